Source: an optimization exercise on an open RTL-to-GDS flow (aim: small area and a short achievable clock period). Production flows keep margins and buffers that such runs may drop.
At most, simulation tests tie the RTL to the original design; equivalence was not proved.
Runs are listed by start time; runs that overlapped did not see each other's results, and the first one shown may already differ from the original design.
Some runs may be left out. An edit can pass the tests and still lose a function that they never use.
Only the layout flow was run in runs 3 to 15, 26, 27, 33, 34, 36 to 39, 42 to 44, 47 to 49, 51 and 52; the RTL was not checked for function there.
Power figures rest on the tool's default switching activity, not on a simulated workload.

==> flow/design.v <==
module SimpleRam(
   input wire reset_i,
   input wire clk_i,
   input wire wr_i,
   input wire rd_i,
   input wire [LOG2_SIZE - 1: 0] addr_i,
   input wire [DATA_WIDTH - 1:0] data_i,
   output wire [DATA_WIDTH - 1:0] data_o
);
   parameter LOG2_SIZE = 5;
   parameter SIZE = 2**LOG2_SIZE;
   parameter DATA_WIDTH = 16;
   reg [DATA_WIDTH - 1:0] storage[SIZE-1:0];
   reg [DATA_WIDTH - 1:0] out;
   assign data_o = out;
   always @ (posedge clk_i)
   begin
      if (reset_i)
      begin
         out <= 16'h0;
      end
      else
      begin
         if (wr_i)
         begin
            storage[addr_i] <= data_i;
         end
         if (rd_i)
         begin
            out <= storage[addr_i];
         end
      end
   end
endmodule
`timescale 1ns / 1ps
module simple_debug(
   input wire [15:0] data_i,               
   output wire [15:0] data_o,              
   input wire [24:0] addr_i,               
   input wire read_i,                      
   input wire write_i,                     
   input wire [1:0] cs_i,                  
   input wire clk_i,                       
   input wire reset_i,                     
   input wire irq_i,                       
   output wire irq_o,                      
   output wire [4:0] leds_o                
);
   localparam DATA_WIDTH = 16;
   localparam COUNTER_WIDTH = 16;
   reg stage_1;
   reg stage_2;
   reg stage_3;
   wire chip_select = cs_i[0] && cs_i[1];
   wire [DATA_WIDTH - 1:0] data_to_iface = data_i;
   reg [DATA_WIDTH - 1:0] data_from_iface;
   assign data_o = data_from_iface;
   reg [15:0] stored_data;
   reg	[COUNTER_WIDTH - 1:0] counter;  
   assign leds_o[0] = 1;
   assign leds_o[1] = counter[0];
   assign leds_o[2] = counter[COUNTER_WIDTH - 1];
   assign leds_o[3] = irq_i;
   assign leds_o[4] = stored_data[0];
   reg irq;
   assign irq_o = irq;
   parameter RAM_ADDRESS_START = 25'h2000;
   parameter RAM_SIZE = 32;
   parameter RAM_SIZE_LOG2 = 5;
   wire ram_accessed = (({cs_i[0], addr_i} >= RAM_ADDRESS_START) && ({cs_i[0], addr_i} < (RAM_ADDRESS_START + RAM_SIZE*2))) ? 1 : 0;
	wire clear_irq = ({cs_i[0], addr_i} == 25'h0);
   wire [DATA_WIDTH - 1:0] ram_d;
   SimpleRam #(.DATA_WIDTH(DATA_WIDTH),
               .SIZE(RAM_SIZE),
               .LOG2_SIZE(RAM_SIZE_LOG2))
             RAM0(.reset_i(!reset_i),
                  .clk_i(clk_i),
                  .rd_i(!read_i && ram_accessed),
                  .wr_i(!write_i && ram_accessed),
                  .addr_i(addr_i[RAM_SIZE_LOG2:1]),  
                  .data_i(data_to_iface),
                  .data_o(ram_d));
   wire iface_accessed = {stage_2, stage_3} == 2'b01;
   always @ (posedge clk_i) 
   begin
      if (!reset_i)
      begin
         counter <= 0;
         stage_3 <= 0;
         stage_2 <= 0;
         stage_1 <= 0;
         data_from_iface <= 0;
         irq <= 0;
      end
      else
      begin
			if (counter == {COUNTER_WIDTH{1'b1}})
			begin
				irq <= 1;
			end
         counter <= counter + 1;
         stage_3 <= stage_2;
         stage_2 <= stage_1;
         stage_1 <= chip_select;
         if (iface_accessed)
         begin
            if (!read_i)
            begin
               if (ram_accessed)
               begin
                  data_from_iface <= ram_d;
               end
               else
               begin
                  data_from_iface <= (addr_i[DATA_WIDTH - 1:0] | cs_i[0]);
               end
            end
            if (!write_i)
            begin
               if (!ram_accessed)
               begin
						if (clear_irq)
						begin
							irq <= data_to_iface[0];
						end
						else
						begin
	                  stored_data <= data_to_iface;
						end
               end
            end
         end
      end
   end
endmodule
==> flow/run.sh <==
#!/bin/bash
# synth_recipe.tcl (not shown) runs the flow's synth.tcl, then flattens the netlist and writes it again
# the make line also repeats each setting of config.mk as NAME=value (left out here)
make -C /OpenROAD-flow-scripts/flow DESIGN_CONFIG=/design/flow/config.mk WORK_HOME=/design/flow/orfs CLKGATE_MAP_FILE= SYNTH_SCRIPT=/design/flow/synth_recipe.tcl finish
==> flow/config.mk <==
export PLATFORM = sky130hd
export DESIGN_NAME = simple_debug
export DESIGN_NICKNAME = simple_debug
export VERILOG_FILES = /design/flow/design.v
export SDC_FILE = /design/flow/constraint.sdc
export NUM_CORES = 4
export LEC_CHECK = 0
export CAP_MARGIN = 20
export CORE_MARGIN = 2
export CORE_UTILIZATION = 40
export SLEW_MARGIN = 20
==> flow/constraint.sdc <==
create_clock -name core_clock -period 3.0 [get_ports {clk_i}]
set_input_delay 0.6000 -clock core_clock [delete_from_list [all_inputs] [get_ports {clk_i}]]
set_output_delay 0.6000 -clock core_clock [all_outputs]
set_load 0.01 [all_outputs]
==> results of run 1 <==
[state kept, by name (all words and copies together) (netlist names)]
signal / count
stage_2: 1
stored_data: 1
RAM0.storage: 512
stage_3: 1
irq: 1
counter: 16
data_from_iface: 16
stage_1: 1
RAM0.out: 16
[power groups by stage]
stage,Sequential (W),Clock [W],Combinational [W]
floorplan,0.00875,0,0.000399
global placement,0.00875,0,0.000824
detailed placement,0.00875,0,0.000828
CTS,0.00858,0.00693,0.000831
global route,0.00858,0.00723,0.000873
finish,0.00858,0.00681,0.000829
[through the flow]
stage	instances	setup slack, ns	util	power, W
2_1_floorplan	1247	0.1169	-	0.009153
3_3_place_gp	2079	-0.2227	0.4502	0.009575
3_5_place_dp	2079	-0.2074	0.4502	0.009580
4_1_cts	2185	0.4307	0.4827	0.01635
5_1_grt	2185	0.1635	0.4827	0.01668
6_report	2186	0.2645	0.4828	0.01623
[layout by cell type (no fill, tap or decap), types with 7 or more instances in the layout]
cell type,count
edfxtp_1,513
mux2i_1,163
buf_4,104
clkdlybuf4s50_1,63
clkbuf_16,57
o22ai_1,54
dfxtp_1,52
mux4_2,51
a21oi_1,46
nor2_1,42
o21ai_0,36
buf_12,35
nand2_1,23
clkinv_1,21
a22oi_1,17
nand3_1,16
and2_1,15
nor2b_1,10
or4_1,10
clkinv_2,10
nor4_1,9
and3_1,7
[logic make-up after synthesis]
logic type,Yosys count
muxes,218
AOI/OAI and AO/OA,189
other,1
buffers and inverters,78
adders and majority gates,1
and+or+nand+nor,184
DFF,565
xor gates and xnor gates,11
[critical path, stage by stage]
cell	delay, ns
clkdlybuf4s50_1	0.47
buf_4	0.20
or4bb_1	0.35
buf_4	0.19
o22ai_1	0.06
nor4_1	0.88
and3_1	0.37
a21oi_1	0.09
[final timing paths]
path                             from     endpoint  cells after the start
setup / recovery            addr_i[3]  RAM0.out[9]                      8
hold / removal             counter[0]   counter[0]                      1
setup reg to reg  RAM0.storage[10][0]  RAM0.out[0]                      5
hold reg to reg            counter[0]   counter[0]                      1
[layer usage]
metal / track usage / share of wire / wire length, um / up-vias
met4: 0.06534 / 0.028 / 1612 / 0
met2: 0.3110 / 0.46 / 26200 / 493
met3: 0.03838 / 0.072 / 4109 / 103
met5: 0 / 0 / 0 / -
li1: - / - / - / 5404
met1: 0.2852 / 0.44 / 25210 / 6284
[final cells by class]
type | instances | area, um^2 | area share
multi-input combinational | 604 | 5239 | 0.1977
inverter | 2 | 7.507 | 0.0002834
tap | 704 | 880.8 | 0.03325
clock buffer | 63 | 1449 | 0.05469
clock inverter | 43 | 336.6 | 0.01270
antenna | 1 | 2.502 | 0.00009446
timing repair buffer | 204 | 2132 | 0.08048
sequential | 565 | 16450 | 0.6208
==> notes.md, run 1 <==
- RSZ-0062 raised after global routing: no
- R2R setup slack: ~0.83 ns
- GRT overflow: 0
- Crit-path max FO: 12
- Crit. End Element: flip-flop
- First-pass GRT wire length: 82570 um
- Leakage: 8.961 nW
- Net Switching: 0.003427 W
- Dpl cell area: 24700 um^2
- Routed via count: 12280
- Fill count: 4631
- Setup Crit Path Kind: in2reg
- Clock Tree Root: clkbuf_16
- Crit start category: primary input
- Num ports: 70
- Post-Synthesis Cells: between 1000 and 1500
- Area grow syn2layout: 19.61%
- Cell taking the most area after synthesis: edfxtp_1
- Compound-Gate Fraction of Synth Area: 0.05332
- Post-cts resize count: 0
- Reg clk slew, reported paths: roughly 0.060 ns
- Clk latency of the worst-skew pair: 0.61 ns
- Full die area: ~57000 um^2
- Starting Density: 0.4036
- Post-synthesis mux area share: 0.1275
- Max-Cap Viols: 0
- Max Buffers Root-to-Sink: 3
- Final WL: 57130 um
- Post-synthesis net count: 1296
- Max-slew violation count: 0
- Core ar.: 54880 um^2
- H-tree Lvls: 2
- Synth Register Bits: 565
- Final nets: 1482
- Drc violations: 0
- Pre-antenna DRT Iters: 5
- Fmax: 365.6 MHz
- Mapped Area: 22150 um^2
- Cell Rows: 86
- Design Area, Final: 26490 um^2
- Outcome: timing/DRC/antenna clean
- Seq/Total Area, Yosys: 0.7425
- Period utilization: 0.9118
- Number of enable flip-flop cells after synthesis: 513
- Gpl congestion: 0.9164
- Final Setup Violations: 0
- P per Cell Area: just over 600 nW/um^2
- Die H: 239.3 um
- Hold Slack: 0.4694 ns
- XOR/XNOR share of the synthesized area: 0.004350
- Num Clock Sinks: 565
- Largest family of logic cells by synthesized area: multiplexers
- CTS tree: yes
- Post-synth top area share: 0.6955
- Clock Skew: 0.02140 ns
- Pin count of the biggest net entering global routing: 54
- Wire per inst: roughly 26 um
- IO buf count: 66
- Post-DP HPWL: ~37000 um
- Number of global-route vias before repair: 11980
- Share of layout cells above drive strength 1: 0.1951
- Most area-consuming cells after synthesis: edfxtp_1 (70%), mux2i_1 (7.4%), mux4_2 (5.2%)
- Fin Setup TNS: 0 ns
- Die Wd: 239.3 um
- Initial antenna violation count: 0
- Crit path time final: 2.735 ns
- Worst min path class: reg2reg
- Relative slew slack: 0.3150
- Yosys warnings: 2
- Net Sw Frac: 0.2112
- Clock power share: 0.420
- Total track usage: 0.2004
- Syn_area_per_cell: 17.76 um^2
- Num CTS Buffers: 56
- Synth async-reset ratio: 0
- Hold buffers post-CTS: 0
- Library cells used by synthesis: 65
- Comb pwr share: 0.051
- Detail Route Antenna Nets: 0
- Worst EP required: 3.48 ns
- Main synth FF type: edfxtp_1
- Synth Area in Adders: 0.0005649
- Hold Fails Final Rpt: 0
- Synth top cells by count: edfxtp_1 (513), mux2i_1 (163), o22ai_1 (54)
- Worst EP arrival: 3.22 ns
- Simple-Gate Fraction of Synth Area: 0.04892
- Reg power frac: 0.529
- Pint: around 0.013 W
- Postcts setup bufs: 0
- First DRT Iteration DRCs: 1251
- Worst VDD drop: 0.6124 mV
- Most numerous cell in the Yosys netlist: edfxtp_1
- Vias/cell: about 5.6
- Worst slew pin tran: 1.018 ns
==> inputs of run 2 (changes only) <==
--- a/flow/config.mk
+++ b/flow/config.mk
@@ -10,2 +10,3 @@
 export CORE_UTILIZATION = 40
+export SETUP_SLACK_MARGIN = 1.5
 export SLEW_MARGIN = 20
==> notes.md, run 2 <==
- Worst slew pin tran: 0.5972 ns (was 1.018 ns)
- Largest reg by FF count: RAM0.storage (unchanged)
- Hold Startpoint: addr_i[11] (was counter[0])
- Pin count of the biggest net entering global routing: 54 (unchanged)
- Relative slew slack: 0.5988 (was 0.3150)
- Yosys warnings: 2 (unchanged)
- Mapped Area: 22150 um^2 (unchanged)
- Register-to-Register Path Depth: 5 (unchanged)
- First-pass GRT wire length: 92360 um (was 82570 um)
- Clock Tree Root: clkbuf_16 (unchanged)
- Total track usage: 0.2261 (was 0.2004)
- Setup Crit Path Kind: in2reg (unchanged)
- Slowest CP cell: nor4_4 (was nor4_1)
- Reg2reg end: RAM0.out[7] (was RAM0.out[0])
- Drc violations: 0 (unchanged)
- Clock Skew: 0.01443 ns (was 0.02140 ns)
- Period utilization: 0.7119 (was 0.9118)
- Fmax: 468.3 MHz (was 365.6 MHz)
- Die H: 239.3 um (unchanged)
- Starting Density: 0.4036 (unchanged)
- Leakage: 10.20 nW (was 8.961 nW)
- Crit. End Element: flip-flop (unchanged)
- Area grow syn2layout: 34.62% (was 19.61%)
- Library cells used by synthesis: 65 (unchanged)
- Most area-consuming cells after synthesis: edfxtp_1 (70%), mux2i_1 (7.4%), mux4_2 (5.2%) (unchanged)
- Final WL: 64910 um (was 57130 um)
- Most common cell after layout, fill and taps aside: edfxtp_1 (unchanged)
- RSZ-0062 raised after global routing: yes (was no)
- Worst VDD drop: 0.3686 mV (was 0.6124 mV)
- Cell taking the most area after synthesis: edfxtp_1 (unchanged)
- CTS tree: yes (unchanged)
- Post-synth top area share: 0.6955 (unchanged)
- Main synth FF type: edfxtp_1 (unchanged)
- Initial antenna violation count: 3 (was 0)
- Seq/Total Area, Yosys: 0.7425 (unchanged)
- Tot Pwr: 0.01670 W (was 0.01623 W)
- H-tree Lvls: 2 (unchanged)
- Pre-antenna DRT Iters: 5 (unchanged)
- Die Wd: 239.3 um (unchanged)
- Most used cell along the critical path: buf_6 (was buf_4)
- Number of global-route vias before repair: 13030 (was 11980)
- R2R Path Start: RAM0.storage[2][7] (was RAM0.storage[10][0])
- R2R setup slack: 1.13 ns (was 0.83 ns)
- First DRT Iteration DRCs: 1381 (was 1251)
- Max Buffers Root-to-Sink: 3 (unchanged)
- Full die area: 57270 um^2 (unchanged)
- Final nets: 1601 (was 1482)
- Worst EP arrival: 2.45 ns (was 3.22 ns)
- Wire length on met1: 27160 um (was 25210 um)
- Routed via count: 13390 (was 12280)
- Synth top cells by count: edfxtp_1 (513), mux2i_1 (163), o22ai_1 (54) (unchanged)
- Max-slew violation count: 0 (unchanged)
- Reg clk slew, reported paths: 0.06 ns (about the same)
- Share of layout cells above drive strength 1: 0.3851 (was 0.1951)
- Vias/cell: 5.803 (was 5.619)
- Clk latency of the worst-skew pair: 0.60 ns (was 0.61 ns)
- Gpl congestion: 0.9064 (was 0.9164)
- Max-Cap Viols: 0 (unchanged)
- Synth Register Bits: 565 (unchanged)
- Final Setup Violations: 0 (unchanged)
- Detail Route Antenna Nets: 0 (unchanged)
- Hold Path Cell Cnt: 3 (was 1)
- Syn_area_per_cell: 17.76 um^2 (unchanged)
- Hold Fails Final Rpt: 0 (unchanged)
- Worst EP required: 3.32 ns (was 3.48 ns)
- Max FFs per register: 512 (unchanged)
- Hold buffers post-CTS: 0 (unchanged)
- Core ar.: 54880 um^2 (unchanged)
- Post-DP HPWL: 37190 um (was 37410 um)
- Post-Synthesis Cells: 1247 (unchanged)
- Cell Rows: 86 (unchanged)
- Synth async-reset ratio: 0 (unchanged)
- IO buf count: 66 (unchanged)
- Number of enable flip-flop cells after synthesis: 513 (unchanged)
- Num ports: 70 (unchanged)
- Num Clock Sinks: 565 (unchanged)
- Crit-path max cell delay: 0.34 ns (was 0.88 ns)
- Hold Slack: 0.2564 ns (was 0.4694 ns)
- Most frequent cells in the layout: edfxtp_1 (513), mux2i_1 (126), buf_4 (114) (was edfxtp_1 (513), mux2i_1 (163), buf_4 (104))
- Max layer used: met4 (unchanged)
- Crit start category: primary input (unchanged)
- Routed wl met2: 30800 um (was 26200 um)
- Post-synthesis net count: 1296 (unchanged)
- Setup WS post-layout: 0.8644 ns (was 0.2645 ns)
- Worst min path class: in2reg (was reg2reg)
- Wire per inst: 28.12 um (was 26.13 um)
- Most numerous cell in the Yosys netlist: edfxtp_1 (unchanged)
- Cell Chain, Critical Path: buf_6 > nor4_4 > nand4b_1 > nor2_4 > buf_6 > buf_6 > nand4_1 > buf_4 > nor2_4 > clkbuf_16 (was clkdlybuf4s50_1 > buf_4 > or4bb_1 > buf_4 > o22ai_1 > nor4_1 > and3_1 > a21oi_1)
- P per Cell Area: 560.2 nW/um^2 (was 612.5 nW/um^2)
- Crit path time final: 2.136 ns (was 2.735 ns)
- Post-place setup slack: -0.2648 ns (was -0.2074 ns)
- Crit-path max FO: 8 (was 12)
- GRT overflow: 0 (unchanged)
- Outcome: timing/DRC/antenna clean (unchanged)
- Routed wl met3: 4703 um (was 4109 um)
- Hold Crit Endpoint: data_from_iface[11] (was counter[0])
- Num CTS Buffers: 58 (was 56)
## run 2: cell type report
class / instances / area [um^2]
repair buffers: 321 / 4220
flip-flops and latches: 565 / 16470
clock buffers: 85 / 1657
fillers: 4228 / 25060
clock inverters: 25 / 191.4
diodes: 2 / 5.005
inverters: 2 / 7.507
well taps: 704 / 880.8
multi-input cells: 604 / 6382
## run 2: worst max-delay path: cells and delay by family
kind	cells	cell delay, ns
AND/OR/NAND/NOR	5	1.10
buffers and inverters	5	0.75
## run 2: report_power, final
part / internal (W) / switching [W] / total [W]
sequential: 0.00858 / 0.00000639 / 0.00859
clock: 0.00407 / 0.00291 / 0.00698
combinational: 0.000519 / 0.000618 / 0.00114
total: 0.0132 / 0.00354 / 0.0167
## run 2: worst max path at each step
stage / startpoint / endpoint
floorplan: addr_i[2] / RAM0.storage[9][0]
global placement: addr_i[4] / RAM0.out[12]
detailed placement: addr_i[4] / RAM0.out[12]
CTS: addr_i[11] / RAM0.storage[10][9]
global route: addr_i[11] / RAM0.storage[10][0]
finish: addr_i[11] / RAM0.storage[15][9]
## run 2: cells by family after synthesis
group           after synthesis  synth area share
buf+inv                      78           0.02265
fa+ha+maj                     1         0.0005648
flops                       565            0.7425
xor+xnor                     11          0.004349
simple gates                184           0.04892
compound gates              189           0.05332
mux                         218            0.1275
other cells                   1         0.0001693
## run 2: per-stage QoR
stage          instance area [um^2]  setup TNS (ns)    util  instances
3_5_place_dp                  24940          -3.604  0.4545       2070
4_1_cts                       29380               0  0.5353       2287
6_report                      29820               0  0.5433       2308
3_3_place_gp                  24940         -0.9324  0.4545       2070
5_1_grt                       29810               0  0.5433       2307
2_1_floorplan                 22410               0       -       1247
## run 2: timing repair
action,CTS,global route
cloned,28,6
pin swaps,73,35
resized for setup,447,47
buffers inserted,79,13
endpoints found under the setup margin,574,572
## run 2: routing by layer
metal | vias up | track usage
met5 | - | 0
li1 | 5690 | -
met4 | 0 | 0.08087
met1 | 7000 | 0.3163
met2 | 577 | 0.3600
met3 | 127 | 0.03561
==> inputs of run 3 (changes only) <==
==> flow/design.v (replaced) <==
module SimpleRam(
   input wire clk_i,
   input wire wr_i,
   input wire [4:0] waddr_i,
   input wire [15:0] wdata_i,
   input wire [4:0] raddr_i,
   output wire [15:0] rdata_o
);
   reg [15:0] storage[31:0];
   always @ (posedge clk_i)
   begin
      if (wr_i)
         storage[waddr_i] <= wdata_i;
   end
   assign rdata_o = storage[raddr_i];
endmodule
`timescale 1ns / 1ps
module simple_debug(
   input wire [15:0] data_i,
   output wire [15:0] data_o,
   input wire [24:0] addr_i,
   input wire read_i,
   input wire write_i,
   input wire [1:0] cs_i,
   input wire clk_i,
   input wire reset_i,
   input wire irq_i,
   output wire irq_o,
   output wire [4:0] leds_o
);
   reg stage_1, stage_2, stage_3;
   reg [15:0] counter;
   reg [15:0] data_q;
   reg irq;
   reg led;
   wire chip_select = cs_i[0] & cs_i[1];
   wire [25:0] a = {cs_i[0], addr_i};
   wire ram_accessed = (a[25:6] == 20'h80);
   wire clear_irq = (a == 26'h0);
   wire access = ~stage_2 & stage_3;
   reg p_wr, p_rd, p_rst;
   reg [4:0] p_addr;
   reg [15:0] p_data;
   reg [15:0] rd_q;         
   wire [15:0] ram_word;
   SimpleRam RAM0(.clk_i(clk_i), .wr_i(p_wr), .waddr_i(p_addr), .wdata_i(p_data),
                  .raddr_i(p_addr), .rdata_o(ram_word));
   wire [15:0] rd_now = p_rst ? 16'h0 : (p_rd ? ram_word : rd_q);
   assign data_o = data_q;
   assign irq_o = irq;
   assign leds_o = {led, irq_i, counter[15], counter[0], 1'b1};
   always @ (posedge clk_i)
   begin
      p_wr <= reset_i & ~write_i & ram_accessed;
      p_rd <= ~read_i & ram_accessed;
      p_rst <= ~reset_i;
      p_addr <= addr_i[5:1];
      p_data <= data_i;
      rd_q <= rd_now;
      if (!reset_i)
      begin
         counter <= 0;
         stage_3 <= 0;
         stage_2 <= 0;
         stage_1 <= 0;
         data_q <= 0;
         irq <= 0;
      end
      else
      begin
         if (&counter)
            irq <= 1;
         counter <= counter + 1;
         stage_3 <= stage_2;
         stage_2 <= stage_1;
         stage_1 <= chip_select;
         if (access)
         begin
            if (!read_i)
               data_q <= ram_accessed ? rd_now : (addr_i[15:0] | {15'b0, cs_i[0]});
            if (!write_i && !ram_accessed)
            begin
               if (clear_irq)
                  irq <= data_i[0];
               else
                  led <= data_i[0];
            end
         end
      end
   end
endmodule
==> notes.md, run 3 <==
- Outcome: timing/DRC/antenna clean (unchanged)
- Full die area: 59080 um^2 (was 57270 um^2)
- Post-place setup slack: 0.2911 ns (was -0.2648 ns)
- CTS tree: yes (unchanged)
- Register area: 16970 um^2 (was 16470 um^2)
- Routed via count: 13730 (was 13390)
- IO buf count: 66 (unchanged)
- Max-Cap Viols: 0 (unchanged)
- Crit path time final: 2.348 ns (was 2.136 ns)
- Fmax: 425.8 MHz (was 468.3 MHz)
- Largest reg by FF count: RAM0.storage (unchanged)
- Hold Fails Final Rpt: 0 (unchanged)
- Main synth FF type: edfxtp_1 (unchanged)
- Fin Setup TNS: 0 ns (unchanged)
- Max-slew violation count: 0 (unchanged)
- Area grow syn2layout: 32.82% (was 34.62%)
- Multi-input logic area: 6270 um^2 (was 6382 um^2)
- Yosys warnings: 2 (unchanged)
- Num CTS Buffers: 61 (was 58)
- Post-DP HPWL: 37720 um (was 37190 um)
- GRT overflow: 0 (unchanged)
- Vias/cell: 5.677 (was 5.803)
- Reg clk slew, reported paths: 0.06 ns (about the same)
- Period utilization: 0.7828 (was 0.7119)
- Worst min path class: in2reg (unchanged)
- Final nets: 1660 (was 1601)
- Most area-consuming cells after synthesis: edfxtp_1 (67%), dfxtp_1 (6.7%), mux2i_1 (5.5%) (was edfxtp_1 (70%), mux2i_1 (7.4%), mux4_2 (5.2%))
- Gpl congestion: 0.8640 (was 0.9064)
- Seq/Total Area, Yosys: 0.7404 (was 0.7425)
- Core ar.: 56500 um^2 (was 54880 um^2)
- Post-Synthesis Cells: 1272 (was 1247)
- Synth async-reset ratio: 0 (unchanged)
- Register-to-Register Path Depth: 9 (was 5)
- Worst slew pin tran: 0.7912 ns (was 0.5972 ns)
- Final Setup Violations: 0 (unchanged)
- Pin count of the biggest net entering global routing: 41 (was 54)
- Crit start category: flip-flop (was primary input)
- Hold Path Cell Cnt: 1 (was 3)
- First DRT Iteration DRCs: 1586 (was 1381)
- Worst EP arrival: 2.87 ns (was 2.45 ns)
- Most frequent cells in the layout: edfxtp_1 (513), buf_4 (129), mux2i_1 (120) (was edfxtp_1 (513), mux2i_1 (126), buf_4 (114))
- Placed cells: 2135 (was 2070)
- Post-synth top area share: 0.6739 (was 0.6955)
- Syn_area_per_cell: 17.97 um^2 (was 17.76 um^2)
- Share of layout cells above drive strength 1: 0.3881 (was 0.3851)
- Dpl cell area: 25050 um^2 (was 24940 um^2)
- H-tree Lvls: 2 (unchanged)
- Cell taking the most area after synthesis: edfxtp_1 (unchanged)
- Crit-path max FO: 7 (was 8)
- Crit. End Element: flip-flop (unchanged)
- Clock Tree Root: clkbuf_16 (unchanged)
- Cell Rows: 87 (was 86)
- Num Clock Sinks: 589 (was 565)
- Relative slew slack: 0.4725 (was 0.5988)
- Setup Crit Path Kind: reg2reg (was in2reg)
- Detail Route Antenna Nets: 0 (unchanged)
- Mapped Area: 22860 um^2 (was 22150 um^2)
- Total track usage: 0.2155 (was 0.2261)
- P per Cell Area: 574.8 nW/um^2 (was 560.2 nW/um^2)
- Post-synthesis net count: 1321 (was 1296)
- Hold Slack: 0.1600 ns (was 0.2564 ns)
- Die H: 243.1 um (was 239.3 um)
- Num ports: 70 (unchanged)
- Clk latency of the worst-skew pair: 0.63 ns (was 0.60 ns)
- Die Wd: 243.1 um (was 239.3 um)
- Library cells used by synthesis: 68 (was 65)
- Leakage: 10.37 nW (was 10.20 nW)
- Drc violations: 0 (unchanged)
- Max Buffers Root-to-Sink: 3 (unchanged)
- Worst EP required: 3.52 ns (was 3.32 ns)
- Most common cell after layout, fill and taps aside: edfxtp_1 (unchanged)
- Number of diodes: 0 (was 2)
- Design Area, Final: 30360 um^2 (was 29820 um^2)
- Synth top cells by count: edfxtp_1 (513), mux2i_1 (126), nor2_1 (82) (was edfxtp_1 (513), mux2i_1 (163), o22ai_1 (54))
- Initial antenna violation count: 0 (was 3)
- Setup WS post-layout: 0.6516 ns (was 0.8644 ns)
- Most numerous cell in the Yosys netlist: edfxtp_1 (unchanged)
- Synth Register Bits: 589 (was 565)
- Fill count: 4357 (was 4228)
- Wire per inst: 27.81 um (was 28.12 um)
- Final WL: 67230 um (was 64910 um)
- Number of enable flip-flop cells after synthesis: 513 (unchanged)
- Worst VDD drop: 0.4785 mV (was 0.3686 mV)
- Max FFs per register: 512 (unchanged)
- Clock Skew: 0.02240 ns (was 0.01443 ns)
- Starting Density: 0.4046 (was 0.4036)
- Tot Pwr: 0.01745 W (was 0.01670 W)
- Pre-antenna DRT Iters: 5 (unchanged)
- Number of global-route vias before repair: 13300 (was 13030)
- RSZ-0062 raised after global routing: yes (unchanged)
- Finished Layout Cells: 2418 (was 2308)
- First-pass GRT wire length: 92720 um (was 92360 um)
- Final Core Density: 0.5374 (was 0.5433)
## run 3: cell count changes in the layout (fill, tap and decap cells not counted), sizes merged, moves of 12 or more
cell,change
a21oi,-14
a22o,+12
a22oi,+17
clkbuf,+19
dfxtp,+24
mux2i,-37
nand2,+15
nor2,+40
o22ai,-35
## run 3: repair_timing
| action | in CTS | in global routing |
|---|---|---|
| pin swaps | 32 | 65 |
| hold buffers | 0 | 0 |
| gates cloned | 18 | 14 |
| setup endpoints to repair | 573 | 573 |
| setup buffers | 71 | 66 |
| resized for setup | 351 | 140 |
## run 3: logic make-up after synthesis
kind of cell | after synthesis | share of synthesized area
mux | 196 | 0.1209
buf+inv | 73 | 0.02649
other cells | 1 | 0.0001640
fa+ha+maj | 1 | 0.0005473
flops | 589 | 0.7404
compound gates | 185 | 0.06032
xor+xnor | 12 | 0.004598
simple gates | 215 | 0.04658
## run 3: routing by layer
| metal | GRT usage | up-vias | share of wire |
|---|---|---|---|
| met1 | 0.3007 | 7090 | 0.41 |
| met3 | 0.04036 | 157 | 0.091 |
| li1 | - | 5797 | - |
| met5 | 0 | - | 0 |
| met4 | 0.05846 | 0 | 0.038 |
| met2 | 0.3473 | 682 | 0.46 |
## run 3: critical path, stage by stage (launching register included)
cell and delay, ns:
dfxtp_4 0.35, buf_12 0.14, buf_12 0.13, buf_16 0.14
mux4_2 0.55, a22o_1 0.27, a211oi_2 0.23, a311oi_4 0.18
a21oi_1 0.17, a21oi_1 0.07
## run 3: final timing paths
| kind | endpoint | slack, ns | start |
|---|---|---|---|
| max | data_q[7] | 0.65 | p_addr[0] |
| min reg2reg | stage_3 | 0.46 | stage_2 |
| max reg2reg | data_q[7] | 0.65 | p_addr[0] |
| min | p_addr[0] | 0.16 | addr_i[1] |
## run 3: report_power, final
part	internal, W	switching (W)
clock	0.00433	0.00313
combinational	0.000464	0.000588
sequential	0.00891	0.0000301
## run 3: area by class of cell
type / count / share of cell area
clock inverter: 31 / 0.009149
tap: 756 / 0.03115
sequential: 589 / 0.5590
clock buffer: 83 / 0.05539
inverter: 4 / 0.0005357
multi-input combinational: 610 / 0.2065
timing repair buffer: 345 / 0.1383
==> inputs of run 4 (changes only) <==
--- a/flow/design.v
+++ b/flow/design.v
@@ -1 +1,13 @@
+module SimpleRamAoi3(
+   input wire a1, a2, b1, b2, c1, c2,
+   output wire y
+);
+   assign y = ~((a1 & a2) | (b1 & b2) | (c1 & c2));
+endmodule
+module SimpleRamNand11(
+   input wire [10:0] n,
+   output wire y
+);
+   assign y = ~&n;
+endmodule
 module SimpleRam(
@@ -5,3 +17,4 @@
    input wire [15:0] wdata_i,
-   input wire [4:0] raddr_i,
+   input wire [32:0] rsel_i,       
+   input wire [15:0] hold_i,
    output wire [15:0] rdata_o
@@ -14,3 +27,20 @@
    end
-   assign rdata_o = storage[raddr_i];
+   genvar b, g;
+   generate
+      for (b = 0; b < 16; b = b + 1) begin : bits
+         wire [32:0] col;
+         wire [10:0] n;
+         for (g = 0; g < 32; g = g + 1) begin : words
+            assign col[g] = storage[g][b];
+         end
+         assign col[32] = hold_i[b];
+         for (g = 0; g < 11; g = g + 1) begin : groups
+            SimpleRamAoi3 aoi(.a1(col[3*g]), .a2(rsel_i[3*g]),
+                              .b1(col[3*g+1]), .b2(rsel_i[3*g+1]),
+                              .c1(col[3*g+2]), .c2(rsel_i[3*g+2]),
+                              .y(n[g]));
+         end
+         SimpleRamNand11 comb(.n(n), .y(rdata_o[b]));
+      end
+   endgenerate
 endmodule
@@ -44,6 +74,7 @@
    reg [15:0] rd_q;         
-   wire [15:0] ram_word;
+   wire p_read = p_rd & ~p_rst;
+   wire [32:0] rsel = {~p_rd & ~p_rst, {32{p_read}} & (32'b1 << p_addr)};
+   wire [15:0] rd_now;
    SimpleRam RAM0(.clk_i(clk_i), .wr_i(p_wr), .waddr_i(p_addr), .wdata_i(p_data),
-                  .raddr_i(p_addr), .rdata_o(ram_word));
-   wire [15:0] rd_now = p_rst ? 16'h0 : (p_rd ? ram_word : rd_q);
+                  .rsel_i(rsel), .hold_i(rd_q), .rdata_o(rd_now));
    assign data_o = data_q;
--- a/flow/config.mk
+++ b/flow/config.mk
@@ -10,3 +10,3 @@
 export CORE_UTILIZATION = 40
-export SETUP_SLACK_MARGIN = 1.5
 export SLEW_MARGIN = 20
+export SYNTH_HIERARCHICAL = 1
==> notes.md, run 4 <==
- Initial antenna violation count: 4 (was 0)
- Worst EP required: 3.50 ns (was 3.52 ns)
- Starting Density: 0.4034 (was 0.4046)
- P per Cell Area: 672.6 nW/um^2 (was 574.8 nW/um^2)
- CTS tree: yes (unchanged)
- Die H: 231.0 um (was 243.1 um)
- Num Clock Sinks: 589 (unchanged)
- GR peak layer: met2 (unchanged)
- Most area-consuming cells after synthesis: edfxtp_1 (75%), a222oi_1 (8.5%), dfxtp_1 (7.4%) (was edfxtp_1 (67%), dfxtp_1 (6.7%), mux2i_1 (5.5%))
- Net Sw Frac: 0.1977 (was 0.2146)
- Drc violations: 0 (unchanged)
- H-tree Lvls: 2 (unchanged)
- Register-to-Register Path Depth: 10 (was 9)
- Clock Tree Root: clkbuf_16 (unchanged)
- Detail Route Antenna Nets: 0 (unchanged)
- Num CTS Buffers: 60 (was 61)
- Library cells used by synthesis: 50 (was 68)
- Leakage: 8.161 nW (was 10.37 nW)
- Max-slew violation count: 0 (unchanged)
- Pre-antenna DRT Iters: 10 (was 5)
- GRT overflow: 0 (unchanged)
- Share of layout cells above drive strength 1: 0.1811 (was 0.3881)
- Core ar.: 51090 um^2 (was 56500 um^2)
- Crit start category: flip-flop (unchanged)
- Crit-path max FO: 16 (was 7)
- Clk latency of the worst-skew pair: 0.62 ns (was 0.63 ns)
- Post-Synthesis Cells: 1100 (was 1272)
- Main synth FF type: edfxtp_1 (unchanged)
- Final nets: 1384 (was 1660)
- Final Setup Violations: 0 (unchanged)
- Fin Setup TNS: 0 ns (unchanged)
- Hold Fails Final Rpt: 0 (unchanged)
- Die Wd: 231.0 um (was 243.1 um)
- Hold Startpoint: data_i[4] (was addr_i[1])
- Full die area: 53370 um^2 (was 59080 um^2)
- Worst EP arrival: 3.41 ns (was 2.87 ns)
- Mapped Area: 20610 um^2 (was 22860 um^2)
- Worst slew pin tran: 0.9085 ns (was 0.7912 ns)
- Reg power frac: 0.530 (was 0.512)
- Syn_area_per_cell: 18.74 um^2 (was 17.97 um^2)
- Clock power share: 0.453 (was 0.427)
- Most numerous cell in the Yosys netlist: edfxtp_1 (unchanged)
- Pin count of the biggest net entering global routing: 33 (was 41)
- Synth top cells by count: edfxtp_1 (513), a222oi_1 (176), nor2_1 (85) (was edfxtp_1 (513), mux2i_1 (126), nor2_1 (82))
- Vias/cell: 5.991 (was 5.677)
- Postcts setup bufs: 0 (was 71)
- Net Switching: 0.003342 W (was 0.003745 W)
- Tot Pwr: 0.01690 W (was 0.01745 W)
- Post-synthesis net count: 1149 (was 1321)
- Max-Cap Viols: 0 (unchanged)
- Worst VDD drop: 0.4558 mV (was 0.4785 mV)
- Gpl congestion: 0.8509 (was 0.8640)
- Total track usage: 0.2087 (was 0.2155)
- Synth async-reset ratio: 0 (unchanged)
- Reg clk slew, reported paths: 0.06 ns (about the same)
- Number of enable flip-flop cells after synthesis: 513 (unchanged)
- Max FFs per register: 512 (unchanged)
- Worst min path class: in2reg (unchanged)
- Cell Rows: 83 (was 87)
- Clock Skew: 0.02236 ns (was 0.02240 ns)
- Fill count: 4238 (was 4357)
- Routed via count: 12380 (was 13730)
- Number of diodes: 0 (unchanged)
- Hold Path Cell Cnt: 1 (unchanged)
- Most common cell after layout, fill and taps aside: edfxtp_1 (unchanged)
- Comb pwr share: 0.017 (was 0.060)
- Most frequent cells in the layout: edfxtp_1 (513), a222oi_1 (176), buf_4 (123) (was edfxtp_1 (513), buf_4 (129), mux2i_1 (120))
- Yosys warnings: 8 (was 2)
- Seq/Total Area, Yosys: 0.8211 (was 0.7404)
- Outcome: timing/DRC/antenna clean (unchanged)
- Met2 Use GR: 0.3357 (was 0.3473)
## run 4: worst max-delay path: stages (launching register included)
cell and delay (ns):
dfxtp_1 0.34, buf_4 0.11, and3b_1 0.22, nand2_1 0.14
nor2_1 0.10, buf_12 0.16, a222oi_1 0.54, nand4_1 0.36
or3_1 0.49, a41oi_1 0.22, a21oi_1 0.09
## run 4: final cells by class
cell class                 count  area [um^2]  share of cell area
clock inverter                40        434.2             0.01728
multi-input combinational    481         3553              0.1414
inverter                       6        22.52           0.0008963
clock buffer                  73         1592             0.06334
timing repair buffer         197         1744             0.06942
sequential                   589        16930              0.6738
tap                          680        850.8             0.03386
## run 4: logic make-up after synthesis
| group | after synthesis | synth area share |
|---|---|---|
| buf+inv | 30 | 0.008558 |
| xor+xnor | 12 | 0.005099 |
| compound gates | 231 | 0.1022 |
| fa+ha+maj | 1 | 0.0006069 |
| other cells | 1 | 0.0001819 |
| flops | 589 | 0.8211 |
| simple gates | 236 | 0.06228 |
## run 4: through the flow
| step | utilization | instances | setup WS (ns) | cell area [um^2] | hold slack (ns) |
|---|---|---|---|---|---|
| 2_1_floorplan | - | 1100 | 0.7072 | 20610 | 0.4119 |
| 3_3_place_gp | 0.4515 | 1953 | 0.01023 | 23070 | 0.4293 |
| 3_5_place_dp | 0.4515 | 1953 | 0.08370 | 23070 | 0.4308 |
| 4_1_cts | 0.4912 | 2066 | 0.03628 | 25100 | 0.3917 |
| 5_1_grt | 0.4918 | 2066 | -0.0004408 | 25130 | 0.4193 |
| 6_report | 0.4918 | 2066 | 0.08748 | 25130 | 0.4275 |
## run 4: Yosys stat by module, one instance, submodules excluded
module	flops+latches	cells inside	cell area, um^2	copies in the design
simple_debug	77	301	2863	1
SimpleRamNand11	0	4	23.77	16
SimpleRam	512	559	15610	1
SimpleRamAoi3	0	1	10.01	176
## run 4: power groups by stage
| stage | registers, W | logic, W | clock network (W) |
|---|---|---|---|
| 3_3_place_gp | 0.00913 | 0.000284 | 0 |
| 6_report | 0.00896 | 0.000295 | 0.00765 |
| 3_5_place_dp | 0.00913 | 0.000290 | 0 |
| 5_1_grt | 0.00895 | 0.000313 | 0.00809 |
| 2_1_floorplan | 0.00915 | 0.0000558 | 0 |
| 4_1_cts | 0.00895 | 0.000293 | 0.00777 |
## run 4: per-layer routing
layer	part of all wire	wire length, um
met5	0	0
met4	0.024	1347
met3	0.092	5149
met2	0.47	26510
met1	0.41	22910
## run 4: timing repair
action | in CTS | in global routing
setup endpoints to repair | 0 | 12
resized for setup | 0 | 8
hold buffers | 0 | 0
==> inputs of run 5 (changes only) <==
--- a/flow/config.mk
+++ b/flow/config.mk
@@ -10,2 +10,3 @@
 export CORE_UTILIZATION = 40
+export CTS_BUF_LIST = sky130_fd_sc_hd__clkbuf_4 sky130_fd_sc_hd__clkbuf_8
 export SLEW_MARGIN = 20
==> notes.md, run 5 <==
- Outcome: timing/DRC/antenna clean (unchanged)
- Syn_area_per_cell: 18.74 um^2 (unchanged)
- Starting Density: 0.4034 (unchanged)
- Worst slew pin tran: 0.9093 ns (was 0.9085 ns)
- Crit start category: flip-flop (unchanged)
- Worst VDD drop: 0.3381 mV (was 0.4558 mV)
- Most area-consuming cells after synthesis: edfxtp_1 (75%), a222oi_1 (8.5%), dfxtp_1 (7.4%) (unchanged)
- CP startpoint: p_rst (unchanged)
- Cell Rows: 83 (unchanged)
- Final nets: 1420 (was 1384)
- Max Buffers Root-to-Sink: 3 (unchanged)
- Post-synthesis mux area share: 0 (unchanged)
- Core ar.: 51090 um^2 (unchanged)
- Initial antenna violation count: 6 (was 4)
- Synth top cells by count: edfxtp_1 (513), a222oi_1 (176), nor2_1 (85) (unchanged)
- Synth Area in Adders: 0.0006070 (unchanged)
- Wire per inst: 26.24 um (was 27.06 um)
- Compound-Gate Fraction of Synth Area: 0.1022 (unchanged)
- Largest family of logic cells by synthesized area: compound AO/OA/AOI/OAI gates (unchanged)
- Worst EP required: 3.54 ns (was 3.50 ns)
- Leakage: 8.210 nW (was 8.161 nW)
- IO buf count: 66 (unchanged)
- Die Wd: 231.0 um (unchanged)
- Num ports: 70 (unchanged)
- Seq/Total Area, Yosys: 0.8211 (unchanged)
- Fin Setup TNS: 0 ns (unchanged)
- Max FFs per register: 512 (unchanged)
- Most numerous cell in the Yosys netlist: edfxtp_1 (unchanged)
- Design Area, Final: 25060 um^2 (was 25130 um^2)
- Reg clk slew, reported paths: 0.06 ns (about the same)
- Cell taking the most area after synthesis: edfxtp_1 (unchanged)
- Simple-Gate Fraction of Synth Area: 0.06228 (unchanged)
- Comb pwr share: 0.018 (was 0.017)
- Total track usage: 0.2093 (was 0.2087)
- Mapped Area: 20610 um^2 (unchanged)
- R2R Path Start: p_rst (unchanged)
- Register-to-Register Path Depth: 10 (unchanged)
- Largest reg by FF count: RAM0.storage (unchanged)
- Routed via count: 12470 (was 12380)
- Post-DP HPWL: 33780 um (unchanged)
- Hold Startpoint: data_i[4] (unchanged)
- Vias/cell: 5.852 (was 5.991)
- CTS tree: yes (unchanged)
- Most frequent cells in the layout: edfxtp_1 (513), a222oi_1 (176), buf_4 (123) (unchanged)
- First DRT Iteration DRCs: 1790 (was 1932)
- Gpl congestion: 0.8509 (unchanged)
- Reg power frac: 0.551 (was 0.530)
- Post-Synthesis Cells: 1100 (unchanged)
- Crit-path max FO: 16 (unchanged)
- Clock Tree Root: clkbuf_8 (was clkbuf_16)
- Setup Crit Path Kind: reg2reg (unchanged)
- Fmax: 339.8 MHz (was 343.3 MHz)
- Max-slew violation count: 0 (unchanged)
- Post-synth top area share: 0.7473 (unchanged)
- Net Switching: 0.003332 W (was 0.003342 W)
- Hold Path Cell Cnt: 1 (unchanged)
- Worst EP arrival: 3.48 ns (was 3.41 ns)
- Synth Register Bits: 589 (unchanged)
- P per Cell Area: 649.3 nW/um^2 (was 672.6 nW/um^2)
- Pint: 0.01294 W (was 0.01356 W)
- Pin count of the biggest net entering global routing: 33 (unchanged)
- Yosys warnings: 8 (unchanged)
- GRT overflow: 0 (unchanged)
- XOR/XNOR share of the synthesized area: 0.005099 (unchanged)
- Net Sw Frac: 0.2048 (was 0.1977)
- Number of enable flip-flop cells after synthesis: 513 (unchanged)
- Worst min path class: in2reg (unchanged)
- Share of layout cells above drive strength 1: 0.2243 (was 0.1811)
- H-tree Lvls: 3 (was 2)
- Post-synthesis net count: 1149 (unchanged)
- Clock Skew: 0.04012 ns (was 0.02236 ns)
- Period utilization: 0.9810 (was 0.9708)
- Final WL: 55900 um (was 55910 um)
- RSZ-0062 raised after global routing: no (was yes)
- Dpl cell area: 23070 um^2 (unchanged)
- Hold Fails Final Rpt: 0 (unchanged)
- Full die area: 53370 um^2 (unchanged)
- Clk latency of the worst-skew pair: 0.68 ns (was 0.62 ns)
- First-pass GRT wire length: 81480 um (was 81410 um)
- Area grow syn2layout: 21.58% (was 21.89%)
- Synth async-reset ratio: 0 (unchanged)
- Crit path time final: 2.943 ns (was 2.913 ns)
- Relative slew slack: 0.3938 (was 0.3943)
- Max-Cap Viols: 0 (unchanged)
- Clock power share: 0.431 (was 0.453)
- Drc violations: 0 (unchanged)
- Main synth FF type: edfxtp_1 (unchanged)
- Number of global-route vias before repair: 12400 (was 12080)
- Num CTS Buffers: 96 (was 60)
- Num Clock Sinks: 589 (unchanged)
- Hold buffers post-CTS: 0 (unchanged)
- Final Setup Violations: 0 (unchanged)
- Crit. End Element: flip-flop (unchanged)
- Detail Route Antenna Nets: 0 (unchanged)
- Pre-antenna DRT Iters: 10 (unchanged)
- Die H: 231.0 um (unchanged)
- Most common cell after layout, fill and taps aside: edfxtp_1 (unchanged)
- Library cells used by synthesis: 50 (unchanged)
run 5: logic make-up (layout without fill, tap and decap cells):
group / Yosys count / in the layout
AOI/OAI and AO/OA: 231 / 231
buffers and inverters: 30 / 379
xor gates and xnor gates: 12 / 12
adders and majority gates: 1 / 1
and+or+nand+nor: 236 / 236
DFF: 589 / 589
other: 1 / 2
run 5: metrics by stage:
stage                     cells    util  power, W  hold WS, ns  setup WS (ns)
after floorplan            1100       -  0.009211       0.4119         0.7072
after global placement     1953  0.4515  0.009411       0.4293        0.01023
after detailed placement   1953  0.4515  0.009419       0.4308        0.08370
after CTS                  2129  0.4899   0.01642       0.3103        0.04415
after global routing       2129  0.4905   0.01678       0.3279       0.003072
final                      2130  0.4905   0.01627       0.3775        0.05714
run 5: repair_timing:
action | 4_1_cts | 5_1_grt
hold endpoints to repair | 0 | 0
setup buffers | 0 | 0
endpoints found under the setup margin | 0 | 14
gates resized for setup | 0 | 9
run 5: final timing paths:
path / end / slack [ns]
max: data_q[6] / 0.06
min: p_data[4] / 0.38
max reg2reg: data_q[6] / 0.06
min reg2reg: stage_2 / 0.44
run 5: layer usage:
metal	track usage	wire length, um	vias up	part of all wire
li1	-	-	5410	-
met1	0.2885	22960	6364	0.41
met2	0.3355	26540	611	0.47
met3	0.04700	5158	80	0.092
met4	0.05806	1232	0	0.022
met5	0	0	-	0
run 5: cell type report:
type	instances	area [um^2]
diodes	1	2.502
clock inverters	33	247.7
inverters	6	22.52
repair buffers	197	1744
well taps	680	850.8
fillers	4253	26030
clock buffers	143	1712
multi-input cells	481	3551
flip-flops and latches	589	16930
run 5: per-module statistics from Yosys, one instance, submodules excluded:
module / flip-flops and latches / times used
SimpleRam: 512 / 1
SimpleRamAoi3: 0 / 176
SimpleRamNand11: 0 / 16
simple_debug: 77 / 1
run 5: power groups by stage:
stage	Clock, W	Sequential [W]	Combinational (W)
6_report	0.00702	0.00896	0.000295
5_1_grt	0.00751	0.00896	0.000312
4_1_cts	0.00717	0.00896	0.000292
3_5_place_dp	0	0.00913	0.000290
3_3_place_gp	0	0.00913	0.000284
2_1_floorplan	0	0.00915	0.0000558
run 5: worst max-delay path, stage by stage, from the launching register on:
cell and delay [ns]:
dfxtp_1 0.33, buf_4 0.11, and3b_1 0.22, nand3_2 0.15, nor2_1 0.10, buf_12 0.17, a222oi_1 0.54, nand4_1 0.40
or3_4 0.46, a41oi_1 0.21, a21oi_1 0.10
==> inputs of run 6 (changes only) <==
--- a/flow/config.mk
+++ b/flow/config.mk
@@ -10,3 +10,3 @@
 export CORE_UTILIZATION = 40
-export CTS_BUF_LIST = sky130_fd_sc_hd__clkbuf_4 sky130_fd_sc_hd__clkbuf_8
+export SETUP_SLACK_MARGIN = 1.2
 export SLEW_MARGIN = 20
==> notes.md, run 6 <==
- Routed via count: 12550 (was 12470)
- Hold Crit Endpoint: p_addr[2] (was p_data[4])
- Crit start category: flip-flop (unchanged)
- Num ports: 70 (unchanged)
- Pre-antenna DRT Iters: 9 (was 10)
- Initial antenna violation count: 0 (was 6)
- Share of layout cells above drive strength 1: 0.2772 (was 0.2243)
- R2R Path Start: p_addr[2] (was p_rst)
- Hold Startpoint: addr_i[3] (was data_i[4])
- RSZ-0062 raised after global routing: yes (was no)
- Met2 Use GR: 0.3109 (was 0.3355)
- Synth async-reset ratio: 0 (unchanged)
- Relative slew slack: 0.3037 (was 0.3938)
- Met1 usage: 0.3084 (was 0.2885)
- Tot Pwr: 0.01683 W (was 0.01627 W)
- Num CTS Buffers: 58 (was 96)
- Setup Crit Path Kind: reg2reg (unchanged)
- Fin Setup TNS: 0 ns (unchanged)
- Yosys warnings: 8 (unchanged)
- Combinational Power: 0.000367 W (was 0.000295 W)
- Hold Path Cell Cnt: 1 (unchanged)
- Area grow syn2layout: 26.51% (was 21.58%)
- Buf/Inv on CP: 0 (was 2)
- Clock Skew: 0.02300 ns (was 0.04012 ns)
- Crit-path max FO: 7 (was 16)
- Detail Route Antenna Nets: 0 (unchanged)
- Register area: 16970 um^2 (was 16930 um^2)
- Max-Cap Viols: 0 (unchanged)
- Pint: 0.01350 W (was 0.01294 W)
- Fill count: 4125 (was 4253)
- Most area-consuming cells after synthesis: edfxtp_1 (75%), a222oi_1 (8.5%), dfxtp_1 (7.4%) (unchanged)
- Most numerous cell in the Yosys netlist: edfxtp_1 (unchanged)
- Cell taking the most area after synthesis: edfxtp_1 (unchanged)
- H-tree Lvls: 2 (was 3)
- Reg power frac: 0.531 (was 0.551)
- Net Sw Frac: 0.1976 (was 0.2048)
- Pin count of the biggest net entering global routing: 33 (unchanged)
- Worst VDD drop: 0.4369 mV (was 0.3381 mV)
- Syn_area_per_cell: 18.74 um^2 (unchanged)
- Worst min path class: in2reg (unchanged)
- Worst slew pin tran: 1.043 ns (was 0.9093 ns)
- Most frequent cells in the layout: edfxtp_1 (513), a222oi_1 (176), buf_4 (112) (was edfxtp_1 (513), a222oi_1 (176), buf_4 (123))
- Worst EP arrival: 3.21 ns (was 3.48 ns)
- Num Clock Sinks: 589 (unchanged)
- Clock Tree Root: clkbuf_16 (was clkbuf_8)
- Full die area: 53370 um^2 (unchanged)
- Main synth FF type: edfxtp_1 (unchanged)
- First DRT Iteration DRCs: 2194 (was 1790)
- GR peak layer: met2 (unchanged)
- Seq/Total Area, Yosys: 0.8211 (unchanged)
- Outcome: timing/DRC/antenna clean (unchanged)
- Final nets: 1419 (was 1420)
- Post-DP HPWL: 33000 um (was 33780 um)
- Leakage: 8.517 nW (was 8.210 nW)
- IO buf count: 66 (unchanged)
- Post-synth top area share: 0.7473 (unchanged)
- Fmax: 369.8 MHz (was 339.8 MHz)
- Cell Chain, Critical Path: nor2_1 > nand2_4 > nor2_4 > a222oi_1 > nand4_1 > or3_4 > a41oi_2 > a21oi_1 (was buf_4 > and3b_1 > nand3_2 > nor2_1 > buf_12 > a222oi_1 > nand4_1 > or3_4 > a41oi_1 > a21oi_1)
- Post-synthesis net count: 1149 (unchanged)
- Slowest CP cell: a222oi_1 (unchanged)
- Cell Rows: 83 (unchanged)
- Core ar.: 51090 um^2 (unchanged)
- CP delay by family, top: simple AND/OR/NAND/NOR gates (unchanged)
- Crit. End Element: flip-flop (unchanged)
- Register-to-Register Path Depth: 8 (was 10)
- Clock power share: 0.447 (was 0.431)
- Number of diodes: 0 (was 1)
- Reg2reg end: data_q[8] (was data_q[6])
- Final WL: 57270 um (was 55900 um)
- Mapped Area: 20610 um^2 (unchanged)
- GR Layer Usage met3: 0.04208 (was 0.04700)
run 6: cell counts after synthesis:
Identical to the previous run, type by type.
run 6: metal layers:
layer  wire [um]  vias to the layer above
met5           0                        -
met4        1576                        0
met3        5563                       80
met2       26000                      683
met1       24140                     6387
li1            -                     5398
run 6: timing repair:
item,4_1_cts,5_1_grt
buffers inserted,41,37
pin swaps,82,67
setup endpoints to repair,117,55
gates resized for setup,180,40
hold endpoints to repair,0,0
gates cloned,8,7
run 6: worst reg2reg max path, delay by kind of cell (launching register included):
kind | cells | cell delay, ns
flip-flops | 1 | 0.41
AND/OR/NAND/NOR | 5 | 1.26
AO/OA/AOI/OAI | 3 | 0.91
run 6: how the worst max path moves through the flow:
| stage | from | end | slack (ns) | cells past startpoint |
|---|---|---|---|---|
| floorplan | p_rst | data_q[13] | 0.96 | 7 |
| finish | p_addr[2] | data_q[8] | 0.30 | 8 |
| global placement | p_addr[4] | data_q[0] | 0.23 | 8 |
| detailed placement | p_addr[4] | data_q[0] | 0.22 | 8 |
| CTS | p_addr[4] | data_q[14] | 0.39 | 9 |
| global route | p_addr[4] | data_q[14] | 0.30 | 9 |
run 6: layout make-up:
| type | count | area share |
|---|---|---|
| inverter | 6 | 0.0008636 |
| multi-input combinational | 488 | 0.1575 |
| sequential | 589 | 0.6508 |
| clock buffer | 76 | 0.06016 |
| tap | 680 | 0.03262 |
| clock inverter | 32 | 0.01607 |
| timing repair buffer | 227 | 0.08204 |
run 6: cell families after synthesis:
| logic type | after synthesis | synth area share |
|---|---|---|
| compound gates | 231 | 0.1022 |
| xor+xnor | 12 | 0.005099 |
| fa+ha+maj | 1 | 0.0006069 |
| buf+inv | 30 | 0.008558 |
| flops | 589 | 0.8211 |
| other cells | 1 | 0.0001819 |
| simple gates | 236 | 0.06228 |
run 6: per-module statistics from Yosys, one instance, submodules excluded:
module	cell area (um^2)	flip-flops and latches	times used
SimpleRamNand11	23.77	0	16
SimpleRam	15610	512	1
simple_debug	2863	77	1
SimpleRamAoi3	10.01	0	176
run 6: per-stage QoR:
step / area, um^2 / utilization / setup WS [ns] / hold WS (ns)
final: 26080 / 0.5104 / 0.2958 / 0.2939
after global routing: 26080 / 0.5104 / 0.2979 / 0.2700
after CTS: 25450 / 0.4981 / 0.3915 / 0.3920
after detailed placement: 22730 / 0.4448 / 0.2230 / 0.4319
after global placement: 22730 / 0.4448 / 0.2333 / 0.4285
after floorplan: 20830 / - / 0.9639 / 0.4119
==> inputs of run 7 (changes only) <==
--- a/flow/design.v
+++ b/flow/design.v
@@ -65,2 +65,3 @@
    reg led;
+   reg [15:0] rd_q;         
    wire chip_select = cs_i[0] & cs_i[1];
@@ -70,10 +71,7 @@
    wire access = ~stage_2 & stage_3;
-   reg p_wr, p_rd, p_rst;
-   reg [4:0] p_addr;
-   reg [15:0] p_data;
-   reg [15:0] rd_q;         
-   wire p_read = p_rd & ~p_rst;
-   wire [32:0] rsel = {~p_rd & ~p_rst, {32{p_read}} & (32'b1 << p_addr)};
+   wire ram_rd = reset_i & ~read_i & ram_accessed;
+   wire ram_wr = reset_i & ~write_i & ram_accessed;
+   wire [32:0] rsel = {reset_i & ~ram_rd, {32{ram_rd}} & (32'b1 << addr_i[5:1])};
    wire [15:0] rd_now;
-   SimpleRam RAM0(.clk_i(clk_i), .wr_i(p_wr), .waddr_i(p_addr), .wdata_i(p_data),
+   SimpleRam RAM0(.clk_i(clk_i), .wr_i(ram_wr), .waddr_i(addr_i[5:1]), .wdata_i(data_i),
                   .rsel_i(rsel), .hold_i(rd_q), .rdata_o(rd_now));
@@ -84,7 +82,2 @@
    begin
-      p_wr <= reset_i & ~write_i & ram_accessed;
-      p_rd <= ~read_i & ram_accessed;
-      p_rst <= ~reset_i;
-      p_addr <= addr_i[5:1];
-      p_data <= data_i;
       rd_q <= rd_now;
@@ -110,3 +103,3 @@
             if (!read_i)
-               data_q <= ram_accessed ? rd_now : (addr_i[15:0] | {15'b0, cs_i[0]});
+               data_q <= ram_accessed ? rd_q : (addr_i[15:0] | {15'b0, cs_i[0]});
             if (!write_i && !ram_accessed)
==> notes.md, run 7 <==
- Yosys warnings: 8 (unchanged)
- Post-Synthesis Cells: 1091 (was 1100)
- Share of layout cells above drive strength 1: 0.2991 (was 0.2772)
- Clk latency of the worst-skew pair: 0.64 ns (was 0.62 ns)
- Crit path time final: 2.489 ns (was 2.704 ns)
- Largest reg by FF count: RAM0.storage (unchanged)
- Worst EP arrival: 3.00 ns (was 3.21 ns)
- Post-synth top area share: 0.7641 (was 0.7473)
- Mapped Area: 20160 um^2 (was 20610 um^2)
- Pint: 0.01275 W (was 0.01350 W)
- RSZ-0062 raised after global routing: yes (unchanged)
- Finished Layout Cells: 2180 (was 2098)
- Full die area: 52210 um^2 (was 53370 um^2)
- Cell Chain, Critical Path: buf_8 > nor4_4 > buf_4 > and3_4 > nand2_8 > buf_8 > buf_6 > nor3_4 > buf_12 > buf_4 > a222oi_1 > nand4_1 > or3_1 (was nor2_1 > nand2_4 > nor2_4 > a222oi_1 > nand4_1 > or3_4 > a41oi_2 > a21oi_1)
- Die H: 228.5 um (was 231.0 um)
- Buf/Inv on CP: 6 (was 0)
- Clock Skew: 0.05486 ns (was 0.02300 ns)
- Max Buffers Root-to-Sink: 3 (unchanged)
- Area grow syn2layout: 35.40% (was 26.51%)
- First-pass GRT wire length: 85800 um (was 81160 um)
- Clock power share: 0.438 (was 0.447)
- Total track usage: 0.2246 (was 0.2076)
- Leakage: 9.339 nW (was 8.517 nW)
- Final WL: 60170 um (was 57270 um)
- Hold Slack: 0.3345 ns (was 0.2939 ns)
- IO buf count: 66 (unchanged)
- Max-Cap Viols: 0 (unchanged)
- Setup Crit Path Kind: in2reg (was reg2reg)
- Core ar.: 49970 um^2 (was 51090 um^2)
- Most frequent cells in the layout: edfxtp_1 (513), a222oi_1 (176), buf_4 (140) (was edfxtp_1 (513), a222oi_1 (176), buf_4 (112))
- Final nets: 1510 (was 1419)
- Period utilization: 0.8296 (was 0.9014)
- Number of diodes: 0 (unchanged)
- Worst EP required: 3.51 ns (was 3.50 ns)
- Most area-consuming cells after synthesis: edfxtp_1 (76%), a222oi_1 (8.7%), dfxtp_1 (5.2%) (was edfxtp_1 (75%), a222oi_1 (8.5%), dfxtp_1 (7.4%))
- Library cells used by synthesis: 45 (was 50)
- P per Cell Area: 583.8 nW/um^2 (was 645.3 nW/um^2)
- First DRT Iteration DRCs: 2070 (was 2194)
- Post-synthesis net count: 1140 (was 1149)
- Wire per inst: 27.60 um (was 27.30 um)
- Clock Tree Root: clkbuf_16 (unchanged)
- Pin count of the biggest net entering global routing: 33 (unchanged)
- Synth top cells by count: edfxtp_1 (513), a222oi_1 (176), nor2_1 (74) (was edfxtp_1 (513), a222oi_1 (176), nor2_1 (85))
- Crit start category: primary input (was flip-flop)
- Crit-path max cell delay: 0.45 ns (was 0.63 ns)
- Num Clock Sinks: 565 (was 589)
- Reg power frac: 0.539 (was 0.531)
- Drc violations: 0 (unchanged)
- Main synth FF type: edfxtp_1 (unchanged)
- Seq/Total Area, Yosys: 0.8157 (was 0.8211)
- Max-slew violation count: 0 (unchanged)
- Crit. End Element: flip-flop (unchanged)
- Number of enable flip-flop cells after synthesis: 513 (unchanged)
- Synth Register Bits: 565 (was 589)
- Slowest CP cell: a222oi_1 (unchanged)
- Worst VDD drop: 0.4773 mV (was 0.4369 mV)
- Gpl congestion: 0.8482 (was 0.8656)
- Placed cells: 1983 (was 1897)
- Hold buffers post-CTS: 0 (unchanged)
- Synth async-reset ratio: 0 (unchanged)
- Starting Density: 0.4035 (was 0.4034)
- CP delay by family, top: simple AND/OR/NAND/NOR gates (unchanged)
- Fmax: 401.8 MHz (was 369.8 MHz)
- GRT overflow: 0 (unchanged)
- Max FFs per register: 512 (unchanged)
- Most numerous cell in the Yosys netlist: edfxtp_1 (unchanged)
- Net Sw Frac: 0.2001 (was 0.1976)
- Num ports: 70 (unchanged)
- Cell taking the most area after synthesis: edfxtp_1 (unchanged)
- Worst slew pin tran: 0.8869 ns (was 1.043 ns)
- Worst min path class: in2reg (unchanged)
- Initial antenna violation count: 0 (unchanged)
- Most common cell after layout, fill and taps aside: edfxtp_1 (unchanged)
- Reg clk slew, reported paths: 0.06 ns (about the same)
- Detail Route Antenna Nets: 0 (unchanged)
- Cell Rows: 82 (was 83)
- Comb pwr share: 0.023 (was 0.022)
- Final Setup Violations: 0 (unchanged)
- Die Wd: 228.5 um (was 231.0 um)
- Post-DP HPWL: 34770 um (was 33000 um)
- Num CTS Buffers: 56 (was 58)
- CTS tree: yes (unchanged)
- Hold Fails Final Rpt: 0 (unchanged)
- Vias/cell: 6.002 (was 5.981)
- Outcome: timing/DRC/antenna clean (unchanged)
- Pre-antenna DRT Iters: 9 (unchanged)
- Syn_area_per_cell: 18.48 um^2 (was 18.74 um^2)
- Net Switching: 0.003190 W (was 0.003326 W)
- Crit-path max FO: 7 (unchanged)
- H-tree Lvls: 2 (unchanged)
- Number of global-route vias before repair: 12720 (was 11970)
- Routed via count: 13080 (was 12550)
- Relative slew slack: 0.4087 (was 0.3037)
[run 7: Yosys stat by module, one instance, submodules excluded]
module	times used	cells inside	area [um^2]
SimpleRam	1	559	15610
SimpleRamNand11	16	4	23.77
SimpleRamAoi3	176	1	10.01
simple_debug	1	292	2410
[run 7: cells by family after synthesis]
family                     count (synthesis)  share of synthesized area
AOI/OAI and AO/OA                        224                     0.1017
xor gates and xnor gates                  10                   0.004345
adders and majority gates                  1                  0.0006205
buffers and inverters                     33                   0.007199
DFF                                      565                     0.8157
other                                      1                  0.0001860
and+or+nand+nor                          257                    0.07019
[run 7: metal layers]
layer	vias up	part of all wire	wire length, um	track usage
li1	5618	-	-	-
met1	6583	0.40	24310	0.3128
met2	803	0.45	27320	0.3419
met3	80	0.11	6561	0.05464
met4	0	0.033	1971	0.08578
met5	-	0	0	0
[run 7: stage by stage]
stage	power (W)	TNS, ns	setup WS, ns	instance area [um^2]	utilization
final	0.01594	0	0.5111	27300	0.5463
after global routing	0.01636	0	0.4345	27300	0.5463
after CTS	0.01601	0	0.5929	26800	0.5364
after detailed placement	0.009116	-93.07	-0.6477	23790	0.4762
after global placement	0.009106	-97.05	-0.6337	23790	0.4762
after floorplan	0.008826	0	0.1562	20440	-
[run 7: worst paths after layout]
path                       startpoint          to  slack (ns)  cells after the start
setup / recovery           addr_i[24]     rd_q[7]        0.51                     13
hold / removal              addr_i[9]   data_q[9]        0.33                      4
setup reg to reg  RAM0.storage[12][6]     rd_q[6]        1.10                      3
hold reg to reg            counter[0]  counter[0]        0.45                      1
[run 7: final cells by class]
type,count,area [um^2]
Fill cell,3889,22670
Sequential cell,565,16450
Multi-Input combinational cell,493,4103
Timing Repair Buffer,340,4023
Clock buffer,80,1593
Tap cell,672,840.8
Clock inverter,25,272.8
Inverter,5,18.77
[run 7: power by group through the flow]
| stage | Combinational [W] | Clock [W] | Sequential (W) |
|---|---|---|---|
| after floorplan | 0.0000706 | 0 | 0.00876 |
| after global placement | 0.000354 | 0 | 0.00875 |
| final | 0.000373 | 0.00698 | 0.00859 |
| after CTS | 0.000368 | 0.00706 | 0.00859 |
| after detailed placement | 0.000364 | 0 | 0.00875 |
| after global routing | 0.000397 | 0.00738 | 0.00858 |
[run 7: repair_timing]
| action | 4_1_cts | 5_1_grt |
|---|---|---|
| pin swaps | 48 | 42 |
| cloned | 21 | 7 |
| endpoints found under the setup margin | 557 | 548 |
| buffers inserted | 43 | 21 |
| resized for setup | 171 | 74 |
==> inputs of run 8 (changes only) <==
--- a/flow/design.v
+++ b/flow/design.v
@@ -6,7 +6,25 @@
 endmodule
-module SimpleRamNand11(
-   input wire [10:0] n,
+module SimpleRamAoi2(
+   input wire a1, a2, b1, b2,
    output wire y
 );
-   assign y = ~&n;
+   assign y = ~((a1 & a2) | (b1 & b2));
+endmodule
+module SimpleRamAnd4(
+   input wire a, b, c, d,
+   output wire y
+);
+   assign y = a & b & c & d;
+endmodule
+module SimpleRamAnd3(
+   input wire a, b, c,
+   output wire y
+);
+   assign y = a & b & c;
+endmodule
+module SimpleRamNand3(
+   input wire a, b, c,
+   output wire y
+);
+   assign y = ~(a & b & c);
 endmodule
@@ -14,8 +32,8 @@
    input wire clk_i,
-   input wire wr_i,
-   input wire [4:0] waddr_i,
-   input wire [15:0] wdata_i,
-   input wire [32:0] rsel_i,       
-   input wire [15:0] hold_i,
-   output wire [15:0] rdata_o
+   input wire wr_i,                
+   input wire rd_i,                
+   input wire clr_i,               
+   input wire [4:0] addr_i,
+   input wire [15:0] data_i,
+   output reg [15:0] data_o
 );
@@ -25,4 +43,6 @@
       if (wr_i)
-         storage[waddr_i] <= wdata_i;
+         storage[addr_i] <= data_i;
    end
+   wire [31:0] rsel = {32{~clr_i}} & (32'b1 << addr_i);
+   wire [15:0] word;
    genvar b, g;
@@ -30,4 +50,5 @@
       for (b = 0; b < 16; b = b + 1) begin : bits
-         wire [32:0] col;
+         wire [31:0] col;
          wire [10:0] n;
+         wire [2:0] m;
          for (g = 0; g < 32; g = g + 1) begin : words
@@ -35,12 +56,20 @@
          end
-         assign col[32] = hold_i[b];
-         for (g = 0; g < 11; g = g + 1) begin : groups
-            SimpleRamAoi3 aoi(.a1(col[3*g]), .a2(rsel_i[3*g]),
-                              .b1(col[3*g+1]), .b2(rsel_i[3*g+1]),
-                              .c1(col[3*g+2]), .c2(rsel_i[3*g+2]),
+         for (g = 0; g < 10; g = g + 1) begin : groups
+            SimpleRamAoi3 aoi(.a1(col[3*g]), .a2(rsel[3*g]),
+                              .b1(col[3*g+1]), .b2(rsel[3*g+1]),
+                              .c1(col[3*g+2]), .c2(rsel[3*g+2]),
                               .y(n[g]));
          end
-         SimpleRamNand11 comb(.n(n), .y(rdata_o[b]));
+         SimpleRamAoi2 aoi2(.a1(col[30]), .a2(rsel[30]), .b1(col[31]), .b2(rsel[31]), .y(n[10]));
+         SimpleRamAnd4 and_0(.a(n[0]), .b(n[1]), .c(n[2]), .d(n[3]), .y(m[0]));
+         SimpleRamAnd4 and_1(.a(n[4]), .b(n[5]), .c(n[6]), .d(n[7]), .y(m[1]));
+         SimpleRamAnd3 and_2(.a(n[8]), .b(n[9]), .c(n[10]), .y(m[2]));
+         SimpleRamNand3 out(.a(m[0]), .b(m[1]), .c(m[2]), .y(word[b]));
       end
    endgenerate
+   always @ (posedge clk_i)
+   begin
+      if (rd_i)
+         data_o <= word;
+   end
 endmodule
@@ -65,3 +94,2 @@
    reg led;
-   reg [15:0] rd_q;         
    wire chip_select = cs_i[0] & cs_i[1];
@@ -71,8 +99,10 @@
    wire access = ~stage_2 & stage_3;
-   wire ram_rd = reset_i & ~read_i & ram_accessed;
-   wire ram_wr = reset_i & ~write_i & ram_accessed;
-   wire [32:0] rsel = {reset_i & ~ram_rd, {32{ram_rd}} & (32'b1 << addr_i[5:1])};
-   wire [15:0] rd_now;
-   SimpleRam RAM0(.clk_i(clk_i), .wr_i(ram_wr), .waddr_i(addr_i[5:1]), .wdata_i(data_i),
-                  .rsel_i(rsel), .hold_i(rd_q), .rdata_o(rd_now));
+   wire [15:0] ram_d;
+   SimpleRam RAM0(.clk_i(clk_i),
+                  .wr_i(reset_i & ~write_i & ram_accessed),
+                  .rd_i(~reset_i | (~read_i & ram_accessed)),
+                  .clr_i(~reset_i),
+                  .addr_i(addr_i[5:1]),
+                  .data_i(data_i),
+                  .data_o(ram_d));
    assign data_o = data_q;
@@ -82,3 +112,2 @@
    begin
-      rd_q <= rd_now;
       if (!reset_i)
@@ -103,3 +132,3 @@
             if (!read_i)
-               data_q <= ram_accessed ? rd_q : (addr_i[15:0] | {15'b0, cs_i[0]});
+               data_q <= ram_accessed ? ram_d : (addr_i[15:0] | {15'b0, cs_i[0]});
             if (!write_i && !ram_accessed)
==> notes.md, run 8 <==
- Clock Skew: 0.02970 ns (was 0.05486 ns)
- Initial antenna violation count: 2 (was 0)
- Core ar.: 50170 um^2 (was 49970 um^2)
- Num Clock Sinks: 565 (unchanged)
- Post-synth top area share: 0.7805 (was 0.7641)
- Area grow syn2layout: 38.18% (was 35.40%)
- Post-synthesis net count: 1117 (was 1140)
- Clock power share: 0.426 (was 0.438)
- Leakage: 9.283 nW (was 9.339 nW)
- Setup Crit Path Kind: in2reg (unchanged)
- Slowest CP cell: nor4_4 (was a222oi_1)
- Num ports: 70 (unchanged)
- Library cells used by synthesis: 48 (was 45)
- Pint: 0.01300 W (was 0.01275 W)
- Number of diodes: 0 (unchanged)
- Most area-consuming cells after synthesis: edfxtp_1 (78%), a222oi_1 (7.9%), dfxtp_1 (3.5%) (was edfxtp_1 (76%), a222oi_1 (8.7%), dfxtp_1 (5.2%))
- Largest reg by FF count: RAM0.storage (unchanged)
- Hold Path Cell Cnt: 3 (was 4)
- Met1 usage: 0.2980 (was 0.3128)
- Number of global-route vias before repair: 12850 (was 12720)
- Period utilization: 0.8058 (was 0.8296)
- Total track usage: 0.2210 (was 0.2246)
- Seq/Total Area, Yosys: 0.8159 (was 0.8157)
- H-tree Lvls: 2 (unchanged)
- Synth Register Bits: 565 (unchanged)
- Outcome: timing/DRC/antenna clean (unchanged)
- Synth async-reset ratio: 0 (unchanged)
- Max-Cap Viols: 0 (unchanged)
- Routed via count: 13080 (about the same)
- Full die area: 52700 um^2 (was 52210 um^2)
- Worst min path class: in2reg (unchanged)
- Max Buffers Root-to-Sink: 3 (unchanged)
- Main synth FF type: edfxtp_1 (unchanged)
- Die Wd: 229.6 um (was 228.5 um)
- Pin count of the biggest net entering global routing: 33 (unchanged)
- Reg power frac: 0.531 (was 0.539)
- P per Cell Area: 580.6 nW/um^2 (was 583.8 nW/um^2)
- Number of enable flip-flop cells after synthesis: 529 (was 513)
- Worst slew pin tran: 0.6912 ns (was 0.8869 ns)
- Most frequent cells in the layout: edfxtp_1 (529), buf_4 (170), a222oi_1 (160) (was edfxtp_1 (513), a222oi_1 (176), buf_4 (140))
- Detail Route Antenna Nets: 0 (unchanged)
- First DRT Iteration DRCs: 1817 (was 2070)
- Worst EP required: 3.33 ns (was 3.51 ns)
- Yosys warnings: 8 (unchanged)
- Placed cells: 1985 (was 1983)
- Relative slew slack: 0.5392 (was 0.4087)
- Final Core Density: 0.5605 (was 0.5463)
- Crit-path max FO: 8 (was 7)
- Crit-path max cell delay: 0.33 ns (was 0.45 ns)
- Cell taking the most area after synthesis: edfxtp_1 (unchanged)
- Hold Fails Final Rpt: 0 (unchanged)
- Postcts setup bufs: 87 (was 43)
- Max FFs per register: 512 (unchanged)
- CTS tree: yes (unchanged)
- Final Setup Violations: 0 (unchanged)
- Met2 Use GR: 0.3458 (was 0.3419)
- IO buf count: 66 (unchanged)
- Fill count: 3766 (was 3889)
- Fmax: 413.7 MHz (was 401.8 MHz)
- Share of layout cells above drive strength 1: 0.3961 (was 0.2991)
- Crit. End Element: flip-flop (unchanged)
- GR Layer Usage met3: 0.06511 (was 0.05464)
- First-pass GRT wire length: 85250 um (was 85800 um)
- Post-DP HPWL: 33570 um (was 34770 um)
- Final WL: 59780 um (was 60170 um)
- Fin Setup TNS: 0 ns (unchanged)
- Max layer used: met5 (was met4)
- RSZ-0062 raised after global routing: yes (unchanged)
- Routed wl met3: 5852 um (was 6561 um)
- Hold Startpoint: addr_i[3] (was addr_i[9])
- Reg2reg end: RAM0.data_o[4] (was rd_q[6])
- Worst VDD drop: 0.4898 mV (was 0.4773 mV)
- Num CTS Buffers: 57 (was 56)
- Synth top cells by count: edfxtp_1 (529), a222oi_1 (160), nor2_1 (83) (was edfxtp_1 (513), a222oi_1 (176), nor2_1 (74))
- Crit start category: primary input (unchanged)
- Register-to-Register Path Depth: 3 (unchanged)
- Cell Rows: 82 (unchanged)
- Finished Layout Cells: 2212 (was 2180)
- Most common cell after layout, fill and taps aside: edfxtp_1 (unchanged)
- Max-slew violation count: 0 (unchanged)
- GRT overflow: 0 (unchanged)
- Starting Density: 0.4057 (was 0.4035)
- Wire length on met1: 23950 um (was 24310 um)
- Syn_area_per_cell: 19.06 um^2 (was 18.48 um^2)
- Most numerous cell in the Yosys netlist: edfxtp_1 (unchanged)
- Clock Tree Root: clkbuf_16 (unchanged)
- Vias/cell: 5.915 (was 6.002)
- Pre-antenna DRT Iters: 10 (was 9)
- Hold buffers post-CTS: 0 (unchanged)
- Final nets: 1548 (was 1510)
- Reg clk slew, reported paths: 0.06 ns (about the same)
- Worst EP arrival: 2.75 ns (was 3.00 ns)
- Net Switching: 0.003328 W (was 0.003190 W)
- Die H: 229.6 um (was 228.5 um)
- Net Sw Frac: 0.2038 (was 0.2001)
- Hold Crit Endpoint: data_q[3] (was data_q[9])
- Routed wl met2: 28420 um (was 27320 um)
- Mapped Area: 20350 um^2 (was 20160 um^2)
- R2R setup slack: 1.29 ns (was 1.10 ns)
- Drc violations: 0 (unchanged)
- Crit path time final: 2.417 ns (was 2.489 ns)
- GR peak layer: met2 (unchanged)
## run 8: cell count changes after synthesis, sizes merged, moves of 12 or more
cell / delta
a22oi: +16
edfxtp: +16
nand4: -33
dfxtp: -16
a222oi: -16
nor4: -15
and3: +12
and4: +31
or3: -20
## run 8: cell type report
class                      instances  area, um^2  area share
sequential                       565       16610      0.5906
timing repair buffer             398        4481      0.1593
multi-input combinational        472        4352      0.1547
clock buffer                      64        1453     0.05165
tap                              672       840.8     0.02990
clock inverter                    36       360.3     0.01281
inverter                           5       26.28   0.0009343
## run 8: power by group through the flow
stage	clock, W	sequential, W	combinational [W]
after floorplan	0	0.00882	0.000143
after global placement	0	0.00883	0.000536
after detailed placement	0	0.00883	0.000547
after CTS	0.00705	0.00866	0.000656
after global routing	0.00735	0.00866	0.000741
final	0.00695	0.00866	0.000710
## run 8: how the worst max path moves through the flow
stage                                       to  slack (ns)  depth (start not counted)
after floorplan            RAM0.storage[12][0]        0.11                          8
after global placement         RAM0.data_o[12]       -0.33                         10
after detailed placement       RAM0.data_o[12]       -0.33                         10
after CTS                   RAM0.storage[0][4]        0.72                          9
after global routing      RAM0.storage[21][13]        0.55                         13
final                     RAM0.storage[21][10]        0.58                         13
## run 8: stage by stage
step | hold WS, ns | worst slack (ns) | power [W] | instance area (um^2)
3_5_place_dp | 0.4169 | -0.3286 | 0.009375 | 24110
6_report | 0.3295 | 0.5825 | 0.01633 | 28120
4_1_cts | 0.2970 | 0.7167 | 0.01637 | 27640
5_1_grt | 0.3144 | 0.5520 | 0.01675 | 28120
3_3_place_gp | 0.4241 | -0.3344 | 0.009365 | 24110
2_1_floorplan | 0.4119 | 0.1133 | 0.008962 | 20580
## run 8: modules after synthesis, one instance, submodules excluded
module	flip-flops and latches	cell area (um^2)	copies in the design	cells inside
SimpleRamAoi3	0	10.01	160	1
SimpleRamNand3	0	5.005	16	1
SimpleRamAnd4	0	8.758	32	1
simple_debug	37	1770	1	206
SimpleRamAnd3	0	6.256	16	1
SimpleRamAoi2	0	12.51	16	1
SimpleRam	528	16320	1	622
## run 8: kinds of logic after synthesis
kind of cell    after synthesis  synth area share
xor+xnor                     11          0.004734
compound gates              232            0.1058
mux                           1         0.0004918
flops                       565            0.8159
fa+ha+maj                     1         0.0006147
other cells                   1         0.0001843
simple gates                225           0.06363
buf+inv                      32          0.008607
## run 8: critical path: cells and delay by family
kind	cells	cell delay, ns
buffers and inverters	7	0.97
AND/OR/NAND/NOR	6	1.17
==> inputs of run 9 (changes only) <==
--- a/flow/config.mk
+++ b/flow/config.mk
@@ -7,2 +7,3 @@
 export LEC_CHECK = 0
+export ABC_CLOCK_PERIOD_IN_PS = 800
 export CAP_MARGIN = 20
==> notes.md, run 9 <==
- Clock power share: 0.426 (about the same)
- Most common cell after layout, fill and taps aside: edfxtp_1 (unchanged)
- Largest reg by FF count: RAM0.storage (unchanged)
- Net Sw Frac: 0.2038 (unchanged)
- Crit start category: primary input (unchanged)
- Hold Path Cell Cnt: 3 (unchanged)
- Total track usage: 0.2210 (unchanged)
- Post-place setup slack: -0.3286 ns (unchanged)
- Hold Fails Final Rpt: 0 (unchanged)
- Fmax: 413.7 MHz (unchanged)
- Net Switching: 0.003328 W (unchanged)
- Cell Rows: 82 (unchanged)
- Finished Layout Cells: 2212 (unchanged)
- Most numerous cell in the Yosys netlist: edfxtp_1 (unchanged)
- Setup WS post-layout: 0.5825 ns (unchanged)
- Most frequent cells in the layout: edfxtp_1 (529), buf_4 (170), a222oi_1 (160) (unchanged)
- Reg power frac: 0.531 (about the same)
- Comb pwr share: 0.043 (about the same)
- Worst min path class: in2reg (unchanged)
- Routed via count: 13080 (unchanged)
- Relative slew slack: 0.5392 (unchanged)
- Outcome: timing/DRC/antenna clean (unchanged)
- Reg clk slew, reported paths: 0.06 ns (about the same)
- Detail Route Antenna Nets: 0 (unchanged)
- Worst slew pin tran: 0.6912 ns (unchanged)
- Most area-consuming cells after synthesis: edfxtp_1 (78%), a222oi_1 (7.9%), dfxtp_1 (3.5%) (unchanged)
- Num ports: 70 (unchanged)
- Register area: 16610 um^2 (unchanged)
- Starting Density: 0.4057 (unchanged)
- Clk latency of the worst-skew pair: 0.61 ns (about the same)
- Max Buffers Root-to-Sink: 3 (unchanged)
- Final Setup Violations: 0 (unchanged)
- Max-slew violation count: 0 (unchanged)
- Multi-input logic area: 4352 um^2 (unchanged)
- Seq/Total Area, Yosys: 0.8159 (unchanged)
- P per Cell Area: 580.6 nW/um^2 (unchanged)
- Max-Cap Viols: 0 (unchanged)
- IO buf count: 66 (unchanged)
- Die H: 229.6 um (unchanged)
- Pint: 0.01300 W (unchanged)
- GRT overflow: 0 (unchanged)
- Clock Tree Root: clkbuf_16 (unchanged)
- CTS tree: yes (unchanged)
- Worst EP arrival: 2.75 ns (about the same)
- Post-DP HPWL: 33570 um (unchanged)
- Hold Slack: 0.3295 ns (unchanged)
- Number of global-route vias before repair: 12850 (unchanged)
- Crit path time final: 2.417 ns (unchanged)
- Final WL: 59780 um (unchanged)
- Num Clock Sinks: 565 (unchanged)
- First-pass GRT wire length: 85250 um (unchanged)
- Wire per inst: 27.02 um (unchanged)
- First DRT Iteration DRCs: 1817 (unchanged)
- Post-synthesis net count: 1117 (unchanged)
- Library cells used by synthesis: 48 (unchanged)
- Die Wd: 229.6 um (unchanged)
- Full die area: 52700 um^2 (unchanged)
- Synth top cells by count: edfxtp_1 (529), a222oi_1 (160), nor2_1 (83) (unchanged)
- Cell taking the most area after synthesis: edfxtp_1 (unchanged)
- Area grow syn2layout: 38.18% (unchanged)
- Number of diodes: 0 (unchanged)
- Worst VDD drop: 0.4898 mV (unchanged)
- Final Core Density: 0.5605 (unchanged)
- Synth async-reset ratio: 0 (unchanged)
- Fill count: 3766 (unchanged)
- Max FFs per register: 512 (unchanged)
- Placed cells: 1985 (unchanged)
- Main synth FF type: edfxtp_1 (unchanged)
- Initial antenna violation count: 2 (unchanged)
- Register-to-Register Path Depth: 3 (unchanged)
- Period utilization: 0.8058 (unchanged)
- Post-synth top area share: 0.7805 (unchanged)
- Crit-path max FO: 8 (unchanged)
- Pin count of the biggest net entering global routing: 33 (unchanged)
- H-tree Lvls: 2 (unchanged)
- Mapped Area: 20350 um^2 (unchanged)
- Core ar.: 50170 um^2 (unchanged)
- Leakage: 9.283 nW (unchanged)
- Share of layout cells above drive strength 1: 0.3961 (unchanged)
- Drc violations: 0 (unchanged)
- Pre-antenna DRT Iters: 10 (unchanged)
- Synth Register Bits: 565 (unchanged)
- Clock Skew: 0.02970 ns (unchanged)
- Final nets: 1548 (unchanged)
- Post-Synthesis Cells: 1068 (unchanged)
- Worst EP required: 3.33 ns (about the same)
- Hold buffers post-CTS: 0 (unchanged)
- Num CTS Buffers: 57 (unchanged)
- Number of enable flip-flop cells after synthesis: 529 (unchanged)
- RSZ-0062 raised after global routing: yes (unchanged)
- Vias/cell: 5.915 (unchanged)
- Gpl congestion: 0.8471 (unchanged)
- Crit. End Element: flip-flop (unchanged)
- Yosys warnings: 8 (unchanged)
- Setup Crit Path Kind: in2reg (unchanged)
- Syn_area_per_cell: 19.06 um^2 (unchanged)
## run 9: final timing paths
| check | startpoint | endpoint | slack [ns] |
|---|---|---|---|
| max | addr_i[24] | RAM0.storage[21][10] | 0.58 |
| min | addr_i[3] | data_q[3] | 0.33 |
| max reg2reg | RAM0.storage[18][4] | RAM0.data_o[4] | 1.29 |
| min reg2reg | stage_1 | stage_2 | 0.46 |
## run 9: stage by stage
stage               instance area [um^2]  total power [W]  TNS, ns
finish                             28120          0.01633        0
global route                       28120          0.01675        0
CTS                                27640          0.01637        0
detailed placement                 24110         0.009375   -84.31
global placement                   24110         0.009365   -79.91
floorplan                          20580         0.008962        0
## run 9: final cells by class
cell class	count	area share
Clock buffer	64	0.05165
Clock inverter	36	0.01281
Inverter	5	0.0009343
Multi-Input combinational cell	472	0.1547
Sequential cell	565	0.5906
Tap cell	672	0.02990
Timing Repair Buffer	398	0.1593
## run 9: power groups by stage
stage	Clock, W	Sequential, W	Combinational [W]
6_report	0.00695	0.00866	0.000710
5_1_grt	0.00735	0.00866	0.000741
4_1_cts	0.00705	0.00866	0.000656
3_5_place_dp	0	0.00883	0.000547
3_3_place_gp	0	0.00883	0.000536
2_1_floorplan	0	0.00882	0.000143
## run 9: logic make-up after synthesis
kind of cell,count (synthesis),synth area share
buf+inv,32,0.008607
mux,1,0.0004918
flops,565,0.8159
other cells,1,0.0001843
simple gates,225,0.06363
xor+xnor,11,0.004734
fa+ha+maj,1,0.0006147
compound gates,232,0.1058
## run 9: timing repair
item	4_1_cts	5_1_grt
resized for setup	363	114
buffers inserted	87	13
setup endpoints to repair	567	545
gates cloned	23	4
pin swaps	79	57
## run 9: metal layers
| metal | global-route usage | vias up | part of all wire |
|---|---|---|---|
| li1 | - | 5617 | - |
| met1 | 0.2980 | 6686 | 0.40 |
| met2 | 0.3458 | 693 | 0.48 |
| met3 | 0.06511 | 85 | 0.098 |
| met4 | 0.06960 | 2 | 0.026 |
| met5 | 0 | - | 0.00022 |
## run 9: critical path, stage by stage
cell and delay [ns]:
buf_2 0.12, nor4_4 0.33, and2_4 0.21, nand3_4 0.09, nor3_4 0.25, buf_4 0.17, buf_6 0.10, buf_6 0.10
nand4b_1 0.12, buf_4 0.16, buf_6 0.12, nor2_4 0.17, clkbuf_16 0.20
==> inputs of run 10 (changes only) <==
--- a/flow/config.mk
+++ b/flow/config.mk
@@ -11,2 +11,4 @@
 export CORE_UTILIZATION = 40
+export CTS_CLUSTER_DIAMETER = 100
+export CTS_CLUSTER_SIZE = 24
 export SETUP_SLACK_MARGIN = 1.2
==> notes.md, run 10 <==
- Outcome: timing/DRC/antenna clean (unchanged)
- R2R setup slack: 1.32 ns (was 1.29 ns)
- CP startpoint: addr_i[9] (was addr_i[24])
- Synth Register Bits: 565 (unchanged)
- Most numerous cell in the Yosys netlist: edfxtp_1 (unchanged)
- XOR/XNOR share of the synthesized area: 0.004734 (unchanged)
- Seq. pwr: 0.00865 W (was 0.00866 W)
- First DRT Iteration DRCs: 1878 (was 1817)
- Total track usage: 0.2122 (was 0.2210)
- Most common cell after layout, fill and taps aside: edfxtp_1 (unchanged)
- Final Core Density: 0.5467 (was 0.5605)
- Worst EP required: 3.30 ns (was 3.33 ns)
- Crit-path max FO: 8 (unchanged)
- Reg2reg end: RAM0.data_o[0] (was RAM0.data_o[4])
- Share of layout cells above drive strength 1: 0.3863 (was 0.3961)
- Max Buffers Root-to-Sink: 3 (unchanged)
- Largest reg by FF count: RAM0.storage (unchanged)
- Hold Path Cell Cnt: 3 (unchanged)
- Synth Area in Adders: 0.0006148 (unchanged)
- Cell Rows: 82 (unchanged)
- Max FFs per register: 512 (unchanged)
- Wire per inst: 27.33 um (was 27.02 um)
- Final Setup Violations: 0 (unchanged)
- Comb pwr share: 0.054 (was 0.043)
- Reg clk slew, reported paths: 0.10 ns (was 0.06 ns)
- Die H: 229.6 um (unchanged)
- Net Switching: 0.002743 W (was 0.003328 W)
- Num CTS Buffers: 27 (was 57)
- Max-Cap Viols: 0 (unchanged)
- Starting Density: 0.4057 (unchanged)
- Full die area: 52700 um^2 (unchanged)
- Pre-antenna DRT Iters: 9 (was 10)
- Simple-Gate Fraction of Synth Area: 0.06363 (unchanged)
- Pint: 0.01060 W (was 0.01300 W)
- Synth async-reset ratio: 0 (unchanged)
- Most frequent cells in the layout: edfxtp_1 (529), buf_4 (171), a222oi_1 (160) (was edfxtp_1 (529), buf_4 (170), a222oi_1 (160))
- Yosys warnings: 8 (unchanged)
- Mapped Area: 20350 um^2 (unchanged)
- Fmax: 406.2 MHz (was 413.7 MHz)
- Period utilization: 0.8205 (was 0.8058)
- Seq/Total Area, Yosys: 0.8159 (unchanged)
- Routed via count: 12870 (was 13080)
- Post-DP HPWL: 33570 um (unchanged)
- Combinational Power: 0.000714 W (was 0.000710 W)
- Compound-Gate Fraction of Synth Area: 0.1058 (unchanged)
- Relative slew slack: 0.5986 (was 0.5392)
- Most area-consuming cells after synthesis: edfxtp_1 (78%), a222oi_1 (7.9%), dfxtp_1 (3.5%) (unchanged)
- Pin count of the biggest net entering global routing: 33 (unchanged)
- Initial antenna violation count: 1 (was 2)
- Clock power share: 0.299 (was 0.426)
- H-tree Lvls: 1 (was 2)
- Register-to-Register Path Depth: 3 (unchanged)
- Library cells used by synthesis: 48 (unchanged)
- Worst slew pin tran: 0.6021 ns (was 0.6912 ns)
- Post-synthesis mux area share: 0.0004918 (unchanged)
- Vias/cell: 5.929 (was 5.915)
- First-pass GRT wire length: 82830 um (was 85250 um)
- Crit path to: RAM0.storage[12][15] (was RAM0.storage[21][10])
- Synth top cells by count: edfxtp_1 (529), a222oi_1 (160), nor2_1 (83) (unchanged)
- Hold Slack: 0.2820 ns (was 0.3295 ns)
- Slowest CP cell: or4b_4 (was nor4_4)
- Number of global-route vias before repair: 12320 (was 12850)
- IO buf count: 66 (unchanged)
- GRT overflow: 0 (unchanged)
- Worst VDD drop: 0.3554 mV (was 0.4898 mV)
- Top power group: registers (unchanged)
- Final WL: 59340 um (was 59780 um)
- Fill count: 3806 (was 3766)
- Num Clock Sinks: 565 (unchanged)
- Worst EP arrival: 2.76 ns (was 2.75 ns)
- Crit start category: primary input (unchanged)
-- run 10: cell count changes in the layout (fill, tap and decap cells not counted), moves of 4 or more --
| cell | previous run | this run |
|---|---|---|
| bufinv_16 | 7 | 0 |
| clkbuf_16 | 68 | 40 |
| clkdlybuf4s15_2 | 4 | 10 |
| nor2_4 | 38 | 43 |
| clkinv_2 | 11 | 0 |
| dfxtp_1 | 33 | 27 |
| clkinv_1 | 12 | 0 |
| clkbuf_1 | 7 | 11 |
| nor2_2 | 15 | 10 |
| dfxtp_2 | 3 | 9 |
| buf_12 | 55 | 59 |
| buf_2 | 23 | 12 |
| buf_6 | 89 | 103 |
-- run 10: area by class of cell --
type	count	area (um^2)	share of cell area
flip-flops and latches	565	16620	0.6058
repair buffers	419	4856	0.1770
multi-input cells	471	4357	0.1588
well taps	672	840.8	0.03065
clock buffers	38	716.9	0.02614
inverters	5	26.28	0.0009579
clock inverters	1	16.27	0.0005930
-- run 10: worst max-delay path: cells and delay by family --
family                 cells  cell delay [ns]
buffers and inverters      5             0.59
AND/OR/NAND/NOR            6             1.55
-- run 10: kinds of logic after synthesis --
kind of cell | after synthesis
flops | 565
simple gates | 225
fa+ha+maj | 1
compound gates | 232
xor+xnor | 11
mux | 1
buf+inv | 32
other cells | 1
-- run 10: per-stage QoR --
step | power [W] | instances
floorplan | 0.008962 | 1068
global placement | 0.009365 | 1985
detailed placement | 0.009375 | 1985
CTS | 0.01329 | 2125
global route | 0.01366 | 2171
finish | 0.01335 | 2171
-- run 10: Yosys stat by module, one instance, submodules excluded --
| module | cells | copies in the design | flip-flops and latches | area (um^2) |
|---|---|---|---|---|
| SimpleRam | 622 | 1 | 528 | 16320 |
| SimpleRamAnd3 | 1 | 16 | 0 | 6.256 |
| SimpleRamAnd4 | 1 | 32 | 0 | 8.758 |
| SimpleRamAoi2 | 1 | 16 | 0 | 12.51 |
| SimpleRamAoi3 | 1 | 160 | 0 | 10.01 |
| SimpleRamNand3 | 1 | 16 | 0 | 5.005 |
| simple_debug | 206 | 1 | 37 | 1770 |
-- run 10: timing repair --
action                     CTS  global route
buffers inserted            76            40
gates cloned                25             6
setup endpoints to repair  567           550
pin swaps                   36            78
gates resized for setup    299           195
-- run 10: per-layer routing --
metal | global-route usage | part of all wire | vias up
met2 | 0.3526 | 0.48 | 610
met5 | 0 | 0 | -
met3 | 0.02851 | 0.080 | 70
li1 | - | - | 5560
met4 | 0.03247 | 0.021 | 0
met1 | 0.3047 | 0.41 | 6631
==> inputs of run 11 (changes only) <==
--- a/flow/design.v
+++ b/flow/design.v
@@ -30,8 +30,78 @@
 endmodule
+module SdNor4(input wire a, b, c, d, output wire y);
+   assign y = ~(a | b | c | d);
+endmodule
+module SdNor3(input wire a, b, c, output wire y);
+   assign y = ~(a | b | c);
+endmodule
+module SdNor2(input wire a, b, output wire y);
+   assign y = ~(a | b);
+endmodule
+module SdNand3(input wire a, b, c, output wire y);
+   assign y = ~(a & b & c);
+endmodule
+module SdAnd2(input wire a, b, output wire y);
+   assign y = a & b;
+endmodule
+module SdInv(input wire a, output wire y);
+   assign y = ~a;
+endmodule
+module SimpleRamDecode(
+   input wire cs0_i,
+   input wire [24:0] addr_i,
+   input wire write_i,             
+   input wire reset_i,             
+   output wire inwin_o,
+   output wire [31:0] wsel_o,
+   output wire [31:0] rsel_o
+);
+   wire [4:0] g;
+   SdNor4 g0(.a(cs0_i), .b(addr_i[24]), .c(addr_i[23]), .d(addr_i[22]), .y(g[0]));
+   SdNor4 g1(.a(addr_i[21]), .b(addr_i[20]), .c(addr_i[19]), .d(addr_i[18]), .y(g[1]));
+   SdNor4 g2(.a(addr_i[17]), .b(addr_i[16]), .c(addr_i[15]), .d(addr_i[14]), .y(g[2]));
+   SdNor4 g3(.a(addr_i[12]), .b(addr_i[11]), .c(addr_i[10]), .d(addr_i[9]), .y(g[3]));
+   SdNor3 g4(.a(addr_i[8]), .b(addr_i[7]), .c(addr_i[6]), .y(g[4]));
+   wire h1, h2;
+   SdNand3 h1g(.a(g[0]), .b(g[1]), .c(g[2]), .y(h1));
+   SdNand3 h2g(.a(g[3]), .b(g[4]), .c(addr_i[13]), .y(h2));
+   SdNor2 inw(.a(h1), .b(h2), .y(inwin_o));
+   wire reset_n, wr, wr_n;         
+   SdInv rinv(.a(reset_i), .y(reset_n));
+   SdNor2 wrg(.a(reset_n), .b(write_i), .y(wr));
+   SdInv wrinv(.a(wr), .y(wr_n));
+   wire [5:1] an;
+   genvar i;
+   generate
+      for (i = 1; i <= 5; i = i + 1) begin : ainv
+         SdInv inv(.a(addr_i[i]), .y(an[i]));
+      end
+   endgenerate
+   wire [7:0] d3n, pb, rb;
+   generate
+      for (i = 0; i < 8; i = i + 1) begin : pre3
+         SdNand3 n(.a(i & 4 ? addr_i[5] : an[5]), .b(i & 2 ? addr_i[4] : an[4]),
+                   .c(i & 1 ? addr_i[3] : an[3]), .y(d3n[i]));
+         SdNor4 w(.a(h1), .b(h2), .c(wr_n), .d(d3n[i]), .y(pb[i]));
+         SdInv r(.a(d3n[i]), .y(rb[i]));
+      end
+   endgenerate
+   wire [3:0] pa, ra;
+   generate
+      for (i = 0; i < 4; i = i + 1) begin : pre2
+         SdNor2 w(.a(i & 2 ? an[2] : addr_i[2]), .b(i & 1 ? an[1] : addr_i[1]), .y(pa[i]));
+         SdNor3 r(.a(reset_n), .b(i & 2 ? an[2] : addr_i[2]), .c(i & 1 ? an[1] : addr_i[1]), .y(ra[i]));
+      end
+   endgenerate
+   generate
+      for (i = 0; i < 32; i = i + 1) begin : sel
+         SdAnd2 w(.a(pa[i & 3]), .b(pb[i >> 2]), .y(wsel_o[i]));
+         SdAnd2 r(.a(ra[i & 3]), .b(rb[i >> 2]), .y(rsel_o[i]));
+      end
+   endgenerate
+endmodule
 module SimpleRam(
    input wire clk_i,
-   input wire wr_i,                
+   input wire [31:0] wsel_i,       
    input wire rd_i,                
-   input wire clr_i,               
-   input wire [4:0] addr_i,
+   input wire [31:0] rsel_i,       
    input wire [15:0] data_i,
@@ -40,8 +110,11 @@
    reg [15:0] storage[31:0];
-   always @ (posedge clk_i)
-   begin
-      if (wr_i)
-         storage[addr_i] <= data_i;
-   end
-   wire [31:0] rsel = {32{~clr_i}} & (32'b1 << addr_i);
+   genvar w;
+   generate
+      for (w = 0; w < 32; w = w + 1) begin : wr
+         always @ (posedge clk_i)
+            if (wsel_i[w])
+               storage[w] <= data_i;
+      end
+   endgenerate
+   wire [31:0] rsel = rsel_i;
    wire [15:0] word;
@@ -96,3 +169,6 @@
    wire [25:0] a = {cs_i[0], addr_i};
-   wire ram_accessed = (a[25:6] == 20'h80);
+   wire ram_accessed;
+   wire [31:0] wsel, rsel;
+   SimpleRamDecode DEC(.cs0_i(cs_i[0]), .addr_i(addr_i), .write_i(write_i), .reset_i(reset_i),
+                       .inwin_o(ram_accessed), .wsel_o(wsel), .rsel_o(rsel));
    wire clear_irq = (a == 26'h0);
@@ -101,6 +177,5 @@
    SimpleRam RAM0(.clk_i(clk_i),
-                  .wr_i(reset_i & ~write_i & ram_accessed),
+                  .wsel_i(wsel),
                   .rd_i(~reset_i | (~read_i & ram_accessed)),
-                  .clr_i(~reset_i),
-                  .addr_i(addr_i[5:1]),
+                  .rsel_i(rsel),
                   .data_i(data_i),
--- a/flow/config.mk
+++ b/flow/config.mk
@@ -7,8 +7,8 @@
 export LEC_CHECK = 0
-export ABC_CLOCK_PERIOD_IN_PS = 800
 export CAP_MARGIN = 20
 export CORE_MARGIN = 2
-export CORE_UTILIZATION = 40
+export CORE_UTILIZATION = 60
 export CTS_CLUSTER_DIAMETER = 100
 export CTS_CLUSTER_SIZE = 24
+export PLACE_DENSITY = 0.72
 export SETUP_SLACK_MARGIN = 1.2
==> notes.md, run 11 <==
- Compound-Gate Fraction of Synth Area: 0.09639 (was 0.1058)
- P per Cell Area: 518.4 nW/um^2 (was 486.6 nW/um^2)
- Pre-antenna DRT Iters: 15 (was 9)
- Starting Density: 0.6101 (was 0.4057)
- Total track usage: 0.3246 (was 0.2122)
- Core ar.: 33620 um^2 (was 50170 um^2)
- Die H: 188.9 um (was 229.6 um)
- Routed via count: 13190 (was 12870)
- Initial antenna violation count: 3 (was 1)
- Final Core Density: 0.7673 (was 0.5467)
- Seq/Total Area, Yosys: 0.8097 (was 0.8159)
- Post-synthesis net count: 1111 (was 1117)
- Number of global-route vias before repair: 12400 (was 12320)
- Design Area, Final: 25790 um^2 (was 27430 um^2)
- Hold buffers post-CTS: 0 (unchanged)
- Crit-path max FO: 6 (was 8)
- Multi-input logic area: 4638 um^2 (was 4357 um^2)
- Simple-Gate Fraction of Synth Area: 0.07352 (was 0.06363)
- Worst EP required: 3.42 ns (was 3.30 ns)
- GR peak layer: met1 (was met2)
- Relative slew slack: 0.4604 (was 0.5986)
- RSZ-0062 raised after global routing: yes (unchanged)
- Setup Crit Path Kind: in2reg (unchanged)
- Max FFs per register: 512 (unchanged)
- Final Setup Violations: 0 (unchanged)
- Max layer used: met5 (was met4)
- Number of enable flip-flop cells after synthesis: 529 (unchanged)
- Synth top cells by count: edfxtp_1 (529), a222oi_1 (160), and2_1 (67) (was edfxtp_1 (529), a222oi_1 (160), nor2_1 (83))
- H-tree Lvls: 1 (unchanged)
- Cell taking the most area after synthesis: edfxtp_1 (unchanged)
- GR Layer Usage met3: 0.06376 (was 0.02851)
- Crit. End Element: flip-flop (unchanged)
- Library cells used by synthesis: 36 (was 48)
- Met1 usage: 0.4963 (was 0.3047)
- Num Clock Sinks: 565 (unchanged)
- Max-Cap Viols: 0 (unchanged)
- Post-synthesis mux area share: 0.007809 (was 0.0004918)
- Most frequent cells in the layout: edfxtp_1 (529), a222oi_1 (160), buf_4 (112) (was edfxtp_1 (529), buf_4 (171), a222oi_1 (160))
- Reg clk slew, reported paths: 0.10 ns (about the same)
- Worst slew pin tran: 0.8094 ns (was 0.6021 ns)
- Yosys warnings: 9 (was 8)
- Area grow syn2layout: 25.76% (was 34.78%)
- Most common cell after layout, fill and taps aside: edfxtp_1 (unchanged)
- Clk latency of the worst-skew pair: 0.60 ns (was 0.59 ns)
- Num ports: 70 (unchanged)
- First DRT Iteration DRCs: 2681 (was 1878)
- Post-DP HPWL: 32910 um (was 33570 um)
- Mapped Area: 20510 um^2 (was 20350 um^2)
- Clock Tree Root: clkbuf_16 (unchanged)
- Post-synth top area share: 0.7746 (was 0.7805)
- Syn_area_per_cell: 19.31 um^2 (was 19.06 um^2)
- Post-Synthesis Cells: 1062 (was 1068)
- Synth Area in Adders: 0.0006101 (was 0.0006148)
- Fmax: 457.2 MHz (was 406.2 MHz)
- Vias/cell: 7.110 (was 5.929)
- Most area-consuming cells after synthesis: edfxtp_1 (77%), a222oi_1 (7.8%), dfxtp_1 (3.5%) (was edfxtp_1 (78%), a222oi_1 (7.9%), dfxtp_1 (3.5%))
- Outcome: timing/DRC/antenna clean (unchanged)
- Detail Route Antenna Nets: 0 (unchanged)
- Max-slew violation count: 0 (unchanged)
- First-pass GRT wire length: 83630 um (was 82830 um)
- Fin Setup TNS: 0 ns (unchanged)
- Tot Pwr: 0.01337 W (was 0.01335 W)
- XOR/XNOR share of the synthesized area: 0.004698 (was 0.004734)
- Cell Rows: 67 (was 82)
- Wire per inst: 32.74 um (was 27.33 um)
- Num CTS Buffers: 27 (unchanged)
- Wire length on met1: 21920 um (was 24600 um)
- Met2 Use GR: 0.4874 (was 0.3526)
- Register area: 16610 um^2 (was 16620 um^2)
- Routed wl met3: 9300 um (was 4741 um)
- Share of layout cells above drive strength 1: 0.3364 (was 0.3863)
run 11: cell types whose count changed after synthesis, sizes merged, moves of 9 or more:
cell,change
a211oi,+15
and2,+63
inv,+16
nor4,+12
a21oi,-9
mux2i,+15
nor2,-47
o21ai,-14
run 11: through the flow:
step | setup WS, ns | instances
after global placement | -0.2435 | 1688
after CTS | 0.9550 | 1831
after detailed placement | -0.2942 | 1688
after floorplan | 0.7408 | 1062
final | 0.8127 | 1855
after global routing | 0.7478 | 1854
run 11: power breakdown:
group          internal [W]  switching (W)  leakage [nW]
Sequential          0.00863      0.0000288          5.07
Combinational      0.000252       0.000403          2.98
Clock               0.00173        0.00233         0.369
run 11: path summary, 6_finish.rpt:
check | cells after the start | start | slack (ns) | endpoint
min | 2 | cs_i[0] | 0.37 | stage_1
min reg2reg | 1 | stage_1 | 0.47 | stage_2
max | 11 | addr_i[9] | 0.81 | data_q[2]
max reg2reg | 3 | RAM0.storage[18][5] | 1.14 | RAM0.data_o[5]
run 11: kinds of logic after synthesis:
group,after synthesis
AOI/OAI and AO/OA,202
buffers and inverters,33
xor gates and xnor gates,11
adders and majority gates,1
DFF,565
other,1
muxes,16
and+or+nand+nor,233
run 11: final cells by class:
class / count / area share
diodes: 1 / 0.00009702
multi-input cells: 496 / 0.1798
well taps: 448 / 0.02173
repair buffers: 275 / 0.1194
inverters: 20 / 0.004900
clock buffers: 47 / 0.02911
clock inverters: 3 / 0.0009217
flip-flops and latches: 565 / 0.6440
run 11: critical path, stage by stage:
cell and delay, ns:
buf_2 0.15, nor4_4 0.21, buf_4 0.18, buf_12 0.10, nand3_4 0.12, buf_6 0.17
nor2_4 0.19, buf_6 0.15, buf_8 0.13, mux2i_1 0.10, a211oi_1 0.49
run 11: what timing repair did:
item / in CTS / in global routing
pin swaps: 73 / 57
setup buffers: 53 / 21
gates resized for setup: 310 / 105
cloned: 40 / 2
endpoints found under the setup margin: 582 / 581
run 11: Yosys stat by module, one instance, submodules excluded, a selection:
| module | flops+latches | cell area, um^2 | cells inside |
|---|---|---|---|
| SimpleRamAoi3 | 0 | 10.01 | 1 |
| SdNor3 | 0 | 10.01 | 1 |
| SdNor2 | 0 | 3.754 | 1 |
| SdAnd2 | 0 | 6.256 | 1 |
| SimpleRamAnd4 | 0 | 8.758 | 1 |
| SdNor4 | 0 | 12.51 | 1 |
| SdNand3 | 0 | 5.005 | 1 |
| SimpleRamAoi2 | 0 | 12.51 | 1 |
==> inputs of run 12 (changes only) <==
--- a/flow/config.mk
+++ b/flow/config.mk
@@ -9,6 +9,5 @@
 export CORE_MARGIN = 2
-export CORE_UTILIZATION = 60
+export CORE_UTILIZATION = 40
 export CTS_CLUSTER_DIAMETER = 100
 export CTS_CLUSTER_SIZE = 24
-export PLACE_DENSITY = 0.72
 export SETUP_SLACK_MARGIN = 1.2
==> notes.md, run 12 <==
- Post-Synthesis Cells: 1062 (unchanged)
- Crit start category: primary input (unchanged)
- Outcome: timing/DRC/antenna clean (unchanged)
- Initial antenna violation count: 0 (was 3)
- Fmax: 502.8 MHz (was 457.2 MHz)
- Most area-consuming cells after synthesis: edfxtp_1 (77%), a222oi_1 (7.8%), dfxtp_1 (3.5%) (unchanged)
- Post-DP HPWL: 31550 um (was 32910 um)
- Design Area, Final: 26320 um^2 (was 25790 um^2)
- Tot Pwr: 0.01330 W (was 0.01337 W)
- Pre-antenna DRT Iters: 14 (was 15)
- Max Buffers Root-to-Sink: 3 (unchanged)
- Clock Skew: 0.03119 ns (was 0.03267 ns)
- Num Clock Sinks: 565 (unchanged)
- Buf/Inv on CP: 8 (was 6)
- Reg clk slew, reported paths: 0.10 ns (about the same)
- H-tree Lvls: 1 (unchanged)
- Most common cell after layout, fill and taps aside: edfxtp_1 (unchanged)
- Max-Cap Viols: 0 (unchanged)
- Leakage: 8.401 nW (was 8.411 nW)
- Cell taking the most area after synthesis: edfxtp_1 (unchanged)
- Share of layout cells above drive strength 1: 0.3307 (was 0.3364)
- Dpl cell area: 23050 um^2 (was 23150 um^2)
- GRT overflow: 0 (unchanged)
- Crit-path max cell delay: 0.28 ns (was 0.49 ns)
- Worst VDD drop: 0.4415 mV (was 0.5156 mV)
- R2R Path Start: counter[1] (was RAM0.storage[18][5])
- Period utilization: 0.6630 (was 0.7291)
- First DRT Iteration DRCs: 2134 (was 2681)
- Number of enable flip-flop cells after synthesis: 529 (unchanged)
- Setup WS post-layout: 1.011 ns (was 0.8127 ns)
- Setup Crit Path Kind: in2reg (unchanged)
- Gpl congestion: 0.7910 (was 0.8792)
- Area grow syn2layout: 28.36% (was 25.76%)
- Number of diodes: 0 (was 1)
- CP startpoint: addr_i[24] (was addr_i[9])
- Crit. End Element: flip-flop (unchanged)
- Wire per inst: 28.33 um (was 32.74 um)
- Post-synthesis net count: 1111 (unchanged)
- Vias/cell: 6.035 (was 7.110)
- Most used cell along the critical path: buf_12 (was buf_6)
- RSZ-0062 raised after global routing: yes (unchanged)
- Clk latency of the worst-skew pair: 0.61 ns (was 0.60 ns)
- Max-slew violation count: 0 (unchanged)
- Final WL: 58360 um (was 60740 um)
- Cell Chain, Critical Path: buf_6 > nor4_4 > buf_4 > nand3_4 > buf_6 > buf_12 > buf_8 > nor4_4 > buf_4 > and2_4 > buf_12 > buf_12 (was buf_2 > nor4_4 > buf_4 > buf_12 > nand3_4 > buf_6 > nor2_4 > buf_6 > buf_8 > mux2i_1 > a211oi_1)
- CP delay by family, top: buffers and inverters (unchanged)
- Worst min path class: in2reg (unchanged)
- Relative slew slack: 0.6399 (was 0.4604)
- Fin Setup TNS: 0 ns (unchanged)
- Worst EP required: 3.31 ns (was 3.42 ns)
- Slowest CP cell: nor4_4 (was a211oi_1)
- Most numerous cell in the Yosys netlist: edfxtp_1 (unchanged)
- Mapped Area: 20510 um^2 (unchanged)
- Starting Density: 0.4071 (was 0.6101)
- Detail Route Antenna Nets: 0 (unchanged)
- Die H: 230.4 um (was 188.9 um)
- Clock Tree Root: clkbuf_16 (unchanged)
- Final Core Density: 0.5226 (was 0.7673)
- Post-place setup slack: -0.1187 ns (was -0.2942 ns)
- Drc violations: 0 (unchanged)
- Post-synth top area share: 0.7746 (unchanged)
- CTS tree: yes (unchanged)
- P per Cell Area: 505.1 nW/um^2 (was 518.4 nW/um^2)
- Routed via count: 12430 (was 13190)
- Seq/Total Area, Yosys: 0.8097 (unchanged)
- Library cells used by synthesis: 36 (unchanged)
- Hold Startpoint: cs_i[0] (unchanged)
- Crit path time final: 1.989 ns (was 2.187 ns)
- Die Wd: 230.4 um (was 188.9 um)
- Cell Rows: 82 (was 67)
- Synth top cells by count: edfxtp_1 (529), a222oi_1 (160), and2_1 (67) (unchanged)
- Crit-path max FO: 7 (was 6)
- Largest reg by FF count: RAM0.storage (unchanged)
- Worst EP arrival: 2.30 ns (was 2.61 ns)
- Worst slew pin tran: 0.5352 ns (was 0.8094 ns)
- IO buf count: 66 (unchanged)
- Synth async-reset ratio: 0 (unchanged)
- Hold Fails Final Rpt: 0 (unchanged)
- Main synth FF type: edfxtp_1 (unchanged)
- First-pass GRT wire length: 83920 um (was 83630 um)
- Synth Register Bits: 565 (unchanged)
- Final nets: 1416 (was 1434)
- Num CTS Buffers: 27 (unchanged)
- Max FFs per register: 512 (unchanged)
- Most frequent cells in the layout: edfxtp_1 (529), a222oi_1 (160), buf_4 (72) (was edfxtp_1 (529), a222oi_1 (160), buf_4 (112))
- Syn_area_per_cell: 19.31 um^2 (unchanged)
- Num ports: 70 (unchanged)
- Core ar.: 50380 um^2 (was 33620 um^2)
- Yosys warnings: 9 (unchanged)
- Total track usage: 0.2160 (was 0.3246)
- Pin count of the biggest net entering global routing: 35 (unchanged)
- Hold buffers post-CTS: 0 (unchanged)
- Number of global-route vias before repair: 12070 (was 12400)
- Final Setup Violations: 0 (unchanged)
- Full die area: 53100 um^2 (was 35680 um^2)
==> run 12: cell counts after synthesis <==
No cell type changed its count.
==> run 12: power breakdown <==
group | internal, W | switching [W] | leakage, nW
combinational | 0.000219 | 0.000337 | 2.96
clock | 0.00172 | 0.00235 | 0.369
sequential | 0.00863 | 0.0000362 | 5.07
total | 0.0106 | 0.00273 | 8.40
==> run 12: cell families after synthesis <==
group,synth area share
xor+xnor,0.004698
flops,0.8097
simple gates,0.07352
buf+inv,0.007077
compound gates,0.09639
fa+ha+maj,0.0006100
other cells,0.0001829
mux,0.007809
==> run 12: repair_timing <==
item	in CTS	in global routing
gates resized for setup	329	97
buffers inserted	89	25
pin swaps	46	59
cloned	32	1
endpoints found under the setup margin	582	574
==> run 12: per-stage QoR <==
step | cells | hold WS, ns
after detailed placement | 1863 | 0.4265
final | 2060 | 0.3042
after global placement | 1863 | 0.4204
after floorplan | 1062 | 0.4118
after CTS | 2034 | 0.3135
after global routing | 2060 | 0.3108
==> run 12: path summary, 6_finish.rpt <==
check	to	slack, ns	depth (start not counted)
max reg2reg	irq	1.36	5
min	stage_1	0.30	2
min reg2reg	counter[0]	0.45	1
max	RAM0.storage[7][3]	1.01	12
==> run 12: area by class of cell <==
cell class	instances	area, um^2
Sequential cell	565	16620
Fill cell	3948	24050
Timing Repair Buffer	272	3517
Multi-Input combinational cell	481	4461
Clock inverter	3	22.52
Tap cell	672	840.8
Inverter	20	111.4
Clock buffer	47	750.7
==> run 12: worst register-to-register path, delay by kind of cell (launching register included) <==
kind,cells,cell delay [ns]
adders and majority gates,1,0.22
AOI/OAI and AO/OA,2,0.23
DFF,1,0.37
and+or+nand+nor,2,0.77
==> run 12: per-layer routing <==
metal,track usage,part of all wire,wire [um],vias up
li1,-,-,-,5298
met1,0.3218,0.41,23850,6379
met2,0.3369,0.46,27020,685
met3,0.02656,0.10,6015,70
met4,0.05786,0.025,1469,0
met5,0,0,0,-
==> run 12: per-module statistics from Yosys, one instance, submodules excluded, excerpt <==
module,copies in the design,cells inside,flip-flops and latches
simple_debug,1,182,37
SimpleRamAoi2,16,1,0
SdNor4,12,1,0
SimpleRamAnd4,32,1,0
SdNor2,6,1,0
SimpleRamNand3,16,1,0
SimpleRamAoi3,160,1,0
SdNor3,5,1,0
SdInv,15,1,0
SdAnd2,64,1,0
SdNand3,10,1,0
SimpleRamAnd3,16,1,0
==> inputs of run 13 (changes only) <==
--- a/flow/config.mk
+++ b/flow/config.mk
@@ -12,3 +12,3 @@
 export CTS_CLUSTER_SIZE = 24
-export SETUP_SLACK_MARGIN = 1.2
+export SETUP_SLACK_MARGIN = 0.9
 export SLEW_MARGIN = 20
==> notes.md, run 13 <==
- Hold Fails Final Rpt: 0 (unchanged)
- Pre-antenna DRT Iters: 10 (was 14)
- H-tree Lvls: 1 (unchanged)
- Drc violations: 0 (unchanged)
- Comb pwr share: 0.041 (was 0.042)
- Post-place setup slack: -0.2085 ns (was -0.1187 ns)
- Synth Register Bits: 565 (unchanged)
- Number of global-route vias before repair: 11760 (was 12070)
- Library cells used by synthesis: 36 (unchanged)
- GRT overflow: 0 (unchanged)
- Tot Pwr: 0.01322 W (was 0.01330 W)
- First DRT Iteration DRCs: 1771 (was 2134)
- Max Buffers Root-to-Sink: 3 (unchanged)
- Pint: 0.01053 W (was 0.01057 W)
- Multi-input logic area: 4359 um^2 (was 4461 um^2)
- Setup Crit Path Kind: in2reg (unchanged)
- Relative slew slack: 0.4948 (was 0.6399)
- Net Sw Frac: 0.2030 (was 0.2050)
- Final Setup Violations: 0 (unchanged)
- Main synth FF type: edfxtp_1 (unchanged)
- Detail Route Antenna Nets: 0 (unchanged)
- Final WL: 56180 um (was 58360 um)
- Area grow syn2layout: 22.47% (was 28.36%)
- CTS tree: yes (unchanged)
- Synth async-reset ratio: 0 (unchanged)
- Num ports: 70 (unchanged)
- Die H: 230.4 um (unchanged)
- Clock power share: 0.304 (was 0.307)
- Largest reg by FF count: RAM0.storage (unchanged)
- Share of layout cells above drive strength 1: 0.2494 (was 0.3307)
- Wire per inst: 27.87 um (was 28.33 um)
- Fin Setup TNS: 0 ns (unchanged)
- Net Switching: 0.002682 W (was 0.002726 W)
- Post-Synthesis Cells: 1062 (unchanged)
- Seq/Total Area, Yosys: 0.8097 (unchanged)
- Max-Cap Viols: 0 (unchanged)
- Number of enable flip-flop cells after synthesis: 529 (unchanged)
- Initial antenna violation count: 2 (was 0)
- Clock Skew: 0.02870 ns (was 0.03119 ns)
- Leakage: 8.078 nW (was 8.401 nW)
- Most area-consuming cells after synthesis: edfxtp_1 (77%), a222oi_1 (7.8%), dfxtp_1 (3.5%) (unchanged)
- Finished Layout Cells: 2016 (was 2060)
- First-pass GRT wire length: 80490 um (was 83920 um)
- Crit-path max FO: 15 (was 7)
- Die Wd: 230.4 um (unchanged)
- Core ar.: 50380 um^2 (unchanged)
- Clk latency of the worst-skew pair: 0.60 ns (was 0.61 ns)
- Mapped Area: 20510 um^2 (unchanged)
- P per Cell Area: 526.2 nW/um^2 (was 505.1 nW/um^2)
- Total track usage: 0.2075 (was 0.2160)
- Most numerous cell in the Yosys netlist: edfxtp_1 (unchanged)
- Post-synth top area share: 0.7746 (unchanged)
- Post-synthesis net count: 1111 (unchanged)
- Syn_area_per_cell: 19.31 um^2 (unchanged)
- Clock Tree Root: clkbuf_16 (unchanged)
- Reg power frac: 0.655 (was 0.652)
- IO buf count: 66 (unchanged)
- Worst VDD drop: 0.4012 mV (was 0.4415 mV)
- Most frequent cells in the layout: edfxtp_1 (529), a222oi_1 (160), buf_4 (103) (was edfxtp_1 (529), a222oi_1 (160), buf_4 (72))
- Full die area: 53100 um^2 (unchanged)
- Setup WS post-layout: 0.8942 ns (was 1.011 ns)
- Hold Slack: 0.3300 ns (was 0.3042 ns)
- Fmax: 474.9 MHz (was 502.8 MHz)
- Starting Density: 0.4071 (unchanged)
- Cell Rows: 82 (unchanged)
- Yosys warnings: 9 (unchanged)
- Reg clk slew, reported paths: 0.09 ns (was 0.10 ns)
- Outcome: timing/DRC/antenna clean (unchanged)
- Fill count: 4100 (was 3948)
- RSZ-0062 raised after global routing: no (was yes)
- Post-DP HPWL: 32400 um (was 31550 um)
- Crit path time final: 2.106 ns (was 1.989 ns)
- Num CTS Buffers: 27 (unchanged)
- Gpl congestion: 0.8480 (was 0.7910)
- Worst EP required: 3.34 ns (was 3.31 ns)
- Period utilization: 0.7019 (was 0.6630)
- Dpl cell area: 23460 um^2 (was 23050 um^2)
- Worst slew pin tran: 0.7578 ns (was 0.5352 ns)
- Cell taking the most area after synthesis: edfxtp_1 (unchanged)
- Worst EP arrival: 2.44 ns (was 2.30 ns)
- Crit. End Element: flip-flop (unchanged)
- Max-slew violation count: 0 (unchanged)
- Worst min path class: in2reg (unchanged)
- Vias/cell: 5.952 (was 6.035)
- Final Core Density: 0.4986 (was 0.5226)
- Max FFs per register: 512 (unchanged)
- Register area: 16610 um^2 (was 16620 um^2)
- Crit start category: primary input (unchanged)
- Routed via count: 12000 (was 12430)
- Num Clock Sinks: 565 (unchanged)
- Most common cell after layout, fill and taps aside: edfxtp_1 (unchanged)
- Design Area, Final: 25120 um^2 (was 26320 um^2)
- Pin count of the biggest net entering global routing: 35 (unchanged)
- Synth top cells by count: edfxtp_1 (529), a222oi_1 (160), and2_1 (67) (unchanged)
- Placed cells: 1915 (was 1863)
- Final nets: 1381 (was 1416)
run 13: path summary, 6_finish.rpt:
| check | from | cells past startpoint | slack, ns | end |
|---|---|---|---|---|
| max | addr_i[3] | 9 | 0.89 | RAM0.data_o[2] |
| min | cs_i[0] | 2 | 0.33 | stage_1 |
| max reg2reg | RAM0.storage[9][2] | 3 | 1.22 | RAM0.data_o[2] |
| min reg2reg | stage_1 | 1 | 0.44 | stage_2 |
run 13: cell families (layout without fill, tap and decap cells):
| logic type | after synthesis | after routing | synth area share |
|---|---|---|---|
| adder cells (fa/ha/maj) | 1 | 1 | 0.0006100 |
| flip-flops | 565 | 565 | 0.8097 |
| AND/OR/NAND/NOR | 233 | 261 | 0.07352 |
| multiplexers | 16 | 16 | 0.007809 |
| buffers and inverters | 33 | 286 | 0.007077 |
| AO/OA/AOI/OAI | 202 | 202 | 0.09639 |
| other | 1 | 2 | 0.0001829 |
| XOR/XNOR | 11 | 11 | 0.004698 |
run 13: routing by layer:
metal,up-vias,wire length (um),global-route usage
met5,-,0,0
met3,73,5291,0.04125
met1,6146,23390,0.2971
li1,5219,-,-
met2,561,26070,0.3272
met4,0,1423,0.05161
run 13: what timing repair did:
item / 4_1_cts / 5_1_grt
endpoints found under the setup margin: 544 / 543
resized for setup: 110 / 48
pin swaps: 43 / 17
gates cloned: 28 / 2
endpoints found under the hold margin: 0 / 0
buffers inserted: 18 / 12
hold buffers: 0 / 0
run 13: worst max-delay path, cell delays in order:
cell      delay (ns)
buf_2           0.14
buf_4           0.16
nand3_2         0.09
inv_1           0.07
and2_4          0.15
buf_12          0.15
a222oi_1        0.63
and4_2          0.38
nand3_2         0.07
run 13: cell type report:
type	count	share of cell area
sequential	565	0.6612
multi-input combinational	492	0.1736
timing repair buffer	226	0.09849
tap	672	0.03348
clock buffer	38	0.02939
inverter	20	0.003387
clock inverter	2	0.0004483
antenna	1	0.00009963
run 13: power by group through the flow:
stage / sequential (W) / combinational, W / clock (W)
2_1_floorplan: 0.00882 / 0.000131 / 0
3_3_place_gp: 0.00883 / 0.000497 / 0
3_5_place_dp: 0.00883 / 0.000506 / 0
4_1_cts: 0.00865 / 0.000533 / 0.00410
5_1_grt: 0.00865 / 0.000579 / 0.00435
6_report: 0.00865 / 0.000545 / 0.00402
==> inputs of run 14 (changes only) <==
--- a/flow/design.v
+++ b/flow/design.v
@@ -51,6 +51,4 @@
    input wire [24:0] addr_i,
-   input wire write_i,             
    input wire reset_i,             
    output wire inwin_o,
-   output wire [31:0] wsel_o,
    output wire [31:0] rsel_o
@@ -67,6 +65,4 @@
    SdNor2 inw(.a(h1), .b(h2), .y(inwin_o));
-   wire reset_n, wr, wr_n;         
+   wire reset_n;
    SdInv rinv(.a(reset_i), .y(reset_n));
-   SdNor2 wrg(.a(reset_n), .b(write_i), .y(wr));
-   SdInv wrinv(.a(wr), .y(wr_n));
    wire [5:1] an;
@@ -78,3 +74,3 @@
    endgenerate
-   wire [7:0] d3n, pb, rb;
+   wire [7:0] d3n, rb;
    generate
@@ -83,3 +79,2 @@
                    .c(i & 1 ? addr_i[3] : an[3]), .y(d3n[i]));
-         SdNor4 w(.a(h1), .b(h2), .c(wr_n), .d(d3n[i]), .y(pb[i]));
          SdInv r(.a(d3n[i]), .y(rb[i]));
@@ -87,6 +82,5 @@
    endgenerate
-   wire [3:0] pa, ra;
+   wire [3:0] ra;
    generate
       for (i = 0; i < 4; i = i + 1) begin : pre2
-         SdNor2 w(.a(i & 2 ? an[2] : addr_i[2]), .b(i & 1 ? an[1] : addr_i[1]), .y(pa[i]));
          SdNor3 r(.a(reset_n), .b(i & 2 ? an[2] : addr_i[2]), .c(i & 1 ? an[1] : addr_i[1]), .y(ra[i]));
@@ -95,5 +89,34 @@
    generate
+      for (i = 0; i < 32; i = i + 1) begin : sel
+         SdAnd2 r(.a(ra[i & 3]), .b(rb[i >> 2]), .y(rsel_o[i]));
+      end
+   endgenerate
+endmodule
+module SimpleRamWDecode(
+   input wire we_i,
+   input wire [4:0] addr_i,
+   output wire [31:0] wsel_o
+);
+   wire [4:0] an;
+   genvar i;
+   generate
+      for (i = 0; i < 5; i = i + 1) begin : ainv
+         SdInv inv(.a(addr_i[i]), .y(an[i]));
+      end
+   endgenerate
+   wire [7:0] d3n, pb;
+   wire [3:0] pa;
+   wire we_n;
+   SdInv weinv(.a(we_i), .y(we_n));
+   generate
+      for (i = 0; i < 8; i = i + 1) begin : pre3
+         SdNand3 n(.a(i & 4 ? addr_i[4] : an[4]), .b(i & 2 ? addr_i[3] : an[3]),
+                   .c(i & 1 ? addr_i[2] : an[2]), .y(d3n[i]));
+         SdNor2 w(.a(we_n), .b(d3n[i]), .y(pb[i]));
+      end
+      for (i = 0; i < 4; i = i + 1) begin : pre2
+         SdNor2 w(.a(i & 2 ? an[1] : addr_i[1]), .b(i & 1 ? an[0] : addr_i[0]), .y(pa[i]));
+      end
       for (i = 0; i < 32; i = i + 1) begin : sel
          SdAnd2 w(.a(pa[i & 3]), .b(pb[i >> 2]), .y(wsel_o[i]));
-         SdAnd2 r(.a(ra[i & 3]), .b(rb[i >> 2]), .y(rsel_o[i]));
       end
@@ -106,2 +129,4 @@
    input wire [31:0] rsel_i,       
+   input wire byp_i,               
+   input wire [15:0] bdata_i,
    input wire [15:0] data_i,
@@ -145,3 +170,3 @@
       if (rd_i)
-         data_o <= word;
+         data_o <= byp_i ? bdata_i : word;
    end
@@ -171,4 +196,15 @@
    wire [31:0] wsel, rsel;
-   SimpleRamDecode DEC(.cs0_i(cs_i[0]), .addr_i(addr_i), .write_i(write_i), .reset_i(reset_i),
-                       .inwin_o(ram_accessed), .wsel_o(wsel), .rsel_o(rsel));
+   SimpleRamDecode DEC(.cs0_i(cs_i[0]), .addr_i(addr_i), .reset_i(reset_i),
+                       .inwin_o(ram_accessed), .rsel_o(rsel));
+   reg pw;
+   reg [4:0] pw_addr;
+   reg [15:0] pw_data;
+   always @ (posedge clk_i)
+   begin
+      pw <= reset_i & ~write_i & ram_accessed;
+      pw_addr <= addr_i[5:1];
+      pw_data <= data_i;
+   end
+   SimpleRamWDecode WDEC(.we_i(pw), .addr_i(pw_addr), .wsel_o(wsel));
+   wire byp = pw & reset_i & (pw_addr == addr_i[5:1]);
    wire clear_irq = (a == 26'h0);
@@ -180,3 +216,5 @@
                   .rsel_i(rsel),
-                  .data_i(data_i),
+                  .byp_i(byp),
+                  .bdata_i(pw_data),
+                  .data_i(pw_data),
                   .data_o(ram_d));
--- a/flow/config.mk
+++ b/flow/config.mk
@@ -12,3 +12,3 @@
 export CTS_CLUSTER_SIZE = 24
-export SETUP_SLACK_MARGIN = 0.9
+export SETUP_SLACK_MARGIN = 1.2
 export SLEW_MARGIN = 20
==> notes.md, run 14 <==
- Comb pwr share: 0.039 (was 0.041)
- Hold Slack: 0.2876 ns (was 0.3300 ns)
- Worst VDD drop: 0.4131 mV (was 0.4012 mV)
- Setup WS post-layout: 0.6536 ns (was 0.8942 ns)
- Net Switching: 0.002859 W (was 0.002682 W)
- Max Buffers Root-to-Sink: 3 (unchanged)
- RSZ-0062 raised after global routing: yes (was no)
- Final Setup Violations: 0 (unchanged)
- Number of diodes: 0 (was 1)
- H-tree Lvls: 1 (unchanged)
- Crit start category: primary input (unchanged)
- Critical path depth: 11 (was 9)
- Outcome: timing/DRC/antenna clean (unchanged)
- GRT overflow: 0 (unchanged)
- IO buf count: 66 (unchanged)
- First-pass GRT wire length: 79800 um (was 80490 um)
- Leakage: 8.378 nW (was 8.078 nW)
- CTS tree: yes (unchanged)
- Starting Density: 0.4047 (was 0.4071)
- R2R Path Start: RAM0.storage[6][12] (was RAM0.storage[9][2])
- Worst min path class: in2reg (unchanged)
- Pin count of the biggest net entering global routing: 34 (was 35)
- Most numerous cell in the Yosys netlist: edfxtp_1 (unchanged)
- Detail Route Antenna Nets: 0 (unchanged)
- Cell taking the most area after synthesis: edfxtp_1 (unchanged)
- Cell Chain, Critical Path: buf_4 > inv_4 > nand3_2 > inv_2 > and2_4 > buf_4 > buf_4 > a222oi_1 > and4_1 > nand3_1 > mux2_4 (was buf_2 > buf_4 > nand3_2 > inv_1 > and2_4 > buf_12 > a222oi_1 > and4_2 > nand3_2)
- Tot Pwr: 0.01388 W (was 0.01322 W)
- Max-slew violation count: 0 (unchanged)
- Library cells used by synthesis: 46 (was 36)
- Most frequent cells in the layout: edfxtp_1 (529), buf_4 (183), a222oi_1 (160) (was edfxtp_1 (529), a222oi_1 (160), buf_4 (103))
- Main synth FF type: edfxtp_1 (unchanged)
- Crit path time final: 2.346 ns (was 2.106 ns)
- Wire per inst: 26.29 um (was 27.87 um)
- Fmax: 426.2 MHz (was 474.9 MHz)
- Cell Rows: 84 (was 82)
- Vias/cell: 5.791 (was 5.952)
- Crit-path max cell delay: 0.60 ns (was 0.63 ns)
- Num CTS Buffers: 28 (was 27)
- Area grow syn2layout: 20.72% (was 22.47%)
- Max-Cap Viols: 0 (unchanged)
- Crit-path max FO: 5 (was 15)
- Number of enable flip-flop cells after synthesis: 529 (unchanged)
- Initial antenna violation count: 1 (was 2)
- Buf/Inv on CP: 5 (was 4)
- Most area-consuming cells after synthesis: edfxtp_1 (75%), a222oi_1 (7.5%), dfxtp_1 (5.5%) (was edfxtp_1 (77%), a222oi_1 (7.8%), dfxtp_1 (3.5%))
- Full die area: 55030 um^2 (was 53100 um^2)
- Drc violations: 0 (unchanged)
- Die Wd: 234.6 um (was 230.4 um)
- Num Clock Sinks: 587 (was 565)
- Post-Synthesis Cells: 1119 (was 1062)
- Hold buffers post-CTS: 0 (unchanged)
- Post-place setup slack: -0.5586 ns (was -0.2085 ns)
- Worst EP arrival: 2.71 ns (was 2.44 ns)
- Clock power share: 0.309 (was 0.304)
- Num ports: 70 (unchanged)
- Yosys warnings: 9 (unchanged)
- Mapped Area: 21270 um^2 (was 20510 um^2)
- Post-synthesis net count: 1168 (was 1111)
- Post-DP HPWL: 36510 um (was 32400 um)
- Final WL: 55910 um (was 56180 um)
- Gpl congestion: 0.8402 (was 0.8480)
- Reg clk slew, reported paths: 0.10 ns (was 0.09 ns)
- Worst slew pin tran: 1.079 ns (was 0.7578 ns)
- Final nets: 1466 (was 1381)
- Net Sw Frac: 0.2060 (was 0.2030)
- Register-to-Register Path Depth: 5 (was 3)
- Synth top cells by count: edfxtp_1 (529), a222oi_1 (160), and2_1 (67) (unchanged)
- Period utilization: 0.7821 (was 0.7019)
- Max FFs per register: 512 (unchanged)
- Finished Layout Cells: 2127 (was 2016)
- Pint: 0.01102 W (was 0.01053 W)
## run 14: changes by cell type after synthesis, sizes merged, moves of 4 or more
cell	previous run	this run
buf	7	11
dfxtp	36	58
inv	20	25
mux2	0	16
nand3	33	41
nor2	36	41
nor4	22	9
xor2	3	8
## run 14: power groups by stage
stage	Sequential [W]	Combinational, W	Clock [W]
2_1_floorplan	0.00919	0.000172	0
3_3_place_gp	0.00924	0.000476	0
3_5_place_dp	0.00924	0.000485	0
4_1_cts	0.00905	0.000516	0.00438
5_1_grt	0.00906	0.000571	0.00467
6_report	0.00905	0.000539	0.00429
## run 14: worst min-delay path by stage
stage	from	to	slack (ns)	depth (start not counted)
final	addr_i[4]	pw_addr[3]	0.29	2
after floorplan	stage_1	stage_2	0.41	1
after detailed placement	stage_1	stage_2	0.43	1
after global placement	stage_1	stage_2	0.42	1
after global routing	addr_i[4]	pw_addr[3]	0.28	2
after CTS	addr_i[4]	pw_addr[3]	0.26	2
## run 14: through the flow
step | area (um^2) | utilization
floorplan | 21400 | -
global placement | 24280 | 0.4620
detailed placement | 24280 | 0.4620
CTS | 25480 | 0.4848
global route | 25680 | 0.4886
finish | 25680 | 0.4886
## run 14: layout make-up
cell class	instances	area, um^2
clock buffers	50	804.5
multi-input cells	494	4345
well taps	688	860.8
inverters	25	110.1
repair buffers	281	2467
clock inverters	2	20.02
fillers	4348	26870
flip-flops and latches	587	17070
## run 14: cell families (layout without fill, tap and decap cells)
group	count (synthesis)	after routing	synth area share
AOI/OAI and AO/OA	205	205	0.09395
xor gates and xnor gates	14	14	0.005765
adders and majority gates	1	1	0.0005882
buffers and inverters	40	358	0.009177
DFF	587	587	0.8015
muxes	32	32	0.01777
other	1	1	0.0001763
and+or+nand+nor	239	241	0.07112
## run 14: worst register-to-register path: cells and delay by family, from the launching register on
family | cells | cell delay (ns)
compound gates | 1 | 0.67
buf+inv | 1 | 0.12
simple gates | 2 | 0.36
mux | 1 | 0.28
flops | 1 | 0.37
## run 14: repair_timing
| item | in CTS | in global routing |
|---|---|---|
| cloned | 1 | 2 |
| setup endpoints to repair | 121 | 208 |
| buffers inserted | 22 | 17 |
| resized for setup | 188 | 55 |
| pin swaps | 33 | 38 |
## run 14: routing by layer
| layer | vias up | track usage | wire length (um) |
|---|---|---|---|
| li1 | 5429 | - | - |
| met2 | 535 | 0.3071 | 25530 |
| met3 | 58 | 0.03779 | 4882 |
| met1 | 6294 | 0.2930 | 24280 |
| met5 | - | 0 | 10 |
| met4 | 2 | 0.04992 | 1207 |
==> inputs of run 15 (changes only) <==
--- a/flow/design.v
+++ b/flow/design.v
@@ -1,30 +1,9 @@
-module SimpleRamAoi3(
-   input wire a1, a2, b1, b2, c1, c2,
-   output wire y
-);
-   assign y = ~((a1 & a2) | (b1 & b2) | (c1 & c2));
-endmodule
-module SimpleRamAoi2(
-   input wire a1, a2, b1, b2,
-   output wire y
-);
-   assign y = ~((a1 & a2) | (b1 & b2));
-endmodule
-module SimpleRamAnd4(
-   input wire a, b, c, d,
-   output wire y
-);
-   assign y = a & b & c & d;
-endmodule
-module SimpleRamAnd3(
-   input wire a, b, c,
-   output wire y
-);
-   assign y = a & b & c;
-endmodule
-module SimpleRamNand3(
-   input wire a, b, c,
-   output wire y
-);
-   assign y = ~(a & b & c);
+module SdOai22(input wire a1, a2, b1, b2, output wire y);
+   assign y = ~((a1 | a2) & (b1 | b2));
+endmodule
+module SdNand4(input wire a, b, c, d, output wire y);
+   assign y = ~(a & b & c & d);
+endmodule
+module SdNand2(input wire a, b, output wire y);
+   assign y = ~(a & b);
 endmodule
@@ -53,3 +32,3 @@
    output wire inwin_o,
-   output wire [31:0] rsel_o
+   output wire [31:0] rsel_n_o
 );
@@ -90,3 +69,3 @@
       for (i = 0; i < 32; i = i + 1) begin : sel
-         SdAnd2 r(.a(ra[i & 3]), .b(rb[i >> 2]), .y(rsel_o[i]));
+         SdNand2 r(.a(ra[i & 3]), .b(rb[i >> 2]), .y(rsel_n_o[i]));
       end
@@ -128,3 +107,4 @@
    input wire rd_i,                
-   input wire [31:0] rsel_i,       
+   input wire clr_i,               
+   input wire [31:0] rsel_n_i,     
    input wire byp_i,               
@@ -143,3 +123,2 @@
    endgenerate
-   wire [31:0] rsel = rsel_i;
    wire [15:0] word;
@@ -149,4 +128,5 @@
          wire [31:0] col;
-         wire [10:0] n;
-         wire [2:0] m;
+         wire [15:0] p;
+         wire [7:0] q;
+         wire [1:0] r;
          for (g = 0; g < 32; g = g + 1) begin : words
@@ -154,13 +134,12 @@
          end
-         for (g = 0; g < 10; g = g + 1) begin : groups
-            SimpleRamAoi3 aoi(.a1(col[3*g]), .a2(rsel[3*g]),
-                              .b1(col[3*g+1]), .b2(rsel[3*g+1]),
-                              .c1(col[3*g+2]), .c2(rsel[3*g+2]),
-                              .y(n[g]));
-         end
-         SimpleRamAoi2 aoi2(.a1(col[30]), .a2(rsel[30]), .b1(col[31]), .b2(rsel[31]), .y(n[10]));
-         SimpleRamAnd4 and_0(.a(n[0]), .b(n[1]), .c(n[2]), .d(n[3]), .y(m[0]));
-         SimpleRamAnd4 and_1(.a(n[4]), .b(n[5]), .c(n[6]), .d(n[7]), .y(m[1]));
-         SimpleRamAnd3 and_2(.a(n[8]), .b(n[9]), .c(n[10]), .y(m[2]));
-         SimpleRamNand3 out(.a(m[0]), .b(m[1]), .c(m[2]), .y(word[b]));
+         for (g = 0; g < 16; g = g + 1) begin : pairs
+            SdOai22 oai(.a1(col[2*g]), .a2(rsel_n_i[2*g]), .b1(col[2*g+1]), .b2(rsel_n_i[2*g+1]),
+                        .y(p[g]));
+         end
+         for (g = 0; g < 8; g = g + 1) begin : quads
+            SdNor2 nor2(.a(p[2*g]), .b(p[2*g+1]), .y(q[g]));
+         end
+         SdNand4 n0(.a(q[0]), .b(q[1]), .c(q[2]), .d(q[3]), .y(r[0]));
+         SdNand4 n1(.a(q[4]), .b(q[5]), .c(q[6]), .d(q[7]), .y(r[1]));
+         SdNor3 clr(.a(r[0]), .b(r[1]), .c(clr_i), .y(word[b]));
       end
@@ -195,5 +174,5 @@
    wire ram_accessed;
-   wire [31:0] wsel, rsel;
+   wire [31:0] wsel, rsel_n;
    SimpleRamDecode DEC(.cs0_i(cs_i[0]), .addr_i(addr_i), .reset_i(reset_i),
-                       .inwin_o(ram_accessed), .rsel_o(rsel));
+                       .inwin_o(ram_accessed), .rsel_n_o(rsel_n));
    reg pw;
@@ -215,3 +194,4 @@
                   .rd_i(~reset_i | (~read_i & ram_accessed)),
-                  .rsel_i(rsel),
+                  .clr_i(~reset_i),
+                  .rsel_n_i(rsel_n),
                   .byp_i(byp),
==> notes.md, run 15 <==
- Max-Cap Viols: 0 (unchanged)
- Seq/Total Area, Yosys: 0.7981 (was 0.8015)
- Tot Pwr: 0.01396 W (was 0.01388 W)
- Fmax: 478.7 MHz (was 426.2 MHz)
- Clock-cell share: 0.03038 (was 0.03211)
- Tap cell count: 688 (unchanged)
- Fin Setup TNS: 0 ns (unchanged)
- Synth async-reset ratio: 0 (unchanged)
- Synth top cells by count: edfxtp_1 (529), o22ai_1 (256), nor2_1 (169) (was edfxtp_1 (529), a222oi_1 (160), and2_1 (67))
- Library cells used by synthesis: 44 (was 46)
- Pre-antenna DRT Iters: 5 (was 9)
- Most numerous cell in the Yosys netlist: edfxtp_1 (unchanged)
- Synth Register Bits: 587 (unchanged)
- Max Buffers Root-to-Sink: 3 (unchanged)
- Post-synth top area share: 0.7437 (was 0.7469)
- Worst min path class: in2reg (unchanged)
- Max FFs per register: 512 (unchanged)
- Crit. End Element: flip-flop (unchanged)
- Most used cell along the critical path: buf_12 (was buf_4)
- Mapped Area: 21360 um^2 (was 21270 um^2)
- P per Cell Area: 513.4 nW/um^2 (was 540.6 nW/um^2)
- Final nets: 1672 (was 1466)
- Count of multi-input gates: 691 (was 494)
- Setup Crit Path Kind: in2reg (unchanged)
- Hold Fails Final Rpt: 0 (unchanged)
- Num Clock Sinks: 587 (unchanged)
- Clock Skew: 0.03380 ns (was 0.03027 ns)
- Most frequent cells in the layout: edfxtp_1 (529), o22ai_1 (189), buf_4 (161) (was edfxtp_1 (529), buf_4 (183), a222oi_1 (160))
- Crit path time final: 2.089 ns (was 2.346 ns)
- Cell taking the most area after synthesis: edfxtp_1 (unchanged)
- Number of diodes: 0 (unchanged)
- Detail Route Antenna Nets: 0 (unchanged)
- Crit-path max FO: 7 (was 5)
- Gpl congestion: 0.8709 (was 0.8402)
- Worst EP required: 3.37 ns (was 3.36 ns)
- Outcome: timing/DRC/antenna clean (unchanged)
- Share of layout cells above drive strength 1: 0.3119 (was 0.2960)
- Routed wl met2: 27040 um (was 25530 um)
- Placed cells: 2227 (was 2033)
- Hold Slack: 0.2131 ns (was 0.2876 ns)
- Core ar.: 52660 um^2 (was 52550 um^2)
- Yosys warnings: 9 (unchanged)
- Crit start category: primary input (unchanged)
- Crit-path max cell delay: 0.29 ns (was 0.60 ns)
- Pin count of the biggest net entering global routing: 34 (unchanged)
- Finished Layout Cells: 2333 (was 2127)
- Routed via count: 13130 (was 12320)
- RSZ-0062 raised after global routing: yes (unchanged)
- CTS tree: yes (unchanged)
- Slowest CP cell: mux2_4 (was a222oi_1)
- Hold Path Cell Cnt: 2 (unchanged)
- Largest reg by FF count: RAM0.storage (unchanged)
- Multi-input logic portion of the cell area: 0.1973 (was 0.1692)
- Starting Density: 0.4056 (was 0.4047)
- Post-Synthesis Cells: 1316 (was 1119)
- Reg clk slew, reported paths: 0.10 ns (about the same)
- Multi-input logic area: 5363 um^2 (was 4345 um^2)
- Num ports: 70 (unchanged)
- Clk latency of the worst-skew pair: 0.61 ns (about the same)
- Total track usage: 0.2049 (was 0.1995)
- Number of global-route vias before repair: 12860 (was 11920)
- Worst EP arrival: 2.46 ns (was 2.71 ns)
- Most area-consuming cells after synthesis: edfxtp_1 (74%), o22ai_1 (7.5%), dfxtp_1 (5.4%) (was edfxtp_1 (75%), a222oi_1 (7.5%), dfxtp_1 (5.5%))
- Syn_area_per_cell: 16.23 um^2 (was 19.01 um^2)
- Wire per inst: 25.03 um (was 26.29 um)
- Relative slew slack: 0.3021 (was 0.2794)
- Buffering overhead: 0.1082 (was 0.09609)
- Clock Tree Root: clkbuf_16 (unchanged)
- Sequential share of cell area: 0.6278 (was 0.6648)
- Max layer used: met4 (was met5)
- Register-to-Register Path Depth: 5 (unchanged)
run 15: changes by cell type in the layout (fill, tap and decap cells not counted), moves of 14 or more:
cell	delta
o22ai_1	+189
a222oi_1	-160
nor2_1	+94
o22ai_2	+47
nand4_1	+32
and2_4	-30
nor2_2	+23
buf_4	-22
buf_12	+20
o22ai_4	+20
and4_1	-18
a22oi_2	-16
and3_1	-15
nor3_2	+14
run 15: power breakdown:
group / internal [W] / leakage, nW / total, W / switching, W
clock: 0.00185 / 0.393 / 0.00428 / 0.00243
combinational: 0.000274 / 3.25 / 0.000668 / 0.000393
sequential: 0.00893 / 5.25 / 0.00901 / 0.0000805
total: 0.0111 / 8.90 / 0.0140 / 0.00291
run 15: per-layer routing:
metal,global-route usage,up-vias
met5,0,-
met4,0.04258,0
met3,0.02009,58
met2,0.3262,479
met1,0.3073,6694
li1,-,5894
run 15: per-stage QoR:
| step | cell area [um^2] | util | setup slack [ns] |
|---|---|---|---|
| 6_report | 27180 | 0.5163 | 0.9109 |
| 5_1_grt | 27180 | 0.5163 | 0.8858 |
| 2_1_floorplan | 21530 | - | 0.7299 |
| 3_3_place_gp | 24560 | 0.4664 | -0.2801 |
| 3_5_place_dp | 24560 | 0.4664 | -0.3043 |
| 4_1_cts | 26780 | 0.5086 | 0.9319 |
run 15: timing repair:
| action | in CTS | in global routing |
|---|---|---|
| cloned | 4 | 3 |
| setup endpoints to repair | 243 | 284 |
| buffers inserted | 43 | 4 |
| pin swaps | 75 | 40 |
| endpoints found under the hold margin | 0 | 0 |
| resized for setup | 303 | 89 |
run 15: cells by family (layout without fill, tap and decap cells):
family | count (synthesis) | after routing | share of synthesized area
XOR/XNOR | 14 | 14 | 0.005741
buffers and inverters | 39 | 367 | 0.008904
adder cells (fa/ha/maj) | 1 | 1 | 0.0005857
multiplexers | 32 | 32 | 0.01769
AND/OR/NAND/NOR | 355 | 356 | 0.08424
flip-flops | 587 | 587 | 0.7981
other | 1 | 1 | 0.0001756
AO/OA/AOI/OAI | 287 | 287 | 0.08459
run 15: worst max-delay path: cells and delay by family:
family / cells / cell delay [ns]
buf+inv: 7 / 0.92
simple gates: 5 / 0.47
mux: 1 / 0.29
compound gates: 1 / 0.15
run 15: final timing paths:
kind | start | to | slack, ns
worst min register to register | stage_1 | stage_2 | 0.45
worst max register to register | pw_addr[1] | RAM0.data_o[2] | 1.09
worst max-delay path | addr_i[2] | RAM0.data_o[6] | 0.91
worst min-delay path | addr_i[1] | pw_addr[0] | 0.21
==> inputs of run 16 (changes only) <==
--- a/flow/design.v
+++ b/flow/design.v
@@ -30,4 +30,6 @@
    input wire [24:0] addr_i,
+   input wire write_i,             
    input wire reset_i,             
    output wire inwin_o,
+   output wire [31:0] wsel_o,
    output wire [31:0] rsel_n_o
@@ -44,4 +46,6 @@
    SdNor2 inw(.a(h1), .b(h2), .y(inwin_o));
-   wire reset_n;
+   wire reset_n, wr, wr_n;         
    SdInv rinv(.a(reset_i), .y(reset_n));
+   SdNor2 wrg(.a(reset_n), .b(write_i), .y(wr));
+   SdInv wrinv(.a(wr), .y(wr_n));
    wire [5:1] an;
@@ -53,3 +57,3 @@
    endgenerate
-   wire [7:0] d3n, rb;
+   wire [7:0] d3n, pb, rb;
    generate
@@ -58,2 +62,3 @@
                    .c(i & 1 ? addr_i[3] : an[3]), .y(d3n[i]));
+         SdNor4 w(.a(h1), .b(h2), .c(wr_n), .d(d3n[i]), .y(pb[i]));
          SdInv r(.a(d3n[i]), .y(rb[i]));
@@ -61,5 +66,6 @@
    endgenerate
-   wire [3:0] ra;
+   wire [3:0] pa, ra;
    generate
       for (i = 0; i < 4; i = i + 1) begin : pre2
+         SdNor2 w(.a(i & 2 ? an[2] : addr_i[2]), .b(i & 1 ? an[1] : addr_i[1]), .y(pa[i]));
          SdNor3 r(.a(reset_n), .b(i & 2 ? an[2] : addr_i[2]), .c(i & 1 ? an[1] : addr_i[1]), .y(ra[i]));
@@ -69,33 +75,4 @@
       for (i = 0; i < 32; i = i + 1) begin : sel
+         SdAnd2 w(.a(pa[i & 3]), .b(pb[i >> 2]), .y(wsel_o[i]));
          SdNand2 r(.a(ra[i & 3]), .b(rb[i >> 2]), .y(rsel_n_o[i]));
-      end
-   endgenerate
-endmodule
-module SimpleRamWDecode(
-   input wire we_i,
-   input wire [4:0] addr_i,
-   output wire [31:0] wsel_o
-);
-   wire [4:0] an;
-   genvar i;
-   generate
-      for (i = 0; i < 5; i = i + 1) begin : ainv
-         SdInv inv(.a(addr_i[i]), .y(an[i]));
-      end
-   endgenerate
-   wire [7:0] d3n, pb;
-   wire [3:0] pa;
-   wire we_n;
-   SdInv weinv(.a(we_i), .y(we_n));
-   generate
-      for (i = 0; i < 8; i = i + 1) begin : pre3
-         SdNand3 n(.a(i & 4 ? addr_i[4] : an[4]), .b(i & 2 ? addr_i[3] : an[3]),
-                   .c(i & 1 ? addr_i[2] : an[2]), .y(d3n[i]));
-         SdNor2 w(.a(we_n), .b(d3n[i]), .y(pb[i]));
-      end
-      for (i = 0; i < 4; i = i + 1) begin : pre2
-         SdNor2 w(.a(i & 2 ? an[1] : addr_i[1]), .b(i & 1 ? an[0] : addr_i[0]), .y(pa[i]));
-      end
-      for (i = 0; i < 32; i = i + 1) begin : sel
-         SdAnd2 w(.a(pa[i & 3]), .b(pb[i >> 2]), .y(wsel_o[i]));
       end
@@ -109,4 +86,2 @@
    input wire [31:0] rsel_n_i,     
-   input wire byp_i,               
-   input wire [15:0] bdata_i,
    input wire [15:0] data_i,
@@ -149,3 +124,3 @@
       if (rd_i)
-         data_o <= byp_i ? bdata_i : word;
+         data_o <= word;
    end
@@ -175,15 +150,4 @@
    wire [31:0] wsel, rsel_n;
-   SimpleRamDecode DEC(.cs0_i(cs_i[0]), .addr_i(addr_i), .reset_i(reset_i),
-                       .inwin_o(ram_accessed), .rsel_n_o(rsel_n));
-   reg pw;
-   reg [4:0] pw_addr;
-   reg [15:0] pw_data;
-   always @ (posedge clk_i)
-   begin
-      pw <= reset_i & ~write_i & ram_accessed;
-      pw_addr <= addr_i[5:1];
-      pw_data <= data_i;
-   end
-   SimpleRamWDecode WDEC(.we_i(pw), .addr_i(pw_addr), .wsel_o(wsel));
-   wire byp = pw & reset_i & (pw_addr == addr_i[5:1]);
+   SimpleRamDecode DEC(.cs0_i(cs_i[0]), .addr_i(addr_i), .write_i(write_i), .reset_i(reset_i),
+                       .inwin_o(ram_accessed), .wsel_o(wsel), .rsel_n_o(rsel_n));
    wire clear_irq = (a == 26'h0);
@@ -196,5 +160,3 @@
                   .rsel_n_i(rsel_n),
-                  .byp_i(byp),
-                  .bdata_i(pw_data),
-                  .data_i(pw_data),
+                  .data_i(data_i),
                   .data_o(ram_d));
==> notes.md, run 16 <==
- Outcome: timing/DRC/antenna clean (unchanged)
- Drc violations: 0 (unchanged)
- Syn_area_per_cell: 16.43 um^2 (was 16.23 um^2)
- Synth Area in Adders: 0.0006068 (was 0.0005858)
- Comb pwr share: 0.050 (was 0.048)
- Synth async-reset ratio: 0 (unchanged)
- Compound-Gate Fraction of Synth Area: 0.08774 (was 0.08459)
- Post-synth top area share: 0.7704 (was 0.7437)
- Max Buffers Root-to-Sink: 3 (unchanged)
- Wire per inst: 27.18 um (was 25.03 um)
- Crit. End Element: flip-flop (unchanged)
- Crit-path max cell delay: 0.20 ns (was 0.29 ns)
- Relative slew slack: 0.6402 (was 0.3021)
- Dpl cell area: 23510 um^2 (was 24560 um^2)
- Post-Synthesis Cells: 1255 (was 1316)
- Gpl congestion: 0.8553 (was 0.8709)
- Final nets: 1572 (was 1672)
- Share of layout cells above drive strength 1: 0.3344 (was 0.3119)
- Clk latency of the worst-skew pair: 0.59 ns (was 0.61 ns)
- Fin Setup TNS: 0 ns (unchanged)
- Design Area, Final: 26360 um^2 (was 27180 um^2)
- Reg power frac: 0.645 (was 0.646)
- Cell Rows: 83 (was 84)
- Post-synthesis net count: 1304 (was 1365)
- Cell Chain, Critical Path: buf_8 > buf_6 > nor3_4 > buf_6 > buf_8 > buf_12 > nand2_8 > buf_16 > o22ai_2 > nor2_1 > buf_4 > nand4_1 > nor3_2 (was buf_8 > buf_6 > nor3_4 > buf_12 > buf_12 > nand2_4 > buf_12 > buf_12 > o22ai_2 > nor2_2 > nand4_1 > buf_6 > nor3_2 > mux2_4)
- Initial antenna violation count: 0 (unchanged)
- Crit start category: primary input (unchanged)
- Number of enable flip-flop cells after synthesis: 529 (unchanged)
- Pin count of the biggest net entering global routing: 35 (was 34)
- Worst EP required: 3.34 ns (was 3.37 ns)
- Crit-path max FO: 8 (was 7)
- Worst min path class: in2reg (unchanged)
- CTS tree: yes (unchanged)
- Routed via count: 12980 (was 13130)
- Net Switching: 0.002826 W (was 0.002907 W)
- Most common cell after layout, fill and taps aside: edfxtp_1 (unchanged)
- Clock power share: 0.305 (was 0.307)
- Post-cts resize count: 371 (was 303)
- Yosys warnings: 9 (unchanged)
- Starting Density: 0.4036 (was 0.4056)
- Detail Route Antenna Nets: 0 (unchanged)
- Total track usage: 0.2223 (was 0.2049)
- Die Wd: 231.0 um (was 235.1 um)
- RSZ-0062 raised after global routing: yes (unchanged)
- Pre-antenna DRT Iters: 5 (unchanged)
- Crit path time final: 1.898 ns (was 2.089 ns)
- Core ar.: 51090 um^2 (was 52660 um^2)
- Area grow syn2layout: 27.82% (was 27.27%)
- R2R setup slack: 1.30 ns (was 1.09 ns)
- Worst slew pin tran: 0.5397 ns (was 1.045 ns)
- Full die area: 53380 um^2 (was 55260 um^2)
- Max-slew violation count: 0 (unchanged)
- Setup Crit Path Kind: in2reg (unchanged)
- Period utilization: 0.6327 (was 0.6964)
- Placed cells: 2106 (was 2227)
- Fmax: 526.8 MHz (was 478.7 MHz)
- Hold Fails Final Rpt: 0 (unchanged)
- Net Sw Frac: 0.2108 (was 0.2082)
- P per Cell Area: 508.6 nW/um^2 (was 513.4 nW/um^2)
- Cell taking the most area after synthesis: edfxtp_1 (unchanged)
- Post-synthesis mux area share: 0.007767 (was 0.01769)
- Final Setup Violations: 0 (unchanged)
- Leakage: 8.478 nW (was 8.898 nW)
- GRT overflow: 0 (unchanged)
- Clock Tree Root: clkbuf_16 (unchanged)
- Most numerous cell in the Yosys netlist: edfxtp_1 (unchanged)
- Num CTS Buffers: 27 (was 28)
- XOR/XNOR share of the synthesized area: 0.003823 (was 0.005741)
- Most frequent cells in the layout: edfxtp_1 (529), o22ai_1 (180), nor2_1 (113) (was edfxtp_1 (529), o22ai_1 (189), buf_4 (161))
- Worst VDD drop: 0.4098 mV (was 0.4427 mV)
- Reg clk slew, reported paths: 0.10 ns (about the same)
run 16: cell count changes after synthesis, sizes merged, moves of 2 or more:
cell   delta
nand3     -9
nor4      +8
dfxtp    -22
xnor2     -5
buf       -3
mux2     -16
inv       -3
nor3      -2
nor2      -8
run 16: worst paths after layout:
kind / from / end / cells past startpoint
setup / recovery: addr_i[2] / RAM0.data_o[3] / 13
hold / removal: addr_i[6] / data_q[6] / 3
setup reg to reg: counter[4] / counter[15] / 4
hold reg to reg: stage_1 / stage_2 / 1
run 16: per-module statistics from Yosys (local to each module, per instance), a selection:
| module | copies in the design | cells inside |
|---|---|---|
| SdNor3 | 21 | 1 |
| SdNor4 | 12 | 1 |
| SdNand4 | 32 | 1 |
| SdNor2 | 134 | 1 |
| simple_debug | 1 | 183 |
| SdNand3 | 10 | 1 |
| SdAnd2 | 32 | 1 |
| SdNand2 | 32 | 1 |
| SdOai22 | 256 | 1 |
| SimpleRam | 1 | 528 |
| SdInv | 15 | 1 |
run 16: per-stage QoR:
step / setup WS, ns / hold slack (ns) / total power, W
2_1_floorplan: 0.7408 / 0.4118 / 0.008968
3_3_place_gp: -0.1624 / 0.4279 / 0.009392
3_5_place_dp: -0.1843 / 0.4279 / 0.009402
4_1_cts: 1.078 / 0.3732 / 0.01343
5_1_grt: 1.072 / 0.3821 / 0.01375
6_report: 1.102 / 0.3849 / 0.01340
run 16: per-layer routing:
metal | wire, um | GRT usage | part of all wire | up-vias
met5 | 0 | 0 | 0 | -
met4 | 1655 | 0.06472 | 0.027 | 0
met3 | 5312 | 0.03408 | 0.088 | 79
met2 | 28710 | 0.3579 | 0.48 | 653
met1 | 24750 | 0.3143 | 0.41 | 6599
li1 | - | - | - | 5649
run 16: layout make-up:
type	count	area, um^2
fillers	4150	24740
flip-flops and latches	565	16630
multi-input cells	684	5458
repair buffers	224	2544
well taps	680	850.8
clock buffers	48	754.5
inverters	21	102.6
clock inverters	1	16.27
run 16: power by group through the flow:
stage          Clock (W)  Sequential [W]  Combinational (W)
4_1_cts          0.00415         0.00864           0.000641
2_1_floorplan          0         0.00882           0.000152
3_3_place_gp           0         0.00882           0.000573
5_1_grt          0.00440         0.00864           0.000700
3_5_place_dp           0         0.00882           0.000582
6_report         0.00409         0.00864           0.000675
run 16: critical path: cells and delay by family:
family,cells,cell delay [ns]
buffers and inverters,7,0.94
and+or+nand+nor,5,0.55
AOI/OAI and AO/OA,1,0.13
==> inputs of run 17 (changes only) <==
--- a/flow/config.mk
+++ b/flow/config.mk
@@ -12,2 +12,3 @@
 export CTS_CLUSTER_SIZE = 24
+export PLACE_DENSITY = 0.75
 export SETUP_SLACK_MARGIN = 1.2
==> notes.md, run 17 <==
- Main synth FF type: edfxtp_1 (unchanged)
- Hold Fails Final Rpt: 0 (unchanged)
- Crit. End Element: flip-flop (unchanged)
- Final Core Density: 0.4974 (was 0.5158)
- R2R Path Start: counter[0] (was counter[4])
- Number of global-route vias before repair: 12570 (was 12580)
- Fin Setup TNS: 0 ns (unchanged)
- Period utilization: 0.6247 (was 0.6327)
- Vias/cell: 6.039 (was 5.839)
- CTS tree: yes (unchanged)
- Pin count of the biggest net entering global routing: 35 (unchanged)
- Clk latency of the worst-skew pair: 0.59 ns (about the same)
- Hold Path Cell Cnt: 3 (unchanged)
- Gpl congestion: 0.8899 (was 0.8553)
- First-pass GRT wire length: 82690 um (was 85620 um)
- Post-Synthesis Cells: 1255 (unchanged)
- Setup Crit Path Kind: in2reg (unchanged)
- Synth top cells by count: edfxtp_1 (529), o22ai_1 (256), nor2_1 (161) (unchanged)
- Number of diodes: 0 (unchanged)
- CP startpoint: addr_i[23] (was addr_i[2])
- Initial antenna violation count: 2 (was 0)
- Reg clk slew, reported paths: 0.10 ns (about the same)
- Crit-path max FO: 8 (unchanged)
- Most numerous cell in the Yosys netlist: edfxtp_1 (unchanged)
- Mapped Area: 20620 um^2 (unchanged)
- Worst EP arrival: 2.17 ns (was 2.23 ns)
- Worst slew pin tran: 0.5364 ns (was 0.5397 ns)
- Worst min path class: in2reg (unchanged)
- Die H: 231.0 um (unchanged)
- First DRT Iteration DRCs: 2018 (was 1498)
- Largest reg by FF count: RAM0.storage (unchanged)
- Synth async-reset ratio: 0 (unchanged)
- Num ports: 70 (unchanged)
- Yosys warnings: 9 (unchanged)
- H-tree Lvls: 1 (unchanged)
- Wire per inst: 26.71 um (was 27.18 um)
- Area grow syn2layout: 23.24% (was 27.82%)
- Core ar.: 51090 um^2 (unchanged)
- Hold Startpoint: addr_i[12] (was addr_i[6])
- Cell taking the most area after synthesis: edfxtp_1 (unchanged)
- Worst EP required: 3.29 ns (was 3.34 ns)
- Routed via count: 13170 (was 12980)
- Final WL: 58260 um (was 60430 um)
- Final Setup Violations: 0 (unchanged)
- Max-Cap Viols: 0 (unchanged)
- Total track usage: 0.2114 (was 0.2223)
- Full die area: 53380 um^2 (unchanged)
- Leakage: 8.153 nW (was 8.478 nW)
- GRT overflow: 0 (unchanged)
- Post-synth top area share: 0.7704 (unchanged)
- Hold buffers post-CTS: 0 (unchanged)
- Relative slew slack: 0.6424 (was 0.6402)
- Clock Skew: 0.01749 ns (was 0.01571 ns)
- Final nets: 1530 (was 1572)
- Syn_area_per_cell: 16.43 um^2 (unchanged)
- Synth Register Bits: 565 (unchanged)
- Register-to-Register Path Depth: 5 (was 4)
- Most frequent cells in the layout: edfxtp_1 (529), o22ai_1 (205), nor2_1 (123) (was edfxtp_1 (529), o22ai_1 (180), nor2_1 (113))
- Fmax: 533.6 MHz (was 526.8 MHz)
- Cell Rows: 83 (unchanged)
- Outcome: timing/DRC/antenna clean (unchanged)
- Reg2reg end: irq (was counter[15])
- Seq/Total Area, Yosys: 0.8053 (unchanged)
- Crit path time final: 1.874 ns (was 1.898 ns)
- IO buf count: 66 (unchanged)
- Num CTS Buffers: 27 (unchanged)
- Most common cell after layout, fill and taps aside: edfxtp_1 (unchanged)
- Register area: 16620 um^2 (was 16630 um^2)
- Max Buffers Root-to-Sink: 3 (unchanged)
- Detail Route Antenna Nets: 0 (unchanged)
- Multi-input logic area: 5066 um^2 (was 5458 um^2)
- P per Cell Area: 524.0 nW/um^2 (was 508.6 nW/um^2)
- Crit path to: RAM0.storage[0][13] (was RAM0.data_o[3])
- Clock Tree Root: clkbuf_16 (unchanged)
- Hold Crit Endpoint: data_q[12] (was data_q[6])
- Die Wd: 231.0 um (unchanged)
- Library cells used by synthesis: 40 (unchanged)
- Fill count: 4050 (was 4150)
- Drc violations: 0 (unchanged)
- Number of enable flip-flop cells after synthesis: 529 (unchanged)
- Starting Density: 0.4036 (unchanged)
- Crit start category: primary input (unchanged)
- Share of layout cells above drive strength 1: 0.2825 (was 0.3344)
- RSZ-0062 raised after global routing: yes (unchanged)
- Worst VDD drop: 0.4213 mV (was 0.4098 mV)
- R2R setup slack: 1.29 ns (was 1.30 ns)
- Post-DP HPWL: 34140 um (was 35540 um)
- Most area-consuming cells after synthesis: edfxtp_1 (77%), o22ai_1 (7.8%), dfxtp_1 (3.5%) (unchanged)
- Max-slew violation count: 0 (unchanged)
- Max FFs per register: 512 (unchanged)
- Pre-antenna DRT Iters: 5 (unchanged)
- Post-synthesis net count: 1304 (unchanged)
- Num Clock Sinks: 565 (unchanged)
==> run 17: logic make-up after synthesis <==
logic type,synth area share
buffers and inverters,0.007160
AO/OA/AOI/OAI,0.08774
multiplexers,0.007767
XOR/XNOR,0.003823
other,0.0001819
adder cells (fa/ha/maj),0.0006067
AND/OR/NAND/NOR,0.08738
flip-flops,0.8053
==> run 17: repair_timing <==
action / CTS / global route
gates resized for setup: 325 / 78
endpoints found under the hold margin: 0 / 0
cloned: 34 / 5
pin swaps: 49 / 35
setup buffers: 11 / 7
setup endpoints to repair: 582 / 576
==> run 17: final cells by class <==
type	count	share of cell area
clock buffer	48	0.02969
inverter	21	0.003939
timing repair buffer	178	0.07888
clock inverter	1	0.0006401
multi-input combinational	688	0.1994
sequential	565	0.6540
tap	680	0.03348
==> run 17: through the flow <==
| stage | cell area (um^2) | hold slack, ns | worst slack [ns] | cells | total power (W) |
|---|---|---|---|---|---|
| 5_1_grt | 25410 | 0.3895 | 1.081 | 2181 | 0.01358 |
| 6_report | 25410 | 0.3452 | 1.126 | 2181 | 0.01332 |
| 2_1_floorplan | 20790 | 0.4118 | 0.7408 | 1255 | 0.008968 |
| 3_5_place_dp | 23240 | 0.4481 | 0.01215 | 2075 | 0.009372 |
| 3_3_place_gp | 23240 | 0.4310 | 0.02369 | 2075 | 0.009359 |
| 4_1_cts | 25110 | 0.3638 | 1.136 | 2169 | 0.01329 |
==> run 17: critical path, cell delays in order <==
cell	delay [ns]
buf_2	0.12
nor4_4	0.29
nand3_4	0.16
buf_12	0.19
nor4_4	0.36
buf_6	0.20
and2_4	0.23
==> run 17: layer usage <==
metal / up-vias / GRT usage / part of all wire
met3: 133 / 0.03236 / 0.12
met4: 4 / 0.07036 / 0.037
li1: 5572 / - / -
met2: 890 / 0.3481 / 0.47
met1: 6571 / 0.2888 / 0.37
met5: - / 0 / 0.00046
==> run 17: modules after synthesis, one instance, submodules excluded, a selection <==
module,cell area [um^2],cells,flip-flops and latches,copies in the design
SdNand4,6.256,1,0,32
SdOai22,6.256,1,0,256
SdNor4,12.51,1,0,12
SdNor2,3.754,1,0,134
SdInv,3.754,1,0,15
SdNand3,5.005,1,0,10
SdNor3,10.01,1,0,21
SimpleRam,15860,528,528,1
SdAnd2,6.256,1,0,32
simple_debug,1673,183,37,1
==> run 17: where the power goes <==
part | internal, W | switching, W
Sequential | 0.00862 | 0.0000251
Clock | 0.00173 | 0.00233
Combinational | 0.000192 | 0.000420
==> inputs of run 18 (changes only) <==
--- a/flow/config.mk
+++ b/flow/config.mk
@@ -12,3 +12,3 @@
 export CTS_CLUSTER_SIZE = 24
-export PLACE_DENSITY = 0.75
+export PLACE_DENSITY = 0.88
 export SETUP_SLACK_MARGIN = 1.2
==> notes.md, run 18 <==
- Outcome: timing/DRC/antenna clean (unchanged)
- Placed cells: 2068 (was 2075)
- Wire per inst: 28.33 um (was 26.71 um)
- Library cells used by synthesis: 40 (unchanged)
- RSZ-0062 raised after global routing: yes (unchanged)
- Reg2reg end: counter[11] (was irq)
- Gpl congestion: 0.9772 (was 0.8899)
- Net Sw Frac: 0.2108 (was 0.2084)
- Seq. pwr: 0.00865 W (about the same)
- Total track usage: 0.2140 (was 0.2114)
- Clk latency of the worst-skew pair: 0.59 ns (about the same)
- Routed via count: 13800 (was 13170)
- R2R setup slack: 1.28 ns (was 1.29 ns)
- Final Setup Violations: 0 (unchanged)
- Worst slew pin tran: 0.5844 ns (was 0.5364 ns)
- Post-place setup slack: 0.02011 ns (was 0.01215 ns)
- Pin count of the biggest net entering global routing: 33 (was 35)
- Worst VDD drop: 0.4222 mV (was 0.4213 mV)
- Number of diodes: 0 (unchanged)
- Final nets: 1520 (was 1530)
- Crit-path max FO: 16 (was 8)
- Clock power share: 0.306 (was 0.305)
- Core ar.: 51090 um^2 (unchanged)
- First DRT Iteration DRCs: 2747 (was 2018)
- Num CTS Buffers: 27 (unchanged)
- Synth Register Bits: 565 (unchanged)
- Post-Synthesis Cells: 1255 (unchanged)
- Most frequent cells in the layout: edfxtp_1 (529), o22ai_1 (195), nor2_1 (128) (was edfxtp_1 (529), o22ai_1 (205), nor2_1 (123))
- Max-slew violation count: 0 (unchanged)
- Crit. End Element: flip-flop (unchanged)
- Fmax: 483.0 MHz (was 533.6 MHz)
- H-tree Lvls: 1 (unchanged)
- Post-synth top area share: 0.7704 (unchanged)
- Period utilization: 0.6901 (was 0.6247)
- Finished Layout Cells: 2171 (was 2181)
- Max FFs per register: 512 (unchanged)
- Cell Rows: 83 (unchanged)
- Pre-antenna DRT Iters: 6 (was 5)
- Fill count: 3930 (was 4050)
- Max Buffers Root-to-Sink: 3 (unchanged)
- Combinational Power: 0.000622 W (was 0.000611 W)
- Register-to-Register Path Depth: 4 (was 5)
- Number of enable flip-flop cells after synthesis: 529 (unchanged)
- Setup WS post-layout: 0.9297 ns (was 1.126 ns)
- Clock Tree Root: clkbuf_16 (unchanged)
- Cell taking the most area after synthesis: edfxtp_1 (unchanged)
- Net Switching: 0.002814 W (was 0.002774 W)
- Relative slew slack: 0.6089 (was 0.6424)
- Drc violations: 0 (unchanged)
- Post-synthesis net count: 1304 (unchanged)
- Synth top cells by count: edfxtp_1 (529), o22ai_1 (256), nor2_1 (161) (unchanged)
- Crit start category: primary input (unchanged)
- Seq/Total Area, Yosys: 0.8053 (unchanged)
- Hold Crit Endpoint: data_q[10] (was data_q[12])
- First-pass GRT wire length: 84150 um (was 82690 um)
- Share of layout cells above drive strength 1: 0.2810 (was 0.2825)
- Leakage: 7.986 nW (was 8.153 nW)
- Crit path time final: 2.070 ns (was 1.874 ns)
- Design Area, Final: 25240 um^2 (was 25410 um^2)
- Comb pwr share: 0.047 (was 0.046)
- Die H: 231.0 um (unchanged)
- Setup Crit Path Kind: in2reg (unchanged)
- Full die area: 53380 um^2 (unchanged)
- Worst EP arrival: 2.49 ns (was 2.17 ns)
- Worst min path class: in2reg (unchanged)
- R2R Path Start: counter[7] (was counter[0])
- Clk. pwr: 0.00408 W (was 0.00405 W)
- Syn_area_per_cell: 16.43 um^2 (unchanged)
- Fin Setup TNS: 0 ns (unchanged)
- Hold Path Cell Cnt: 3 (unchanged)
- Largest reg by FF count: RAM0.storage (unchanged)
- Detail Route Antenna Nets: 0 (unchanged)
- Number of global-route vias before repair: 13170 (was 12570)
- Hold Startpoint: addr_i[10] (was addr_i[12])
- Starting Density: 0.4036 (unchanged)
- Top power group: registers (unchanged)
- Final WL: 61510 um (was 58260 um)
- Max-Cap Viols: 0 (unchanged)
- Most common cell after layout, fill and taps aside: edfxtp_1 (unchanged)
- Hold Fails Final Rpt: 0 (unchanged)
- Worst EP required: 3.41 ns (was 3.29 ns)
- Yosys warnings: 9 (unchanged)
- Post-DP HPWL: 34070 um (was 34140 um)
- Dpl cell area: 23150 um^2 (was 23240 um^2)
- Pint: 0.01053 W (was 0.01054 W)
- Initial antenna violation count: 0 (was 2)
- Hold Slack: 0.3849 ns (was 0.3452 ns)
- Reg clk slew, reported paths: 0.10 ns (about the same)
- GRT overflow: 0 (unchanged)
- P per Cell Area: 528.8 nW/um^2 (was 524.0 nW/um^2)
- CTS tree: yes (unchanged)
- Num Clock Sinks: 565 (unchanged)
- Synth async-reset ratio: 0 (unchanged)
- Most numerous cell in the Yosys netlist: edfxtp_1 (unchanged)
- Vias/cell: 6.355 (was 6.039)
- Area grow syn2layout: 22.41% (was 23.24%)
- Num ports: 70 (unchanged)
- Die Wd: 231.0 um (unchanged)
- Clock Skew: 0.01872 ns (was 0.01749 ns)
- Most area-consuming cells after synthesis: edfxtp_1 (77%), o22ai_1 (7.8%), dfxtp_1 (3.5%) (unchanged)
- Mapped Area: 20620 um^2 (unchanged)
- IO buf count: 66 (unchanged)
- Main synth FF type: edfxtp_1 (unchanged)
- Tot Pwr: 0.01335 W (was 0.01332 W)
- Final Core Density: 0.4940 (was 0.4974)
- Reg power frac: 0.648 (was 0.650)
-- run 18: worst max path at each step --
| stage | startpoint | to | cells past startpoint |
|---|---|---|---|
| after floorplan | addr_i[19] | RAM0.data_o[0] | 7 |
| after global placement | addr_i[9] | RAM0.storage[15][8] | 6 |
| after detailed placement | addr_i[11] | RAM0.storage[14][10] | 6 |
| after CTS | addr_i[15] | RAM0.storage[12][3] | 7 |
| after global routing | addr_i[2] | RAM0.data_o[10] | 10 |
| final | addr_i[2] | RAM0.data_o[10] | 10 |
-- run 18: timing repair --
action,in CTS,in global routing
pin swaps,37,43
setup buffers,9,9
hold buffers,0,0
endpoints found under the setup margin,582,571
resized for setup,258,158
gates cloned,30,6
-- run 18: cell type report --
| type | instances | area, um^2 | area share |
|---|---|---|---|
| clock buffer | 48 | 754.5 | 0.02989 |
| clock inverter | 1 | 16.27 | 0.0006444 |
| inverter | 21 | 97.59 | 0.003867 |
| multi-input combinational | 688 | 5059 | 0.2004 |
| sequential | 565 | 16620 | 0.6584 |
| tap | 680 | 850.8 | 0.03371 |
| timing repair buffer | 168 | 1844 | 0.07307 |
-- run 18: per-module statistics from Yosys (local to each module, per instance), a selection --
module	cells inside	cell area, um^2	flip-flops and latches
SdNand3	1	5.005	0
SdInv	1	3.754	0
simple_debug	183	1673	37
SdOai22	1	6.256	0
SdNor3	1	10.01	0
SimpleRam	528	15860	528
SdNand2	1	3.754	0
SdAnd2	1	6.256	0
SdNor4	1	12.51	0
SdNand4	1	6.256	0
SdNor2	1	3.754	0
-- run 18: worst max-delay path, cell delays in order --
cell	delay (ns)
buf_2	0.18
buf_6	0.16
nor3_4	0.05
buf_6	0.15
nand2_1	0.12
buf_12	0.20
o22ai_4	0.11
nor2_2	0.17
nand4_1	0.39
nor3_2	0.35
-- run 18: kinds of logic after synthesis --
group / after synthesis / synth area share
compound gates: 287 / 0.08774
mux: 16 / 0.007767
flops: 565 / 0.8053
xor+xnor: 9 / 0.003823
buf+inv: 34 / 0.007160
fa+ha+maj: 1 / 0.0006067
other cells: 1 / 0.0001819
simple gates: 342 / 0.08738
-- run 18: routing by layer --
metal  vias up  share of wire  GRT usage
li1       5541              -          -
met2      1281           0.47     0.3529
met3       304           0.13    0.03949
met4         0          0.069     0.1238
met5         -              0          0
met1      6671           0.33     0.2657
==> inputs of run 19 (changes only) <==
--- a/flow/config.mk
+++ b/flow/config.mk
@@ -9,6 +9,6 @@
 export CORE_MARGIN = 2
-export CORE_UTILIZATION = 40
+export CORE_UTILIZATION = 55
 export CTS_CLUSTER_DIAMETER = 100
 export CTS_CLUSTER_SIZE = 24
-export PLACE_DENSITY = 0.88
+export PLACE_DENSITY = 0.8
 export SETUP_SLACK_MARGIN = 1.2
==> notes.md, run 19 <==
- Pre-antenna DRT Iters: 6 (unchanged)
- Hold buffers post-CTS: 0 (unchanged)
- Post-Synthesis Cells: 1255 (unchanged)
- Initial antenna violation count: 0 (unchanged)
- Num ports: 70 (unchanged)
- Share of layout cells above drive strength 1: 0.2979 (was 0.2810)
- Crit path time final: 1.956 ns (was 2.070 ns)
- Core ar.: 36790 um^2 (was 51090 um^2)
- Synth top cells by count: edfxtp_1 (529), o22ai_1 (256), nor2_1 (161) (unchanged)
- Number of diodes: 0 (unchanged)
- Hold Startpoint: cs_i[0] (was addr_i[10])
- P per Cell Area: 519.2 nW/um^2 (was 528.8 nW/um^2)
- Max FFs per register: 512 (unchanged)
- Setup WS post-layout: 1.044 ns (was 0.9297 ns)
- Worst min path class: in2reg (unchanged)
- Post-synthesis mux area share: 0.007767 (unchanged)
- Leakage: 8.414 nW (was 7.986 nW)
- H-tree Lvls: 1 (unchanged)
- Post-synthesis net count: 1304 (unchanged)
- Final WL: 61700 um (was 61510 um)
- Synth Register Bits: 565 (unchanged)
- XOR/XNOR share of the synthesized area: 0.003823 (unchanged)
- Crit start category: primary input (unchanged)
- Clock Skew: 0.02792 ns (was 0.01872 ns)
- Total track usage: 0.2981 (was 0.2140)
- Setup Crit Path Kind: in2reg (unchanged)
- Routed via count: 13910 (was 13800)
- Die H: 197.6 um (was 231.0 um)
- Crit. End Element: flip-flop (unchanged)
- Max-Cap Viols: 0 (unchanged)
- CP startpoint: addr_i[2] (unchanged)
- Reg clk slew, reported paths: 0.11 ns (was 0.10 ns)
- Simple-Gate Fraction of Synth Area: 0.08738 (unchanged)
- Outcome: timing/DRC/antenna clean (unchanged)
- Mapped Area: 20620 um^2 (unchanged)
- Period utilization: 0.6521 (was 0.6901)
- Num Clock Sinks: 565 (unchanged)
- Die Wd: 197.6 um (was 231.0 um)
- Wire per inst: 30.97 um (was 28.33 um)
- Number of global-route vias before repair: 12830 (was 13170)
- Yosys warnings: 9 (unchanged)
- Fin Setup TNS: 0 ns (unchanged)
- Worst slew pin tran: 0.5882 ns (was 0.5844 ns)
- Num CTS Buffers: 27 (unchanged)
- Worst EP arrival: 2.31 ns (was 2.49 ns)
- Max-slew violation count: 0 (unchanged)
- Cell Rows: 70 (was 83)
- Worst VDD drop: 0.4017 mV (was 0.4222 mV)
- Pin count of the biggest net entering global routing: 39 (was 33)
- Fmax: 511.2 MHz (was 483.0 MHz)
- Post-DP HPWL: 32990 um (was 34070 um)
- Cell taking the most area after synthesis: edfxtp_1 (unchanged)
- Fill count: 2069 (was 3930)
- Final nets: 1554 (was 1520)
- Gpl congestion: 0.9317 (was 0.9772)
- Worst EP required: 3.35 ns (was 3.41 ns)
- First-pass GRT wire length: 83790 um (was 84150 um)
- Detail Route Antenna Nets: 0 (unchanged)
- Full die area: 39060 um^2 (was 53380 um^2)
- Library cells used by synthesis: 40 (unchanged)
- Synth Area in Adders: 0.0006068 (unchanged)
- RSZ-0062 raised after global routing: yes (unchanged)
- Clock Tree Root: clkbuf_16 (unchanged)
- Post-place setup slack: 0.01410 ns (was 0.02011 ns)
- Largest reg by FF count: RAM0.storage (unchanged)
- Most area-consuming cells after synthesis: edfxtp_1 (77%), o22ai_1 (7.8%), dfxtp_1 (3.5%) (unchanged)
- Area grow syn2layout: 25.13% (was 22.41%)
- Vias/cell: 6.982 (was 6.355)
- First DRT Iteration DRCs: 2595 (was 2747)
- Compound-Gate Fraction of Synth Area: 0.08774 (unchanged)
- Post-synth top area share: 0.7704 (unchanged)
- Most numerous cell in the Yosys netlist: edfxtp_1 (unchanged)
- R2R Path Start: counter[1] (was counter[7])
- Seq/Total Area, Yosys: 0.8053 (unchanged)
- Clk latency of the worst-skew pair: 0.59 ns (about the same)
- Most common cell after layout, fill and taps aside: edfxtp_1 (unchanged)
- Main synth FF type: edfxtp_1 (unchanged)
- Crit-path max FO: 8 (was 16)
- Hold Fails Final Rpt: 0 (unchanged)
- Largest family of logic cells by synthesized area: compound AO/OA/AOI/OAI gates (unchanged)
- GRT overflow: 0 (unchanged)
- Relative slew slack: 0.6067 (was 0.6089)
- Synth async-reset ratio: 0 (unchanged)
- CTS tree: yes (unchanged)
- Syn_area_per_cell: 16.43 um^2 (unchanged)
- Starting Density: 0.5605 (was 0.4036)
- Most frequent cells in the layout: edfxtp_1 (529), o22ai_1 (194), nor2_1 (133) (was edfxtp_1 (529), o22ai_1 (195), nor2_1 (128))
- Hold Slack: 0.2809 ns (was 0.3849 ns)
- Final Setup Violations: 0 (unchanged)
- Max Buffers Root-to-Sink: 3 (unchanged)
- Number of enable flip-flop cells after synthesis: 529 (unchanged)
- Final Core Density: 0.7014 (was 0.4940)
- IO buf count: 66 (unchanged)
- Drc violations: 0 (unchanged)
[run 19: cell counts after synthesis]
No cell type changed its count.
[run 19: worst max-delay path, stage by stage]
cell and delay, ns:
buf_8 0.11, buf_8 0.13, nor3_4 0.23, buf_6 0.16
buf_4 0.11, nand2_4 0.07, clkbuf_16 0.17, o22ai_1 0.25
nor2_1 0.12, nand4_1 0.25, nor3_2 0.09
[run 19: what timing repair did]
item                       4_1_cts  5_1_grt
resized for setup              304      151
gates cloned                    39        7
pin swaps                       43       51
buffers inserted                15       26
setup endpoints to repair      582      545
[run 19: area by class of cell]
class	count	area, um^2	area share
Inverter	21	111.4	0.004316
Clock buffer	47	750.7	0.02910
Clock inverter	1	16.27	0.0006304
Tap cell	468	585.6	0.02269
Timing Repair Buffer	202	2495	0.09669
Sequential cell	565	16620	0.6441
Multi-Input combinational cell	688	5225	0.2025
[run 19: stage by stage]
stage / cell area [um^2] / power, W / cells
6_report: 25800 / 0.01340 / 1992
5_1_grt: 25800 / 0.01360 / 1992
4_1_cts: 24930 / 0.01322 / 1959
3_5_place_dp: 22990 / 0.009361 / 1857
3_3_place_gp: 22990 / 0.009344 / 1857
2_1_floorplan: 20790 / 0.008968 / 1255
[run 19: per-layer routing]
| metal | global-route usage | wire (um) |
|---|---|---|
| met5 | 0 | 0 |
| met4 | 0.09190 | 2596 |
| met3 | 0.06215 | 8911 |
| met2 | 0.4817 | 29370 |
| met1 | 0.4122 | 20820 |
[run 19: power by group]
part	leakage (nW)	switching [W]	total, W	internal [W]
registers	5.06	0.0000199	0.00864	0.00862
clock network	0.363	0.00237	0.00409	0.00172
logic	2.99	0.000451	0.000666	0.000215
total	8.41	0.00284	0.0134	0.0106
[run 19: cells by family (layout without fill, tap and decap cells)]
| family | Yosys count | count (layout) |
|---|---|---|
| compound gates | 287 | 287 |
| mux | 16 | 16 |
| fa+ha+maj | 1 | 1 |
| simple gates | 342 | 374 |
| flops | 565 | 565 |
| buf+inv | 34 | 271 |
| xor+xnor | 9 | 9 |
| other cells | 1 | 1 |
[run 19: path summary, 6_finish.rpt]
kind	endpoint	slack [ns]	cells after the start
worst max-delay path	RAM0.data_o[14]	1.04	11
worst min-delay path	stage_1	0.28	2
worst min register to register	stage_2	0.49	1
worst max register to register	irq	1.20	5
[run 19: per-module statistics from Yosys, one instance, submodules excluded, a selection]
module        cells inside  area (um^2)
SimpleRam              528        15860
SdAnd2                   1        6.256
SdOai22                  1        6.256
SdNand4                  1        6.256
simple_debug           183         1673
SdNor2                   1        3.754
SdInv                    1        3.754
==> inputs of run 20 (changes only) <==
--- a/flow/design.v
+++ b/flow/design.v
@@ -21,4 +21,4 @@
 endmodule
-module SdAnd2(input wire a, b, output wire y);
-   assign y = a & b;
+module SdAnd3(input wire a, b, c, output wire y);
+   assign y = a & b & c;
 endmodule
@@ -62,3 +62,3 @@
                    .c(i & 1 ? addr_i[3] : an[3]), .y(d3n[i]));
-         SdNor4 w(.a(h1), .b(h2), .c(wr_n), .d(d3n[i]), .y(pb[i]));
+         SdNor2 w(.a(wr_n), .b(d3n[i]), .y(pb[i]));
          SdInv r(.a(d3n[i]), .y(rb[i]));
@@ -75,3 +75,3 @@
       for (i = 0; i < 32; i = i + 1) begin : sel
-         SdAnd2 w(.a(pa[i & 3]), .b(pb[i >> 2]), .y(wsel_o[i]));
+         SdAnd3 w(.a(pa[i & 3]), .b(pb[i >> 2]), .c(inwin_o), .y(wsel_o[i]));
          SdNand2 r(.a(ra[i & 3]), .b(rb[i >> 2]), .y(rsel_n_o[i]));
--- a/flow/config.mk
+++ b/flow/config.mk
@@ -9,6 +9,6 @@
 export CORE_MARGIN = 2
-export CORE_UTILIZATION = 55
+export CORE_UTILIZATION = 40
 export CTS_CLUSTER_DIAMETER = 100
 export CTS_CLUSTER_SIZE = 24
-export PLACE_DENSITY = 0.8
+export PLACE_DENSITY = 0.75
 export SETUP_SLACK_MARGIN = 1.2
==> notes.md, run 20 <==
- Cell Rows: 83 (was 70)
- Crit start category: primary input (unchanged)
- Most area-consuming cells after synthesis: edfxtp_1 (77%), o22ai_1 (7.8%), dfxtp_1 (3.5%) (unchanged)
- Tot Pwr: 0.01352 W (was 0.01340 W)
- Crit-path max cell delay: 0.29 ns (was 0.25 ns)
- Starting Density: 0.4022 (was 0.5605)
- Synth top cells by count: edfxtp_1 (529), o22ai_1 (256), nor2_1 (169) (was edfxtp_1 (529), o22ai_1 (256), nor2_1 (161))
- Most frequent cells in the layout: edfxtp_1 (529), o22ai_1 (171), nor2_1 (115) (was edfxtp_1 (529), o22ai_1 (194), nor2_1 (133))
- Reg clk slew, reported paths: 0.09 ns (was 0.11 ns)
- Dpl cell area: 23100 um^2 (was 22990 um^2)
- IO buf count: 66 (unchanged)
- Post-DP HPWL: 33180 um (was 32990 um)
- Mapped Area: 20550 um^2 (was 20620 um^2)
- Number of enable flip-flop cells after synthesis: 529 (unchanged)
- First DRT Iteration DRCs: 2054 (was 2595)
- P per Cell Area: 499.0 nW/um^2 (was 519.2 nW/um^2)
- Simple-Gate Fraction of Synth Area: 0.08427 (was 0.08738)
- Post-synthesis net count: 1304 (unchanged)
- Hold Startpoint: cs_i[0] (unchanged)
- First-pass GRT wire length: 87350 um (was 83790 um)
- Cell taking the most area after synthesis: edfxtp_1 (unchanged)
- Hold Path Cell Cnt: 2 (unchanged)
- Hold Fails Final Rpt: 0 (unchanged)
- Pin count of the biggest net entering global routing: 33 (was 39)
- Crit path to: RAM0.data_o[4] (was RAM0.data_o[14])
- Num ports: 70 (unchanged)
- Largest family of logic cells by synthesized area: compound AO/OA/AOI/OAI gates (unchanged)
- Outcome: timing/DRC/antenna clean (unchanged)
- Slowest CP cell: nand4_1 (was o22ai_1)
- Synth async-reset ratio: 0 (unchanged)
- Main synth FF type: edfxtp_1 (unchanged)
- Synth Area in Adders: 0.0006089 (was 0.0006068)
- Relative slew slack: 0.5925 (was 0.6067)
- Leakage: 8.577 nW (was 8.414 nW)
- Total track usage: 0.2220 (was 0.2981)
- Fmax: 472.8 MHz (was 511.2 MHz)
- Worst slew pin tran: 0.6093 ns (was 0.5882 ns)
- XOR/XNOR share of the synthesized area: 0.003836 (was 0.003823)
- Max-Cap Viols: 0 (unchanged)
- Clock Tree Root: clkbuf_16 (unchanged)
- Crit. End Element: flip-flop (unchanged)
- Full die area: 53200 um^2 (was 39060 um^2)
- Design Area, Final: 27090 um^2 (was 25800 um^2)
- Post-synth top area share: 0.7730 (was 0.7704)
- Share of layout cells above drive strength 1: 0.3617 (was 0.2979)
- Final nets: 1601 (was 1554)
- CTS tree: yes (unchanged)
- Reg2reg end: irq (unchanged)
- Number of global-route vias before repair: 13160 (was 12830)
- Final WL: 64520 um (was 61700 um)
- R2R setup slack: 1.29 ns (was 1.20 ns)
- CP delay by family, top: simple AND/OR/NAND/NOR gates (unchanged)
- RSZ-0062 raised after global routing: yes (unchanged)
- Initial antenna violation count: 3 (was 0)
- Crit path time final: 2.115 ns (was 1.956 ns)
- Post-synthesis mux area share: 0.007793 (was 0.007767)
- Clk latency of the worst-skew pair: 0.62 ns (was 0.59 ns)
- Worst EP arrival: 2.44 ns (was 2.31 ns)
- Worst min path class: in2reg (unchanged)
- Setup Crit Path Kind: in2reg (unchanged)
- Max FFs per register: 512 (unchanged)
- Buf/Inv on CP: 5 (unchanged)
- Pre-antenna DRT Iters: 6 (unchanged)
- Worst EP required: 3.33 ns (was 3.35 ns)
- Seq/Total Area, Yosys: 0.8081 (was 0.8053)
- Period utilization: 0.7051 (was 0.6521)
- Cell Chain, Critical Path: buf_8 > clkinvlp_4 > buf_12 > nor3_4 > buf_12 > buf_4 > nand2_8 > o22ai_1 > nor2_1 > nand4_1 > nor3_4 (was buf_8 > buf_8 > nor3_4 > buf_6 > buf_4 > nand2_4 > clkbuf_16 > o22ai_1 > nor2_1 > nand4_1 > nor3_2)
- Syn_area_per_cell: 16.37 um^2 (was 16.43 um^2)
- Core ar.: 51090 um^2 (was 36790 um^2)
- Crit-path max FO: 16 (was 8)
- Most numerous cell in the Yosys netlist: edfxtp_1 (unchanged)
-- run 20: cell count changes in the layout (fill, tap and decap cells not counted), moves of 18 or more --
cell and change:
and2_4 -64, and3_4 +57, buf_4 +37, nor2_1 -18, o22ai_1 -23, o22ai_2 +19
-- run 20: kinds of logic after synthesis --
family          count (synthesis)
xor+xnor                        9
fa+ha+maj                       1
simple gates                  342
compound gates                287
flops                         565
buf+inv                        34
mux                            16
other cells                     1
-- run 20: worst reg2reg max path, stage by stage, from the launching register on --
cell,delay (ns)
dfxtp_4,0.38
ha_2,0.21
nand2_1,0.13
or3_2,0.54
o32ai_1,0.28
o21a_1,0.13
-- run 20: area by class of cell --
cell class | count | area, um^2 | area share
Antenna cell | 2 | 5.005 | 0.0001847
Clock buffer | 48 | 754.5 | 0.02785
Clock inverter | 2 | 25.02 | 0.0009237
Inverter | 21 | 125.1 | 0.004619
Multi-Input combinational cell | 682 | 5741 | 0.2119
Sequential cell | 565 | 16620 | 0.6137
Tap cell | 680 | 850.8 | 0.03141
Timing Repair Buffer | 255 | 2964 | 0.1094
-- run 20: routing by layer --
| layer | routed length (um) | global-route usage | part of all wire |
|---|---|---|---|
| met4 | 3729 | 0.08810 | 0.058 |
| met1 | 21680 | 0.2824 | 0.34 |
| met3 | 7713 | 0.03533 | 0.12 |
| met5 | 13 | 0 | 0.00020 |
| met2 | 31380 | 0.3813 | 0.49 |
-- run 20: power breakdown --
group / switching (W) / internal, W / leakage (nW) / total, W
logic: 0.000474 / 0.000226 / 3.14 / 0.000700
clock network: 0.00244 / 0.00173 / 0.369 / 0.00417
registers: 0.0000221 / 0.00862 / 5.07 / 0.00865
total: 0.00293 / 0.0106 / 8.58 / 0.0135
-- run 20: worst min path at each step --
stage,endpoint,slack (ns)
2_1_floorplan,stage_2,0.41
3_3_place_gp,stage_2,0.43
3_5_place_dp,stage_2,0.43
4_1_cts,stage_1,0.30
5_1_grt,stage_1,0.31
6_report,stage_1,0.32
-- run 20: what timing repair did --
item / in CTS / in global routing
gates resized for setup: 423 / 170
pin swaps: 112 / 75
setup buffers: 51 / 32
gates cloned: 35 / 6
setup endpoints to repair: 581 / 547
-- run 20: per-stage QoR --
step	TNS, ns	setup WS, ns	hold WS [ns]	instances	utilization
final	0	0.8848	0.3162	2255	0.5302
after global routing	0	0.8203	0.3077	2254	0.5301
after detailed placement	-0.6494	-0.1359	0.4295	2079	0.4522
after global placement	-0.2447	-0.07829	0.4308	2079	0.4522
after CTS	0	1.002	0.3041	2215	0.5118
after floorplan	0	0.6001	0.4118	1255	-
==> inputs of run 21 (changes only) <==
--- a/flow/design.v
+++ b/flow/design.v
@@ -66,3 +66,3 @@
    endgenerate
-   wire [3:0] pa, ra;
+   wire [3:0] pa;
    generate
@@ -70,3 +70,2 @@
          SdNor2 w(.a(i & 2 ? an[2] : addr_i[2]), .b(i & 1 ? an[1] : addr_i[1]), .y(pa[i]));
-         SdNor3 r(.a(reset_n), .b(i & 2 ? an[2] : addr_i[2]), .c(i & 1 ? an[1] : addr_i[1]), .y(ra[i]));
       end
@@ -76,3 +75,3 @@
          SdAnd3 w(.a(pa[i & 3]), .b(pb[i >> 2]), .c(inwin_o), .y(wsel_o[i]));
-         SdNand2 r(.a(ra[i & 3]), .b(rb[i >> 2]), .y(rsel_n_o[i]));
+         SdNand2 r(.a(pa[i & 3]), .b(rb[i >> 2]), .y(rsel_n_o[i]));
       end
==> notes.md, run 21 <==
- IO buf count: 66 (unchanged)
- Most common cell after layout, fill and taps aside: edfxtp_1 (unchanged)
- Detail Route Antenna Nets: 0 (unchanged)
- Die Wd: 230.4 um (was 230.7 um)
- Num CTS Buffers: 27 (unchanged)
- Clock Skew: 0.02315 ns (was 0.04116 ns)
- Main synth FF type: edfxtp_1 (unchanged)
- Routed via count: 13000 (was 14130)
- Number of global-route vias before repair: 12730 (was 13160)
- Worst EP required: 3.35 ns (was 3.33 ns)
- Drc violations: 0 (unchanged)
- Cell Rows: 82 (was 83)
- Cell taking the most area after synthesis: edfxtp_1 (unchanged)
- Share of layout cells above drive strength 1: 0.2697 (was 0.3617)
- Synth Area in Adders: 0.0006101 (was 0.0006089)
- Synth Register Bits: 565 (unchanged)
- Vias/cell: 5.957 (was 6.266)
- Largest reg by FF count: RAM0.storage (unchanged)
- Leakage: 8.144 nW (was 8.577 nW)
- Library cells used by synthesis: 40 (unchanged)
- P per Cell Area: 526.5 nW/um^2 (was 499.0 nW/um^2)
- Number of enable flip-flop cells after synthesis: 529 (unchanged)
- Crit path time final: 1.871 ns (was 2.115 ns)
- Pin count of the biggest net entering global routing: 39 (was 33)
- Final Core Density: 0.5056 (was 0.5302)
- Syn_area_per_cell: 16.39 um^2 (was 16.37 um^2)
- RSZ-0062 raised after global routing: yes (unchanged)
- Total track usage: 0.2061 (was 0.2220)
- Die H: 230.4 um (was 230.7 um)
- Worst min path class: in2reg (unchanged)
- Clk latency of the worst-skew pair: 0.58 ns (was 0.62 ns)
- Crit start category: primary input (unchanged)
- GRT overflow: 0 (unchanged)
- Post-synthesis net count: 1300 (was 1304)
- Hold Fails Final Rpt: 0 (unchanged)
- Hold buffers post-CTS: 0 (unchanged)
- Final Setup Violations: 0 (unchanged)
- Simple-Gate Fraction of Synth Area: 0.08248 (was 0.08427)
- Gpl congestion: 0.9212 (was 0.8733)
- CTS tree: yes (unchanged)
- Fin Setup TNS: 0 ns (unchanged)
- Fmax: 534.6 MHz (was 472.8 MHz)
- Starting Density: 0.4071 (was 0.4022)
- Worst slew pin tran: 0.5033 ns (was 0.6093 ns)
- Pre-antenna DRT Iters: 5 (was 6)
- Most frequent cells in the layout: edfxtp_1 (529), o22ai_1 (240), nor2_1 (125) (was edfxtp_1 (529), o22ai_1 (171), nor2_1 (115))
- Full die area: 53100 um^2 (was 53200 um^2)
- Post-synthesis mux area share: 0.007809 (was 0.007793)
- Max Buffers Root-to-Sink: 3 (unchanged)
- Most area-consuming cells after synthesis: edfxtp_1 (77%), o22ai_1 (7.8%), dfxtp_1 (3.5%) (unchanged)
- Worst EP arrival: 2.22 ns (was 2.44 ns)
- Max-Cap Viols: 0 (unchanged)
- Final nets: 1539 (was 1601)
- Final WL: 56800 um (was 64520 um)
- Max FFs per register: 512 (unchanged)
- Crit. End Element: flip-flop (unchanged)
- Most numerous cell in the Yosys netlist: edfxtp_1 (unchanged)
- Register-to-Register Path Depth: 4 (was 5)
- Area grow syn2layout: 24.19% (was 31.83%)
- Synth async-reset ratio: 0 (unchanged)
- Mapped Area: 20510 um^2 (was 20550 um^2)
- Clock Tree Root: clkbuf_16 (unchanged)
- XOR/XNOR share of the synthesized area: 0.003843 (was 0.003836)
- Outcome: timing/DRC/antenna clean (unchanged)
- First-pass GRT wire length: 81710 um (was 87350 um)
- Yosys warnings: 9 (unchanged)
- Core ar.: 50380 um^2 (was 51090 um^2)
- Post-Synthesis Cells: 1251 (was 1255)
- Synth top cells by count: edfxtp_1 (529), o22ai_1 (256), nor2_1 (169) (unchanged)
- Wire per inst: 26.03 um (was 28.61 um)
- Relative slew slack: 0.6645 (was 0.5925)
- Crit-path max FO: 16 (unchanged)
- First DRT Iteration DRCs: 1896 (was 2054)
- Initial antenna violation count: 1 (was 3)
- H-tree Lvls: 1 (unchanged)
- Period utilization: 0.6235 (was 0.7051)
- Setup Crit Path Kind: in2reg (unchanged)
- Post-synth top area share: 0.7745 (was 0.7730)
- Hold Path Cell Cnt: 2 (unchanged)
- Max-slew violation count: 0 (unchanged)
- Num ports: 70 (unchanged)
- Post-DP HPWL: 32320 um (was 33180 um)
- Reg clk slew, reported paths: 0.10 ns (was 0.09 ns)
- Num Clock Sinks: 565 (unchanged)
- Worst VDD drop: 0.3444 mV (was 0.3253 mV)
- Compound-Gate Fraction of Synth Area: 0.08821 (was 0.08804)
- Largest family of logic cells by synthesized area: compound AO/OA/AOI/OAI gates (unchanged)
- Seq/Total Area, Yosys: 0.8097 (was 0.8081)
[run 21: report_power, final]
group	switching (W)	total [W]	internal [W]
registers	0.0000320	0.00866	0.00863
clock network	0.00232	0.00404	0.00172
logic	0.000470	0.000714	0.000245
[run 21: cell families after synthesis]
| kind of cell | Yosys count |
|---|---|
| compound gates | 287 |
| buf+inv | 34 |
| simple gates | 338 |
| fa+ha+maj | 1 |
| xor+xnor | 9 |
| flops | 565 |
| mux | 16 |
| other cells | 1 |
[run 21: timing repair]
| action | in CTS | in global routing |
|---|---|---|
| gates resized for setup | 294 | 82 |
| setup buffers | 24 | 14 |
| endpoints found under the setup margin | 578 | 387 |
| pin swaps | 56 | 38 |
| gates cloned | 27 | 5 |
[run 21: metal layers]
layer	up-vias	global-route usage	wire (um)
li1	5598	-	-
met1	6404	0.2781	20900
met2	865	0.3368	27260
met3	131	0.02927	6164
met4	0	0.08629	2475
met5	-	0	0
[run 21: final timing paths]
path	start	slack, ns	endpoint
hold reg to reg	stage_1	0.48	stage_2
hold / removal	cs_i[0]	0.35	stage_1
setup / recovery	addr_i[2]	1.13	RAM0.data_o[7]
setup reg to reg	counter[7]	1.31	counter[15]
[run 21: modules after synthesis (local to each module, per instance), excerpt]
module,area (um^2),copies in the design,flip-flops and latches
SdNand4,6.256,32,0
SimpleRam,15860,1,528
SdNor4,12.51,4,0
SdAnd3,6.256,32,0
SdInv,3.754,15,0
SdNor2,3.754,142,0
SdOai22,6.256,256,0
simple_debug,1673,1,37
SdNor3,10.01,17,0
[run 21: final cells by class]
type                    count  area, um^2
clock buffers              47       750.7
multi-input cells         670        4725
inverters                  21       106.4
flip-flops and latches    565       16610
fillers                  3926       24910
diodes                      1       2.502
well taps                 672       840.8
clock inverters             1       16.27
repair buffers            205        2417
[run 21: critical path: stages]
cell and delay, ns:
clkbuf_4 0.15, buf_4 0.15, nor2_4 0.14, buf_6 0.13, buf_16 0.14, buf_4 0.18, nand2_8 0.13, o22ai_2 0.21
nor2_1 0.06, nand4_1 0.25, nor3_2 0.08
[run 21: through the flow]
stage / worst slack, ns / hold WS [ns] / cells / power, W / cell area [um^2]
floorplan: 0.6001 / 0.4118 / 1251 / 0.009017 / 20710
finish: 1.129 / 0.3508 / 2182 / 0.01341 / 25470
detailed placement: 0.05797 / 0.4551 / 2063 / 0.009433 / 23200
CTS: 1.159 / 0.3718 / 2162 / 0.01334 / 25190
global route: 1.138 / 0.3414 / 2181 / 0.01375 / 25470
global placement: 0.1073 / 0.4259 / 2063 / 0.009415 / 23200
==> inputs of run 22 (changes only) <==
--- a/flow/config.mk
+++ b/flow/config.mk
@@ -12,3 +12,3 @@
 export CTS_CLUSTER_SIZE = 24
-export PLACE_DENSITY = 0.75
+export PLACE_DENSITY = 0.68
 export SETUP_SLACK_MARGIN = 1.2
==> notes.md, run 22 <==
- Die H: 230.4 um (unchanged)
- Clk. pwr: 0.00408 W (was 0.00404 W)
- Library cells used by synthesis: 40 (unchanged)
- Fill count: 3939 (was 3926)
- Max FFs per register: 512 (unchanged)
- Worst VDD drop: 0.4481 mV (was 0.3444 mV)
- Seq/Total Area, Yosys: 0.8097 (unchanged)
- Top power group: registers (unchanged)
- Placed cells: 2074 (was 2063)
- Max layer used: met4 (unchanged)
- Setup Crit Path Kind: in2reg (unchanged)
- Pin count of the biggest net entering global routing: 33 (was 39)
- Die Wd: 230.4 um (unchanged)
- Outcome: timing/DRC/antenna clean (unchanged)
- Initial antenna violation count: 1 (unchanged)
- Number of global-route vias before repair: 12810 (was 12730)
- Wire per inst: 26.86 um (was 26.03 um)
- Simple-Gate Fraction of Synth Area: 0.08248 (unchanged)
- First-pass GRT wire length: 84950 um (was 81710 um)
- Fmax: 540.0 MHz (was 534.6 MHz)
- Vias/cell: 5.977 (was 5.957)
- Gpl congestion: 0.8371 (was 0.9212)
- Reg clk slew, reported paths: 0.10 ns (about the same)
- Main synth FF type: edfxtp_1 (unchanged)
- Cell Rows: 82 (unchanged)
- Clock power share: 0.303 (was 0.301)
- Worst EP arrival: 2.29 ns (was 2.22 ns)
- CP startpoint: addr_i[5] (was addr_i[2])
- Synth Area in Adders: 0.0006101 (unchanged)
- First DRT Iteration DRCs: 1803 (was 1896)
- Worst min path class: in2reg (unchanged)
- Routed wl met2: 28380 um (was 27260 um)
- Cell taking the most area after synthesis: edfxtp_1 (unchanged)
- Largest reg by FF count: RAM0.storage (unchanged)
- Full die area: 53100 um^2 (unchanged)
- Routed wl met3: 6878 um (was 6164 um)
- Hold buffers post-CTS: 0 (unchanged)
- Tot Pwr: 0.01349 W (was 0.01341 W)
- Most numerous cell in the Yosys netlist: edfxtp_1 (unchanged)
- Wire length on met1: 22820 um (was 20900 um)
- Period utilization: 0.6172 (was 0.6235)
- IO buf count: 66 (unchanged)
- Final WL: 59620 um (was 56800 um)
- Starting Density: 0.4071 (unchanged)
- Post-DP HPWL: 33420 um (was 32320 um)
- R2R Path Start: counter[1] (was counter[7])
- Register-to-Register Path Depth: 5 (was 4)
- Worst slew pin tran: 0.6031 ns (was 0.5033 ns)
- Post-Synthesis Cells: 1251 (unchanged)
- Mapped Area: 20510 um^2 (unchanged)
- Design Area, Final: 25920 um^2 (was 25470 um^2)
- GRT overflow: 0 (unchanged)
- Combinational Power: 0.000761 W (was 0.000714 W)
- Most common cell after layout, fill and taps aside: edfxtp_1 (unchanged)
- Most area-consuming cells after synthesis: edfxtp_1 (77%), o22ai_1 (7.8%), dfxtp_1 (3.5%) (unchanged)
- Leakage: 8.335 nW (was 8.144 nW)
- CTS tree: yes (unchanged)
- Crit path to: RAM0.data_o[11] (was RAM0.data_o[7])
- Post-synth top area share: 0.7745 (unchanged)
- Max Buffers Root-to-Sink: 3 (unchanged)
- Reg2reg end: irq (was counter[15])
- Crit. End Element: flip-flop (unchanged)
- P per Cell Area: 520.6 nW/um^2 (was 526.5 nW/um^2)
- Setup WS post-layout: 1.148 ns (was 1.129 ns)
- Final Setup Violations: 0 (unchanged)
- H-tree Lvls: 1 (unchanged)
- Max-Cap Viols: 0 (unchanged)
- Worst EP required: 3.44 ns (was 3.35 ns)
- RSZ-0062 raised after global routing: yes (unchanged)
- Area grow syn2layout: 26.37% (was 24.19%)
- Syn_area_per_cell: 16.39 um^2 (unchanged)
- Largest family of logic cells by synthesized area: compound AO/OA/AOI/OAI gates (unchanged)
- Pre-antenna DRT Iters: 6 (was 5)
- Number of diodes: 0 (was 1)
- Dpl cell area: 23240 um^2 (was 23200 um^2)
- Post-synthesis net count: 1300 (unchanged)
- Core ar.: 50380 um^2 (unchanged)
- Total track usage: 0.2158 (was 0.2061)
- Net Sw Frac: 0.2131 (was 0.2101)
- Most frequent cells in the layout: edfxtp_1 (529), o22ai_1 (246), nor2_1 (131) (was edfxtp_1 (529), o22ai_1 (240), nor2_1 (125))
- XOR/XNOR share of the synthesized area: 0.003843 (unchanged)
- Synth Register Bits: 565 (unchanged)
- Num Clock Sinks: 565 (unchanged)
- Detail Route Antenna Nets: 0 (unchanged)
- Comb pwr share: 0.056 (was 0.053)
- Share of layout cells above drive strength 1: 0.2901 (was 0.2697)
- Max-slew violation count: 0 (unchanged)
- Pint: 0.01062 W (was 0.01059 W)
- Final nets: 1577 (was 1539)
- Clk latency of the worst-skew pair: 0.59 ns (was 0.58 ns)
- Synth async-reset ratio: 0 (unchanged)
- Drc violations: 0 (unchanged)
- Compound-Gate Fraction of Synth Area: 0.08821 (unchanged)
- Relative slew slack: 0.5967 (was 0.6645)
- Reg power frac: 0.641 (was 0.646)
- R2R setup slack: 1.26 ns (was 1.31 ns)
- Clock Skew: 0.01356 ns (was 0.02315 ns)
- Num ports: 70 (unchanged)
- Fin Setup TNS: 0 ns (unchanged)
- Clock Tree Root: clkbuf_16 (unchanged)
- Post-place setup slack: -0.1037 ns (was 0.05797 ns)
- Finished Layout Cells: 2220 (was 2182)
==> run 22: cell counts after synthesis <==
Identical to the previous run, type by type.
==> run 22: worst max-delay path: stages <==
cell and delay, ns:
buf_2 0.22, inv_4 0.10, nand3_4 0.14, inv_4 0.09
nand2_4 0.13, buf_12 0.13, o22ai_1 0.10, nor2_1 0.31
nand4_1 0.22, nor3_2 0.22
==> run 22: how the worst min path moves through the flow <==
| stage | slack [ns] | end | cells after the start | start |
|---|---|---|---|---|
| 4_1_cts | 0.31 | stage_1 | 2 | cs_i[0] |
| 2_1_floorplan | 0.41 | stage_2 | 1 | stage_1 |
| 3_3_place_gp | 0.43 | stage_2 | 1 | stage_1 |
| 5_1_grt | 0.28 | stage_1 | 2 | cs_i[0] |
| 6_report | 0.29 | stage_1 | 2 | cs_i[0] |
| 3_5_place_dp | 0.43 | stage_2 | 1 | stage_1 |
==> run 22: final cells by class <==
cell class / instances / area [um^2] / area share
multi-input cells: 672 / 4740 / 0.1829
clock inverters: 1 / 16.27 / 0.0006276
flip-flops and latches: 565 / 16630 / 0.6415
repair buffers: 241 / 2828 / 0.1091
clock buffers: 48 / 754.5 / 0.02911
inverters: 21 / 111.4 / 0.004297
well taps: 672 / 840.8 / 0.03244
==> run 22: kinds of logic after synthesis <==
family	count (synthesis)
multiplexers	16
buffers and inverters	34
other	1
AND/OR/NAND/NOR	338
adder cells (fa/ha/maj)	1
XOR/XNOR	9
flip-flops	565
AO/OA/AOI/OAI	287
==> run 22: modules after synthesis, one instance, submodules excluded, excerpt <==
module / flops+latches / cells inside / cell area, um^2 / copies in the design
SdAnd3: 0 / 1 / 6.256 / 32
SdInv: 0 / 1 / 3.754 / 15
SimpleRam: 528 / 528 / 15860 / 1
SdNand3: 0 / 1 / 5.005 / 10
simple_debug: 37 / 183 / 1673 / 1
SdNand2: 0 / 1 / 3.754 / 32
SdNor3: 0 / 1 / 10.01 / 17
SdNand4: 0 / 1 / 6.256 / 32
SdNor2: 0 / 1 / 3.754 / 142
SdNor4: 0 / 1 / 12.51 / 4
SdOai22: 0 / 1 / 6.256 / 256
==> run 22: layer usage <==
layer,GRT usage,vias to the layer above
met1,0.3027,6634
met2,0.3473,851
met3,0.03755,99
met5,0,-
met4,0.06210,0
li1,-,5686
==> run 22: timing repair <==
| action | CTS | global route |
|---|---|---|
| gates resized for setup | 329 | 79 |
| cloned | 27 | 7 |
| endpoints found under the hold margin | 0 | 0 |
| setup endpoints to repair | 575 | 448 |
| setup buffers | 44 | 19 |
| pin swaps | 54 | 37 |
==> inputs of run 23 (changes only) <==
--- a/flow/config.mk
+++ b/flow/config.mk
@@ -12,4 +12,4 @@
 export CTS_CLUSTER_SIZE = 24
-export PLACE_DENSITY = 0.68
-export SETUP_SLACK_MARGIN = 1.2
+export PLACE_DENSITY = 0.75
+export SETUP_SLACK_MARGIN = 1.4
 export SLEW_MARGIN = 20
==> notes.md, run 23 <==
- Outcome: timing/DRC/antenna clean (unchanged)
- Vias/cell: 6.351 (was 5.977)
- Setup Crit Path Kind: in2reg (unchanged)
- Core ar.: 50380 um^2 (unchanged)
- Crit start category: primary input (unchanged)
- IO buf count: 66 (unchanged)
- Synth top cells by count: edfxtp_1 (529), o22ai_1 (256), nor2_1 (169) (unchanged)
- Syn_area_per_cell: 16.39 um^2 (unchanged)
- Clock Tree Root: clkbuf_16 (unchanged)
- Fin Setup TNS: 0 ns (unchanged)
- Max-slew violation count: 0 (unchanged)
- Fmax: 501.6 MHz (was 540.0 MHz)
- Setup WS post-layout: 1.006 ns (was 1.148 ns)
- Hold buffers post-CTS: 0 (unchanged)
- Max FFs per register: 512 (unchanged)
- Number of global-route vias before repair: 13820 (was 12810)
- Clock Skew: 0.03315 ns (was 0.01356 ns)
- Number of enable flip-flop cells after synthesis: 529 (unchanged)
- Post-synthesis net count: 1300 (unchanged)
- Dpl cell area: 23200 um^2 (was 23240 um^2)
- Post-cts resize count: 602 (was 329)
- Period utilization: 0.6646 (was 0.6172)
- Post-place setup slack: 0.05797 ns (was -0.1037 ns)
- Fill count: 3376 (was 3939)
- Initial antenna violation count: 2 (was 1)
- Largest reg by FF count: RAM0.storage (unchanged)
- Worst EP required: 3.42 ns (was 3.44 ns)
- Wire per inst: 30.73 um (was 26.86 um)
- Yosys warnings: 9 (unchanged)
- Starting Density: 0.4071 (unchanged)
- H-tree Lvls: 1 (unchanged)
- Seq/Total Area, Yosys: 0.8097 (unchanged)
- Wire length on met1: 23180 um (was 22820 um)
- Synth async-reset ratio: 0 (unchanged)
- Postcts setup bufs: 67 (was 44)
- Share of layout cells above drive strength 1: 0.4128 (was 0.2901)
- Gpl congestion: 0.9212 (was 0.8371)
- Clk latency of the worst-skew pair: 0.60 ns (was 0.59 ns)
- Max Buffers Root-to-Sink: 3 (unchanged)
- RSZ-0062 raised after global routing: yes (unchanged)
- Cell Rows: 82 (unchanged)
- Relative slew slack: 0.6164 (was 0.5967)
- Final nets: 1629 (was 1577)
- Worst slew pin tran: 0.5754 ns (was 0.6031 ns)
- Total track usage: 0.2333 (was 0.2158)
- Most frequent cells in the layout: edfxtp_1 (529), o22ai_1 (149), nor2_1 (103) (was edfxtp_1 (529), o22ai_1 (246), nor2_1 (131))
- Number of diodes: 0 (unchanged)
- Worst VDD drop: 0.3392 mV (was 0.4481 mV)
- P per Cell Area: 482.5 nW/um^2 (was 520.6 nW/um^2)
- Tot Pwr: 0.01376 W (was 0.01349 W)
- Worst min path class: in2reg (unchanged)
- First DRT Iteration DRCs: 2208 (was 1803)
- Post-synth top area share: 0.7745 (unchanged)
- Post-DP HPWL: 32320 um (was 33420 um)
- First-pass GRT wire length: 91830 um (was 84950 um)
- Reg clk slew, reported paths: 0.10 ns (about the same)
- Routed wl met2: 34010 um (was 28380 um)
- Most numerous cell in the Yosys netlist: edfxtp_1 (unchanged)
- Final Core Density: 0.5659 (was 0.5145)
- Final Setup Violations: 0 (unchanged)
- Max-Cap Viols: 0 (unchanged)
- Drc violations: 0 (unchanged)
- GRT overflow: 0 (unchanged)
- Library cells used by synthesis: 40 (unchanged)
- Routed wl met3: 7927 um (was 6878 um)
- Cell taking the most area after synthesis: edfxtp_1 (unchanged)
- Leakage: 9.007 nW (was 8.335 nW)
- Post-Synthesis Cells: 1251 (unchanged)
- Detail Route Antenna Nets: 0 (unchanged)
- Pin count of the biggest net entering global routing: 39 (was 33)
- Die H: 230.4 um (unchanged)
- Pre-antenna DRT Iters: 5 (was 6)
- Crit path time final: 1.994 ns (was 1.852 ns)
- Crit-path max FO: 8 (was 7)
- Mapped Area: 20510 um^2 (unchanged)
- Worst EP arrival: 2.41 ns (was 2.29 ns)
- Design Area, Final: 28510 um^2 (was 25920 um^2)
- Full die area: 53100 um^2 (unchanged)
- CTS tree: yes (unchanged)
- Max layer used: met5 (was met4)
- Main synth FF type: edfxtp_1 (unchanged)
- R2R setup slack: 1.32 ns (was 1.26 ns)
- Num Clock Sinks: 565 (unchanged)
- Synth Register Bits: 565 (unchanged)
- Area grow syn2layout: 39.00% (was 26.37%)
- Most area-consuming cells after synthesis: edfxtp_1 (77%), o22ai_1 (7.8%), dfxtp_1 (3.5%) (unchanged)
- Hold Fails Final Rpt: 0 (unchanged)
- Num ports: 70 (unchanged)
- Most common cell after layout, fill and taps aside: edfxtp_1 (unchanged)
- Final WL: 69790 um (was 59620 um)
- Die Wd: 230.4 um (unchanged)
- Routed via count: 14420 (was 13270)
- Num CTS Buffers: 27 (unchanged)
- Crit. End Element: flip-flop (unchanged)
-- run 23: cell counts after synthesis --
Identical to the previous run, type by type.
-- run 23: area by class of cell --
type / count / area (um^2) / area share
Timing Repair Buffer: 290 / 3869 / 0.1357
Tap cell: 672 / 840.8 / 0.02949
Sequential cell: 565 / 16640 / 0.5838
Inverter: 21 / 161.4 / 0.005662
Multi-Input combinational cell: 675 / 6227 / 0.2184
Clock buffer: 47 / 750.7 / 0.02633
Clock inverter: 1 / 16.27 / 0.0005706
-- run 23: routing by layer --
layer | vias up | track usage
li1 | 5784 | -
met1 | 7096 | 0.2909
met2 | 1253 | 0.3927
met3 | 287 | 0.04088
met4 | 2 | 0.1179
met5 | - | 0
-- run 23: path summary, 6_finish.rpt --
| kind | from | endpoint | cells past startpoint |
|---|---|---|---|
| setup / recovery | addr_i[4] | RAM0.data_o[0] | 12 |
| hold / removal | cs_i[0] | stage_1 | 2 |
| setup reg to reg | counter[0] | counter[15] | 5 |
| hold reg to reg | stage_1 | stage_2 | 1 |
-- run 23: report_power, final --
part           total (W)  switching, W  internal (W)
Clock            0.00415       0.00243       0.00172
Combinational   0.000939      0.000592      0.000347
Sequential       0.00867     0.0000396       0.00863
-- run 23: Yosys stat by module (local to each module, per instance), excerpt --
| module | times used | cells inside |
|---|---|---|
| SdNor4 | 4 | 1 |
| SdOai22 | 256 | 1 |
| SdNand3 | 10 | 1 |
| SdNor3 | 17 | 1 |
| SdInv | 15 | 1 |
| SdNand2 | 32 | 1 |
-- run 23: cells by family (layout without fill, tap and decap cells) --
group,Yosys count,count (layout),share of synthesized area
AOI/OAI and AO/OA,287,287,0.08821
muxes,16,16,0.007809
xor gates and xnor gates,9,9,0.003844
other,1,1,0.0001828
DFF,565,565,0.8097
and+or+nand+nor,338,361,0.08248
buffers and inverters,34,359,0.007199
adders and majority gates,1,1,0.0006100
-- run 23: metrics by stage --
stage | instances | hold slack (ns)
after floorplan | 1251 | 0.4118
after global placement | 2063 | 0.4259
after detailed placement | 2063 | 0.4551
after CTS | 2227 | 0.3199
after global routing | 2271 | 0.3532
final | 2271 | 0.3578
-- run 23: worst max-delay path, cell delays in order --
cell      delay (ns)
buf_6           0.10
inv_4           0.05
buf_6           0.12
nand3_4         0.11
clkinv_8        0.10
nand2_8         0.09
buf_8           0.14
buf_6           0.10
o22ai_4         0.07
nor2_4          0.13
nand4_1         0.45
nor3_2          0.34
==> inputs of run 24 (changes only) <==
--- a/flow/config.mk
+++ b/flow/config.mk
@@ -12,4 +12,4 @@
 export CTS_CLUSTER_SIZE = 24
-export PLACE_DENSITY = 0.75
-export SETUP_SLACK_MARGIN = 1.4
+export PLACE_DENSITY = 0.68
+export SETUP_SLACK_MARGIN = 1.3
 export SLEW_MARGIN = 20
==> notes.md, run 24 <==
- Outcome: timing/DRC/antenna clean (unchanged)
- Pre-antenna DRT Iters: 5 (unchanged)
- Hold Fails Final Rpt: 0 (unchanged)
- Period utilization: 0.6053 (was 0.6646)
- Crit. End Element: output pin (was flip-flop)
- Syn_area_per_cell: 16.39 um^2 (unchanged)
- CTS tree: yes (unchanged)
- Final nets: 1614 (was 1629)
- Placed cells: 2074 (was 2063)
- Cell Chain, Critical Path: clkdlybuf4s15_1 (was buf_6 > inv_4 > buf_6 > nand3_4 > clkinv_8 > nand2_8 > buf_8 > buf_6 > o22ai_4 > nor2_4 > nand4_1 > nor3_2)
- Most numerous cell in the Yosys netlist: edfxtp_1 (unchanged)
- Relative slew slack: 0.5972 (was 0.6164)
- P per Cell Area: 503.9 nW/um^2 (was 482.5 nW/um^2)
- Reg clk slew, reported paths: 0.10 ns (about the same)
- First-pass GRT wire length: 85820 um (was 91830 um)
- Leakage: 8.723 nW (was 9.007 nW)
- Slowest CP cell: dfxtp_1 (was nand4_1)
- R2R setup slack: 1.31 ns (was 1.32 ns)
- Worst min path class: in2reg (unchanged)
- Most frequent cells in the layout: edfxtp_1 (529), o22ai_1 (207), buf_4 (129) (was edfxtp_1 (529), o22ai_1 (149), nor2_1 (103))
- Clock Skew: 0.01901 ns (was 0.03315 ns)
- Largest family of logic cells by synthesized area: compound AO/OA/AOI/OAI gates (unchanged)
- Share of layout cells above drive strength 1: 0.3495 (was 0.4128)
- Core ar.: 50380 um^2 (unchanged)
- GRT overflow: 0 (unchanged)
- Number of diodes: 0 (unchanged)
- Main synth FF type: edfxtp_1 (unchanged)
- Mapped Area: 20510 um^2 (unchanged)
- Post-synth top area share: 0.7745 (unchanged)
- Synth top cells by count: edfxtp_1 (529), o22ai_1 (256), nor2_1 (169) (unchanged)
- IO buf count: 66 (unchanged)
- Area grow syn2layout: 31.57% (was 39.00%)
- Final Setup Violations: 0 (unchanged)
- Synth Area in Adders: 0.0006101 (unchanged)
- Pin count of the biggest net entering global routing: 33 (was 39)
- Die Wd: 230.4 um (unchanged)
- Synth Register Bits: 565 (unchanged)
- Crit-path max cell delay: 0.38 ns (was 0.45 ns)
- Cell Rows: 82 (unchanged)
- Reg2reg end: irq (was counter[15])
- Starting Density: 0.4071 (unchanged)
- Dpl cell area: 23240 um^2 (was 23200 um^2)
- Crit-path max FO: 2 (was 8)
- Gpl congestion: 0.8371 (was 0.9212)
- Vias/cell: 6.054 (was 6.351)
- Crit start category: flip-flop (was primary input)
- Synth async-reset ratio: 0 (unchanged)
- Number of global-route vias before repair: 12970 (was 13820)
- H-tree Lvls: 1 (unchanged)
- XOR/XNOR share of the synthesized area: 0.003843 (unchanged)
- Total track usage: 0.2175 (was 0.2333)
- Compound-Gate Fraction of Synth Area: 0.08821 (unchanged)
- Drc violations: 0 (unchanged)
- Detail Route Antenna Nets: 0 (unchanged)
- Initial antenna violation count: 1 (was 2)
- RSZ-0062 raised after global routing: yes (unchanged)
- Cell taking the most area after synthesis: edfxtp_1 (unchanged)
- Crit path to: irq_o (was RAM0.data_o[0])
- Postcts setup bufs: 61 (was 67)
- Max Buffers Root-to-Sink: 3 (unchanged)
- Post-Synthesis Cells: 1251 (unchanged)
- Final WL: 61560 um (was 69790 um)
- Fmax: 550.7 MHz (was 501.6 MHz)
- Critical path depth: 1 (was 12)
- Number of enable flip-flop cells after synthesis: 529 (unchanged)
- Num Clock Sinks: 565 (unchanged)
- Worst VDD drop: 0.4561 mV (was 0.3392 mV)
- Library cells used by synthesis: 40 (unchanged)
- Full die area: 53100 um^2 (unchanged)
- Die H: 230.4 um (unchanged)
- First DRT Iteration DRCs: 1913 (was 2208)
-- run 24: cell types whose count changed in the layout (fill, tap and decap cells not counted), moves of 14 or more --
cell	change
o22ai_2	-28
o22ai_4	-30
o22ai_1	+58
buf_6	-24
nor2_1	+16
buf_4	+34
buf_16	-14
-- run 24: routing by layer --
layer | global-route usage | routed length, um | vias to the layer above
met5 | 0 | 0 | -
met4 | 0.06290 | 2136 | 0
met3 | 0.03545 | 6956 | 127
met2 | 0.3518 | 29000 | 909
met1 | 0.3052 | 23460 | 6857
li1 | - | - | 5770
-- run 24: power by group --
group / leakage, nW / switching [W] / total [W] / internal (W)
combinational: 3.28 / 0.000536 / 0.000852 / 0.000317
sequential: 5.08 / 0.0000226 / 0.00865 / 0.00862
clock: 0.364 / 0.00237 / 0.00410 / 0.00173
total: 8.72 / 0.00293 / 0.0136 / 0.0107
-- run 24: stage by stage --
step           power, W  TNS (ns)  utilization  hold slack [ns]  worst slack (ns)
2_1_floorplan  0.009017         0            -           0.4118            0.6001
6_report        0.01360         0       0.5357           0.2924             1.184
4_1_cts         0.01349         0       0.5108           0.2744             1.140
3_3_place_gp   0.009450  -0.06417       0.4614           0.4270          -0.03630
3_5_place_dp   0.009463   -0.2588       0.4614           0.4317           -0.1037
5_1_grt         0.01388         0       0.5357           0.2748             1.143
-- run 24: modules after synthesis (local to each module, per instance), a selection --
module	copies in the design	flip-flops and latches	area (um^2)
SdNand4	32	0	6.256
SdInv	15	0	3.754
SdNand2	32	0	3.754
simple_debug	1	37	1673
SdNand3	10	0	5.005
SimpleRam	1	528	15860
SdAnd3	32	0	6.256
SdOai22	256	0	6.256
SdNor3	17	0	10.01
SdNor4	4	0	12.51
SdNor2	142	0	3.754
-- run 24: worst min-delay path by stage --
| stage | start | end | slack [ns] | depth (start not counted) |
|---|---|---|---|---|
| floorplan | stage_1 | stage_2 | 0.41 | 1 |
| global placement | stage_1 | stage_2 | 0.43 | 1 |
| detailed placement | stage_1 | stage_2 | 0.43 | 1 |
| CTS | cs_i[0] | stage_1 | 0.27 | 2 |
| global route | cs_i[0] | stage_1 | 0.27 | 2 |
| finish | cs_i[0] | stage_1 | 0.29 | 2 |
-- run 24: layout make-up --
cell class	count	area, um^2	share of cell area
Clock buffer	48	754.5	0.02796
Multi-Input combinational cell	675	5330	0.1975
Tap cell	672	840.8	0.03116
Timing Repair Buffer	275	3258	0.1207
Inverter	21	136.4	0.005054
Clock inverter	1	16.27	0.0006028
Sequential cell	565	16650	0.6170
==> inputs of run 25 (changes only) <==
--- a/flow/design.v
+++ b/flow/design.v
@@ -66,3 +66,3 @@
    endgenerate
-   wire [3:0] pa;
+   wire [3:0] pa, ra;
    generate
@@ -70,2 +70,3 @@
          SdNor2 w(.a(i & 2 ? an[2] : addr_i[2]), .b(i & 1 ? an[1] : addr_i[1]), .y(pa[i]));
+         SdNor3 r(.a(reset_n), .b(i & 2 ? an[2] : addr_i[2]), .c(i & 1 ? an[1] : addr_i[1]), .y(ra[i]));
       end
@@ -75,3 +76,3 @@
          SdAnd3 w(.a(pa[i & 3]), .b(pb[i >> 2]), .c(inwin_o), .y(wsel_o[i]));
-         SdNand2 r(.a(pa[i & 3]), .b(rb[i >> 2]), .y(rsel_n_o[i]));
+         SdNand2 r(.a(ra[i & 3]), .b(rb[i >> 2]), .y(rsel_n_o[i]));
       end
--- a/flow/config.mk
+++ b/flow/config.mk
@@ -13,3 +13,3 @@
 export PLACE_DENSITY = 0.68
-export SETUP_SLACK_MARGIN = 1.3
+export SETUP_SLACK_MARGIN = 1.2
 export SLEW_MARGIN = 20
==> notes.md, run 25 <==
- Outcome: timing/DRC/antenna clean (unchanged)
- Tot Pwr: 0.01333 W (was 0.01360 W)
- Net Sw Frac: 0.2081 (was 0.2157)
- Post-synth top area share: 0.7730 (was 0.7745)
- Initial antenna violation count: 0 (was 1)
- Num ports: 70 (unchanged)
- Most frequent cells in the layout: edfxtp_1 (529), o22ai_1 (218), nor2_1 (133) (was edfxtp_1 (529), o22ai_1 (207), buf_4 (129))
- Setup Crit Path Kind: in2reg (was reg2out)
- Post-synthesis net count: 1304 (was 1300)
- Library cells used by synthesis: 40 (unchanged)
- Final nets: 1556 (was 1614)
- P per Cell Area: 518.6 nW/um^2 (was 503.9 nW/um^2)
- Routed via count: 12880 (was 13660)
- H-tree Lvls: 1 (unchanged)
- GRT overflow: 0 (unchanged)
- Most common cell after layout, fill and taps aside: edfxtp_1 (unchanged)
- Clock Skew: 0.03880 ns (was 0.01901 ns)
- Final WL: 55520 um (was 61560 um)
- Pin count of the biggest net entering global routing: 47 (was 33)
- Clock Tree Root: clkbuf_16 (unchanged)
- Die Wd: 230.7 um (was 230.4 um)
- Pre-antenna DRT Iters: 5 (unchanged)
- Relative slew slack: 0.6552 (was 0.5972)
- Net Switching: 0.002775 W (was 0.002933 W)
- First DRT Iteration DRCs: 1580 (was 1913)
- CP startpoint: reset_i (was irq)
- Cell Chain, Critical Path: buf_2 > inv_4 > nor3_4 > buf_12 > nand2_2 > buf_12 > o22ai_1 > nor2_1 > nand4_1 > nor3_2 (was clkdlybuf4s15_1)
- Reg power frac: 0.648 (was 0.636)
- Total track usage: 0.2046 (was 0.2175)
- Crit path to: RAM0.data_o[7] (was irq_o)
- Vias/cell: 5.832 (was 6.054)
- Period utilization: 0.6007 (was 0.6053)
- Gpl congestion: 0.8642 (was 0.8371)
- First-pass GRT wire length: 81520 um (was 85820 um)
- Full die area: 53200 um^2 (was 53100 um^2)
- Worst slew pin tran: 0.5172 ns (was 0.6024 ns)
- Pint: 0.01056 W (was 0.01067 W)
- Clock power share: 0.304 (was 0.302)
- Clk latency of the worst-skew pair: 0.61 ns (was 0.60 ns)
- Drc violations: 0 (unchanged)
- IO buf count: 66 (unchanged)
- Detail Route Antenna Nets: 0 (unchanged)
- Number of global-route vias before repair: 12590 (was 12970)
- Reg2reg end: counter[11] (was irq)
- Main synth FF type: edfxtp_1 (unchanged)
- Worst EP arrival: 2.27 ns (was 1.22 ns)
- R2R setup slack: 1.28 ns (was 1.31 ns)
- Crit. End Element: flip-flop (was output pin)
- Seq/Total Area, Yosys: 0.8081 (was 0.8097)
- Max-Cap Viols: 0 (unchanged)
- Max-slew violation count: 0 (unchanged)
- Synth top cells by count: edfxtp_1 (529), o22ai_1 (256), nor2_1 (169) (unchanged)
- Share of layout cells above drive strength 1: 0.2984 (was 0.3495)
- RSZ-0062 raised after global routing: yes (unchanged)
- Crit-path max cell delay: 0.30 ns (was 0.38 ns)
- Worst EP required: 3.46 ns (was 2.40 ns)
- Post-Synthesis Cells: 1255 (was 1251)
- Fmax: 554.9 MHz (was 550.7 MHz)
- Most area-consuming cells after synthesis: edfxtp_1 (77%), o22ai_1 (7.8%), dfxtp_1 (3.5%) (unchanged)
- R2R Path Start: counter[2] (was counter[1])
- Register-to-Register Path Depth: 4 (was 5)
- Die H: 230.7 um (was 230.4 um)
- Reg clk slew, reported paths: 0.10 ns (about the same)
- Post-DP HPWL: 33220 um (was 33420 um)
- Cell Rows: 83 (was 82)
- Hold Fails Final Rpt: 0 (unchanged)
- Number of diodes: 0 (unchanged)
- Crit start category: primary input (was flip-flop)
- Largest reg by FF count: RAM0.storage (unchanged)
- Worst VDD drop: 0.5485 mV (was 0.4561 mV)
- Worst min path class: in2reg (unchanged)
- Synth Register Bits: 565 (unchanged)
- Hold buffers post-CTS: 0 (unchanged)
- Crit path time final: 1.802 ns (was 1.816 ns)
- Max FFs per register: 512 (unchanged)
- Slowest CP cell: nand4_1 (was dfxtp_1)
- Hold Path Cell Cnt: 2 (unchanged)
- Num Clock Sinks: 565 (unchanged)
- Mapped Area: 20550 um^2 (was 20510 um^2)
- Synth async-reset ratio: 0 (unchanged)
- Most numerous cell in the Yosys netlist: edfxtp_1 (unchanged)
- Comb pwr share: 0.047 (was 0.063)
- Area grow syn2layout: 25.10% (was 31.57%)
- CTS tree: yes (unchanged)
- Yosys warnings: 9 (unchanged)
- Cell taking the most area after synthesis: edfxtp_1 (unchanged)
- Syn_area_per_cell: 16.37 um^2 (was 16.39 um^2)
- Number of enable flip-flop cells after synthesis: 529 (unchanged)
- Num CTS Buffers: 27 (unchanged)
- Crit-path max FO: 14 (was 2)
- Final Setup Violations: 0 (unchanged)
- Max Buffers Root-to-Sink: 3 (unchanged)
- Starting Density: 0.4022 (was 0.4071)
- Most used cell along the critical path: buf_12
- Core ar.: 51090 um^2 (was 50380 um^2)
- Wire per inst: 25.15 um (was 27.27 um)
- Leakage: 8.184 nW (was 8.723 nW)
- Fin Setup TNS: 0 ns (unchanged)
[run 25: worst min path at each step]
stage	from	endpoint	slack (ns)
2_1_floorplan	stage_1	stage_2	0.41
3_3_place_gp	stage_1	stage_2	0.45
3_5_place_dp	stage_1	stage_2	0.43
4_1_cts	cs_i[0]	stage_1	0.31
5_1_grt	cs_i[0]	stage_1	0.32
6_report	cs_i[0]	stage_1	0.31
[run 25: critical path: cells and delay by family]
family          cells  cell delay, ns
simple gates        5            1.00
buf+inv             4            0.56
compound gates      1            0.08
[run 25: cells by family after synthesis]
family,Yosys count,share of synthesized area
flip-flops,565,0.8081
AND/OR/NAND/NOR,342,0.08427
AO/OA/AOI/OAI,287,0.08804
buffers and inverters,34,0.007185
multiplexers,16,0.007793
XOR/XNOR,9,0.003836
adder cells (fa/ha/maj),1,0.0006088
other,1,0.0001825
[run 25: timing repair]
action | 4_1_cts | 5_1_grt
pin swaps | 70 | 28
buffers inserted | 25 | 14
endpoints found under the setup margin | 572 | 308
resized for setup | 359 | 70
gates cloned | 25 | 4
[run 25: area by class of cell]
cell class | instances | area, um^2
clock buffers | 48 | 754.5
fillers | 4152 | 25390
clock inverters | 2 | 25.02
flip-flops and latches | 565 | 16620
inverters | 21 | 130.1
repair buffers | 216 | 2255
multi-input cells | 676 | 5072
well taps | 680 | 850.8
[run 25: power by group through the flow]
| stage | registers [W] | logic [W] | clock network, W |
|---|---|---|---|
| floorplan | 0.00882 | 0.000158 | 0 |
| global placement | 0.00882 | 0.000514 | 0 |
| detailed placement | 0.00882 | 0.000529 | 0 |
| CTS | 0.00864 | 0.000598 | 0.00410 |
| global route | 0.00865 | 0.000658 | 0.00435 |
| finish | 0.00865 | 0.000631 | 0.00406 |
[run 25: metrics by stage]
step | worst slack [ns] | std cells | utilization | hold slack, ns | cell area (um^2)
2_1_floorplan | 0.6001 | 1255 | - | 0.4118 | 20760
3_3_place_gp | -0.04740 | 2090 | 0.4541 | 0.4474 | 23200
3_5_place_dp | -0.07614 | 2090 | 0.4541 | 0.4253 | 23200
4_1_cts | 1.135 | 2190 | 0.4953 | 0.3056 | 25310
5_1_grt | 1.160 | 2208 | 0.5032 | 0.3209 | 25710
6_report | 1.198 | 2208 | 0.5032 | 0.3074 | 25710
[run 25: metal layers]
layer / wire (um) / up-vias / GRT usage
met3: 5116 / 74 / 0.02582
li1: - / 5642 / -
met2: 26330 / 696 / 0.3319
met5: 0 / - / 0
met1: 22640 / 6464 / 0.2915
met4: 1442 / 0 / 0.05927
==> inputs of run 26 (changes only) <==
--- a/flow/design.v
+++ b/flow/design.v
@@ -60,2 +60,4 @@
       for (i = 0; i < 8; i = i + 1) begin : pre3
+         SdNor3 r(.a(i & 4 ? an[5] : addr_i[5]), .b(i & 2 ? an[4] : addr_i[4]),
+                  .c(i & 1 ? an[3] : addr_i[3]), .y(rb[i]));
          SdNand3 n(.a(i & 4 ? addr_i[5] : an[5]), .b(i & 2 ? addr_i[4] : an[4]),
@@ -63,6 +65,5 @@
          SdNor2 w(.a(wr_n), .b(d3n[i]), .y(pb[i]));
-         SdInv r(.a(d3n[i]), .y(rb[i]));
       end
    endgenerate
-   wire [3:0] pa, ra;
+   wire [3:0] pa;
    generate
@@ -70,3 +71,2 @@
          SdNor2 w(.a(i & 2 ? an[2] : addr_i[2]), .b(i & 1 ? an[1] : addr_i[1]), .y(pa[i]));
-         SdNor3 r(.a(reset_n), .b(i & 2 ? an[2] : addr_i[2]), .c(i & 1 ? an[1] : addr_i[1]), .y(ra[i]));
       end
@@ -76,3 +76,3 @@
          SdAnd3 w(.a(pa[i & 3]), .b(pb[i >> 2]), .c(inwin_o), .y(wsel_o[i]));
-         SdNand2 r(.a(ra[i & 3]), .b(rb[i >> 2]), .y(rsel_n_o[i]));
+         SdNand2 r(.a(pa[i & 3]), .b(rb[i >> 2]), .y(rsel_n_o[i]));
       end
==> notes.md, run 26 <==
- Total track usage: 0.2129 (was 0.2046)
- H-tree Lvls: 1 (unchanged)
- Most frequent cells in the layout: edfxtp_1 (529), o22ai_1 (225), nor2_1 (122) (was edfxtp_1 (529), o22ai_1 (218), nor2_1 (133))
- Gpl congestion: 0.8767 (was 0.8642)
- Clk latency of the worst-skew pair: 0.60 ns (was 0.61 ns)
- Area grow syn2layout: 24.67% (was 25.10%)
- Mapped Area: 20560 um^2 (was 20550 um^2)
- Starting Density: 0.4024 (was 0.4022)
- Num ports: 70 (unchanged)
- Post-synthesis net count: 1300 (was 1304)
- Final nets: 1574 (was 1556)
- Placed cells: 2094 (was 2090)
- Drc violations: 0 (unchanged)
- Reg power frac: 0.643 (was 0.648)
- Setup Crit Path Kind: in2reg (unchanged)
- Most numerous cell in the Yosys netlist: edfxtp_1 (unchanged)
- Max-slew violation count: 0 (unchanged)
- Synth async-reset ratio: 0 (unchanged)
- Syn_area_per_cell: 16.43 um^2 (was 16.37 um^2)
- Seq/Total Area, Yosys: 0.8077 (was 0.8081)
- Max FFs per register: 512 (unchanged)
- Worst VDD drop: 0.4755 mV (was 0.5485 mV)
- Core ar.: 51090 um^2 (unchanged)
- Crit-path max FO: 8 (was 14)
- Number of diodes: 0 (unchanged)
- Die H: 230.7 um (about the same)
- Number of enable flip-flop cells after synthesis: 529 (unchanged)
- Pre-antenna DRT Iters: 5 (unchanged)
- Most area-consuming cells after synthesis: edfxtp_1 (77%), o22ai_1 (7.8%), dfxtp_1 (3.5%) (unchanged)
- Wire per inst: 26.64 um (was 25.15 um)
- Fin Setup TNS: 0 ns (unchanged)
- Hold Path Cell Cnt: 2 (unchanged)
- Clock power share: 0.302 (was 0.304)
- First DRT Iteration DRCs: 1665 (was 1580)
- Final WL: 59290 um (was 55520 um)
- Library cells used by synthesis: 40 (unchanged)
- Period utilization: 0.6163 (was 0.6007)
- Crit-path max cell delay: 0.22 ns (was 0.30 ns)
- GRT overflow: 0 (unchanged)
- Max Buffers Root-to-Sink: 3 (unchanged)
- Max-Cap Viols: 0 (unchanged)
- Detail Route Antenna Nets: 0 (unchanged)
- Outcome: timing/DRC/antenna clean (unchanged)
- Worst EP arrival: 2.20 ns (was 2.27 ns)
- Crit start category: primary input (unchanged)
- Num Clock Sinks: 565 (unchanged)
- Synth Register Bits: 565 (unchanged)
- Share of layout cells above drive strength 1: 0.2984 (about the same)
- Initial antenna violation count: 1 (was 0)
- RSZ-0062 raised after global routing: yes (unchanged)
- Cell taking the most area after synthesis: edfxtp_1 (unchanged)
- Tot Pwr: 0.01346 W (was 0.01333 W)
- Post-synth top area share: 0.7726 (was 0.7730)
- First-pass GRT wire length: 83520 um (was 81520 um)
- CTS tree: yes (unchanged)
- Design Area, Final: 25630 um^2 (was 25710 um^2)
- Comb pwr share: 0.055 (was 0.047)
- Crit path time final: 1.849 ns (was 1.802 ns)
- Leakage: 8.105 nW (was 8.184 nW)
- Dpl cell area: 23100 um^2 (was 23200 um^2)
- Worst slew pin tran: 0.5083 ns (was 0.5172 ns)
- Reg clk slew, reported paths: 0.10 ns (about the same)
- Slowest CP cell: o22ai_2 (was nand4_1)
- Full die area: 53230 um^2 (was 53200 um^2)
- Net Sw Frac: 0.2117 (was 0.2081)
- Routed via count: 13390 (was 12880)
- Register-to-Register Path Depth: 4 (unchanged)
- Pin count of the biggest net entering global routing: 35 (was 47)
- Finished Layout Cells: 2225 (was 2208)
- Hold Fails Final Rpt: 0 (unchanged)
- Main synth FF type: edfxtp_1 (unchanged)
==> run 26: worst max-delay path, delay by kind of cell <==
kind | cells | cell delay, ns
buffers and inverters | 5 | 0.75
and+or+nand+nor | 5 | 0.62
AOI/OAI and AO/OA | 1 | 0.22
==> run 26: final timing paths <==
| kind | end | slack [ns] |
|---|---|---|
| worst max register to register | counter[11] | 1.32 |
| worst min register to register | counter[0] | 0.44 |
| worst min-delay path | stage_1 | 0.25 |
| worst max-delay path | RAM0.data_o[0] | 1.15 |
==> run 26: cells by family after synthesis <==
group / share of synthesized area
AOI/OAI and AO/OA: 0.08800
DFF: 0.8077
xor gates and xnor gates: 0.003834
adders and majority gates: 0.0006085
muxes: 0.007790
buffers and inverters: 0.005720
other: 0.0001824
and+or+nand+nor: 0.08617
==> run 26: final cells by class <==
| class | instances | area (um^2) | area share |
|---|---|---|---|
| well taps | 680 | 850.8 | 0.03320 |
| repair buffers | 230 | 2379 | 0.09280 |
| inverters | 13 | 60.06 | 0.002343 |
| clock buffers | 48 | 754.5 | 0.02944 |
| flip-flops and latches | 565 | 16630 | 0.6488 |
| multi-input cells | 688 | 4942 | 0.1928 |
| clock inverters | 1 | 16.27 | 0.0006346 |
==> run 26: what timing repair did <==
item                                    in CTS  in global routing
endpoints found under the setup margin     597                543
cloned                                      33                  9
endpoints found under the hold margin        0                  0
pin swaps                                   46                 44
hold buffers                                 0                  0
buffers inserted                            33                  7
gates resized for setup                    301                150
==> run 26: per-module statistics from Yosys, one instance, submodules excluded, excerpt <==
module,cells inside,times used
SdInv,1,7
SdAnd3,1,32
simple_debug,183,1
SdNor3,1,25
SimpleRam,528,1
SdNand3,1,10
SdOai22,1,256
SdNand4,1,32
SdNor4,1,4
SdNand2,1,32
SdNor2,1,142
==> run 26: power by group through the flow <==
| stage | logic (W) | clock network [W] | registers [W] |
|---|---|---|---|
| detailed placement | 0.000618 | 0 | 0.00883 |
| global placement | 0.000602 | 0 | 0.00883 |
| finish | 0.000738 | 0.00407 | 0.00865 |
| floorplan | 0.000195 | 0 | 0.00882 |
| CTS | 0.000683 | 0.00409 | 0.00865 |
| global route | 0.000763 | 0.00435 | 0.00865 |
==> run 26: routing by layer <==
layer / vias to the layer above / routed length (um) / track usage / share of wire
met5: - / 0 / 0 / 0
met1: 6696 / 22860 / 0.2964 / 0.39
met3: 134 / 6400 / 0.03471 / 0.11
li1: 5723 / - / - / -
met4: 0 / 2363 / 0.08044 / 0.040
met2: 834 / 27670 / 0.3379 / 0.47
==> inputs of run 27 (changes only) <==
--- a/flow/config.mk
+++ b/flow/config.mk
@@ -7,3 +7,3 @@
 export LEC_CHECK = 0
-export CAP_MARGIN = 20
+export CAP_MARGIN = 0
 export CORE_MARGIN = 2
@@ -14,3 +14,3 @@
 export SETUP_SLACK_MARGIN = 1.2
-export SLEW_MARGIN = 20
+export SLEW_MARGIN = 0
 export SYNTH_HIERARCHICAL = 1
==> notes.md, run 27 <==
- Initial antenna violation count: 1 (unchanged)
- Tot Pwr: 0.01346 W (unchanged)
- GR Layer Usage met3: 0.03471 (unchanged)
- Largest reg by FF count: RAM0.storage (unchanged)
- Synth async-reset ratio: 0 (unchanged)
- Gpl congestion: 0.8767 (unchanged)
- Post-synthesis net count: 1300 (unchanged)
- Library cells used by synthesis: 40 (unchanged)
- R2R setup slack: 1.32 ns (about the same)
- Met1 usage: 0.2964 (unchanged)
- Max-slew violation count: 0 (unchanged)
- Number of diodes: 0 (unchanged)
- Buf/Inv on CP: 5 (unchanged)
- Pre-antenna DRT Iters: 5 (unchanged)
- Share of layout cells above drive strength 1: 0.2984 (unchanged)
- CP delay by family, top: buffers and inverters (unchanged)
- Crit path to: RAM0.data_o[0] (unchanged)
- GR peak layer: met2 (unchanged)
- Clock Skew: 0.01787 ns (unchanged)
- Drc violations: 0 (unchanged)
- Worst min path class: in2reg (unchanged)
- Worst slew pin tran: 0.5083 ns (unchanged)
- H-tree Lvls: 1 (unchanged)
- Final Setup Violations: 0 (unchanged)
- Yosys warnings: 9 (unchanged)
- Cell Rows: 83 (unchanged)
- Max FFs per register: 512 (unchanged)
- Crit path time final: 1.849 ns (unchanged)
- Setup Crit Path Kind: in2reg (unchanged)
- Reg2reg end: counter[11] (unchanged)
- Cell taking the most area after synthesis: edfxtp_1 (unchanged)
- Pint: 0.01061 W (unchanged)
- Seq/Total Area, Yosys: 0.8077 (unchanged)
- Setup WS post-layout: 1.151 ns (unchanged)
- Leakage: 8.105 nW (unchanged)
- Finished Layout Cells: 2225 (unchanged)
- Num CTS Buffers: 27 (unchanged)
- Starting Density: 0.4024 (unchanged)
- Most area-consuming cells after synthesis: edfxtp_1 (77%), o22ai_1 (7.8%), dfxtp_1 (3.5%) (unchanged)
- Crit-path max cell delay: 0.22 ns (about the same)
- Routed via count: 13390 (unchanged)
- Fill count: 4144 (unchanged)
- Register-to-Register Path Depth: 4 (unchanged)
- Crit. End Element: flip-flop (unchanged)
- Die Wd: 230.7 um (unchanged)
- RSZ-0062 raised after global routing: yes (unchanged)
- Die H: 230.7 um (unchanged)
- Vias/cell: 6.017 (unchanged)
- Number of enable flip-flop cells after synthesis: 529 (unchanged)
- Reg clk slew, reported paths: 0.10 ns (about the same)
- Num Clock Sinks: 565 (unchanged)
- Worst VDD drop: 0.4755 mV (unchanged)
- Post-DP HPWL: 33390 um (unchanged)
- Pin count of the biggest net entering global routing: 35 (unchanged)
- Fmax: 540.9 MHz (unchanged)
- Clk latency of the worst-skew pair: 0.60 ns (about the same)
- Wire per inst: 26.64 um (unchanged)
- Area grow syn2layout: 24.67% (unchanged)
- Core ar.: 51090 um^2 (unchanged)
- Hold buffers post-CTS: 0 (unchanged)
- Met2 Use GR: 0.3379 (unchanged)
- Crit-path max FO: 8 (unchanged)
- Detail Route Antenna Nets: 0 (unchanged)
- Syn_area_per_cell: 16.43 um^2 (unchanged)
- First DRT Iteration DRCs: 1665 (unchanged)
- Worst EP arrival: 2.20 ns (about the same)
- Hold Slack: 0.2457 ns (unchanged)
- Max-Cap Viols: 0 (unchanged)
- CTS tree: yes (unchanged)
- Worst EP required: 3.35 ns (about the same)
- Outcome: timing/DRC/antenna clean (unchanged)
- Post-Synthesis Cells: 1251 (unchanged)
- Dpl cell area: 23100 um^2 (unchanged)
- Slowest CP cell: o22ai_2 (unchanged)
- Most frequent cells in the layout: edfxtp_1 (529), o22ai_1 (225), nor2_1 (122) (unchanged)
- Number of global-route vias before repair: 12530 (unchanged)
- Comb pwr share: 0.055 (about the same)
- GRT overflow: 0 (unchanged)
- Post-synth top area share: 0.7726 (unchanged)
- Crit start category: primary input (unchanged)
- Max Buffers Root-to-Sink: 3 (unchanged)
- Final nets: 1574 (unchanged)
- Clock power share: 0.302 (about the same)
- Synth top cells by count: edfxtp_1 (529), o22ai_1 (256), nor2_1 (169) (unchanged)
- Final WL: 59290 um (unchanged)
- IO buf count: 66 (unchanged)
- First-pass GRT wire length: 83520 um (unchanged)
- Total track usage: 0.2129 (unchanged)
- Most numerous cell in the Yosys netlist: edfxtp_1 (unchanged)
- Most common cell after layout, fill and taps aside: edfxtp_1 (unchanged)
- Relative slew slack: 0.6611 (unchanged)
- Post-place setup slack: -0.06269 ns (unchanged)
- Period utilization: 0.6163 (unchanged)
- R2R Path Start: counter[8] (unchanged)
- Main synth FF type: edfxtp_1 (unchanged)
- Reg power frac: 0.643 (about the same)
- Design Area, Final: 25630 um^2 (unchanged)
- Cell Chain, Critical Path: buf_2 > buf_8 > nor3_2 > buf_4 > nand2_1 > buf_6 > buf_6 > o22ai_2 > nor2_4 > nand4_1 > nor3_2 (unchanged)
- Synth Register Bits: 565 (unchanged)
- Full die area: 53230 um^2 (unchanged)
- Fin Setup TNS: 0 ns (unchanged)
- Final Core Density: 0.5016 (unchanged)
==> run 27: cell counts after synthesis <==
No cell type changed its count.
==> run 27: layout make-up <==
class | count | area [um^2] | area share
Inverter | 13 | 60.06 | 0.002343
Multi-Input combinational cell | 688 | 4942 | 0.1928
Clock buffer | 48 | 754.5 | 0.02944
Tap cell | 680 | 850.8 | 0.03320
Sequential cell | 565 | 16630 | 0.6488
Clock inverter | 1 | 16.27 | 0.0006346
Timing Repair Buffer | 230 | 2379 | 0.09280
==> run 27: modules after synthesis, one instance, submodules excluded, a selection <==
module,cells,flops+latches
SdAnd3,1,0
SdInv,1,0
SdNand2,1,0
SdNand3,1,0
SdNand4,1,0
SdNor2,1,0
SdNor3,1,0
SdNor4,1,0
SdOai22,1,0
SimpleRam,528,528
simple_debug,183,37
==> run 27: repair_timing <==
item | in CTS | in global routing
endpoints found under the setup margin | 597 | 543
cloned | 33 | 9
gates resized for setup | 301 | 150
buffers inserted | 33 | 7
pin swaps | 46 | 44
==> run 27: power by group through the flow <==
stage                     Sequential, W  Clock (W)  Combinational, W
after global routing            0.00865    0.00435          0.000763
final                           0.00865    0.00407          0.000738
after global placement          0.00883          0          0.000602
after floorplan                 0.00882          0          0.000195
after CTS                       0.00865    0.00409          0.000683
after detailed placement        0.00883          0          0.000618
==> run 27: worst min path at each step <==
stage / startpoint / to / slack (ns) / cells past startpoint
floorplan: stage_1 / stage_2 / 0.41 / 1
global placement: stage_1 / stage_2 / 0.44 / 1
detailed placement: stage_1 / stage_2 / 0.43 / 1
CTS: addr_i[15] / data_q[15] / 0.37 / 3
global route: cs_i[0] / stage_1 / 0.26 / 2
finish: cs_i[0] / stage_1 / 0.25 / 2
==> run 27: layer usage <==
layer  vias up  wire [um]
met4         0       2363
li1       5723          -
met2       834      27670
met1      6696      22860
met3       134       6400
met5         -          0
==> run 27: kinds of logic after synthesis <==
group / after synthesis / synth area share
other: 1 / 0.0001824
AND/OR/NAND/NOR: 346 / 0.08617
AO/OA/AOI/OAI: 287 / 0.08800
XOR/XNOR: 9 / 0.003834
flip-flops: 565 / 0.8077
multiplexers: 16 / 0.007790
adder cells (fa/ha/maj): 1 / 0.0006085
buffers and inverters: 26 / 0.005720
==> run 27: worst register-to-register path: cells and delay by family, from the launching register on <==
family          cells  cell delay [ns]
compound gates      1             0.15
flops               1             0.38
simple gates        3             1.09
==> inputs of run 28 (changes only) <==
--- a/flow/design.v
+++ b/flow/design.v
@@ -60,4 +60,2 @@
       for (i = 0; i < 8; i = i + 1) begin : pre3
-         SdNor3 r(.a(i & 4 ? an[5] : addr_i[5]), .b(i & 2 ? an[4] : addr_i[4]),
-                  .c(i & 1 ? an[3] : addr_i[3]), .y(rb[i]));
          SdNand3 n(.a(i & 4 ? addr_i[5] : an[5]), .b(i & 2 ? addr_i[4] : an[4]),
@@ -65,2 +63,3 @@
          SdNor2 w(.a(wr_n), .b(d3n[i]), .y(pb[i]));
+         SdInv r(.a(d3n[i]), .y(rb[i]));
       end
==> notes.md, run 28 <==
- Outcome: timing/DRC/antenna clean (unchanged)
- CP startpoint: addr_i[5] (was addr_i[4])
- Num CTS Buffers: 27 (unchanged)
- Most numerous cell in the Yosys netlist: edfxtp_1 (unchanged)
- First DRT Iteration DRCs: 1803 (was 1665)
- Clock Skew: 0.01356 ns (was 0.01787 ns)
- P per Cell Area: 520.6 nW/um^2 (was 525.0 nW/um^2)
- Combinational Power: 0.000761 W (was 0.000738 W)
- Crit-path max FO: 7 (was 8)
- Dpl cell area: 23240 um^2 (was 23100 um^2)
- Clk latency of the worst-skew pair: 0.59 ns (was 0.60 ns)
- Post-synthesis net count: 1300 (unchanged)
- Leakage: 8.335 nW (was 8.105 nW)
- Tot Pwr: 0.01349 W (was 0.01346 W)
- Worst EP required: 3.44 ns (was 3.35 ns)
- Routed wl met2: 28380 um (was 27670 um)
- Hold Slack: 0.2903 ns (was 0.2457 ns)
- Fin Setup TNS: 0 ns (unchanged)
- Cell taking the most area after synthesis: edfxtp_1 (unchanged)
- Synth Register Bits: 565 (unchanged)
- Synth async-reset ratio: 0 (unchanged)
- RSZ-0062 raised after global routing: yes (unchanged)
- Pint: 0.01062 W (was 0.01061 W)
- Most frequent cells in the layout: edfxtp_1 (529), o22ai_1 (246), nor2_1 (131) (was edfxtp_1 (529), o22ai_1 (225), nor2_1 (122))
- Wire per inst: 26.86 um (was 26.64 um)
- Total track usage: 0.2158 (was 0.2129)
- Full die area: 53100 um^2 (was 53230 um^2)
- Max Buffers Root-to-Sink: 3 (unchanged)
- Post-Synthesis Cells: 1251 (unchanged)
- Comb pwr share: 0.056 (was 0.055)
- Worst EP arrival: 2.29 ns (was 2.20 ns)
- CTS tree: yes (unchanged)
- First-pass GRT wire length: 84950 um (was 83520 um)
- Reg power frac: 0.641 (was 0.643)
- IO buf count: 66 (unchanged)
- Net Switching: 0.002875 W (was 0.002848 W)
- Max layer used: met4 (unchanged)
- Post-synth top area share: 0.7745 (was 0.7726)
- Gpl congestion: 0.8371 (was 0.8767)
- Net Sw Frac: 0.2131 (was 0.2117)
- Seq. pwr: 0.00865 W (about the same)
- Seq/Total Area, Yosys: 0.8097 (was 0.8077)
- Relative slew slack: 0.5967 (was 0.6611)
- Mapped Area: 20510 um^2 (was 20560 um^2)
- Cell Rows: 82 (was 83)
- R2R Path Start: counter[1] (was counter[8])
- Finished Layout Cells: 2220 (was 2225)
- Hold Fails Final Rpt: 0 (unchanged)
- Placed cells: 2074 (was 2094)
- Design Area, Final: 25920 um^2 (was 25630 um^2)
- Max-slew violation count: 0 (unchanged)
- Post-place setup slack: -0.1037 ns (was -0.06269 ns)
- Core ar.: 50380 um^2 (was 51090 um^2)
- Hold Startpoint: cs_i[0] (unchanged)
- Most area-consuming cells after synthesis: edfxtp_1 (77%), o22ai_1 (7.8%), dfxtp_1 (3.5%) (unchanged)
- Final Core Density: 0.5145 (was 0.5016)
- Largest reg by FF count: RAM0.storage (unchanged)
- Fill count: 3939 (was 4144)
- Period utilization: 0.6172 (was 0.6163)
- Starting Density: 0.4071 (was 0.4024)
- Routed wl met3: 6878 um (was 6400 um)
- Final nets: 1577 (was 1574)
- Number of diodes: 0 (unchanged)
- Synth top cells by count: edfxtp_1 (529), o22ai_1 (256), nor2_1 (169) (unchanged)
- Max-Cap Viols: 0 (unchanged)
- Routed via count: 13270 (was 13390)
- Die H: 230.4 um (was 230.7 um)
- Post-DP HPWL: 33420 um (was 33390 um)
- Most common cell after layout, fill and taps aside: edfxtp_1 (unchanged)
- Most used cell along the critical path: inv_4
- Slowest CP cell: nor2_1 (was o22ai_2)
[run 28: changes by cell type in the layout (fill, tap and decap cells not counted), sizes merged, moves of 2 or more]
cell	change
buf	+13
and3	-8
nor3	-8
inv	+6
clkdlybuf4s15	-2
clkinvlp	+2
[run 28: routing by layer]
| layer | GRT usage | up-vias |
|---|---|---|
| met5 | 0 | - |
| met4 | 0.06210 | 0 |
| met3 | 0.03755 | 99 |
| met2 | 0.3473 | 851 |
| met1 | 0.3027 | 6634 |
| li1 | - | 5686 |
[run 28: cell type report]
cell class | instances | area [um^2] | share of cell area
flip-flops and latches | 565 | 16630 | 0.6415
multi-input cells | 672 | 4740 | 0.1829
repair buffers | 241 | 2828 | 0.1091
well taps | 672 | 840.8 | 0.03244
clock buffers | 48 | 754.5 | 0.02911
inverters | 21 | 111.4 | 0.004297
clock inverters | 1 | 16.27 | 0.0006276
[run 28: final timing paths]
kind	endpoint	slack, ns	cells after the start
max	RAM0.data_o[11]	1.15	10
max reg2reg	irq	1.26	5
min reg2reg	counter[0]	0.46	1
min	stage_1	0.29	2
[run 28: per-module statistics from Yosys, one instance, submodules excluded, excerpt]
| module | cell area, um^2 | times used | cells inside | flops+latches |
|---|---|---|---|---|
| SdNand3 | 5.005 | 10 | 1 | 0 |
| SdNor2 | 3.754 | 142 | 1 | 0 |
| SdNor3 | 10.01 | 17 | 1 | 0 |
| SdNor4 | 12.51 | 4 | 1 | 0 |
| SdNand2 | 3.754 | 32 | 1 | 0 |
| SdInv | 3.754 | 15 | 1 | 0 |
| SdNand4 | 6.256 | 32 | 1 | 0 |
| SdOai22 | 6.256 | 256 | 1 | 0 |
| SdAnd3 | 6.256 | 32 | 1 | 0 |
[run 28: critical path, delay by kind of cell]
kind	cells	cell delay, ns
AO/OA/AOI/OAI	1	0.10
buffers and inverters	4	0.54
AND/OR/NAND/NOR	5	1.02
[run 28: cells by family (layout without fill, tap and decap cells)]
kind of cell | after synthesis | count (layout) | synth area share
muxes | 16 | 16 | 0.007809
AOI/OAI and AO/OA | 287 | 287 | 0.08821
buffers and inverters | 34 | 311 | 0.007199
DFF | 565 | 565 | 0.8097
xor gates and xnor gates | 9 | 9 | 0.003844
and+or+nand+nor | 338 | 358 | 0.08248
other | 1 | 1 | 0.0001828
adders and majority gates | 1 | 1 | 0.0006100
[run 28: repair_timing]
action                                  in CTS  in global routing
setup buffers                               44                 19
endpoints found under the setup margin     575                448
hold buffers                                 0                  0
resized for setup                          329                 79
pin swaps                                   54                 37
gates cloned                                27                  7
==> inputs of run 29 (changes only) <==
--- a/flow/config.mk
+++ b/flow/config.mk
@@ -7,3 +7,3 @@
 export LEC_CHECK = 0
-export CAP_MARGIN = 0
+export CAP_MARGIN = 20
 export CORE_MARGIN = 2
@@ -12,5 +12,6 @@
 export CTS_CLUSTER_SIZE = 24
+export GPL_TIMING_DRIVEN = 0
 export PLACE_DENSITY = 0.68
 export SETUP_SLACK_MARGIN = 1.2
-export SLEW_MARGIN = 0
+export SLEW_MARGIN = 20
 export SYNTH_HIERARCHICAL = 1
==> notes.md, run 29 <==
- Number of global-route vias before repair: 12870 (was 12810)
- Clk latency of the worst-skew pair: 0.59 ns (about the same)
- Worst EP required: 3.42 ns (was 3.44 ns)
- GRT overflow: 0 (unchanged)
- CTS tree: yes (unchanged)
- Cell Rows: 82 (unchanged)
- P per Cell Area: 531.7 nW/um^2 (was 520.6 nW/um^2)
- Hold Fails Final Rpt: 0 (unchanged)
- Crit start category: primary input (unchanged)
- Pre-antenna DRT Iters: 6 (unchanged)
- Library cells used by synthesis: 40 (unchanged)
- Post-synth top area share: 0.7745 (unchanged)
- Core ar.: 50380 um^2 (unchanged)
- H-tree Lvls: 1 (unchanged)
- Final WL: 58500 um (was 59620 um)
- Setup Crit Path Kind: in2reg (unchanged)
- Relative slew slack: 0.4319 (was 0.5967)
- Number of enable flip-flop cells after synthesis: 529 (unchanged)
- Max Buffers Root-to-Sink: 3 (unchanged)
- Number of diodes: 0 (unchanged)
- Syn_area_per_cell: 16.39 um^2 (unchanged)
- Main synth FF type: edfxtp_1 (unchanged)
- Clock Tree Root: clkbuf_16 (unchanged)
- Max-Cap Viols: 0 (unchanged)
- Total track usage: 0.2157 (was 0.2158)
- IO buf count: 67 (was 66)
- Cell taking the most area after synthesis: edfxtp_1 (unchanged)
- Die Wd: 230.4 um (unchanged)
- Most common cell after layout, fill and taps aside: edfxtp_1 (unchanged)
- Reg clk slew, reported paths: 0.10 ns (about the same)
- Num CTS Buffers: 27 (unchanged)
- Post-DP HPWL: 30520 um (was 33420 um)
- Initial antenna violation count: 1 (unchanged)
- Routed wl met3: 6048 um (was 6878 um)
- Outcome: timing/DRC/antenna clean (unchanged)
- Gpl congestion: 0.8349 (was 0.8371)
- Final nets: 1521 (was 1577)
- Fmax: 542.1 MHz (was 540.0 MHz)
- Period utilization: 0.6149 (was 0.6172)
- Area grow syn2layout: 23.32% (was 26.37%)
- Num ports: 70 (unchanged)
- Hold buffers post-CTS: 0 (unchanged)
- Max FFs per register: 512 (unchanged)
- Share of layout cells above drive strength 1: 0.2721 (was 0.2901)
- Most numerous cell in the Yosys netlist: edfxtp_1 (unchanged)
- Yosys warnings: 9 (unchanged)
- Post-Synthesis Cells: 1251 (unchanged)
- Largest reg by FF count: RAM0.storage (unchanged)
- Crit. End Element: flip-flop (unchanged)
- Mapped Area: 20510 um^2 (unchanged)
- Clock Skew: 0.01449 ns (was 0.01356 ns)
- Max-slew violation count: 0 (unchanged)
- Setup WS post-layout: 1.155 ns (was 1.148 ns)
- Full die area: 53100 um^2 (unchanged)
- Routed via count: 13290 (was 13270)
- Placed cells: 1991 (was 2074)
- Most area-consuming cells after synthesis: edfxtp_1 (77%), o22ai_1 (7.8%), dfxtp_1 (3.5%) (unchanged)
- Met2 Use GR: 0.3525 (was 0.3473)
- GR peak layer: met2 (unchanged)
- Pin count of the biggest net entering global routing: 35 (was 33)
- Fill count: 3953 (was 3939)
- First DRT Iteration DRCs: 1807 (was 1803)
- Starting Density: 0.4071 (unchanged)
- Worst slew pin tran: 0.8521 ns (was 0.6031 ns)
- Synth Register Bits: 565 (unchanged)
- Worst VDD drop: 0.4345 mV (was 0.4481 mV)
- Post-synthesis net count: 1300 (unchanged)
- Crit-path max FO: 7 (unchanged)
- Finished Layout Cells: 2164 (was 2220)
- Final Setup Violations: 0 (unchanged)
- Most frequent cells in the layout: edfxtp_1 (529), o22ai_1 (254), nor2_1 (125) (was edfxtp_1 (529), o22ai_1 (246), nor2_1 (131))
- Drc violations: 0 (unchanged)
- Fin Setup TNS: 0 ns (unchanged)
- Post-place setup slack: -0.5856 ns (was -0.1037 ns)
- Synth async-reset ratio: 0 (unchanged)
- Seq/Total Area, Yosys: 0.8097 (unchanged)
- Num Clock Sinks: 565 (unchanged)
- Crit path time final: 1.845 ns (was 1.852 ns)
- Leakage: 7.923 nW (was 8.335 nW)
- RSZ-0062 raised after global routing: yes (unchanged)
- Vias/cell: 6.140 (was 5.977)
- Die H: 230.4 um (unchanged)
- Tot Pwr: 0.01345 W (was 0.01349 W)
- Routed wl met2: 27530 um (was 28380 um)
- Wire per inst: 27.03 um (was 26.86 um)
- Met1 usage: 0.2923 (was 0.3027)
- Max layer used: met5 (was met4)
- Worst EP arrival: 2.26 ns (was 2.29 ns)
- Worst min path class: in2reg (unchanged)
- Detail Route Antenna Nets: 0 (unchanged)
- First-pass GRT wire length: 84780 um (was 84950 um)
- GR Layer Usage met3: 0.03347 (was 0.03755)
- Wire length on met1: 22410 um (was 22820 um)
- Synth top cells by count: edfxtp_1 (529), o22ai_1 (256), nor2_1 (169) (unchanged)
## run 29: through the flow
step,instance area [um^2],util,hold WS (ns)
floorplan,20710,-,0.4118
global placement,22230,0.4412,0.4403
detailed placement,22180,0.4402,0.4325
CTS,25070,0.4976,0.3666
global route,25290,0.5021,0.3306
finish,25290,0.5021,0.3270
## run 29: cell families (layout without fill, tap and decap cells)
kind of cell | count (synthesis) | in the layout | synth area share
compound gates | 287 | 287 | 0.08821
xor+xnor | 9 | 9 | 0.003844
fa+ha+maj | 1 | 1 | 0.0006100
buf+inv | 34 | 237 | 0.007199
flops | 565 | 565 | 0.8097
mux | 16 | 16 | 0.007809
other cells | 1 | 1 | 0.0001828
simple gates | 338 | 376 | 0.08248
## run 29: path summary, 6_finish.rpt
kind / startpoint / to / slack [ns] / cells after the start
worst min register to register: stage_1 / stage_2 / 0.46 / 1
worst min-delay path: cs_i[0] / stage_1 / 0.33 / 2
worst max register to register: counter[0] / irq / 1.31 / 6
worst max-delay path: addr_i[4] / RAM0.data_o[5] / 1.16 / 11
## run 29: worst max-delay path: stages
cell        delay [ns]
buf_12            0.11
inv_4             0.06
nand3_4           0.09
clkinvlp_4        0.11
buf_6             0.15
nand2_4           0.13
buf_4             0.12
o22ai_1           0.07
nor2_1            0.23
nand4_1           0.31
nor3_4            0.27
## run 29: modules after synthesis (local to each module, per instance), excerpt
module | cells inside | copies in the design | cell area, um^2
simple_debug | 183 | 1 | 1673
SdNand2 | 1 | 32 | 3.754
SdNand3 | 1 | 10 | 5.005
SdNor4 | 1 | 4 | 12.51
SdOai22 | 1 | 256 | 6.256
SdNor3 | 1 | 17 | 10.01
SimpleRam | 528 | 1 | 15860
SdNand4 | 1 | 32 | 6.256
SdInv | 1 | 15 | 3.754
SdAnd3 | 1 | 32 | 6.256
SdNor2 | 1 | 142 | 3.754
## run 29: timing repair
item	CTS	global route
gates resized for setup	374	92
pin swaps	105	38
setup buffers	74	4
setup endpoints to repair	582	422
cloned	44	2
## run 29: cell type report
class                      instances  area (um^2)  area share
inverter                          21        128.9    0.005095
tap                              672        840.8     0.03324
clock buffer                      48        754.5     0.02983
sequential                       565        16630      0.6574
buffer                            13        111.4    0.004403
timing repair buffer             154         1685     0.06664
multi-input combinational        690         5129      0.2028
clock inverter                     1        16.27   0.0006431
## run 29: power breakdown
group / internal, W / total (W) / switching, W
Sequential: 0.00863 / 0.00864 / 0.0000123
Combinational: 0.000217 / 0.000745 / 0.000527
Clock: 0.00172 / 0.00406 / 0.00234
Total: 0.0106 / 0.0134 / 0.00288
==> inputs of run 30 (changes only) <==
==> flow/flow/run.sh (new file) <==
#!/bin/bash
# The standard layout, with the port buffers inserted as buf_2 cells
# instead of the default delay-cell buffers, and timing-driven global
# placement that does not keep its trial buffering. The whole make output
# goes to standard.log; each ORFS step also writes its own log under orfs/logs.
set -euo pipefail
bash standard.sh "BUFFER_PORTS_ARGS=-buffer_cell sky130_fd_sc_hd__buf_2" GPL_KEEP_OVERFLOW=0 finish > standard.log 2>&1
==> flow/standard.sh (new file) <==
#!/bin/bash
# synth_recipe.tcl (not shown) runs the flow's synth.tcl, then flattens the netlist and writes it again
# the make line also repeats each setting of config.mk as NAME=value (left out here)
make -C /OpenROAD-flow-scripts/flow DESIGN_CONFIG=/design/flow/config.mk WORK_HOME=/design/flow/orfs CLKGATE_MAP_FILE= SYNTH_SCRIPT=/design/flow/synth_recipe.tcl "${@:-finish}"
--- a/flow/config.mk
+++ b/flow/config.mk
@@ -12,3 +12,2 @@
 export CTS_CLUSTER_SIZE = 24
-export GPL_TIMING_DRIVEN = 0
 export PLACE_DENSITY = 0.68
removed: flow/run.sh
==> notes.md, run 30 <==
- Syn_area_per_cell: 16.39 um^2 (unchanged)
- Vias/cell: 6.011 (was 6.140)
- Period utilization: 0.6137 (was 0.6149)
- GRT overflow: 0 (unchanged)
- Max-Cap Viols: 0 (unchanged)
- Initial antenna violation count: 0 (was 1)
- Cell Rows: 82 (unchanged)
- Num CTS Buffers: 27 (unchanged)
- Buf/Inv on CP: 4 (was 5)
- Cell Chain, Critical Path: buf_12 > inv_4 > nand3_4 > clkinvlp_4 > nand2_8 > buf_12 > o22ai_1 > nor2_1 > nand4_1 > nor3_2 (was buf_12 > inv_4 > nand3_4 > clkinvlp_4 > buf_6 > nand2_4 > buf_4 > o22ai_1 > nor2_1 > nand4_1 > nor3_4)
- R2R setup slack: 1.27 ns (was 1.31 ns)
- Most used cell along the critical path: buf_12
- CP startpoint: addr_i[5] (was addr_i[4])
- Hold Startpoint: cs_i[1] (was cs_i[0])
- Routed via count: 12840 (was 13290)
- IO buf count: 66 (was 67)
- GR Layer Usage met3: 0.03162 (was 0.03347)
- Final nets: 1493 (was 1521)
- Clk latency of the worst-skew pair: 0.59 ns (about the same)
- Cell taking the most area after synthesis: edfxtp_1 (unchanged)
- Reg2reg end: counter[11] (was irq)
- Outcome: timing/DRC/antenna clean (unchanged)
- Register-to-Register Path Depth: 4 (was 6)
- Synth async-reset ratio: 0 (unchanged)
- CP delay by family, top: simple AND/OR/NAND/NOR gates (unchanged)
- Main synth FF type: edfxtp_1 (unchanged)
- Yosys warnings: 9 (unchanged)
- Num ports: 70 (unchanged)
- Pre-antenna DRT Iters: 5 (was 6)
- Fmax: 543.2 MHz (was 542.1 MHz)
- Share of layout cells above drive strength 1: 0.2514 (was 0.2721)
- Hold Fails Final Rpt: 0 (unchanged)
- Met2 Use GR: 0.3279 (was 0.3525)
- Worst EP required: 3.38 ns (was 3.42 ns)
- CTS tree: yes (unchanged)
- Relative slew slack: 0.4343 (was 0.4319)
- Number of diodes: 0 (unchanged)
- Starting Density: 0.4071 (unchanged)
- Max layer used: met4 (was met5)
- Leakage: 7.772 nW (was 7.923 nW)
- Worst slew pin tran: 0.8486 ns (was 0.8521 ns)
- Final WL: 56050 um (was 58500 um)
- Worst VDD drop: 0.4214 mV (was 0.4345 mV)
- Num Clock Sinks: 565 (unchanged)
- Wire per inst: 26.24 um (was 27.03 um)
- GR peak layer: met2 (unchanged)
- Seq/Total Area, Yosys: 0.8097 (unchanged)
- Synth Register Bits: 565 (unchanged)
- Crit start category: primary input (unchanged)
- Setup Crit Path Kind: in2reg (unchanged)
- Max Buffers Root-to-Sink: 3 (unchanged)
- Routed wl met2: 26600 um (was 27530 um)
- Slowest CP cell: nor3_2 (was nand4_1)
- Die Wd: 230.4 um (unchanged)
- H-tree Lvls: 1 (unchanged)
- Area grow syn2layout: 18.77% (was 23.32%)
- Post-synthesis net count: 1300 (unchanged)
- Post-DP HPWL: 32160 um (was 30520 um)
- Max FFs per register: 512 (unchanged)
- Met1 usage: 0.2792 (was 0.2923)
- Library cells used by synthesis: 40 (unchanged)
- Crit path time final: 1.841 ns (was 1.845 ns)
- Most numerous cell in the Yosys netlist: edfxtp_1 (unchanged)
- Most area-consuming cells after synthesis: edfxtp_1 (77%), o22ai_1 (7.8%), dfxtp_1 (3.5%) (unchanged)
- Die H: 230.4 um (unchanged)
- Hold buffers post-CTS: 0 (unchanged)
- First DRT Iteration DRCs: 1621 (was 1807)
- Worst EP arrival: 2.22 ns (was 2.26 ns)
- Synth top cells by count: edfxtp_1 (529), o22ai_1 (256), nor2_1 (169) (unchanged)
- Hold Path Cell Cnt: 2 (unchanged)
- Wire length on met1: 21930 um (was 22410 um)
## run 30: power by group
group / switching [W] / total, W / internal, W
Combinational: 0.000469 / 0.000652 / 0.000183
Sequential: 0.0000272 / 0.00866 / 0.00863
Clock: 0.00233 / 0.00405 / 0.00172
Total: 0.00283 / 0.0134 / 0.0105
## run 30: cell families after synthesis
| family | Yosys count | share of synthesized area |
|---|---|---|
| AO/OA/AOI/OAI | 287 | 0.08821 |
| adder cells (fa/ha/maj) | 1 | 0.0006100 |
| other | 1 | 0.0001828 |
| multiplexers | 16 | 0.007809 |
| flip-flops | 565 | 0.8097 |
| AND/OR/NAND/NOR | 338 | 0.08248 |
| buffers and inverters | 34 | 0.007199 |
| XOR/XNOR | 9 | 0.003844 |
## run 30: what timing repair did
item,in CTS,in global routing
hold endpoints to repair,0,0
buffers inserted,70,15
pin swaps,41,32
gates cloned,8,13
setup endpoints to repair,435,532
gates resized for setup,117,69
## run 30: per-module statistics from Yosys (local to each module, per instance), a selection
module	area (um^2)	flip-flops and latches
SimpleRam	15860	528
SdNand3	5.005	0
simple_debug	1673	37
SdInv	3.754	0
SdNand2	3.754	0
SdOai22	6.256	0
SdNand4	6.256	0
SdNor2	3.754	0
## run 30: worst register-to-register path, cell delays in order, from the launching register on
cell     delay [ns]
dfxtp_1        0.40
nand4_1        0.19
or4_4          0.56
or3_1          0.34
a21oi_1        0.17
## run 30: final cells by class
type	count	area (um^2)
Timing Repair Buffer	158	1330
Inverter	21	113.9
Fill cell	4079	26020
Multi-Input combinational cell	671	4691
Sequential cell	565	16610
Clock inverter	1	16.27
Clock buffer	48	754.5
Tap cell	672	840.8
## run 30: through the flow
stage                     setup WS [ns]    util  area [um^2]  total power [W]  instances
after global routing              1.057  0.4835        24360          0.01366       2136
after global placement          -0.7114  0.4327        21800         0.009327       1976
after detailed placement        0.05001  0.4346        21890         0.009342       1981
final                             1.159  0.4835        24360          0.01336       2136
after floorplan                  0.6001       -        20710         0.009017       1251
after CTS                         1.159  0.4732        23840          0.01332       2108
## run 30: worst max-delay path by stage
stage                           endpoint  slack [ns]  depth (start not counted)
global route          RAM0.storage[0][6]        1.06                          7
CTS                 RAM0.storage[19][12]        1.16                          7
detailed placement       RAM0.data_o[13]        0.05                          8
floorplan                 RAM0.data_o[0]        0.60                          7
finish                    RAM0.data_o[2]        1.16                         10
global placement               data_q[0]       -0.71                          4
==> inputs of run 31 (changes only) <==
==> flow/flow/run.sh (replaced) <==
#!/bin/bash
# The standard layout, with the port buffers inserted as buf_2 cells
# instead of the default delay-cell buffers. The whole make output goes to
# standard.log; each ORFS step also writes its own log under orfs/logs.
set -euo pipefail
bash standard.sh "BUFFER_PORTS_ARGS=-buffer_cell sky130_fd_sc_hd__buf_2" finish > standard.log 2>&1
==> notes.md, run 31 <==
- Crit. End Element: flip-flop (unchanged)
- Mapped Area: 20510 um^2 (unchanged)
- Most frequent cells in the layout: edfxtp_1 (529), o22ai_1 (252), nor2_1 (123) (was edfxtp_1 (529), o22ai_1 (256), nor2_1 (131))
- Num CTS Buffers: 27 (unchanged)
- Crit-path max FO: 52 (was 8)
- Setup WS post-layout: 1.185 ns (was 1.159 ns)
- Post-Synthesis Cells: 1251 (unchanged)
- First DRT Iteration DRCs: 1344 (was 1621)
- Tot Pwr: 0.01325 W (was 0.01336 W)
- Worst EP arrival: 2.09 ns (was 2.22 ns)
- Crit start category: primary input (unchanged)
- Largest reg by FF count: RAM0.storage (unchanged)
- Full die area: 53100 um^2 (unchanged)
- Most numerous cell in the Yosys netlist: edfxtp_1 (unchanged)
- Core ar.: 50380 um^2 (unchanged)
- Max FFs per register: 512 (unchanged)
- Hold Fails Final Rpt: 0 (unchanged)
- Fin Setup TNS: 0 ns (unchanged)
- Worst min path class: in2reg (unchanged)
- Leakage: 7.491 nW (was 7.772 nW)
- Worst EP required: 3.27 ns (was 3.38 ns)
- Clk latency of the worst-skew pair: 0.59 ns (about the same)
- Post-DP HPWL: 32310 um (was 32160 um)
- Slowest CP cell: and3_4 (was nor3_2)
- Final WL: 54030 um (was 56050 um)
- Cell Rows: 82 (unchanged)
- P per Cell Area: 557.7 nW/um^2 (was 548.6 nW/um^2)
- Most common cell after layout, fill and taps aside: edfxtp_1 (unchanged)
- Register-to-Register Path Depth: 5 (was 4)
- Hold Path Cell Cnt: 2 (unchanged)
- Gpl congestion: 0.8612 (was 0.8700)
- Pre-antenna DRT Iters: 7 (was 5)
- Worst VDD drop: 0.3820 mV (was 0.4214 mV)
- Clock Skew: 0.02216 ns (was 0.01692 ns)
- Worst slew pin tran: 0.8589 ns (was 0.8486 ns)
- Post-synth top area share: 0.7745 (unchanged)
- Final nets: 1441 (was 1493)
- Detail Route Antenna Nets: 0 (unchanged)
- Fmax: 551.0 MHz (was 543.2 MHz)
- Clock Tree Root: clkbuf_16 (unchanged)
- Drc violations: 0 (unchanged)
- Library cells used by synthesis: 40 (unchanged)
- Final Core Density: 0.4714 (was 0.4835)
- Max-Cap Viols: 0 (unchanged)
- CP delay by family, top: simple AND/OR/NAND/NOR gates (unchanged)
- Vias/cell: 5.941 (was 6.011)
- Hold Slack: 0.2724 ns (was 0.2698 ns)
- Relative slew slack: 0.4274 (was 0.4343)
- Wire length on met1: 21620 um (was 21930 um)
- Synth top cells by count: edfxtp_1 (529), o22ai_1 (256), nor2_1 (169) (unchanged)
- Synth async-reset ratio: 0 (unchanged)
- Main synth FF type: edfxtp_1 (unchanged)
- Yosys warnings: 9 (unchanged)
- Routed wl met2: 26200 um (was 26600 um)
- H-tree Lvls: 1 (unchanged)
- Final Setup Violations: 0 (unchanged)
- Dpl cell area: 21970 um^2 (was 21890 um^2)
- Period utilization: 0.6049 (was 0.6137)
- Cell taking the most area after synthesis: edfxtp_1 (unchanged)
- IO buf count: 66 (unchanged)
- Outcome: timing/DRC/antenna clean (unchanged)
- Seq/Total Area, Yosys: 0.8097 (unchanged)
- Pin count of the biggest net entering global routing: 52 (was 35)
- Post-synthesis net count: 1300 (unchanged)
- Synth Register Bits: 565 (unchanged)
- Wire per inst: 26.03 um (was 26.24 um)
- Routed wl met3: 4976 um (was 5906 um)
- Max Buffers Root-to-Sink: 3 (unchanged)
- Hold buffers post-CTS: 0 (unchanged)
- Critical path depth: 6 (was 10)
- Area grow syn2layout: 15.79% (was 18.77%)
- Setup Crit Path Kind: in2reg (unchanged)
- Share of layout cells above drive strength 1: 0.2288 (was 0.2514)
- CTS tree: yes (unchanged)
- Number of global-route vias before repair: 11690 (was 12030)
- RSZ-0062 raised after global routing: yes (unchanged)
- Design Area, Final: 23750 um^2 (was 24360 um^2)
- Buf/Inv on CP: 2 (was 4)
- Die H: 230.4 um (unchanged)
- Max-slew violation count: 0 (unchanged)
- GRT overflow: 0 (unchanged)
- Num ports: 70 (unchanged)
- Num Clock Sinks: 565 (unchanged)
- Post-place setup slack: 0.2563 ns (was 0.05001 ns)
- Starting Density: 0.4071 (unchanged)
- Crit path time final: 1.815 ns (was 1.841 ns)
- Syn_area_per_cell: 16.39 um^2 (unchanged)
- Finished Layout Cells: 2076 (was 2136)
- Placed cells: 1995 (was 1981)
- First-pass GRT wire length: 77520 um (was 78980 um)
- Number of enable flip-flop cells after synthesis: 529 (unchanged)
- Die Wd: 230.4 um (unchanged)
- Most area-consuming cells after synthesis: edfxtp_1 (77%), o22ai_1 (7.8%), dfxtp_1 (3.5%) (unchanged)
- Max layer used: met4 (unchanged)
- Crit-path max cell delay: 0.43 ns (was 0.36 ns)
- Total track usage: 0.1967 (was 0.2004)
- Cell Chain, Critical Path: buf_2 > nor4_2 > nand3_1 > nor2_4 > buf_12 > and3_4 (was buf_12 > inv_4 > nand3_4 > clkinvlp_4 > nand2_8 > buf_12 > o22ai_1 > nor2_1 > nand4_1 > nor3_2)
- Reg clk slew, reported paths: 0.09 ns (was 0.10 ns)
- Initial antenna violation count: 1 (was 0)
- Routed via count: 12330 (was 12840)
## run 31: cell types whose count changed in the layout (fill, tap and decap cells not counted), moves of 6 or more
cell,previous run,this run
buf_4,66,31
nand2_8,13,7
nor2_1,131,123
clkbuf_1,21,11
buf_12,17,10
and3_4,38,32
nor2_2,33,41
## run 31: cells by family (layout without fill, tap and decap cells)
| kind of cell | after synthesis | in the layout | synth area share |
|---|---|---|---|
| flip-flops | 565 | 565 | 0.8097 |
| AND/OR/NAND/NOR | 338 | 343 | 0.08248 |
| AO/OA/AOI/OAI | 287 | 287 | 0.08821 |
| buffers and inverters | 34 | 181 | 0.007199 |
| multiplexers | 16 | 16 | 0.007809 |
| XOR/XNOR | 9 | 9 | 0.003844 |
| adder cells (fa/ha/maj) | 1 | 1 | 0.0006100 |
| other | 1 | 2 | 0.0001828 |
## run 31: final timing paths
kind / startpoint / end / slack [ns]
worst max register to register: counter[0] / irq / 1.31
worst min register to register: counter[0] / counter[0] / 0.46
worst max-delay path: addr_i[11] / RAM0.storage[27][5] / 1.19
worst min-delay path: cs_i[1] / stage_1 / 0.27
## run 31: what timing repair did
item | in CTS | in global routing
setup endpoints to repair | 546 | 531
pin swaps | 28 | 36
buffers inserted | 16 | 16
gates cloned | 3 | 5
resized for setup | 87 | 92
## run 31: routing by layer
layer / global-route usage / up-vias
li1: - / 5350
met3: 0.02927 / 77
met1: 0.2757 / 6267
met2: 0.3217 / 640
met5: 0 / -
met4: 0.05484 / 0
## run 31: layout make-up
type	instances	area [um^2]
inverter	21	105.1
fill	4165	26630
multi-input combinational	657	4496
tap	672	840.8
clock inverter	2	13.76
clock buffer	38	716.9
sequential	565	16610
timing repair buffer	120	964.7
antenna	1	2.502
## run 31: modules after synthesis, one instance, submodules excluded, a selection
module / cell area (um^2) / flip-flops and latches / times used
SdNand2: 3.754 / 0 / 32
SdNor2: 3.754 / 0 / 142
SdInv: 3.754 / 0 / 15
SdNor4: 12.51 / 0 / 4
simple_debug: 1673 / 37 / 1
SimpleRam: 15860 / 528 / 1
SdNand4: 6.256 / 0 / 32
SdAnd3: 6.256 / 0 / 32
SdNand3: 5.005 / 0 / 10
SdNor3: 10.01 / 0 / 17
SdOai22: 6.256 / 0 / 256
## run 31: report_power, final
| part | internal, W | switching (W) | leakage, nW |
|---|---|---|---|
| registers | 0.00863 | 0.0000263 | 5.06 |
| clock network | 0.00167 | 0.00229 | 0.354 |
| logic | 0.000174 | 0.000451 | 2.07 |
==> inputs of run 32 (changes only) <==
==> flow/flow/run.sh (replaced) <==
#!/bin/bash
# The standard layout, with the port buffers inserted as buf_1 cells
# instead of the default delay-cell buffers. The whole make output goes to
# standard.log; each ORFS step also writes its own log under orfs/logs.
set -euo pipefail
bash standard.sh "BUFFER_PORTS_ARGS=-buffer_cell sky130_fd_sc_hd__buf_1" finish > standard.log 2>&1
==> notes.md, run 32 <==
- Outcome: timing/DRC/antenna clean (unchanged)
- Post-synthesis net count: 1300 (unchanged)
- Number of diodes: 0 (was 1)
- Comb pwr share: 0.046 (was 0.047)
- Library cells used by synthesis: 40 (unchanged)
- Slowest CP cell: and3_4 (unchanged)
- Number of global-route vias before repair: 11710 (was 11690)
- Post-cts resize count: 70 (was 87)
- First-pass GRT wire length: 76310 um (was 77520 um)
- Clock power share: 0.304 (was 0.299)
- Final Core Density: 0.4772 (was 0.4714)
- Num CTS Buffers: 27 (unchanged)
- Most area-consuming cells after synthesis: edfxtp_1 (77%), o22ai_1 (7.8%), dfxtp_1 (3.5%) (unchanged)
- Seq/Total Area, Yosys: 0.8097 (unchanged)
- Core ar.: 50380 um^2 (unchanged)
- RSZ-0062 raised after global routing: yes (unchanged)
- Yosys warnings: 9 (unchanged)
- Most used cell along the critical path: nor2_1
- Post-place setup slack: 0.1269 ns (was 0.2563 ns)
- Clock Tree Root: clkbuf_16 (unchanged)
- Fmax: 529.3 MHz (was 551.0 MHz)
- Crit-path max FO: 16 (was 52)
- CP startpoint: write_i (was addr_i[11])
- Vias/cell: 5.960 (was 5.941)
- Cell Chain, Critical Path: buf_1 > nor2_1 > inv_1 > nor2_1 > and3_4 (was buf_2 > nor4_2 > nand3_1 > nor2_4 > buf_12 > and3_4)
- Net Sw Frac: 0.2091 (about the same)
- Most common cell after layout, fill and taps aside: edfxtp_1 (unchanged)
- Max-slew violation count: 0 (unchanged)
- Gpl congestion: 0.8916 (was 0.8612)
- Setup WS post-layout: 1.111 ns (was 1.185 ns)
- First DRT Iteration DRCs: 1663 (was 1344)
- Routed wl met3: 5602 um (was 4976 um)
- Net Switching: 0.002782 W (was 0.002769 W)
- Final nets: 1483 (was 1441)
- Worst slew pin tran: 1.079 ns (was 0.8589 ns)
- Synth top cells by count: edfxtp_1 (529), o22ai_1 (256), nor2_1 (169) (unchanged)
- Critical path depth: 5 (was 6)
- Crit-path max cell delay: 0.46 ns (was 0.43 ns)
- GRT overflow: 0 (unchanged)
- Clock Skew: 0.05291 ns (was 0.02216 ns)
- Routed via count: 12680 (was 12330)
- Crit path time final: 1.889 ns (was 1.815 ns)
- Crit start category: primary input (unchanged)
- Starting Density: 0.4071 (unchanged)
- Mapped Area: 20510 um^2 (unchanged)
- GR Layer Usage met3: 0.02495 (was 0.02927)
- Period utilization: 0.6298 (was 0.6049)
- Reg power frac: 0.650 (was 0.653)
- Initial antenna violation count: 2 (was 1)
- Max Buffers Root-to-Sink: 3 (unchanged)
- Drc violations: 0 (unchanged)
- Cell Rows: 82 (unchanged)
- Die Wd: 230.4 um (unchanged)
- Die H: 230.4 um (unchanged)
- Wire per inst: 25.76 um (was 26.03 um)
- Setup Crit Path Kind: in2reg (unchanged)
- Relative slew slack: 0.2793 (was 0.4274)
- Pin count of the biggest net entering global routing: 52 (unchanged)
- Cell taking the most area after synthesis: edfxtp_1 (unchanged)
- Finished Layout Cells: 2127 (was 2076)
- Postcts setup bufs: 14 (was 16)
- Placed cells: 2030 (was 1995)
- Dpl cell area: 22160 um^2 (was 21970 um^2)
- Post-Synthesis Cells: 1251 (unchanged)
- Met2 Use GR: 0.3218 (was 0.3217)
- Main synth FF type: edfxtp_1 (unchanged)
- Num Clock Sinks: 565 (unchanged)
- Syn_area_per_cell: 16.39 um^2 (unchanged)
- Max FFs per register: 512 (unchanged)
- Worst EP arrival: 2.15 ns (was 2.09 ns)
- Most frequent cells in the layout: edfxtp_1 (529), o22ai_1 (253), nor2_1 (130) (was edfxtp_1 (529), o22ai_1 (252), nor2_1 (123))
- Fin Setup TNS: 0 ns (unchanged)
- Hold Fails Final Rpt: 0 (unchanged)
- Full die area: 53100 um^2 (unchanged)
- Reg2reg end: irq (unchanged)
- P per Cell Area: 553.5 nW/um^2 (was 557.7 nW/um^2)
- GR peak layer: met2 (unchanged)
- CP delay by family, top: simple AND/OR/NAND/NOR gates (unchanged)
- Worst VDD drop: 0.4484 mV (was 0.3820 mV)
- Met1 usage: 0.2694 (was 0.2757)
- Synth async-reset ratio: 0 (unchanged)
- Share of layout cells above drive strength 1: 0.2048 (was 0.2288)
- Hold buffers post-CTS: 0 (unchanged)
- Synth Register Bits: 565 (unchanged)
- Crit. End Element: flip-flop (unchanged)
- Hold Slack: 0.2250 ns (was 0.2724 ns)
- Design Area, Final: 24040 um^2 (was 23750 um^2)
- H-tree Lvls: 1 (unchanged)
- Num ports: 70 (unchanged)
- Post-DP HPWL: 32170 um (was 32310 um)
- Tot Pwr: 0.01331 W (was 0.01325 W)
- Number of enable flip-flop cells after synthesis: 529 (unchanged)
- CTS tree: yes (unchanged)
- Wire length on met1: 21890 um (was 21620 um)
- Max-Cap Viols: 0 (unchanged)
- IO buf count: 66 (unchanged)
- Pre-antenna DRT Iters: 5 (was 7)
- Detail Route Antenna Nets: 0 (unchanged)
- Max layer used: met4 (unchanged)
- R2R Path Start: counter[0] (unchanged)
- Worst EP required: 3.26 ns (was 3.27 ns)
- Routed wl met2: 26340 um (was 26200 um)
[run 32: changes by cell type in the layout (fill, tap and decap cells not counted), moves of 4 or more]
cell	delta
and3_2	+6
nor2_1	+7
buf_4	+26
nor2_2	-7
buf_2	-56
buf_1	+55
clkbuf_2	+4
nand2_4	-10
nand2_2	+4
clkbuf_1	+10
and3_4	+7
buf_8	+4
[run 32: worst reg2reg max path, delay by kind of cell, from the launching register on]
family | cells | cell delay, ns
fa+ha+maj | 1 | 0.22
compound gates | 2 | 0.42
flops | 1 | 0.39
simple gates | 2 | 0.58
[run 32: power groups by stage]
stage / Sequential, W / Clock [W] / Combinational [W]
after floorplan: 0.00882 / 0 / 0.000199
after global placement: 0.00883 / 0 / 0.000519
after detailed placement: 0.00883 / 0 / 0.000533
after CTS: 0.00865 / 0.00408 / 0.000566
after global routing: 0.00865 / 0.00436 / 0.000641
final: 0.00865 / 0.00405 / 0.000610
[run 32: worst min path at each step]
| stage | startpoint | endpoint | slack (ns) | cells past startpoint |
|---|---|---|---|---|
| detailed placement | stage_1 | stage_2 | 0.42 | 1 |
| CTS | cs_i[1] | stage_1 | 0.21 | 2 |
| finish | cs_i[1] | stage_1 | 0.23 | 2 |
| floorplan | stage_1 | stage_2 | 0.41 | 1 |
| global placement | stage_1 | stage_2 | 0.44 | 1 |
| global route | cs_i[1] | stage_1 | 0.26 | 2 |
[run 32: per-module statistics from Yosys (local to each module, per instance), a selection]
| module | area, um^2 | flops+latches | copies in the design |
|---|---|---|---|
| SdOai22 | 6.256 | 0 | 256 |
| simple_debug | 1673 | 37 | 1 |
| SdNor2 | 3.754 | 0 | 142 |
| SdAnd3 | 6.256 | 0 | 32 |
| SdNand3 | 5.005 | 0 | 10 |
| SdNor4 | 12.51 | 0 | 4 |
| SdNand2 | 3.754 | 0 | 32 |
[run 32: cells by family (layout without fill, tap and decap cells)]
kind of cell	after synthesis	count (layout)	synth area share
AOI/OAI and AO/OA	287	287	0.08821
xor gates and xnor gates	9	9	0.003844
adders and majority gates	1	1	0.0006100
buffers and inverters	34	224	0.007199
DFF	565	565	0.8097
muxes	16	16	0.007809
other	1	1	0.0001828
and+or+nand+nor	338	352	0.08248
[run 32: cell type report]
class | count | area, um^2
Timing Repair Buffer | 153 | 1194
Clock buffer | 48 | 754.5
Multi-Input combinational cell | 666 | 4519
Inverter | 21 | 93.84
Tap cell | 672 | 840.8
Fill cell | 4109 | 26340
Sequential cell | 565 | 16610
Clock inverter | 2 | 25.02
==> inputs of run 33 (changes only) <==
--- a/flow/design.v
+++ b/flow/design.v
@@ -66,3 +66,3 @@
    endgenerate
-   wire [3:0] pa;
+   wire [3:0] pa, ra;
    generate
@@ -70,8 +70,12 @@
          SdNor2 w(.a(i & 2 ? an[2] : addr_i[2]), .b(i & 1 ? an[1] : addr_i[1]), .y(pa[i]));
-      end
-   endgenerate
+         SdNor2 r(.a(i & 2 ? an[2] : addr_i[2]), .b(i & 1 ? an[1] : addr_i[1]), .y(ra[i]));
+      end
+   endgenerate
+   wire [1:0] inwh;
+   SdNor2 inw0(.a(h1), .b(h2), .y(inwh[0]));
+   SdNor2 inw1(.a(h1), .b(h2), .y(inwh[1]));
    generate
       for (i = 0; i < 32; i = i + 1) begin : sel
-         SdAnd3 w(.a(pa[i & 3]), .b(pb[i >> 2]), .c(inwin_o), .y(wsel_o[i]));
-         SdNand2 r(.a(pa[i & 3]), .b(rb[i >> 2]), .y(rsel_n_o[i]));
+         SdAnd3 w(.a(pa[i & 3]), .b(pb[i >> 2]), .c(inwh[i >> 4]), .y(wsel_o[i]));
+         SdNand2 r(.a(ra[i & 3]), .b(rb[i >> 2]), .y(rsel_n_o[i]));
       end
==> flow/flow/run.sh (replaced) <==
#!/bin/bash
# The standard layout, with the port buffers inserted as buf_2 cells
# instead of the default delay-cell buffers. The whole make output goes to
# standard.log; each ORFS step also writes its own log under orfs/logs.
set -euo pipefail
bash standard.sh "BUFFER_PORTS_ARGS=-buffer_cell sky130_fd_sc_hd__buf_2" finish > standard.log 2>&1
==> notes.md, run 33 <==
- Main synth FF type: edfxtp_1 (unchanged)
- H-tree Lvls: 1 (unchanged)
- Most numerous cell in the Yosys netlist: edfxtp_1 (unchanged)
- Gpl congestion: 0.9179 (was 0.8916)
- Worst min path class: in2reg (unchanged)
- Final WL: 57410 um (was 54780 um)
- Max-slew violation count: 0 (unchanged)
- Most area-consuming cells after synthesis: edfxtp_1 (77%), o22ai_1 (7.8%), dfxtp_1 (3.5%) (unchanged)
- Num CTS Buffers: 27 (unchanged)
- First-pass GRT wire length: 78640 um (was 76310 um)
- Total track usage: 0.1993 (was 0.1914)
- Number of diodes: 0 (unchanged)
- Routed via count: 12970 (was 12680)
- Share of layout cells above drive strength 1: 0.2362 (was 0.2048)
- Final Core Density: 0.4734 (was 0.4772)
- Num ports: 70 (unchanged)
- Number of global-route vias before repair: 11670 (was 11710)
- Die H: 230.6 um (was 230.4 um)
- P per Cell Area: 552.5 nW/um^2 (was 553.5 nW/um^2)
- First DRT Iteration DRCs: 1796 (was 1663)
- Hold Slack: 0.2517 ns (was 0.2250 ns)
- RSZ-0062 raised after global routing: yes (unchanged)
- Yosys warnings: 9 (unchanged)
- Drc violations: 0 (unchanged)
- CP startpoint: cs_i[0] (was write_i)
- Hold Crit Endpoint: stage_1 (unchanged)
- Clk latency of the worst-skew pair: 0.60 ns (was 0.61 ns)
- Crit path time final: 1.830 ns (was 1.889 ns)
- Num Clock Sinks: 565 (unchanged)
- Leakage: 7.704 nW (was 7.471 nW)
- Relative slew slack: 0.4189 (was 0.2793)
- Area grow syn2layout: 17.57% (was 17.22%)
- Final nets: 1481 (was 1483)
- Outcome: timing/DRC/antenna clean (unchanged)
- Max Buffers Root-to-Sink: 3 (unchanged)
- Dpl cell area: 22050 um^2 (was 22160 um^2)
- Syn_area_per_cell: 16.33 um^2 (was 16.39 um^2)
- Seq/Total Area, Yosys: 0.8088 (was 0.8097)
- Most common cell after layout, fill and taps aside: edfxtp_1 (unchanged)
- Initial antenna violation count: 0 (was 2)
- Worst EP arrival: 2.12 ns (was 2.15 ns)
- Synth top cells by count: edfxtp_1 (529), o22ai_1 (256), nor2_1 (175) (was edfxtp_1 (529), o22ai_1 (256), nor2_1 (169))
- Detail Route Antenna Nets: 0 (unchanged)
- R2R setup slack: 1.30 ns (about the same)
- GRT overflow: 0 (unchanged)
- Hold Startpoint: cs_i[1] (unchanged)
- Pre-antenna DRT Iters: 6 (was 5)
- Register-to-Register Path Depth: 4 (was 5)
- Design Area, Final: 24140 um^2 (was 24040 um^2)
- CTS tree: yes (unchanged)
- Setup WS post-layout: 1.170 ns (was 1.111 ns)
- Reg clk slew, reported paths: 0.09 ns (about the same)
- Tot Pwr: 0.01334 W (was 0.01331 W)
- Clock Skew: 0.02856 ns (was 0.05291 ns)
- Final Setup Violations: 0 (unchanged)
- Max-Cap Viols: 0 (unchanged)
- Cell taking the most area after synthesis: edfxtp_1 (unchanged)
- Fin Setup TNS: 0 ns (unchanged)
- Synth Register Bits: 565 (unchanged)
- Crit-path max FO: 14 (was 16)
- Period utilization: 0.6101 (was 0.6298)
- Core ar.: 50990 um^2 (was 50380 um^2)
- Fill count: 4211 (was 4109)
- Cell Rows: 83 (was 82)
- Pin count of the biggest net entering global routing: 48 (was 52)
- Post-synthesis net count: 1306 (was 1300)
- Synth async-reset ratio: 0 (unchanged)
- Post-place setup slack: 0.2369 ns (was 0.1269 ns)
- Post-Synthesis Cells: 1257 (was 1251)
- Post-synth top area share: 0.7737 (was 0.7745)
- Crit. End Element: flip-flop (unchanged)
- R2R Path Start: counter[2] (was counter[0])
- Crit-path max cell delay: 0.35 ns (was 0.46 ns)
- Finished Layout Cells: 2132 (was 2127)
- Library cells used by synthesis: 40 (unchanged)
- Mapped Area: 20530 um^2 (was 20510 um^2)
- Full die area: 53160 um^2 (was 53100 um^2)
- Reg2reg end: counter[15] (was irq)
- Hold Fails Final Rpt: 0 (unchanged)
- Starting Density: 0.4027 (was 0.4071)
- Most frequent cells in the layout: edfxtp_1 (529), o22ai_1 (248), nor2_1 (141) (was edfxtp_1 (529), o22ai_1 (253), nor2_1 (130))
- IO buf count: 66 (unchanged)
- Largest reg by FF count: RAM0.storage (unchanged)
- Worst slew pin tran: 0.8717 ns (was 1.079 ns)
- Slowest CP cell: and3_4 (unchanged)
- Max FFs per register: 512 (unchanged)
- Post-DP HPWL: 33880 um (was 32170 um)
- Worst VDD drop: 0.4048 mV (was 0.4484 mV)
- Die Wd: 230.6 um (was 230.4 um)
- Clock Tree Root: clkbuf_16 (unchanged)
- Cell Chain, Critical Path: buf_2 > nor4_2 > nand3_2 > nor2_4 > clkbuf_4 > and3_4 (was buf_1 > nor2_1 > inv_1 > nor2_1 > and3_4)
- Fmax: 546.4 MHz (was 529.3 MHz)
- Number of enable flip-flop cells after synthesis: 529 (unchanged)
- Worst EP required: 3.29 ns (was 3.26 ns)
- Hold Path Cell Cnt: 2 (unchanged)
- Setup Crit Path Kind: in2reg (unchanged)
- Wire per inst: 26.93 um (was 25.76 um)
- Placed cells: 2033 (was 2030)
- Crit start category: primary input (unchanged)
- Vias/cell: 6.083 (was 5.960)
-- run 33: cells by family (layout without fill, tap and decap cells) --
| kind of cell | count (synthesis) | in the layout | share of synthesized area |
|---|---|---|---|
| DFF | 565 | 565 | 0.8088 |
| and+or+nand+nor | 344 | 358 | 0.08349 |
| AOI/OAI and AO/OA | 287 | 287 | 0.08812 |
| buffers and inverters | 34 | 215 | 0.007191 |
| muxes | 16 | 16 | 0.007800 |
| xor gates and xnor gates | 9 | 9 | 0.003839 |
| adders and majority gates | 1 | 1 | 0.0006093 |
| other | 1 | 1 | 0.0001826 |
-- run 33: critical path, delay by kind of cell --
kind / cells / cell delay, ns
buffers and inverters: 2 / 0.46
AND/OR/NAND/NOR: 4 / 1.05
-- run 33: what timing repair did --
item	4_1_cts	5_1_grt
buffers inserted	7	16
setup endpoints to repair	335	454
hold buffers	0	0
resized for setup	91	154
gates cloned	8	19
pin swaps	14	38
-- run 33: layout make-up --
| class | count | area [um^2] | share of cell area |
|---|---|---|---|
| clock inverter | 1 | 11.26 | 0.0004665 |
| tap | 680 | 850.8 | 0.03525 |
| multi-input combinational | 672 | 4616 | 0.1912 |
| inverter | 21 | 93.84 | 0.003887 |
| sequential | 565 | 16610 | 0.6880 |
| timing repair buffer | 145 | 1205 | 0.04991 |
| clock buffer | 48 | 754.5 | 0.03125 |
-- run 33: how the worst max path moves through the flow --
| stage | slack (ns) | depth (start not counted) | endpoint |
|---|---|---|---|
| 3_3_place_gp | 0.26 | 10 | RAM0.data_o[14] |
| 5_1_grt | 1.12 | 6 | RAM0.storage[2][8] |
| 6_report | 1.17 | 6 | RAM0.storage[4][0] |
| 2_1_floorplan | 0.85 | 7 | RAM0.data_o[0] |
| 4_1_cts | 1.14 | 10 | RAM0.data_o[9] |
| 3_5_place_dp | 0.24 | 10 | RAM0.data_o[14] |
-- run 33: layer usage --
metal,routed length (um),global-route usage
met1,21430,0.2778
met2,26680,0.3197
met3,6879,0.02866
met4,2423,0.07359
met5,0,0
-- run 33: per-module statistics from Yosys, one instance, submodules excluded, a selection --
module / flops+latches / cells inside
SimpleRam: 528 / 528
SdInv: 0 / 1
SdOai22: 0 / 1
SdAnd3: 0 / 1
simple_debug: 37 / 183
SdNand2: 0 / 1
SdNand4: 0 / 1
SdNor3: 0 / 1
-- run 33: report_power, final --
group,internal (W),switching [W]
logic,0.000172,0.000466
registers,0.00863,0.0000238
clock network,0.00172,0.00232
total,0.0105,0.00281
==> inputs of run 34 (changes only) <==
--- a/flow/design.v
+++ b/flow/design.v
@@ -60,2 +60,4 @@
       for (i = 0; i < 8; i = i + 1) begin : pre3
+         SdNor3 r(.a(i & 4 ? an[5] : addr_i[5]), .b(i & 2 ? an[4] : addr_i[4]),
+                  .c(i & 1 ? an[3] : addr_i[3]), .y(rb[i]));
          SdNand3 n(.a(i & 4 ? addr_i[5] : an[5]), .b(i & 2 ? addr_i[4] : an[4]),
@@ -63,3 +65,2 @@
          SdNor2 w(.a(wr_n), .b(d3n[i]), .y(pb[i]));
-         SdInv r(.a(d3n[i]), .y(rb[i]));
       end
==> notes.md, run 34 <==
- Hold Crit Endpoint: stage_1 (unchanged)
- Total track usage: 0.1971 (was 0.1993)
- Syn_area_per_cell: 16.37 um^2 (was 16.33 um^2)
- Period utilization: 0.6442 (was 0.6101)
- Post-synthesis net count: 1306 (unchanged)
- Area grow syn2layout: 20.70% (was 17.57%)
- Synth Register Bits: 565 (unchanged)
- Hold Fails Final Rpt: 0 (unchanged)
- Library cells used by synthesis: 40 (unchanged)
- Number of enable flip-flop cells after synthesis: 529 (unchanged)
- Post-DP HPWL: 32120 um (was 33880 um)
- Clk latency of the worst-skew pair: 0.59 ns (was 0.60 ns)
- Initial antenna violation count: 0 (unchanged)
- H-tree Lvls: 1 (unchanged)
- Relative slew slack: 0.4436 (was 0.4189)
- Design Area, Final: 24840 um^2 (was 24140 um^2)
- Num CTS Buffers: 27 (unchanged)
- Final nets: 1493 (was 1481)
- Final Setup Violations: 0 (unchanged)
- First-pass GRT wire length: 77770 um (was 78640 um)
- Mapped Area: 20580 um^2 (was 20530 um^2)
- Worst VDD drop: 0.4410 mV (was 0.4048 mV)
- Most frequent cells in the layout: edfxtp_1 (529), o22ai_1 (197), nor2_1 (136) (was edfxtp_1 (529), o22ai_1 (248), nor2_1 (141))
- Gpl congestion: 0.8763 (was 0.9179)
- Dpl cell area: 22130 um^2 (was 22050 um^2)
- Number of global-route vias before repair: 11910 (was 11670)
- Max Buffers Root-to-Sink: 3 (unchanged)
- Outcome: timing/DRC/antenna clean (unchanged)
- CTS tree: yes (unchanged)
- Seq/Total Area, Yosys: 0.8068 (was 0.8088)
- Num Clock Sinks: 565 (unchanged)
- Hold Path Cell Cnt: 2 (unchanged)
- Fill count: 4126 (was 4211)
- Detail Route Antenna Nets: 0 (unchanged)
- GRT overflow: 0 (unchanged)
- Crit-path max FO: 16 (was 14)
- Most numerous cell in the Yosys netlist: edfxtp_1 (unchanged)
- Core ar.: 51090 um^2 (was 50990 um^2)
- R2R Path Start: counter[0] (was counter[2])
- Register-to-Register Path Depth: 5 (was 4)
- Post-synth top area share: 0.7718 (was 0.7737)
- R2R setup slack: 1.30 ns (about the same)
- Worst EP arrival: 2.17 ns (was 2.12 ns)
- Setup WS post-layout: 1.067 ns (was 1.170 ns)
- Crit path time final: 1.933 ns (was 1.830 ns)
- Crit. End Element: flip-flop (unchanged)
- Finished Layout Cells: 2144 (was 2132)
- Tot Pwr: 0.01347 W (was 0.01334 W)
- Final WL: 56530 um (was 57410 um)
- Max-slew violation count: 0 (unchanged)
- Die H: 230.8 um (was 230.6 um)
- First DRT Iteration DRCs: 1576 (was 1796)
- Reg2reg end: irq (was counter[15])
- Placed cells: 2036 (was 2033)
- Clock Tree Root: clkbuf_16 (unchanged)
- Cell Rows: 83 (unchanged)
- Multi-input logic area: 4913 um^2 (was 4616 um^2)
- Routed via count: 12740 (was 12970)
- Leakage: 7.829 nW (was 7.704 nW)
- Main synth FF type: edfxtp_1 (unchanged)
- Synth top cells by count: edfxtp_1 (529), o22ai_1 (256), nor2_1 (175) (unchanged)
- Most area-consuming cells after synthesis: edfxtp_1 (77%), o22ai_1 (7.8%), dfxtp_1 (3.5%) (unchanged)
- Num ports: 70 (unchanged)
- Wire per inst: 26.37 um (was 26.93 um)
- Crit start category: primary input (unchanged)
- Register area: 16610 um^2 (about the same)
- RSZ-0062 raised after global routing: yes (unchanged)
- Worst slew pin tran: 0.8316 ns (was 0.8717 ns)
- Most common cell after layout, fill and taps aside: edfxtp_1 (unchanged)
- Full die area: 53290 um^2 (was 53160 um^2)
- Max FFs per register: 512 (unchanged)
- Synth async-reset ratio: 0 (unchanged)
- Reg clk slew, reported paths: 0.09 ns (about the same)
- Clock Skew: 0.01843 ns (was 0.02856 ns)
- Pin count of the biggest net entering global routing: 40 (was 48)
- Setup Crit Path Kind: in2reg (unchanged)
- Worst EP required: 3.23 ns (was 3.29 ns)
- Worst min path class: in2reg (unchanged)
- Starting Density: 0.4028 (was 0.4027)
- Number of diodes: 0 (unchanged)
- Fmax: 517.4 MHz (was 546.4 MHz)
- Pre-antenna DRT Iters: 7 (was 6)
- Drc violations: 0 (unchanged)
- Post-place setup slack: -0.03117 ns (was 0.2369 ns)
- Max-Cap Viols: 0 (unchanged)
- Post-Synthesis Cells: 1257 (unchanged)
- Cell taking the most area after synthesis: edfxtp_1 (unchanged)
- Largest reg by FF count: RAM0.storage (unchanged)
- IO buf count: 66 (unchanged)
- Hold Startpoint: cs_i[1] (unchanged)
- P per Cell Area: 542.2 nW/um^2 (was 552.5 nW/um^2)
- Die Wd: 230.8 um (was 230.6 um)
- Vias/cell: 5.942 (was 6.083)
- Share of layout cells above drive strength 1: 0.2739 (was 0.2362)
- Yosys warnings: 9 (unchanged)
-- run 34: cell count changes after synthesis, sizes merged --
cell,before,now
inv,21,13
nor3,18,26
-- run 34: final cells by class --
| type | count | area share |
|---|---|---|
| sequential | 565 | 0.6686 |
| clock inverter | 1 | 0.0003526 |
| multi-input combinational | 667 | 0.1978 |
| clock buffer | 48 | 0.03123 |
| timing repair buffer | 170 | 0.06522 |
| tap | 680 | 0.03425 |
| inverter | 13 | 0.002518 |
-- run 34: stage by stage --
step	utilization	setup TNS [ns]	hold slack [ns]
after floorplan	-	0	0.4118
after global routing	0.4862	0	0.2509
final	0.4862	0	0.2553
after global placement	0.4331	0	0.4251
after detailed placement	0.4331	-0.04759	0.4280
after CTS	0.4606	0	0.2485
-- run 34: layer usage --
layer  GRT usage  vias up  share of wire
li1            -     5492              -
met1      0.2849     6347           0.40
met2      0.3041      791           0.45
met3     0.03755      109           0.11
met4     0.05786        0          0.035
met5           0        -              0
-- run 34: repair_timing --
action / in CTS / in global routing
pin swaps: 29 / 77
buffers inserted: 18 / 31
gates resized for setup: 105 / 173
hold buffers: 0 / 0
setup endpoints to repair: 500 / 496
gates cloned: 2 / 8
-- run 34: cells by family (layout without fill, tap and decap cells) --
kind of cell / after synthesis / in the layout / share of synthesized area
adders and majority gates: 1 / 1 / 0.0006078
xor gates and xnor gates: 9 / 9 / 0.003830
DFF: 565 / 565 / 0.8068
buffers and inverters: 26 / 232 / 0.005714
AOI/OAI and AO/OA: 287 / 287 / 0.08790
muxes: 16 / 16 / 0.007781
and+or+nand+nor: 352 / 353 / 0.08717
other: 1 / 1 / 0.0001822
-- run 34: worst max-delay path by stage --
stage / startpoint / slack (ns) / end
final: addr_i[24] / 1.07 / RAM0.storage[3][4]
after CTS: addr_i[24] / 1.11 / RAM0.storage[8][3]
after global placement: addr_i[2] / 0.006 / RAM0.data_o[13]
after floorplan: addr_i[20] / 0.85 / RAM0.data_o[0]
after global routing: addr_i[24] / 1.01 / RAM0.storage[3][4]
after detailed placement: addr_i[1] / -0.03 / RAM0.data_o[6]
-- run 34: critical path, stage by stage --
cell and delay [ns]:
buf_2 0.11, nor4_2 0.27, nand3_1 0.24, nor2_1 0.16
buf_4 0.25, and3_2 0.52
-- run 34: where the power goes --
part | total, W | leakage [nW] | internal, W | switching, W
logic | 0.000684 | 2.39 | 0.000220 | 0.000464
clock network | 0.00413 | 0.373 | 0.00177 | 0.00236
registers | 0.00866 | 5.06 | 0.00863 | 0.0000285
==> inputs of run 35 (changes only) <==
--- a/flow/design.v
+++ b/flow/design.v
@@ -60,4 +60,2 @@
       for (i = 0; i < 8; i = i + 1) begin : pre3
-         SdNor3 r(.a(i & 4 ? an[5] : addr_i[5]), .b(i & 2 ? an[4] : addr_i[4]),
-                  .c(i & 1 ? an[3] : addr_i[3]), .y(rb[i]));
          SdNand3 n(.a(i & 4 ? addr_i[5] : an[5]), .b(i & 2 ? addr_i[4] : an[4]),
@@ -65,5 +63,6 @@
          SdNor2 w(.a(wr_n), .b(d3n[i]), .y(pb[i]));
+         SdInv r(.a(d3n[i]), .y(rb[i]));
       end
    endgenerate
-   wire [3:0] pa, ra;
+   wire [3:0] pa;
    generate
@@ -71,12 +70,8 @@
          SdNor2 w(.a(i & 2 ? an[2] : addr_i[2]), .b(i & 1 ? an[1] : addr_i[1]), .y(pa[i]));
-         SdNor2 r(.a(i & 2 ? an[2] : addr_i[2]), .b(i & 1 ? an[1] : addr_i[1]), .y(ra[i]));
       end
    endgenerate
-   wire [1:0] inwh;
-   SdNor2 inw0(.a(h1), .b(h2), .y(inwh[0]));
-   SdNor2 inw1(.a(h1), .b(h2), .y(inwh[1]));
    generate
       for (i = 0; i < 32; i = i + 1) begin : sel
-         SdAnd3 w(.a(pa[i & 3]), .b(pb[i >> 2]), .c(inwh[i >> 4]), .y(wsel_o[i]));
-         SdNand2 r(.a(ra[i & 3]), .b(rb[i >> 2]), .y(rsel_n_o[i]));
+         SdAnd3 w(.a(pa[i & 3]), .b(pb[i >> 2]), .c(inwin_o), .y(wsel_o[i]));
+         SdNand2 r(.a(pa[i & 3]), .b(rb[i >> 2]), .y(rsel_n_o[i]));
       end
==> flow/flow/run.sh (replaced) <==
#!/bin/bash
# The standard layout, with the port buffers inserted as buf_2 cells
# instead of the default delay-cell buffers, and gate resizing not limited
# to cells of the same footprint. The whole make output goes to
# standard.log; each ORFS step also writes its own log under orfs/logs.
set -euo pipefail
bash standard.sh "BUFFER_PORTS_ARGS=-buffer_cell sky130_fd_sc_hd__buf_2" MATCH_CELL_FOOTPRINT=0 finish > standard.log 2>&1
==> notes.md, run 35 <==
- Detail Route Antenna Nets: 0 (unchanged)
- Max-Cap Viols: 0 (unchanged)
- H-tree Lvls: 1 (unchanged)
- Num ports: 70 (unchanged)
- Vias/cell: 5.935 (was 5.942)
- Crit-path max FO: 6 (was 16)
- Finished Layout Cells: 2129 (was 2144)
- Final WL: 54440 um (was 56530 um)
- Period utilization: 0.6253 (was 0.6442)
- Setup WS post-layout: 1.124 ns (was 1.067 ns)
- Hold Startpoint: cs_i[1] (unchanged)
- Max Buffers Root-to-Sink: 3 (unchanged)
- Setup Crit Path Kind: in2reg (unchanged)
- Slowest CP cell: nand4_1 (was and3_2)
- Met2 Use GR: 0.3213 (was 0.3041)
- Worst min path class: in2reg (unchanged)
- Max FFs per register: 512 (unchanged)
- Clock Tree Root: clkbuf_16 (unchanged)
- GRT overflow: 0 (unchanged)
- R2R Path Start: counter[2] (was counter[0])
- Main synth FF type: edfxtp_1 (unchanged)
- Gpl congestion: 0.8339 (was 0.8763)
- Synth async-reset ratio: 0 (unchanged)
- Placed cells: 2005 (was 2036)
- Number of diodes: 0 (unchanged)
- IO buf count: 66 (unchanged)
- CTS tree: yes (unchanged)
- Tot Pwr: 0.01327 W (was 0.01347 W)
- Die Wd: 230.4 um (was 230.8 um)
- Hold Path Cell Cnt: 2 (unchanged)
- Seq/Total Area, Yosys: 0.8097 (was 0.8068)
- Crit start category: primary input (unchanged)
- Starting Density: 0.4071 (was 0.4028)
- Register-to-Register Path Depth: 4 (was 5)
- Final Core Density: 0.4839 (was 0.4862)
- Reg clk slew, reported paths: 0.10 ns (was 0.09 ns)
- Num CTS Buffers: 27 (unchanged)
- Full die area: 53100 um^2 (was 53290 um^2)
- Final Setup Violations: 0 (unchanged)
- Pin count of the biggest net entering global routing: 52 (was 40)
- Num Clock Sinks: 565 (unchanged)
- Post-synthesis net count: 1300 (was 1306)
- Library cells used by synthesis: 40 (unchanged)
- Wire length on met1: 22050 um (was 22560 um)
- Synth top cells by count: edfxtp_1 (529), o22ai_1 (256), nor2_1 (169) (was edfxtp_1 (529), o22ai_1 (256), nor2_1 (175))
- GR peak layer: met2 (unchanged)
- Initial antenna violation count: 0 (unchanged)
- Clock Skew: 0.02655 ns (was 0.01843 ns)
- R2R setup slack: 1.30 ns (about the same)
- Synth Register Bits: 565 (unchanged)
- Max layer used: met4 (unchanged)
- Post-DP HPWL: 31260 um (was 32120 um)
- Cell Chain, Critical Path: buf_8 > buf_6 > nand3_4 > clkinvlp_4 > nand2_4 > o22ai_2 > nor2_2 > nand4_1 > nor3_2 (was buf_2 > nor4_2 > nand3_1 > nor2_1 > buf_4 > and3_2)
- Worst slew pin tran: 0.8357 ns (was 0.8316 ns)
- Share of layout cells above drive strength 1: 0.2533 (was 0.2739)
- Worst EP required: 3.40 ns (was 3.23 ns)
- Core ar.: 50380 um^2 (was 51090 um^2)
- GR Layer Usage met3: 0.02347 (was 0.03755)
- Outcome: timing/DRC/antenna clean (unchanged)
- Worst VDD drop: 0.3774 mV (was 0.4410 mV)
- First-pass GRT wire length: 76690 um (was 77770 um)
- Max-slew violation count: 0 (unchanged)
- Fill count: 4107 (was 4126)
- First DRT Iteration DRCs: 1581 (was 1576)
- Routed wl met3: 4879 um (was 6425 um)
- Post-place setup slack: 0.2330 ns (was -0.03117 ns)
- RSZ-0062 raised after global routing: yes (unchanged)
- Post-Synthesis Cells: 1251 (was 1257)
- Most frequent cells in the layout: edfxtp_1 (529), o22ai_1 (247), nor2_1 (135) (was edfxtp_1 (529), o22ai_1 (197), nor2_1 (136))
- Number of global-route vias before repair: 11870 (was 11910)
- Yosys warnings: 9 (unchanged)
-- run 35: changes by cell type in the layout (fill, tap and decap cells not counted), sizes merged --
cell	change
nor2	-6
nand2	-1
clkbuf	-14
inv	+8
clkinv	+1
buf	+5
clkinvlp	-1
and3	+9
nor3	-8
-- run 35: stage by stage --
step                instance area [um^2]  hold slack, ns
CTS                                23760          0.2947
detailed placement                 22040          0.4537
global placement                   22040          0.4182
global route                       24370          0.2933
floorplan                          20710          0.4118
finish                             24370          0.2931
-- run 35: cells by family (layout without fill, tap and decap cells) --
family	Yosys count	after routing	synth area share
and+or+nand+nor	338	347	0.08248
adders and majority gates	1	1	0.0006100
other	1	1	0.0001828
xor gates and xnor gates	9	9	0.003844
buffers and inverters	34	231	0.007199
AOI/OAI and AO/OA	287	287	0.08821
muxes	16	16	0.007809
DFF	565	565	0.8097
-- run 35: worst max-delay path: cells and delay by family --
family          cells  cell delay, ns
compound gates      1            0.10
simple gates        5            1.09
buf+inv             3            0.48
-- run 35: modules after synthesis (local to each module, per instance), a selection --
module	flip-flops and latches	cells
SimpleRam	528	528
SdNor3	0	1
SdNand3	0	1
simple_debug	37	183
SdOai22	0	1
SdNor2	0	1
SdNand4	0	1
SdNor4	0	1
SdAnd3	0	1
SdInv	0	1
SdNand2	0	1
-- run 35: what timing repair did --
item,4_1_cts,5_1_grt
gates resized for setup,126,100
endpoints found under the setup margin,529,547
setup buffers,53,18
pin swaps,48,48
hold endpoints to repair,0,0
hold buffers,0,0
gates cloned,3,11
-- run 35: final cells by class --
type / instances / area (um^2) / area share
flip-flops and latches: 565 / 16610 / 0.6815
clock inverters: 1 / 11.26 / 0.0004620
inverters: 21 / 123.9 / 0.005082
multi-input cells: 661 / 4669 / 0.1916
well taps: 672 / 840.8 / 0.03450
clock buffers: 38 / 716.9 / 0.02941
repair buffers: 171 / 1400 / 0.05744
-- run 35: worst max path at each step --
stage	start	endpoint	depth (start not counted)
floorplan	addr_i[20]	RAM0.data_o[0]	7
global placement	addr_i[2]	RAM0.data_o[7]	9
detailed placement	addr_i[2]	RAM0.data_o[9]	8
CTS	addr_i[20]	RAM0.storage[27][14]	6
global route	addr_i[4]	RAM0.data_o[9]	10
finish	addr_i[4]	RAM0.data_o[9]	9
-- run 35: power by group --
part / switching (W) / internal (W) / total (W)
Clock: 0.00229 / 0.00167 / 0.00397
Combinational: 0.000456 / 0.000191 / 0.000647
Sequential: 0.0000265 / 0.00863 / 0.00865
Total: 0.00278 / 0.0105 / 0.0133
==> inputs of run 36 (changes only) <==
--- a/flow/design.v
+++ b/flow/design.v
@@ -21,4 +21,4 @@
 endmodule
-module SdAnd3(input wire a, b, c, output wire y);
-   assign y = a & b & c;
+module SdAnd2(input wire a, b, output wire y);
+   assign y = a & b;
 endmodule
@@ -60,12 +60,14 @@
       for (i = 0; i < 8; i = i + 1) begin : pre3
+         SdNor3 r(.a(i & 4 ? an[5] : addr_i[5]), .b(i & 2 ? an[4] : addr_i[4]),
+                  .c(i & 1 ? an[3] : addr_i[3]), .y(rb[i]));
          SdNand3 n(.a(i & 4 ? addr_i[5] : an[5]), .b(i & 2 ? addr_i[4] : an[4]),
                    .c(i & 1 ? addr_i[3] : an[3]), .y(d3n[i]));
-         SdNor2 w(.a(wr_n), .b(d3n[i]), .y(pb[i]));
-         SdInv r(.a(d3n[i]), .y(rb[i]));
-      end
-   endgenerate
-   wire [3:0] pa;
+         SdNor3 w(.a(wr_n), .b(d3n[i]), .c(h1), .y(pb[i]));
+      end
+   endgenerate
+   wire [3:0] pa, ra;
    generate
       for (i = 0; i < 4; i = i + 1) begin : pre2
-         SdNor2 w(.a(i & 2 ? an[2] : addr_i[2]), .b(i & 1 ? an[1] : addr_i[1]), .y(pa[i]));
+         SdNor3 w(.a(i & 2 ? an[2] : addr_i[2]), .b(i & 1 ? an[1] : addr_i[1]), .c(h2), .y(pa[i]));
+         SdNor2 r(.a(i & 2 ? an[2] : addr_i[2]), .b(i & 1 ? an[1] : addr_i[1]), .y(ra[i]));
       end
@@ -74,4 +76,4 @@
       for (i = 0; i < 32; i = i + 1) begin : sel
-         SdAnd3 w(.a(pa[i & 3]), .b(pb[i >> 2]), .c(inwin_o), .y(wsel_o[i]));
-         SdNand2 r(.a(pa[i & 3]), .b(rb[i >> 2]), .y(rsel_n_o[i]));
+         SdAnd2 w(.a(pa[i & 3]), .b(pb[i >> 2]), .y(wsel_o[i]));
+         SdNand2 r(.a(ra[i & 3]), .b(rb[i >> 2]), .y(rsel_n_o[i]));
       end
==> flow/flow/run.sh (replaced) <==
#!/bin/bash
# The standard layout, with the port buffers inserted as buf_2 cells
# instead of the default delay-cell buffers. The whole make output goes to
# standard.log; each ORFS step also writes its own log under orfs/logs.
set -euo pipefail
bash standard.sh "BUFFER_PORTS_ARGS=-buffer_cell sky130_fd_sc_hd__buf_2" finish > standard.log 2>&1
--- a/flow/config.mk
+++ b/flow/config.mk
@@ -12,3 +12,3 @@
 export CTS_CLUSTER_SIZE = 24
-export PLACE_DENSITY = 0.68
+export PLACE_DENSITY = 0.72
 export SETUP_SLACK_MARGIN = 1.2
==> notes.md, run 36 <==
- Synth async-reset ratio: 0 (unchanged)
- Syn_area_per_cell: 16.45 um^2 (was 16.39 um^2)
- CTS tree: yes (unchanged)
- Max layer used: met4 (unchanged)
- First-pass GRT wire length: 74800 um (was 76690 um)
- Max-slew violation count: 0 (unchanged)
- Final Setup Violations: 0 (unchanged)
- Wire per inst: 25.59 um (was 25.57 um)
- Fmax: 545.0 MHz (was 533.1 MHz)
- Area grow syn2layout: 18.90% (was 18.84%)
- Crit path time final: 1.835 ns (was 1.876 ns)
- Die H: 231.2 um (was 230.4 um)
- Final nets: 1457 (was 1496)
- Post-DP HPWL: 31550 um (was 31260 um)
- Post-Synthesis Cells: 1255 (was 1251)
- Routed via count: 12540 (was 12640)
- Seq/Total Area, Yosys: 0.8042 (was 0.8097)
- Hold buffers post-CTS: 0 (unchanged)
- Fill count: 4121 (was 4107)
- First DRT Iteration DRCs: 1572 (was 1581)
- RSZ-0062 raised after global routing: yes (unchanged)
- Combinational Power: 0.000686 W (was 0.000647 W)
- Hold Fails Final Rpt: 0 (unchanged)
- Core ar.: 51200 um^2 (was 50380 um^2)
- Synth top cells by count: edfxtp_1 (529), o22ai_1 (256), nor2_1 (161) (was edfxtp_1 (529), o22ai_1 (256), nor2_1 (169))
- Reg power frac: 0.644 (was 0.652)
- Max FFs per register: 512 (unchanged)
- Num ports: 70 (unchanged)
- Fin Setup TNS: 0 ns (unchanged)
- Starting Density: 0.4033 (was 0.4071)
- Main synth FF type: edfxtp_1 (unchanged)
- Number of enable flip-flop cells after synthesis: 529 (unchanged)
- Most area-consuming cells after synthesis: edfxtp_1 (77%), o22ai_1 (7.8%), dfxtp_1 (3.5%) (unchanged)
- Die Wd: 231.2 um (was 230.4 um)
- Register area: 16610 um^2 (about the same)
- Leakage: 7.579 nW (was 7.703 nW)
- Most numerous cell in the Yosys netlist: edfxtp_1 (unchanged)
- Period utilization: 0.6116 (was 0.6253)
- Design Area, Final: 24550 um^2 (was 24370 um^2)
- Clk. pwr: 0.00409 W (was 0.00397 W)
- Worst VDD drop: 0.4414 mV (was 0.3774 mV)
- Reg clk slew, reported paths: 0.10 ns (about the same)
- Drc violations: 0 (unchanged)
- Net Sw Frac: 0.2136 (was 0.2092)
- Number of global-route vias before repair: 11850 (was 11870)
- Worst EP arrival: 2.17 ns (was 2.28 ns)
- Seq. pwr: 0.00865 W (about the same)
- Net Switching: 0.002869 W (was 0.002776 W)
- IO buf count: 66 (unchanged)
- Max Buffers Root-to-Sink: 3 (unchanged)
- Setup Crit Path Kind: in2reg (unchanged)
- Pre-antenna DRT Iters: 5 (unchanged)
- H-tree Lvls: 1 (unchanged)
- Pint: 0.01056 W (was 0.01049 W)
- Synth Register Bits: 565 (unchanged)
- Crit. End Element: flip-flop (unchanged)
- Mapped Area: 20650 um^2 (was 20510 um^2)
- Num Clock Sinks: 565 (unchanged)
- Post-synth top area share: 0.7693 (was 0.7745)
- Worst min path class: in2reg (unchanged)
- Cell Rows: 83 (was 82)
- Cell taking the most area after synthesis: edfxtp_1 (unchanged)
- Share of layout cells above drive strength 1: 0.2526 (was 0.2533)
- Routed wl met2: 25520 um (was 26290 um)
- Total track usage: 0.1866 (was 0.1927)
- Hold Slack: 0.2679 ns (was 0.2931 ns)
- Pin count of the biggest net entering global routing: 48 (was 52)
- Comb pwr share: 0.051 (was 0.049)
- Largest reg by FF count: RAM0.storage (unchanged)
- Max-Cap Viols: 0 (unchanged)
- Multi-input logic area: 5125 um^2 (was 4669 um^2)
- P per Cell Area: 547.0 nW/um^2 (was 544.4 nW/um^2)
- Top power group: registers (unchanged)
- Post-synthesis net count: 1304 (was 1300)
- Crit start category: primary input (unchanged)
- Most frequent cells in the layout: edfxtp_1 (529), o22ai_1 (212), nor2_1 (137) (was edfxtp_1 (529), o22ai_1 (247), nor2_1 (135))
- Clock Skew: 0.02928 ns (was 0.02655 ns)
- GRT overflow: 0 (unchanged)
- Final WL: 53960 um (was 54440 um)
- Worst slew pin tran: 0.8211 ns (was 0.8357 ns)
- Routed wl met3: 5744 um (was 4879 um)
- Number of diodes: 0 (unchanged)
- Dpl cell area: 22230 um^2 (was 22040 um^2)
- Library cells used by synthesis: 40 (unchanged)
- Most common cell after layout, fill and taps aside: edfxtp_1 (unchanged)
- Clk latency of the worst-skew pair: 0.61 ns (was 0.59 ns)
- Relative slew slack: 0.4526 (was 0.4429)
- Gpl congestion: 0.9134 (was 0.8339)
- Detail Route Antenna Nets: 0 (unchanged)
- Clock power share: 0.305 (was 0.299)
- Final Core Density: 0.4796 (was 0.4839)
- Outcome: timing/DRC/antenna clean (unchanged)
- Worst EP required: 3.34 ns (was 3.40 ns)
- Initial antenna violation count: 0 (unchanged)
- Full die area: 53460 um^2 (was 53100 um^2)
- Yosys warnings: 9 (unchanged)
- Crit-path max FO: 11 (was 6)
- Clock Tree Root: clkbuf_16 (unchanged)
- Num CTS Buffers: 27 (unchanged)
- Vias/cell: 5.946 (was 5.935)
- Wire length on met1: 21020 um (was 22050 um)
==> run 36: stage by stage <==
stage                     cells  worst slack, ns  total power, W
after floorplan            1255           0.7424        0.009026
after global placement     2010           0.1588        0.009335
after detailed placement   2010           0.1134        0.009357
after CTS                  2086            1.121         0.01333
after global routing       2109            1.118         0.01370
final                      2109            1.165         0.01343
==> run 36: cell families (layout without fill, tap and decap cells) <==
| group | after synthesis | count (layout) | synth area share |
|---|---|---|---|
| buf+inv | 26 | 190 | 0.005695 |
| fa+ha+maj | 1 | 1 | 0.0006058 |
| compound gates | 287 | 287 | 0.08762 |
| flops | 565 | 565 | 0.8042 |
| other cells | 1 | 1 | 0.0001816 |
| simple gates | 350 | 360 | 0.09016 |
| mux | 16 | 16 | 0.007756 |
| xor+xnor | 9 | 9 | 0.003817 |
==> run 36: layer usage <==
metal  GRT usage  vias up
met2      0.2912      724
li1            -     5406
met4     0.06391        0
met3     0.03851       87
met5           0        -
met1      0.2615     6323
==> run 36: Yosys stat by module (local to each module, per instance), a selection <==
module	copies in the design	cell area [um^2]	flip-flops and latches	cells
SdAnd2	32	6.256	0	1
SdInv	7	3.754	0	1
SdNand2	32	3.754	0	1
SdNand3	10	5.005	0	1
SdNand4	32	6.256	0	1
SdNor2	134	3.754	0	1
SdNor3	37	10.01	0	1
SdNor4	4	12.51	0	1
SdOai22	256	6.256	0	1
SimpleRam	1	15860	528	528
simple_debug	1	1673	37	183
==> run 36: path summary, 6_finish.rpt <==
kind / start / to / cells after the start / slack [ns]
worst max-delay path: addr_i[5] / RAM0.data_o[10] / 10 / 1.17
worst min-delay path: cs_i[1] / stage_1 / 2 / 0.27
worst max register to register: counter[4] / counter[11] / 4 / 1.30
worst min register to register: stage_1 / stage_2 / 1 / 0.45
==> run 36: what timing repair did <==
action,CTS,global route
pin swaps,27,41
gates cloned,0,10
gates resized for setup,84,106
setup endpoints to repair,356,169
buffers inserted,26,13
==> run 36: final cells by class <==
| cell class | instances | share of cell area |
|---|---|---|
| clock buffer | 48 | 0.03073 |
| clock inverter | 2 | 0.001019 |
| inverter | 13 | 0.002854 |
| multi-input combinational | 674 | 0.2087 |
| sequential | 565 | 0.6765 |
| tap | 680 | 0.03465 |
| timing repair buffer | 127 | 0.04551 |
==> run 36: worst max-delay path, cell delays in order <==
cell and delay [ns]:
buf_16 0.13, clkinvlp_4 0.14, buf_4 0.16, nor3_4 0.21
buf_12 0.21, nand2_8 0.10, o22ai_1 0.21, nor2_1 0.11
nand4_1 0.20, nor3_2 0.08
==> inputs of run 37 (changes only) <==
--- a/flow/config.mk
+++ b/flow/config.mk
@@ -12,3 +12,3 @@
 export CTS_CLUSTER_SIZE = 24
-export PLACE_DENSITY = 0.72
+export PLACE_DENSITY = 0.68
 export SETUP_SLACK_MARGIN = 1.2
==> notes.md, run 37 <==
- Outcome: timing/DRC/antenna clean (unchanged)
- Worst EP required: 3.40 ns (was 3.34 ns)
- Synth async-reset ratio: 0 (unchanged)
- Starting Density: 0.4033 (unchanged)
- Number of global-route vias before repair: 12030 (was 11850)
- Yosys warnings: 9 (unchanged)
- Crit-path max FO: 6 (was 11)
- Design Area, Final: 24720 um^2 (was 24550 um^2)
- Cell Rows: 83 (unchanged)
- Largest reg by FF count: RAM0.storage (unchanged)
- Fin Setup TNS: 0 ns (unchanged)
- Core ar.: 51200 um^2 (unchanged)
- Post-synthesis net count: 1304 (unchanged)
- Max FFs per register: 512 (unchanged)
- Num ports: 70 (unchanged)
- H-tree Lvls: 1 (unchanged)
- CTS tree: yes (unchanged)
- Clock Skew: 0.02296 ns (was 0.02928 ns)
- Clock power share: 0.302 (was 0.305)
- Worst min path class: in2reg (unchanged)
- Total track usage: 0.1956 (was 0.1866)
- Hold Fails Final Rpt: 0 (unchanged)
- Cell Chain, Critical Path: buf_8 > clkinvlp_4 > buf_6 > nor3_4 > buf_12 > buf_12 > nand2_8 > buf_8 > o22ai_4 > nor2_2 > nand4_1 > nor3_2 (was buf_16 > clkinvlp_4 > buf_4 > nor3_4 > buf_12 > nand2_8 > o22ai_1 > nor2_1 > nand4_1 > nor3_2)
- Max Buffers Root-to-Sink: 3 (unchanged)
- Dpl cell area: 22290 um^2 (was 22230 um^2)
- Clk latency of the worst-skew pair: 0.58 ns (was 0.61 ns)
- Setup Crit Path Kind: in2reg (unchanged)
- Number of diodes: 0 (unchanged)
- Die H: 231.2 um (unchanged)
- Synth top cells by count: edfxtp_1 (529), o22ai_1 (256), nor2_1 (161) (unchanged)
- Final Setup Violations: 0 (unchanged)
- Hold buffers post-CTS: 0 (unchanged)
- Pre-antenna DRT Iters: 5 (unchanged)
- Reg clk slew, reported paths: 0.10 ns (about the same)
- Full die area: 53460 um^2 (unchanged)
- Die Wd: 231.2 um (unchanged)
- Post-place setup slack: 0.1149 ns (was 0.1134 ns)
- Clock Tree Root: clkbuf_16 (unchanged)
- Final Core Density: 0.4829 (was 0.4796)
- Comb pwr share: 0.052 (was 0.051)
- Main synth FF type: edfxtp_1 (unchanged)
- CP delay by family, top: simple AND/OR/NAND/NOR gates (unchanged)
- First-pass GRT wire length: 77960 um (was 74800 um)
- Buf/Inv on CP: 6 (was 4)
- Most common cell after layout, fill and taps aside: edfxtp_1 (unchanged)
- Num Clock Sinks: 565 (unchanged)
- Max-Cap Viols: 0 (unchanged)
- Synth Register Bits: 565 (unchanged)
- Num CTS Buffers: 27 (unchanged)
- Crit. End Element: flip-flop (unchanged)
- Area grow syn2layout: 19.73% (was 18.90%)
- Vias/cell: 5.906 (was 5.946)
- Syn_area_per_cell: 16.45 um^2 (unchanged)
- Max-slew violation count: 0 (unchanged)
- Period utilization: 0.6374 (was 0.6116)
- Initial antenna violation count: 0 (unchanged)
- Library cells used by synthesis: 40 (unchanged)
- Most numerous cell in the Yosys netlist: edfxtp_1 (unchanged)
- Placed cells: 2015 (was 2010)
- Routed via count: 12570 (was 12540)
- Net Sw Frac: 0.2102 (was 0.2136)
- P per Cell Area: 541.2 nW/um^2 (was 547.0 nW/um^2)
- GRT overflow: 0 (unchanged)
- Pint: 0.01057 W (was 0.01056 W)
- Gpl congestion: 0.8517 (was 0.9134)
- Setup WS post-layout: 1.088 ns (was 1.165 ns)
- Leakage: 7.734 nW (was 7.579 nW)
- Final WL: 54850 um (was 53960 um)
- Crit-path max cell delay: 0.34 ns (was 0.21 ns)
- Detail Route Antenna Nets: 0 (unchanged)
- Most frequent cells in the layout: edfxtp_1 (529), o22ai_1 (214), nor2_1 (115) (was edfxtp_1 (529), o22ai_1 (212), nor2_1 (137))
==> run 37: kinds of logic after synthesis <==
| family | synth area share |
|---|---|
| buf+inv | 0.005695 |
| compound gates | 0.08762 |
| xor+xnor | 0.003817 |
| simple gates | 0.09016 |
| fa+ha+maj | 0.0006058 |
| flops | 0.8042 |
| mux | 0.007756 |
| other cells | 0.0001816 |
==> run 37: final timing paths <==
| kind | startpoint | endpoint | slack, ns | depth (start not counted) |
|---|---|---|---|---|
| max reg2reg | counter[6] | counter[11] | 1.32 | 4 |
| min | cs_i[1] | stage_1 | 0.25 | 2 |
| min reg2reg | counter[0] | counter[0] | 0.44 | 1 |
| max | addr_i[4] | RAM0.data_o[6] | 1.09 | 12 |
==> run 37: cell type report <==
| type | instances | area (um^2) |
|---|---|---|
| Tap cell | 680 | 850.8 |
| Sequential cell | 565 | 16610 |
| Multi-Input combinational cell | 670 | 5099 |
| Timing Repair Buffer | 152 | 1324 |
| Clock buffer | 48 | 754.5 |
| Fill cell | 4142 | 26470 |
| Clock inverter | 1 | 16.27 |
| Inverter | 13 | 70.07 |
==> run 37: modules after synthesis (local to each module, per instance), excerpt <==
module        area, um^2  flops+latches  copies in the design  cells inside
SdNand3            5.005              0                    10             1
SdNand4            6.256              0                    32             1
SdNor4             12.51              0                     4             1
SdNor2             3.754              0                   134             1
simple_debug        1673             37                     1           183
SdNand2            3.754              0                    32             1
SdNor3             10.01              0                    37             1
SdOai22            6.256              0                   256             1
SdAnd2             6.256              0                    32             1
==> run 37: timing repair <==
| item | in CTS | in global routing |
|---|---|---|
| pin swaps | 44 | 77 |
| cloned | 1 | 5 |
| buffers inserted | 32 | 27 |
| resized for setup | 112 | 104 |
| endpoints found under the setup margin | 389 | 470 |
==> run 37: metal layers <==
layer / share of wire / vias to the layer above / global-route usage / routed length (um)
met4: 0.029 / 0 / 0.06089 / 1590
met2: 0.48 / 692 / 0.3176 / 26200
met3: 0.10 / 94 / 0.03088 / 5595
met5: 0 / - / 0 / 0
li1: - / 5435 / - / -
met1: 0.39 / 6352 / 0.2719 / 21460
==> run 37: power by group through the flow <==
stage          clock, W  sequential, W  combinational [W]
2_1_floorplan         0        0.00882           0.000209
3_3_place_gp          0        0.00883           0.000523
3_5_place_dp          0        0.00883           0.000539
4_1_cts         0.00406        0.00865           0.000630
5_1_grt         0.00433        0.00865           0.000723
6_report        0.00404        0.00865           0.000690
==> inputs of run 38 (changes only) <==
==> flow/flow/run.sh (replaced) <==
#!/bin/bash
# The standard layout, with the port buffers inserted as buf_2 cells
# instead of the default delay-cell buffers, and gate resizing not limited
# to cells of the same footprint. The whole make output goes to
# standard.log; each ORFS step also writes its own log under orfs/logs.
set -euo pipefail
bash standard.sh "BUFFER_PORTS_ARGS=-buffer_cell sky130_fd_sc_hd__buf_2" MATCH_CELL_FOOTPRINT=0 finish > standard.log 2>&1
--- a/flow/config.mk
+++ b/flow/config.mk
@@ -13,3 +13,3 @@
 export PLACE_DENSITY = 0.68
-export SETUP_SLACK_MARGIN = 1.2
+export SETUP_SLACK_MARGIN = 1.3
 export SLEW_MARGIN = 20
==> notes.md, run 38 <==
- Syn_area_per_cell: 16.45 um^2 (unchanged)
- CTS tree: yes (unchanged)
- Most area-consuming cells after synthesis: edfxtp_1 (77%), o22ai_1 (7.8%), dfxtp_1 (3.5%) (unchanged)
- Largest reg by FF count: RAM0.storage (unchanged)
- Routed wl met2: 29000 um (was 26200 um)
- Wire length on met1: 23070 um (was 21460 um)
- Design Area, Final: 26100 um^2 (was 24720 um^2)
- Num ports: 70 (unchanged)
- Period utilization: 0.6451 (was 0.6374)
- Crit path time final: 1.935 ns (was 1.912 ns)
- IO buf count: 66 (unchanged)
- Max FFs per register: 512 (unchanged)
- Full die area: 53460 um^2 (unchanged)
- Hold Slack: 0.2352 ns (was 0.2465 ns)
- Initial antenna violation count: 0 (unchanged)
- Setup Crit Path Kind: in2reg (unchanged)
- Routed via count: 13330 (was 12570)
- Relative slew slack: 0.4727 (was 0.4607)
- R2R Path Start: counter[2] (was counter[6])
- Most numerous cell in the Yosys netlist: edfxtp_1 (unchanged)
- Clk latency of the worst-skew pair: 0.61 ns (was 0.58 ns)
- Clock Skew: 0.03450 ns (was 0.02296 ns)
- P per Cell Area: 518.9 nW/um^2 (was 541.2 nW/um^2)
- Area grow syn2layout: 26.38% (was 19.73%)
- Cell Rows: 83 (unchanged)
- Leakage: 8.171 nW (was 7.734 nW)
- Vias/cell: 6.102 (was 5.906)
- Post-synth top area share: 0.7693 (unchanged)
- Gpl congestion: 0.8205 (was 0.8517)
- Library cells used by synthesis: 40 (unchanged)
- Main synth FF type: edfxtp_1 (unchanged)
- Max Buffers Root-to-Sink: 3 (unchanged)
- Synth top cells by count: edfxtp_1 (529), o22ai_1 (256), nor2_1 (161) (unchanged)
- CP startpoint: addr_i[3] (was addr_i[4])
- Worst VDD drop: 0.4519 mV (was 0.3862 mV)
- Post-DP HPWL: 32410 um (was 32350 um)
- Num Clock Sinks: 565 (unchanged)
- Pre-antenna DRT Iters: 6 (was 5)
- H-tree Lvls: 1 (unchanged)
- Post-synthesis net count: 1304 (unchanged)
- Number of enable flip-flop cells after synthesis: 529 (unchanged)
- Setup WS post-layout: 1.065 ns (was 1.088 ns)
- First-pass GRT wire length: 85610 um (was 77960 um)
- Share of layout cells above drive strength 1: 0.3387 (was 0.2761)
- Drc violations: 0 (unchanged)
- Final Core Density: 0.5097 (was 0.4829)
- Routed wl met3: 6633 um (was 5595 um)
- Max-Cap Viols: 0 (unchanged)
- Num CTS Buffers: 27 (unchanged)
- Hold Startpoint: cs_i[1] (unchanged)
- Die H: 231.2 um (unchanged)
- Post-Synthesis Cells: 1255 (unchanged)
- Max-slew violation count: 0 (unchanged)
- Crit. End Element: flip-flop (unchanged)
- Wire per inst: 27.86 um (was 25.76 um)
- GRT overflow: 0 (unchanged)
- Most common cell after layout, fill and taps aside: edfxtp_1 (unchanged)
- Seq/Total Area, Yosys: 0.8042 (unchanged)
- Detail Route Antenna Nets: 0 (unchanged)
- Starting Density: 0.4033 (unchanged)
- Mapped Area: 20650 um^2 (unchanged)
- Worst min path class: in2reg (unchanged)
- Dpl cell area: 22220 um^2 (was 22290 um^2)
- Placed cells: 2008 (was 2015)
- Tot Pwr: 0.01354 W (was 0.01338 W)
- Hold buffers post-CTS: 0 (unchanged)
- Finished Layout Cells: 2184 (was 2129)
- Synth Register Bits: 565 (unchanged)
- Cell taking the most area after synthesis: edfxtp_1 (unchanged)
- First DRT Iteration DRCs: 2068 (was 1478)
- Fin Setup TNS: 0 ns (unchanged)
- Final nets: 1531 (was 1478)
- Pin count of the biggest net entering global routing: 39 (was 35)
- Worst EP required: 3.32 ns (was 3.40 ns)
- Final Setup Violations: 0 (unchanged)
- Outcome: timing/DRC/antenna clean (unchanged)
- Worst EP arrival: 2.26 ns (was 2.31 ns)
- Crit-path max FO: 8 (was 6)
- Total track usage: 0.2188 (was 0.1956)
- Post-place setup slack: 0.09809 ns (was 0.1149 ns)
- Die Wd: 231.2 um (unchanged)
- Reg clk slew, reported paths: 0.09 ns (was 0.10 ns)
- Fmax: 516.7 MHz (was 523.0 MHz)
- Most frequent cells in the layout: edfxtp_1 (529), o22ai_1 (173), nor2_1 (122) (was edfxtp_1 (529), o22ai_1 (214), nor2_1 (115))
- Max layer used: met4 (unchanged)
- RSZ-0062 raised after global routing: yes (unchanged)
- Final WL: 60850 um (was 54850 um)
- Core ar.: 51200 um^2 (unchanged)
- Clock Tree Root: clkbuf_16 (unchanged)
- Crit start category: primary input (unchanged)
- Synth async-reset ratio: 0 (unchanged)
- Worst slew pin tran: 0.7910 ns (was 0.8089 ns)
- Yosys warnings: 9 (unchanged)
- Hold Fails Final Rpt: 0 (unchanged)
- Number of global-route vias before repair: 12630 (was 12030)
## run 38: cell counts after synthesis
No cell type changed its count.
## run 38: critical path, stage by stage
cell and delay (ns):
buf_8 0.08, clkinvlp_4 0.18, buf_6 0.19, nor3_4 0.18
buf_12 0.25, nand2_8 0.13, o22ai_2 0.21, nor2_2 0.09
nand4_1 0.26, nor3_2 0.07
## run 38: per-module statistics from Yosys, one instance, submodules excluded, excerpt
module	cells	copies in the design	flip-flops and latches	area [um^2]
SimpleRam	528	1	528	15860
SdOai22	1	256	0	6.256
SdNor4	1	4	0	12.51
simple_debug	183	1	37	1673
SdAnd2	1	32	0	6.256
SdInv	1	7	0	3.754
SdNor2	1	134	0	3.754
SdNand4	1	32	0	6.256
SdNor3	1	37	0	10.01
SdNand3	1	10	0	5.005
SdNand2	1	32	0	3.754
## run 38: power breakdown
| group | internal (W) | leakage, nW | switching (W) |
|---|---|---|---|
| sequential | 0.00863 | 5.07 | 0.0000325 |
| combinational | 0.000235 | 2.72 | 0.000517 |
| clock | 0.00177 | 0.380 | 0.00236 |
| total | 0.0106 | 8.17 | 0.00291 |
## run 38: logic make-up after synthesis
kind of cell / count (synthesis) / share of synthesized area
flops: 565 / 0.8042
fa+ha+maj: 1 / 0.0006058
compound gates: 287 / 0.08762
other cells: 1 / 0.0001816
xor+xnor: 9 / 0.003817
mux: 16 / 0.007756
simple gates: 350 / 0.09016
buf+inv: 26 / 0.005695
## run 38: worst paths after layout
kind | endpoint | slack, ns | cells after the start
setup / recovery | RAM0.data_o[8] | 1.06 | 10
hold / removal | stage_1 | 0.24 | 2
setup reg to reg | counter[11] | 1.37 | 4
hold reg to reg | stage_2 | 0.45 | 1
## run 38: layer usage
layer  global-route usage  vias up
met1               0.3019     6691
met3              0.03383      122
met4              0.07440        0
li1                     -     5585
met2               0.3555      928
met5                    0        -
## run 38: layout make-up
type / count / area [um^2]
Fill cell: 3892 / 25100
Multi-Input combinational cell: 700 / 5867
Sequential cell: 565 / 16630
Timing Repair Buffer: 175 / 1888
Inverter: 13 / 68.82
Clock inverter: 3 / 37.54
Clock buffer: 47 / 750.7
Antenna cell: 1 / 2.502
Tap cell: 680 / 850.8
## run 38: repair_timing
action	4_1_cts	5_1_grt
pin swaps	103	55
endpoints found under the setup margin	570	563
resized for setup	257	102
setup buffers	60	24
gates cloned	35	6
==> inputs of run 39 (changes only) <==
--- a/flow/config.mk
+++ b/flow/config.mk
@@ -13,3 +13,3 @@
 export PLACE_DENSITY = 0.68
-export SETUP_SLACK_MARGIN = 1.3
+export SETUP_SLACK_MARGIN = 1.2
 export SLEW_MARGIN = 20
==> notes.md, run 39 <==
- Worst EP arrival: 2.20 ns (was 2.26 ns)
- Most used cell along the critical path: buf_12
- First-pass GRT wire length: 79410 um (was 85610 um)
- H-tree Lvls: 1 (unchanged)
- Synth async-reset ratio: 0 (unchanged)
- Largest family of logic cells by synthesized area: simple AND/OR/NAND/NOR gates (unchanged)
- Fmax: 532.9 MHz (was 516.7 MHz)
- Mapped Area: 20650 um^2 (unchanged)
- Final WL: 56080 um (was 60850 um)
- Period utilization: 0.6255 (was 0.6451)
- Post-Synthesis Cells: 1255 (unchanged)
- Simple-Gate Fraction of Synth Area: 0.09016 (unchanged)
- Outcome: timing/DRC/antenna clean (unchanged)
- Post-synthesis net count: 1304 (unchanged)
- Met1 usage: 0.2910 (was 0.3019)
- Synth Register Bits: 565 (unchanged)
- First DRT Iteration DRCs: 1860 (was 2068)
- Post-synth top area share: 0.7693 (unchanged)
- Initial antenna violation count: 0 (unchanged)
- Hold buffers post-CTS: 0 (unchanged)
- Die H: 231.2 um (unchanged)
- Cell Chain, Critical Path: buf_8 > clkinvlp_4 > buf_12 > nor3_4 > buf_12 > nand2_8 > o22ai_2 > nor2_2 > nand4_1 > nor3_2 (was buf_8 > clkinvlp_4 > buf_6 > nor3_4 > buf_12 > nand2_8 > o22ai_2 > nor2_2 > nand4_1 > nor3_2)
- Cell Rows: 83 (unchanged)
- Die Wd: 231.2 um (unchanged)
- Full die area: 53460 um^2 (unchanged)
- Final Setup Violations: 0 (unchanged)
- Num CTS Buffers: 27 (unchanged)
- Max FFs per register: 512 (unchanged)
- Num Clock Sinks: 565 (unchanged)
- CTS tree: yes (unchanged)
- Clock Tree Root: clkbuf_16 (unchanged)
- Synth Area in Adders: 0.0006059 (unchanged)
- Tot Pwr: 0.01350 W (was 0.01354 W)
- Main synth FF type: edfxtp_1 (unchanged)
- Crit-path max FO: 8 (unchanged)
- Compound-Gate Fraction of Synth Area: 0.08762 (unchanged)
- IO buf count: 66 (unchanged)
- Most numerous cell in the Yosys netlist: edfxtp_1 (unchanged)
- Number of global-route vias before repair: 11930 (was 12630)
- Max-slew violation count: 0 (unchanged)
- Hold Fails Final Rpt: 0 (unchanged)
- Wire per inst: 26.25 um (was 27.86 um)
- Number of diodes: 0 (was 1)
- Worst min path class: in2reg (unchanged)
- Met2 Use GR: 0.3159 (was 0.3555)
- Max Buffers Root-to-Sink: 3 (unchanged)
- Post-DP HPWL: 32410 um (unchanged)
- Crit-path max cell delay: 0.25 ns (was 0.26 ns)
- Finished Layout Cells: 2136 (was 2184)
- GR Layer Usage met3: 0.03371 (was 0.03383)
- Most area-consuming cells after synthesis: edfxtp_1 (77%), o22ai_1 (7.8%), dfxtp_1 (3.5%) (unchanged)
- Worst slew pin tran: 0.7859 ns (was 0.7910 ns)
- R2R setup slack: 1.29 ns (was 1.37 ns)
- Most frequent cells in the layout: edfxtp_1 (529), o22ai_1 (184), nor2_1 (124) (was edfxtp_1 (529), o22ai_1 (173), nor2_1 (122))
- Gpl congestion: 0.8205 (unchanged)
- Syn_area_per_cell: 16.45 um^2 (unchanged)
- Fin Setup TNS: 0 ns (unchanged)
- Pre-antenna DRT Iters: 6 (unchanged)
- Pin count of the biggest net entering global routing: 39 (unchanged)
- Design Area, Final: 25160 um^2 (was 26100 um^2)
- Seq/Total Area, Yosys: 0.8042 (unchanged)
- Cell taking the most area after synthesis: edfxtp_1 (unchanged)
- Crit. End Element: flip-flop (unchanged)
- Library cells used by synthesis: 40 (unchanged)
- Detail Route Antenna Nets: 0 (unchanged)
- Worst VDD drop: 0.5796 mV (was 0.4519 mV)
- Num ports: 70 (unchanged)
- Area grow syn2layout: 21.82% (was 26.38%)
- Routed via count: 12650 (was 13330)
- Buf/Inv on CP: 4 (unchanged)
- Vias/cell: 5.924 (was 6.102)
==> run 39: cell counts after synthesis <==
Identical to the previous run, type by type.
==> run 39: logic make-up after synthesis <==
kind of cell | count (synthesis)
flip-flops | 565
AO/OA/AOI/OAI | 287
XOR/XNOR | 9
adder cells (fa/ha/maj) | 1
AND/OR/NAND/NOR | 350
other | 1
multiplexers | 16
buffers and inverters | 26
==> run 39: what timing repair did <==
item / CTS / global route
setup endpoints to repair: 292 / 548
gates cloned: 9 / 6
gates resized for setup: 149 / 90
buffers inserted: 36 / 27
pin swaps: 41 / 79
==> run 39: per-stage QoR <==
stage | setup WS (ns) | hold slack [ns]
finish | 1.124 | 0.2457
global route | 1.097 | 0.2386
CTS | 1.134 | 0.2290
detailed placement | 0.09809 | 0.4234
global placement | 0.1551 | 0.4288
floorplan | 0.7424 | 0.4118
==> run 39: layout make-up <==
| type | instances | area [um^2] |
|---|---|---|
| clock inverter | 3 | 37.54 |
| tap | 680 | 850.8 |
| clock buffer | 47 | 750.7 |
| timing repair buffer | 151 | 1333 |
| inverter | 13 | 66.31 |
| sequential | 565 | 16610 |
| multi-input combinational | 677 | 5510 |
| fill | 4038 | 26040 |
==> run 39: routing by layer <==
| layer | share of wire | routed length (um) |
|---|---|---|
| met1 | 0.40 | 22380 |
| met4 | 0.032 | 1778 |
| met5 | 0 | 0 |
| met2 | 0.46 | 26020 |
| met3 | 0.11 | 5898 |
==> run 39: power by group <==
part	switching (W)	leakage (nW)	total [W]	internal, W
clock network	0.00234	0.380	0.00411	0.00177
logic	0.000502	2.29	0.000728	0.000227
registers	0.0000312	5.06	0.00866	0.00863
total	0.00287	7.73	0.0135	0.0106
==> run 39: final timing paths <==
kind         cells after the start        from              end
max                             10   addr_i[5]  RAM0.data_o[10]
min reg2reg                      1     stage_1          stage_2
min                              2     cs_i[1]          stage_1
max reg2reg                      5  counter[0]              irq
==> run 39: modules after synthesis, one instance, submodules excluded, excerpt <==
module / cells / cell area, um^2
SdNor2: 1 / 3.754
SdOai22: 1 / 6.256
SdNor3: 1 / 10.01
SdInv: 1 / 3.754
simple_debug: 183 / 1673
SdNand4: 1 / 6.256
SdAnd2: 1 / 6.256
SimpleRam: 528 / 15860
==> run 39: worst reg2reg max path, delay by kind of cell (launching register included) <==
kind                     cells  cell delay (ns)
adder cells (fa/ha/maj)      1             0.23
flip-flops                   1             0.37
AO/OA/AOI/OAI                2             0.45
AND/OR/NAND/NOR              2             0.61
==> inputs of run 40 (changes only) <==
--- a/flow/design.v
+++ b/flow/design.v
@@ -21,4 +21,4 @@
 endmodule
-module SdAnd2(input wire a, b, output wire y);
-   assign y = a & b;
+module SdAnd3(input wire a, b, c, output wire y);
+   assign y = a & b & c;
 endmodule
@@ -60,14 +60,12 @@
       for (i = 0; i < 8; i = i + 1) begin : pre3
-         SdNor3 r(.a(i & 4 ? an[5] : addr_i[5]), .b(i & 2 ? an[4] : addr_i[4]),
-                  .c(i & 1 ? an[3] : addr_i[3]), .y(rb[i]));
          SdNand3 n(.a(i & 4 ? addr_i[5] : an[5]), .b(i & 2 ? addr_i[4] : an[4]),
                    .c(i & 1 ? addr_i[3] : an[3]), .y(d3n[i]));
-         SdNor3 w(.a(wr_n), .b(d3n[i]), .c(h1), .y(pb[i]));
+         SdNor2 w(.a(wr_n), .b(d3n[i]), .y(pb[i]));
+         SdInv r(.a(d3n[i]), .y(rb[i]));
       end
    endgenerate
-   wire [3:0] pa, ra;
+   wire [3:0] pa;
    generate
       for (i = 0; i < 4; i = i + 1) begin : pre2
-         SdNor3 w(.a(i & 2 ? an[2] : addr_i[2]), .b(i & 1 ? an[1] : addr_i[1]), .c(h2), .y(pa[i]));
-         SdNor2 r(.a(i & 2 ? an[2] : addr_i[2]), .b(i & 1 ? an[1] : addr_i[1]), .y(ra[i]));
+         SdNor2 w(.a(i & 2 ? an[2] : addr_i[2]), .b(i & 1 ? an[1] : addr_i[1]), .y(pa[i]));
       end
@@ -76,4 +74,4 @@
       for (i = 0; i < 32; i = i + 1) begin : sel
-         SdAnd2 w(.a(pa[i & 3]), .b(pb[i >> 2]), .y(wsel_o[i]));
-         SdNand2 r(.a(ra[i & 3]), .b(rb[i >> 2]), .y(rsel_n_o[i]));
+         SdAnd3 w(.a(pa[i & 3]), .b(pb[i >> 2]), .c(inwin_o), .y(wsel_o[i]));
+         SdNand2 r(.a(pa[i & 3]), .b(rb[i >> 2]), .y(rsel_n_o[i]));
       end
==> flow/flow/run.sh (replaced) <==
#!/bin/bash
# The standard layout, with the port buffers inserted as buf_2 cells
# instead of the default delay-cell buffers. The whole make output goes to
# standard.log; each ORFS step also writes its own log under orfs/logs.
set -euo pipefail
bash standard.sh "BUFFER_PORTS_ARGS=-buffer_cell sky130_fd_sc_hd__buf_2" finish > standard.log 2>&1
--- a/flow/config.mk
+++ b/flow/config.mk
@@ -13,3 +13,3 @@
 export PLACE_DENSITY = 0.68
-export SETUP_SLACK_MARGIN = 1.2
+export SETUP_SLACK_MARGIN = 1.1
 export SLEW_MARGIN = 20
==> notes.md, run 40 <==
- Outcome: timing/DRC/antenna clean (unchanged)
- GRT overflow: 0 (unchanged)
- Post-Synthesis Cells: 1251 (was 1255)
- Finished Layout Cells: 2050 (was 2136)
- Crit-path max FO: 51 (was 8)
- Comb pwr share: 0.044 (was 0.054)
- Crit path time final: 1.947 ns (was 1.876 ns)
- Cell taking the most area after synthesis: edfxtp_1 (unchanged)
- Max FFs per register: 512 (unchanged)
- Net Sw Frac: 0.2081 (was 0.2127)
- Slowest CP cell: and3_2 (was nand4_1)
- Placed cells: 1995 (was 2008)
- Period utilization: 0.6491 (was 0.6255)
- Fmax: 513.5 MHz (was 532.9 MHz)
- Crit-path max cell delay: 0.53 ns (was 0.25 ns)
- Crit. End Element: flip-flop (unchanged)
- Number of enable flip-flop cells after synthesis: 529 (unchanged)
- First-pass GRT wire length: 76460 um (was 79410 um)
- Area grow syn2layout: 13.65% (was 21.82%)
- Full die area: 53100 um^2 (was 53460 um^2)
- Pin count of the biggest net entering global routing: 52 (was 39)
- Detail Route Antenna Nets: 0 (unchanged)
- Max-Cap Viols: 0 (unchanged)
- Die H: 230.4 um (was 231.2 um)
- Number of diodes: 0 (unchanged)
- Post-place setup slack: 0.2563 ns (was 0.09809 ns)
- Register area: 16610 um^2 (about the same)
- Library cells used by synthesis: 40 (unchanged)
- Clock Tree Root: clkbuf_16 (unchanged)
- Worst slew pin tran: 0.8637 ns (was 0.7859 ns)
- Setup Crit Path Kind: in2reg (unchanged)
- Worst EP required: 3.23 ns (was 3.32 ns)
- Final Setup Violations: 0 (unchanged)
- Number of global-route vias before repair: 11530 (was 11930)
- Syn_area_per_cell: 16.39 um^2 (was 16.45 um^2)
- Die Wd: 230.4 um (was 231.2 um)
- Num ports: 70 (unchanged)
- Setup WS post-layout: 1.053 ns (was 1.124 ns)
- Initial antenna violation count: 0 (unchanged)
- Share of layout cells above drive strength 1: 0.1952 (was 0.2946)
- Most numerous cell in the Yosys netlist: edfxtp_1 (unchanged)
- Relative slew slack: 0.4242 (was 0.4761)
- Hold Fails Final Rpt: 0 (unchanged)
- Fill count: 4211 (was 4038)
- H-tree Lvls: 1 (unchanged)
- Synth top cells by count: edfxtp_1 (529), o22ai_1 (256), nor2_1 (169) (was edfxtp_1 (529), o22ai_1 (256), nor2_1 (161))
- Pre-antenna DRT Iters: 5 (was 6)
- Leakage: 7.363 nW (was 7.732 nW)
- Total track usage: 0.1936 (was 0.2010)
- Max Buffers Root-to-Sink: 3 (unchanged)
- Max-slew violation count: 0 (unchanged)
- IO buf count: 66 (unchanged)
- Vias/cell: 5.934 (was 5.924)
- Post-synth top area share: 0.7745 (was 0.7693)
- CP delay by family, top: simple AND/OR/NAND/NOR gates (unchanged)
- Most common cell after layout, fill and taps aside: edfxtp_1 (unchanged)
- First DRT Iteration DRCs: 1337 (was 1860)
- Buf/Inv on CP: 2 (was 4)
- Fin Setup TNS: 0 ns (unchanged)
- Routed via count: 12160 (was 12650)
- Largest reg by FF count: RAM0.storage (unchanged)
- Post-synthesis net count: 1300 (was 1304)
- Worst EP arrival: 2.18 ns (was 2.20 ns)
- Final nets: 1416 (was 1484)
- Core ar.: 50380 um^2 (was 51200 um^2)
- Crit start category: primary input (unchanged)
- RSZ-0062 raised after global routing: yes (unchanged)
- Final WL: 52620 um (was 56080 um)
- Multi-input logic area: 4358 um^2 (was 5510 um^2)
- Net Switching: 0.002746 W (was 0.002870 W)
- Num Clock Sinks: 565 (unchanged)
## run 40: per-stage QoR
step	hold slack [ns]	utilization	power (W)
floorplan	0.4118	-	0.009017
global placement	0.4261	0.4361	0.009337
detailed placement	0.4356	0.4361	0.009351
CTS	0.2605	0.4539	0.01317
global route	0.2627	0.4627	0.01351
finish	0.2746	0.4627	0.01319
## run 40: routing by layer
| layer | wire, um | vias up | share of wire | global-route usage |
|---|---|---|---|---|
| li1 | - | 5296 | - | - |
| met5 | 0 | - | 0 | 0 |
| met1 | 21460 | 6196 | 0.41 | 0.2759 |
| met4 | 1110 | 0 | 0.021 | 0.04899 |
| met2 | 25310 | 607 | 0.48 | 0.3171 |
| met3 | 4747 | 65 | 0.090 | 0.02458 |
## run 40: worst paths after layout
| kind | start | endpoint | slack [ns] | cells after the start |
|---|---|---|---|---|
| max | addr_i[11] | RAM0.storage[6][12] | 1.05 | 6 |
| min reg2reg | counter[0] | counter[0] | 0.46 | 1 |
| max reg2reg | counter[0] | irq | 1.23 | 5 |
| min | cs_i[1] | stage_1 | 0.27 | 2 |
## run 40: cell families (layout without fill, tap and decap cells)
logic type	after synthesis	in the layout	share of synthesized area
AND/OR/NAND/NOR	338	340	0.08248
other	1	1	0.0001828
flip-flops	565	565	0.8097
AO/OA/AOI/OAI	287	287	0.08821
adder cells (fa/ha/maj)	1	1	0.0006100
XOR/XNOR	9	9	0.003844
buffers and inverters	34	159	0.007199
multiplexers	16	16	0.007809
## run 40: timing repair
action | CTS | global route
resized for setup | 34 | 86
hold buffers | 0 | 0
setup endpoints to repair | 99 | 449
gates cloned | 0 | 3
pin swaps | 6 | 25
setup buffers | 3 | 9
## run 40: power groups by stage
stage	combinational (W)	sequential (W)	clock [W]
after floorplan	0.000199	0.00882	0
after global placement	0.000503	0.00883	0
after detailed placement	0.000516	0.00883	0
after CTS	0.000533	0.00865	0.00399
after global routing	0.000608	0.00866	0.00425
final	0.000576	0.00865	0.00396
## run 40: modules after synthesis, one instance, submodules excluded, a selection
module        times used  area [um^2]
SdNor3                17        10.01
SdNand3               10        5.005
SdNor4                 4        12.51
SdNand4               32        6.256
SdNand2               32        3.754
SdNor2               142        3.754
simple_debug           1         1673
## run 40: final cells by class
type | count | area share
Inverter | 21 | 0.003650
Clock buffer | 38 | 0.03076
Sequential cell | 565 | 0.7125
Timing Repair Buffer | 98 | 0.02952
Multi-Input combinational cell | 654 | 0.1870
Tap cell | 672 | 0.03607
Clock inverter | 2 | 0.0005904
==> inputs of run 41 (changes only) <==
--- a/flow/config.mk
+++ b/flow/config.mk
@@ -13,3 +13,3 @@
 export PLACE_DENSITY = 0.68
-export SETUP_SLACK_MARGIN = 1.1
+export SETUP_SLACK_MARGIN = 1.25
 export SLEW_MARGIN = 20
==> notes.md, run 41 <==
- CTS tree: yes (unchanged)
- Synth top cells by count: edfxtp_1 (529), o22ai_1 (256), nor2_1 (169) (unchanged)
- Reg clk slew, reported paths: 0.09 ns (about the same)
- Starting Density: 0.4071 (unchanged)
- Full die area: 53100 um^2 (unchanged)
- Routed via count: 12690 (was 12160)
- Register-to-Register Path Depth: 5 (unchanged)
- Hold Path Cell Cnt: 2 (unchanged)
- Max-Cap Viols: 0 (unchanged)
- Outcome: timing/DRC/antenna clean (unchanged)
- Comb pwr share: 0.050 (was 0.044)
- Net Sw Frac: 0.2113 (was 0.2081)
- Post-Synthesis Cells: 1251 (unchanged)
- Crit-path max cell delay: 0.29 ns (was 0.53 ns)
- Max FFs per register: 512 (unchanged)
- Post-synth top area share: 0.7745 (unchanged)
- Worst VDD drop: 0.3831 mV (was 0.3834 mV)
- Syn_area_per_cell: 16.39 um^2 (unchanged)
- Num Clock Sinks: 565 (unchanged)
- Final Setup Violations: 0 (unchanged)
- H-tree Lvls: 1 (unchanged)
- Crit. End Element: flip-flop (unchanged)
- Design Area, Final: 24350 um^2 (was 23310 um^2)
- Wire length on met1: 22310 um (was 21460 um)
- Leakage: 7.730 nW (was 7.363 nW)
- Library cells used by synthesis: 40 (unchanged)
- Routed wl met2: 27180 um (was 25310 um)
- Max-slew violation count: 0 (unchanged)
- GR Layer Usage met3: 0.02964 (was 0.02458)
- Detail Route Antenna Nets: 0 (unchanged)
- R2R setup slack: 1.35 ns (was 1.23 ns)
- Setup Crit Path Kind: in2reg (unchanged)
- Worst EP arrival: 2.27 ns (was 2.18 ns)
- Hold Startpoint: cs_i[1] (unchanged)
- Largest reg by FF count: RAM0.storage (unchanged)
- Synth async-reset ratio: 0 (unchanged)
- Number of diodes: 0 (unchanged)
- Most used cell along the critical path: buf_6
- Share of layout cells above drive strength 1: 0.2562 (was 0.1952)
- Area grow syn2layout: 18.75% (was 13.65%)
- Most common cell after layout, fill and taps aside: edfxtp_1 (unchanged)
- Worst slew pin tran: 0.8649 ns (was 0.8637 ns)
- Vias/cell: 5.999 (was 5.934)
- Crit start category: primary input (unchanged)
- Buf/Inv on CP: 5 (was 2)
- First-pass GRT wire length: 78610 um (was 76460 um)
- Total track usage: 0.1993 (was 0.1936)
- CP delay by family, top: simple AND/OR/NAND/NOR gates (unchanged)
- Num CTS Buffers: 27 (unchanged)
- R2R Path Start: counter[1] (was counter[0])
- Core ar.: 50380 um^2 (unchanged)
- GR peak layer: met2 (unchanged)
- Most area-consuming cells after synthesis: edfxtp_1 (77%), o22ai_1 (7.8%), dfxtp_1 (3.5%) (unchanged)
- Mapped Area: 20510 um^2 (unchanged)
- Worst EP required: 3.43 ns (was 3.23 ns)
- RSZ-0062 raised after global routing: yes (unchanged)
- Hold Slack: 0.2757 ns (was 0.2746 ns)
- Relative slew slack: 0.4234 (was 0.4242)
- Cell Rows: 82 (unchanged)
- Most numerous cell in the Yosys netlist: edfxtp_1 (unchanged)
- First DRT Iteration DRCs: 1536 (was 1337)
- Clk latency of the worst-skew pair: 0.60 ns (was 0.59 ns)
- Cell taking the most area after synthesis: edfxtp_1 (unchanged)
- Met1 usage: 0.2790 (was 0.2759)
- Drc violations: 0 (unchanged)
- Period utilization: 0.6137 (was 0.6491)
- Die Wd: 230.4 um (unchanged)
- Crit-path max FO: 8 (was 51)
- IO buf count: 66 (unchanged)
- Clock Skew: 0.03100 ns (was 0.02557 ns)
- Final WL: 56660 um (was 52620 um)
- Pint: 0.01049 W (was 0.01045 W)
- Post-synthesis net count: 1300 (unchanged)
- Max Buffers Root-to-Sink: 3 (unchanged)
- Slowest CP cell: nand4_1 (was and3_2)
- Die H: 230.4 um (unchanged)
- Synth Register Bits: 565 (unchanged)
- Post-place setup slack: 0.2563 ns (unchanged)
- Max layer used: met5 (was met4)
- P per Cell Area: 546.2 nW/um^2 (was 566.0 nW/um^2)
- Cell Chain, Critical Path: buf_6 > inv_4 > nand3_4 > clkinvlp_4 > buf_6 > nand2_8 > buf_4 > o22ai_1 > nor2_2 > nand4_1 > nor3_2 (was buf_2 > nor4_2 > nand3_1 > nor2_4 > buf_12 > and3_2)
- Fmax: 543.2 MHz (was 513.5 MHz)
- Reg power frac: 0.651 (was 0.656)
- Post-DP HPWL: 32310 um (unchanged)
- Final nets: 1482 (was 1416)
- Net Switching: 0.002810 W (was 0.002746 W)
- Wire per inst: 26.78 um (was 25.67 um)
- Yosys warnings: 9 (unchanged)
- Pin count of the biggest net entering global routing: 52 (unchanged)
- Main synth FF type: edfxtp_1 (unchanged)
- Setup WS post-layout: 1.159 ns (was 1.053 ns)
- Tot Pwr: 0.01330 W (was 0.01319 W)
- Hold Fails Final Rpt: 0 (unchanged)
- Met2 Use GR: 0.3256 (was 0.3171)
- Worst min path class: in2reg (unchanged)
- Final Core Density: 0.4835 (was 0.4627)
- Clock Tree Root: clkbuf_16 (unchanged)
- Gpl congestion: 0.8612 (unchanged)
- Crit path time final: 1.841 ns (was 1.947 ns)
- Most frequent cells in the layout: edfxtp_1 (529), o22ai_1 (254), nor2_1 (116) (was edfxtp_1 (529), o22ai_1 (256), nor2_1 (136))
- Fin Setup TNS: 0 ns (unchanged)
- Initial antenna violation count: 0 (unchanged)
run 41: timing repair:
| action | CTS | global route |
|---|---|---|
| hold buffers | 0 | 0 |
| gates resized for setup | 98 | 123 |
| cloned | 5 | 18 |
| buffers inserted | 37 | 21 |
| setup endpoints to repair | 548 | 551 |
| pin swaps | 30 | 44 |
run 41: kinds of logic (layout without fill, tap and decap cells):
family / after synthesis / count (layout) / share of synthesized area
flip-flops: 565 / 565 / 0.8097
multiplexers: 16 / 16 / 0.007809
AO/OA/AOI/OAI: 287 / 287 / 0.08821
adder cells (fa/ha/maj): 1 / 1 / 0.0006100
other: 1 / 1 / 0.0001828
XOR/XNOR: 9 / 9 / 0.003844
buffers and inverters: 34 / 211 / 0.007199
AND/OR/NAND/NOR: 338 / 354 / 0.08248
run 41: worst reg2reg max path, delay by kind of cell, from the launching register on:
family | cells | cell delay (ns)
AND/OR/NAND/NOR | 2 | 0.57
flip-flops | 1 | 0.37
adder cells (fa/ha/maj) | 1 | 0.24
AO/OA/AOI/OAI | 2 | 0.42
run 41: power by group through the flow:
| stage | clock network [W] | registers (W) | logic [W] |
|---|---|---|---|
| 2_1_floorplan | 0 | 0.00882 | 0.000199 |
| 3_3_place_gp | 0 | 0.00883 | 0.000503 |
| 3_5_place_dp | 0 | 0.00883 | 0.000516 |
| 4_1_cts | 0.00399 | 0.00865 | 0.000584 |
| 5_1_grt | 0.00425 | 0.00866 | 0.000693 |
| 6_report | 0.00398 | 0.00865 | 0.000665 |
run 41: per-module statistics from Yosys (local to each module, per instance), a selection:
module,flip-flops and latches,times used
SimpleRam,528,1
SdNor4,0,4
SdAnd3,0,32
SdNand4,0,32
SdNand3,0,10
SdNor2,0,142
SdNand2,0,32
run 41: final cells by class:
class                   count  area (um^2)
inverters                  21        111.4
clock buffers              38        716.9
repair buffers            150         1375
multi-input cells         668         4678
well taps                 672        840.8
fillers                  4091        26020
flip-flops and latches    565        16620
clock inverters             2        13.76
run 41: how the worst max path moves through the flow:
stage                from                    to  cells after the start
5_1_grt           reset_i  RAM0.storage[10][15]                      7
4_1_cts        addr_i[11]   RAM0.storage[27][5]                      6
2_1_floorplan  addr_i[20]        RAM0.data_o[0]                      7
6_report        addr_i[3]        RAM0.data_o[4]                     11
3_3_place_gp    addr_i[1]        RAM0.data_o[6]                      9
3_5_place_dp    addr_i[1]       RAM0.data_o[12]                      9
==> inputs of run 42 (changes only) <==
--- a/flow/design.v
+++ b/flow/design.v
@@ -21,4 +21,4 @@
 endmodule
-module SdAnd3(input wire a, b, c, output wire y);
-   assign y = a & b & c;
+module SdAnd2(input wire a, b, output wire y);
+   assign y = a & b;
 endmodule
@@ -62,10 +62,11 @@
                    .c(i & 1 ? addr_i[3] : an[3]), .y(d3n[i]));
-         SdNor2 w(.a(wr_n), .b(d3n[i]), .y(pb[i]));
          SdInv r(.a(d3n[i]), .y(rb[i]));
+         SdNor3 w(.a(wr_n), .b(d3n[i]), .c(h1), .y(pb[i]));
       end
    endgenerate
-   wire [3:0] pa;
+   wire [3:0] pa, ra;
    generate
       for (i = 0; i < 4; i = i + 1) begin : pre2
-         SdNor2 w(.a(i & 2 ? an[2] : addr_i[2]), .b(i & 1 ? an[1] : addr_i[1]), .y(pa[i]));
+         SdNor3 w(.a(i & 2 ? an[2] : addr_i[2]), .b(i & 1 ? an[1] : addr_i[1]), .c(h2), .y(pa[i]));
+         SdNor2 r(.a(i & 2 ? an[2] : addr_i[2]), .b(i & 1 ? an[1] : addr_i[1]), .y(ra[i]));
       end
@@ -74,4 +75,4 @@
       for (i = 0; i < 32; i = i + 1) begin : sel
-         SdAnd3 w(.a(pa[i & 3]), .b(pb[i >> 2]), .c(inwin_o), .y(wsel_o[i]));
-         SdNand2 r(.a(pa[i & 3]), .b(rb[i >> 2]), .y(rsel_n_o[i]));
+         SdAnd2 w(.a(pa[i & 3]), .b(pb[i >> 2]), .y(wsel_o[i]));
+         SdNand2 r(.a(ra[i & 3]), .b(rb[i >> 2]), .y(rsel_n_o[i]));
       end
--- a/flow/config.mk
+++ b/flow/config.mk
@@ -13,3 +13,3 @@
 export PLACE_DENSITY = 0.68
-export SETUP_SLACK_MARGIN = 1.25
+export SETUP_SLACK_MARGIN = 1.2
 export SLEW_MARGIN = 20
==> notes.md, run 42 <==
- Worst min path class: in2reg (unchanged)
- Reg power frac: 0.652 (was 0.651)
- R2R setup slack: 1.31 ns (was 1.35 ns)
- Post-place setup slack: 0.3023 ns (was 0.2563 ns)
- Hold buffers post-CTS: 0 (unchanged)
- H-tree Lvls: 1 (unchanged)
- Core ar.: 51090 um^2 (was 50380 um^2)
- Worst slew pin tran: 0.7898 ns (was 0.8649 ns)
- Routed via count: 12140 (was 12690)
- Most area-consuming cells after synthesis: edfxtp_1 (77%), o22ai_1 (7.8%), dfxtp_1 (3.5%) (unchanged)
- First DRT Iteration DRCs: 1254 (was 1536)
- Pre-antenna DRT Iters: 5 (was 6)
- Wire per inst: 24.02 um (was 26.78 um)
- Num CTS Buffers: 27 (unchanged)
- Post-DP HPWL: 31300 um (was 32310 um)
- Number of diodes: 0 (unchanged)
- Worst VDD drop: 0.3072 mV (was 0.3831 mV)
- Yosys warnings: 9 (unchanged)
- Register-to-Register Path Depth: 4 (was 5)
- P per Cell Area: 553.7 nW/um^2 (was 546.2 nW/um^2)
- Main synth FF type: edfxtp_1 (unchanged)
- Worst EP required: 3.25 ns (was 3.43 ns)
- Fill count: 4315 (was 4091)
- Worst EP arrival: 2.14 ns (was 2.27 ns)
- Post-Synthesis Cells: 1255 (was 1251)
- Reg2reg end: counter[11] (was irq)
- Full die area: 53330 um^2 (was 53100 um^2)
- Mapped Area: 20600 um^2 (was 20510 um^2)
- Die H: 230.9 um (was 230.4 um)
- Drc violations: 0 (unchanged)
- Cell Chain, Critical Path: buf_2 > nor4_4 > nand3_4 > nor3_2 > buf_4 > and2_4 (was buf_6 > inv_4 > nand3_4 > clkinvlp_4 > buf_6 > nand2_8 > buf_4 > o22ai_1 > nor2_2 > nand4_1 > nor3_2)
- RSZ-0062 raised after global routing: yes (unchanged)
- Fmax: 530.4 MHz (was 543.2 MHz)
- Hold Crit Endpoint: stage_1 (unchanged)
- Vias/cell: 5.766 (was 5.999)
- Starting Density: 0.4032 (was 0.4071)
- CTS tree: yes (unchanged)
- Max-slew violation count: 0 (unchanged)
- Crit start category: primary input (unchanged)
- Design Area, Final: 23980 um^2 (was 24350 um^2)
- Cell Rows: 83 (was 82)
- Crit. End Element: flip-flop (unchanged)
- Most frequent cells in the layout: edfxtp_1 (529), o22ai_1 (251), nor2_1 (129) (was edfxtp_1 (529), o22ai_1 (254), nor2_1 (116))
- Max Buffers Root-to-Sink: 3 (unchanged)
- Net Switching: 0.002752 W (was 0.002810 W)
- First-pass GRT wire length: 74250 um (was 78610 um)
- Leakage: 7.576 nW (was 7.730 nW)
- Initial antenna violation count: 2 (was 0)
- Share of layout cells above drive strength 1: 0.2342 (was 0.2562)
- Slowest CP cell: and2_4 (was nand4_1)
- Most numerous cell in the Yosys netlist: edfxtp_1 (unchanged)
- Seq/Total Area, Yosys: 0.8061 (was 0.8097)
- Number of global-route vias before repair: 11610 (was 11860)
- Die Wd: 230.9 um (was 230.4 um)
- Hold Slack: 0.2778 ns (was 0.2757 ns)
- Period utilization: 0.6285 (was 0.6137)
- Synth top cells by count: edfxtp_1 (529), o22ai_1 (256), nor2_1 (161) (was edfxtp_1 (529), o22ai_1 (256), nor2_1 (169))
- Crit-path max FO: 16 (was 8)
- Setup Crit Path Kind: in2reg (unchanged)
- R2R Path Start: counter[3] (was counter[1])
- Final Core Density: 0.4694 (was 0.4835)
- Total track usage: 0.1844 (was 0.1993)
- Placed cells: 2007 (was 1995)
- Hold Path Cell Cnt: 2 (unchanged)
- Gpl congestion: 0.8514 (was 0.8612)
- Post-synthesis net count: 1304 (was 1300)
- Net Sw Frac: 0.2072 (was 0.2113)
- Tot Pwr: 0.01328 W (was 0.01330 W)
- Number of enable flip-flop cells after synthesis: 529 (unchanged)
- Final nets: 1455 (was 1482)
- Clock Skew: 0.01786 ns (was 0.03100 ns)
- Comb pwr share: 0.046 (was 0.050)
- Dpl cell area: 22140 um^2 (was 21970 um^2)
- Largest reg by FF count: RAM0.storage (unchanged)
- Max-Cap Viols: 0 (unchanged)
- Num Clock Sinks: 565 (unchanged)
- Max FFs per register: 512 (unchanged)
- Hold Fails Final Rpt: 0 (unchanged)
- Buf/Inv on CP: 2 (was 5)
- Pin count of the biggest net entering global routing: 39 (was 52)
- IO buf count: 66 (unchanged)
- Multi-input logic area: 4629 um^2 (was 4678 um^2)
- Post-synth top area share: 0.7711 (was 0.7745)
- Area grow syn2layout: 16.42% (was 18.75%)
- Clock Tree Root: clkbuf_16 (unchanged)
- Num ports: 70 (unchanged)
- Reg clk slew, reported paths: 0.09 ns (about the same)
- Cell taking the most area after synthesis: edfxtp_1 (unchanged)
- Pint: 0.01053 W (was 0.01049 W)
- GRT overflow: 0 (unchanged)
- Final WL: 50580 um (was 56660 um)
- Synth Register Bits: 565 (unchanged)
- Most common cell after layout, fill and taps aside: edfxtp_1 (unchanged)
- Outcome: timing/DRC/antenna clean (unchanged)
- Register area: 16610 um^2 (was 16620 um^2)
- Finished Layout Cells: 2106 (was 2116)
- Synth async-reset ratio: 0 (unchanged)
- Detail Route Antenna Nets: 0 (unchanged)
- Crit-path max cell delay: 0.35 ns (was 0.29 ns)
- Clock power share: 0.302 (was 0.299)
- Relative slew slack: 0.4734 (was 0.4234)
- Critical path depth: 6 (was 11)
-- run 42: power groups by stage --
stage	clock [W]	sequential [W]	combinational [W]
6_report	0.00401	0.00865	0.000613
5_1_grt	0.00434	0.00866	0.000647
4_1_cts	0.00405	0.00865	0.000575
3_5_place_dp	0	0.00883	0.000503
3_3_place_gp	0	0.00883	0.000491
2_1_floorplan	0	0.00882	0.000202
-- run 42: how the worst max path moves through the flow --
stage               slack, ns  startpoint              endpoint
detailed placement       0.30   addr_i[2]        RAM0.data_o[3]
floorplan                0.74  addr_i[19]        RAM0.data_o[0]
global route             1.08  addr_i[11]   RAM0.storage[25][0]
CTS                      1.17  addr_i[11]   RAM0.storage[3][15]
global placement         0.33   addr_i[5]        RAM0.data_o[1]
finish                   1.11  addr_i[11]  RAM0.storage[13][10]
-- run 42: timing repair --
item | 4_1_cts | 5_1_grt
setup buffers | 39 | 9
resized for setup | 81 | 57
cloned | 0 | 2
setup endpoints to repair | 337 | 294
pin swaps | 33 | 21
-- run 42: per-module statistics from Yosys (local to each module, per instance), excerpt --
module / copies in the design / cells inside
SdInv: 15 / 1
SdAnd2: 32 / 1
SdOai22: 256 / 1
SdNor4: 4 / 1
SimpleRam: 1 / 528
SdNand3: 10 / 1
SdNor2: 134 / 1
SdNor3: 29 / 1
simple_debug: 1 / 183
SdNand2: 32 / 1
SdNand4: 32 / 1
-- run 42: final cells by class --
type | instances | area share
Sequential cell | 565 | 0.6926
Timing Repair Buffer | 133 | 0.04174
Multi-Input combinational cell | 658 | 0.1930
Clock inverter | 1 | 0.0006782
Tap cell | 680 | 0.03548
Inverter | 21 | 0.005009
Clock buffer | 48 | 0.03146
-- run 42: cells by family after synthesis --
group,after synthesis,share of synthesized area
xor gates and xnor gates,9,0.003827
other,1,0.0001820
and+or+nand+nor,342,0.08649
muxes,16,0.007774
AOI/OAI and AO/OA,287,0.08783
buffers and inverters,34,0.007167
DFF,565,0.8061
adders and majority gates,1,0.0006073
-- run 42: layer usage --
| metal | share of wire | global-route usage | vias to the layer above |
|---|---|---|---|
| li1 | - | - | 5366 |
| met1 | 0.42 | 0.2681 | 6150 |
| met2 | 0.48 | 0.3005 | 564 |
| met3 | 0.085 | 0.02149 | 60 |
| met4 | 0.018 | 0.03851 | 4 |
| met5 | 0.00042 | 0 | - |
==> inputs of run 43 (changes only) <==
--- a/flow/config.mk
+++ b/flow/config.mk
@@ -12,3 +12,3 @@
 export CTS_CLUSTER_SIZE = 24
-export PLACE_DENSITY = 0.68
+export PLACE_DENSITY = 0.75
 export SETUP_SLACK_MARGIN = 1.2
==> notes.md, run 43 <==
- Simple-Gate Fraction of Synth Area: 0.08649 (unchanged)
- Clk latency of the worst-skew pair: 0.60 ns (was 0.58 ns)
- First-pass GRT wire length: 76420 um (was 74250 um)
- Synth top cells by count: edfxtp_1 (529), o22ai_1 (256), nor2_1 (161) (unchanged)
- Pint: 0.01055 W (was 0.01053 W)
- Relative slew slack: 0.4476 (was 0.4734)
- Num Clock Sinks: 565 (unchanged)
- CTS tree: yes (unchanged)
- Worst EP arrival: 2.19 ns (was 2.14 ns)
- Area grow syn2layout: 18.04% (was 16.42%)
- Num ports: 70 (unchanged)
- Comb pwr share: 0.049 (was 0.046)
- Cell taking the most area after synthesis: edfxtp_1 (unchanged)
- Number of global-route vias before repair: 11880 (was 11610)
- Full die area: 53330 um^2 (unchanged)
- Post-synthesis mux area share: 0.007775 (unchanged)
- Crit. End Element: flip-flop (unchanged)
- Reg power frac: 0.647 (was 0.652)
- Core ar.: 51090 um^2 (unchanged)
- Largest family of logic cells by synthesized area: compound AO/OA/AOI/OAI gates (unchanged)
- Wire per inst: 25.14 um (was 24.02 um)
- Main synth FF type: edfxtp_1 (unchanged)
- Worst VDD drop: 0.4123 mV (was 0.3072 mV)
- Outcome: timing/DRC/antenna clean (unchanged)
- Worst slew pin tran: 0.8286 ns (was 0.7898 ns)
- Syn_area_per_cell: 16.41 um^2 (unchanged)
- Hold buffers post-CTS: 0 (unchanged)
- Worst min path class: in2reg (unchanged)
- Starting Density: 0.4032 (unchanged)
- Most area-consuming cells after synthesis: edfxtp_1 (77%), o22ai_1 (7.8%), dfxtp_1 (3.5%) (unchanged)
- Post-synthesis net count: 1304 (unchanged)
- H-tree Lvls: 1 (unchanged)
- First DRT Iteration DRCs: 1760 (was 1254)
- Seq/Total Area, Yosys: 0.8061 (unchanged)
- Detail Route Antenna Nets: 0 (unchanged)
- Crit-path max FO: 9 (was 16)
- Final Core Density: 0.4759 (was 0.4694)
- Max Buffers Root-to-Sink: 3 (unchanged)
- Cell Rows: 83 (unchanged)
- Max FFs per register: 512 (unchanged)
- Max-Cap Viols: 0 (unchanged)
- Compound-Gate Fraction of Synth Area: 0.08783 (unchanged)
- Leakage: 7.683 nW (was 7.576 nW)
- Mapped Area: 20600 um^2 (unchanged)
- Register-to-Register Path Depth: 4 (unchanged)
- Yosys warnings: 9 (unchanged)
- GRT overflow: 0 (unchanged)
- Reg clk slew, reported paths: 0.09 ns (about the same)
- Synth Area in Adders: 0.0006074 (unchanged)
- Hold Path Cell Cnt: 2 (unchanged)
- P per Cell Area: 550.1 nW/um^2 (was 553.7 nW/um^2)
- Setup Crit Path Kind: in2reg (unchanged)
- Post-Synthesis Cells: 1255 (unchanged)
- Synth Register Bits: 565 (unchanged)
- Most numerous cell in the Yosys netlist: edfxtp_1 (unchanged)
- Most common cell after layout, fill and taps aside: edfxtp_1 (unchanged)
- Routed via count: 12770 (was 12140)
- Final nets: 1473 (was 1455)
- Die H: 230.9 um (unchanged)
- Number of enable flip-flop cells after synthesis: 529 (unchanged)
- Multi-input logic area: 4780 um^2 (was 4629 um^2)
- Largest reg by FF count: RAM0.storage (unchanged)
- RSZ-0062 raised after global routing: yes (unchanged)
- Crit start category: primary input (unchanged)
- Max-slew violation count: 0 (unchanged)
- Num CTS Buffers: 27 (unchanged)
- Crit path time final: 1.873 ns (was 1.885 ns)
- Worst EP required: 3.31 ns (was 3.25 ns)
- Clock Skew: 0.03981 ns (was 0.01786 ns)
- Synth async-reset ratio: 0 (unchanged)
- Library cells used by synthesis: 40 (unchanged)
- Fill count: 4143 (was 4315)
- Net Switching: 0.002826 W (was 0.002752 W)
- XOR/XNOR share of the synthesized area: 0.003827 (unchanged)
- Final WL: 53450 um (was 50580 um)
- Gpl congestion: 0.8869 (was 0.8514)
- Period utilization: 0.6244 (was 0.6285)
- Most frequent cells in the layout: edfxtp_1 (529), o22ai_1 (242), nor2_1 (137) (was edfxtp_1 (529), o22ai_1 (251), nor2_1 (129))
- IO buf count: 66 (unchanged)
- Drc violations: 0 (unchanged)
- Pin count of the biggest net entering global routing: 38 (was 39)
- Clock Tree Root: clkbuf_16 (unchanged)
- Final Setup Violations: 0 (unchanged)
- Total track usage: 0.1903 (was 0.1844)
- Fmax: 533.9 MHz (was 530.4 MHz)
- Fin Setup TNS: 0 ns (unchanged)
- Vias/cell: 6.004 (was 5.766)
- Clock power share: 0.304 (was 0.302)
- Net Sw Frac: 0.2113 (was 0.2072)
- Pre-antenna DRT Iters: 7 (was 5)
- Initial antenna violation count: 4 (was 2)
- Post-DP HPWL: 32300 um (was 31300 um)
- Register area: 16610 um^2 (about the same)
- Share of layout cells above drive strength 1: 0.2429 (was 0.2342)
- Post-synth top area share: 0.7711 (unchanged)
- Die Wd: 230.9 um (unchanged)
- Hold Fails Final Rpt: 0 (unchanged)
## run 43: routing by layer
layer  global-route usage  share of wire  vias up
met5                    0        0.00086        -
met3              0.03446           0.12       87
li1                     -              -     5416
met4              0.06653          0.032        6
met1               0.2664           0.38     6391
met2               0.2997           0.47      865
## run 43: critical path, cell delays in order
cell and delay, ns:
buf_2 0.14, clkinvlp_4 0.19, nor2_4 0.15, buf_12 0.16, buf_8 0.13, nand2_4 0.08, buf_4 0.16, o22ai_1 0.17
nor2_2 0.09, nand4_1 0.23, nor3_2 0.09
## run 43: power by group through the flow
stage / Clock (W) / Sequential [W] / Combinational, W
floorplan: 0 / 0.00882 / 0.000202
global placement: 0 / 0.00883 / 0.000484
detailed placement: 0 / 0.00883 / 0.000501
CTS: 0.00406 / 0.00865 / 0.000585
global route: 0.00434 / 0.00866 / 0.000687
finish: 0.00406 / 0.00865 / 0.000661
## run 43: kinds of logic after synthesis
| group | after synthesis |
|---|---|
| other | 1 |
| adder cells (fa/ha/maj) | 1 |
| buffers and inverters | 34 |
| flip-flops | 565 |
| XOR/XNOR | 9 |
| AO/OA/AOI/OAI | 287 |
| AND/OR/NAND/NOR | 342 |
| multiplexers | 16 |
## run 43: path summary, 6_finish.rpt
path | startpoint | end | slack (ns)
worst max-delay path | addr_i[1] | RAM0.data_o[0] | 1.13
worst min-delay path | cs_i[1] | stage_1 | 0.27
worst max register to register | counter[2] | counter[15] | 1.29
worst min register to register | stage_1 | stage_2 | 0.45
## run 43: repair_timing
action                                 4_1_cts  5_1_grt
endpoints found under the hold margin        0        0
pin swaps                                   31       31
resized for setup                           88       63
gates cloned                                 2        6
setup endpoints to repair                  140      140
buffers inserted                            37       28
## run 43: area by class of cell
class                      count  area share
clock inverter                 2    0.001029
antenna                        1   0.0001029
tap                          680     0.03499
inverter                      21    0.004785
timing repair buffer         145     0.04852
clock buffer                  48     0.03103
multi-input combinational    664      0.1966
sequential                   565      0.6830
## run 43: per-stage QoR
stage	setup slack, ns	hold WS (ns)	total power (W)	cells	instance area (um^2)
CTS	1.140	0.2515	0.01329	2091	23710
floorplan	0.7424	0.4118	0.009019	1255	20900
global placement	0.2130	0.4318	0.009316	2002	22100
detailed placement	0.1350	0.4246	0.009334	2002	22100
global route	1.105	0.2651	0.01368	2126	24320
finish	1.127	0.2651	0.01338	2126	24320
==> inputs of run 44 (changes only) <==
--- a/flow/design.v
+++ b/flow/design.v
@@ -21,4 +21,4 @@
 endmodule
-module SdAnd2(input wire a, b, output wire y);
-   assign y = a & b;
+module SdAnd3(input wire a, b, c, output wire y);
+   assign y = a & b & c;
 endmodule
@@ -62,11 +62,10 @@
                    .c(i & 1 ? addr_i[3] : an[3]), .y(d3n[i]));
+         SdNor2 w(.a(wr_n), .b(d3n[i]), .y(pb[i]));
          SdInv r(.a(d3n[i]), .y(rb[i]));
-         SdNor3 w(.a(wr_n), .b(d3n[i]), .c(h1), .y(pb[i]));
       end
    endgenerate
-   wire [3:0] pa, ra;
+   wire [3:0] pa;
    generate
       for (i = 0; i < 4; i = i + 1) begin : pre2
-         SdNor3 w(.a(i & 2 ? an[2] : addr_i[2]), .b(i & 1 ? an[1] : addr_i[1]), .c(h2), .y(pa[i]));
-         SdNor2 r(.a(i & 2 ? an[2] : addr_i[2]), .b(i & 1 ? an[1] : addr_i[1]), .y(ra[i]));
+         SdNor2 w(.a(i & 2 ? an[2] : addr_i[2]), .b(i & 1 ? an[1] : addr_i[1]), .y(pa[i]));
       end
@@ -75,4 +74,4 @@
       for (i = 0; i < 32; i = i + 1) begin : sel
-         SdAnd2 w(.a(pa[i & 3]), .b(pb[i >> 2]), .y(wsel_o[i]));
-         SdNand2 r(.a(ra[i & 3]), .b(rb[i >> 2]), .y(rsel_n_o[i]));
+         SdAnd3 w(.a(pa[i & 3]), .b(pb[i >> 2]), .c(inwin_o), .y(wsel_o[i]));
+         SdNand2 r(.a(pa[i & 3]), .b(rb[i >> 2]), .y(rsel_n_o[i]));
       end
@@ -113,8 +112,9 @@
          end
-         for (g = 0; g < 8; g = g + 1) begin : quads
+         for (g = 0; g < 7; g = g + 1) begin : quads
             SdNor2 nor2(.a(p[2*g]), .b(p[2*g+1]), .y(q[g]));
          end
+         SdNor3 clr(.a(p[14]), .b(p[15]), .c(clr_i), .y(q[7]));
          SdNand4 n0(.a(q[0]), .b(q[1]), .c(q[2]), .d(q[3]), .y(r[0]));
          SdNand4 n1(.a(q[4]), .b(q[5]), .c(q[6]), .d(q[7]), .y(r[1]));
-         SdNor3 clr(.a(r[0]), .b(r[1]), .c(clr_i), .y(word[b]));
+         SdNor2 out(.a(r[0]), .b(r[1]), .y(word[b]));
       end
--- a/flow/config.mk
+++ b/flow/config.mk
@@ -12,3 +12,3 @@
 export CTS_CLUSTER_SIZE = 24
-export PLACE_DENSITY = 0.75
+export PLACE_DENSITY = 0.68
 export SETUP_SLACK_MARGIN = 1.2
==> notes.md, run 44 <==
- Initial antenna violation count: 5 (was 4)
- Yosys warnings: 9 (unchanged)
- Crit. End Element: flip-flop (unchanged)
- Die H: 230.4 um (was 230.9 um)
- R2R Path Start: counter[0] (was counter[2])
- Worst slew pin tran: 0.7733 ns (was 0.8286 ns)
- Full die area: 53100 um^2 (was 53330 um^2)
- Library cells used by synthesis: 40 (unchanged)
- Net Switching: 0.002730 W (was 0.002826 W)
- Synth top cells by count: edfxtp_1 (529), o22ai_1 (256), nor2_1 (169) (was edfxtp_1 (529), o22ai_1 (256), nor2_1 (161))
- Routed via count: 12050 (was 12770)
- Most common cell after layout, fill and taps aside: edfxtp_1 (unchanged)
- Hold Path Cell Cnt: 2 (unchanged)
- Setup Crit Path Kind: in2reg (unchanged)
- Syn_area_per_cell: 16.39 um^2 (was 16.41 um^2)
- Max-slew violation count: 0 (unchanged)
- Crit path to: RAM0.storage[13][6] (was RAM0.data_o[0])
- GRT overflow: 0 (unchanged)
- Final Setup Violations: 0 (unchanged)
- Cell Rows: 82 (was 83)
- Num Clock Sinks: 565 (unchanged)
- Max-Cap Viols: 0 (unchanged)
- Die Wd: 230.4 um (was 230.9 um)
- Reg clk slew, reported paths: 0.09 ns (about the same)
- Hold Slack: 0.2995 ns (was 0.2651 ns)
- Period utilization: 0.6315 (was 0.6244)
- Clk latency of the worst-skew pair: 0.58 ns (was 0.60 ns)
- Outcome: timing/DRC/antenna clean (unchanged)
- H-tree Lvls: 1 (unchanged)
- Final WL: 49210 um (was 53450 um)
- Hold Startpoint: cs_i[1] (unchanged)
- Hold Crit Endpoint: stage_1 (unchanged)
- Core ar.: 50380 um^2 (was 51090 um^2)
- Final nets: 1428 (was 1473)
- Pint: 0.01051 W (was 0.01055 W)
- Worst EP required: 3.22 ns (was 3.31 ns)
- Synth async-reset ratio: 0 (unchanged)
- Fill count: 4212 (was 4143)
- Area grow syn2layout: 14.25% (was 18.04%)
- Most area-consuming cells after synthesis: edfxtp_1 (77%), o22ai_1 (7.8%), dfxtp_1 (3.5%) (unchanged)
- Number of diodes: 0 (was 1)
- Wire per inst: 23.75 um (was 25.14 um)
- Cell taking the most area after synthesis: edfxtp_1 (unchanged)
- Fmax: 527.9 MHz (was 533.9 MHz)
- Final Core Density: 0.4652 (was 0.4759)
- First-pass GRT wire length: 71930 um (was 76420 um)
- Fin Setup TNS: 0 ns (unchanged)
- CP startpoint: addr_i[20] (was addr_i[1])
- Net Sw Frac: 0.2062 (was 0.2113)
- Drc violations: 0 (unchanged)
- RSZ-0062 raised after global routing: yes (unchanged)
- Max FFs per register: 512 (unchanged)
- Largest reg by FF count: RAM0.storage (unchanged)
- Multi-input logic area: 4324 um^2 (was 4780 um^2)
- Max Buffers Root-to-Sink: 3 (unchanged)
- Crit path time final: 1.894 ns (was 1.873 ns)
- Clock Skew: 0.02586 ns (was 0.03981 ns)
- CTS tree: yes (unchanged)
- Register-to-Register Path Depth: 5 (was 4)
- Total track usage: 0.1794 (was 0.1903)
- IO buf count: 66 (unchanged)
- Hold buffers post-CTS: 0 (unchanged)
- First DRT Iteration DRCs: 1360 (was 1760)
- Most numerous cell in the Yosys netlist: edfxtp_1 (unchanged)
- Post-synthesis net count: 1300 (was 1304)
- Number of enable flip-flop cells after synthesis: 529 (unchanged)
- Number of global-route vias before repair: 11220 (was 11880)
- Post-synth top area share: 0.7745 (was 0.7711)
- Num ports: 70 (unchanged)
- Worst min path class: in2reg (unchanged)
- Register area: 16610 um^2 (about the same)
-- run 44: changes by cell type after synthesis --
cell	delta
nor2_1	+8
nor3_2	-12
and3_1	+32
and2_1	-32
-- run 44: layout make-up --
type	instances	area share
inverters	21	0.004111
repair buffers	112	0.03337
flip-flops and latches	565	0.7088
clock inverters	2	0.001068
multi-input cells	652	0.1845
well taps	672	0.03588
clock buffers	48	0.03220
-- run 44: power groups by stage --
stage	logic [W]	clock network, W	registers (W)
finish	0.000560	0.00403	0.00865
global placement	0.000473	0	0.00883
global route	0.000594	0.00437	0.00865
CTS	0.000528	0.00406	0.00865
floorplan	0.000189	0	0.00882
detailed placement	0.000487	0	0.00883
-- run 44: layer usage --
metal | vias to the layer above | track usage | wire length, um | part of all wire
li1 | 5340 | - | - | -
met1 | 6077 | 0.2666 | 20800 | 0.42
met2 | 557 | 0.2761 | 22570 | 0.46
met3 | 64 | 0.03187 | 4748 | 0.096
met4 | 10 | 0.04194 | 1028 | 0.021
met5 | - | 0 | 57 | 0.0012
-- run 44: per-module statistics from Yosys (local to each module, per instance), excerpt --
module,copies in the design,cells,flops+latches,area [um^2]
SdNand4,32,1,0,6.256
SdAnd3,32,1,0,6.256
SdInv,15,1,0,3.754
SimpleRam,1,528,528,15860
SdNor2,142,1,0,3.754
SdOai22,256,1,0,6.256
SdNor4,4,1,0,12.51
simple_debug,1,183,37,1673
SdNand2,32,1,0,3.754
SdNand3,10,1,0,5.005
SdNor3,17,1,0,10.01
-- run 44: cell families (layout without fill, tap and decap cells) --
logic type | Yosys count | in the layout | synth area share
flip-flops | 565 | 565 | 0.8097
AND/OR/NAND/NOR | 338 | 338 | 0.08248
AO/OA/AOI/OAI | 287 | 287 | 0.08821
buffers and inverters | 34 | 183 | 0.007199
multiplexers | 16 | 16 | 0.007809
XOR/XNOR | 9 | 9 | 0.003844
adder cells (fa/ha/maj) | 1 | 1 | 0.0006100
other | 1 | 1 | 0.0001828
-- run 44: per-stage QoR --
stage,worst slack [ns],power [W],cells,area [um^2]
floorplan,0.6001,0.009006,1251,20710
global placement,0.2508,0.009300,1993,21940
detailed placement,0.2079,0.009315,1993,21940
CTS,1.137,0.01324,2059,23090
global route,1.046,0.01361,2072,23430
finish,1.106,0.01324,2072,23430
-- run 44: repair_timing --
action,in CTS,in global routing
setup endpoints to repair,477,466
setup buffers,16,13
endpoints found under the hold margin,0,0
gates resized for setup,59,55
pin swaps,17,18
==> inputs of run 45 (changes only) <==
--- a/flow/design.v
+++ b/flow/design.v
@@ -21,4 +21,4 @@
 endmodule
-module SdAnd3(input wire a, b, c, output wire y);
-   assign y = a & b & c;
+module SdAnd2(input wire a, b, output wire y);
+   assign y = a & b;
 endmodule
@@ -62,10 +62,11 @@
                    .c(i & 1 ? addr_i[3] : an[3]), .y(d3n[i]));
-         SdNor2 w(.a(wr_n), .b(d3n[i]), .y(pb[i]));
          SdInv r(.a(d3n[i]), .y(rb[i]));
-      end
-   endgenerate
-   wire [3:0] pa;
+         SdNor3 w(.a(wr_n), .b(d3n[i]), .c(h1), .y(pb[i]));
+      end
+   endgenerate
+   wire [3:0] pa, ra;
    generate
       for (i = 0; i < 4; i = i + 1) begin : pre2
-         SdNor2 w(.a(i & 2 ? an[2] : addr_i[2]), .b(i & 1 ? an[1] : addr_i[1]), .y(pa[i]));
+         SdNor3 w(.a(i & 2 ? an[2] : addr_i[2]), .b(i & 1 ? an[1] : addr_i[1]), .c(h2), .y(pa[i]));
+         SdNor2 r(.a(i & 2 ? an[2] : addr_i[2]), .b(i & 1 ? an[1] : addr_i[1]), .y(ra[i]));
       end
@@ -74,4 +75,4 @@
       for (i = 0; i < 32; i = i + 1) begin : sel
-         SdAnd3 w(.a(pa[i & 3]), .b(pb[i >> 2]), .c(inwin_o), .y(wsel_o[i]));
-         SdNand2 r(.a(pa[i & 3]), .b(rb[i >> 2]), .y(rsel_n_o[i]));
+         SdAnd2 w(.a(pa[i & 3]), .b(pb[i >> 2]), .y(wsel_o[i]));
+         SdNand2 r(.a(ra[i & 3]), .b(rb[i >> 2]), .y(rsel_n_o[i]));
       end
==> notes.md, run 45 <==
- Multi-input logic area: 4373 um^2 (was 4324 um^2)
- Clock Skew: 0.01978 ns (was 0.02586 ns)
- Vias/cell: 5.741 (was 5.815)
- Largest family of logic cells by synthesized area: compound AO/OA/AOI/OAI gates (unchanged)
- Cell Rows: 83 (was 82)
- Die Wd: 230.9 um (was 230.4 um)
- Detail Route Antenna Nets: 0 (unchanged)
- Post-DP HPWL: 30530 um (was 30240 um)
- Worst VDD drop: 0.4508 mV (was 0.3883 mV)
- Starting Density: 0.4032 (was 0.4071)
- IO buf count: 66 (unchanged)
- Worst EP required: 3.43 ns (was 3.22 ns)
- Fill count: 4400 (was 4212)
- Fmax: 560.0 MHz (was 527.9 MHz)
- Full die area: 53330 um^2 (was 53100 um^2)
- Period utilization: 0.5952 (was 0.6315)
- Register area: 16610 um^2 (about the same)
- Worst EP arrival: 2.21 ns (was 2.12 ns)
- Postcts setup bufs: 23 (was 16)
- Gpl congestion: 0.8653 (was 0.8263)
- Net Sw Frac: 0.2088 (was 0.2062)
- Num Clock Sinks: 565 (unchanged)
- Clock power share: 0.307 (was 0.304)
- Most used cell along the critical path: nor2_1
- Final nets: 1428 (unchanged)
- Crit start category: primary input (unchanged)
- Pin count of the biggest net entering global routing: 35 (was 52)
- Most frequent cells in the layout: edfxtp_1 (529), o22ai_1 (252), nor2_1 (142) (was edfxtp_1 (529), o22ai_1 (254), nor2_1 (140))
- Routed via count: 11940 (was 12050)
- CP delay by family, top: simple AND/OR/NAND/NOR gates (unchanged)
- Leakage: 7.451 nW (was 7.415 nW)
- XOR/XNOR share of the synthesized area: 0.003827 (was 0.003843)
- First-pass GRT wire length: 71920 um (was 71930 um)
- Hold buffers post-CTS: 0 (unchanged)
- Post-Synthesis Cells: 1255 (was 1251)
- Hold Startpoint: cs_i[1] (unchanged)
- Syn_area_per_cell: 16.41 um^2 (was 16.39 um^2)
- P per Cell Area: 566.1 nW/um^2 (was 564.9 nW/um^2)
- Final Setup Violations: 0 (unchanged)
- Post-synthesis mux area share: 0.007775 (was 0.007809)
- Pint: 0.01050 W (was 0.01051 W)
- Setup Crit Path Kind: in2reg (unchanged)
- R2R Path Start: counter[0] (unchanged)
- Max FFs per register: 512 (unchanged)
- First DRT Iteration DRCs: 1361 (was 1360)
- Reg clk slew, reported paths: 0.10 ns (was 0.09 ns)
- Largest reg by FF count: RAM0.storage (unchanged)
- Net Switching: 0.002771 W (was 0.002730 W)
- Post-place setup slack: 0.2434 ns (was 0.2079 ns)
- Comb pwr share: 0.041 (was 0.042)
- Most area-consuming cells after synthesis: edfxtp_1 (77%), o22ai_1 (7.8%), dfxtp_1 (3.5%) (unchanged)
- Crit-path max cell delay: 0.33 ns (was 0.52 ns)
- Number of global-route vias before repair: 11370 (was 11220)
- Drc violations: 0 (unchanged)
- Max Buffers Root-to-Sink: 3 (unchanged)
- Fin Setup TNS: 0 ns (unchanged)
- CP startpoint: addr_i[5] (was addr_i[20])
- Seq/Total Area, Yosys: 0.8061 (was 0.8097)
- Reg power frac: 0.652 (was 0.653)
- Yosys warnings: 9 (unchanged)
- Cell taking the most area after synthesis: edfxtp_1 (unchanged)
- Main synth FF type: edfxtp_1 (unchanged)
- H-tree Lvls: 1 (unchanged)
- Num ports: 70 (unchanged)
- RSZ-0062 raised after global routing: yes (unchanged)
- Synth Register Bits: 565 (unchanged)
- Outcome: timing/DRC/antenna clean (unchanged)
- Most common cell after layout, fill and taps aside: edfxtp_1 (unchanged)
- Worst min path class: in2reg (unchanged)
- Clock Tree Root: clkbuf_16 (unchanged)
- Total track usage: 0.1793 (was 0.1794)
run 45: kinds of logic (layout without fill, tap and decap cells):
kind of cell | after synthesis | count (layout)
mux | 16 | 16
buf+inv | 34 | 176
xor+xnor | 9 | 9
simple gates | 342 | 344
other cells | 1 | 1
compound gates | 287 | 287
flops | 565 | 565
fa+ha+maj | 1 | 1
run 45: cell type report:
| type | count | share of cell area |
|---|---|---|
| Sequential cell | 565 | 0.7084 |
| Multi-Input combinational cell | 658 | 0.1865 |
| Tap cell | 680 | 0.03629 |
| Clock buffer | 48 | 0.03218 |
| Timing Repair Buffer | 106 | 0.03176 |
| Inverter | 21 | 0.004163 |
| Clock inverter | 1 | 0.0006939 |
run 45: per-stage QoR:
stage | total power, W | instances | util | hold slack (ns) | cell area (um^2)
finish | 0.01327 | 2079 | 0.4588 | 0.2705 | 23440
global route | 0.01358 | 2079 | 0.4588 | 0.3054 | 23440
CTS | 0.01328 | 2078 | 0.4568 | 0.2554 | 23340
detailed placement | 0.009316 | 2004 | 0.4326 | 0.4353 | 22100
global placement | 0.009301 | 2004 | 0.4326 | 0.4251 | 22100
floorplan | 0.009008 | 1255 | - | 0.4118 | 20890
run 45: per-module statistics from Yosys, one instance, submodules excluded, excerpt:
module / copies in the design / flops+latches / cells inside / area, um^2
simple_debug: 1 / 37 / 183 / 1673
SdOai22: 256 / 0 / 1 / 6.256
SdInv: 15 / 0 / 1 / 3.754
SdNand2: 32 / 0 / 1 / 3.754
SdNor4: 4 / 0 / 1 / 12.51
SdNor2: 134 / 0 / 1 / 3.754
SdNor3: 29 / 0 / 1 / 10.01
SdAnd2: 32 / 0 / 1 / 6.256
SdNand4: 32 / 0 / 1 / 6.256
SdNand3: 10 / 0 / 1 / 5.005
SimpleRam: 1 / 528 / 528 / 15860
run 45: worst paths after layout:
path | endpoint | depth (start not counted)
hold / removal | stage_1 | 2
setup / recovery | RAM0.data_o[8] | 10
setup reg to reg | irq | 5
hold reg to reg | stage_2 | 1
run 45: per-layer routing:
layer / routed length [um] / GRT usage
met5: 53 / 0
met4: 855 / 0.04254
met3: 4336 / 0.02989
met2: 22760 / 0.2826
met1: 20970 / 0.2613
run 45: power by group through the flow:
stage / logic, W / clock network, W / registers (W)
floorplan: 0.000190 / 0 / 0.00882
global placement: 0.000469 / 0 / 0.00883
detailed placement: 0.000483 / 0 / 0.00883
CTS: 0.000530 / 0.00410 / 0.00865
global route: 0.000578 / 0.00435 / 0.00865
finish: 0.000544 / 0.00408 / 0.00865
==> inputs of run 46 (changes only) <==
--- a/flow/config.mk
+++ b/flow/config.mk
@@ -12,3 +12,3 @@
 export CTS_CLUSTER_SIZE = 24
-export PLACE_DENSITY = 0.68
+export PLACE_DENSITY = 0.72
 export SETUP_SLACK_MARGIN = 1.2
==> notes.md, run 46 <==
- Outcome: timing/DRC/antenna clean (unchanged)
- Syn_area_per_cell: 16.41 um^2 (unchanged)
- GR peak layer: met2 (unchanged)
- Synth Register Bits: 565 (unchanged)
- Crit start category: primary input (unchanged)
- Hold buffers post-CTS: 0 (unchanged)
- Total track usage: 0.1843 (was 0.1793)
- Period utilization: 0.6146 (was 0.5952)
- Hold Crit Endpoint: stage_1 (unchanged)
- Register area: 16610 um^2 (about the same)
- Initial antenna violation count: 1 (was 6)
- Dpl cell area: 22080 um^2 (was 22100 um^2)
- Comb pwr share: 0.042 (was 0.041)
- Synth async-reset ratio: 0 (unchanged)
- Fill count: 4278 (was 4400)
- Starting Density: 0.4032 (unchanged)
- Hold Startpoint: cs_i[1] (unchanged)
- RSZ-0062 raised after global routing: yes (unchanged)
- Die Wd: 230.9 um (unchanged)
- Pint: 0.01051 W (was 0.01050 W)
- Vias/cell: 5.847 (was 5.741)
- Mapped Area: 20600 um^2 (unchanged)
- Core ar.: 51090 um^2 (unchanged)
- IO buf count: 66 (unchanged)
- Library cells used by synthesis: 40 (unchanged)
- Reg2reg end: irq (unchanged)
- Post-synth top area share: 0.7711 (unchanged)
- Gpl congestion: 0.8572 (was 0.8653)
- Die H: 230.9 um (unchanged)
- Worst EP arrival: 2.31 ns (was 2.21 ns)
- Most numerous cell in the Yosys netlist: edfxtp_1 (unchanged)
- Reg clk slew, reported paths: 0.10 ns (about the same)
- Fmax: 542.4 MHz (was 560.0 MHz)
- First DRT Iteration DRCs: 1689 (was 1361)
- Number of diodes: 0 (unchanged)
- Crit path to: RAM0.data_o[12] (was RAM0.data_o[8])
- R2R Path Start: counter[0] (unchanged)
- Post-cts resize count: 40 (was 50)
- Routed via count: 12120 (was 11940)
- Num CTS Buffers: 27 (unchanged)
- Post-Synthesis Cells: 1255 (unchanged)
- Register-to-Register Path Depth: 5 (unchanged)
- Pin count of the biggest net entering global routing: 35 (unchanged)
- Cell taking the most area after synthesis: edfxtp_1 (unchanged)
- Worst min path class: in2reg (unchanged)
- Seq/Total Area, Yosys: 0.8061 (unchanged)
- Clk latency of the worst-skew pair: 0.60 ns (was 0.58 ns)
- Relative slew slack: 0.4689 (was 0.4614)
- Reg power frac: 0.652 (about the same)
- Max-Cap Viols: 0 (unchanged)
- Main synth FF type: edfxtp_1 (unchanged)
- Max FFs per register: 512 (unchanged)
- Detail Route Antenna Nets: 0 (unchanged)
- Final Setup Violations: 0 (unchanged)
- Hold Path Cell Cnt: 2 (unchanged)
- Met2 Use GR: 0.2833 (was 0.2826)
- Synth top cells by count: edfxtp_1 (529), o22ai_1 (256), nor2_1 (161) (unchanged)
- Setup Crit Path Kind: in2reg (unchanged)
- Hold Fails Final Rpt: 0 (unchanged)
- Net Sw Frac: 0.2093 (was 0.2088)
- Final WL: 50670 um (was 48980 um)
- Most common cell after layout, fill and taps aside: edfxtp_1 (unchanged)
- Max-slew violation count: 0 (unchanged)
- Yosys warnings: 9 (unchanged)
- CTS tree: yes (unchanged)
- Max Buffers Root-to-Sink: 3 (unchanged)
- Cell Rows: 83 (unchanged)
- Fin Setup TNS: 0 ns (unchanged)
- CP startpoint: addr_i[5] (unchanged)
- Worst slew pin tran: 0.7966 ns (was 0.8079 ns)
- Crit-path max FO: 8 (was 7)
- Worst VDD drop: 0.6209 mV (was 0.4508 mV)
- GRT overflow: 0 (unchanged)
- Post-synthesis net count: 1304 (unchanged)
- H-tree Lvls: 1 (unchanged)
- Worst EP required: 3.47 ns (was 3.43 ns)
- Final Core Density: 0.4601 (was 0.4588)
- Num ports: 70 (unchanged)
- Area grow syn2layout: 14.13% (was 13.80%)
- Clock Tree Root: clkbuf_16 (unchanged)
- Number of enable flip-flop cells after synthesis: 529 (unchanged)
- Crit path time final: 1.844 ns (was 1.786 ns)
- Share of layout cells above drive strength 1: 0.2033 (was 0.1994)
- Most area-consuming cells after synthesis: edfxtp_1 (77%), o22ai_1 (7.8%), dfxtp_1 (3.5%) (unchanged)
- Largest reg by FF count: RAM0.storage (unchanged)
- Full die area: 53330 um^2 (unchanged)
- Setup WS post-layout: 1.156 ns (was 1.214 ns)
- Wire per inst: 24.45 um (was 23.56 um)
- Clock Skew: 0.03596 ns (was 0.01978 ns)
- Num Clock Sinks: 565 (unchanged)
- Drc violations: 0 (unchanged)
- P per Cell Area: 565.3 nW/um^2 (was 566.1 nW/um^2)
- Multi-input logic area: 4471 um^2 (was 4373 um^2)
- Post-place setup slack: 0.2711 ns (was 0.2434 ns)
- Design Area, Final: 23510 um^2 (was 23440 um^2)
- Number of global-route vias before repair: 11440 (was 11370)
- Met1 usage: 0.2672 (was 0.2613)
- Most frequent cells in the layout: edfxtp_1 (529), o22ai_1 (248), nor2_1 (141) (was edfxtp_1 (529), o22ai_1 (252), nor2_1 (142))
- Pre-antenna DRT Iters: 7 (was 5)
- Crit. End Element: flip-flop (unchanged)
- Postcts setup bufs: 10 (was 23)
- R2R setup slack: 1.30 ns (was 1.28 ns)
-- run 46: cell counts after synthesis --
No cell type changed its count.
-- run 46: modules after synthesis (local to each module, per instance), a selection --
| module | flip-flops and latches | cells inside | cell area [um^2] | copies in the design |
|---|---|---|---|---|
| SdOai22 | 0 | 1 | 6.256 | 256 |
| simple_debug | 37 | 183 | 1673 | 1 |
| SdNor3 | 0 | 1 | 10.01 | 29 |
| SimpleRam | 528 | 528 | 15860 | 1 |
| SdAnd2 | 0 | 1 | 6.256 | 32 |
| SdNand3 | 0 | 1 | 5.005 | 10 |
| SdInv | 0 | 1 | 3.754 | 15 |
-- run 46: routing by layer --
layer,wire (um),up-vias,part of all wire
met5,13,-,0.00026
met4,948,2,0.019
met3,5904,64,0.12
met2,23250,660,0.46
met1,20550,6096,0.41
li1,-,5294,-
-- run 46: cells by family (layout without fill, tap and decap cells) --
family	count (synthesis)	count (layout)	synth area share
multiplexers	16	16	0.007774
XOR/XNOR	9	9	0.003827
AND/OR/NAND/NOR	342	343	0.08649
AO/OA/AOI/OAI	287	287	0.08783
adder cells (fa/ha/maj)	1	1	0.0006073
buffers and inverters	34	170	0.007167
other	1	1	0.0001820
flip-flops	565	565	0.8061
-- run 46: power groups by stage --
stage	clock network [W]	registers, W	logic (W)
4_1_cts	0.00409	0.00866	0.000516
5_1_grt	0.00436	0.00866	0.000596
2_1_floorplan	0	0.00882	0.000190
3_5_place_dp	0	0.00884	0.000480
6_report	0.00407	0.00866	0.000564
3_3_place_gp	0	0.00884	0.000466
-- run 46: cell type report --
cell class | count | area share
flip-flops and latches | 565 | 0.7065
multi-input cells | 657 | 0.1902
well taps | 680 | 0.03619
clock buffers | 48 | 0.03209
repair buffers | 99 | 0.02975
inverters | 21 | 0.004204
clock inverters | 2 | 0.001064
-- run 46: metrics by stage --
step / hold WS [ns] / total power, W / std cells
finish: 0.2374 / 0.01329 / 2072
CTS: 0.2103 / 0.01327 / 2061
global route: 0.2282 / 0.01362 / 2072
floorplan: 0.4118 / 0.009008 / 1255
global placement: 0.4223 / 0.009303 / 2001
detailed placement: 0.4435 / 0.009318 / 2001
-- run 46: worst max-delay path, cell delays in order --
cell,delay [ns]
buf_2,0.22
inv_2,0.10
nand3_2,0.17
clkinvlp_4,0.19
buf_4,0.22
nand2_4,0.15
o22ai_1,0.12
nor2_2,0.18
nand4_1,0.22
nor2_1,0.14
==> inputs of run 47 (changes only) <==
--- a/flow/design.v
+++ b/flow/design.v
@@ -36,16 +36,24 @@
 );
-   wire [4:0] g;
-   SdNor4 g0(.a(cs0_i), .b(addr_i[24]), .c(addr_i[23]), .d(addr_i[22]), .y(g[0]));
-   SdNor4 g1(.a(addr_i[21]), .b(addr_i[20]), .c(addr_i[19]), .d(addr_i[18]), .y(g[1]));
-   SdNor4 g2(.a(addr_i[17]), .b(addr_i[16]), .c(addr_i[15]), .d(addr_i[14]), .y(g[2]));
-   SdNor4 g3(.a(addr_i[12]), .b(addr_i[11]), .c(addr_i[10]), .d(addr_i[9]), .y(g[3]));
-   SdNor3 g4(.a(addr_i[8]), .b(addr_i[7]), .c(addr_i[6]), .y(g[4]));
-   wire h1, h2;
-   SdNand3 h1g(.a(g[0]), .b(g[1]), .c(g[2]), .y(h1));
-   SdNand3 h2g(.a(g[3]), .b(g[4]), .c(addr_i[13]), .y(h2));
-   SdNor2 inw(.a(h1), .b(h2), .y(inwin_o));
-   wire reset_n, wr, wr_n;         
+   wire [9:0] z;
+   wire an13;
+   SdInv a13inv(.a(addr_i[13]), .y(an13));
+   SdNor2 z0(.a(cs0_i), .b(addr_i[24]), .y(z[0]));
+   SdNor2 z1(.a(addr_i[23]), .b(addr_i[22]), .y(z[1]));
+   SdNor2 z2(.a(addr_i[21]), .b(addr_i[20]), .y(z[2]));
+   SdNor2 z3(.a(addr_i[19]), .b(addr_i[18]), .y(z[3]));
+   SdNor2 z4(.a(addr_i[17]), .b(addr_i[16]), .y(z[4]));
+   SdNor2 z5(.a(addr_i[15]), .b(addr_i[14]), .y(z[5]));
+   SdNor2 z6(.a(addr_i[12]), .b(addr_i[11]), .y(z[6]));
+   SdNor2 z7(.a(addr_i[10]), .b(addr_i[9]), .y(z[7]));
+   SdNor2 z8(.a(addr_i[8]), .b(addr_i[7]), .y(z[8]));
+   SdNor2 z9(.a(addr_i[6]), .b(an13), .y(z[9]));
+   wire hA, hB, hC;                
+   SdNand4 hAg(.a(z[0]), .b(z[1]), .c(z[2]), .d(z[3]), .y(hA));
+   SdNand4 hBg(.a(z[4]), .b(z[5]), .c(z[6]), .d(z[7]), .y(hB));
+   SdNand2 hCg(.a(z[8]), .b(z[9]), .y(hC));
+   SdNor3 inw(.a(hA), .b(hB), .c(hC), .y(inwin_o));
+   wire reset_n, wr, wrc_n;        
    SdInv rinv(.a(reset_i), .y(reset_n));
    SdNor2 wrg(.a(reset_n), .b(write_i), .y(wr));
-   SdInv wrinv(.a(wr), .y(wr_n));
+   SdNand3 wrcg(.a(wr), .b(z[8]), .c(z[9]), .y(wrc_n));
    wire [5:1] an;
@@ -63,3 +71,3 @@
          SdInv r(.a(d3n[i]), .y(rb[i]));
-         SdNor3 w(.a(wr_n), .b(d3n[i]), .c(h1), .y(pb[i]));
+         SdNor3 w(.a(wrc_n), .b(d3n[i]), .c(hA), .y(pb[i]));
       end
@@ -69,3 +77,3 @@
       for (i = 0; i < 4; i = i + 1) begin : pre2
-         SdNor3 w(.a(i & 2 ? an[2] : addr_i[2]), .b(i & 1 ? an[1] : addr_i[1]), .c(h2), .y(pa[i]));
+         SdNor3 w(.a(i & 2 ? an[2] : addr_i[2]), .b(i & 1 ? an[1] : addr_i[1]), .c(hB), .y(pa[i]));
          SdNor2 r(.a(i & 2 ? an[2] : addr_i[2]), .b(i & 1 ? an[1] : addr_i[1]), .y(ra[i]));
==> notes.md, run 47 <==
- GR peak layer: met2 (unchanged)
- Crit. End Element: flip-flop (unchanged)
- P per Cell Area: 560.5 nW/um^2 (was 565.3 nW/um^2)
- Met1 usage: 0.2670 (was 0.2672)
- Vias/cell: 5.821 (was 5.847)
- R2R setup slack: 1.30 ns (about the same)
- Crit start category: primary input (unchanged)
- Final Setup Violations: 0 (unchanged)
- Clock Tree Root: clkbuf_16 (unchanged)
- Crit-path max cell delay: 0.24 ns (was 0.22 ns)
- Num Clock Sinks: 565 (unchanged)
- Most numerous cell in the Yosys netlist: edfxtp_1 (unchanged)
- First DRT Iteration DRCs: 1228 (was 1689)
- Max-slew violation count: 0 (unchanged)
- Post-synthesis net count: 1311 (was 1304)
- Pin count of the biggest net entering global routing: 35 (unchanged)
- Fin Setup TNS: 0 ns (unchanged)
- Yosys warnings: 9 (unchanged)
- Worst slew pin tran: 0.8051 ns (was 0.7966 ns)
- Fill count: 4288 (was 4278)
- Relative slew slack: 0.4633 (was 0.4689)
- Worst EP arrival: 2.16 ns (was 2.31 ns)
- Final WL: 50950 um (was 50670 um)
- Postcts setup bufs: 10 (unchanged)
- Fmax: 549.9 MHz (was 542.4 MHz)
- Drc violations: 0 (unchanged)
- Max-Cap Viols: 0 (unchanged)
- Post-DP HPWL: 31860 um (was 31170 um)
- Main synth FF type: edfxtp_1 (unchanged)
- Number of global-route vias before repair: 11770 (was 11440)
- Seq/Total Area, Yosys: 0.8063 (was 0.8061)
- Starting Density: 0.4031 (was 0.4032)
- Synth top cells by count: edfxtp_1 (529), o22ai_1 (256), nor2_1 (170) (was edfxtp_1 (529), o22ai_1 (256), nor2_1 (161))
- Outcome: timing/DRC/antenna clean (unchanged)
- Most used cell along the critical path: nor2_1
- GRT overflow: 0 (unchanged)
- Hold Startpoint: cs_i[1] (unchanged)
- Worst min path class: in2reg (unchanged)
- Number of enable flip-flop cells after synthesis: 529 (unchanged)
- Initial antenna violation count: 2 (was 1)
- RSZ-0062 raised after global routing: yes (unchanged)
- Setup Crit Path Kind: in2reg (unchanged)
- CP startpoint: addr_i[2] (was addr_i[5])
- R2R Path Start: counter[1] (was counter[0])
- CTS tree: yes (unchanged)
- Synth Register Bits: 565 (unchanged)
- Number of diodes: 0 (unchanged)
- Reg clk slew, reported paths: 0.10 ns (about the same)
- Worst EP required: 3.34 ns (was 3.47 ns)
- Gpl congestion: 0.8600 (was 0.8572)
- Total track usage: 0.1891 (was 0.1843)
- Worst VDD drop: 0.4336 mV (was 0.6209 mV)
- Most area-consuming cells after synthesis: edfxtp_1 (77%), o22ai_1 (7.8%), dfxtp_1 (3.5%) (unchanged)
- GR Layer Usage met3: 0.04434 (was 0.04422)
- Post-cts resize count: 53 (was 40)
- Crit path time final: 1.819 ns (was 1.844 ns)
- Most frequent cells in the layout: edfxtp_1 (529), o22ai_1 (243), nor2_1 (150) (was edfxtp_1 (529), o22ai_1 (248), nor2_1 (141))
- Share of layout cells above drive strength 1: 0.2111 (was 0.2033)
- Register-to-Register Path Depth: 5 (unchanged)
- Detail Route Antenna Nets: 0 (unchanged)
- Library cells used by synthesis: 39 (was 40)
- Full die area: 53320 um^2 (was 53330 um^2)
- Final nets: 1436 (was 1420)
- Reg2reg end: irq (unchanged)
- H-tree Lvls: 1 (unchanged)
- Num CTS Buffers: 27 (unchanged)
- Largest reg by FF count: RAM0.storage (unchanged)
- Post-synth top area share: 0.7713 (was 0.7711)
- Cell taking the most area after synthesis: edfxtp_1 (unchanged)
- Area grow syn2layout: 14.83% (was 14.13%)
- Die H: 230.9 um (about the same)
- Synth async-reset ratio: 0 (unchanged)
- Most common cell after layout, fill and taps aside: edfxtp_1 (unchanged)
- Tot Pwr: 0.01325 W (was 0.01329 W)
- Core ar.: 51090 um^2 (unchanged)
- Pre-antenna DRT Iters: 5 (was 7)
- Wire per inst: 24.41 um (was 24.45 um)
- Cell Rows: 83 (unchanged)
- Num ports: 70 (unchanged)
- Routed via count: 12150 (was 12120)
- Max FFs per register: 512 (unchanged)
- Hold Fails Final Rpt: 0 (unchanged)
- Post-Synthesis Cells: 1262 (was 1255)
- Met2 Use GR: 0.2907 (was 0.2833)
- Die Wd: 230.9 um (about the same)
- Leakage: 7.392 nW (was 7.366 nW)
- Dpl cell area: 22080 um^2 (about the same)
- Clk latency of the worst-skew pair: 0.59 ns (was 0.60 ns)
- Period utilization: 0.6062 (was 0.6146)
- Design Area, Final: 23650 um^2 (was 23510 um^2)
- Routed wl met3: 5626 um (was 5904 um)
- First-pass GRT wire length: 75420 um (was 73600 um)
- Crit-path max FO: 16 (was 8)
- Hold Crit Endpoint: stage_1 (unchanged)
- Wire length on met1: 20600 um (was 20550 um)
- Slowest CP cell: nand4_1 (was buf_2)
- Syn_area_per_cell: 16.32 um^2 (was 16.41 um^2)
- Hold Path Cell Cnt: 2 (unchanged)
- Routed wl met2: 23080 um (was 23250 um)
- IO buf count: 66 (unchanged)
- Max layer used: met5 (unchanged)
- Clock Skew: 0.01686 ns (was 0.03596 ns)
-- run 47: per-module statistics from Yosys (local to each module, per instance), excerpt --
module        flops+latches  area (um^2)  cells inside
SdInv                     0        3.754             1
SdAnd2                    0        6.256             1
SdNor3                    0        10.01             1
SdNor2                    0        3.754             1
SdNand4                   0        6.256             1
simple_debug             37         1673           183
SdNand3                   0        5.005             1
SdNand2                   0        3.754             1
SimpleRam               528        15860           528
SdOai22                   0        6.256             1
-- run 47: how the worst max path moves through the flow --
stage / to / slack [ns] / cells past startpoint
5_1_grt: RAM0.data_o[9] / 1.14 / 9
6_report: RAM0.data_o[14] / 1.18 / 10
4_1_cts: RAM0.data_o[14] / 1.17 / 9
3_3_place_gp: RAM0.data_o[6] / 0.22 / 9
3_5_place_dp: RAM0.data_o[6] / 0.22 / 9
2_1_floorplan: RAM0.data_o[0] / 0.65 / 7
-- run 47: cell families (layout without fill, tap and decap cells) --
family	after synthesis	after routing	share of synthesized area
buffers and inverters	34	178	0.007169
flip-flops	565	565	0.8063
multiplexers	16	16	0.007776
other	1	1	0.0001821
XOR/XNOR	9	9	0.003828
AO/OA/AOI/OAI	287	287	0.08785
adder cells (fa/ha/maj)	1	1	0.0006074
AND/OR/NAND/NOR	349	350	0.08627
-- run 47: critical path, delay by kind of cell --
kind | cells | cell delay (ns)
compound gates | 1 | 0.19
buf+inv | 4 | 0.68
simple gates | 5 | 0.67
-- run 47: per-stage QoR --
| step | worst slack [ns] | utilization | std cells | hold slack, ns |
|---|---|---|---|---|
| 2_1_floorplan | 0.6497 | - | 1262 | 0.4118 |
| 6_report | 1.181 | 0.4629 | 2087 | 0.2697 |
| 3_3_place_gp | 0.2182 | 0.4321 | 2013 | 0.4266 |
| 3_5_place_dp | 0.2236 | 0.4321 | 2013 | 0.4326 |
| 4_1_cts | 1.169 | 0.4536 | 2072 | 0.2628 |
| 5_1_grt | 1.139 | 0.4629 | 2087 | 0.2784 |
-- run 47: power by group --
group / leakage (nW) / switching (W) / internal, W
registers: 5.06 / 0.0000257 / 0.00863
clock network: 0.364 / 0.00230 / 0.00172
logic: 1.96 / 0.000422 / 0.000153
-- run 47: final cells by class --
type                    instances  area, um^2  share of cell area
inverters                      21       116.4            0.004920
flip-flops and latches        565       16610              0.7024
well taps                     680       850.8             0.03598
clock inverters                 1       16.27           0.0006878
clock buffers                  48       754.5             0.03190
repair buffers                108       732.0             0.03095
multi-input cells             664        4568              0.1932
==> inputs of run 48 (changes only) <==
--- a/flow/config.mk
+++ b/flow/config.mk
@@ -12,3 +12,3 @@
 export CTS_CLUSTER_SIZE = 24
-export PLACE_DENSITY = 0.72
+export PLACE_DENSITY = 0.68
 export SETUP_SLACK_MARGIN = 1.2
==> notes.md, run 48 <==
- Outcome: timing/DRC/antenna clean (unchanged)
- Crit-path max cell delay: 0.30 ns (was 0.24 ns)
- Clock Tree Root: clkbuf_16 (unchanged)
- Clock Skew: 0.01361 ns (was 0.01686 ns)
- Share of layout cells above drive strength 1: 0.2179 (was 0.2111)
- Hold Fails Final Rpt: 0 (unchanged)
- Hold Slack: 0.2689 ns (was 0.2697 ns)
- Routed via count: 12260 (was 12150)
- Largest family of logic cells by synthesized area: compound AO/OA/AOI/OAI gates (unchanged)
- Die H: 230.9 um (unchanged)
- Fin Setup TNS: 0 ns (unchanged)
- Reg2reg end: counter[13] (was irq)
- XOR/XNOR share of the synthesized area: 0.003827 (unchanged)
- First DRT Iteration DRCs: 1360 (was 1228)
- Post-Synthesis Cells: 1262 (unchanged)
- Final Setup Violations: 0 (unchanged)
- Reg clk slew, reported paths: 0.10 ns (about the same)
- Drc violations: 0 (unchanged)
- Yosys warnings: 9 (unchanged)
- Most used cell along the critical path: nor2_1 (unchanged)
- Cell Chain, Critical Path: buf_2 > inv_1 > nand3_1 > inv_4 > nand2_4 > o22ai_1 > nor2_1 > nand4_1 > nor2_1 (was buf_2 > clkinvlp_4 > nor2_4 > buf_12 > buf_4 > nand2_8 > o22ai_1 > nor2_1 > nand4_1 > nor2_1)
- Core ar.: 51090 um^2 (unchanged)
- First-pass GRT wire length: 75600 um (was 75420 um)
- Max Buffers Root-to-Sink: 3 (unchanged)
- Worst min path class: in2reg (unchanged)
- H-tree Lvls: 1 (unchanged)
- Cell taking the most area after synthesis: edfxtp_1 (unchanged)
- Tot Pwr: 0.01331 W (was 0.01325 W)
- Buf/Inv on CP: 3 (was 4)
- Largest reg by FF count: RAM0.storage (unchanged)
- Die Wd: 230.9 um (unchanged)
- Worst slew pin tran: 0.9503 ns (was 0.8051 ns)
- Post-DP HPWL: 33110 um (was 31860 um)
- Num Clock Sinks: 565 (unchanged)
- Placed cells: 2016 (was 2013)
- Fmax: 532.5 MHz (was 549.9 MHz)
- Number of global-route vias before repair: 11630 (was 11770)
- Pin count of the biggest net entering global routing: 35 (unchanged)
- Area grow syn2layout: 15.08% (was 14.83%)
- R2R Path Start: counter[2] (was counter[1])
- Number of diodes: 0 (unchanged)
- Register area: 16610 um^2 (about the same)
- CP startpoint: addr_i[5] (was addr_i[2])
- R2R setup slack: 1.31 ns (was 1.30 ns)
- Number of enable flip-flop cells after synthesis: 529 (unchanged)
- Clk latency of the worst-skew pair: 0.58 ns (was 0.59 ns)
- Design Area, Final: 23700 um^2 (was 23650 um^2)
- Dpl cell area: 22120 um^2 (was 22080 um^2)
- Detail Route Antenna Nets: 0 (unchanged)
- Hold buffers post-CTS: 0 (unchanged)
- Wire per inst: 25.71 um (was 24.41 um)
- Compound-Gate Fraction of Synth Area: 0.08785 (unchanged)
- CTS tree: yes (unchanged)
- Worst VDD drop: 0.3891 mV (was 0.4336 mV)
- Setup Crit Path Kind: in2reg (unchanged)
- Mapped Area: 20590 um^2 (unchanged)
- Hold Path Cell Cnt: 2 (unchanged)
- Finished Layout Cells: 2098 (was 2087)
- Syn_area_per_cell: 16.32 um^2 (unchanged)
- Crit. End Element: flip-flop (unchanged)
- Synth top cells by count: edfxtp_1 (529), o22ai_1 (256), nor2_1 (170) (unchanged)
- Crit path time final: 1.878 ns (was 1.819 ns)
- Multi-input logic area: 4609 um^2 (was 4568 um^2)
- RSZ-0062 raised after global routing: yes (unchanged)
- Total track usage: 0.1933 (was 0.1891)
- Most numerous cell in the Yosys netlist: edfxtp_1 (unchanged)
- Post-synthesis mux area share: 0.007776 (unchanged)
- Crit start category: primary input (unchanged)
- Max-Cap Viols: 0 (unchanged)
- Most area-consuming cells after synthesis: edfxtp_1 (77%), o22ai_1 (7.8%), dfxtp_1 (3.5%) (unchanged)
- Crit path to: RAM0.data_o[15] (was RAM0.data_o[14])
run 48: cells by family (layout without fill, tap and decap cells):
family	Yosys count	after routing
buffers and inverters	34	182
XOR/XNOR	9	9
AO/OA/AOI/OAI	287	287
AND/OR/NAND/NOR	349	357
adder cells (fa/ha/maj)	1	1
multiplexers	16	16
other	1	1
flip-flops	565	565
run 48: through the flow:
step | setup WS (ns) | utilization
4_1_cts | 1.168 | 0.4531
2_1_floorplan | 0.6497 | -
3_3_place_gp | 0.3392 | 0.4328
3_5_place_dp | 0.3449 | 0.4328
6_report | 1.122 | 0.4639
5_1_grt | 1.096 | 0.4639
run 48: report_power, final:
group,internal [W],switching [W]
logic,0.000156,0.000447
clock network,0.00175,0.00231
registers,0.00863,0.0000215
run 48: worst min path at each step:
stage,to,startpoint,slack (ns)
finish,stage_1,cs_i[1],0.27
global route,stage_1,cs_i[1],0.27
floorplan,stage_2,stage_1,0.41
global placement,stage_2,stage_1,0.42
CTS,stage_1,cs_i[1],0.26
detailed placement,stage_2,stage_1,0.44
run 48: metal layers:
layer | part of all wire | vias to the layer above | wire, um | track usage
li1 | - | 5363 | - | -
met1 | 0.40 | 6205 | 21620 | 0.2712
met2 | 0.47 | 593 | 25220 | 0.3057
met3 | 0.11 | 92 | 5695 | 0.04496
met4 | 0.025 | 4 | 1374 | 0.04778
met5 | 0.00050 | - | 27 | 0
run 48: timing repair:
action	in CTS	in global routing
resized for setup	41	75
setup endpoints to repair	16	412
pin swaps	8	36
gates cloned	0	8
setup buffers	6	19
run 48: cell type report:
cell class | instances | share of cell area
inverters | 21 | 0.004593
multi-input cells | 671 | 0.1945
repair buffers | 112 | 0.03152
clock buffers | 48 | 0.03226
well taps | 680 | 0.03590
flip-flops and latches | 565 | 0.7008
clock inverters | 1 | 0.0004751
run 48: per-module statistics from Yosys, one instance, submodules excluded, excerpt:
module | times used | cells inside | cell area [um^2]
simple_debug | 1 | 183 | 1673
SdNand4 | 34 | 1 | 6.256
SimpleRam | 1 | 528 | 15860
SdNor3 | 29 | 1 | 10.01
SdAnd2 | 32 | 1 | 6.256
SdNor2 | 143 | 1 | 3.754
SdInv | 15 | 1 | 3.754
SdNand2 | 33 | 1 | 3.754
SdOai22 | 256 | 1 | 6.256
SdNand3 | 9 | 1 | 5.005
==> inputs of run 49 (changes only) <==
--- a/flow/config.mk
+++ b/flow/config.mk
@@ -12,3 +12,4 @@
 export CTS_CLUSTER_SIZE = 24
-export PLACE_DENSITY = 0.68
+export GPL_ROUTABILITY_DRIVEN = 0
+export PLACE_DENSITY = 0.72
 export SETUP_SLACK_MARGIN = 1.2
==> notes.md, run 49 <==
- Outcome: timing/DRC/antenna clean (unchanged)
- Routed via count: 12150 (was 12260)
- Most numerous cell in the Yosys netlist: edfxtp_1 (unchanged)
- Die Wd: 230.9 um (unchanged)
- Worst slew pin tran: 0.8051 ns (was 0.9503 ns)
- Final nets: 1436 (was 1447)
- Worst EP required: 3.34 ns (was 3.43 ns)
- Setup Crit Path Kind: in2reg (unchanged)
- Clock Tree Root: clkbuf_16 (unchanged)
- CP delay by family, top: buffers and inverters (was simple AND/OR/NAND/NOR gates)
- Syn_area_per_cell: 16.32 um^2 (unchanged)
- Dpl cell area: 22080 um^2 (was 22120 um^2)
- Max Buffers Root-to-Sink: 3 (unchanged)
- Most common cell after layout, fill and taps aside: edfxtp_1 (unchanged)
- Num Clock Sinks: 565 (unchanged)
- Die H: 230.9 um (unchanged)
- Main synth FF type: edfxtp_1 (unchanged)
- Pre-antenna DRT Iters: 5 (unchanged)
- GRT overflow: 0 (unchanged)
- P per Cell Area: 560.5 nW/um^2 (was 561.6 nW/um^2)
- Drc violations: 0 (unchanged)
- Fill count: 4288 (was 4363)
- Synth Register Bits: 565 (unchanged)
- Post-synthesis net count: 1311 (unchanged)
- Number of enable flip-flop cells after synthesis: 529 (unchanged)
- Finished Layout Cells: 2087 (was 2098)
- Hold Startpoint: cs_i[1] (unchanged)
- CTS tree: yes (unchanged)
- R2R setup slack: 1.30 ns (was 1.31 ns)
- Vias/cell: 5.821 (was 5.842)
- Pin count of the biggest net entering global routing: 35 (unchanged)
- Wire per inst: 24.41 um (was 25.71 um)
- Reg clk slew, reported paths: 0.10 ns (about the same)
- Fmax: 549.9 MHz (was 532.5 MHz)
- RSZ-0062 raised after global routing: yes (unchanged)
- Max FFs per register: 512 (unchanged)
- Tot Pwr: 0.01325 W (was 0.01331 W)
- Seq/Total Area, Yosys: 0.8063 (unchanged)
- Core ar.: 51090 um^2 (unchanged)
- Worst VDD drop: 0.4336 mV (was 0.3891 mV)
- Crit-path max cell delay: 0.24 ns (was 0.30 ns)
- Largest reg by FF count: RAM0.storage (unchanged)
- R2R Path Start: counter[1] (was counter[2])
- Hold Slack: 0.2697 ns (was 0.2689 ns)
- Max-slew violation count: 0 (unchanged)
- Hold Path Cell Cnt: 2 (unchanged)
- Number of global-route vias before repair: 11770 (was 11630)
- Reg2reg end: irq (was counter[13])
- IO buf count: 66 (unchanged)
- Wire length on met1: 20600 um (was 21620 um)
- Share of layout cells above drive strength 1: 0.2111 (was 0.2179)
- Cell Rows: 83 (unchanged)
- First DRT Iteration DRCs: 1228 (was 1360)
- Synth top cells by count: edfxtp_1 (529), o22ai_1 (256), nor2_1 (170) (unchanged)
- Crit start category: primary input (unchanged)
- Clk latency of the worst-skew pair: 0.59 ns (was 0.58 ns)
- Hold Fails Final Rpt: 0 (unchanged)
- Final WL: 50950 um (was 53940 um)
- Design Area, Final: 23650 um^2 (was 23700 um^2)
- Crit. End Element: flip-flop (unchanged)
- Slowest CP cell: nand4_1 (was nand3_1)
- Yosys warnings: 9 (unchanged)
- Library cells used by synthesis: 39 (unchanged)
- Hold Crit Endpoint: stage_1 (unchanged)
- Total track usage: 0.1891 (was 0.1933)
- Number of diodes: 0 (unchanged)
- Placed cells: 2013 (was 2016)
- Starting Density: 0.4031 (unchanged)
- Crit path time final: 1.819 ns (was 1.878 ns)
- Routed wl met2: 23080 um (was 25220 um)
- Most frequent cells in the layout: edfxtp_1 (529), o22ai_1 (243), nor2_1 (150) (was edfxtp_1 (529), o22ai_1 (241), nor2_1 (149))
[run 49: routing by layer]
layer / global-route usage / vias up
met1: 0.2670 / 6124
met4: 0.05988 / 4
met3: 0.04434 / 78
met5: 0 / -
li1: - / 5347
met2: 0.2907 / 596
[run 49: power by group]
group / internal [W] / total, W / switching, W
combinational: 0.000153 / 0.000574 / 0.000422
clock: 0.00172 / 0.00403 / 0.00230
sequential: 0.00863 / 0.00865 / 0.0000257
[run 49: final cells by class]
class / count / area [um^2] / area share
timing repair buffer: 108 / 732.0 / 0.03095
inverter: 21 / 116.4 / 0.004920
tap: 680 / 850.8 / 0.03598
multi-input combinational: 664 / 4568 / 0.1932
clock inverter: 1 / 16.27 / 0.0006878
clock buffer: 48 / 754.5 / 0.03190
sequential: 565 / 16610 / 0.7024
[run 49: modules after synthesis (local to each module, per instance), a selection]
module,times used,cells
SimpleRam,1,528
simple_debug,1,183
SdNor3,29,1
SdAnd2,32,1
SdNand4,34,1
SdOai22,256,1
SdNand3,9,1
SdInv,15,1
SdNand2,33,1
SdNor2,143,1
[run 49: logic make-up (layout without fill, tap and decap cells)]
family	Yosys count	count (layout)	synth area share
xor gates and xnor gates	9	9	0.003828
AOI/OAI and AO/OA	287	287	0.08785
and+or+nand+nor	349	350	0.08627
DFF	565	565	0.8063
buffers and inverters	34	178	0.007169
adders and majority gates	1	1	0.0006074
muxes	16	16	0.007776
other	1	1	0.0001821
[run 49: repair_timing]
| item | 4_1_cts | 5_1_grt |
|---|---|---|
| buffers inserted | 10 | 14 |
| cloned | 0 | 1 |
| gates resized for setup | 53 | 68 |
| pin swaps | 12 | 22 |
| endpoints found under the setup margin | 33 | 84 |
| hold buffers | 0 | 0 |
[run 49: worst max path at each step]
stage                     startpoint         endpoint  slack, ns  cells past startpoint
after global placement     addr_i[1]   RAM0.data_o[6]       0.22                      9
after CTS                  addr_i[3]  RAM0.data_o[14]       1.17                      9
after global routing       addr_i[5]   RAM0.data_o[9]       1.14                      9
after floorplan           addr_i[22]   RAM0.data_o[0]       0.65                      7
final                      addr_i[2]  RAM0.data_o[14]       1.18                     10
after detailed placement   addr_i[1]   RAM0.data_o[6]       0.22                      9
[run 49: stage by stage]
stage / util / setup WS (ns)
after global placement: 0.4321 / 0.2182
after CTS: 0.4536 / 1.169
after floorplan: - / 0.6497
after global routing: 0.4629 / 1.139
final: 0.4629 / 1.181
after detailed placement: 0.4321 / 0.2236
==> inputs of run 50 (changes only) <==
--- a/flow/design.v
+++ b/flow/design.v
@@ -36,24 +36,16 @@
 );
-   wire [9:0] z;
-   wire an13;
-   SdInv a13inv(.a(addr_i[13]), .y(an13));
-   SdNor2 z0(.a(cs0_i), .b(addr_i[24]), .y(z[0]));
-   SdNor2 z1(.a(addr_i[23]), .b(addr_i[22]), .y(z[1]));
-   SdNor2 z2(.a(addr_i[21]), .b(addr_i[20]), .y(z[2]));
-   SdNor2 z3(.a(addr_i[19]), .b(addr_i[18]), .y(z[3]));
-   SdNor2 z4(.a(addr_i[17]), .b(addr_i[16]), .y(z[4]));
-   SdNor2 z5(.a(addr_i[15]), .b(addr_i[14]), .y(z[5]));
-   SdNor2 z6(.a(addr_i[12]), .b(addr_i[11]), .y(z[6]));
-   SdNor2 z7(.a(addr_i[10]), .b(addr_i[9]), .y(z[7]));
-   SdNor2 z8(.a(addr_i[8]), .b(addr_i[7]), .y(z[8]));
-   SdNor2 z9(.a(addr_i[6]), .b(an13), .y(z[9]));
-   wire hA, hB, hC;                
-   SdNand4 hAg(.a(z[0]), .b(z[1]), .c(z[2]), .d(z[3]), .y(hA));
-   SdNand4 hBg(.a(z[4]), .b(z[5]), .c(z[6]), .d(z[7]), .y(hB));
-   SdNand2 hCg(.a(z[8]), .b(z[9]), .y(hC));
-   SdNor3 inw(.a(hA), .b(hB), .c(hC), .y(inwin_o));
-   wire reset_n, wr, wrc_n;        
+   wire [4:0] g;
+   SdNor4 g0(.a(cs0_i), .b(addr_i[24]), .c(addr_i[23]), .d(addr_i[22]), .y(g[0]));
+   SdNor4 g1(.a(addr_i[21]), .b(addr_i[20]), .c(addr_i[19]), .d(addr_i[18]), .y(g[1]));
+   SdNor4 g2(.a(addr_i[17]), .b(addr_i[16]), .c(addr_i[15]), .d(addr_i[14]), .y(g[2]));
+   SdNor4 g3(.a(addr_i[12]), .b(addr_i[11]), .c(addr_i[10]), .d(addr_i[9]), .y(g[3]));
+   SdNor3 g4(.a(addr_i[8]), .b(addr_i[7]), .c(addr_i[6]), .y(g[4]));
+   wire h1, h2;
+   SdNand3 h1g(.a(g[0]), .b(g[1]), .c(g[2]), .y(h1));
+   SdNand3 h2g(.a(g[3]), .b(g[4]), .c(addr_i[13]), .y(h2));
+   SdNor2 inw(.a(h1), .b(h2), .y(inwin_o));
+   wire reset_n, wr, wr_n;         
    SdInv rinv(.a(reset_i), .y(reset_n));
    SdNor2 wrg(.a(reset_n), .b(write_i), .y(wr));
-   SdNand3 wrcg(.a(wr), .b(z[8]), .c(z[9]), .y(wrc_n));
+   SdInv wrinv(.a(wr), .y(wr_n));
    wire [5:1] an;
@@ -71,3 +63,3 @@
          SdInv r(.a(d3n[i]), .y(rb[i]));
-         SdNor3 w(.a(wrc_n), .b(d3n[i]), .c(hA), .y(pb[i]));
+         SdNor3 w(.a(wr_n), .b(d3n[i]), .c(h1), .y(pb[i]));
       end
@@ -77,3 +69,3 @@
       for (i = 0; i < 4; i = i + 1) begin : pre2
-         SdNor3 w(.a(i & 2 ? an[2] : addr_i[2]), .b(i & 1 ? an[1] : addr_i[1]), .c(hB), .y(pa[i]));
+         SdNor3 w(.a(i & 2 ? an[2] : addr_i[2]), .b(i & 1 ? an[1] : addr_i[1]), .c(h2), .y(pa[i]));
          SdNor2 r(.a(i & 2 ? an[2] : addr_i[2]), .b(i & 1 ? an[1] : addr_i[1]), .y(ra[i]));
--- a/flow/config.mk
+++ b/flow/config.mk
@@ -13,3 +13,3 @@
 export GPL_ROUTABILITY_DRIVEN = 0
-export PLACE_DENSITY = 0.72
+export PLACE_DENSITY = 0.68
 export SETUP_SLACK_MARGIN = 1.2
==> notes.md, run 50 <==
- Reg clk slew, reported paths: 0.10 ns (about the same)
- Tot Pwr: 0.01327 W (was 0.01325 W)
- Crit-path max FO: 7 (was 16)
- Clock Tree Root: clkbuf_16 (unchanged)
- Final nets: 1428 (was 1436)
- Number of global-route vias before repair: 11370 (was 11770)
- Full die area: 53330 um^2 (was 53320 um^2)
- Post-DP HPWL: 30530 um (was 31860 um)
- Crit-path max cell delay: 0.33 ns (was 0.24 ns)
- Mapped Area: 20600 um^2 (was 20590 um^2)
- Period utilization: 0.5952 (was 0.6062)
- Register-to-Register Path Depth: 5 (unchanged)
- Design Area, Final: 23440 um^2 (was 23650 um^2)
- Number of enable flip-flop cells after synthesis: 529 (unchanged)
- Synth Register Bits: 565 (unchanged)
- Dpl cell area: 22100 um^2 (was 22080 um^2)
- Outcome: timing/DRC/antenna clean (unchanged)
- Post-synthesis mux area share: 0.007775 (was 0.007776)
- Most used cell along the critical path: nor2_1 (unchanged)
- Num CTS Buffers: 27 (unchanged)
- Simple-Gate Fraction of Synth Area: 0.08649 (was 0.08627)
- CTS tree: yes (unchanged)
- Synth top cells by count: edfxtp_1 (529), o22ai_1 (256), nor2_1 (161) (was edfxtp_1 (529), o22ai_1 (256), nor2_1 (170))
- Largest reg by FF count: RAM0.storage (unchanged)
- Num Clock Sinks: 565 (unchanged)
- Drc violations: 0 (unchanged)
- IO buf count: 66 (unchanged)
- Post-place setup slack: 0.2434 ns (was 0.2236 ns)
- Leakage: 7.451 nW (was 7.392 nW)
- Clock Skew: 0.01978 ns (was 0.01686 ns)
- Crit start category: primary input (unchanged)
- Reg2reg end: irq (unchanged)
- Post-synth top area share: 0.7711 (was 0.7713)
- Worst min path class: in2reg (unchanged)
- Core ar.: 51090 um^2 (unchanged)
- Buf/Inv on CP: 4 (unchanged)
- Crit path time final: 1.786 ns (was 1.819 ns)
- First-pass GRT wire length: 71920 um (was 75420 um)
- Placed cells: 2004 (was 2013)
- Worst EP required: 3.43 ns (was 3.34 ns)
- Compound-Gate Fraction of Synth Area: 0.08783 (was 0.08785)
- Area grow syn2layout: 13.80% (was 14.83%)
- CP startpoint: addr_i[5] (was addr_i[2])
- Largest family of logic cells by synthesized area: compound AO/OA/AOI/OAI gates (unchanged)
- Max FFs per register: 512 (unchanged)
- Synth Area in Adders: 0.0006074 (was 0.0006075)
- Most area-consuming cells after synthesis: edfxtp_1 (77%), o22ai_1 (7.8%), dfxtp_1 (3.5%) (unchanged)
- Wire per inst: 23.56 um (was 24.41 um)
- RSZ-0062 raised after global routing: yes (unchanged)
- Crit path to: RAM0.data_o[8] (was RAM0.data_o[14])
- Max-slew violation count: 0 (unchanged)
- Slowest CP cell: nand4_1 (unchanged)
- GRT overflow: 0 (unchanged)
- Cell Rows: 83 (unchanged)
- First DRT Iteration DRCs: 1361 (was 1228)
- Most frequent cells in the layout: edfxtp_1 (529), o22ai_1 (252), nor2_1 (142) (was edfxtp_1 (529), o22ai_1 (243), nor2_1 (150))
- Worst slew pin tran: 0.8079 ns (was 0.8051 ns)
- P per Cell Area: 566.1 nW/um^2 (was 560.5 nW/um^2)
- Num ports: 70 (unchanged)
- Net Sw Frac: 0.2088 (was 0.2074)
- Most numerous cell in the Yosys netlist: edfxtp_1 (unchanged)
- Synth async-reset ratio: 0 (unchanged)
- XOR/XNOR share of the synthesized area: 0.003827 (about the same)
- Clock power share: 0.307 (was 0.304)
- Post-Synthesis Cells: 1255 (was 1262)
- Share of layout cells above drive strength 1: 0.1994 (was 0.2111)
- Vias/cell: 5.741 (was 5.821)
- Worst EP arrival: 2.21 ns (was 2.16 ns)
- Max-Cap Viols: 0 (unchanged)
- H-tree Lvls: 1 (unchanged)
- Final WL: 48980 um (was 50950 um)
run 50: changes by cell type after synthesis:
cell     change
nand4_1      -2
nand2_1      -1
nand3_1      +1
nor2_1       -9
nor4_2       +4
run 50: worst register-to-register path, cell delays in order (launching register included):
cell and delay [ns]:
dfxtp_1 0.40, ha_2 0.23, nand2_1 0.13, or3_2 0.51
o32ai_1 0.28, o21a_1 0.13
run 50: logic make-up after synthesis:
group,Yosys count
simple gates,342
compound gates,287
buf+inv,34
flops,565
mux,16
xor+xnor,9
other cells,1
fa+ha+maj,1
run 50: modules after synthesis (local to each module, per instance), excerpt:
module / copies in the design / cell area [um^2] / cells inside / flops+latches
SdNand4: 32 / 6.256 / 1 / 0
SimpleRam: 1 / 15860 / 528 / 528
SdNand3: 10 / 5.005 / 1 / 0
SdNor3: 29 / 10.01 / 1 / 0
simple_debug: 1 / 1673 / 183 / 37
SdNand2: 32 / 3.754 / 1 / 0
run 50: how the worst min path moves through the flow:
stage | slack (ns) | endpoint | depth (start not counted)
after floorplan | 0.41 | stage_2 | 1
after global placement | 0.43 | stage_2 | 1
after detailed placement | 0.44 | stage_2 | 1
after CTS | 0.26 | stage_1 | 2
after global routing | 0.31 | stage_1 | 2
final | 0.27 | stage_1 | 2
run 50: cell type report:
class | count | area (um^2)
multi-input combinational | 658 | 4373
clock buffer | 48 | 754.5
inverter | 21 | 97.59
clock inverter | 1 | 16.27
sequential | 565 | 16610
timing repair buffer | 106 | 744.5
tap | 680 | 850.8
fill | 4400 | 27650
run 50: repair_timing:
action	4_1_cts	5_1_grt
hold buffers	0	0
setup endpoints to repair	270	198
resized for setup	50	30
gates cloned	2	0
pin swaps	24	12
buffers inserted	23	1
run 50: power groups by stage:
stage                     clock, W  combinational [W]  sequential [W]
final                      0.00408           0.000544         0.00865
after global routing       0.00435           0.000578         0.00865
after detailed placement         0           0.000483         0.00883
after floorplan                  0           0.000190         0.00882
after global placement           0           0.000469         0.00883
after CTS                  0.00410           0.000530         0.00865
run 50: layer usage:
metal / wire, um / GRT usage / vias up / part of all wire
li1: - / - / 5312 / -
met1: 20970 / 0.2613 / 6018 / 0.43
met2: 22760 / 0.2826 / 540 / 0.46
met3: 4336 / 0.02989 / 54 / 0.089
met4: 855 / 0.04254 / 12 / 0.017
met5: 53 / 0 / - / 0.0011
==> inputs of run 51 (changes only) <==
--- a/flow/design.v
+++ b/flow/design.v
@@ -34,3 +34,3 @@
    output wire [31:0] wsel_o,
-   output wire [31:0] rsel_n_o
+   output wire [63:0] rsel_n_o
 );
@@ -76,3 +76,4 @@
          SdAnd2 w(.a(pa[i & 3]), .b(pb[i >> 2]), .y(wsel_o[i]));
-         SdNand2 r(.a(ra[i & 3]), .b(rb[i >> 2]), .y(rsel_n_o[i]));
+         SdNand2 r0(.a(ra[i & 3]), .b(rb[i >> 2]), .y(rsel_n_o[i]));
+         SdNand2 r1(.a(ra[i & 3]), .b(rb[i >> 2]), .y(rsel_n_o[32 + i]));
       end
@@ -85,3 +86,3 @@
    input wire clr_i,               
-   input wire [31:0] rsel_n_i,     
+   input wire [63:0] rsel_n_i,     
    input wire [15:0] data_i,
@@ -110,3 +111,3 @@
          for (g = 0; g < 16; g = g + 1) begin : pairs
-            SdOai22 oai(.a1(col[2*g]), .a2(rsel_n_i[2*g]), .b1(col[2*g+1]), .b2(rsel_n_i[2*g+1]),
+            SdOai22 oai(.a1(col[2*g]), .a2(rsel_n_i[32*(b/8) + 2*g]), .b1(col[2*g+1]), .b2(rsel_n_i[32*(b/8) + 2*g+1]),
                         .y(p[g]));
@@ -150,3 +151,4 @@
    wire ram_accessed;
-   wire [31:0] wsel, rsel_n;
+   wire [31:0] wsel;
+   wire [63:0] rsel_n;
    SimpleRamDecode DEC(.cs0_i(cs_i[0]), .addr_i(addr_i), .write_i(write_i), .reset_i(reset_i),
--- a/flow/config.mk
+++ b/flow/config.mk
@@ -12,4 +12,3 @@
 export CTS_CLUSTER_SIZE = 24
-export GPL_ROUTABILITY_DRIVEN = 0
-export PLACE_DENSITY = 0.68
+export PLACE_DENSITY = 0.72
 export SETUP_SLACK_MARGIN = 1.2
==> notes.md, run 51 <==
- Fin Setup TNS: 0 ns (unchanged)
- Net Sw Frac: 0.2058 (was 0.2088)
- Final nets: 1457 (was 1428)
- Crit start category: primary input (unchanged)
- Synth Register Bits: 565 (unchanged)
- Clock Skew: 0.01164 ns (was 0.01978 ns)
- Most numerous cell in the Yosys netlist: edfxtp_1 (unchanged)
- Worst min path class: in2reg (unchanged)
- Synth async-reset ratio: 0 (unchanged)
- Library cells used by synthesis: 40 (unchanged)
- Core ar.: 51300 um^2 (was 51090 um^2)
- Area grow syn2layout: 13.58% (was 13.80%)
- Reg clk slew, reported paths: 0.10 ns (about the same)
- Final Core Density: 0.4587 (was 0.4588)
- GRT overflow: 0 (unchanged)
- Clk. pwr: 0.00396 W (was 0.00408 W)
- Clk latency of the worst-skew pair: 0.57 ns (was 0.58 ns)
- Starting Density: 0.4039 (was 0.4032)
- Outcome: timing/DRC/antenna clean (unchanged)
- Top power group: registers (unchanged)
- Leakage: 7.247 nW (was 7.451 nW)
- Syn_area_per_cell: 16.10 um^2 (was 16.41 um^2)
- Worst EP required: 3.39 ns (was 3.43 ns)
- Gpl congestion: 0.9206
- Cell taking the most area after synthesis: edfxtp_1 (unchanged)
- Num CTS Buffers: 27 (unchanged)
- Max-slew violation count: 0 (unchanged)
- Die H: 231.6 um (was 230.9 um)
- First-pass GRT wire length: 72650 um (was 71920 um)
- Period utilization: 0.6244 (was 0.5952)
- Net Switching: 0.002705 W (was 0.002771 W)
- Clock Tree Root: clkbuf_16 (unchanged)
- Mapped Area: 20720 um^2 (was 20600 um^2)
- Final Setup Violations: 0 (unchanged)
- Cell Rows: 83 (unchanged)
- CTS tree: yes (unchanged)
- Post-DP HPWL: 31910 um (was 30530 um)
- Max Buffers Root-to-Sink: 3 (unchanged)
- Initial antenna violation count: 3 (was 6)
- Max FFs per register: 512 (unchanged)
- Detail Route Antenna Nets: 0 (unchanged)
- Full die area: 53640 um^2 (was 53330 um^2)
- Seq/Total Area, Yosys: 0.8014 (was 0.8061)
- H-tree Lvls: 1 (unchanged)
- P per Cell Area: 558.5 nW/um^2 (was 566.1 nW/um^2)
- Crit. End Element: flip-flop (unchanged)
- Max-Cap Viols: 0 (unchanged)
- Most common cell after layout, fill and taps aside: edfxtp_1 (unchanged)
- Most frequent cells in the layout: edfxtp_1 (529), o22ai_1 (246), nor2_1 (153) (was edfxtp_1 (529), o22ai_1 (252), nor2_1 (142))
- Drc violations: 0 (unchanged)
- RSZ-0062 raised after global routing: yes (unchanged)
- Post-synth top area share: 0.7667 (was 0.7711)
- Reg power frac: 0.659 (was 0.652)
- Combinational Power: 0.000530 W (was 0.000544 W)
- Worst EP arrival: 2.26 ns (was 2.21 ns)
- Setup Crit Path Kind: in2reg (unchanged)
- Die Wd: 231.6 um (was 230.9 um)
- Largest reg by FF count: RAM0.storage (unchanged)
- Crit-path max FO: 8 (was 7)
- Crit path time final: 1.873 ns (was 1.786 ns)
- Hold Slack: 0.3006 ns (was 0.2705 ns)
- Final WL: 50630 um (was 48980 um)
- Post-Synthesis Cells: 1287 (was 1255)
- Routed via count: 12290 (was 11940)
- Post-synthesis net count: 1336 (was 1304)
- Comb pwr share: 0.040 (was 0.041)
- Fmax: 533.9 MHz (was 560.0 MHz)
- Synth top cells by count: edfxtp_1 (529), o22ai_1 (256), nor2_1 (161) (unchanged)
- Worst VDD drop: 0.4634 mV (was 0.4508 mV)
- First DRT Iteration DRCs: 1430 (was 1361)
- Pint: 0.01044 W (was 0.01050 W)
- Hold Fails Final Rpt: 0 (unchanged)
- Main synth FF type: edfxtp_1 (unchanged)
- Pin count of the biggest net entering global routing: 35 (unchanged)
- IO buf count: 66 (unchanged)
- Relative slew slack: 0.4974 (was 0.4614)
- Worst slew pin tran: 0.7539 ns (was 0.8079 ns)
- Total track usage: 0.1808 (was 0.1793)
- Share of layout cells above drive strength 1: 0.2094 (was 0.1994)
- Number of global-route vias before repair: 11780 (was 11370)
- Placed cells: 2035 (was 2004)
- Finished Layout Cells: 2099 (was 2079)
- Clock power share: 0.301 (was 0.307)
- Pre-antenna DRT Iters: 5 (unchanged)
- Number of enable flip-flop cells after synthesis: 529 (unchanged)
- Wire per inst: 24.12 um (was 23.56 um)
- Seq. pwr: 0.00866 W (was 0.00865 W)
- Yosys warnings: 9 (unchanged)
- Hold buffers post-CTS: 0 (unchanged)
- Most area-consuming cells after synthesis: edfxtp_1 (77%), o22ai_1 (7.7%), dfxtp_1 (3.5%) (was edfxtp_1 (77%), o22ai_1 (7.8%), dfxtp_1 (3.5%))
- Num Clock Sinks: 565 (unchanged)
- Num ports: 70 (unchanged)
- Vias/cell: 5.855 (was 5.741)
-- run 51: repair_timing --
item                                    in CTS  in global routing
endpoints found under the setup margin      69                548
hold endpoints to repair                     0                  0
buffers inserted                             7                 13
gates resized for setup                     22                 75
pin swaps                                    3                 16
gates cloned                                 0                  4
-- run 51: cell type report --
type,instances,area (um^2)
fill,4349,27770
sequential,565,16610
multi-input combinational,691,4433
tap,680,850.8
timing repair buffer,102,800.8
clock buffer,37,713.2
inverter,21,100.1
clock inverter,2,25.02
antenna,1,2.502
-- run 51: metrics by stage --
step | power (W) | worst slack [ns] | area [um^2]
after global placement | 0.009311 | 0.4819 | 22190
after floorplan | 0.009010 | 0.7424 | 20940
final | 0.01314 | 1.127 | 23530
after detailed placement | 0.009326 | 0.4397 | 22190
after CTS | 0.01312 | 1.194 | 23060
after global routing | 0.01345 | 1.098 | 23530
-- run 51: metal layers --
| layer | track usage | vias up | wire (um) |
|---|---|---|---|
| met5 | 0 | - | 42 |
| met4 | 0.05308 | 6 | 1589 |
| met1 | 0.2518 | 6128 | 20580 |
| met2 | 0.2875 | 660 | 23310 |
| li1 | - | 5393 | - |
| met3 | 0.03740 | 102 | 5112 |
-- run 51: logic make-up (layout without fill, tap and decap cells) --
kind of cell | Yosys count | after routing | synth area share
flops | 565 | 565 | 0.8014
other cells | 1 | 2 | 0.0001810
buf+inv | 34 | 162 | 0.007126
fa+ha+maj | 1 | 1 | 0.0006038
simple gates | 374 | 377 | 0.09179
xor+xnor | 9 | 9 | 0.003805
compound gates | 287 | 287 | 0.08732
mux | 16 | 16 | 0.007729
-- run 51: path summary, 6_finish.rpt --
| path | start | endpoint | slack, ns | cells past startpoint |
|---|---|---|---|---|
| max | addr_i[5] | RAM0.data_o[1] | 1.13 | 9 |
| min | cs_i[1] | stage_1 | 0.30 | 2 |
| max reg2reg | counter[3] | counter[11] | 1.33 | 4 |
| min reg2reg | counter[0] | counter[0] | 0.45 | 1 |
-- run 51: per-module statistics from Yosys (local to each module, per instance), excerpt --
module	cell area (um^2)	cells
SdInv	3.754	1
SdNor2	3.754	1
SdNand4	6.256	1
SdNand2	3.754	1
SdOai22	6.256	1
SdNand3	5.005	1
SdAnd2	6.256	1
SdNor4	12.51	1
simple_debug	1673	183
SimpleRam	15860	528
SdNor3	10.01	1
-- run 51: critical path: stages --
cell and delay [ns]:
buf_2 0.17, inv_1 0.11, nand3_1 0.22, clkinv_4 0.17, nand2_2 0.20, o22ai_2 0.12, nor2_1 0.19, nand4_1 0.20
nor2_1 0.26
==> inputs of run 52 (changes only) <==
--- a/flow/config.mk
+++ b/flow/config.mk
@@ -12,3 +12,3 @@
 export CTS_CLUSTER_SIZE = 24
-export PLACE_DENSITY = 0.72
+export PLACE_DENSITY = 0.68
 export SETUP_SLACK_MARGIN = 1.2
==> notes.md, run 52 <==
- Outcome: timing/DRC/antenna clean (unchanged)
- Library cells used by synthesis: 40 (unchanged)
- Net Sw Frac: 0.2064 (was 0.2058)
- Post-Synthesis Cells: 1287 (unchanged)
- Post-DP HPWL: 32590 um (was 31910 um)
- Seq/Total Area, Yosys: 0.8014 (unchanged)
- Number of diodes: 0 (was 1)
- RSZ-0062 raised after global routing: yes (unchanged)
- CTS tree: yes (unchanged)
- Crit-path max FO: 8 (unchanged)
- Die H: 231.6 um (unchanged)
- R2R Path Start: counter[3] (unchanged)
- Post-synth top area share: 0.7667 (unchanged)
- Reg power frac: 0.657 (was 0.659)
- Design Area, Final: 23600 um^2 (was 23530 um^2)
- Worst EP required: 3.34 ns (was 3.39 ns)
- Most frequent cells in the layout: edfxtp_1 (529), o22ai_1 (254), nor2_1 (155) (was edfxtp_1 (529), o22ai_1 (246), nor2_1 (153))
- Num Clock Sinks: 565 (unchanged)
- Hold Slack: 0.2563 ns (was 0.3006 ns)
- Gpl congestion: 0.8837 (was 0.9206)
- Multi-input logic area: 4345 um^2 (was 4433 um^2)
- Number of enable flip-flop cells after synthesis: 529 (unchanged)
- Syn_area_per_cell: 16.10 um^2 (unchanged)
- Vias/cell: 5.812 (was 5.855)
- Register area: 16610 um^2 (unchanged)
- Post-place setup slack: 0.4382 ns (was 0.4397 ns)
- Pint: 0.01045 W (was 0.01044 W)
- Setup Crit Path Kind: in2reg (unchanged)
- Hold Fails Final Rpt: 0 (unchanged)
- Fill count: 4352 (was 4349)
- First-pass GRT wire length: 74270 um (was 72650 um)
- Mapped Area: 20720 um^2 (unchanged)
- Worst VDD drop: 0.3699 mV (was 0.4634 mV)
- Total track usage: 0.1850 (was 0.1808)
- Final Setup Violations: 0 (unchanged)
- Initial antenna violation count: 4 (was 3)
- Leakage: 7.303 nW (was 7.247 nW)
- Clock Tree Root: clkbuf_16 (unchanged)
- P per Cell Area: 558.0 nW/um^2 (was 558.5 nW/um^2)
- Pin count of the biggest net entering global routing: 38 (was 35)
- Most numerous cell in the Yosys netlist: edfxtp_1 (unchanged)
- Dpl cell area: 22280 um^2 (was 22190 um^2)
- Reg clk slew, reported paths: 0.10 ns (about the same)
- CP startpoint: addr_i[5] (unchanged)
- Worst slew pin tran: 0.7961 ns (was 0.7539 ns)
- Max FFs per register: 512 (unchanged)
- Comb pwr share: 0.042 (was 0.040)
- IO buf count: 66 (unchanged)
- Crit start category: primary input (unchanged)
- Number of global-route vias before repair: 11890 (was 11780)
- Die Wd: 231.6 um (unchanged)
- Final Core Density: 0.4601 (was 0.4587)
- Yosys warnings: 9 (unchanged)
- Core ar.: 51300 um^2 (unchanged)
- Wire per inst: 24.34 um (was 24.12 um)
- Fmax: 551.1 MHz (was 533.9 MHz)
- Most area-consuming cells after synthesis: edfxtp_1 (77%), o22ai_1 (7.7%), dfxtp_1 (3.5%) (unchanged)
- Starting Density: 0.4039 (unchanged)
- Drc violations: 0 (unchanged)
- Largest reg by FF count: RAM0.storage (unchanged)
- Period utilization: 0.6048 (was 0.6244)
- GRT overflow: 0 (unchanged)
- Max-slew violation count: 0 (unchanged)
- Final nets: 1473 (was 1457)
- Hold Startpoint: cs_i[1] (unchanged)
- Clock power share: 0.301 (about the same)
- Num ports: 70 (unchanged)
- Cell taking the most area after synthesis: edfxtp_1 (unchanged)
- Clock Skew: 0.009987 ns (was 0.01164 ns)
- Share of layout cells above drive strength 1: 0.1974 (was 0.2094)
- Area grow syn2layout: 13.91% (was 13.58%)
- Pre-antenna DRT Iters: 5 (unchanged)
- Worst EP arrival: 2.16 ns (was 2.26 ns)
- Detail Route Antenna Nets: 0 (unchanged)
- Max Buffers Root-to-Sink: 3 (unchanged)
- Main synth FF type: edfxtp_1 (unchanged)
- Num CTS Buffers: 27 (unchanged)
- Setup WS post-layout: 1.185 ns (was 1.127 ns)
- Worst min path class: in2reg (unchanged)
- Crit path time final: 1.815 ns (was 1.873 ns)
- Synth Register Bits: 565 (unchanged)
- Max-Cap Viols: 0 (unchanged)
- Post-synthesis net count: 1336 (unchanged)
- Clk latency of the worst-skew pair: 0.58 ns (was 0.57 ns)
- Most common cell after layout, fill and taps aside: edfxtp_1 (unchanged)
- First DRT Iteration DRCs: 1453 (was 1430)
- Synth async-reset ratio: 0 (unchanged)
- Routed via count: 12290 (about the same)
- Final WL: 51450 um (was 50630 um)
- Cell Rows: 83 (unchanged)
- Crit. End Element: flip-flop (unchanged)
- H-tree Lvls: 1 (unchanged)
- Synth top cells by count: edfxtp_1 (529), o22ai_1 (256), nor2_1 (161) (unchanged)
- Full die area: 53640 um^2 (unchanged)
- Net Switching: 0.002718 W (was 0.002705 W)
- Relative slew slack: 0.4692 (was 0.4974)
- Fin Setup TNS: 0 ns (unchanged)
-- run 52: metal layers --
metal  global-route usage  up-vias  part of all wire
met5                    0        -           0.00070
met4              0.04046        6             0.023
met3              0.04540       84              0.10
met2               0.2933      577              0.46
met1               0.2596     6185              0.41
li1                     -     5434                 -
-- run 52: per-module statistics from Yosys, one instance, submodules excluded, excerpt --
module	flip-flops and latches	cells	cell area (um^2)
SimpleRam	528	528	15860
simple_debug	37	183	1673
SdNor3	0	1	10.01
SdOai22	0	1	6.256
SdNand3	0	1	5.005
SdNor2	0	1	3.754
-- run 52: worst max-delay path, cell delays in order --
cell and delay [ns]:
clkbuf_4 0.17, inv_1 0.14, nand3_1 0.20, inv_4 0.20
nand2_1 0.19, o22ai_1 0.33, nor2_1 0.09, nand4_1 0.17
nor2_1 0.05
-- run 52: layout make-up --
type                       instances  area share
sequential                       565      0.7037
multi-input combinational        693      0.1841
timing repair buffer             116     0.04071
tap                              680     0.03605
clock buffer                      38     0.03038
inverter                          21    0.004400
clock inverter                     1   0.0006891
-- run 52: path summary, 6_finish.rpt --
path,to,slack [ns],cells after the start
setup / recovery,RAM0.data_o[14],1.19,9
hold / removal,stage_1,0.26,2
setup reg to reg,counter[11],1.23,4
hold reg to reg,stage_2,0.46,1
-- run 52: power groups by stage --
stage / Sequential (W) / Clock, W / Combinational, W
global route: 0.00866 / 0.00429 / 0.000582
finish: 0.00865 / 0.00397 / 0.000548
CTS: 0.00865 / 0.00401 / 0.000504
global placement: 0.00883 / 0 / 0.000487
floorplan: 0.00882 / 0 / 0.000193
detailed placement: 0.00883 / 0 / 0.000498
-- run 52: kinds of logic after synthesis --
logic type      count (synthesis)  share of synthesized area
flops                         565                     0.8014
xor+xnor                        9                   0.003805
simple gates                  374                    0.09179
fa+ha+maj                       1                  0.0006038
mux                            16                   0.007729
other cells                     1                  0.0001810
buf+inv                        34                   0.007126
compound gates                287                    0.08732
-- run 52: timing repair --
| action | CTS | global route |
|---|---|---|
| setup endpoints to repair | 177 | 404 |
| gates cloned | 0 | 6 |
| gates resized for setup | 14 | 69 |
| hold buffers | 0 | 0 |
| pin swaps | 2 | 21 |
| buffers inserted | 5 | 17 |
-- run 52: stage by stage --
stage          std cells  power (W)
6_report            2114    0.01317
5_1_grt             2114    0.01353
4_1_cts             2091    0.01317
3_5_place_dp        2047   0.009332
3_3_place_gp        2047   0.009320
2_1_floorplan       1287   0.009010

[what the ideal ports hide]
In the flow no input, the clock included, has a driving cell. The finished layouts below were timed again as built, in two steps. Step 1: set_driving_cell puts a clkbuf_16 on clk_i and a buf_2 on each other input, an assumption about the parent block. Step 2 adds t to the input delays and takes it off the output delays; t is the mean of the earliest and latest rising clock arrival at the registers after step 1. Input paths then give back, and output paths get back, about the clock's delay inside the block. Slacks: ideal / step 1 / step 2; pairs: ideal / step 1.
| run | shift t [ns] | slack for setup (ns) | slew at the worst register clock pin (ns) | worst slew at a driven data input, ns | pins driven straight from the clock port |
|---|---|---|---|---|---|
| run 1 | 0.655 | 0.265 / 0.293 / -0.362 | 0.07 / 0.07 | 0.06 | 1 |
| run 2 | 0.659 | 0.864 / 0.887 / 0.228 | 0.06 / 0.06 | 0.28 | 1 |
| run 3 | 0.677 | 0.652 / 0.652 / 0.539 | 0.07 / 0.07 | 0.06 | 1 |
| run 4 | 0.669 | 0.087 / 0.087 / 0.087 | 0.07 / 0.07 | 0.06 | 1 |
| run 5 | 0.714 | 0.057 / 0.057 / 0.057 | 0.07 / 0.07 | 0.06 | 1 |
| run 6 | 0.671 | 0.296 / 0.296 / 0.296 | 0.07 / 0.07 | 0.06 | 1 |
| run 7 | 0.673 | 0.511 / 0.515 / -0.158 | 0.07 / 0.07 | 0.06 | 1 |
| run 8 | 0.654 | 0.583 / 0.597 / -0.057 | 0.06 / 0.06 | 0.07 | 1 |
| run 9 | 0.654 | 0.583 / 0.597 / -0.057 | 0.06 / 0.06 | 0.07 | 1 |
| run 10 | 0.632 | 0.538 / 0.539 / -0.093 | 0.10 / 0.10 | 0.08 | 1 |
| run 11 | 0.631 | 0.813 / 0.801 / 0.169 | 0.11 / 0.11 | 0.09 | 1 |
| run 12 | 0.651 | 1.011 / 1.034 / 0.383 | 0.10 / 0.10 | 0.06 | 1 |
| run 13 | 0.641 | 0.894 / 0.920 / 0.279 | 0.10 / 0.10 | 0.06 | 1 |
| run 14 | 0.658 | 0.654 / 0.670 / 0.012 | 0.10 / 0.10 | 0.06 | 1 |
| run 15 | 0.652 | 0.911 / 0.916 / 0.264 | 0.10 / 0.10 | 0.08 | 1 |
| run 16 | 0.639 | 1.102 / 1.119 / 0.480 | 0.10 / 0.10 | 0.06 | 1 |
| run 17 | 0.635 | 1.126 / 1.137 / 0.502 | 0.10 / 0.10 | 0.07 | 1 |
| run 18 | 0.643 | 0.930 / 0.943 / 0.301 | 0.11 / 0.11 | 0.06 | 1 |
| run 19 | 0.634 | 1.044 / 1.059 / 0.425 | 0.11 / 0.11 | 0.06 | 1 |
| run 20 | 0.661 | 0.885 / 0.889 / 0.228 | 0.11 / 0.11 | 0.12 | 1 |
| run 21 | 0.633 | 1.129 / 1.162 / 0.528 | 0.10 / 0.10 | 0.06 | 1 |
| run 22 | 0.645 | 1.148 / 1.158 / 0.512 | 0.10 / 0.10 | 0.06 | 1 |
| run 23 | 0.647 | 1.006 / 1.003 / 0.356 | 0.11 / 0.11 | 0.07 | 1 |
| run 24 | 0.648 | 1.184 / 1.128 / 0.559 | 0.10 / 0.10 | 0.06 | 1 |
| run 25 | 0.643 | 1.198 / 1.163 / 0.567 | 0.10 / 0.10 | 0.06 | 1 |
| run 26 | 0.649 | 1.151 / 1.149 / 0.500 | 0.10 / 0.10 | 0.08 | 1 |
| run 27 | 0.649 | 1.151 / 1.149 / 0.500 | 0.10 / 0.10 | 0.08 | 1 |
| run 28 | 0.645 | 1.148 / 1.158 / 0.512 | 0.10 / 0.10 | 0.06 | 1 |
| run 29 | 0.645 | 1.155 / 1.133 / 0.488 | 0.10 / 0.10 | 0.08 | 1 |
| run 30 | 0.639 | 1.159 / 1.145 / 0.507 | 0.10 / 0.10 | 0.07 | 1 |
| run 31 | 0.635 | 1.185 / 1.181 / 0.568 | 0.10 / 0.10 | 0.07 | 1 |
| run 32 | 0.642 | 1.111 / 1.142 / 0.500 | 0.10 / 0.10 | 0.06 | 1 |
| run 33 | 0.640 | 1.170 / 1.197 / 0.557 | 0.10 / 0.10 | 0.06 | 1 |
| run 34 | 0.638 | 1.067 / 1.007 / 0.369 | 0.10 / 0.10 | 0.14 | 1 |
| run 35 | 0.631 | 1.124 / 1.139 / 0.509 | 0.10 / 0.10 | 0.06 | 1 |
| run 36 | 0.649 | 1.165 / 1.121 / 0.472 | 0.11 / 0.11 | 0.10 | 1 |
| run 37 | 0.631 | 1.088 / 1.097 / 0.466 | 0.10 / 0.10 | 0.07 | 1 |
| run 38 | 0.649 | 1.065 / 1.047 / 0.397 | 0.10 / 0.10 | 0.07 | 1 |
| run 39 | 0.644 | 1.124 / 1.108 / 0.464 | 0.10 / 0.10 | 0.07 | 1 |
| run 40 | 0.635 | 1.053 / 1.083 / 0.448 | 0.10 / 0.10 | 0.06 | 1 |
| run 41 | 0.643 | 1.159 / 1.174 / 0.531 | 0.11 / 0.11 | 0.06 | 1 |
| run 42 | 0.621 | 1.115 / 1.146 / 0.525 | 0.10 / 0.10 | 0.06 | 1 |
| run 43 | 0.639 | 1.127 / 1.105 / 0.465 | 0.10 / 0.10 | 0.10 | 1 |
| run 44 | 0.623 | 1.106 / 1.144 / 0.521 | 0.10 / 0.10 | 0.06 | 1 |
| run 45 | 0.628 | 1.214 / 1.210 / 0.613 | 0.10 / 0.10 | 0.06 | 1 |
| run 46 | 0.643 | 1.156 / 1.187 / 0.544 | 0.10 / 0.10 | 0.06 | 1 |
| run 47 | 0.639 | 1.181 / 1.215 / 0.577 | 0.10 / 0.10 | 0.06 | 1 |
| run 48 | 0.634 | 1.122 / 1.142 / 0.508 | 0.10 / 0.10 | 0.06 | 1 |
| run 49 | 0.639 | 1.181 / 1.215 / 0.577 | 0.10 / 0.10 | 0.06 | 1 |
| run 50 | 0.628 | 1.214 / 1.210 / 0.613 | 0.10 / 0.10 | 0.06 | 1 |
| run 51 | 0.619 | 1.127 / 1.151 / 0.532 | 0.10 / 0.10 | 0.11 | 1 |
| run 52 | 0.625 | 1.185 / 1.209 / 0.584 | 0.10 / 0.10 | 0.12 | 1 |
With both steps, setup timing fails in 5 of these runs, where it was met with ideal ports. The setup slack of run 34, which loses most, moves by -0.060 ns with the drivers and by -0.698 ns with both steps.
